Background: an optimization exercise with open tools, aiming at small area, a short achievable clock period and few clock cycles per item. Do not read the settings as production practice.
Where RTL was checked, it was by simulation tests only, not by an equivalence proof against the original.
Runs are listed by start time; runs that overlapped did not see each other's results, and the first one shown may already differ from the original design.
Some runs may be left out. An edit can pass the tests and still lose a function that they never use.
No functional check of the RTL was part of runs 22 and 23.

`design/flow/constraint.sdc`:
```
create_clock -name core_clock -period 10.0 [get_ports {clk}]
set_input_delay 2.0000 -clock core_clock [delete_from_list [all_inputs] [get_ports {clk}]]
set_output_delay 2.0000 -clock core_clock [all_outputs]
set_load 0.01 [all_outputs]
```
`design/flow/config.mk`:
```
export PLATFORM = sky130hd
export DESIGN_NAME = ntt256
export DESIGN_NICKNAME = ntt256
export VERILOG_FILES = /design/flow/design.v
export SDC_FILE = /design/flow/constraint.sdc
export NUM_CORES = 4
export LEC_CHECK = 0
export CAP_MARGIN = 20
export CORE_MARGIN = 2
export CORE_UTILIZATION = 40
export SLEW_MARGIN = 20
```
`design/flow/design.v`:
```
`timescale 1ns / 1ps
module mod_add #(
    parameter WIDTH = 24
)(
    input  wire [WIDTH-1:0] a,
    input  wire [WIDTH-1:0] b,
    input  wire [WIDTH-1:0] q,  
    output wire [WIDTH-1:0] res
);
    wire [WIDTH:0] sum;
    assign sum = a + b;
    assign res = (sum >= q) ? (sum - q) : sum[WIDTH-1:0];
endmodule
`timescale 1ns / 1ps
module mod_sub #(
    parameter WIDTH = 24
)(
    input  wire [WIDTH-1:0] a,
    input  wire [WIDTH-1:0] b,
    input  wire [WIDTH-1:0] q,  
    output wire [WIDTH-1:0] res
);
    wire [WIDTH:0] sub_res;
    assign sub_res = (a >= b) ? (a - b) : (a + q - b);
    assign res = sub_res[WIDTH-1:0];
endmodule
`timescale 1ns / 1ps
module Barrett_reduce #(
    parameter WIDTH = 24
)(
    input  wire               clk,
    input  wire [2*WIDTH-1:0] prod,  
    input  wire [WIDTH-1:0]   q,     
    input  wire [WIDTH+1:0]   mu,    
    output reg  [WIDTH-1:0]   res
);
    (* use_dsp = "yes" *) reg [3*WIDTH+1:0] r1_big_prod;
    reg [2*WIDTH-1:0] r1_prod; 
    reg [WIDTH-1:0]   r1_q;
    always @(posedge clk) begin
        r1_big_prod <= prod * mu;
        r1_prod     <= prod;
        r1_q        <= q;
    end
    (* use_dsp = "yes" *) reg [WIDTH+2:0] r2_q_times_qhat;
    reg [WIDTH+2:0]   r2_prod_low; 
    reg [WIDTH-1:0]   r2_q;
    wire [WIDTH+2:0] q_hat;
    assign q_hat = r1_big_prod >> 48; 
    always @(posedge clk) begin
        r2_q_times_qhat <= q_hat * r1_q;
        r2_prod_low     <= r1_prod[WIDTH+2:0]; 
        r2_q            <= r1_q;
    end
    wire [WIDTH+2:0] r_raw;
    wire [WIDTH+2:0] r_corr;
    wire [WIDTH-1:0] r_final;
    assign r_raw = r2_prod_low - r2_q_times_qhat;
    assign r_corr  = (r_raw >= r2_q) ? (r_raw - r2_q) : r_raw;
    assign r_final = (r_corr >= r2_q) ? (r_corr - r2_q) : r_corr[WIDTH-1:0];
    always @(posedge clk) begin
        res <= r_final;
    end
endmodule
`timescale 1ns / 1ps
(* use_dsp48="no" *)  
module g1_rom(
    g1,
    mid,
    clk
);
    output reg [23:0] g1;
    input      [8:0]  mid;
    input             clk;
    reg [23:0] lut_val;
    always @(*) begin
        case(mid)
            9'd1:   lut_val = 24'd8380416; 
            9'd2:   lut_val = 24'd4808194;   
            9'd4:   lut_val = 24'd3765607; 
            9'd8:   lut_val = 24'd5178923;  
            9'd16:  lut_val = 24'd7778734; 
            9'd32:  lut_val = 24'd5010068; 
            9'd64:  lut_val = 24'd3602218; 
            9'd128: lut_val = 24'd3073009; 
            default: lut_val = 24'd1;
        endcase
    end
    always @(posedge clk) begin
        g1 <= lut_val;
    end
endmodule
`timescale 1ns / 1ps
module ntt_core #(
    parameter WIDTH = 24
)(
    input  wire          clk,
    input  wire          rst_n,
    input  wire          start,
    output reg           done,
    output reg  [7:0]    ram_addr_a,
    output reg           ram_we_a,        
    output reg  [WIDTH-1:0] ram_wdata_a,
    input  wire [WIDTH-1:0] ram_rdata_a,
    output reg  [7:0]    ram_addr_b,
    output reg           ram_we_b,        
    output reg  [WIDTH-1:0] ram_wdata_b,
    input  wire [WIDTH-1:0] ram_rdata_b,
    output wire [WIDTH-1:0] dbg_gk,
    output wire [WIDTH-1:0] dbg_g1,
    output wire [WIDTH-1:0] dbg_val_u,
    output wire [WIDTH-1:0] dbg_val_v,
    output wire [WIDTH-1:0] dbg_prod_y,
    output wire             dbg_butterfly_done
);
    localparam [WIDTH-1:0] Q = 24'd8380417;
    localparam [WIDTH-1:0] G = 24'd1753;
    localparam [25:0]      MU = 26'd33587228;
    localparam [2:0]       MUL_LATENCY = 3'd5;
    localparam S_IDLE           = 6'd0;
    localparam S_PRE_READ       = 6'd1;
    localparam S_PRE_READ_WAIT  = 6'd2;  
    localparam S_PRE_MUL_DAT    = 6'd3;
    localparam S_PRE_WAIT_DAT   = 6'd4;
    localparam S_PRE_MUL_G      = 6'd5;
    localparam S_PRE_WAIT_G     = 6'd6;
    localparam S_BR_CHECK       = 6'd7;
    localparam S_BR_READ_AB     = 6'd8;  
    localparam S_BR_WAIT_AB     = 6'd9; 
    localparam S_BR_WRITE_AB    = 6'd10; 
    localparam S_STAGE_INIT     = 6'd11;
    localparam S_STAGE_INIT_WAIT= 6'd12;
    localparam S_LOOP_I         = 6'd13;
    localparam S_LOOP_J         = 6'd14;
    localparam S_READ_UV        = 6'd15;  
    localparam S_READ_UV_WAIT   = 6'd16; 
    localparam S_CALC_MUL_REQ   = 6'd17; 
    localparam S_CALC_MUL_WAIT  = 6'd18; 
    localparam S_CALC_ADD       = 6'd19; 
    localparam S_WRITE_UV       = 6'd20;  
    localparam S_UPD_GK_REQ     = 6'd21;
    localparam S_UPD_GK_WAIT    = 6'd22;
    localparam S_DONE           = 6'd23;
    reg [5:0] state;
    reg [2:0] wait_cnt;
    reg [8:0] cnt;
    reg [WIDTH-1:0] g_pow;
    reg [7:0] idx_u, idx_rev;
    reg [8:0] mid;
    reg [8:0] i, j;
    reg [WIDTH-1:0] g1, gk;
    reg [WIDTH-1:0] val_u, val_v, prod_y, res_u, res_v;
    reg [WIDTH-1:0] pre_cal_data;
    wire [WIDTH-1:0] mod_add_out, mod_sub_out;
    mod_add #( .WIDTH(WIDTH) ) u_mod_add ( .a(val_u), .b(prod_y), .q(Q), .res(mod_add_out) );
    mod_sub #( .WIDTH(WIDTH) ) u_mod_sub ( .a(val_u), .b(prod_y), .q(Q), .res(mod_sub_out) );
    wire [WIDTH-1:0] g1_rom_out;
    g1_rom u_g1_rom ( .clk(clk), .mid(mid), .g1(g1_rom_out) );
    reg  [WIDTH-1:0] mul_op1, mul_op2;
    wire [WIDTH-1:0] mul_res;
    (* use_dsp = "yes" *) reg [47:0] prod_reg;
    always @(posedge clk) prod_reg <= mul_op1 * mul_op2;
    Barrett_reduce #( .WIDTH(WIDTH) ) u_barrett (
        .clk(clk), .prod(prod_reg), .q(Q), .mu(MU), .res(mul_res)
    );
    function [7:0] bit_reverse(input [7:0] in);
        integer k;
        begin
            for (k = 0; k < 8; k = k + 1) bit_reverse[k] = in[7-k];
        end
    endfunction
    assign dbg_gk = gk;
    assign dbg_g1 = g1;
    assign dbg_val_u = val_u;
    assign dbg_val_v = val_v;
    assign dbg_prod_y = prod_y;
    assign dbg_butterfly_done = (state == S_WRITE_UV);
    always @(posedge clk or negedge rst_n) begin
        if (!rst_n) begin
            state <= S_IDLE;
            done <= 0;
            ram_we_a <= 0; ram_addr_a <= 0; ram_wdata_a <= 0;
            ram_we_b <= 0; ram_addr_b <= 0; ram_wdata_b <= 0;
            cnt <= 0; g_pow <= 1;
            mid <= 1; mul_op1 <= 0; mul_op2 <= 0;
            val_u <= 0; val_v <= 0;
        end else begin
            case (state)
                S_IDLE: begin
                    done <= 0;
                    ram_we_a <= 0; ram_we_b <= 0;
                    if (start) begin
                        cnt <= 0;
                        g_pow <= 24'd1; 
                        state <= S_PRE_READ;
                    end
                end
                S_PRE_READ: begin
                    ram_we_a <= 0;
                    ram_addr_a <= cnt[7:0];
                    state <= S_PRE_READ_WAIT;
                end
                S_PRE_READ_WAIT: begin
                    state <= S_PRE_MUL_DAT;
                end
                S_PRE_MUL_DAT: begin
                    mul_op1 <= ram_rdata_a;
                    mul_op2 <= g_pow; 
                    wait_cnt <= MUL_LATENCY;
                    state <= S_PRE_WAIT_DAT;
                end
                S_PRE_WAIT_DAT: begin
                    if (wait_cnt == 0) begin
                        pre_cal_data <= mul_res; 
                        mul_op1 <= g_pow; mul_op2 <= G;
                        wait_cnt <= MUL_LATENCY;
                        state <= S_PRE_MUL_G;
                    end else wait_cnt <= wait_cnt - 1;
                end
                S_PRE_MUL_G: begin
                    ram_we_a <= 1;
                    ram_addr_a <= cnt[7:0];
                    ram_wdata_a <= pre_cal_data;
                    state <= S_PRE_WAIT_G;
                end
                S_PRE_WAIT_G: begin
                    ram_we_a <= 0; 
                    if (wait_cnt == 0) begin
                        g_pow <= mul_res;  
                        cnt <= cnt + 1;
                        if (cnt == 255) begin
                            cnt <= 0;
                            state <= S_BR_CHECK; 
                        end else state <= S_PRE_READ;
                    end else wait_cnt <= wait_cnt - 1;
                end
                S_BR_CHECK: begin
                    ram_we_a <= 0; ram_we_b <= 0;
                    if (cnt > 255) begin
                        mid <= 1;
                        state <= S_STAGE_INIT;
                    end else begin
                        idx_u = cnt[7:0];
                        idx_rev = bit_reverse(idx_u);
                        if (idx_u < idx_rev) begin
                            state <= S_BR_READ_AB;
                        end else begin
                            cnt <= cnt + 1;
                            state <= S_BR_CHECK;
                        end
                    end
                end
                S_BR_READ_AB: begin
                    ram_addr_a <= idx_u;
                    ram_addr_b <= idx_rev;
                    state <= S_BR_WAIT_AB;
                end
                S_BR_WAIT_AB: begin
                    state <= S_BR_WRITE_AB;
                end
                S_BR_WRITE_AB: begin
                    ram_we_a <= 1;
                    ram_addr_a <= idx_u;
                    ram_wdata_a <= ram_rdata_b;  
                    ram_we_b <= 1;
                    ram_addr_b <= idx_rev;
                    ram_wdata_b <= ram_rdata_a;  
                    cnt <= cnt + 1;
                    state <= S_BR_CHECK;
                end
                S_STAGE_INIT: begin
                    ram_we_a <= 0; ram_we_b <= 0;
                    if (mid < 256) state <= S_STAGE_INIT_WAIT;
                    else state <= S_DONE;
                end
                S_STAGE_INIT_WAIT: begin
                    g1 <= g1_rom_out;  
                    i <= 0;
                    state <= S_LOOP_I;
                end
                S_LOOP_I: begin
                    if (i < 256) begin
                        gk <= 24'd1;
                        j <= 0; state <= S_LOOP_J;
                    end else begin
                        mid <= mid << 1;  
                        state <= S_STAGE_INIT;
                    end
                end
                S_LOOP_J: begin
                    if (j < mid) state <= S_READ_UV;
                    else begin 
                        i <= i + (mid << 1); 
                        state <= S_LOOP_I;
                    end
                end
                S_READ_UV: begin
                    ram_addr_a <= i + j;
                    ram_addr_b <= i + j + mid;
                    state <= S_READ_UV_WAIT;
                end
                S_READ_UV_WAIT: begin
                    state <= S_CALC_MUL_REQ;
                end
                S_CALC_MUL_REQ: begin
                    val_u <= ram_rdata_a;  
                    val_v <= ram_rdata_b;  
                    mul_op1 <= ram_rdata_b; 
                    mul_op2 <= gk; 
                    wait_cnt <= MUL_LATENCY;
                    state <= S_CALC_MUL_WAIT;
                end
                S_CALC_MUL_WAIT: begin
                    if (wait_cnt == 0) begin
                        prod_y <= mul_res; 
                        state <= S_CALC_ADD;
                    end else wait_cnt <= wait_cnt - 1;
                end
                S_CALC_ADD: begin
                    res_u <= mod_add_out;
                    res_v <= mod_sub_out;
                    state <= S_WRITE_UV;
                end
                S_WRITE_UV: begin
                    ram_we_a <= 1;
                    ram_addr_a <= i + j;
                    ram_wdata_a <= res_u;
                    ram_we_b <= 1;
                    ram_addr_b <= i + j + mid;
                    ram_wdata_b <= res_v;
                    state <= S_UPD_GK_REQ;
                end
                S_UPD_GK_REQ: begin
                    ram_we_a <= 0; ram_we_b <= 0;
                    mul_op1 <= gk; mul_op2 <= g1; 
                    wait_cnt <= MUL_LATENCY;
                    state <= S_UPD_GK_WAIT;
                end
                S_UPD_GK_WAIT: begin
                    if (wait_cnt == 0) begin
                        gk <= mul_res;
                        j <= j + 1;
                        state <= S_LOOP_J;
                    end else wait_cnt <= wait_cnt - 1;
                end
                S_DONE: begin
                    done <= 1;
                    if (start == 0) state <= S_IDLE;
                end
                default: state <= S_IDLE;
            endcase
        end
    end
endmodule
`timescale 1ns / 1ps
module ntt256 (
    input  wire        clk,
    input  wire        rst_n,
    input  wire        start,
    output wire        done,
    output wire [7:0]  ram_addr_a,
    output wire        ram_we_a,
    output wire [23:0] ram_wdata_a,
    input  wire [23:0] ram_rdata_a,
    output wire [7:0]  ram_addr_b,
    output wire        ram_we_b,
    output wire [23:0] ram_wdata_b,
    input  wire [23:0] ram_rdata_b
);
    ntt_core #( .WIDTH(24) ) u_ntt (
        .clk(clk), .rst_n(rst_n), .start(start), .done(done),
        .ram_addr_a(ram_addr_a), .ram_we_a(ram_we_a), .ram_wdata_a(ram_wdata_a), .ram_rdata_a(ram_rdata_a),
        .ram_addr_b(ram_addr_b), .ram_we_b(ram_we_b), .ram_wdata_b(ram_wdata_b), .ram_rdata_b(ram_rdata_b),
        .dbg_gk(), .dbg_g1(), .dbg_val_u(), .dbg_val_v(), .dbg_prod_y(), .dbg_butterfly_done()
    );
endmodule
```
`design/flow/run.sh`:
```
#!/bin/bash
# synth_recipe.tcl (not shown) runs the flow's synth.tcl, then flattens the netlist and writes it again
# the make line also repeats each setting of config.mk as NAME=value (left out here)
make -C /OpenROAD-flow-scripts/flow DESIGN_CONFIG=/design/flow/config.mk WORK_HOME=/design/flow/orfs CLKGATE_MAP_FILE= SYNTH_SCRIPT=/design/flow/synth_recipe.tcl finish
```
==> impl_metrics.csv, run 1 <==
group,metric,value,unit
run_status,status,"complete, no violations",
detailed_routing,ant_nets,0,
yosys,ys_ff_latch,559,
grt,grt_pass1_wl,240000,um
cells_and_area,layout-drive-gt1-share,0.0503,
worst_setup_path,crit_required,10.56,ns
cells_and_area,synthToLayoutAreaGrowth,10.1,%
sta,finalSetupTns,0,ns
detailed_routing,route.detailed.drc,0,
floorplanning,core,0.137,mm^2
worst_setup_path,start_kind,"register",
worst_setup_path,crit_path_max_incr_delay,0.89,ns
yosys,synth_ff_type,"dfxtp_1",
job,max-cap-violations,0,
worst_setup_path,endpoint_kind,"register",
worst_setup_path,rr_endpoint,"u_ntt.prod_reg[46]",
worst_setup_path,cpMaxStageDelayCell,"dfrtp_1",
cts,cts_tree,"done",
cts,clk_pin_slew,0.07,ns
sta,skew,0.0444,ns
sta,drv_slew,0,
worst_setup_path,startpoint,"u_ntt.mul_op2[4]",
detailed_routing,met2RoutedLength,70500,um
yosys,synth_area_per_cell,9.70,um^2
detailed_routing,wl_per_cell,20.2,um
place,gp_congestion,0.909,
grt,grt_pass1_vias,40751,
floorplanning,ios,118,
grt,grt.total_usage,0.220,
grt,gr-total-overflow,0,
detailed_routing,vias_per_cell,5.29,
cts,root_buffer,"clkbuf_16",
cts,insertion_delay,0.68,ns
worst_setup_path,timing.rr.start,"u_ntt.mul_op2[4]",
cells_and_area,nets,7026,
yosys,synth_top_cell_area_share,0.240,
cells_and_area,largest_reg_flops,48,
detailed_routing,drtPass1Iterations,7,
worst_setup_path,crit_arrival,9.08,ns
floorplanning,die_y,375,um
detailed_routing,topRoutingLayerUsed,"met5",
cts,cts_hold_buf,0,
place,portBuffers,117,
cts,cts_buffer_depth,3,
worst_setup_path,r2r_slack,1.48,ns
worst_setup_path,criticalPathCategory,"register to register",
detailed_routing,met3WireLength,9580,um
floorplanning,dieArea,0.141,mm^2
grt,grt_max_degree,66,
sta,relSlewSlack,0.260,
sta,finalCritPeriodShare,0.852,
floorplanning,initial_core_util,0.402,
cts,cts_setup_buffers,0,
yosys,synth_cell_types,116,
yosys,netlist_area,0.0552,mm^2
detailed_routing,drt-met1-wl,68000,um
sta,worst_pin_slew,1.11,ns
worst_hold_path,hold_depth,0,
sta,maxClockFrequency,0.117,GHz
worst_setup_path,worstSetupEndpoint,"u_ntt.prod_reg[46]",
cts,clkSinkCount,559,
worst_hold_path,min_path_type,"register to register",
worst_setup_path,cp_max_fo,25,
yosys,yosysSeqAreaShare,0.251,
detailed_routing,first_iter_violations,3404,
floorplanning,dieWidth,375,um
cts,ctsResizeCount,0,
floorplanning,core.rowCount,136,
cells_and_area,layout_common_cells,"inv_1, fa_1, ha_1",
worst_setup_path,ff2ff_path_depth,30,
grt,antenna_found_initial,13,
detailed_routing,wl,153000,um
sta,fin_crit,8.52,ns
sta,setup_viol,0,
place,hpwl,119000,um
yosys,synth-edff-count,171,
yosys,yosysTopAreaCell,"fa_1",
sta,hold_viol_final,0,
detailed_routing,vias,40052,
yosys,syn_inst,5691,
cts,h-tree-depth,3,
yosys,yosys_warnings,3,
cts,cts-buffers-inserted,69,
yosys,async_flop_share,0.333,
cells_and_area,final_common_cell,"inv_1",
sta,rsz0062_at_grt,"false",
yosys,synth_area_leaders,"fa_1, ha_1, edfxtp_1",
kinds of logic after synthesis:
kind of cell               after synthesis  synth area share
and+or+nand+nor                       1479             0.132
buffers and inverters                 1205            0.0830
DFF                                    559             0.251
xor gates and xnor gates               272            0.0439
adders and majority gates             1250             0.373
muxes                                   22           0.00433
AOI/OAI and AO/OA                      904             0.113
cell usage after synthesis, types with 23 or more instances:
cell type and number:
a211oi_1 26, a21o_1 66, a21oi_1 242, a222oi_1 40, a22o_1 36, a22oi_1 62, a31oi_1 53, and2_1 347
and3_1 30, clkbuf_1 197, dfrtp_1 184, dfxtp_1 202, edfxtp_1 171, fa_1 661, ha_1 589, inv_1 973
nand2_1 544, nand2b_1 35, nand3_1 56, nand4_1 23, nor2_1 254, nor2b_1 34, nor3_1 61, o21ai_0 152
o21bai_1 41, xnor2_1 207, xor2_1 60
per-stage QoR:
| step | cells | util | area (um^2) | setup slack, ns | hold WS [ns] |
|---|---|---|---|---|---|
| global placement | 7447 | 0.425 | 58300 | 1.53 | 0.312 |
| CTS | 7573 | 0.443 | 60700 | 1.46 | 0.297 |
| global route | 7574 | 0.443 | 60700 | 0.836 | 0.310 |
| detailed placement | 7447 | 0.425 | 58300 | 1.52 | 0.312 |
| finish | 7577 | 0.443 | 60800 | 1.48 | 0.300 |
| floorplan | 5691 | - | 55200 | 2.46 | 0.310 |
how the worst min path moves through the flow:
stage | startpoint | end
2_1_floorplan | u_ntt.u_barrett.r1_prod[0] | u_ntt.u_barrett.r2_prod_low[0]
3_3_place_gp | u_ntt.u_barrett.r1_prod[23] | u_ntt.u_barrett.r2_prod_low[23]
3_5_place_dp | u_ntt.u_barrett.r1_prod[14] | u_ntt.u_barrett.r2_prod_low[14]
4_1_cts | u_ntt.u_barrett.r1_prod[12] | u_ntt.u_barrett.r2_prod_low[12]
5_1_grt | u_ntt.u_barrett.r1_prod[12] | u_ntt.u_barrett.r2_prod_low[12]
6_report | u_ntt.u_barrett.r1_prod[12] | u_ntt.u_barrett.r2_prod_low[12]
worst max-delay path, delay by kind of cell, from the launching register on:
kind | cells | cell delay, ns
AOI/OAI and AO/OA | 11 | 2.72
xor gates and xnor gates | 1 | 0.14
DFF | 1 | 0.89
and+or+nand+nor | 3 | 0.38
buffers and inverters | 7 | 0.37
adders and majority gates | 8 | 3.88
layer usage:
| layer | track usage | up-vias |
|---|---|---|
| met3 | 0.0328 | 213 |
| met5 | 0 | - |
| met1 | 0.310 | 20118 |
| met2 | 0.350 | 1159 |
| li1 | - | 18558 |
| met4 | 0.0624 | 4 |
area by class of cell:
| class | count | area (um^2) |
|---|---|---|
| Sequential cell | 559 | 13800 |
| Tap cell | 1794 | 2240 |
| Antenna cell | 3 | 7.51 |
| Clock buffer | 94 | 1950 |
| Fill cell | 13100 | 76400 |
| Clock inverter | 32 | 423 |
| Inverter | 977 | 3670 |
| Multi-Input combinational cell | 3927 | 36900 |
| Timing Repair Buffer | 191 | 1740 |
Testbench counts, summed over its fixed seeds: cycles 444,708, ntts 18.
Power of run 1 is left out: the tool's default activity adds up to more than one toggle a clock period on the data nets, which glitch-free logic cannot reach.
==> run 2: changes to the inputs <==
==> design/flow/design.v (replaced) <==
`timescale 1ns / 1ps
module mod_add #(
    parameter WIDTH = 23
)(
    input  wire [WIDTH-1:0] a,
    input  wire [WIDTH-1:0] b,
    input  wire [WIDTH-1:0] q,
    output wire [WIDTH-1:0] res
);
    wire [WIDTH:0]   sum  = a + b;
    wire [WIDTH+1:0] diff = {1'b0, sum} - {2'b00, q};
    assign res = diff[WIDTH+1] ? sum[WIDTH-1:0] : diff[WIDTH-1:0];
endmodule
`timescale 1ns / 1ps
module mod_sub #(
    parameter WIDTH = 23
)(
    input  wire [WIDTH-1:0] a,
    input  wire [WIDTH-1:0] b,
    input  wire [WIDTH-1:0] q,
    output wire [WIDTH-1:0] res
);
    wire [WIDTH:0] diff = {1'b0, a} - {1'b0, b};
    wire [WIDTH:0] corr = diff + {1'b0, q};
    assign res = diff[WIDTH] ? corr[WIDTH-1:0] : diff[WIDTH-1:0];
endmodule
`timescale 1ns / 1ps
module modq_fold1 (
    input  wire [45:0] p,
    output wire [26:0] r
);
    wire [22:0] p0  = p[22:0];
    wire [22:0] p1  = p[45:23];
    wire [9:0]  p1a = p1[9:0];
    wire [12:0] p1b = p1[22:10];
    assign r = {4'd0, p0} + {4'd0, p1a, 13'd0} + {1'b0, p1b, 13'd0}
             + {14'd0, ~p1b} + {4'd0, ~p1} + 27'd8364036;
endmodule
module modq_fold2 (
    input  wire [26:0] r,
    output wire [22:0] t
);
    wire [22:0] r0 = r[22:0];
    wire [3:0]  r1 = r[26:23];
    wire [25:0] s  = {3'd0, r0} + {9'd0, r1, 13'd0} - {22'd0, r1};
    wire [25:0] sm = s - 26'd8380417;
    wire [25:0] sp = s + 26'd8380417;
    assign t = s[25] ? sp[22:0] : (sm[25] ? s[22:0] : sm[22:0]);
endmodule
`timescale 1ns / 1ps
module g1_rom(
    input  wire [7:0]  e,
    output reg  [22:0] w
);
    always @(*) begin
        case (e)
            8'd0: w = 23'd1;
            8'd1: w = 23'd1753;
            8'd2: w = 23'd3073009;
            8'd3: w = 23'd6757063;
            8'd4: w = 23'd3602218;
            8'd5: w = 23'd4234153;
            8'd6: w = 23'd5801164;
            8'd7: w = 23'd3994671;
            8'd8: w = 23'd5010068;
            8'd9: w = 23'd8352605;
            8'd10: w = 23'd1528066;
            8'd11: w = 23'd5346675;
            8'd12: w = 23'd3415069;
            8'd13: w = 23'd2998219;
            8'd14: w = 23'd1356448;
            8'd15: w = 23'd6195333;
            8'd16: w = 23'd7778734;
            8'd17: w = 23'd1182243;
            8'd18: w = 23'd2508980;
            8'd19: w = 23'd6903432;
            8'd20: w = 23'd394148;
            8'd21: w = 23'd3747250;
            8'd22: w = 23'd7062739;
            8'd23: w = 23'd3105558;
            8'd24: w = 23'd5152541;
            8'd25: w = 23'd6695264;
            8'd26: w = 23'd4213992;
            8'd27: w = 23'd3980599;
            8'd28: w = 23'd5483103;
            8'd29: w = 23'd7921677;
            8'd30: w = 23'd348812;
            8'd31: w = 23'd8077412;
            8'd32: w = 23'd5178923;
            8'd33: w = 23'd2660408;
            8'd34: w = 23'd4183372;
            8'd35: w = 23'd586241;
            8'd36: w = 23'd5269599;
            8'd37: w = 23'd2387513;
            8'd38: w = 23'd3482206;
            8'd39: w = 23'd3363542;
            8'd40: w = 23'd4855975;
            8'd41: w = 23'd6400920;
            8'd42: w = 23'd7814814;
            8'd43: w = 23'd5767564;
            8'd44: w = 23'd3756790;
            8'd45: w = 23'd7025525;
            8'd46: w = 23'd4912752;
            8'd47: w = 23'd5365997;
            8'd48: w = 23'd3764867;
            8'd49: w = 23'd4423672;
            8'd50: w = 23'd2811291;
            8'd51: w = 23'd507927;
            8'd52: w = 23'd2071829;
            8'd53: w = 23'd3195676;
            8'd54: w = 23'd3901472;
            8'd55: w = 23'd860144;
            8'd56: w = 23'd7737789;
            8'd57: w = 23'd4829411;
            8'd58: w = 23'd1736313;
            8'd59: w = 23'd1665318;
            8'd60: w = 23'd2917338;
            8'd61: w = 23'd2039144;
            8'd62: w = 23'd4561790;
            8'd63: w = 23'd1900052;
            8'd64: w = 23'd3765607;
            8'd65: w = 23'd5720892;
            8'd66: w = 23'd5744944;
            8'd67: w = 23'd6006015;
            8'd68: w = 23'd2740543;
            8'd69: w = 23'd2192938;
            8'd70: w = 23'd5989328;
            8'd71: w = 23'd7009900;
            8'd72: w = 23'd2663378;
            8'd73: w = 23'd1009365;
            8'd74: w = 23'd1148858;
            8'd75: w = 23'd2647994;
            8'd76: w = 23'd7562881;
            8'd77: w = 23'd8291116;
            8'd78: w = 23'd2683270;
            8'd79: w = 23'd2358373;
            8'd80: w = 23'd2682288;
            8'd81: w = 23'd636927;
            8'd82: w = 23'd1937570;
            8'd83: w = 23'd2491325;
            8'd84: w = 23'd1095468;
            8'd85: w = 23'd1239911;
            8'd86: w = 23'd3035980;
            8'd87: w = 23'd508145;
            8'd88: w = 23'd2453983;
            8'd89: w = 23'd2678278;
            8'd90: w = 23'd1987814;
            8'd91: w = 23'd6764887;
            8'd92: w = 23'd556856;
            8'd93: w = 23'd4040196;
            8'd94: w = 23'd1011223;
            8'd95: w = 23'd4405932;
            8'd96: w = 23'd5234739;
            8'd97: w = 23'd8321269;
            8'd98: w = 23'd5258977;
            8'd99: w = 23'd527981;
            8'd100: w = 23'd3704823;
            8'd101: w = 23'd8111961;
            8'd102: w = 23'd7080401;
            8'd103: w = 23'd545376;
            8'd104: w = 23'd676590;
            8'd105: w = 23'd4423473;
            8'd106: w = 23'd2462444;
            8'd107: w = 23'd749577;
            8'd108: w = 23'd6663429;
            8'd109: w = 23'd7070156;
            8'd110: w = 23'd7727142;
            8'd111: w = 23'd2926054;
            8'd112: w = 23'd557458;
            8'd113: w = 23'd5095502;
            8'd114: w = 23'd7270901;
            8'd115: w = 23'd7655613;
            8'd116: w = 23'd3241972;
            8'd117: w = 23'd1254190;
            8'd118: w = 23'd2925816;
            8'd119: w = 23'd140244;
            8'd120: w = 23'd2815639;
            8'd121: w = 23'd8129971;
            8'd122: w = 23'd5130263;
            8'd123: w = 23'd1163598;
            8'd124: w = 23'd3345963;
            8'd125: w = 23'd7561656;
            8'd126: w = 23'd6143691;
            8'd127: w = 23'd1054478;
            8'd128: w = 23'd4808194;
            8'd129: w = 23'd6444997;
            8'd130: w = 23'd1277625;
            8'd131: w = 23'd2105286;
            8'd132: w = 23'd3182878;
            8'd133: w = 23'd6607829;
            8'd134: w = 23'd1787943;
            8'd135: w = 23'd8368538;
            8'd136: w = 23'd4317364;
            8'd137: w = 23'd822541;
            8'd138: w = 23'd482649;
            8'd139: w = 23'd8041997;
            8'd140: w = 23'd1759347;
            8'd141: w = 23'd141835;
            8'd142: w = 23'd5604662;
            8'd143: w = 23'd3123762;
            8'd144: w = 23'd3542485;
            8'd145: w = 23'd87208;
            8'd146: w = 23'd2028118;
            8'd147: w = 23'd1994046;
            8'd148: w = 23'd928749;
            8'd149: w = 23'd2296099;
            8'd150: w = 23'd2461387;
            8'd151: w = 23'd7277073;
            8'd152: w = 23'd1714295;
            8'd153: w = 23'd4969849;
            8'd154: w = 23'd4892034;
            8'd155: w = 23'd2569011;
            8'd156: w = 23'd3192354;
            8'd157: w = 23'd6458423;
            8'd158: w = 23'd8052569;
            8'd159: w = 23'd3531229;
            8'd160: w = 23'd5496691;
            8'd161: w = 23'd6600190;
            8'd162: w = 23'd5157610;
            8'd163: w = 23'd7200804;
            8'd164: w = 23'd2101410;
            8'd165: w = 23'd4768667;
            8'd166: w = 23'd4197502;
            8'd167: w = 23'd214880;
            8'd168: w = 23'd7946292;
            8'd169: w = 23'd1596822;
            8'd170: w = 23'd169688;
            8'd171: w = 23'd4148469;
            8'd172: w = 23'd6444618;
            8'd173: w = 23'd613238;
            8'd174: w = 23'd2312838;
            8'd175: w = 23'd6663603;
            8'd176: w = 23'd7375178;
            8'd177: w = 23'd6084020;
            8'd178: w = 23'd5396636;
            8'd179: w = 23'd7192532;
            8'd180: w = 23'd4361428;
            8'd181: w = 23'd2642980;
            8'd182: w = 23'd7153756;
            8'd183: w = 23'd3430436;
            8'd184: w = 23'd4795319;
            8'd185: w = 23'd635956;
            8'd186: w = 23'd235407;
            8'd187: w = 23'd2028038;
            8'd188: w = 23'd1853806;
            8'd189: w = 23'd6500539;
            8'd190: w = 23'd6458164;
            8'd191: w = 23'd7598542;
            8'd192: w = 23'd3761513;
            8'd193: w = 23'd6924527;
            8'd194: w = 23'd3852015;
            8'd195: w = 23'd6346610;
            8'd196: w = 23'd4793971;
            8'd197: w = 23'd6653329;
            8'd198: w = 23'd6125690;
            8'd199: w = 23'd3020393;
            8'd200: w = 23'd6705802;
            8'd201: w = 23'd5926272;
            8'd202: w = 23'd5418153;
            8'd203: w = 23'd3009748;
            8'd204: w = 23'd4805951;
            8'd205: w = 23'd2513018;
            8'd206: w = 23'd5601629;
            8'd207: w = 23'd6187330;
            8'd208: w = 23'd2129892;
            8'd209: w = 23'd4415111;
            8'd210: w = 23'd4564692;
            8'd211: w = 23'd6987258;
            8'd212: w = 23'd4874037;
            8'd213: w = 23'd4541938;
            8'd214: w = 23'd621164;
            8'd215: w = 23'd7826699;
            8'd216: w = 23'd1460718;
            8'd217: w = 23'd4611469;
            8'd218: w = 23'd5183169;
            8'd219: w = 23'd1723229;
            8'd220: w = 23'd3870317;
            8'd221: w = 23'd4908348;
            8'd222: w = 23'd6026202;
            8'd223: w = 23'd4606686;
            8'd224: w = 23'd5178987;
            8'd225: w = 23'd2772600;
            8'd226: w = 23'd8106357;
            8'd227: w = 23'd5637006;
            8'd228: w = 23'd1159875;
            8'd229: w = 23'd5199961;
            8'd230: w = 23'd6018354;
            8'd231: w = 23'd7609976;
            8'd232: w = 23'd7044481;
            8'd233: w = 23'd4620952;
            8'd234: w = 23'd5046034;
            8'd235: w = 23'd4357667;
            8'd236: w = 23'd4430364;
            8'd237: w = 23'd6161950;
            8'd238: w = 23'd7921254;
            8'd239: w = 23'd7987710;
            8'd240: w = 23'd7159240;
            8'd241: w = 23'd4663471;
            8'd242: w = 23'd4158088;
            8'd243: w = 23'd6545891;
            8'd244: w = 23'd2156050;
            8'd245: w = 23'd8368000;
            8'd246: w = 23'd3374250;
            8'd247: w = 23'd6866265;
            8'd248: w = 23'd2283733;
            8'd249: w = 23'd5925040;
            8'd250: w = 23'd3258457;
            8'd251: w = 23'd5011144;
            8'd252: w = 23'd1858416;
            8'd253: w = 23'd6201452;
            8'd254: w = 23'd1744507;
            8'd255: w = 23'd7648983;
        endcase
    end
endmodule
`timescale 1ns / 1ps
module ntt_core #(
    parameter WIDTH = 24
)(
    input  wire          clk,
    input  wire          rst_n,
    input  wire          start,
    output reg           done,
    output reg  [7:0]    ram_addr_a,
    output reg           ram_we_a,
    output wire [WIDTH-1:0] ram_wdata_a,
    input  wire [WIDTH-1:0] ram_rdata_a,
    output reg  [7:0]    ram_addr_b,
    output reg           ram_we_b,
    output wire [WIDTH-1:0] ram_wdata_b,
    input  wire [WIDTH-1:0] ram_rdata_b
);
    localparam [22:0] Q = 23'd8380417;
    localparam [10:0] T_END = 11'd1040;    
    function [7:0] rd_addr(input [1:0] P, input [5:0] g, input [1:0] k);
        begin
            case (P)
                2'd0: rd_addr = {k[0], k[1], g[2], g[3], g[4], g[5], g[1], g[0]};
                2'd1: rd_addr = {g[5], g[4], k[0], k[1], g[1], g[0], g[3], g[2]};
                2'd2: rd_addr = {g[5], g[4], k[1], k[0], g[1], g[0], g[3], g[2]};
                2'd3: rd_addr = {k[1], k[0], g[1], g[0], g[5], g[4], g[3], g[2]};
            endcase
        end
    endfunction
    function [7:0] wr_addr(input [1:0] P, input [5:0] g, input [1:0] k);
        begin
            case (P)
                2'd0: wr_addr = {g[0], g[1], g[2], g[3], g[4], g[5], k[1], k[0]};
                2'd1: wr_addr = {g[5], g[4], g[0], g[1], k[1], k[0], g[3], g[2]};
                2'd2: wr_addr = {g[5], g[4], k[1], k[0], g[1], g[0], g[3], g[2]};
                2'd3: wr_addr = {k[1], k[0], g[1], g[0], g[5], g[4], g[3], g[2]};
            endcase
        end
    endfunction
    function [7:0] tw_exp(input [1:0] P, input [5:0] g, input [1:0] sel);
        reg [7:0] m;
        begin
            m = 8'd0;
            case (P)
                2'd0: m = {1'b0, 1'b0, 1'b0, 1'b0, 1'b0, 1'b0, 1'b0, 1'b0};
                2'd1: m = {1'b0, 1'b0, 1'b0, 1'b0, 1'b0, 1'b0, g[3], g[2]};
                2'd2: m = {1'b0, 1'b0, 1'b0, 1'b0, g[1], g[0], g[3], g[2]};
                2'd3: m = {1'b0, 1'b0, g[1], g[0], g[5], g[4], g[3], g[2]};
            endcase
            case (P)
                2'd0: tw_exp = (sel == 2'd0) ? (((m << 1) | 8'd1) << 7) :
                             (sel == 2'd1) ? (((m << 1) | 8'd1) << 6) :
                                             (((m << 1) | 8'd3) << 6);
                2'd1: tw_exp = (sel == 2'd0) ? (((m << 1) | 8'd1) << 5) :
                             (sel == 2'd1) ? (((m << 1) | 8'd1) << 4) :
                                             (((m << 1) | 8'd9) << 4);
                2'd2: tw_exp = (sel == 2'd0) ? (((m << 1) | 8'd1) << 3) :
                             (sel == 2'd1) ? (((m << 1) | 8'd1) << 2) :
                                             (((m << 1) | 8'd33) << 2);
                2'd3: tw_exp = (sel == 2'd0) ? (((m << 1) | 8'd1) << 1) :
                             (sel == 2'd1) ? (((m << 1) | 8'd1) << 0) :
                                             (((m << 1) | 8'd129) << 0);
            endcase
        end
    endfunction
    reg         running;
    reg  [10:0] t;
    wire [10:0] n   = t + 11'd1;          
    wire [1:0]  ph  = n[1:0];
    wire [8:0]  qn  = n[10:2];
    wire [8:0]  gw  = qn - 9'd4;          
    wire        rd_ok = (qn < 9'd256);
    wire        wr_ok = (qn >= 9'd4) && (qn < 9'd260);
    reg  [7:0] nxt_a, nxt_b;
    reg        nxt_we;
    always @(*) begin
        nxt_a  = 8'd0;
        nxt_b  = 8'd128;
        nxt_we = 1'b0;
        case (ph)
            2'd0: if (rd_ok) begin
                nxt_a = rd_addr(qn[7:6], qn[5:0], 2'd0);
                nxt_b = rd_addr(qn[7:6], qn[5:0], 2'd1);
            end
            2'd2: if (rd_ok) begin
                nxt_a = rd_addr(qn[7:6], qn[5:0], 2'd2);
                nxt_b = rd_addr(qn[7:6], qn[5:0], 2'd3);
            end
            2'd1: if (wr_ok) begin
                nxt_a  = wr_addr(gw[7:6], gw[5:0], 2'd0);
                nxt_b  = wr_addr(gw[7:6], gw[5:0], 2'd2);
                nxt_we = 1'b1;
            end
            default: if (wr_ok) begin
                nxt_a  = wr_addr(gw[7:6], gw[5:0], 2'd1);
                nxt_b  = wr_addr(gw[7:6], gw[5:0], 2'd3);
                nxt_we = 1'b1;
            end
        endcase
    end
    always @(posedge clk or negedge rst_n) begin
        if (!rst_n) begin
            running    <= 1'b0;
            done       <= 1'b0;
            t          <= 11'd0;
            ram_addr_a <= 8'd0;
            ram_addr_b <= 8'd128;
            ram_we_a   <= 1'b0;
            ram_we_b   <= 1'b0;
        end else begin
            ram_addr_a <= nxt_a;
            ram_addr_b <= nxt_b;
            ram_we_a   <= nxt_we & running;
            ram_we_b   <= nxt_we & running;
            if (running) begin
                if (n == T_END) begin
                    running <= 1'b0;
                    done    <= 1'b1;
                    t       <= 11'd0;
                end else begin
                    t <= n;
                end
            end else if (start) begin
                running <= 1'b1;
                done    <= 1'b0;
                t       <= 11'd1;
            end
        end
    end
    wire [10:0] te  = t + 11'd2;
    wire [1:0]  phe = te[1:0];
    reg  [8:0]  ge;
    reg  [1:0]  sel;
    always @(*) begin
        case (phe)
            2'd3:    begin ge = te[10:2];          sel = 2'd0; end
            2'd1:    begin ge = te[10:2] - 9'd1;   sel = 2'd0; end
            2'd0:    begin ge = te[10:2] - 9'd3;   sel = 2'd1; end
            default: begin ge = te[10:2] - 9'd3;   sel = 2'd2; end
        endcase
    end
    reg  [7:0]  e;
    reg  [22:0] w;
    wire [22:0] rom_w;
    g1_rom u_rom ( .e(e), .w(rom_w) );
    reg  [22:0] rd_a, rd_b;           
    reg  [22:0] u, v;                 
    reg  [22:0] h0, h1, h2, h3;       
    reg  [22:0] u1, u2, u3, u4;
    reg  [34:0] pl;
    reg  [33:0] ph_;
    reg  [45:0] prod;
    reg  [26:0] r1;
    reg  [22:0] tm;
    reg  [22:0] x, y;
    wire [26:0] fold1_out;
    wire [22:0] fold2_out;
    wire [22:0] add_out, sub_out;
    modq_fold1 u_fold1 ( .p(prod), .r(fold1_out) );
    modq_fold2 u_fold2 ( .r(r1), .t(fold2_out) );
    mod_add #( .WIDTH(23) ) u_add ( .a(u4), .b(tm), .q(Q), .res(add_out) );
    mod_sub #( .WIDTH(23) ) u_sub ( .a(u4), .b(tm), .q(Q), .res(sub_out) );
    always @(posedge clk) begin
        e    <= tw_exp(ge[7:6], ge[5:0], sel);
        w    <= rom_w;
        rd_a <= ram_rdata_a[22:0];
        rd_b <= ram_rdata_b[22:0];
        case (ph)
            2'd0:    begin u <= h0;   v <= h2;   end
            2'd2:    begin u <= h2;   v <= h3;   end
            default: begin u <= rd_a; v <= rd_b; end
        endcase
        case (t[1:0])
            2'd0: begin h0 <= x; h1 <= y; end
            2'd2: begin h2 <= x; h3 <= y; end
            2'd3: begin h2 <= h1; end
            default: ;
        endcase
        pl   <= v * w[11:0];
        ph_  <= v * w[22:12];
        u1   <= u;
        prod <= {11'd0, pl} + {ph_, 12'd0};
        u2   <= u1;
        r1   <= fold1_out;
        u3   <= u2;
        tm   <= fold2_out;
        u4   <= u3;
        x    <= add_out;
        y    <= sub_out;
    end
    assign ram_wdata_a = {1'b0, x};
    assign ram_wdata_b = {1'b0, y};
endmodule
`timescale 1ns / 1ps
module ntt256 (
    input  wire        clk,
    input  wire        rst_n,
    input  wire        start,
    output wire        done,
    output wire [7:0]  ram_addr_a,
    output wire        ram_we_a,
    output wire [23:0] ram_wdata_a,
    input  wire [23:0] ram_rdata_a,
    output wire [7:0]  ram_addr_b,
    output wire        ram_we_b,
    output wire [23:0] ram_wdata_b,
    input  wire [23:0] ram_rdata_b
);
    ntt_core #( .WIDTH(24) ) u_ntt (
        .clk(clk), .rst_n(rst_n), .start(start), .done(done),
        .ram_addr_a(ram_addr_a), .ram_we_a(ram_we_a), .ram_wdata_a(ram_wdata_a), .ram_rdata_a(ram_rdata_a),
        .ram_addr_b(ram_addr_b), .ram_we_b(ram_we_b), .ram_wdata_b(ram_wdata_b), .ram_rdata_b(ram_rdata_b)
    );
endmodule
==> run 2 against run 1 <==
  * The run now fails in 1_2_yosys
==> impl_metrics.csv, run 2 <==
group,metric,value,unit
yosys,yosys_warnings,2,
run_status,error,"ERROR: TCL interpreter returned an error: Source files actually used in the design:",
run_status,status,"did not finish",
run_status,lastStage,"1_2_yosys",
Testbench counts for the RTL of run 2, summed over its fixed seeds: cycles 18,720, ntts 18.
==> run 3: changes to the inputs <==
--- a/design/flow/config.mk
+++ b/design/flow/config.mk
@@ -10,2 +10,3 @@
 export CORE_UTILIZATION = 40
 export SLEW_MARGIN = 20
+export SYNTH_MEMORY_MAX_BITS = 8192
==> run 3 against run 2 <==
  * Now clean on timing, DRC and antenna
==> impl_metrics.csv, run 3 <==
group,metric,value,unit
cells_and_area,largest_reg_flops,46,
job,max-cap-violations,0,
cells_and_area,layout_common_cells,"nand2_1, inv_1, fa_1",
place,gp_congestion,1.02,
sta,drv_slew,0,
floorplanning,core.rowCount,127,
cts,cts_tree,"done",
yosys,synth_area_leaders,"fa_1, dfxtp_1, ha_1",
cts,clkSinkCount,548,
floorplanning,initial_core_util,0.404,
yosys,yosysSeqAreaShare,0.248,
grt,gr-total-overflow,0,
worst_setup_path,crit_buf_inv,3,
cells_and_area,reg_top3,"u_ntt.prod (46), u_ntt.pl (35), u_ntt.ph_ (34)",
worst_setup_path,cpMaxStageDelayCell,"dfxtp_1",
floorplanning,dieArea,0.124,mm^2
worst_hold_path,min_path_type,"register to register",
worst_setup_path,worstPathCellList,"nand2_1 > fa_1 > fa_1 > inv_1 > fa_1 > fa_1 > inv_1 > fa_1 > inv_1 > ha_1 > nand3_1 > nor4_1 > o21bai_1 > a211oi_1 > a31oi_1 > o2111ai_1 > a31o_2 > a21oi_1 > xnor2_1",
yosys,synth_cell_types,105,
sta,fin_crit,6.93,ns
sta,rsz0062_at_grt,"false",
floorplanning,dieWidth,353,um
yosys,synth_top_cell_area_share,0.176,
run_status,status,"complete, no violations",
sta,skew,0.0900,ns
cts,cts-buffers-inserted,60,
sta,relSlewSlack,0.237,
worst_setup_path,cp_max_fo,23,
grt,grt.total_usage,0.266,
detailed_routing,route.detailed.drc,0,
cts,h-tree-depth,2,
worst_setup_path,cp_common_cell,"fa_1",
yosys,synth.most_common_cell,"nand2_1",
cts,insertion_delay,0.72,ns
cts,root_buffer,"clkbuf_16",
cells_and_area,synthToLayoutAreaGrowth,9.90,%
cells_and_area,nets,6449,
sta,finalCritPeriodShare,0.693,
grt,grt_pass1_wl,255000,um
sta,hold_viol_final,0,
sta,worst_pin_slew,1.14,ns
cts,cts_buffer_depth,3,
yosys,synth_ff_type,"dfxtp_1",
detailed_routing,drtPass1Iterations,6,
yosys,ys_ff_latch,548,
cts,clk_pin_slew,0.07,ns
detailed_routing,wl_per_cell,23.2,um
grt,grt_pass1_vias,40748,
sta,maxClockFrequency,0.144,GHz
yosys,async_flop_share,0.0547,
worst_setup_path,start_kind,"register",
floorplanning,ios,118,
yosys,syn_inst,5686,
sta,setup_viol,0,
worst_setup_path,endpoint_kind,"register",
detailed_routing,vias,41920,
cts,ctsResizeCount,0,
sta,finalSetupTns,0,ns
worst_setup_path,crit_required,10.52,ns
yosys,synth-edff-count,92,
grt,antenna_found_initial,8,
grt,grt_max_degree,137,
detailed_routing,first_iter_violations,3985,
cts,cts_setup_buffers,0,
detailed_routing,vias_per_cell,5.75,
cells_and_area,layout-drive-gt1-share,0.0578,
yosys,yosys_warnings,2,
place,portBuffers,113,
worst_setup_path,criticalPathCategory,"register to register",
worst_setup_path,crit_arrival,7.46,ns
yosys,synth_area_per_cell,8.55,um^2
yosys,netlist_area,0.0486,mm^2
yosys,synth_common_cells,"nand2_1, inv_1, fa_1",
floorplanning,die_y,353,um
worst_setup_path,crit_family,"adder cells",
detailed_routing,wl,169000,um
worst_setup_path,crit_path_max_incr_delay,0.95,ns
yosys,yosysTopAreaCell,"fa_1",
place,hpwl,124000,um
detailed_routing,ant_nets,0,
floorplanning,core,0.120,mm^2
cts,cts_hold_buf,0,
cells_and_area,n_antenna_cell,0,
cells_and_area,final_common_cell,"nand2_1",
run 3: cell families (layout without fill, tap and decap cells):
kind of cell | count (synthesis) | in the layout | share of synthesized area
other | 1 | 2 | 0.0000771
flip-flops | 548 | 548 | 0.248
AND/OR/NAND/NOR | 1787 | 1787 | 0.171
multiplexers | 67 | 67 | 0.0194
XOR/XNOR | 238 | 238 | 0.0433
AO/OA/AOI/OAI | 1307 | 1307 | 0.178
buffers and inverters | 965 | 955 | 0.0759
adder cells (fa/ha/maj) | 773 | 773 | 0.265
run 3: worst register-to-register path: stages, from the launching register on:
cell and delay, ns:
dfxtp_1 0.95, nand2_1 0.21, fa_1 0.54, fa_1 0.54, inv_1 0.05, fa_1 0.50, fa_1 0.55, inv_1 0.06
fa_1 0.53, inv_1 0.04, ha_1 0.34, nand3_1 0.15, nor4_1 0.50, o21bai_1 0.22, a211oi_1 0.57, a31oi_1 0.27
o2111ai_1 0.33, a31o_2 0.19, a21oi_1 0.07, xnor2_1 0.12
run 3: cell type report:
type | instances | area [um^2]
fill | 11879 | 66900
timing repair buffer | 217 | 1940
clock buffer | 74 | 1640
tap | 1612 | 2020
sequential | 548 | 12100
clock inverter | 40 | 495
inverter | 624 | 2340
multi-input combinational | 4174 | 32900
run 3: final timing paths:
kind	startpoint	to	slack, ns	cells after the start
setup / recovery	u_ntt.w[11]	u_ntt.pl[31]	3.07	19
min in group asynchronous	rst_n	u_ntt.t[9]	1.67	2
setup reg to reg	u_ntt.w[11]	u_ntt.pl[31]	3.07	19
hold / removal	u_ntt.u1[12]	u_ntt.u2[12]	0.32	0
hold reg to reg	u_ntt.u1[12]	u_ntt.u2[12]	0.32	0
max in group asynchronous	rst_n	u_ntt.ram_addr_b[7]	8.01	2
run 3: metal layers:
metal,share of wire,vias up,track usage
met5,0.00024,-,0
met4,0.052,6,0.121
met3,0.078,428,0.0446
met2,0.44,1798,0.417
met1,0.43,20524,0.359
li1,-,19164,-
run 3: through the flow:
step	hold slack [ns]	setup slack, ns	instances	instance area [um^2]	util
after floorplan	0.310	4.36	5687	48600	-
after global placement	0.310	3.25	7175	51300	0.426
after detailed placement	0.312	3.18	7175	51300	0.426
after CTS	0.324	3.09	7289	53400	0.444
after global routing	0.326	2.71	7289	53400	0.444
final	0.323	3.07	7289	53400	0.444
Power of run 3 is left out for the same reason.
==> run 4: changes to the inputs <==
--- a/design/flow/config.mk
+++ b/design/flow/config.mk
@@ -6,7 +6,9 @@
 export NUM_CORES = 4
 export LEC_CHECK = 0
+export ABC_CLOCK_PERIOD_IN_PS = 3000
 export CAP_MARGIN = 20
 export CORE_MARGIN = 2
 export CORE_UTILIZATION = 40
+export SETUP_SLACK_MARGIN = 5
 export SLEW_MARGIN = 20
 export SYNTH_MEMORY_MAX_BITS = 8192
==> run 4 against run 3 <==
  * Final cell count up 1.3%
  * Worst hold slack worse by 0.00074 ns
  * Via count up 2.4%
  * Clock skew down 0.052 ns
  * Worst setup slack better by 1.3 ns
  * Sequential share of layout area down 0.83 points
  * Utilization up 2.1 points
  * Wire length up 7.0%
  * Synthesized cell count unchanged
  * Global-route usage up 1.5 points
  * Critical path type unchanged
==> impl_metrics.csv, run 4 <==
group,metric,value,unit
run_status,status,"complete, no violations",
cts,root_buffer,"clkbuf_16",
worst_setup_path,cp_common_cell,"fa_1",
grt,grt_pass1_wl,265000,um
floorplanning,dieArea,0.124,mm^2
worst_setup_path,crit_path_max_incr_delay,0.55,ns
cells_and_area,fin_area,0.0560,mm^2
grt,grt_max_degree,204,
floorplanning,die_y,353,um
grt,grt.total_usage,0.281,
worst_setup_path,criticalPathCategory,"register to register",
yosys,synth_adder_area_share,0.265,
sta,rsz0062_at_grt,"true",
detailed_routing,wl_per_cell,24.5,um
yosys,synth_ff_type,"dfxtp_1",
yosys,yosysTopAreaCell,"fa_1",
sta,drv_slew,0,
cells_and_area,final_common_cell,"nand2_1",
sta,finalSetupTns,0,ns
cells_and_area,layout-drive-gt1-share,0.110,
cells_and_area,synthToLayoutAreaGrowth,15.2,%
sta,setup_viol,0,
detailed_routing,first_iter_violations,4273,
cts,cts_tree,"done",
detailed_routing,drtPass1Iterations,6,
worst_setup_path,start_kind,"register",
floorplanning,core.rowCount,127,
place,portBuffers,113,
yosys,synth_mux_area_frac,0.0194,
job,max-cap-violations,0,
yosys,synth_top_cell_area_share,0.176,
yosys,synth_area_per_cell,8.55,um^2
worst_setup_path,endpoint_kind,"register",
yosys,synth_common_cells,"nand2_1, inv_1, fa_1",
cts,cts-buffers-inserted,59,
cts,cts_buffer_depth,3,
worst_hold_path,min_path_type,"register to register",
grt,gr-total-overflow,0,
yosys,netlist_area,0.0486,mm^2
worst_setup_path,cpMaxStageDelayCell,"fa_1",
sta,maxClockFrequency,0.178,GHz
floorplanning,ios,118,
worst_setup_path,worstPathCellList,"buf_12 > buf_6 > buf_6 > and2_4 > fa_1 > fa_1 > fa_1 > fa_1 > inv_1 > fa_1 > inv_2 > ha_4 > and3_4 > nand2_4 > nor3_4 > a221o_1 > o31ai_4 > a311oi_4 > o31a_1 > mux2i_1 > nand2_1",
floorplanning,dieWidth,353,um
floorplanning,initial_core_util,0.404,
cts,clkSinkCount,548,
cts,cts_hold_buf,0,
yosys,yosysSeqAreaShare,0.248,
yosys,syn_inst,5686,
detailed_routing,wl,181000,um
yosys,synth-xor-area-share,0.0433,
sta,fin_crit,5.61,ns
yosys,synth.most_common_cell,"nand2_1",
place,gp_congestion,1.01,
yosys,synth_area_leaders,"fa_1, dfxtp_1, ha_1",
yosys,yosys_warnings,2,
cells_and_area,largest_reg_flops,46,
yosys,synth_top_family_by_area,"adder cells",
worst_setup_path,crit_arrival,6.15,ns
cts,h-tree-depth,2,
place,hpwl,125000,um
cts,clk_pin_slew,0.06,ns
detailed_routing,route.detailed.drc,0,
sta,relSlewSlack,0.135,
sta,hold_viol_final,0,
detailed_routing,vias,42906,
worst_setup_path,cp_max_fo,5,
detailed_routing,ant_nets,0,
yosys,ys_ff_latch,548,
place,dpl_cell_area,0.0516,mm^2
cts,insertion_delay,0.69,ns
cells_and_area,layout_common_cells,"nand2_1, inv_1, fa_1",
detailed_routing,vias_per_cell,5.81,
cells_and_area,nets,6543,
sta,skew,0.0384,ns
worst_setup_path,crit_required,10.54,ns
cells_and_area,reg_top3,"u_ntt.prod (46), u_ntt.pl (35), u_ntt.ph_ (34)",
floorplanning,core,0.120,mm^2
grt,antenna_found_initial,12,
yosys,synth-edff-count,92,
sta,finalCritPeriodShare,0.561,
yosys,synth_simple_gate_area_frac,0.171,
grt,grt_pass1_vias,41497,
yosys,synth_cell_types,105,
yosys,synth-compound-area-share,0.178,
sta,worst_pin_slew,1.29,ns
yosys,async_flop_share,0.0547,
run 4: cell counts after synthesis:
Identical to the previous run, type by type.
run 4: metrics by stage:
stage | setup slack (ns) | cells | hold WS (ns) | util
after floorplan | 4.82 | 5687 | 0.310 | -
after global placement | 3.63 | 7155 | 0.310 | 0.429
after CTS | 4.40 | 7351 | 0.323 | 0.459
after global routing | 4.23 | 7382 | 0.329 | 0.466
final | 4.39 | 7384 | 0.322 | 0.466
after detailed placement | 3.61 | 7155 | 0.312 | 0.429
run 4: final cells by class:
class / count / area, um^2
fill: 11572 / 64300
multi-input combinational: 4174 / 34000
sequential: 548 / 12200
timing repair buffer: 312 / 3370
inverter: 624 / 2340
tap: 1612 / 2020
clock buffer: 78 / 1650
clock inverter: 34 / 452
antenna: 2 / 5.00
run 4: per-layer routing:
metal  global-route usage  part of all wire  vias to the layer above
met2                0.429              0.44                     2032
met3               0.0568             0.086                      486
met1                0.378              0.42                    21024
li1                     -                 -                    19352
met4                0.137             0.056                       12
met5                    0           0.00051                        -
run 4: worst max-delay path: cells and delay by family, from the launching register on:
family	cells	cell delay [ns]
buffers and inverters	5	0.47
AO/OA/AOI/OAI	4	1.25
flip-flops	1	0.37
multiplexers	1	0.17
AND/OR/NAND/NOR	5	0.52
adder cells (fa/ha/maj)	6	2.66
run 4: logic make-up after synthesis:
family                   Yosys count
AO/OA/AOI/OAI                   1307
multiplexers                      67
XOR/XNOR                         238
AND/OR/NAND/NOR                 1787
flip-flops                       548
adder cells (fa/ha/maj)          773
other                              1
buffers and inverters            965
run 4: worst paths after layout:
| check | startpoint | end | slack [ns] | cells after the start |
|---|---|---|---|---|
| setup / recovery | u_ntt.v[5] | u_ntt.pl[30] | 4.39 | 21 |
| hold / removal | u_ntt.u1[20] | u_ntt.u2[20] | 0.32 | 0 |
| setup reg to reg | u_ntt.v[5] | u_ntt.pl[30] | 4.39 | 21 |
| hold reg to reg | u_ntt.u1[20] | u_ntt.u2[20] | 0.32 | 0 |
| max in group asynchronous | rst_n | u_ntt.ram_addr_b[7] | 7.98 | 2 |
| min in group asynchronous | rst_n | u_ntt.done | 1.70 | 2 |
run 4: repair_timing:
item,in CTS,in global routing
endpoints found under the setup margin,44,60
pin swaps,75,62
setup buffers,82,26
cloned,2,5
gates resized for setup,132,116
Power of run 4 is left out for the same reason.
==> run 5: changes to the inputs <==
--- a/design/flow/design.v
+++ b/design/flow/design.v
@@ -26,14 +26,991 @@
 endmodule
 `timescale 1ns / 1ps
+module mul_cs (
+    input  wire [22:0] a,
+    input  wire [22:0] b,
+    output wire [45:0] s,
+    output wire [45:0] c
+);
+    wire n1 = b[1] & ~(b[0] & 1'b0);
+    wire n2 = b[0] ^ 1'b0;
+    wire n3 = (b[1] & ~b[0] & ~1'b0) | (~b[1] & b[0] & 1'b0);
+    wire n4 = ((n2 & a[0]) | (n3 & 1'b0)) ^ n1;
+    wire n5 = ((n2 & a[1]) | (n3 & a[0])) ^ n1;
+    wire n6 = ((n2 & a[2]) | (n3 & a[1])) ^ n1;
+    wire n7 = ((n2 & a[3]) | (n3 & a[2])) ^ n1;
+    wire n8 = ((n2 & a[4]) | (n3 & a[3])) ^ n1;
+    wire n9 = ((n2 & a[5]) | (n3 & a[4])) ^ n1;
+    wire n10 = ((n2 & a[6]) | (n3 & a[5])) ^ n1;
+    wire n11 = ((n2 & a[7]) | (n3 & a[6])) ^ n1;
+    wire n12 = ((n2 & a[8]) | (n3 & a[7])) ^ n1;
+    wire n13 = ((n2 & a[9]) | (n3 & a[8])) ^ n1;
+    wire n14 = ((n2 & a[10]) | (n3 & a[9])) ^ n1;
+    wire n15 = ((n2 & a[11]) | (n3 & a[10])) ^ n1;
+    wire n16 = ((n2 & a[12]) | (n3 & a[11])) ^ n1;
+    wire n17 = ((n2 & a[13]) | (n3 & a[12])) ^ n1;
+    wire n18 = ((n2 & a[14]) | (n3 & a[13])) ^ n1;
+    wire n19 = ((n2 & a[15]) | (n3 & a[14])) ^ n1;
+    wire n20 = ((n2 & a[16]) | (n3 & a[15])) ^ n1;
+    wire n21 = ((n2 & a[17]) | (n3 & a[16])) ^ n1;
+    wire n22 = ((n2 & a[18]) | (n3 & a[17])) ^ n1;
+    wire n23 = ((n2 & a[19]) | (n3 & a[18])) ^ n1;
+    wire n24 = ((n2 & a[20]) | (n3 & a[19])) ^ n1;
+    wire n25 = ((n2 & a[21]) | (n3 & a[20])) ^ n1;
+    wire n26 = ((n2 & a[22]) | (n3 & a[21])) ^ n1;
+    wire n27 = ((n2 & 1'b0) | (n3 & a[22])) ^ n1;
+    wire n28 = ~n1;
+    wire n29 = b[3] & ~(b[2] & b[1]);
+    wire n30 = b[2] ^ b[1];
+    wire n31 = (b[3] & ~b[2] & ~b[1]) | (~b[3] & b[2] & b[1]);
+    wire n32 = ((n30 & a[0]) | (n31 & 1'b0)) ^ n29;
+    wire n33 = ((n30 & a[1]) | (n31 & a[0])) ^ n29;
+    wire n34 = ((n30 & a[2]) | (n31 & a[1])) ^ n29;
+    wire n35 = ((n30 & a[3]) | (n31 & a[2])) ^ n29;
+    wire n36 = ((n30 & a[4]) | (n31 & a[3])) ^ n29;
+    wire n37 = ((n30 & a[5]) | (n31 & a[4])) ^ n29;
+    wire n38 = ((n30 & a[6]) | (n31 & a[5])) ^ n29;
+    wire n39 = ((n30 & a[7]) | (n31 & a[6])) ^ n29;
+    wire n40 = ((n30 & a[8]) | (n31 & a[7])) ^ n29;
+    wire n41 = ((n30 & a[9]) | (n31 & a[8])) ^ n29;
+    wire n42 = ((n30 & a[10]) | (n31 & a[9])) ^ n29;
+    wire n43 = ((n30 & a[11]) | (n31 & a[10])) ^ n29;
+    wire n44 = ((n30 & a[12]) | (n31 & a[11])) ^ n29;
+    wire n45 = ((n30 & a[13]) | (n31 & a[12])) ^ n29;
+    wire n46 = ((n30 & a[14]) | (n31 & a[13])) ^ n29;
+    wire n47 = ((n30 & a[15]) | (n31 & a[14])) ^ n29;
+    wire n48 = ((n30 & a[16]) | (n31 & a[15])) ^ n29;
+    wire n49 = ((n30 & a[17]) | (n31 & a[16])) ^ n29;
+    wire n50 = ((n30 & a[18]) | (n31 & a[17])) ^ n29;
+    wire n51 = ((n30 & a[19]) | (n31 & a[18])) ^ n29;
+    wire n52 = ((n30 & a[20]) | (n31 & a[19])) ^ n29;
+    wire n53 = ((n30 & a[21]) | (n31 & a[20])) ^ n29;
+    wire n54 = ((n30 & a[22]) | (n31 & a[21])) ^ n29;
+    wire n55 = ((n30 & 1'b0) | (n31 & a[22])) ^ n29;
+    wire n56 = ~n29;
+    wire n57 = b[5] & ~(b[4] & b[3]);
+    wire n58 = b[4] ^ b[3];
+    wire n59 = (b[5] & ~b[4] & ~b[3]) | (~b[5] & b[4] & b[3]);
+    wire n60 = ((n58 & a[0]) | (n59 & 1'b0)) ^ n57;
+    wire n61 = ((n58 & a[1]) | (n59 & a[0])) ^ n57;
+    wire n62 = ((n58 & a[2]) | (n59 & a[1])) ^ n57;
+    wire n63 = ((n58 & a[3]) | (n59 & a[2])) ^ n57;
+    wire n64 = ((n58 & a[4]) | (n59 & a[3])) ^ n57;
+    wire n65 = ((n58 & a[5]) | (n59 & a[4])) ^ n57;
+    wire n66 = ((n58 & a[6]) | (n59 & a[5])) ^ n57;
+    wire n67 = ((n58 & a[7]) | (n59 & a[6])) ^ n57;
+    wire n68 = ((n58 & a[8]) | (n59 & a[7])) ^ n57;
+    wire n69 = ((n58 & a[9]) | (n59 & a[8])) ^ n57;
+    wire n70 = ((n58 & a[10]) | (n59 & a[9])) ^ n57;
+    wire n71 = ((n58 & a[11]) | (n59 & a[10])) ^ n57;
+    wire n72 = ((n58 & a[12]) | (n59 & a[11])) ^ n57;
+    wire n73 = ((n58 & a[13]) | (n59 & a[12])) ^ n57;
+    wire n74 = ((n58 & a[14]) | (n59 & a[13])) ^ n57;
+    wire n75 = ((n58 & a[15]) | (n59 & a[14])) ^ n57;
+    wire n76 = ((n58 & a[16]) | (n59 & a[15])) ^ n57;
+    wire n77 = ((n58 & a[17]) | (n59 & a[16])) ^ n57;
+    wire n78 = ((n58 & a[18]) | (n59 & a[17])) ^ n57;
+    wire n79 = ((n58 & a[19]) | (n59 & a[18])) ^ n57;
+    wire n80 = ((n58 & a[20]) | (n59 & a[19])) ^ n57;
+    wire n81 = ((n58 & a[21]) | (n59 & a[20])) ^ n57;
+    wire n82 = ((n58 & a[22]) | (n59 & a[21])) ^ n57;
+    wire n83 = ((n58 & 1'b0) | (n59 & a[22])) ^ n57;
+    wire n84 = ~n57;
+    wire n85 = b[7] & ~(b[6] & b[5]);
+    wire n86 = b[6] ^ b[5];
+    wire n87 = (b[7] & ~b[6] & ~b[5]) | (~b[7] & b[6] & b[5]);
+    wire n88 = ((n86 & a[0]) | (n87 & 1'b0)) ^ n85;
+    wire n89 = ((n86 & a[1]) | (n87 & a[0])) ^ n85;
+    wire n90 = ((n86 & a[2]) | (n87 & a[1])) ^ n85;
+    wire n91 = ((n86 & a[3]) | (n87 & a[2])) ^ n85;
+    wire n92 = ((n86 & a[4]) | (n87 & a[3])) ^ n85;
+    wire n93 = ((n86 & a[5]) | (n87 & a[4])) ^ n85;
+    wire n94 = ((n86 & a[6]) | (n87 & a[5])) ^ n85;
+    wire n95 = ((n86 & a[7]) | (n87 & a[6])) ^ n85;
+    wire n96 = ((n86 & a[8]) | (n87 & a[7])) ^ n85;
+    wire n97 = ((n86 & a[9]) | (n87 & a[8])) ^ n85;
+    wire n98 = ((n86 & a[10]) | (n87 & a[9])) ^ n85;
+    wire n99 = ((n86 & a[11]) | (n87 & a[10])) ^ n85;
+    wire n100 = ((n86 & a[12]) | (n87 & a[11])) ^ n85;
+    wire n101 = ((n86 & a[13]) | (n87 & a[12])) ^ n85;
+    wire n102 = ((n86 & a[14]) | (n87 & a[13])) ^ n85;
+    wire n103 = ((n86 & a[15]) | (n87 & a[14])) ^ n85;
+    wire n104 = ((n86 & a[16]) | (n87 & a[15])) ^ n85;
+    wire n105 = ((n86 & a[17]) | (n87 & a[16])) ^ n85;
+    wire n106 = ((n86 & a[18]) | (n87 & a[17])) ^ n85;
+    wire n107 = ((n86 & a[19]) | (n87 & a[18])) ^ n85;
+    wire n108 = ((n86 & a[20]) | (n87 & a[19])) ^ n85;
+    wire n109 = ((n86 & a[21]) | (n87 & a[20])) ^ n85;
+    wire n110 = ((n86 & a[22]) | (n87 & a[21])) ^ n85;
+    wire n111 = ((n86 & 1'b0) | (n87 & a[22])) ^ n85;
+    wire n112 = ~n85;
+    wire n113 = b[9] & ~(b[8] & b[7]);
+    wire n114 = b[8] ^ b[7];
+    wire n115 = (b[9] & ~b[8] & ~b[7]) | (~b[9] & b[8] & b[7]);
+    wire n116 = ((n114 & a[0]) | (n115 & 1'b0)) ^ n113;
+    wire n117 = ((n114 & a[1]) | (n115 & a[0])) ^ n113;
+    wire n118 = ((n114 & a[2]) | (n115 & a[1])) ^ n113;
+    wire n119 = ((n114 & a[3]) | (n115 & a[2])) ^ n113;
+    wire n120 = ((n114 & a[4]) | (n115 & a[3])) ^ n113;
+    wire n121 = ((n114 & a[5]) | (n115 & a[4])) ^ n113;
+    wire n122 = ((n114 & a[6]) | (n115 & a[5])) ^ n113;
+    wire n123 = ((n114 & a[7]) | (n115 & a[6])) ^ n113;
+    wire n124 = ((n114 & a[8]) | (n115 & a[7])) ^ n113;
+    wire n125 = ((n114 & a[9]) | (n115 & a[8])) ^ n113;
+    wire n126 = ((n114 & a[10]) | (n115 & a[9])) ^ n113;
+    wire n127 = ((n114 & a[11]) | (n115 & a[10])) ^ n113;
+    wire n128 = ((n114 & a[12]) | (n115 & a[11])) ^ n113;
+    wire n129 = ((n114 & a[13]) | (n115 & a[12])) ^ n113;
+    wire n130 = ((n114 & a[14]) | (n115 & a[13])) ^ n113;
+    wire n131 = ((n114 & a[15]) | (n115 & a[14])) ^ n113;
+    wire n132 = ((n114 & a[16]) | (n115 & a[15])) ^ n113;
+    wire n133 = ((n114 & a[17]) | (n115 & a[16])) ^ n113;
+    wire n134 = ((n114 & a[18]) | (n115 & a[17])) ^ n113;
+    wire n135 = ((n114 & a[19]) | (n115 & a[18])) ^ n113;
+    wire n136 = ((n114 & a[20]) | (n115 & a[19])) ^ n113;
+    wire n137 = ((n114 & a[21]) | (n115 & a[20])) ^ n113;
+    wire n138 = ((n114 & a[22]) | (n115 & a[21])) ^ n113;
+    wire n139 = ((n114 & 1'b0) | (n115 & a[22])) ^ n113;
+    wire n140 = ~n113;
+    wire n141 = b[11] & ~(b[10] & b[9]);
+    wire n142 = b[10] ^ b[9];
+    wire n143 = (b[11] & ~b[10] & ~b[9]) | (~b[11] & b[10] & b[9]);
+    wire n144 = ((n142 & a[0]) | (n143 & 1'b0)) ^ n141;
+    wire n145 = ((n142 & a[1]) | (n143 & a[0])) ^ n141;
+    wire n146 = ((n142 & a[2]) | (n143 & a[1])) ^ n141;
+    wire n147 = ((n142 & a[3]) | (n143 & a[2])) ^ n141;
+    wire n148 = ((n142 & a[4]) | (n143 & a[3])) ^ n141;
+    wire n149 = ((n142 & a[5]) | (n143 & a[4])) ^ n141;
+    wire n150 = ((n142 & a[6]) | (n143 & a[5])) ^ n141;
+    wire n151 = ((n142 & a[7]) | (n143 & a[6])) ^ n141;
+    wire n152 = ((n142 & a[8]) | (n143 & a[7])) ^ n141;
+    wire n153 = ((n142 & a[9]) | (n143 & a[8])) ^ n141;
+    wire n154 = ((n142 & a[10]) | (n143 & a[9])) ^ n141;
+    wire n155 = ((n142 & a[11]) | (n143 & a[10])) ^ n141;
+    wire n156 = ((n142 & a[12]) | (n143 & a[11])) ^ n141;
+    wire n157 = ((n142 & a[13]) | (n143 & a[12])) ^ n141;
+    wire n158 = ((n142 & a[14]) | (n143 & a[13])) ^ n141;
+    wire n159 = ((n142 & a[15]) | (n143 & a[14])) ^ n141;
+    wire n160 = ((n142 & a[16]) | (n143 & a[15])) ^ n141;
+    wire n161 = ((n142 & a[17]) | (n143 & a[16])) ^ n141;
+    wire n162 = ((n142 & a[18]) | (n143 & a[17])) ^ n141;
+    wire n163 = ((n142 & a[19]) | (n143 & a[18])) ^ n141;
+    wire n164 = ((n142 & a[20]) | (n143 & a[19])) ^ n141;
+    wire n165 = ((n142 & a[21]) | (n143 & a[20])) ^ n141;
+    wire n166 = ((n142 & a[22]) | (n143 & a[21])) ^ n141;
+    wire n167 = ((n142 & 1'b0) | (n143 & a[22])) ^ n141;
+    wire n168 = ~n141;
+    wire n169 = b[13] & ~(b[12] & b[11]);
+    wire n170 = b[12] ^ b[11];
+    wire n171 = (b[13] & ~b[12] & ~b[11]) | (~b[13] & b[12] & b[11]);
+    wire n172 = ((n170 & a[0]) | (n171 & 1'b0)) ^ n169;
+    wire n173 = ((n170 & a[1]) | (n171 & a[0])) ^ n169;
+    wire n174 = ((n170 & a[2]) | (n171 & a[1])) ^ n169;
+    wire n175 = ((n170 & a[3]) | (n171 & a[2])) ^ n169;
+    wire n176 = ((n170 & a[4]) | (n171 & a[3])) ^ n169;
+    wire n177 = ((n170 & a[5]) | (n171 & a[4])) ^ n169;
+    wire n178 = ((n170 & a[6]) | (n171 & a[5])) ^ n169;
+    wire n179 = ((n170 & a[7]) | (n171 & a[6])) ^ n169;
+    wire n180 = ((n170 & a[8]) | (n171 & a[7])) ^ n169;
+    wire n181 = ((n170 & a[9]) | (n171 & a[8])) ^ n169;
+    wire n182 = ((n170 & a[10]) | (n171 & a[9])) ^ n169;
+    wire n183 = ((n170 & a[11]) | (n171 & a[10])) ^ n169;
+    wire n184 = ((n170 & a[12]) | (n171 & a[11])) ^ n169;
+    wire n185 = ((n170 & a[13]) | (n171 & a[12])) ^ n169;
+    wire n186 = ((n170 & a[14]) | (n171 & a[13])) ^ n169;
+    wire n187 = ((n170 & a[15]) | (n171 & a[14])) ^ n169;
+    wire n188 = ((n170 & a[16]) | (n171 & a[15])) ^ n169;
+    wire n189 = ((n170 & a[17]) | (n171 & a[16])) ^ n169;
+    wire n190 = ((n170 & a[18]) | (n171 & a[17])) ^ n169;
+    wire n191 = ((n170 & a[19]) | (n171 & a[18])) ^ n169;
+    wire n192 = ((n170 & a[20]) | (n171 & a[19])) ^ n169;
+    wire n193 = ((n170 & a[21]) | (n171 & a[20])) ^ n169;
+    wire n194 = ((n170 & a[22]) | (n171 & a[21])) ^ n169;
+    wire n195 = ((n170 & 1'b0) | (n171 & a[22])) ^ n169;
+    wire n196 = ~n169;
+    wire n197 = b[15] & ~(b[14] & b[13]);
+    wire n198 = b[14] ^ b[13];
+    wire n199 = (b[15] & ~b[14] & ~b[13]) | (~b[15] & b[14] & b[13]);
+    wire n200 = ((n198 & a[0]) | (n199 & 1'b0)) ^ n197;
+    wire n201 = ((n198 & a[1]) | (n199 & a[0])) ^ n197;
+    wire n202 = ((n198 & a[2]) | (n199 & a[1])) ^ n197;
+    wire n203 = ((n198 & a[3]) | (n199 & a[2])) ^ n197;
+    wire n204 = ((n198 & a[4]) | (n199 & a[3])) ^ n197;
+    wire n205 = ((n198 & a[5]) | (n199 & a[4])) ^ n197;
+    wire n206 = ((n198 & a[6]) | (n199 & a[5])) ^ n197;
+    wire n207 = ((n198 & a[7]) | (n199 & a[6])) ^ n197;
+    wire n208 = ((n198 & a[8]) | (n199 & a[7])) ^ n197;
+    wire n209 = ((n198 & a[9]) | (n199 & a[8])) ^ n197;
+    wire n210 = ((n198 & a[10]) | (n199 & a[9])) ^ n197;
+    wire n211 = ((n198 & a[11]) | (n199 & a[10])) ^ n197;
+    wire n212 = ((n198 & a[12]) | (n199 & a[11])) ^ n197;
+    wire n213 = ((n198 & a[13]) | (n199 & a[12])) ^ n197;
+    wire n214 = ((n198 & a[14]) | (n199 & a[13])) ^ n197;
+    wire n215 = ((n198 & a[15]) | (n199 & a[14])) ^ n197;
+    wire n216 = ((n198 & a[16]) | (n199 & a[15])) ^ n197;
+    wire n217 = ((n198 & a[17]) | (n199 & a[16])) ^ n197;
+    wire n218 = ((n198 & a[18]) | (n199 & a[17])) ^ n197;
+    wire n219 = ((n198 & a[19]) | (n199 & a[18])) ^ n197;
+    wire n220 = ((n198 & a[20]) | (n199 & a[19])) ^ n197;
+    wire n221 = ((n198 & a[21]) | (n199 & a[20])) ^ n197;
+    wire n222 = ((n198 & a[22]) | (n199 & a[21])) ^ n197;
+    wire n223 = ((n198 & 1'b0) | (n199 & a[22])) ^ n197;
+    wire n224 = ~n197;
+    wire n225 = b[17] & ~(b[16] & b[15]);
+    wire n226 = b[16] ^ b[15];
+    wire n227 = (b[17] & ~b[16] & ~b[15]) | (~b[17] & b[16] & b[15]);
+    wire n228 = ((n226 & a[0]) | (n227 & 1'b0)) ^ n225;
+    wire n229 = ((n226 & a[1]) | (n227 & a[0])) ^ n225;
+    wire n230 = ((n226 & a[2]) | (n227 & a[1])) ^ n225;
+    wire n231 = ((n226 & a[3]) | (n227 & a[2])) ^ n225;
+    wire n232 = ((n226 & a[4]) | (n227 & a[3])) ^ n225;
+    wire n233 = ((n226 & a[5]) | (n227 & a[4])) ^ n225;
+    wire n234 = ((n226 & a[6]) | (n227 & a[5])) ^ n225;
+    wire n235 = ((n226 & a[7]) | (n227 & a[6])) ^ n225;
+    wire n236 = ((n226 & a[8]) | (n227 & a[7])) ^ n225;
+    wire n237 = ((n226 & a[9]) | (n227 & a[8])) ^ n225;
+    wire n238 = ((n226 & a[10]) | (n227 & a[9])) ^ n225;
+    wire n239 = ((n226 & a[11]) | (n227 & a[10])) ^ n225;
+    wire n240 = ((n226 & a[12]) | (n227 & a[11])) ^ n225;
+    wire n241 = ((n226 & a[13]) | (n227 & a[12])) ^ n225;
+    wire n242 = ((n226 & a[14]) | (n227 & a[13])) ^ n225;
+    wire n243 = ((n226 & a[15]) | (n227 & a[14])) ^ n225;
+    wire n244 = ((n226 & a[16]) | (n227 & a[15])) ^ n225;
+    wire n245 = ((n226 & a[17]) | (n227 & a[16])) ^ n225;
+    wire n246 = ((n226 & a[18]) | (n227 & a[17])) ^ n225;
+    wire n247 = ((n226 & a[19]) | (n227 & a[18])) ^ n225;
+    wire n248 = ((n226 & a[20]) | (n227 & a[19])) ^ n225;
+    wire n249 = ((n226 & a[21]) | (n227 & a[20])) ^ n225;
+    wire n250 = ((n226 & a[22]) | (n227 & a[21])) ^ n225;
+    wire n251 = ((n226 & 1'b0) | (n227 & a[22])) ^ n225;
+    wire n252 = ~n225;
+    wire n253 = b[19] & ~(b[18] & b[17]);
+    wire n254 = b[18] ^ b[17];
+    wire n255 = (b[19] & ~b[18] & ~b[17]) | (~b[19] & b[18] & b[17]);
+    wire n256 = ((n254 & a[0]) | (n255 & 1'b0)) ^ n253;
+    wire n257 = ((n254 & a[1]) | (n255 & a[0])) ^ n253;
+    wire n258 = ((n254 & a[2]) | (n255 & a[1])) ^ n253;
+    wire n259 = ((n254 & a[3]) | (n255 & a[2])) ^ n253;
+    wire n260 = ((n254 & a[4]) | (n255 & a[3])) ^ n253;
+    wire n261 = ((n254 & a[5]) | (n255 & a[4])) ^ n253;
+    wire n262 = ((n254 & a[6]) | (n255 & a[5])) ^ n253;
+    wire n263 = ((n254 & a[7]) | (n255 & a[6])) ^ n253;
+    wire n264 = ((n254 & a[8]) | (n255 & a[7])) ^ n253;
+    wire n265 = ((n254 & a[9]) | (n255 & a[8])) ^ n253;
+    wire n266 = ((n254 & a[10]) | (n255 & a[9])) ^ n253;
+    wire n267 = ((n254 & a[11]) | (n255 & a[10])) ^ n253;
+    wire n268 = ((n254 & a[12]) | (n255 & a[11])) ^ n253;
+    wire n269 = ((n254 & a[13]) | (n255 & a[12])) ^ n253;
+    wire n270 = ((n254 & a[14]) | (n255 & a[13])) ^ n253;
+    wire n271 = ((n254 & a[15]) | (n255 & a[14])) ^ n253;
+    wire n272 = ((n254 & a[16]) | (n255 & a[15])) ^ n253;
+    wire n273 = ((n254 & a[17]) | (n255 & a[16])) ^ n253;
+    wire n274 = ((n254 & a[18]) | (n255 & a[17])) ^ n253;
+    wire n275 = ((n254 & a[19]) | (n255 & a[18])) ^ n253;
+    wire n276 = ((n254 & a[20]) | (n255 & a[19])) ^ n253;
+    wire n277 = ((n254 & a[21]) | (n255 & a[20])) ^ n253;
+    wire n278 = ((n254 & a[22]) | (n255 & a[21])) ^ n253;
+    wire n279 = ((n254 & 1'b0) | (n255 & a[22])) ^ n253;
+    wire n280 = ~n253;
+    wire n281 = b[21] & ~(b[20] & b[19]);
+    wire n282 = b[20] ^ b[19];
+    wire n283 = (b[21] & ~b[20] & ~b[19]) | (~b[21] & b[20] & b[19]);
+    wire n284 = ((n282 & a[0]) | (n283 & 1'b0)) ^ n281;
+    wire n285 = ((n282 & a[1]) | (n283 & a[0])) ^ n281;
+    wire n286 = ((n282 & a[2]) | (n283 & a[1])) ^ n281;
+    wire n287 = ((n282 & a[3]) | (n283 & a[2])) ^ n281;
+    wire n288 = ((n282 & a[4]) | (n283 & a[3])) ^ n281;
+    wire n289 = ((n282 & a[5]) | (n283 & a[4])) ^ n281;
+    wire n290 = ((n282 & a[6]) | (n283 & a[5])) ^ n281;
+    wire n291 = ((n282 & a[7]) | (n283 & a[6])) ^ n281;
+    wire n292 = ((n282 & a[8]) | (n283 & a[7])) ^ n281;
+    wire n293 = ((n282 & a[9]) | (n283 & a[8])) ^ n281;
+    wire n294 = ((n282 & a[10]) | (n283 & a[9])) ^ n281;
+    wire n295 = ((n282 & a[11]) | (n283 & a[10])) ^ n281;
+    wire n296 = ((n282 & a[12]) | (n283 & a[11])) ^ n281;
+    wire n297 = ((n282 & a[13]) | (n283 & a[12])) ^ n281;
+    wire n298 = ((n282 & a[14]) | (n283 & a[13])) ^ n281;
+    wire n299 = ((n282 & a[15]) | (n283 & a[14])) ^ n281;
+    wire n300 = ((n282 & a[16]) | (n283 & a[15])) ^ n281;
+    wire n301 = ((n282 & a[17]) | (n283 & a[16])) ^ n281;
+    wire n302 = ((n282 & a[18]) | (n283 & a[17])) ^ n281;
+    wire n303 = ((n282 & a[19]) | (n283 & a[18])) ^ n281;
+    wire n304 = ((n282 & a[20]) | (n283 & a[19])) ^ n281;
+    wire n305 = ((n282 & a[21]) | (n283 & a[20])) ^ n281;
+    wire n306 = ((n282 & a[22]) | (n283 & a[21])) ^ n281;
+    wire n307 = ((n282 & 1'b0) | (n283 & a[22])) ^ n281;
+    wire n308 = ~n281;
+    wire n309 = 1'b0 & ~(b[22] & b[21]);
+    wire n310 = b[22] ^ b[21];
+    wire n311 = (1'b0 & ~b[22] & ~b[21]) | (~1'b0 & b[22] & b[21]);
+    wire n312 = ((n310 & a[0]) | (n311 & 1'b0)) ^ n309;
+    wire n313 = ((n310 & a[1]) | (n311 & a[0])) ^ n309;
+    wire n314 = ((n310 & a[2]) | (n311 & a[1])) ^ n309;
+    wire n315 = ((n310 & a[3]) | (n311 & a[2])) ^ n309;
+    wire n316 = ((n310 & a[4]) | (n311 & a[3])) ^ n309;
+    wire n317 = ((n310 & a[5]) | (n311 & a[4])) ^ n309;
+    wire n318 = ((n310 & a[6]) | (n311 & a[5])) ^ n309;
+    wire n319 = ((n310 & a[7]) | (n311 & a[6])) ^ n309;
+    wire n320 = ((n310 & a[8]) | (n311 & a[7])) ^ n309;
+    wire n321 = ((n310 & a[9]) | (n311 & a[8])) ^ n309;
+    wire n322 = ((n310 & a[10]) | (n311 & a[9])) ^ n309;
+    wire n323 = ((n310 & a[11]) | (n311 & a[10])) ^ n309;
+    wire n324 = ((n310 & a[12]) | (n311 & a[11])) ^ n309;
+    wire n325 = ((n310 & a[13]) | (n311 & a[12])) ^ n309;
+    wire n326 = ((n310 & a[14]) | (n311 & a[13])) ^ n309;
+    wire n327 = ((n310 & a[15]) | (n311 & a[14])) ^ n309;
+    wire n328 = ((n310 & a[16]) | (n311 & a[15])) ^ n309;
+    wire n329 = ((n310 & a[17]) | (n311 & a[16])) ^ n309;
+    wire n330 = ((n310 & a[18]) | (n311 & a[17])) ^ n309;
+    wire n331 = ((n310 & a[19]) | (n311 & a[18])) ^ n309;
+    wire n332 = ((n310 & a[20]) | (n311 & a[19])) ^ n309;
+    wire n333 = ((n310 & a[21]) | (n311 & a[20])) ^ n309;
+    wire n334 = ((n310 & a[22]) | (n311 & a[21])) ^ n309;
+    wire n335 = ((n310 & 1'b0) | (n311 & a[22])) ^ n309;
+    wire n336 = n20 ^ n46;
+    wire n337 = n20 & n46;
+    wire n338 = n21 ^ n47;
+    wire n339 = n21 & n47;
+    wire n340 = n22 ^ n48 ^ n74;
+    wire n341 = (n22 & n48) | (n22 & n74) | (n48 & n74);
+    wire n342 = n100 ^ n126;
+    wire n343 = n100 & n126;
+    wire n344 = n23 ^ n49 ^ n75;
+    wire n345 = (n23 & n49) | (n23 & n75) | (n49 & n75);
+    wire n346 = n101 ^ n127;
+    wire n347 = n101 & n127;
+    wire n348 = n24 ^ n50 ^ n76;
+    wire n349 = (n24 & n50) | (n24 & n76) | (n50 & n76);
+    wire n350 = n102 ^ n128 ^ n154;
+    wire n351 = (n102 & n128) | (n102 & n154) | (n128 & n154);
+    wire n352 = n180 ^ n206;
+    wire n353 = n180 & n206;
+    wire n354 = n25 ^ n51 ^ n77;
+    wire n355 = (n25 & n51) | (n25 & n77) | (n51 & n77);
+    wire n356 = n103 ^ n129 ^ n155;
+    wire n357 = (n103 & n129) | (n103 & n155) | (n129 & n155);
+    wire n358 = n181 ^ n207;
+    wire n359 = n181 & n207;
+    wire n360 = n26 ^ n52 ^ n78;
+    wire n361 = (n26 & n52) | (n26 & n78) | (n52 & n78);
+    wire n362 = n104 ^ n130 ^ n156;
+    wire n363 = (n104 & n130) | (n104 & n156) | (n130 & n156);
+    wire n364 = n182 ^ n208 ^ n234;
+    wire n365 = (n182 & n208) | (n182 & n234) | (n208 & n234);
+    wire n366 = n260 ^ n286;
+    wire n367 = n260 & n286;
+    wire n368 = n27 ^ n53 ^ n79;
+    wire n369 = (n27 & n53) | (n27 & n79) | (n53 & n79);
+    wire n370 = n105 ^ n131 ^ n157;
+    wire n371 = (n105 & n131) | (n105 & n157) | (n131 & n157);
+    wire n372 = n183 ^ n209 ^ n235;
+    wire n373 = (n183 & n209) | (n183 & n235) | (n209 & n235);
+    wire n374 = n261 ^ n287;
+    wire n375 = n261 & n287;
+    wire n376 = n28 ^ n54 ^ n80;
+    wire n377 = (n28 & n54) | (n28 & n80) | (n54 & n80);
+    wire n378 = n106 ^ n132 ^ n158;
+    wire n379 = (n106 & n132) | (n106 & n158) | (n132 & n158);
+    wire n380 = n184 ^ n210 ^ n236;
+    wire n381 = (n184 & n210) | (n184 & n236) | (n210 & n236);
+    wire n382 = n262 ^ n288 ^ n314;
+    wire n383 = (n262 & n288) | (n262 & n314) | (n288 & n314);
+    wire n384 = n55 ^ n81 ^ n107;
+    wire n385 = (n55 & n81) | (n55 & n107) | (n81 & n107);
+    wire n386 = n133 ^ n159 ^ n185;
+    wire n387 = (n133 & n159) | (n133 & n185) | (n159 & n185);
+    wire n388 = n211 ^ n237 ^ n263;
+    wire n389 = (n211 & n237) | (n211 & n263) | (n237 & n263);
+    wire n390 = n289 ^ n315;
+    wire n391 = n289 & n315;
+    wire n392 = n56 ^ n82 ^ n108;
+    wire n393 = (n56 & n82) | (n56 & n108) | (n82 & n108);
+    wire n394 = n134 ^ n160 ^ n186;
+    wire n395 = (n134 & n160) | (n134 & n186) | (n160 & n186);
+    wire n396 = n212 ^ n238 ^ n264;
+    wire n397 = (n212 & n238) | (n212 & n264) | (n238 & n264);
+    wire n398 = n83 ^ n109 ^ n135;
+    wire n399 = (n83 & n109) | (n83 & n135) | (n109 & n135);
+    wire n400 = n161 ^ n187 ^ n213;
+    wire n401 = (n161 & n187) | (n161 & n213) | (n187 & n213);
+    wire n402 = n239 ^ n265;
+    wire n403 = n239 & n265;
+    wire n404 = n84 ^ n110 ^ n136;
+    wire n405 = (n84 & n110) | (n84 & n136) | (n110 & n136);
+    wire n406 = n162 ^ n188 ^ n214;
+    wire n407 = (n162 & n188) | (n162 & n214) | (n188 & n214);
+    wire n408 = n111 ^ n137 ^ n163;
+    wire n409 = (n111 & n137) | (n111 & n163) | (n137 & n163);
+    wire n410 = n189 ^ n215;
+    wire n411 = n189 & n215;
+    wire n412 = n112 ^ n138 ^ n164;
+    wire n413 = (n112 & n138) | (n112 & n164) | (n138 & n164);
+    wire n414 = n139 ^ n165;
+    wire n415 = n139 & n165;
+    wire n416 = n14 ^ n40;
+    wire n417 = n14 & n40;
+    wire n418 = n15 ^ n41;
+    wire n419 = n15 & n41;
+    wire n420 = n16 ^ n42 ^ n68;
+    wire n421 = (n16 & n42) | (n16 & n68) | (n42 & n68);
+    wire n422 = n94 ^ n120;
+    wire n423 = n94 & n120;
+    wire n424 = n17 ^ n43 ^ n69;
+    wire n425 = (n17 & n43) | (n17 & n69) | (n43 & n69);
+    wire n426 = n95 ^ n121;
+    wire n427 = n95 & n121;
+    wire n428 = n18 ^ n44 ^ n70;
+    wire n429 = (n18 & n44) | (n18 & n70) | (n44 & n70);
+    wire n430 = n96 ^ n122 ^ n148;
+    wire n431 = (n96 & n122) | (n96 & n148) | (n122 & n148);
+    wire n432 = n174 ^ n200;
+    wire n433 = n174 & n200;
+    wire n434 = n19 ^ n45 ^ n71;
+    wire n435 = (n19 & n45) | (n19 & n71) | (n45 & n71);
+    wire n436 = n97 ^ n123 ^ n149;
+    wire n437 = (n97 & n123) | (n97 & n149) | (n123 & n149);
+    wire n438 = n175 ^ n201;
+    wire n439 = n175 & n201;
+    wire n440 = n336 ^ n72 ^ n98;
+    wire n441 = (n336 & n72) | (n336 & n98) | (n72 & n98);
+    wire n442 = n124 ^ n150 ^ n176;
+    wire n443 = (n124 & n150) | (n124 & n176) | (n150 & n176);
+    wire n444 = n202 ^ n228 ^ n225;
+    wire n445 = (n202 & n228) | (n202 & n225) | (n228 & n225);
+    wire n446 = n337 ^ n338 ^ n73;
+    wire n447 = (n337 & n338) | (n337 & n73) | (n338 & n73);
+    wire n448 = n99 ^ n125 ^ n151;
+    wire n449 = (n99 & n125) | (n99 & n151) | (n125 & n151);
+    wire n450 = n177 ^ n203 ^ n229;
+    wire n451 = (n177 & n203) | (n177 & n229) | (n203 & n229);
+    wire n452 = n339 ^ n340 ^ n342;
+    wire n453 = (n339 & n340) | (n339 & n342) | (n340 & n342);
+    wire n454 = n152 ^ n178 ^ n204;
+    wire n455 = (n152 & n178) | (n152 & n204) | (n178 & n204);
+    wire n456 = n230 ^ n256 ^ n253;
+    wire n457 = (n230 & n256) | (n230 & n253) | (n256 & n253);
+    wire n458 = n341 ^ n343 ^ n344;
+    wire n459 = (n341 & n343) | (n341 & n344) | (n343 & n344);
+    wire n460 = n346 ^ n153 ^ n179;
+    wire n461 = (n346 & n153) | (n346 & n179) | (n153 & n179);
+    wire n462 = n205 ^ n231 ^ n257;
+    wire n463 = (n205 & n231) | (n205 & n257) | (n231 & n257);
+    wire n464 = n345 ^ n347 ^ n348;
+    wire n465 = (n345 & n347) | (n345 & n348) | (n347 & n348);
+    wire n466 = n350 ^ n352 ^ n232;
+    wire n467 = (n350 & n352) | (n350 & n232) | (n352 & n232);
+    wire n468 = n258 ^ n284 ^ n281;
+    wire n469 = (n258 & n284) | (n258 & n281) | (n284 & n281);
+    wire n470 = n349 ^ n351 ^ n353;
+    wire n471 = (n349 & n351) | (n349 & n353) | (n351 & n353);
+    wire n472 = n354 ^ n356 ^ n358;
+    wire n473 = (n354 & n356) | (n354 & n358) | (n356 & n358);
+    wire n474 = n233 ^ n259 ^ n285;
+    wire n475 = (n233 & n259) | (n233 & n285) | (n259 & n285);
+    wire n476 = n355 ^ n357 ^ n359;
+    wire n477 = (n355 & n357) | (n355 & n359) | (n357 & n359);
+    wire n478 = n360 ^ n362 ^ n364;
+    wire n479 = (n360 & n362) | (n360 & n364) | (n362 & n364);
+    wire n480 = n366 ^ n312 ^ n309;
+    wire n481 = (n366 & n312) | (n366 & n309) | (n312 & n309);
+    wire n482 = n361 ^ n363 ^ n365;
+    wire n483 = (n361 & n363) | (n361 & n365) | (n363 & n365);
+    wire n484 = n367 ^ n368 ^ n370;
+    wire n485 = (n367 & n368) | (n367 & n370) | (n368 & n370);
+    wire n486 = n372 ^ n374 ^ n313;
+    wire n487 = (n372 & n374) | (n372 & n313) | (n374 & n313);
+    wire n488 = n369 ^ n371 ^ n373;
+    wire n489 = (n369 & n371) | (n369 & n373) | (n371 & n373);
+    wire n490 = n375 ^ n376 ^ n378;
+    wire n491 = (n375 & n376) | (n375 & n378) | (n376 & n378);
+    wire n492 = n380 ^ n382 ^ 1'b1;
+    wire n493 = (n380 & n382) | (n380 & 1'b1) | (n382 & 1'b1);
+    wire n494 = n377 ^ n379 ^ n381;
+    wire n495 = (n377 & n379) | (n377 & n381) | (n379 & n381);
+    wire n496 = n383 ^ n384 ^ n386;
+    wire n497 = (n383 & n384) | (n383 & n386) | (n384 & n386);
+    wire n498 = n388 ^ n390 ^ 1'b1;
+    wire n499 = (n388 & n390) | (n388 & 1'b1) | (n390 & 1'b1);
+    wire n500 = n385 ^ n387 ^ n389;
+    wire n501 = (n385 & n387) | (n385 & n389) | (n387 & n389);
+    wire n502 = n391 ^ n392 ^ n394;
+    wire n503 = (n391 & n392) | (n391 & n394) | (n392 & n394);
+    wire n504 = n396 ^ n290 ^ n316;
+    wire n505 = (n396 & n290) | (n396 & n316) | (n290 & n316);
+    wire n506 = n393 ^ n395 ^ n397;
+    wire n507 = (n393 & n395) | (n393 & n397) | (n395 & n397);
+    wire n508 = n398 ^ n400 ^ n402;
+    wire n509 = (n398 & n400) | (n398 & n402) | (n400 & n402);
+    wire n510 = n291 ^ n317 ^ 1'b1;
+    wire n511 = (n291 & n317) | (n291 & 1'b1) | (n317 & 1'b1);
+    wire n512 = n399 ^ n401 ^ n403;
+    wire n513 = (n399 & n401) | (n399 & n403) | (n401 & n403);
+    wire n514 = n404 ^ n406 ^ n240;
+    wire n515 = (n404 & n406) | (n404 & n240) | (n406 & n240);
+    wire n516 = n266 ^ n292 ^ n318;
+    wire n517 = (n266 & n292) | (n266 & n318) | (n292 & n318);
+    wire n518 = n405 ^ n407 ^ n408;
+    wire n519 = (n405 & n407) | (n405 & n408) | (n407 & n408);
+    wire n520 = n410 ^ n241 ^ n267;
+    wire n521 = (n410 & n241) | (n410 & n267) | (n241 & n267);
+    wire n522 = n293 ^ n319 ^ 1'b1;
+    wire n523 = (n293 & n319) | (n293 & 1'b1) | (n319 & 1'b1);
+    wire n524 = n409 ^ n411 ^ n412;
+    wire n525 = (n409 & n411) | (n409 & n412) | (n411 & n412);
+    wire n526 = n190 ^ n216 ^ n242;
+    wire n527 = (n190 & n216) | (n190 & n242) | (n216 & n242);
+    wire n528 = n268 ^ n294 ^ n320;
+    wire n529 = (n268 & n294) | (n268 & n320) | (n294 & n320);
+    wire n530 = n413 ^ n414 ^ n191;
+    wire n531 = (n413 & n414) | (n413 & n191) | (n414 & n191);
+    wire n532 = n217 ^ n243 ^ n269;
+    wire n533 = (n217 & n243) | (n217 & n269) | (n243 & n269);
+    wire n534 = n295 ^ n321 ^ 1'b1;
+    wire n535 = (n295 & n321) | (n295 & 1'b1) | (n321 & 1'b1);
+    wire n536 = n415 ^ n140 ^ n166;
+    wire n537 = (n415 & n140) | (n415 & n166) | (n140 & n166);
+    wire n538 = n192 ^ n218 ^ n244;
+    wire n539 = (n192 & n218) | (n192 & n244) | (n218 & n244);
+    wire n540 = n270 ^ n296 ^ n322;
+    wire n541 = (n270 & n296) | (n270 & n322) | (n296 & n322);
+    wire n542 = n167 ^ n193 ^ n219;
+    wire n543 = (n167 & n193) | (n167 & n219) | (n193 & n219);
+    wire n544 = n245 ^ n271 ^ n297;
+    wire n545 = (n245 & n271) | (n245 & n297) | (n271 & n297);
+    wire n546 = n323 ^ 1'b1;
+    wire n547 = n323 & 1'b1;
+    wire n548 = n168 ^ n194 ^ n220;
+    wire n549 = (n168 & n194) | (n168 & n220) | (n194 & n220);
+    wire n550 = n246 ^ n272 ^ n298;
+    wire n551 = (n246 & n272) | (n246 & n298) | (n272 & n298);
+    wire n552 = n195 ^ n221 ^ n247;
+    wire n553 = (n195 & n221) | (n195 & n247) | (n221 & n247);
+    wire n554 = n273 ^ n299;
+    wire n555 = n273 & n299;
+    wire n556 = n196 ^ n222 ^ n248;
+    wire n557 = (n196 & n222) | (n196 & n248) | (n222 & n248);
+    wire n558 = n223 ^ n249;
+    wire n559 = n223 & n249;
+    wire n560 = n10 ^ n36;
+    wire n561 = n10 & n36;
+    wire n562 = n11 ^ n37;
+    wire n563 = n11 & n37;
+    wire n564 = n12 ^ n38 ^ n64;
+    wire n565 = (n12 & n38) | (n12 & n64) | (n38 & n64);
+    wire n566 = n90 ^ n116;
+    wire n567 = n90 & n116;
+    wire n568 = n13 ^ n39 ^ n65;
+    wire n569 = (n13 & n39) | (n13 & n65) | (n39 & n65);
+    wire n570 = n91 ^ n117;
+    wire n571 = n91 & n117;
+    wire n572 = n416 ^ n66 ^ n92;
+    wire n573 = (n416 & n66) | (n416 & n92) | (n66 & n92);
+    wire n574 = n118 ^ n144 ^ n141;
+    wire n575 = (n118 & n144) | (n118 & n141) | (n144 & n141);
+    wire n576 = n417 ^ n418 ^ n67;
+    wire n577 = (n417 & n418) | (n417 & n67) | (n418 & n67);
+    wire n578 = n93 ^ n119 ^ n145;
+    wire n579 = (n93 & n119) | (n93 & n145) | (n119 & n145);
+    wire n580 = n419 ^ n420 ^ n422;
+    wire n581 = (n419 & n420) | (n419 & n422) | (n420 & n422);
+    wire n582 = n146 ^ n172 ^ n169;
+    wire n583 = (n146 & n172) | (n146 & n169) | (n172 & n169);
+    wire n584 = n421 ^ n423 ^ n424;
+    wire n585 = (n421 & n423) | (n421 & n424) | (n423 & n424);
+    wire n586 = n426 ^ n147 ^ n173;
+    wire n587 = (n426 & n147) | (n426 & n173) | (n147 & n173);
+    wire n588 = n425 ^ n427 ^ n428;
+    wire n589 = (n425 & n427) | (n425 & n428) | (n427 & n428);
+    wire n590 = n430 ^ n432 ^ n197;
+    wire n591 = (n430 & n432) | (n430 & n197) | (n432 & n197);
+    wire n592 = n429 ^ n431 ^ n433;
+    wire n593 = (n429 & n431) | (n429 & n433) | (n431 & n433);
+    wire n594 = n434 ^ n436 ^ n438;
+    wire n595 = (n434 & n436) | (n434 & n438) | (n436 & n438);
+    wire n596 = n435 ^ n437 ^ n439;
+    wire n597 = (n435 & n437) | (n435 & n439) | (n437 & n439);
+    wire n598 = n440 ^ n442 ^ n444;
+    wire n599 = (n440 & n442) | (n440 & n444) | (n442 & n444);
+    wire n600 = n441 ^ n443 ^ n445;
+    wire n601 = (n441 & n443) | (n441 & n445) | (n443 & n445);
+    wire n602 = n446 ^ n448 ^ n450;
+    wire n603 = (n446 & n448) | (n446 & n450) | (n448 & n450);
+    wire n604 = n447 ^ n449 ^ n451;
+    wire n605 = (n447 & n449) | (n447 & n451) | (n449 & n451);
+    wire n606 = n452 ^ n454 ^ n456;
+    wire n607 = (n452 & n454) | (n452 & n456) | (n454 & n456);
+    wire n608 = n453 ^ n455 ^ n457;
+    wire n609 = (n453 & n455) | (n453 & n457) | (n455 & n457);
+    wire n610 = n458 ^ n460 ^ n462;
+    wire n611 = (n458 & n460) | (n458 & n462) | (n460 & n462);
+    wire n612 = n459 ^ n461 ^ n463;
+    wire n613 = (n459 & n461) | (n459 & n463) | (n461 & n463);
+    wire n614 = n464 ^ n466 ^ n468;
+    wire n615 = (n464 & n466) | (n464 & n468) | (n466 & n468);
+    wire n616 = n465 ^ n467 ^ n469;
+    wire n617 = (n465 & n467) | (n465 & n469) | (n467 & n469);
+    wire n618 = n470 ^ n472 ^ n474;
+    wire n619 = (n470 & n472) | (n470 & n474) | (n472 & n474);
+    wire n620 = n471 ^ n473 ^ n475;
+    wire n621 = (n471 & n473) | (n471 & n475) | (n473 & n475);
+    wire n622 = n476 ^ n478 ^ n480;
+    wire n623 = (n476 & n478) | (n476 & n480) | (n478 & n480);
+    wire n624 = n477 ^ n479 ^ n481;
+    wire n625 = (n477 & n479) | (n477 & n481) | (n479 & n481);
+    wire n626 = n482 ^ n484 ^ n486;
+    wire n627 = (n482 & n484) | (n482 & n486) | (n484 & n486);
+    wire n628 = n483 ^ n485 ^ n487;
+    wire n629 = (n483 & n485) | (n483 & n487) | (n485 & n487);
+    wire n630 = n488 ^ n490 ^ n492;
+    wire n631 = (n488 & n490) | (n488 & n492) | (n490 & n492);
+    wire n632 = n489 ^ n491 ^ n493;
+    wire n633 = (n489 & n491) | (n489 & n493) | (n491 & n493);
+    wire n634 = n494 ^ n496 ^ n498;
+    wire n635 = (n494 & n496) | (n494 & n498) | (n496 & n498);
+    wire n636 = n495 ^ n497 ^ n499;
+    wire n637 = (n495 & n497) | (n495 & n499) | (n497 & n499);
+    wire n638 = n500 ^ n502 ^ n504;
+    wire n639 = (n500 & n502) | (n500 & n504) | (n502 & n504);
+    wire n640 = n501 ^ n503 ^ n505;
+    wire n641 = (n501 & n503) | (n501 & n505) | (n503 & n505);
+    wire n642 = n506 ^ n508 ^ n510;
+    wire n643 = (n506 & n508) | (n506 & n510) | (n508 & n510);
+    wire n644 = n507 ^ n509 ^ n511;
+    wire n645 = (n507 & n509) | (n507 & n511) | (n509 & n511);
+    wire n646 = n512 ^ n514 ^ n516;
+    wire n647 = (n512 & n514) | (n512 & n516) | (n514 & n516);
+    wire n648 = n513 ^ n515 ^ n517;
+    wire n649 = (n513 & n515) | (n513 & n517) | (n515 & n517);
+    wire n650 = n518 ^ n520 ^ n522;
+    wire n651 = (n518 & n520) | (n518 & n522) | (n520 & n522);
+    wire n652 = n519 ^ n521 ^ n523;
+    wire n653 = (n519 & n521) | (n519 & n523) | (n521 & n523);
+    wire n654 = n524 ^ n526 ^ n528;
+    wire n655 = (n524 & n526) | (n524 & n528) | (n526 & n528);
+    wire n656 = n525 ^ n527 ^ n529;
+    wire n657 = (n525 & n527) | (n525 & n529) | (n527 & n529);
+    wire n658 = n530 ^ n532 ^ n534;
+    wire n659 = (n530 & n532) | (n530 & n534) | (n532 & n534);
+    wire n660 = n531 ^ n533 ^ n535;
+    wire n661 = (n531 & n533) | (n531 & n535) | (n533 & n535);
+    wire n662 = n536 ^ n538 ^ n540;
+    wire n663 = (n536 & n538) | (n536 & n540) | (n538 & n540);
+    wire n664 = n537 ^ n539 ^ n541;
+    wire n665 = (n537 & n539) | (n537 & n541) | (n539 & n541);
+    wire n666 = n542 ^ n544 ^ n546;
+    wire n667 = (n542 & n544) | (n542 & n546) | (n544 & n546);
+    wire n668 = n543 ^ n545 ^ n547;
+    wire n669 = (n543 & n545) | (n543 & n547) | (n545 & n547);
+    wire n670 = n548 ^ n550 ^ n324;
+    wire n671 = (n548 & n550) | (n548 & n324) | (n550 & n324);
+    wire n672 = n549 ^ n551 ^ n552;
+    wire n673 = (n549 & n551) | (n549 & n552) | (n551 & n552);
+    wire n674 = n554 ^ n325 ^ 1'b1;
+    wire n675 = (n554 & n325) | (n554 & 1'b1) | (n325 & 1'b1);
+    wire n676 = n553 ^ n555 ^ n556;
+    wire n677 = (n553 & n555) | (n553 & n556) | (n555 & n556);
+    wire n678 = n274 ^ n300 ^ n326;
+    wire n679 = (n274 & n300) | (n274 & n326) | (n300 & n326);
+    wire n680 = n557 ^ n558 ^ n275;
+    wire n681 = (n557 & n558) | (n557 & n275) | (n558 & n275);
+    wire n682 = n301 ^ n327 ^ 1'b1;
+    wire n683 = (n301 & n327) | (n301 & 1'b1) | (n327 & 1'b1);
+    wire n684 = n559 ^ n224 ^ n250;
+    wire n685 = (n559 & n224) | (n559 & n250) | (n224 & n250);
+    wire n686 = n276 ^ n302 ^ n328;
+    wire n687 = (n276 & n302) | (n276 & n328) | (n302 & n328);
+    wire n688 = n251 ^ n277 ^ n303;
+    wire n689 = (n251 & n277) | (n251 & n303) | (n277 & n303);
+    wire n690 = n329 ^ 1'b1;
+    wire n691 = n329 & 1'b1;
+    wire n692 = n252 ^ n278 ^ n304;
+    wire n693 = (n252 & n278) | (n252 & n304) | (n278 & n304);
+    wire n694 = n279 ^ n305;
+    wire n695 = n279 & n305;
+    wire n696 = n8 ^ n34;
+    wire n697 = n8 & n34;
+    wire n698 = n9 ^ n35;
+    wire n699 = n9 & n35;
+    wire n700 = n560 ^ n62 ^ n88;
+    wire n701 = (n560 & n62) | (n560 & n88) | (n62 & n88);
+    wire n702 = n561 ^ n562 ^ n63;
+    wire n703 = (n561 & n562) | (n561 & n63) | (n562 & n63);
+    wire n704 = n563 ^ n564 ^ n566;
+    wire n705 = (n563 & n564) | (n563 & n566) | (n564 & n566);
+    wire n706 = n565 ^ n567 ^ n568;
+    wire n707 = (n565 & n567) | (n565 & n568) | (n567 & n568);
+    wire n708 = n569 ^ n571 ^ n572;
+    wire n709 = (n569 & n571) | (n569 & n572) | (n571 & n572);
+    wire n710 = n573 ^ n575 ^ n576;
+    wire n711 = (n573 & n575) | (n573 & n576) | (n575 & n576);
+    wire n712 = n577 ^ n579 ^ n580;
+    wire n713 = (n577 & n579) | (n577 & n580) | (n579 & n580);
+    wire n714 = n581 ^ n583 ^ n584;
+    wire n715 = (n581 & n583) | (n581 & n584) | (n583 & n584);
+    wire n716 = n585 ^ n587 ^ n588;
+    wire n717 = (n585 & n587) | (n585 & n588) | (n587 & n588);
+    wire n718 = n589 ^ n591 ^ n592;
+    wire n719 = (n589 & n591) | (n589 & n592) | (n591 & n592);
+    wire n720 = n593 ^ n595 ^ n596;
+    wire n721 = (n593 & n595) | (n593 & n596) | (n595 & n596);
+    wire n722 = n597 ^ n599 ^ n600;
+    wire n723 = (n597 & n599) | (n597 & n600) | (n599 & n600);
+    wire n724 = n601 ^ n603 ^ n604;
+    wire n725 = (n601 & n603) | (n601 & n604) | (n603 & n604);
+    wire n726 = n605 ^ n607 ^ n608;
+    wire n727 = (n605 & n607) | (n605 & n608) | (n607 & n608);
+    wire n728 = n609 ^ n611 ^ n612;
+    wire n729 = (n609 & n611) | (n609 & n612) | (n611 & n612);
+    wire n730 = n613 ^ n615 ^ n616;
+    wire n731 = (n613 & n615) | (n613 & n616) | (n615 & n616);
+    wire n732 = n617 ^ n619 ^ n620;
+    wire n733 = (n617 & n619) | (n617 & n620) | (n619 & n620);
+    wire n734 = n621 ^ n623 ^ n624;
+    wire n735 = (n621 & n623) | (n621 & n624) | (n623 & n624);
+    wire n736 = n625 ^ n627 ^ n628;
+    wire n737 = (n625 & n627) | (n625 & n628) | (n627 & n628);
+    wire n738 = n629 ^ n631 ^ n632;
+    wire n739 = (n629 & n631) | (n629 & n632) | (n631 & n632);
+    wire n740 = n633 ^ n635 ^ n636;
+    wire n741 = (n633 & n635) | (n633 & n636) | (n635 & n636);
+    wire n742 = n637 ^ n639 ^ n640;
+    wire n743 = (n637 & n639) | (n637 & n640) | (n639 & n640);
+    wire n744 = n641 ^ n643 ^ n644;
+    wire n745 = (n641 & n643) | (n641 & n644) | (n643 & n644);
+    wire n746 = n645 ^ n647 ^ n648;
+    wire n747 = (n645 & n647) | (n645 & n648) | (n647 & n648);
+    wire n748 = n649 ^ n651 ^ n652;
+    wire n749 = (n649 & n651) | (n649 & n652) | (n651 & n652);
+    wire n750 = n653 ^ n655 ^ n656;
+    wire n751 = (n653 & n655) | (n653 & n656) | (n655 & n656);
+    wire n752 = n657 ^ n659 ^ n660;
+    wire n753 = (n657 & n659) | (n657 & n660) | (n659 & n660);
+    wire n754 = n661 ^ n663 ^ n664;
+    wire n755 = (n661 & n663) | (n661 & n664) | (n663 & n664);
+    wire n756 = n665 ^ n667 ^ n668;
+    wire n757 = (n665 & n667) | (n665 & n668) | (n667 & n668);
+    wire n758 = n669 ^ n671 ^ n672;
+    wire n759 = (n669 & n671) | (n669 & n672) | (n671 & n672);
+    wire n760 = n673 ^ n675 ^ n676;
+    wire n761 = (n673 & n675) | (n673 & n676) | (n675 & n676);
+    wire n762 = n677 ^ n679 ^ n680;
+    wire n763 = (n677 & n679) | (n677 & n680) | (n679 & n680);
+    wire n764 = n681 ^ n683 ^ n684;
+    wire n765 = (n681 & n683) | (n681 & n684) | (n683 & n684);
+    wire n766 = n685 ^ n687 ^ n688;
+    wire n767 = (n685 & n687) | (n685 & n688) | (n687 & n688);
+    wire n768 = n689 ^ n691 ^ n692;
+    wire n769 = (n689 & n691) | (n689 & n692) | (n691 & n692);
+    wire n770 = n693 ^ n694 ^ n331;
+    wire n771 = (n693 & n694) | (n693 & n331) | (n694 & n331);
+    wire n772 = n695 ^ n280 ^ n306;
+    wire n773 = (n695 & n280) | (n695 & n306) | (n280 & n306);
+    wire n774 = n307 ^ n333;
+    wire n775 = n307 & n333;
+    wire n776 = n6 ^ n32;
+    wire n777 = n6 & n32;
+    wire n778 = n7 ^ n33;
+    wire n779 = n7 & n33;
+    wire n780 = n696 ^ n60 ^ n57;
+    wire n781 = (n696 & n60) | (n696 & n57) | (n60 & n57);
+    wire n782 = n697 ^ n698 ^ n61;
+    wire n783 = (n697 & n698) | (n697 & n61) | (n698 & n61);
+    wire n784 = n699 ^ n700 ^ n85;
+    wire n785 = (n699 & n700) | (n699 & n85) | (n700 & n85);
+    wire n786 = n701 ^ n702 ^ n89;
+    wire n787 = (n701 & n702) | (n701 & n89) | (n702 & n89);
+    wire n788 = n703 ^ n704 ^ n113;
+    wire n789 = (n703 & n704) | (n703 & n113) | (n704 & n113);
+    wire n790 = n705 ^ n706 ^ n570;
+    wire n791 = (n705 & n706) | (n705 & n570) | (n706 & n570);
+    wire n792 = n707 ^ n708 ^ n574;
+    wire n793 = (n707 & n708) | (n707 & n574) | (n708 & n574);
+    wire n794 = n709 ^ n710 ^ n578;
+    wire n795 = (n709 & n710) | (n709 & n578) | (n710 & n578);
+    wire n796 = n711 ^ n712 ^ n582;
+    wire n797 = (n711 & n712) | (n711 & n582) | (n712 & n582);
+    wire n798 = n713 ^ n714 ^ n586;
+    wire n799 = (n713 & n714) | (n713 & n586) | (n714 & n586);
+    wire n800 = n715 ^ n716 ^ n590;
+    wire n801 = (n715 & n716) | (n715 & n590) | (n716 & n590);
+    wire n802 = n717 ^ n718 ^ n594;
+    wire n803 = (n717 & n718) | (n717 & n594) | (n718 & n594);
+    wire n804 = n719 ^ n720 ^ n598;
+    wire n805 = (n719 & n720) | (n719 & n598) | (n720 & n598);
+    wire n806 = n721 ^ n722 ^ n602;
+    wire n807 = (n721 & n722) | (n721 & n602) | (n722 & n602);
+    wire n808 = n723 ^ n724 ^ n606;
+    wire n809 = (n723 & n724) | (n723 & n606) | (n724 & n606);
+    wire n810 = n725 ^ n726 ^ n610;
+    wire n811 = (n725 & n726) | (n725 & n610) | (n726 & n610);
+    wire n812 = n727 ^ n728 ^ n614;
+    wire n813 = (n727 & n728) | (n727 & n614) | (n728 & n614);
+    wire n814 = n729 ^ n730 ^ n618;
+    wire n815 = (n729 & n730) | (n729 & n618) | (n730 & n618);
+    wire n816 = n731 ^ n732 ^ n622;
+    wire n817 = (n731 & n732) | (n731 & n622) | (n732 & n622);
+    wire n818 = n733 ^ n734 ^ n626;
+    wire n819 = (n733 & n734) | (n733 & n626) | (n734 & n626);
+    wire n820 = n735 ^ n736 ^ n630;
+    wire n821 = (n735 & n736) | (n735 & n630) | (n736 & n630);
+    wire n822 = n737 ^ n738 ^ n634;
+    wire n823 = (n737 & n738) | (n737 & n634) | (n738 & n634);
+    wire n824 = n739 ^ n740 ^ n638;
+    wire n825 = (n739 & n740) | (n739 & n638) | (n740 & n638);
+    wire n826 = n741 ^ n742 ^ n642;
+    wire n827 = (n741 & n742) | (n741 & n642) | (n742 & n642);
+    wire n828 = n743 ^ n744 ^ n646;
+    wire n829 = (n743 & n744) | (n743 & n646) | (n744 & n646);
+    wire n830 = n745 ^ n746 ^ n650;
+    wire n831 = (n745 & n746) | (n745 & n650) | (n746 & n650);
+    wire n832 = n747 ^ n748 ^ n654;
+    wire n833 = (n747 & n748) | (n747 & n654) | (n748 & n654);
+    wire n834 = n749 ^ n750 ^ n658;
+    wire n835 = (n749 & n750) | (n749 & n658) | (n750 & n658);
+    wire n836 = n751 ^ n752 ^ n662;
+    wire n837 = (n751 & n752) | (n751 & n662) | (n752 & n662);
+    wire n838 = n753 ^ n754 ^ n666;
+    wire n839 = (n753 & n754) | (n753 & n666) | (n754 & n666);
+    wire n840 = n755 ^ n756 ^ n670;
+    wire n841 = (n755 & n756) | (n755 & n670) | (n756 & n670);
+    wire n842 = n757 ^ n758 ^ n674;
+    wire n843 = (n757 & n758) | (n757 & n674) | (n758 & n674);
+    wire n844 = n759 ^ n760 ^ n678;
+    wire n845 = (n759 & n760) | (n759 & n678) | (n760 & n678);
+    wire n846 = n761 ^ n762 ^ n682;
+    wire n847 = (n761 & n762) | (n761 & n682) | (n762 & n682);
+    wire n848 = n763 ^ n764 ^ n686;
+    wire n849 = (n763 & n764) | (n763 & n686) | (n764 & n686);
+    wire n850 = n765 ^ n766 ^ n690;
+    wire n851 = (n765 & n766) | (n765 & n690) | (n766 & n690);
+    wire n852 = n767 ^ n768 ^ n330;
+    wire n853 = (n767 & n768) | (n767 & n330) | (n768 & n330);
+    wire n854 = n769 ^ n770 ^ 1'b1;
+    wire n855 = (n769 & n770) | (n769 & 1'b1) | (n770 & 1'b1);
+    wire n856 = n771 ^ n772 ^ n332;
+    wire n857 = (n771 & n772) | (n771 & n332) | (n772 & n332);
+    wire n858 = n773 ^ n774 ^ 1'b1;
+    wire n859 = (n773 & n774) | (n773 & 1'b1) | (n774 & 1'b1);
+    wire n860 = n775 ^ n308 ^ n334;
+    wire n861 = (n775 & n308) | (n775 & n334) | (n308 & n334);
+    wire n862 = n335 ^ 1'b1;
+    wire n863 = n335 & 1'b1;
+    assign s = {n861, n859, n857, n855, n853, n851, n849, n847, n845, n843, n841, n839, n837, n835, n833, n831, n829, n827, n825, n823, n821, n819, n817, n815, n813, n811, n809, n807, n805, n803, n801, n799, n797, n795, n793, n791, n789, n787, n785, n783, n781, n779, n777, n776, n5, n4};
+    assign c = {n862, n860, n858, n856, n854, n852, n850, n848, n846, n844, n842, n840, n838, n836, n834, n832, n830, n828, n826, n824, n822, n820, n818, n816, n814, n812, n810, n808, n806, n804, n802, n800, n798, n796, n794, n792, n790, n788, n786, n784, n782, n780, n778, n29, 1'b0, n1};
+endmodule
 module modq_fold1 (
     input  wire [45:0] p,
     output wire [26:0] r
 );
-    wire [22:0] p0  = p[22:0];
-    wire [22:0] p1  = p[45:23];
-    wire [9:0]  p1a = p1[9:0];
-    wire [12:0] p1b = p1[22:10];
-    assign r = {4'd0, p0} + {4'd0, p1a, 13'd0} + {1'b0, p1b, 13'd0}
-             + {14'd0, ~p1b} + {4'd0, ~p1} + 27'd8364036;
+    wire n1 = p[13] ^ p[23];
+    wire n2 = p[13] & p[23];
+    wire n3 = p[14] ^ p[24];
+    wire n4 = p[14] & p[24];
+    wire n5 = p[15] ^ p[25] ^ p[35];
+    wire n6 = (p[15] & p[25]) | (p[15] & p[35]) | (p[25] & p[35]);
+    wire n7 = p[16] ^ p[26] ^ p[36];
+    wire n8 = (p[16] & p[26]) | (p[16] & p[36]) | (p[26] & p[36]);
+    wire n9 = p[17] ^ p[27] ^ p[37];
+    wire n10 = (p[17] & p[27]) | (p[17] & p[37]) | (p[27] & p[37]);
+    wire n11 = p[18] ^ p[28] ^ p[38];
+    wire n12 = (p[18] & p[28]) | (p[18] & p[38]) | (p[28] & p[38]);
+    wire n13 = p[19] ^ p[29] ^ p[39];
+    wire n14 = (p[19] & p[29]) | (p[19] & p[39]) | (p[29] & p[39]);
+    wire n15 = p[20] ^ p[30] ^ p[40];
+    wire n16 = (p[20] & p[30]) | (p[20] & p[40]) | (p[30] & p[40]);
+    wire n17 = p[21] ^ p[31] ^ p[41];
+    wire n18 = (p[21] & p[31]) | (p[21] & p[41]) | (p[31] & p[41]);
+    wire n19 = p[22] ^ p[32] ^ p[42];
+    wire n20 = (p[22] & p[32]) | (p[22] & p[42]) | (p[32] & p[42]);
+    wire n21 = p[2] ^ ~p[35];
+    wire n22 = p[2] & ~p[35];
+    wire n23 = p[3] ^ ~p[36];
+    wire n24 = p[3] & ~p[36];
+    wire n25 = p[4] ^ ~p[37];
+    wire n26 = p[4] & ~p[37];
+    wire n27 = p[5] ^ ~p[38];
+    wire n28 = p[5] & ~p[38];
+    wire n29 = p[6] ^ ~p[39];
+    wire n30 = p[6] & ~p[39];
+    wire n31 = p[7] ^ ~p[40];
+    wire n32 = p[7] & ~p[40];
+    wire n33 = p[8] ^ ~p[41];
+    wire n34 = p[8] & ~p[41];
+    wire n35 = p[9] ^ ~p[42];
+    wire n36 = p[9] & ~p[42];
+    wire n37 = p[10] ^ ~p[43];
+    wire n38 = p[10] & ~p[43];
+    wire n39 = p[11] ^ ~p[44];
+    wire n40 = p[11] & ~p[44];
+    wire n41 = p[12] ^ ~p[45];
+    wire n42 = p[12] & ~p[45];
+    wire n43 = n1 ^ p[33] ^ ~p[36];
+    wire n44 = (n1 & p[33]) | (n1 & ~p[36]) | (p[33] & ~p[36]);
+    wire n45 = n2 ^ n3 ^ p[34];
+    wire n46 = (n2 & n3) | (n2 & p[34]) | (n3 & p[34]);
+    wire n47 = n4 ^ n5 ^ ~p[38];
+    wire n48 = (n4 & n5) | (n4 & ~p[38]) | (n5 & ~p[38]);
+    wire n49 = n6 ^ n7 ^ ~p[39];
+    wire n50 = (n6 & n7) | (n6 & ~p[39]) | (n7 & ~p[39]);
+    wire n51 = n8 ^ n9 ^ ~p[40];
+    wire n52 = (n8 & n9) | (n8 & ~p[40]) | (n9 & ~p[40]);
+    wire n53 = n10 ^ n11 ^ ~p[41];
+    wire n54 = (n10 & n11) | (n10 & ~p[41]) | (n11 & ~p[41]);
+    wire n55 = n12 ^ n13 ^ ~p[42];
+    wire n56 = (n12 & n13) | (n12 & ~p[42]) | (n13 & ~p[42]);
+    wire n57 = n14 ^ n15 ^ ~p[43];
+    wire n58 = (n14 & n15) | (n14 & ~p[43]) | (n15 & ~p[43]);
+    wire n59 = n16 ^ n17 ^ ~p[44];
+    wire n60 = (n16 & n17) | (n16 & ~p[44]) | (n17 & ~p[44]);
+    wire n61 = n18 ^ n19 ^ ~p[45];
+    wire n62 = (n18 & n19) | (n18 & ~p[45]) | (n19 & ~p[45]);
+    wire n63 = p[0] ^ ~p[33];
+    wire n64 = p[0] & ~p[33];
+    wire n65 = p[1] ^ ~p[34] ^ ~p[24];
+    wire n66 = (p[1] & ~p[34]) | (p[1] & ~p[24]) | (~p[34] & ~p[24]);
+    wire n67 = n21 ^ ~p[25] ^ 1'b1;
+    wire n68 = (n21 & ~p[25]) | (n21 & 1'b1) | (~p[25] & 1'b1);
+    wire n69 = n22 ^ n23 ^ ~p[26];
+    wire n70 = (n22 & n23) | (n22 & ~p[26]) | (n23 & ~p[26]);
+    wire n71 = n24 ^ n25 ^ ~p[27];
+    wire n72 = (n24 & n25) | (n24 & ~p[27]) | (n25 & ~p[27]);
+    wire n73 = n26 ^ n27 ^ ~p[28];
+    wire n74 = (n26 & n27) | (n26 & ~p[28]) | (n27 & ~p[28]);
+    wire n75 = n28 ^ n29 ^ ~p[29];
+    wire n76 = (n28 & n29) | (n28 & ~p[29]) | (n29 & ~p[29]);
+    wire n77 = n30 ^ n31 ^ ~p[30];
+    wire n78 = (n30 & n31) | (n30 & ~p[30]) | (n31 & ~p[30]);
+    wire n79 = n32 ^ n33 ^ ~p[31];
+    wire n80 = (n32 & n33) | (n32 & ~p[31]) | (n33 & ~p[31]);
+    wire n81 = n34 ^ n35 ^ ~p[32];
+    wire n82 = (n34 & n35) | (n34 & ~p[32]) | (n35 & ~p[32]);
+    wire n83 = n36 ^ n37 ^ ~p[33];
+    wire n84 = (n36 & n37) | (n36 & ~p[33]) | (n37 & ~p[33]);
+    wire n85 = n38 ^ n39 ^ ~p[34];
+    wire n86 = (n38 & n39) | (n38 & ~p[34]) | (n39 & ~p[34]);
+    wire n87 = n40 ^ n41 ^ ~p[35];
+    wire n88 = (n40 & n41) | (n40 & ~p[35]) | (n41 & ~p[35]);
+    wire n89 = n42 ^ n43 ^ 1'b1;
+    wire n90 = (n42 & n43) | (n42 & 1'b1) | (n43 & 1'b1);
+    wire n91 = n44 ^ n45 ^ ~p[37];
+    wire n92 = (n44 & n45) | (n44 & ~p[37]) | (n45 & ~p[37]);
+    wire n93 = n46 ^ n47 ^ 1'b1;
+    wire n94 = (n46 & n47) | (n46 & 1'b1) | (n47 & 1'b1);
+    wire n95 = n48 ^ n49 ^ 1'b1;
+    wire n96 = (n48 & n49) | (n48 & 1'b1) | (n49 & 1'b1);
+    wire n97 = n50 ^ n51 ^ 1'b1;
+    wire n98 = (n50 & n51) | (n50 & 1'b1) | (n51 & 1'b1);
+    wire n99 = n52 ^ n53 ^ 1'b1;
+    wire n100 = (n52 & n53) | (n52 & 1'b1) | (n53 & 1'b1);
+    wire n101 = n54 ^ n55 ^ 1'b1;
+    wire n102 = (n54 & n55) | (n54 & 1'b1) | (n55 & 1'b1);
+    wire n103 = n56 ^ n57 ^ 1'b1;
+    wire n104 = (n56 & n57) | (n56 & 1'b1) | (n57 & 1'b1);
+    wire n105 = n58 ^ n59 ^ 1'b1;
+    wire n106 = (n58 & n59) | (n58 & 1'b1) | (n59 & 1'b1);
+    wire n107 = n60 ^ n61 ^ 1'b1;
+    wire n108 = (n60 & n61) | (n60 & 1'b1) | (n61 & 1'b1);
+    wire n109 = n62 ^ n20 ^ p[43];
+    wire n110 = (n62 & n20) | (n62 & p[43]) | (n20 & p[43]);
+    assign r = {1'b0, p[45], n110, n108, n106, n104, n102, n100, n98, n96, n94, n92, n90, n88, n86, n84, n82, n80, n78, n76, n74, n72, n70, n68, n66, n64, n63} + {1'b0, 1'b0, p[44], n109, n107, n105, n103, n101, n99, n97, n95, n93, n91, n89, n87, n85, n83, n81, n79, n77, n75, n73, n71, n69, n67, n65, ~p[23]};
 endmodule
 module modq_fold2 (
@@ -41,11 +1018,248 @@
     output wire [22:0] t
 );
-    wire [22:0] r0 = r[22:0];
-    wire [3:0]  r1 = r[26:23];
-    wire [25:0] s  = {3'd0, r0} + {9'd0, r1, 13'd0} - {22'd0, r1};
-    wire [25:0] sm = s - 26'd8380417;
-    wire [25:0] sp = s + 26'd8380417;
+    wire n1 = r[0] ^ ~r[23];
+    wire n2 = r[0] & ~r[23];
+    wire n3 = r[1] ^ ~r[24];
+    wire n4 = r[1] & ~r[24];
+    wire n5 = r[2] ^ ~r[25];
+    wire n6 = r[2] & ~r[25];
+    wire n7 = r[3] ^ ~r[26];
+    wire n8 = r[3] & ~r[26];
+    wire n9 = r[4] ^ 1'b1;
+    wire n10 = r[4] & 1'b1;
+    wire n11 = r[5] ^ 1'b1;
+    wire n12 = r[5] & 1'b1;
+    wire n13 = r[6] ^ 1'b1;
+    wire n14 = r[6] & 1'b1;
+    wire n15 = r[7] ^ 1'b1;
+    wire n16 = r[7] & 1'b1;
+    wire n17 = r[8] ^ 1'b1;
+    wire n18 = r[8] & 1'b1;
+    wire n19 = r[9] ^ 1'b1;
+    wire n20 = r[9] & 1'b1;
+    wire n21 = r[10] ^ 1'b1;
+    wire n22 = r[10] & 1'b1;
+    wire n23 = r[11] ^ 1'b1;
+    wire n24 = r[11] & 1'b1;
+    wire n25 = r[12] ^ 1'b1;
+    wire n26 = r[12] & 1'b1;
+    wire n27 = r[13] ^ r[23] ^ 1'b1;
+    wire n28 = (r[13] & r[23]) | (r[13] & 1'b1) | (r[23] & 1'b1);
+    wire n29 = r[14] ^ r[24] ^ 1'b1;
+    wire n30 = (r[14] & r[24]) | (r[14] & 1'b1) | (r[24] & 1'b1);
+    wire n31 = r[15] ^ r[25] ^ 1'b1;
+    wire n32 = (r[15] & r[25]) | (r[15] & 1'b1) | (r[25] & 1'b1);
+    wire n33 = r[16] ^ r[26] ^ 1'b1;
+    wire n34 = (r[16] & r[26]) | (r[16] & 1'b1) | (r[26] & 1'b1);
+    wire n35 = r[17] ^ 1'b1;
+    wire n36 = r[17] & 1'b1;
+    wire n37 = r[18] ^ 1'b1;
+    wire n38 = r[18] & 1'b1;
+    wire n39 = r[19] ^ 1'b1;
+    wire n40 = r[19] & 1'b1;
+    wire n41 = r[20] ^ 1'b1;
+    wire n42 = r[20] & 1'b1;
+    wire n43 = r[21] ^ 1'b1;
+    wire n44 = r[21] & 1'b1;
+    wire n45 = r[22] ^ 1'b1;
+    wire n46 = r[22] & 1'b1;
+    wire [25:0] s = {1'b1, 1'b1, n46, n44, n42, n40, n38, n36, n34, n32, n30, n28, n26, n24, n22, n20, n18, n16, n14, n12, n10, n8, n6, n4, n2, n1} + {1'b0, 1'b0, 1'b1, n45, n43, n41, n39, n37, n35, n33, n31, n29, n27, n25, n23, n21, n19, n17, n15, n13, n11, n9, n7, n5, n3, 1'b1};
+    wire [25:0] sm = {1'b1, 1'b1, 1'b1, r[22], r[21], r[20], r[19], r[18], r[17], r[16], r[15], r[14], r[13], r[12], r[11], r[10], r[9], r[8], r[7], r[6], r[5], r[4], r[3], r[2], r[1], r[0]} + {1'b0, 1'b0, 1'b0, 1'b0, 1'b0, 1'b0, 1'b0, 1'b0, 1'b0, r[26], r[25], r[24], r[23], 1'b1, 1'b1, 1'b1, 1'b1, 1'b1, 1'b1, 1'b1, 1'b1, 1'b1, ~r[26], ~r[25], ~r[24], ~r[23]};
+    wire n47 = r[1] ^ ~r[24];
+    wire n48 = r[1] & ~r[24];
+    wire n49 = r[2] ^ ~r[25];
+    wire n50 = r[2] & ~r[25];
+    wire n51 = r[3] ^ ~r[26];
+    wire n52 = r[3] & ~r[26];
+    wire n53 = r[4] ^ 1'b1;
+    wire n54 = r[4] & 1'b1;
+    wire n55 = r[5] ^ 1'b1;
+    wire n56 = r[5] & 1'b1;
+    wire n57 = r[6] ^ 1'b1;
+    wire n58 = r[6] & 1'b1;
+    wire n59 = r[7] ^ 1'b1;
+    wire n60 = r[7] & 1'b1;
+    wire n61 = r[8] ^ 1'b1;
+    wire n62 = r[8] & 1'b1;
+    wire n63 = r[9] ^ 1'b1;
+    wire n64 = r[9] & 1'b1;
+    wire n65 = r[10] ^ 1'b1;
+    wire n66 = r[10] & 1'b1;
+    wire n67 = r[11] ^ 1'b1;
+    wire n68 = r[11] & 1'b1;
+    wire n69 = r[12] ^ 1'b1;
+    wire n70 = r[12] & 1'b1;
+    wire n71 = r[13] ^ r[23];
+    wire n72 = r[13] & r[23];
+    wire n73 = r[14] ^ r[24] ^ 1'b1;
+    wire n74 = (r[14] & r[24]) | (r[14] & 1'b1) | (r[24] & 1'b1);
+    wire n75 = r[15] ^ r[25] ^ 1'b1;
+    wire n76 = (r[15] & r[25]) | (r[15] & 1'b1) | (r[25] & 1'b1);
+    wire n77 = r[16] ^ r[26] ^ 1'b1;
+    wire n78 = (r[16] & r[26]) | (r[16] & 1'b1) | (r[26] & 1'b1);
+    wire n79 = r[17] ^ 1'b1;
+    wire n80 = r[17] & 1'b1;
+    wire n81 = r[18] ^ 1'b1;
+    wire n82 = r[18] & 1'b1;
+    wire n83 = r[19] ^ 1'b1;
+    wire n84 = r[19] & 1'b1;
+    wire n85 = r[20] ^ 1'b1;
+    wire n86 = r[20] & 1'b1;
+    wire n87 = r[21] ^ 1'b1;
+    wire n88 = r[21] & 1'b1;
+    wire n89 = r[22] ^ 1'b1;
+    wire n90 = r[22] & 1'b1;
+    wire [25:0] sp = {1'b0, 1'b0, n90, n88, n86, n84, n82, n80, n78, n76, n74, n72, n70, n68, n66, n64, n62, n60, n58, n56, n54, n52, n50, n48, n47, r[0]} + {1'b0, 1'b0, 1'b0, n89, n87, n85, n83, n81, n79, n77, n75, n73, n71, n69, n67, n65, n63, n61, n59, n57, n55, n53, n51, n49, 1'b1, ~r[23]};
     assign t = s[25] ? sp[22:0] : (sm[25] ? s[22:0] : sm[22:0]);
 endmodule
+module modq_addsub (
+    input  wire [22:0] u,
+    input  wire [22:0] t,
+    output wire [22:0] x,
+    output wire [22:0] y
+);
+    wire [24:0] s = {1'b0, 1'b0, u[22], u[21], u[20], u[19], u[18], u[17], u[16], u[15], u[14], u[13], u[12], u[11], u[10], u[9], u[8], u[7], u[6], u[5], u[4], u[3], u[2], u[1], u[0]} + {1'b0, 1'b0, t[22], t[21], t[20], t[19], t[18], t[17], t[16], t[15], t[14], t[13], t[12], t[11], t[10], t[9], t[8], t[7], t[6], t[5], t[4], t[3], t[2], t[1], t[0]};
+    wire n1 = u[0] ^ t[0];
+    wire n2 = u[0] & t[0];
+    wire n3 = u[1] ^ t[1] ^ 1'b1;
+    wire n4 = (u[1] & t[1]) | (u[1] & 1'b1) | (t[1] & 1'b1);
+    wire n5 = u[2] ^ t[2] ^ 1'b1;
+    wire n6 = (u[2] & t[2]) | (u[2] & 1'b1) | (t[2] & 1'b1);
+    wire n7 = u[3] ^ t[3] ^ 1'b1;
+    wire n8 = (u[3] & t[3]) | (u[3] & 1'b1) | (t[3] & 1'b1);
+    wire n9 = u[4] ^ t[4] ^ 1'b1;
+    wire n10 = (u[4] & t[4]) | (u[4] & 1'b1) | (t[4] & 1'b1);
+    wire n11 = u[5] ^ t[5] ^ 1'b1;
+    wire n12 = (u[5] & t[5]) | (u[5] & 1'b1) | (t[5] & 1'b1);
+    wire n13 = u[6] ^ t[6] ^ 1'b1;
+    wire n14 = (u[6] & t[6]) | (u[6] & 1'b1) | (t[6] & 1'b1);
+    wire n15 = u[7] ^ t[7] ^ 1'b1;
+    wire n16 = (u[7] & t[7]) | (u[7] & 1'b1) | (t[7] & 1'b1);
+    wire n17 = u[8] ^ t[8] ^ 1'b1;
+    wire n18 = (u[8] & t[8]) | (u[8] & 1'b1) | (t[8] & 1'b1);
+    wire n19 = u[9] ^ t[9] ^ 1'b1;
+    wire n20 = (u[9] & t[9]) | (u[9] & 1'b1) | (t[9] & 1'b1);
+    wire n21 = u[10] ^ t[10] ^ 1'b1;
+    wire n22 = (u[10] & t[10]) | (u[10] & 1'b1) | (t[10] & 1'b1);
+    wire n23 = u[11] ^ t[11] ^ 1'b1;
+    wire n24 = (u[11] & t[11]) | (u[11] & 1'b1) | (t[11] & 1'b1);
+    wire n25 = u[12] ^ t[12] ^ 1'b1;
+    wire n26 = (u[12] & t[12]) | (u[12] & 1'b1) | (t[12] & 1'b1);
+    wire n27 = u[13] ^ t[13];
+    wire n28 = u[13] & t[13];
+    wire n29 = u[14] ^ t[14];
+    wire n30 = u[14] & t[14];
+    wire n31 = u[15] ^ t[15];
+    wire n32 = u[15] & t[15];
+    wire n33 = u[16] ^ t[16];
+    wire n34 = u[16] & t[16];
+    wire n35 = u[17] ^ t[17];
+    wire n36 = u[17] & t[17];
+    wire n37 = u[18] ^ t[18];
+    wire n38 = u[18] & t[18];
+    wire n39 = u[19] ^ t[19];
+    wire n40 = u[19] & t[19];
+    wire n41 = u[20] ^ t[20];
+    wire n42 = u[20] & t[20];
+    wire n43 = u[21] ^ t[21];
+    wire n44 = u[21] & t[21];
+    wire n45 = u[22] ^ t[22];
+    wire n46 = u[22] & t[22];
+    wire [24:0] sm = {1'b1, n46, n44, n42, n40, n38, n36, n34, n32, n30, n28, n26, n24, n22, n20, n18, n16, n14, n12, n10, n8, n6, n4, n2, n1} + {1'b0, 1'b1, n45, n43, n41, n39, n37, n35, n33, n31, n29, n27, n25, n23, n21, n19, n17, n15, n13, n11, n9, n7, n5, n3, 1'b1};
+    wire n47 = u[0] ^ ~t[0];
+    wire n48 = u[0] & ~t[0];
+    wire n49 = u[1] ^ ~t[1];
+    wire n50 = u[1] & ~t[1];
+    wire n51 = u[2] ^ ~t[2];
+    wire n52 = u[2] & ~t[2];
+    wire n53 = u[3] ^ ~t[3];
+    wire n54 = u[3] & ~t[3];
+    wire n55 = u[4] ^ ~t[4];
+    wire n56 = u[4] & ~t[4];
+    wire n57 = u[5] ^ ~t[5];
+    wire n58 = u[5] & ~t[5];
+    wire n59 = u[6] ^ ~t[6];
+    wire n60 = u[6] & ~t[6];
+    wire n61 = u[7] ^ ~t[7];
+    wire n62 = u[7] & ~t[7];
+    wire n63 = u[8] ^ ~t[8];
+    wire n64 = u[8] & ~t[8];
+    wire n65 = u[9] ^ ~t[9];
+    wire n66 = u[9] & ~t[9];
+    wire n67 = u[10] ^ ~t[10];
+    wire n68 = u[10] & ~t[10];
+    wire n69 = u[11] ^ ~t[11];
+    wire n70 = u[11] & ~t[11];
+    wire n71 = u[12] ^ ~t[12];
+    wire n72 = u[12] & ~t[12];
+    wire n73 = u[13] ^ ~t[13];
+    wire n74 = u[13] & ~t[13];
+    wire n75 = u[14] ^ ~t[14];
+    wire n76 = u[14] & ~t[14];
+    wire n77 = u[15] ^ ~t[15];
+    wire n78 = u[15] & ~t[15];
+    wire n79 = u[16] ^ ~t[16];
+    wire n80 = u[16] & ~t[16];
+    wire n81 = u[17] ^ ~t[17];
+    wire n82 = u[17] & ~t[17];
+    wire n83 = u[18] ^ ~t[18];
+    wire n84 = u[18] & ~t[18];
+    wire n85 = u[19] ^ ~t[19];
+    wire n86 = u[19] & ~t[19];
+    wire n87 = u[20] ^ ~t[20];
+    wire n88 = u[20] & ~t[20];
+    wire n89 = u[21] ^ ~t[21];
+    wire n90 = u[21] & ~t[21];
+    wire n91 = u[22] ^ ~t[22];
+    wire n92 = u[22] & ~t[22];
+    wire [24:0] d = {1'b1, n92, n90, n88, n86, n84, n82, n80, n78, n76, n74, n72, n70, n68, n66, n64, n62, n60, n58, n56, n54, n52, n50, n48, n47} + {1'b0, 1'b1, n91, n89, n87, n85, n83, n81, n79, n77, n75, n73, n71, n69, n67, n65, n63, n61, n59, n57, n55, n53, n51, n49, 1'b1};
+    wire n93 = u[1] ^ ~t[1];
+    wire n94 = u[1] & ~t[1];
+    wire n95 = u[2] ^ ~t[2];
+    wire n96 = u[2] & ~t[2];
+    wire n97 = u[3] ^ ~t[3];
+    wire n98 = u[3] & ~t[3];
+    wire n99 = u[4] ^ ~t[4];
+    wire n100 = u[4] & ~t[4];
+    wire n101 = u[5] ^ ~t[5];
+    wire n102 = u[5] & ~t[5];
+    wire n103 = u[6] ^ ~t[6];
+    wire n104 = u[6] & ~t[6];
+    wire n105 = u[7] ^ ~t[7];
+    wire n106 = u[7] & ~t[7];
+    wire n107 = u[8] ^ ~t[8];
+    wire n108 = u[8] & ~t[8];
+    wire n109 = u[9] ^ ~t[9];
+    wire n110 = u[9] & ~t[9];
+    wire n111 = u[10] ^ ~t[10];
+    wire n112 = u[10] & ~t[10];
+    wire n113 = u[11] ^ ~t[11];
+    wire n114 = u[11] & ~t[11];
+    wire n115 = u[12] ^ ~t[12];
+    wire n116 = u[12] & ~t[12];
+    wire n117 = u[13] ^ ~t[13] ^ 1'b1;
+    wire n118 = (u[13] & ~t[13]) | (u[13] & 1'b1) | (~t[13] & 1'b1);
+    wire n119 = u[14] ^ ~t[14] ^ 1'b1;
+    wire n120 = (u[14] & ~t[14]) | (u[14] & 1'b1) | (~t[14] & 1'b1);
+    wire n121 = u[15] ^ ~t[15] ^ 1'b1;
+    wire n122 = (u[15] & ~t[15]) | (u[15] & 1'b1) | (~t[15] & 1'b1);
+    wire n123 = u[16] ^ ~t[16] ^ 1'b1;
+    wire n124 = (u[16] & ~t[16]) | (u[16] & 1'b1) | (~t[16] & 1'b1);
+    wire n125 = u[17] ^ ~t[17] ^ 1'b1;
+    wire n126 = (u[17] & ~t[17]) | (u[17] & 1'b1) | (~t[17] & 1'b1);
+    wire n127 = u[18] ^ ~t[18] ^ 1'b1;
+    wire n128 = (u[18] & ~t[18]) | (u[18] & 1'b1) | (~t[18] & 1'b1);
+    wire n129 = u[19] ^ ~t[19] ^ 1'b1;
+    wire n130 = (u[19] & ~t[19]) | (u[19] & 1'b1) | (~t[19] & 1'b1);
+    wire n131 = u[20] ^ ~t[20] ^ 1'b1;
+    wire n132 = (u[20] & ~t[20]) | (u[20] & 1'b1) | (~t[20] & 1'b1);
+    wire n133 = u[21] ^ ~t[21] ^ 1'b1;
+    wire n134 = (u[21] & ~t[21]) | (u[21] & 1'b1) | (~t[21] & 1'b1);
+    wire n135 = u[22] ^ ~t[22] ^ 1'b1;
+    wire n136 = (u[22] & ~t[22]) | (u[22] & 1'b1) | (~t[22] & 1'b1);
+    wire [24:0] dp = {1'b1, n136, n134, n132, n130, n128, n126, n124, n122, n120, n118, n116, n114, n112, n110, n108, n106, n104, n102, n100, n98, n96, n94, n93, u[0]} + {1'b0, 1'b1, n135, n133, n131, n129, n127, n125, n123, n121, n119, n117, n115, n113, n111, n109, n107, n105, n103, n101, n99, n97, n95, 1'b1, ~t[0]};
+    assign x = sm[24] ? s[22:0] : sm[22:0];
+    assign y = d[24] ? dp[22:0] : d[22:0];
+endmodule
 `timescale 1ns / 1ps
 module g1_rom(
@@ -463,6 +1677,5 @@
     reg  [22:0] h0, h1, h2, h3;       
     reg  [22:0] u1, u2, u3, u4;
-    reg  [34:0] pl;
-    reg  [33:0] ph_;
+    reg  [45:0] ms, mc;               
     reg  [45:0] prod;
     reg  [26:0] r1;
@@ -472,8 +1685,9 @@
     wire [22:0] fold2_out;
     wire [22:0] add_out, sub_out;
+    wire [45:0] mul_s, mul_c;
+    mul_cs     u_mul   ( .a(v), .b(w), .s(mul_s), .c(mul_c) );
     modq_fold1 u_fold1 ( .p(prod), .r(fold1_out) );
     modq_fold2 u_fold2 ( .r(r1), .t(fold2_out) );
-    mod_add #( .WIDTH(23) ) u_add ( .a(u4), .b(tm), .q(Q), .res(add_out) );
-    mod_sub #( .WIDTH(23) ) u_sub ( .a(u4), .b(tm), .q(Q), .res(sub_out) );
+    modq_addsub u_as   ( .u(u4), .t(tm), .x(add_out), .y(sub_out) );
     always @(posedge clk) begin
         e    <= tw_exp(ge[7:6], ge[5:0], sel);
@@ -492,8 +1706,8 @@
             default: ;
         endcase
-        pl   <= v * w[11:0];
-        ph_  <= v * w[22:12];
+        ms   <= mul_s;
+        mc   <= mul_c;
         u1   <= u;
-        prod <= {11'd0, pl} + {ph_, 12'd0};
+        prod <= ms + mc;
         u2   <= u1;
         r1   <= fold1_out;
--- a/design/flow/config.mk
+++ b/design/flow/config.mk
@@ -6,5 +6,4 @@
 export NUM_CORES = 4
 export LEC_CHECK = 0
-export ABC_CLOCK_PERIOD_IN_PS = 3000
 export CAP_MARGIN = 20
 export CORE_MARGIN = 2
==> run 5 against run 4 <==
  * Still clean on timing, DRC and antenna
  * Clock skew shrank 0.0091 ns
  * Clock-buffer cell count grew 10
  * Via count shrank 5.6%
  * Sequential share of layout area grew 2.9 points
  * Worst hold slack lost 0.0095 ns
  * Worst setup slack gained 0.64 ns
  * Die area shrank 5.6%
  * Final cell count shrank 8.2%
  * Final area shrank 9.4%
  * Critical path type unchanged
  * Highest routed layer unchanged
==> impl_metrics.csv, run 5 <==
group,metric,value,unit
worst_setup_path,endpoint_kind,"register",
yosys,synth.most_common_cell,"inv_1",
sta,finalCritPeriodShare,0.497,
yosys,netlist_area,0.0459,mm^2
floorplanning,dieArea,0.117,mm^2
worst_setup_path,crit_buf_inv,4,
place,gp_congestion,1.04,
cells_and_area,reg_top3,"u_ntt.ms (46), u_ntt.prod (46), u_ntt.mc (45)",
floorplanning,ios,118,
cells_and_area,multi_input_area,0.0302,mm^2
cts,cts_setup_buffers,0,
detailed_routing,vias,40485,
detailed_routing,wl,169000,um
sta,skew,0.0292,ns
yosys,synth_area_per_cell,8.69,um^2
run_status,status,"complete, no violations",
worst_setup_path,criticalPathCategory,"register to register",
grt,gr-total-overflow,0,
sta,rsz0062_at_grt,"false",
yosys,yosys_warnings,2,
sta,setup_viol,0,
job,max-cap-violations,0,
floorplanning,dieWidth,343,um
worst_hold_path,min_from,"u_ntt.u2[16]",
yosys,synth_area_leaders,"dfxtp_1, fa_1, ha_1",
detailed_routing,vias_per_cell,5.97,
cts,cts-buffers-inserted,67,
sta,relSlewSlack,0.177,
cells_and_area,seq_area,0.0125,mm^2
sta,fin_crit,4.97,ns
yosys,synth_cell_types,93,
floorplanning,core,0.114,mm^2
worst_setup_path,ff2ff_path_depth,12,
worst_setup_path,timing.rr.start,"u_ntt.e[1]",
yosys,synth_common_cells,"inv_1, nand2_1, dfxtp_1",
place,portBuffers,113,
worst_setup_path,rr_endpoint,"u_ntt.w[10]",
cts,root_buffer,"clkbuf_16",
yosys,yosysSeqAreaShare,0.272,
yosys,async_flop_share,0.0526,
sta,drv_slew,0,
cts,cts_hold_buf,0,
worst_hold_path,hold_path_end,"u_ntt.u3[16]",
detailed_routing,first_iter_violations,4728,
cells_and_area,layout-drive-gt1-share,0.0663,
worst_setup_path,cp_common_cell,"a21oi_1",
cts,clk_pin_slew,0.06,ns
sta,worst_pin_slew,1.23,ns
cts,clkSinkCount,570,
worst_hold_path,hold_depth,0,
worst_setup_path,start_kind,"register",
sta,hold_viol_final,0,
worst_hold_path,min_path_type,"register to register",
cts,insertion_delay,0.64,ns
cells_and_area,layout_common_cells,"inv_1, nand2_1, dfxtp_1",
worst_setup_path,crit_required,10.48,ns
yosys,synth_top_cell_area_share,0.195,
floorplanning,die_y,343,um
cells_and_area,final_common_cell,"inv_1",
yosys,yosysTopAreaCell,"dfxtp_1",
grt,antenna_found_initial,8,
worst_setup_path,crit_arrival,5.45,ns
cells_and_area,nets,5878,
cts,cts_buffer_depth,3,
place,hpwl,119000,um
grt,grt_pass1_wl,251000,um
worst_setup_path,r2r_slack,5.03,ns
detailed_routing,route.detailed.drc,0,
detailed_routing,drtPass1Iterations,6,
grt,grt.total_usage,0.281,
detailed_routing,wl_per_cell,24.9,um
worst_setup_path,worstPathCellList,"buf_4 > clkinvlp_4 > ha_1 > buf_4 > clkinv_1 > nand2_1 > a21oi_1 > o31ai_1 > a211oi_1 > a21oi_1 > nor2_1 > a21oi_1",
grt,grt_max_degree,184,
detailed_routing,ant_nets,0,
yosys,synth-edff-count,92,
floorplanning,initial_core_util,0.402,
sta,maxClockFrequency,0.201,GHz
yosys,synth_ff_type,"dfxtp_1",
yosys,ys_ff_latch,570,
grt,grt_pass1_vias,39107,
cts,h-tree-depth,3,
worst_setup_path,cpMaxStageDelayCell,"clkinvlp_4",
cells_and_area,n_fill_cell,11073,
yosys,syn_inst,5282,
cells_and_area,synthToLayoutAreaGrowth,10.7,%
worst_setup_path,crit_family,"buffers and inverters",
cts,cts_tree,"done",
floorplanning,core.rowCount,124,
worst_setup_path,cp_max_fo,28,
sta,finalSetupTns,0,ns
worst_setup_path,crit_path_max_incr_delay,0.62,ns
run 5: changes by cell type after synthesis, sizes merged, moves of 116 or more:
cell	delta
nand2	-309
a22oi	+248
and2	-196
fa	-165
xnor2	+165
inv	-116
run 5: layer usage:
metal	GRT usage	routed length [um]
met2	0.435	74200
met3	0.0576	16000
met4	0.128	9000
met5	0	53
met1	0.376	69500
run 5: kinds of logic (layout without fill, tap and decap cells):
logic type	count (synthesis)	count (layout)	synth area share
XOR/XNOR	419	419	0.0805
adder cells (fa/ha/maj)	618	618	0.211
AO/OA/AOI/OAI	1556	1556	0.225
other	1	5	0.0000817
flip-flops	570	570	0.272
multiplexers	81	81	0.0268
buffers and inverters	870	853	0.0719
AND/OR/NAND/NOR	1167	1167	0.112
run 5: per-stage QoR:
stage,utilization,std cells,setup WS (ns),hold WS (ns),area [um^2]
after floorplan,-,5283,5.70,0.310,45900
after global placement,0.425,6655,4.65,0.310,48400
after detailed placement,0.425,6655,4.73,0.312,48400
after CTS,0.445,6778,5.08,0.310,50700
after global routing,0.445,6780,5.01,0.323,50800
final,0.445,6781,5.03,0.313,50800
run 5: final cells by class:
cell class	count	area share
multi-input combinational	3843	0.594
tap	1512	0.0373
sequential	570	0.246
clock buffer	88	0.0366
clock inverter	35	0.00895
inverter	510	0.0379
antenna	3	0.000148
timing repair buffer	220	0.0388
run 5: how the worst max path moves through the flow:
stage               slack, ns        from  cells after the start           end
floorplan                5.70  u_ntt.w[9]                     14  u_ntt.mc[22]
global placement         4.65  u_ntt.e[0]                     11   u_ntt.w[15]
detailed placement       4.73  u_ntt.e[0]                     11   u_ntt.w[15]
CTS                      5.08  u_ntt.e[0]                     11   u_ntt.w[15]
global route             5.01  u_ntt.e[1]                     15    u_ntt.w[6]
finish                   5.03  u_ntt.e[1]                     12   u_ntt.w[10]
run 5: timing repair:
action	in CTS	in global routing
endpoints found under the setup margin	4	16
cloned	0	0
gates resized for setup	1	6
Testbench counts for the RTL of run 5, summed over its fixed seeds: cycles 18,720, ntts 18.
Power of run 5 is left out for the same reason.
==> run 6: changes to the inputs <==
--- a/design/flow/config.mk
+++ b/design/flow/config.mk
@@ -9,5 +9,5 @@
 export CORE_MARGIN = 2
 export CORE_UTILIZATION = 40
-export SETUP_SLACK_MARGIN = 5
+export SETUP_SLACK_MARGIN = 3
 export SLEW_MARGIN = 20
 export SYNTH_MEMORY_MAX_BITS = 8192
==> run 6 against run 5 <==
  * Utilization barely moved
  * Still clean on timing, DRC and antenna
  * Final cell count barely moved
  * Critical path type unchanged
  * Highest routed layer unchanged
  * Area after synthesis did not move
  * Worst setup slack worse by 0.71 ns
  * Critical endpoint is now u_ntt.w[15]
  * Sequential share of layout area barely moved
  * Die area did not move
  * Critical path depth is 1 lower
  * Flip-flop and latch count stayed put
  * Wire length barely moved
==> impl_metrics.csv, run 6 <==
group,metric,value,unit
run_status,status,"complete, no violations",
job,max-cap-violations,0,
cts,cts_hold_buf,0,
place,hpwl,119000,um
cts,ctsResizeCount,0,
cts,h-tree-depth,3,
cts,clk_pin_slew,0.06,ns
place,placedCellCount,6655,
sta,finalSetupTns,0,ns
sta,worst_pin_slew,1.21,ns
place,gp_congestion,1.04,
cells_and_area,layout_common_cells,"inv_1, nand2_1, dfxtp_1",
cts,cts_buffer_depth,3,
yosys,synth_top_cell_area_share,0.195,
sta,hold_viol_final,0,
detailed_routing,vias_per_cell,5.98,
floorplanning,initial_core_util,0.402,
sta,final.setup.worst_slack,4.32,ns
yosys,netlist_area,0.0459,mm^2
sta,relSlewSlack,0.193,
detailed_routing,route.detailed.drc,0,
cells_and_area,synthToLayoutAreaGrowth,10.6,%
place,portBuffers,113,
yosys,synth_area_leaders,"dfxtp_1, fa_1, ha_1",
detailed_routing,ant_nets,0,
sta,setup_viol,0,
yosys,synth_ff_type,"dfxtp_1",
cts,clkSinkCount,570,
cells_and_area,nets,5878,
worst_hold_path,min_path_type,"register to register",
worst_setup_path,endpoint_kind,"register",
worst_setup_path,crit_arrival,6.09,ns
detailed_routing,wl_per_cell,24.9,um
yosys,yosysSeqAreaShare,0.272,
yosys,synth_cell_types,93,
floorplanning,die_y,343,um
cells_and_area,fin_util,0.445,
yosys,ys_ff_latch,570,
cts,root_buffer,"clkbuf_16",
place,pre_cts_slack,4.73,ns
grt,gr-total-overflow,0,
detailed_routing,drtPass1Iterations,8,
grt,grt_max_degree,184,
worst_setup_path,criticalPathCategory,"register to register",
cells_and_area,final_common_cell,"inv_1",
grt,grt_pass1_wl,251000,um
cts,cts_setup_buffers,0,
cells_and_area,layout-drive-gt1-share,0.0655,
grt,antenna_found_initial,8,
yosys,synth.most_common_cell,"inv_1",
sta,finalCritPeriodShare,0.568,
yosys,synth-edff-count,92,
detailed_routing,first_iter_violations,4589,
detailed_routing,wl,169000,um
worst_setup_path,cp_max_fo,28,
yosys,syn_inst,5282,
sta,fin_crit,5.68,ns
yosys,synth_common_cells,"inv_1, nand2_1, dfxtp_1",
yosys,synth_area_per_cell,8.69,um^2
cells_and_area,final_cells,6780,
detailed_routing,vias,40550,
cells_and_area,n_fill_cell,11074,
floorplanning,dieArea,0.117,mm^2
sta,drv_slew,0,
sta,maxClockFrequency,0.176,GHz
yosys,yosysTopAreaCell,"dfxtp_1",
floorplanning,core,0.114,mm^2
sta,skew,0.0287,ns
yosys,yosys_warnings,2,
yosys,async_flop_share,0.0526,
sta,rsz0062_at_grt,"false",
worst_setup_path,start_kind,"register",
cts,cts_tree,"done",
floorplanning,dieWidth,343,um
grt,grt_pass1_vias,39107,
floorplanning,ios,118,
cells_and_area,reg_top3,"u_ntt.ms (46), u_ntt.prod (46), u_ntt.mc (45)",
cts,insertion_delay,0.64,ns
grt,grt.total_usage,0.281,
floorplanning,core.rowCount,124,
cts,cts-buffers-inserted,67,
worst_setup_path,crit_required,10.41,ns
[run 6: logic make-up after synthesis]
kind of cell,after synthesis,share of synthesized area
multiplexers,81,0.0268
other,1,0.0000817
AND/OR/NAND/NOR,1167,0.112
XOR/XNOR,419,0.0805
adder cells (fa/ha/maj),618,0.211
flip-flops,570,0.272
buffers and inverters,870,0.0719
AO/OA/AOI/OAI,1556,0.225
[run 6: worst paths after layout]
kind | start | to | slack (ns) | cells past startpoint
worst min register to register | u_ntt.u2[16] | u_ntt.u3[16] | 0.31 | 0
min in group asynchronous | rst_n | u_ntt.t[9] | 1.75 | 2
worst min-delay path | u_ntt.u2[16] | u_ntt.u3[16] | 0.31 | 0
max in group asynchronous | rst_n | u_ntt.ram_addr_b[7] | 7.92 | 2
worst max register to register | u_ntt.e[1] | u_ntt.w[15] | 4.32 | 11
worst max-delay path | u_ntt.e[1] | u_ntt.w[15] | 4.32 | 11
[run 6: metrics by stage]
stage               hold slack, ns  area (um^2)
global route                 0.323        50700
detailed placement           0.312        48400
global placement             0.310        48400
finish                       0.313        50700
CTS                          0.310        50700
floorplan                    0.310        45900
[run 6: worst max-delay path: stages (launching register included)]
cell and delay [ns]:
dfxtp_1 0.30, buf_4 0.42, clkinv_1 0.82, ha_1 0.59, buf_4 0.29, clkinv_1 0.33
nor2_2 0.97, nor2_1 0.29, nor3_1 0.67, o311ai_0 0.36, o21ai_0 0.17, o21ai_0 0.22
[run 6: routing by layer]
| metal | vias to the layer above | GRT usage | part of all wire | routed length, um |
|---|---|---|---|---|
| met2 | 2203 | 0.435 | 0.44 | 74400 |
| met1 | 19497 | 0.376 | 0.41 | 69400 |
| met4 | 8 | 0.128 | 0.053 | 8900 |
| met3 | 517 | 0.0576 | 0.094 | 15900 |
| met5 | - | 0 | 0.00031 | 53 |
| li1 | 18325 | - | - | - |
[run 6: layout make-up]
cell class,count,area [um^2],share of cell area
Clock buffer,88,1860,0.0366
Tap cell,1512,1890,0.0373
Clock inverter,35,454,0.00895
Sequential cell,570,12500,0.246
Antenna cell,2,5.00,0.0000986
Timing Repair Buffer,220,1970,0.0389
Inverter,510,1910,0.0377
Multi-Input combinational cell,3843,30200,0.594
Power of run 6 is left out for the same reason.
==> run 7: changes to the inputs <==
==> design/flow/flow/run.sh (new file) <==
#!/bin/bash
# Standard layout (standard.sh), with timing repair aiming for 7 ns of setup slack.
set -euo pipefail
bash standard.sh SETUP_SLACK_MARGIN=7 finish > standard_flow.log 2>&1
==> design/flow/standard.sh (new file) <==
#!/bin/bash
# synth_recipe.tcl (not shown) runs the flow's synth.tcl, then flattens the netlist and writes it again
# the make line also repeats each setting of config.mk as NAME=value (left out here)
make -C /OpenROAD-flow-scripts/flow DESIGN_CONFIG=/design/flow/config.mk WORK_HOME=/design/flow/orfs CLKGATE_MAP_FILE= SYNTH_SCRIPT=/design/flow/synth_recipe.tcl "${@:-finish}"
--- a/design/flow/config.mk
+++ b/design/flow/config.mk
@@ -9,5 +9,5 @@
 export CORE_MARGIN = 2
 export CORE_UTILIZATION = 40
-export SETUP_SLACK_MARGIN = 3
+export SETUP_SLACK_MARGIN = 5
 export SLEW_MARGIN = 20
 export SYNTH_MEMORY_MAX_BITS = 8192
removed: design/flow/run.sh
==> run 7 against run 6 <==
  * Area after synthesis stayed put
  * Sequential share of layout area shrank 3.9 points
  * Final area grew 21%
  * Flip-flop and latch count stayed put
  * Via count grew 8.9%
==> impl_metrics.csv, run 7 <==
group,metric,value,unit
cells_and_area,multi_input_area,0.0356,mm^2
floorplanning,core,0.114,mm^2
sta,rsz0062_at_grt,"true",
cells_and_area,nets,6323,
sta,finalSetupTns,0,ns
yosys,synth-edff-count,92,
cells_and_area,reg_top3,"u_ntt.ms (46), u_ntt.prod (46), u_ntt.mc (45)",
detailed_routing,route.detailed.drc,0,
yosys,synth_common_cells,"inv_1, nand2_1, dfxtp_1",
detailed_routing,wl,190000,um
sta,finalCritPeriodShare,0.387,
place,hpwl,119000,um
grt,grt_pass1_vias,42329,
detailed_routing,ant_nets,0,
yosys,synth_cell_types,93,
sta,drv_slew,0,
yosys,yosysSeqAreaShare,0.272,
grt,use_met2,0.463,
floorplanning,ios,118,
yosys,synth_area_per_cell,8.69,um^2
grt,grt_pass1_wl,274000,um
detailed_routing,first_iter_violations,5439,
grt,antenna_found_initial,9,
yosys,synth.most_common_cell,"inv_1",
grt,grt_max_degree,88,
grt,grt_busiest_layer,"met2",
sta,skew,0.0392,ns
detailed_routing,vias_per_cell,6.11,
grt,gr-total-overflow,0,
cts,clk_pin_slew,0.06,ns
cts,insertion_delay,0.63,ns
worst_setup_path,start_kind,"register",
yosys,synth_top_cell_area_share,0.195,
cts,cts_tree,"done",
cts,h-tree-depth,3,
worst_setup_path,cp_max_fo,9,
worst_setup_path,crit_required,10.48,ns
cts,cts_hold_buf,0,
yosys,yosys_warnings,2,
grt,grt.total_usage,0.308,
grt,met1_usage,0.403,
yosys,synth_ff_type,"dfxtp_1",
sta,setup_viol,0,
yosys,netlist_area,0.0459,mm^2
cts,cts-buffers-inserted,68,
run_status,status,"complete, no violations",
yosys,async_flop_share,0.0526,
yosys,syn_inst,5282,
worst_setup_path,criticalPathCategory,"register to register",
sta,hold_viol_final,0,
sta,maxClockFrequency,0.258,GHz
floorplanning,dieArea,0.117,mm^2
floorplanning,dieWidth,343,um
cells_and_area,seq_area,0.0128,mm^2
place,gp_congestion,1.08,
yosys,yosysTopAreaCell,"dfxtp_1",
yosys,ys_ff_latch,570,
cts,clkSinkCount,570,
floorplanning,die_y,343,um
detailed_routing,vias,44151,
cells_and_area,final_common_cell,"nand2_1",
job,max-cap-violations,0,
sta,relSlewSlack,0.367,
cells_and_area,n_fill_cell,9925,
place,portBuffers,113,
cts,root_buffer,"clkbuf_16",
worst_hold_path,min_path_type,"register to register",
sta,fin_crit,3.87,ns
cells_and_area,layout-drive-gt1-share,0.324,
sta,worst_pin_slew,0.949,ns
detailed_routing,wl_per_cell,26.3,um
cells_and_area,synthToLayoutAreaGrowth,34.2,%
grt,grtUsageMet3,0.0780,
floorplanning,initial_core_util,0.402,
yosys,synth_area_leaders,"dfxtp_1, fa_1, ha_1",
worst_setup_path,endpoint_kind,"register",
cts,cts_buffer_depth,3,
floorplanning,core.rowCount,124,
worst_setup_path,crit_arrival,4.35,ns
detailed_routing,drtPass1Iterations,8,
cells_and_area,layout_common_cells,"nand2_1, inv_1, buf_4",
run 7: logic make-up (layout without fill, tap and decap cells):
| group | Yosys count | after routing | share of synthesized area |
|---|---|---|---|
| AND/OR/NAND/NOR | 1167 | 1174 | 0.112 |
| AO/OA/AOI/OAI | 1556 | 1567 | 0.225 |
| adder cells (fa/ha/maj) | 618 | 618 | 0.211 |
| other | 1 | 4 | 0.0000817 |
| buffers and inverters | 870 | 1281 | 0.0719 |
| XOR/XNOR | 419 | 419 | 0.0805 |
| flip-flops | 570 | 570 | 0.272 |
| multiplexers | 81 | 81 | 0.0268 |
run 7: layout make-up:
class	instances	share of cell area
diodes	2	0.0000813
clock buffers	93	0.0305
clock inverters	32	0.00864
inverters	510	0.0335
multi-input cells	3861	0.579
flip-flops and latches	570	0.208
well taps	1512	0.0307
repair buffers	646	0.110
run 7: worst max-delay path, cell delays in order (launching register included):
cell	delay (ns)
dfxtp_2	0.34
nand2b_1	0.18
o21ai_4	0.19
buf_12	0.18
buf_4	0.17
nand2_1	0.09
xor2_2	0.18
fa_2	0.37
fa_2	0.56
inv_1	0.06
fa_2	0.40
fa_1	0.51
inv_1	0.06
fa_1	0.45
run 7: what timing repair did:
item                                    in CTS  in global routing
cloned                                      25                  8
gates resized for setup                   1204                499
buffers inserted                           275                150
pin swaps                                  254                292
endpoints found under the setup margin     284                278
run 7: routing by layer:
metal,routed length [um],share of wire
met5,89,0.00047
met4,13200,0.069
met3,21200,0.11
met2,82200,0.43
met1,73700,0.39
run 7: through the flow:
stage | std cells | hold WS (ns) | cell area [um^2] | setup slack (ns) | util
after detailed placement | 6641 | 0.312 | 49300 | 4.69 | 0.432
final | 7226 | 0.318 | 61600 | 6.13 | 0.540
after floorplan | 5283 | 0.310 | 47500 | 6.36 | -
after CTS | 7066 | 0.317 | 58100 | 6.13 | 0.509
after global routing | 7225 | 0.311 | 61600 | 6.03 | 0.540
after global placement | 6641 | 0.310 | 49300 | 4.69 | 0.432
run 7: worst paths after layout:
path	from	to	slack [ns]	cells past startpoint
hold / removal	u_ntt.u3[17]	u_ntt.u4[17]	0.32	0
hold reg to reg	u_ntt.u3[17]	u_ntt.u4[17]	0.32	0
setup / recovery	u_ntt.w[4]	u_ntt.mc[29]	6.13	13
setup reg to reg	u_ntt.w[4]	u_ntt.mc[29]	6.13	13
min in group asynchronous	rst_n	u_ntt.t[7]	1.74	2
max in group asynchronous	rst_n	u_ntt.ram_addr_b[7]	7.93	2
Power of run 7 is left out for the same reason.
==> run 8: changes to the inputs <==
==> design/flow/flow/run.sh (replaced) <==
#!/bin/bash
# Standard layout (standard.sh), with timing repair aiming for 6 ns of setup slack.
set -euo pipefail
bash standard.sh SETUP_SLACK_MARGIN=6 finish > standard_flow.log 2>&1
==> run 8 against run 7 <==
  * Sequential share of layout area is 3.2 points higher
  * First-iteration DRC count is 10% lower
  * Register-to-register slack worse by 0.22 ns
  * Non-clock buffer count is 360 lower
  * Wire length is 7.9% lower
  * Fmax is 5.3% lower
  * Die area stayed put
  * Synthesized cell count stayed put
  * Via count is 6.6% lower
  * Global-route usage is 1.8 points lower
  * Critical path depth is 1 higher
  * Critical endpoint is now u_ntt.w[17]
  * Highest routed layer unchanged
==> impl_metrics.csv, run 8 <==
group,metric,value,unit
cts,insertion_delay,0.68,ns
run_status,status,"complete, no violations",
sta,relSlewSlack,0.181,
worst_setup_path,endpoint_kind,"register",
yosys,ys_ff_latch,570,
place,pre_cts_slack,4.71,ns
worst_setup_path,cpMaxStageDelayCell,"o21ai_0",
worst_setup_path,worstPathCellList,"buf_6 > clkinv_1 > buf_4 > ha_1 > buf_4 > nand2b_1 > nand2_1 > o21ai_0 > a21oi_1 > nand2_1 > o211ai_1 > o21ai_0 > nor2_1 > a21oi_1",
worst_hold_path,hold_path_end,"u_ntt.u1[16]",
worst_setup_path,cp_max_fo,28,
grt,grt_pass1_vias,39453,
worst_hold_path,min_path_type,"register to register",
detailed_routing,ant_nets,0,
yosys,netlist_area,0.0459,mm^2
yosys,synth_area_per_cell,8.69,um^2
detailed_routing,vias_per_cell,6.03,
cells_and_area,final_common_cell,"inv_1",
yosys,synth_top_cell_area_share,0.195,
worst_setup_path,start_kind,"register",
worst_hold_path,hold_depth,0,
yosys,synth_ff_type,"dfxtp_1",
grt,gr-total-overflow,0,
cells_and_area,layout_common_cells,"inv_1, nand2_1, dfxtp_1",
cells_and_area,fin_area,0.0522,mm^2
sta,finalSetupTns,0,ns
cts,cts-buffers-inserted,61,
cts,cts_buffer_depth,3,
cts,clk_pin_slew,0.07,ns
cts,cts_tree,"done",
cts,h-tree-depth,2,
cells_and_area,fin_util,0.458,
worst_setup_path,crit_arrival,4.64,ns
place,hpwl,122000,um
yosys,synth.most_common_cell,"inv_1",
yosys,yosysTopAreaCell,"dfxtp_1",
floorplanning,core.rowCount,124,
yosys,yosysSeqAreaShare,0.272,
detailed_routing,wl_per_cell,25.6,um
place,gp_congestion,1.02,
sta,finalCritPeriodShare,0.409,
floorplanning,ios,118,
sta,final.setup.worst_slack,5.91,ns
job,max-cap-violations,0,
worst_setup_path,rr_endpoint,"u_ntt.w[17]",
cells_and_area,n_fill_cell,11036,
detailed_routing,wl,175000,um
grt,grt_pass1_wl,258000,um
cells_and_area,layout-drive-gt1-share,0.103,
cts,root_buffer,"clkbuf_16",
floorplanning,dieArea,0.117,mm^2
sta,skew,0.0624,ns
worst_setup_path,r2r_slack,5.91,ns
sta,drv_slew,0,
floorplanning,initial_core_util,0.402,
cts,cts_hold_buf,0,
detailed_routing,drtPass1Iterations,6,
sta,fin_crit,4.09,ns
grt,grt_max_degree,173,
place,portBuffers,113,
cells_and_area,nets,5941,
cells_and_area,synthToLayoutAreaGrowth,13.8,%
worst_hold_path,min_from,"u_ntt.u[16]",
floorplanning,core,0.114,mm^2
sta,maxClockFrequency,0.245,GHz
yosys,yosys_warnings,2,
worst_setup_path,criticalPathCategory,"register to register",
detailed_routing,route.detailed.drc,0,
detailed_routing,vias,41221,
worst_setup_path,crit_path_max_incr_delay,0.72,ns
cts,clkSinkCount,570,
yosys,synth_common_cells,"inv_1, nand2_1, dfxtp_1",
floorplanning,die_y,343,um
yosys,async_flop_share,0.0526,
yosys,synth_area_leaders,"dfxtp_1, fa_1, ha_1",
worst_setup_path,crit_required,10.55,ns
grt,antenna_found_initial,8,
worst_setup_path,timing.rr.start,"u_ntt.e[1]",
detailed_routing,first_iter_violations,4895,
worst_setup_path,ff2ff_path_depth,14,
sta,worst_pin_slew,1.22,ns
cells_and_area,reg_top3,"u_ntt.ms (46), u_ntt.prod (46), u_ntt.mc (45)",
floorplanning,dieWidth,343,um
sta,hold_viol_final,0,
place,dpl_cell_area,0.0485,mm^2
sta,rsz0062_at_grt,"true",
yosys,synth-edff-count,92,
sta,setup_viol,0,
grt,grt.total_usage,0.290,
yosys,syn_inst,5282,
yosys,synth_cell_types,93,
-- run 8: per-stage QoR --
step,instances,hold WS (ns)
floorplan,5283,0.310
global placement,6660,0.310
detailed placement,6660,0.312
CTS,6799,0.287
global route,6838,0.289
finish,6839,0.292
-- run 8: area by class of cell --
type	count	area, um^2	area share
Antenna cell	2	5.00	0.0000958
Clock buffer	74	1670	0.0319
Clock inverter	39	589	0.0113
Inverter	510	1960	0.0375
Multi-Input combinational cell	3845	30800	0.590
Sequential cell	570	12500	0.240
Tap cell	1512	1890	0.0362
Timing Repair Buffer	286	2750	0.0526
Timing Repair inverter	1	5.00	0.0000958
-- run 8: logic make-up (layout without fill, tap and decap cells) --
logic type               count (synthesis)  in the layout  synth area share
AND/OR/NAND/NOR                       1167           1169             0.112
AO/OA/AOI/OAI                         1556           1556             0.225
adder cells (fa/ha/maj)                618            618             0.211
other                                    1              4         0.0000817
multiplexers                            81             81            0.0268
XOR/XNOR                               419            419            0.0805
flip-flops                             570            570             0.272
buffers and inverters                  870            910            0.0719
-- run 8: worst max-delay path by stage --
stage,to,slack (ns),startpoint,cells after the start
after floorplan,u_ntt.mc[22],5.99,u_ntt.w[5],13
after global placement,u_ntt.w[6],4.56,u_ntt.e[0],14
after detailed placement,u_ntt.w[6],4.71,u_ntt.e[0],14
after CTS,u_ntt.w[6],5.90,u_ntt.e[0],14
after global routing,u_ntt.mc[25],5.98,u_ntt.w[3],13
final,u_ntt.w[17],5.91,u_ntt.e[1],14
-- run 8: repair_timing --
item	CTS	global route
pin swaps	9	37
endpoints found under the setup margin	125	104
cloned	7	8
resized for setup	106	142
setup buffers	19	29
-- run 8: critical path, delay by kind of cell, from the launching register on --
family                     cells  cell delay (ns)
DFF                            1             0.30
and+or+nand+nor                4             0.98
AOI/OAI and AO/OA              5             1.38
buffers and inverters          4             1.07
adders and majority gates      1             0.21
-- run 8: per-layer routing --
metal	share of wire	GRT usage	wire, um
met4	0.055	0.139	9570
met1	0.41	0.387	72100
met3	0.097	0.0619	17000
met2	0.44	0.445	76600
met5	0.00027	0	48
Power of run 8 is left out for the same reason.
## Run 9: large edit since run 8, in outline
design/flow/design.v: 1743 -> 1752 lines; modules unchanged: 7
  booth_enc: new, 41 lines
  mul_cs: edited, 872 -> 836 lines, shown in part
  ntt_core: edited, 192 -> 196 lines
==> module booth_enc as of run 9 <==
module booth_enc (
    input  wire [22:0] b,
    output wire [35:0] bd
);
    assign bd[0] = b[1] & ~(b[0] & 1'b0);
    assign bd[1] = b[0] ^ 1'b0;
    assign bd[2] = (b[1] & ~b[0] & ~1'b0) | (~b[1] & b[0] & 1'b0);
    assign bd[3] = b[3] & ~(b[2] & b[1]);
    assign bd[4] = b[2] ^ b[1];
    assign bd[5] = (b[3] & ~b[2] & ~b[1]) | (~b[3] & b[2] & b[1]);
    assign bd[6] = b[5] & ~(b[4] & b[3]);
    assign bd[7] = b[4] ^ b[3];
    assign bd[8] = (b[5] & ~b[4] & ~b[3]) | (~b[5] & b[4] & b[3]);
    assign bd[9] = b[7] & ~(b[6] & b[5]);
    assign bd[10] = b[6] ^ b[5];
    assign bd[11] = (b[7] & ~b[6] & ~b[5]) | (~b[7] & b[6] & b[5]);
    assign bd[12] = b[9] & ~(b[8] & b[7]);
    assign bd[13] = b[8] ^ b[7];
    assign bd[14] = (b[9] & ~b[8] & ~b[7]) | (~b[9] & b[8] & b[7]);
    assign bd[15] = b[11] & ~(b[10] & b[9]);
    assign bd[16] = b[10] ^ b[9];
    assign bd[17] = (b[11] & ~b[10] & ~b[9]) | (~b[11] & b[10] & b[9]);
    assign bd[18] = b[13] & ~(b[12] & b[11]);
    assign bd[19] = b[12] ^ b[11];
    assign bd[20] = (b[13] & ~b[12] & ~b[11]) | (~b[13] & b[12] & b[11]);
    assign bd[21] = b[15] & ~(b[14] & b[13]);
    assign bd[22] = b[14] ^ b[13];
    assign bd[23] = (b[15] & ~b[14] & ~b[13]) | (~b[15] & b[14] & b[13]);
    assign bd[24] = b[17] & ~(b[16] & b[15]);
    assign bd[25] = b[16] ^ b[15];
    assign bd[26] = (b[17] & ~b[16] & ~b[15]) | (~b[17] & b[16] & b[15]);
    assign bd[27] = b[19] & ~(b[18] & b[17]);
    assign bd[28] = b[18] ^ b[17];
    assign bd[29] = (b[19] & ~b[18] & ~b[17]) | (~b[19] & b[18] & b[17]);
    assign bd[30] = b[21] & ~(b[20] & b[19]);
    assign bd[31] = b[20] ^ b[19];
    assign bd[32] = (b[21] & ~b[20] & ~b[19]) | (~b[21] & b[20] & b[19]);
    assign bd[33] = 1'b0 & ~(b[22] & b[21]);
    assign bd[34] = b[22] ^ b[21];
    assign bd[35] = (1'b0 & ~b[22] & ~b[21]) | (~1'b0 & b[22] & b[21]);
endmodule
==> module mul_cs as of run 9, first 35 of 836 lines <==
module mul_cs (
    input  wire [22:0] a,
    input  wire [35:0] bd,
    output wire [45:0] s,
    output wire [45:0] c
);
    wire n1 = ((bd[1] & a[0]) | (bd[2] & 1'b0)) ^ bd[0];
    wire n2 = ((bd[1] & a[1]) | (bd[2] & a[0])) ^ bd[0];
    wire n3 = ((bd[1] & a[2]) | (bd[2] & a[1])) ^ bd[0];
    wire n4 = ((bd[1] & a[3]) | (bd[2] & a[2])) ^ bd[0];
    wire n5 = ((bd[1] & a[4]) | (bd[2] & a[3])) ^ bd[0];
    wire n6 = ((bd[1] & a[5]) | (bd[2] & a[4])) ^ bd[0];
    wire n7 = ((bd[1] & a[6]) | (bd[2] & a[5])) ^ bd[0];
    wire n8 = ((bd[1] & a[7]) | (bd[2] & a[6])) ^ bd[0];
    wire n9 = ((bd[1] & a[8]) | (bd[2] & a[7])) ^ bd[0];
    wire n10 = ((bd[1] & a[9]) | (bd[2] & a[8])) ^ bd[0];
    wire n11 = ((bd[1] & a[10]) | (bd[2] & a[9])) ^ bd[0];
    wire n12 = ((bd[1] & a[11]) | (bd[2] & a[10])) ^ bd[0];
    wire n13 = ((bd[1] & a[12]) | (bd[2] & a[11])) ^ bd[0];
    wire n14 = ((bd[1] & a[13]) | (bd[2] & a[12])) ^ bd[0];
    wire n15 = ((bd[1] & a[14]) | (bd[2] & a[13])) ^ bd[0];
    wire n16 = ((bd[1] & a[15]) | (bd[2] & a[14])) ^ bd[0];
    wire n17 = ((bd[1] & a[16]) | (bd[2] & a[15])) ^ bd[0];
    wire n18 = ((bd[1] & a[17]) | (bd[2] & a[16])) ^ bd[0];
    wire n19 = ((bd[1] & a[18]) | (bd[2] & a[17])) ^ bd[0];
    wire n20 = ((bd[1] & a[19]) | (bd[2] & a[18])) ^ bd[0];
    wire n21 = ((bd[1] & a[20]) | (bd[2] & a[19])) ^ bd[0];
    wire n22 = ((bd[1] & a[21]) | (bd[2] & a[20])) ^ bd[0];
    wire n23 = ((bd[1] & a[22]) | (bd[2] & a[21])) ^ bd[0];
    wire n24 = ((bd[1] & 1'b0) | (bd[2] & a[22])) ^ bd[0];
    wire n25 = ~bd[0];
    wire n26 = ((bd[4] & a[0]) | (bd[5] & 1'b0)) ^ bd[3];
    wire n27 = ((bd[4] & a[1]) | (bd[5] & a[0])) ^ bd[3];
    wire n28 = ((bd[4] & a[2]) | (bd[5] & a[1])) ^ bd[3];
    wire n29 = ((bd[4] & a[3]) | (bd[5] & a[2])) ^ bd[3];
==> module ntt_core, changes in run 9 <==
@@ -127,5 +127,5 @@
         end
     end
-    wire [10:0] te  = t + 11'd2;
+    wire [10:0] te  = t + 11'd3;
     wire [1:0]  phe = te[1:0];
     reg  [8:0]  ge;
@@ -140,7 +140,10 @@
     end
     reg  [7:0]  e;
-    reg  [22:0] w;
+    reg  [22:0] wr;
+    reg  [35:0] w;                    
     wire [22:0] rom_w;
-    g1_rom u_rom ( .e(e), .w(rom_w) );
+    wire [35:0] w_enc;
+    g1_rom   u_rom  ( .e(e), .w(rom_w) );
+    booth_enc u_enc ( .b(wr), .bd(w_enc) );
     reg  [22:0] rd_a, rd_b;           
     reg  [22:0] u, v;                 
@@ -156,5 +159,5 @@
     wire [22:0] add_out, sub_out;
     wire [45:0] mul_s, mul_c;
-    mul_cs     u_mul   ( .a(v), .b(w), .s(mul_s), .c(mul_c) );
+    mul_cs     u_mul   ( .a(v), .bd(w), .s(mul_s), .c(mul_c) );
     modq_fold1 u_fold1 ( .p(prod), .r(fold1_out) );
     modq_fold2 u_fold2 ( .r(r1), .t(fold2_out) );
@@ -162,5 +165,6 @@
     always @(posedge clk) begin
         e    <= tw_exp(ge[7:6], ge[5:0], sel);
-        w    <= rom_w;
+        wr   <= rom_w;
+        w    <= w_enc;
         rd_a <= ram_rdata_a[22:0];
         rd_b <= ram_rdata_b[22:0];
--- a/design/flow/config.mk
+++ b/design/flow/config.mk
@@ -9,5 +9,4 @@
 export CORE_MARGIN = 2
 export CORE_UTILIZATION = 40
-export SETUP_SLACK_MARGIN = 5
 export SLEW_MARGIN = 20
 export SYNTH_MEMORY_MAX_BITS = 8192
==> run 9 against run 8 <==
  * Utilization shrank 0.73 points
  * Register-to-register slack lost 0.08 ns
  * Critical path depth shrank 2
  * Worst hold slack gained 0.023 ns
  * Final cell count grew 0.23%
  * Via count shrank 0.21%
  * Flip-flop and latch count grew 35
  * Global-route usage shrank 0.83 points
  * Non-clock buffer count shrank 51
  * Largest cell class unchanged
  * Final area grew 0.14%
  * Clock-buffer cell count grew 19
  * Die area grew 1.8%
==> impl_metrics.csv, run 9 <==
group,metric,value,unit
cells_and_area,nets,5940,
detailed_routing,wl,173000,um
cts,insertion_delay,0.64,ns
yosys,synth.most_common_cell,"inv_1",
place,gp_congestion,1.04,
cells_and_area,layout_common_cells,"inv_1, dfxtp_1, nand2_1",
sta,setup_viol,0,
cts,cts_buffer_depth,3,
worst_hold_path,min_from,"u_ntt.u[3]",
worst_setup_path,r2r_slack,5.83,ns
sta,hold_viol_final,0,
detailed_routing,vias_per_cell,6.00,
job,max-cap-violations,0,
cells_and_area,synthToLayoutAreaGrowth,11.9,%
cts,cts-buffers-inserted,69,
detailed_routing,drtPass1Iterations,6,
yosys,yosysTopAreaCell,"dfxtp_1",
grt,antenna_found_initial,7,
worst_setup_path,crit_required,10.46,ns
sta,skew,0.0336,ns
yosys,synth_common_cells,"inv_1, dfxtp_1, nand2_1",
cells_and_area,layout-drive-gt1-share,0.0839,
detailed_routing,wl_per_cell,25.3,um
worst_setup_path,rr_endpoint,"u_ntt.wr[13]",
cts,h-tree-depth,3,
sta,fin_crit,4.17,ns
floorplanning,core.rowCount,125,
sta,drv_slew,0,
detailed_routing,route.detailed.drc,0,
place,portBuffers,113,
grt,grt_pass1_wl,257000,um
cts,clk_pin_slew,0.07,ns
cts,clkSinkCount,605,
sta,maxClockFrequency,0.240,GHz
yosys,synth_cell_types,90,
cells_and_area,final_common_cell,"inv_1",
worst_setup_path,timing.rr.start,"u_ntt.e[1]",
cts,cts_tree,"done",
sta,finalSetupTns,0,ns
grt,grt.total_usage,0.282,
worst_setup_path,cp_max_fo,27,
detailed_routing,first_iter_violations,4606,
yosys,syn_inst,5338,
detailed_routing,ant_nets,0,
sta,worst_pin_slew,1.15,ns
detailed_routing,vias,41136,
cells_and_area,reg_top3,"u_ntt.ms (46), u_ntt.prod (46), u_ntt.mc (45)",
floorplanning,initial_core_util,0.403,
worst_setup_path,ff2ff_path_depth,12,
grt,grt_pass1_vias,39995,
worst_setup_path,endpoint_kind,"register",
grt,gr-total-overflow,0,
yosys,synth_top_cell_area_share,0.207,
yosys,synth_ff_type,"dfxtp_1",
worst_hold_path,hold_path_end,"u_ntt.u1[3]",
worst_setup_path,crit_arrival,4.63,ns
yosys,synth-edff-count,92,
place,hpwl,122000,um
run_status,status,"complete, no violations",
grt,grt_max_degree,160,
floorplanning,core,0.116,mm^2
floorplanning,die_y,346,um
sta,finalCritPeriodShare,0.417,
sta,rsz0062_at_grt,"true",
yosys,netlist_area,0.0467,mm^2
yosys,synth_area_leaders,"dfxtp_1, fa_1, ha_1",
yosys,async_flop_share,0.0496,
worst_hold_path,min_path_type,"register to register",
yosys,yosys_warnings,2,
floorplanning,dieWidth,346,um
floorplanning,ios,118,
worst_hold_path,hold_depth,0,
yosys,ys_ff_latch,605,
worst_setup_path,criticalPathCategory,"register to register",
yosys,yosysSeqAreaShare,0.282,
yosys,synth_area_per_cell,8.75,um^2
floorplanning,dieArea,0.120,mm^2
sta,relSlewSlack,0.232,
worst_setup_path,start_kind,"register",
cts,root_buffer,"clkbuf_16",
run 9: changes by cell type after synthesis, sizes merged, moves of 15 or more:
| cell | before | now |
|---|---|---|
| o21ai | 296 | 334 |
| nand3 | 123 | 82 |
| mux4 | 31 | 15 |
| a22oi | 309 | 336 |
| nand2 | 470 | 406 |
| dfxtp | 448 | 483 |
| clkbuf | 292 | 319 |
| o211ai | 41 | 62 |
| a21oi | 378 | 337 |
| buf | 68 | 53 |
| xnor2 | 330 | 362 |
run 9: layout make-up:
type	instances	area, um^2
clock inverter	33	428
fill	11316	63800
inverter	516	1950
clock buffer	93	2010
antenna	1	2.50
sequential	605	13200
multi-input combinational	3848	30700
timing repair buffer	235	2090
tap	1524	1910
run 9: critical path, stage by stage, from the launching register on:
cell and delay (ns):
dfxtp_2 0.31, buf_6 0.21, clkinv_1 0.13, buf_4 0.24
ha_1 0.52, inv_1 0.37, nor2_1 0.44, nor2_1 0.27
nand2_1 0.24, o31ai_1 0.09, mux4_2 0.47, o21ai_0 0.48
o21ai_0 0.18
run 9: worst max path at each step:
stage                  from      endpoint  cells past startpoint
3_5_place_dp   u_ntt.r1[23]  u_ntt.tm[22]                     15
6_report         u_ntt.e[1]  u_ntt.wr[13]                     12
5_1_grt        u_ntt.r1[24]  u_ntt.tm[20]                     15
4_1_cts        u_ntt.r1[23]   u_ntt.tm[2]                     16
3_3_place_gp   u_ntt.r1[23]  u_ntt.tm[22]                     15
2_1_floorplan   u_ntt.v[21]  u_ntt.mc[29]                     12
run 9: timing repair:
action | CTS | global route
hold buffers | 0 | 0
cloned | 2 | 0
resized for setup | 67 | 61
setup buffers | 5 | 2
pin swaps | 8 | 9
endpoints found under the setup margin | 92 | 88
endpoints found under the hold margin | 0 | 0
run 9: layer usage:
layer | global-route usage | routed length, um | vias to the layer above
met5 | 0 | 13 | -
met4 | 0.139 | 9330 | 2
met3 | 0.0576 | 15500 | 480
met2 | 0.429 | 75400 | 2122
met1 | 0.379 | 73200 | 19958
li1 | - | - | 18574
run 9: kinds of logic after synthesis:
group | count (synthesis) | synth area share
compound gates | 1623 | 0.231
simple gates | 1094 | 0.105
buf+inv | 888 | 0.0719
fa+ha+maj | 617 | 0.207
flops | 605 | 0.282
xor+xnor | 444 | 0.0832
mux | 66 | 0.0191
other cells | 1 | 0.0000803
run 9: through the flow:
step / area (um^2) / utilization / std cells / hold slack, ns / worst slack (ns)
floorplan: 46700 / - / 5339 / 0.310 / 6.04
global placement: 49300 / 0.425 / 6719 / 0.310 / 5.12
detailed placement: 49300 / 0.425 / 6719 / 0.312 / 5.14
CTS: 52000 / 0.448 / 6852 / 0.314 / 6.01
global route: 52300 / 0.451 / 6854 / 0.323 / 5.82
finish: 52300 / 0.451 / 6855 / 0.315 / 5.83
Testbench counts for the RTL of run 9, summed over its fixed seeds: cycles 18,720, ntts 18.
Power of run 9 is left out for the same reason.
==> run 10: changes to the inputs <==
==> design/flow/flow/run.sh (replaced) <==
#!/bin/bash
# Standard layout (standard.sh), with timing repair aiming for 6.5 ns of setup slack.
set -euo pipefail
bash standard.sh SETUP_SLACK_MARGIN=6.5 finish > standard_flow.log 2>&1
==> run 10 against run 9 <==
  * Via count increased by 4.2%
  * Worst hold slack got worse by 0.0034 ns
  * Utilization increased by 4.2 points
  * Die area unchanged
  * Non-clock buffer count increased by 173
  * Register-to-register slack improved by 0.51 ns
  * First-iteration DRC count increased by 16%
  * Area after synthesis unchanged
  * Critical path depth increased by 3
  * Flip-flop and latch count unchanged
  * Critical endpoint is now u_ntt.tm[22]
==> impl_metrics.csv, run 10 <==
group,metric,value,unit
run_status,status,"complete, no violations",
floorplanning,initial_core_util,0.403,
worst_setup_path,crit_required,10.48,ns
worst_hold_path,hold_path_end,"u_ntt.u1[20]",
yosys,async_flop_share,0.0496,
yosys,synth_top_family_by_area,"compound AO/OA/AOI/OAI gates",
cells_and_area,final_cells,7030,
sta,hold_viol_final,0,
worst_setup_path,cp_max_fo,7,
cells_and_area,synthToLayoutAreaGrowth,22.4,%
sta,rsz0062_at_grt,"true",
detailed_routing,vias,42859,
worst_setup_path,cpMaxStageDelayCell,"fa_1",
detailed_routing,vias_per_cell,6.10,
floorplanning,ios,118,
cts,insertion_delay,0.63,ns
place,dpl_cell_area,0.0493,mm^2
detailed_routing,ant_nets,0,
detailed_routing,drtPass1Iterations,8,
grt,grt.total_usage,0.292,
worst_setup_path,endpoint_kind,"register",
grt,antenna_found_initial,8,
sta,maxClockFrequency,0.274,GHz
cts,clkSinkCount,605,
sta,fin_crit,3.65,ns
yosys,netlist_area,0.0467,mm^2
yosys,synth_ff_type,"dfxtp_1",
yosys,synth_common_cells,"inv_1, dfxtp_1, nand2_1",
worst_hold_path,min_path_type,"register to register",
floorplanning,dieArea,0.120,mm^2
yosys,synth_area_per_cell,8.75,um^2
yosys,yosysSeqAreaShare,0.282,
job,max-cap-violations,0,
cts,root_buffer,"clkbuf_16",
cts,cts-buffers-inserted,70,
sta,finalSetupTns,0,ns
yosys,syn_inst,5338,
sta,relSlewSlack,0.256,
yosys,yosysTopAreaCell,"dfxtp_1",
yosys,synth-edff-count,92,
sta,finalCritPeriodShare,0.365,
yosys,ys_ff_latch,605,
detailed_routing,wl,187000,um
sta,setup_viol,0,
sta,skew,0.0301,ns
floorplanning,core,0.116,mm^2
cts,cts_hold_buf,0,
worst_setup_path,ff2ff_path_depth,15,
yosys,synth-compound-area-share,0.231,
worst_setup_path,crit_path_max_incr_delay,0.46,ns
cts,clk_pin_slew,0.06,ns
yosys,synth_adder_area_share,0.207,
cells_and_area,reg_top3,"u_ntt.ms (46), u_ntt.prod (46), u_ntt.mc (45)",
grt,grt_max_degree,174,
grt,grt_pass1_vias,40912,
yosys,synth.most_common_cell,"inv_1",
grt,gr-total-overflow,0,
place,placedCellCount,6716,
worst_setup_path,crit_arrival,4.14,ns
detailed_routing,first_iter_violations,5321,
cells_and_area,n_fill_cell,10812,
worst_hold_path,min_from,"u_ntt.u[20]",
yosys,synth-xor-area-share,0.0832,
worst_setup_path,cp_common_cell,"o21ai_2",
place,gp_congestion,1.02,
worst_setup_path,rr_endpoint,"u_ntt.tm[22]",
worst_setup_path,worstPathCellList,"inv_4 > ha_4 > inv_4 > fa_1 > nor2b_1 > o21ai_2 > a211oi_2 > o21ai_2 > a21oi_2 > o21ai_2 > a21oi_2 > a21oi_4 > or2_4 > a221o_1 > a211oi_4",
cts,cts_tree,"done",
sta,drv_slew,0,
cts,h-tree-depth,3,
cells_and_area,fin_area,0.0572,mm^2
yosys,synth_simple_gate_area_frac,0.105,
worst_setup_path,criticalPathCategory,"register to register",
sta,worst_pin_slew,1.11,ns
yosys,synth_cell_types,90,
worst_setup_path,start_kind,"register",
cts,cts_buffer_depth,3,
detailed_routing,route.detailed.drc,0,
yosys,synth_top_cell_area_share,0.207,
floorplanning,die_y,346,um
grt,grt_pass1_wl,266000,um
place,hpwl,121000,um
cells_and_area,layout-drive-gt1-share,0.193,
floorplanning,core.rowCount,125,
yosys,synth_area_leaders,"dfxtp_1, fa_1, ha_1",
worst_setup_path,r2r_slack,6.35,ns
cells_and_area,layout_common_cells,"inv_1, dfxtp_1, nand2_1",
yosys,yosys_warnings,2,
worst_hold_path,hold_depth,0,
place,portBuffers,113,
worst_setup_path,timing.rr.start,"u_ntt.r1[23]",
cells_and_area,final_common_cell,"inv_1",
floorplanning,dieWidth,346,um
detailed_routing,wl_per_cell,26.6,um
yosys,synth_mux_area_frac,0.0191,
cells_and_area,nets,6118,
-- run 10: worst max-delay path by stage --
stage	startpoint	to	slack, ns
detailed placement	u_ntt.e[1]	u_ntt.wr[13]	4.90
global route	u_ntt.r1[23]	u_ntt.tm[22]	6.24
CTS	u_ntt.r1[23]	u_ntt.tm[20]	6.39
global placement	u_ntt.e[1]	u_ntt.wr[18]	4.86
finish	u_ntt.r1[23]	u_ntt.tm[22]	6.35
floorplan	u_ntt.v[21]	u_ntt.mc[29]	6.49
-- run 10: stage by stage --
stage                util  hold slack (ns)  setup WS (ns)
floorplan               -            0.310           6.49
finish              0.493            0.311           6.35
CTS                 0.469            0.316           6.39
detailed placement  0.425            0.312           4.90
global route        0.493            0.323           6.24
global placement    0.425            0.310           4.86
-- run 10: per-layer routing --
metal | up-vias | track usage | routed length [um]
li1 | 18953 | - | -
met3 | 554 | 0.0587 | 18700
met1 | 20874 | 0.394 | 75600
met4 | 2 | 0.132 | 10500
met5 | - | 0 | 12
met2 | 2476 | 0.451 | 82300
-- run 10: final cells by class --
| cell class | count | area (um^2) | area share |
|---|---|---|---|
| antenna | 2 | 5.00 | 0.0000875 |
| clock buffer | 94 | 1950 | 0.0342 |
| clock inverter | 29 | 347 | 0.00606 |
| inverter | 516 | 1990 | 0.0347 |
| multi-input combinational | 3852 | 32900 | 0.576 |
| sequential | 605 | 13400 | 0.234 |
| tap | 1524 | 1910 | 0.0333 |
| timing repair buffer | 408 | 4640 | 0.0812 |
-- run 10: critical path, delay by kind of cell (launching register included) --
kind            cells  cell delay (ns)
flops               1             0.36
compound gates      9             1.96
simple gates        2             0.47
fa+ha+maj           2             0.61
buf+inv             2             0.10
-- run 10: repair_timing --
| action | 4_1_cts | 5_1_grt |
|---|---|---|
| buffers inserted | 72 | 81 |
| endpoints found under the setup margin | 239 | 141 |
| pin swaps | 80 | 194 |
| resized for setup | 534 | 383 |
| cloned | 18 | 17 |
-- run 10: logic make-up (layout without fill, tap and decap cells) --
group,count (synthesis),count (layout)
compound gates,1623,1624
xor+xnor,444,445
fa+ha+maj,617,617
buf+inv,888,1047
flops,605,605
mux,66,66
other cells,1,4
simple gates,1094,1098
Power of run 10 is left out for the same reason.
==> run 11: changes to the inputs <==
--- a/design/flow/config.mk
+++ b/design/flow/config.mk
@@ -8,5 +8,5 @@
 export CAP_MARGIN = 20
 export CORE_MARGIN = 2
-export CORE_UTILIZATION = 40
+export CORE_UTILIZATION = 60
 export SLEW_MARGIN = 20
 export SYNTH_MEMORY_MAX_BITS = 8192
==> run 11 against run 10 <==
  * Clock-buffer cell count is 8 lower
  * Fmax fell by 4.9%
  * Clock skew rose by 0.0098 ns
  * First-iteration DRC count up 21%
  * Critical path depth unchanged
  * Sequential share of layout area grew 0.33 points
  * Flip-flop and latch count did not move
  * Die area is 33% lower
  * Still clean
  * Synthesized cell count did not move
  * Area after synthesis did not move
==> impl_metrics.csv, run 11 <==
group,metric,value,unit
yosys,synth-edff-count,92,
worst_setup_path,endpoint_kind,"register",
yosys,synth_area_per_cell,8.75,um^2
detailed_routing,wl,190000,um
grt,grt_pass1_wl,268000,um
grt,grt.total_usage,0.438,
grt,antenna_found_initial,14,
worst_hold_path,hold_depth,0,
floorplanning,dieWidth,283,um
cells_and_area,final_cells,6560,
sta,setup_viol,0,
floorplanning,initial_core_util,0.604,
yosys,synth-compound-area-share,0.231,
cells_and_area,layout_common_cells,"inv_1, nand2_1, dfxtp_1",
sta,maxClockFrequency,0.260,GHz
grt,grt_max_degree,198,
sta,skew,0.0399,ns
place,gp_congestion,1.05,
detailed_routing,wl_per_cell,29.0,um
sta,fin_crit,3.84,ns
yosys,synth-xor-area-share,0.0832,
worst_setup_path,crit_required,10.51,ns
cts,root_buffer,"clkbuf_16",
grt,gr-total-overflow,0,
worst_setup_path,cp_max_fo,3,
detailed_routing,drtPass1Iterations,10,
yosys,synth_simple_gate_area_frac,0.105,
yosys,synth_area_leaders,"dfxtp_1, fa_1, ha_1",
floorplanning,core.rowCount,102,
yosys,syn_inst,5338,
sta,drv_slew,0,
yosys,synth.most_common_cell,"inv_1",
sta,finalCritPeriodShare,0.384,
cts,cts_buffer_depth,3,
yosys,yosysTopAreaCell,"dfxtp_1",
cells_and_area,nets,6127,
cts,h-tree-depth,3,
sta,finalSetupTns,0,ns
detailed_routing,ant_nets,0,
detailed_routing,first_iter_violations,6445,
place,hpwl,116000,um
worst_hold_path,hold_path_end,"u_ntt.u2[0]",
floorplanning,ios,118,
cells_and_area,final_common_cell,"inv_1",
yosys,yosysSeqAreaShare,0.282,
grt,grt_pass1_vias,42783,
sta,hold_viol_final,0,
cts,cts-buffers-inserted,67,
cells_and_area,reg_top3,"u_ntt.ms (46), u_ntt.prod (46), u_ntt.mc (45)",
yosys,netlist_area,0.0467,mm^2
cts,insertion_delay,0.64,ns
cts,clk_pin_slew,0.06,ns
worst_setup_path,crit_arrival,4.36,ns
yosys,synth_mux_area_frac,0.0191,
worst_hold_path,min_from,"u_ntt.u1[0]",
detailed_routing,route.detailed.drc,0,
worst_hold_path,min_path_type,"register to register",
detailed_routing,vias_per_cell,6.89,
worst_setup_path,start_kind,"register",
worst_setup_path,ff2ff_path_depth,15,
run_status,status,"complete, no violations",
yosys,synth_top_cell_area_share,0.207,
job,max-cap-violations,0,
cts,cts_hold_buf,0,
worst_setup_path,rr_endpoint,"u_ntt.r1[25]",
yosys,synth_top_family_by_area,"compound AO/OA/AOI/OAI gates",
cells_and_area,synthToLayoutAreaGrowth,21.1,%
floorplanning,core,0.0773,mm^2
cts,clkSinkCount,605,
yosys,ys_ff_latch,605,
sta,relSlewSlack,0.204,
worst_setup_path,timing.rr.start,"u_ntt.prod[43]",
sta,rsz0062_at_grt,"true",
worst_setup_path,criticalPathCategory,"register to register",
cells_and_area,n_fill_cell,5274,
floorplanning,dieArea,0.0801,mm^2
detailed_routing,vias,45208,
place,portBuffers,113,
yosys,synth_adder_area_share,0.207,
sta,worst_pin_slew,1.19,ns
yosys,async_flop_share,0.0496,
yosys,yosys_warnings,2,
yosys,synth_common_cells,"inv_1, dfxtp_1, nand2_1",
yosys,synth_cell_types,90,
place,placedCellCount,6224,
yosys,synth_ff_type,"dfxtp_1",
worst_setup_path,r2r_slack,6.16,ns
cts,cts_tree,"done",
cells_and_area,layout-drive-gt1-share,0.204,
floorplanning,die_y,283,um
## run 11: cell families after synthesis
group | count (synthesis)
adders and majority gates | 617
DFF | 605
buffers and inverters | 888
muxes | 66
and+or+nand+nor | 1094
xor gates and xnor gates | 444
other | 1
AOI/OAI and AO/OA | 1623
## run 11: layout make-up
type | count | area, um^2 | area share
repair buffers | 418 | 4630 | 0.0819
flip-flops and latches | 605 | 13400 | 0.237
diodes | 5 | 12.5 | 0.000221
clock inverters | 36 | 424 | 0.00750
well taps | 1040 | 1300 | 0.0230
inverters | 516 | 1990 | 0.0352
clock buffers | 86 | 1850 | 0.0327
multi-input cells | 3854 | 32900 | 0.582
## run 11: worst max-delay path by stage
stage | startpoint | end | cells after the start
global route | u_ntt.r1[25] | u_ntt.tm[19] | 14
CTS | u_ntt.tm[7] | u_ntt.x[10] | 17
finish | u_ntt.prod[43] | u_ntt.r1[25] | 15
floorplan | u_ntt.v[21] | u_ntt.mc[29] | 12
global placement | u_ntt.r1[23] | u_ntt.tm[22] | 15
detailed placement | u_ntt.r1[23] | u_ntt.tm[22] | 15
## run 11: per-stage QoR
stage               utilization  setup slack, ns  hold slack [ns]  instance area (um^2)
global placement          0.629             5.28            0.310                 48600
finish                    0.731             6.16            0.307                 56600
detailed placement        0.629             5.30            0.312                 48600
global route              0.731             6.12            0.312                 56600
floorplan                     -             6.49            0.310                 46900
CTS                       0.703             6.36            0.313                 54400
## run 11: what timing repair did
| item | CTS | global route |
|---|---|---|
| gates cloned | 31 | 4 |
| buffers inserted | 102 | 72 |
| endpoints found under the hold margin | 0 | 0 |
| pin swaps | 135 | 183 |
| endpoints found under the setup margin | 229 | 160 |
| gates resized for setup | 579 | 374 |
## run 11: layer usage
layer,global-route usage,up-vias,share of wire
met3,0.130,1126,0.14
met5,0.00417,-,0.0011
met2,0.657,3711,0.42
met4,0.265,14,0.084
met1,0.557,21363,0.36
li1,-,18994,-
## run 11: worst max-delay path, cell delays in order, from the launching register on
cell,delay (ns)
dfxtp_4,0.36
inv_1,0.21
ha_4,0.25
fa_1,0.52
ha_4,0.31
nand4_1,0.18
nor2_2,0.21
nand2_1,0.09
o31a_1,0.31
nand2b_1,0.17
nand3_2,0.11
o41ai_4,0.08
nand2b_4,0.20
a21oi_4,0.22
mux2i_2,0.30
xnor2_2,0.20
Power of run 11 is left out for the same reason.
==> run 12: changes to the inputs <==
--- a/design/flow/config.mk
+++ b/design/flow/config.mk
@@ -9,4 +9,5 @@
 export CORE_MARGIN = 2
 export CORE_UTILIZATION = 60
+export PLACE_DENSITY = 0.75
 export SLEW_MARGIN = 20
 export SYNTH_MEMORY_MAX_BITS = 8192
==> run 12 against run 11 <==
  * Global-route usage is 1.9 points lower
  * Critical endpoint is now u_ntt.wr[1]
  * Sequential share of layout area up 0.12 points
  * Still clean on timing, DRC and antenna
  * Synthesized cell count did not move
  * Critical path type unchanged
  * Area after synthesis is the same
  * Clock-buffer cell count up 1
==> impl_metrics.csv, run 12 <==
group,metric,value,unit
yosys,yosys_warnings,2,
sta,fin_crit,3.68,ns
detailed_routing,first_iter_violations,6391,
cts,root_buffer,"clkbuf_16",
floorplanning,ios,118,
detailed_routing,route.detailed.drc,0,
sta,relSlewSlack,0.215,
cts,h-tree-depth,3,
place,placedCellCount,6224,
sta,rsz0062_at_grt,"true",
yosys,synth-edff-count,92,
detailed_routing,ant_nets,0,
detailed_routing,vias,44722,
yosys,netlist_area,0.0467,mm^2
worst_setup_path,worstPathCellList,"buf_12 > clkinv_8 > ha_1 > buf_4 > nand2_2 > nand2_1 > nor2_2 > o31ai_1 > a31oi_1 > o21ai_0 > a41oi_1",
yosys,synth_common_cells,"inv_1, dfxtp_1, nand2_1",
grt,antenna_found_initial,11,
detailed_routing,wl,184000,um
place,gp_congestion,1.09,
cells_and_area,nets,6121,
floorplanning,initial_core_util,0.604,
worst_hold_path,min_path_type,"register to register",
worst_setup_path,endpoint_kind,"register",
worst_setup_path,crit_path_max_incr_delay,0.50,ns
worst_setup_path,crit_arrival,4.16,ns
cts,cts_tree,"done",
worst_setup_path,start_kind,"register",
worst_setup_path,cpMaxStageDelayCell,"a41oi_1",
yosys,ys_ff_latch,605,
yosys,synth_top_cell_area_share,0.207,
cts,clkSinkCount,605,
grt,grt_max_degree,156,
job,max-cap-violations,0,
cells_and_area,reg_top3,"u_ntt.ms (46), u_ntt.prod (46), u_ntt.mc (45)",
grt,grt_pass1_vias,41923,
cells_and_area,synthToLayoutAreaGrowth,20.6,%
run_status,status,"complete, no violations",
place,pre_cts_slack,5.02,ns
sta,finalSetupTns,0,ns
cells_and_area,final_common_cell,"inv_1",
yosys,yosysSeqAreaShare,0.282,
floorplanning,die_y,283,um
sta,setup_viol,0,
sta,worst_pin_slew,1.17,ns
worst_setup_path,criticalPathCategory,"register to register",
place,portBuffers,113,
cts,insertion_delay,0.64,ns
place,hpwl,113000,um
floorplanning,dieArea,0.0801,mm^2
cells_and_area,layout-drive-gt1-share,0.194,
detailed_routing,drtPass1Iterations,10,
worst_setup_path,cp_max_fo,24,
yosys,synth_area_per_cell,8.75,um^2
sta,drv_slew,0,
cts,clk_pin_slew,0.06,ns
yosys,syn_inst,5338,
detailed_routing,vias_per_cell,6.82,
detailed_routing,wl_per_cell,28.0,um
floorplanning,core.rowCount,102,
floorplanning,dieWidth,283,um
worst_setup_path,crit_required,10.49,ns
floorplanning,core,0.0773,mm^2
yosys,async_flop_share,0.0496,
sta,skew,0.0450,ns
sta,hold_viol_final,0,
cts,cts-buffers-inserted,67,
cts,cts_buffer_depth,3,
grt,grt_pass1_wl,258000,um
yosys,synth_ff_type,"dfxtp_1",
cells_and_area,final_cells,6556,
yosys,synth_area_leaders,"dfxtp_1, fa_1, ha_1",
grt,gr-total-overflow,0,
yosys,yosysTopAreaCell,"dfxtp_1",
yosys,synth.most_common_cell,"inv_1",
sta,maxClockFrequency,0.272,GHz
sta,final.setup.worst_slack,6.32,ns
worst_setup_path,r2r_slack,6.32,ns
cells_and_area,layout_common_cells,"inv_1, nand2_1, dfxtp_1",
yosys,synth_cell_types,90,
sta,finalCritPeriodShare,0.368,
grt,grt.total_usage,0.419,
-- run 12: timing repair --
item	in CTS	in global routing
endpoints found under the setup margin	236	137
setup buffers	88	88
gates resized for setup	526	376
pin swaps	96	200
cloned	17	10
hold buffers	0	0
-- run 12: path summary, 6_finish.rpt --
kind	from	endpoint	cells past startpoint
max in group asynchronous	rst_n	u_ntt.t[5]	2
worst max register to register	u_ntt.e[0]	u_ntt.wr[1]	11
worst min register to register	u_ntt.u[0]	u_ntt.u1[0]	0
min in group asynchronous	rst_n	u_ntt.ram_addr_b[2]	2
worst max-delay path	u_ntt.e[0]	u_ntt.wr[1]	11
worst min-delay path	u_ntt.u[0]	u_ntt.u1[0]	0
-- run 12: cells by family after synthesis --
| kind of cell | count (synthesis) | share of synthesized area |
|---|---|---|
| compound gates | 1623 | 0.231 |
| xor+xnor | 444 | 0.0832 |
| fa+ha+maj | 617 | 0.207 |
| buf+inv | 888 | 0.0719 |
| flops | 605 | 0.282 |
| mux | 66 | 0.0191 |
| other cells | 1 | 0.0000803 |
| simple gates | 1094 | 0.105 |
-- run 12: layout make-up --
| cell class | instances | area, um^2 |
|---|---|---|
| multi-input combinational | 3852 | 32700 |
| clock inverter | 36 | 449 |
| fill | 5431 | 21000 |
| tap | 1040 | 1300 |
| clock buffer | 87 | 1880 |
| inverter | 516 | 2000 |
| timing repair buffer | 414 | 4520 |
| sequential | 605 | 13500 |
| antenna | 6 | 15.0 |
-- run 12: routing by layer --
metal  global-route usage  vias to the layer above  wire (um)
li1                     -                    18958          -
met1                0.536                    21146      66400
met2                0.623                     3548      76800
met3                0.125                     1056      24700
met4                0.258                       14      15800
met5                    0                        -        161
-- run 12: stage by stage --
stage	hold slack (ns)	instance area, um^2	utilization
2_1_floorplan	0.310	46900	-
3_3_place_gp	0.310	48600	0.629
3_5_place_dp	0.312	48600	0.629
4_1_cts	0.309	53800	0.696
5_1_grt	0.322	56300	0.728
6_report	0.308	56300	0.729
-- run 12: worst max-delay path: cells and delay by family, from the launching register on --
family | cells | cell delay [ns]
flops | 1 | 0.35
compound gates | 4 | 1.07
fa+ha+maj | 1 | 0.24
simple gates | 3 | 1.22
buf+inv | 3 | 0.63
Power of run 12 is left out for the same reason.
==> run 13: changes to the inputs <==
--- a/design/flow/config.mk
+++ b/design/flow/config.mk
@@ -6,8 +6,8 @@
 export NUM_CORES = 4
 export LEC_CHECK = 0
+export ABC_AREA = 1
 export CAP_MARGIN = 20
 export CORE_MARGIN = 2
-export CORE_UTILIZATION = 60
-export PLACE_DENSITY = 0.75
+export CORE_UTILIZATION = 40
 export SLEW_MARGIN = 20
 export SYNTH_MEMORY_MAX_BITS = 8192
==> run 13 against run 12 <==
  * Clock skew down 0.012 ns
  * Fmax down 0.25%
  * Still clean
  * First-iteration DRC count down 13%
  * Non-clock buffer count down 70
  * Worst setup slack worse by 0.0091 ns
  * Global-route usage down 7.8 points
==> impl_metrics.csv, run 13 <==
group,metric,value,unit
cells_and_area,synthToLayoutAreaGrowth,17.4,%
floorplanning,ios,118,
sta,finalSetupTns,0,ns
floorplanning,dieArea,0.122,mm^2
yosys,ys_ff_latch,605,
yosys,synth_common_cells,"nand2_1, inv_1, dfxtp_1",
cts,cts_tree,"done",
sta,setup_viol,0,
grt,gr-total-overflow,0,
worst_setup_path,crit_required,10.60,ns
yosys,synth_ff_type,"dfxtp_1",
cts,root_buffer,"clkbuf_16",
run_status,status,"complete, no violations",
place,portBuffers,113,
job,max-cap-violations,0,
sta,fin_crit,3.69,ns
cts,insertion_delay,0.65,ns
cts,clkSinkCount,605,
sta,hold_viol_final,0,
grt,grt.total_usage,0.341,
cells_and_area,nets,7013,
yosys,synth_cell_types,64,
sta,maxClockFrequency,0.271,GHz
detailed_routing,vias_per_cell,5.86,
detailed_routing,first_iter_violations,5549,
cells_and_area,layout-drive-gt1-share,0.122,
cts,h-tree-depth,3,
sta,finalCritPeriodShare,0.369,
yosys,netlist_area,0.0477,mm^2
yosys,yosysSeqAreaShare,0.277,
detailed_routing,wl,215000,um
floorplanning,dieWidth,349,um
worst_setup_path,start_kind,"register",
place,hpwl,154000,um
yosys,yosysTopAreaCell,"dfxtp_1",
yosys,synth-edff-count,92,
cells_and_area,layout_common_cells,"nand2_1, inv_1, dfxtp_1",
detailed_routing,wl_per_cell,27.0,um
cells_and_area,n_fill_cell,11618,
worst_setup_path,endpoint_kind,"register",
detailed_routing,vias,46538,
floorplanning,core,0.118,mm^2
yosys,syn_inst,6180,
floorplanning,die_y,349,um
worst_hold_path,min_path_type,"register to register",
worst_setup_path,criticalPathCategory,"register to register",
cts,cts-buffers-inserted,68,
place,gp_congestion,1.07,
sta,relSlewSlack,0.332,
cts,cts_buffer_depth,3,
grt,grt_pass1_wl,306000,um
detailed_routing,drtPass1Iterations,9,
detailed_routing,route.detailed.drc,0,
sta,worst_pin_slew,1.00,ns
cts,cts_hold_buf,0,
worst_setup_path,crit_arrival,4.28,ns
yosys,synth_area_per_cell,7.71,um^2
sta,skew,0.0331,ns
floorplanning,initial_core_util,0.404,
sta,rsz0062_at_grt,"true",
yosys,synth_area_leaders,"dfxtp_1, fa_1, ha_1",
floorplanning,core.rowCount,126,
worst_setup_path,ff2ff_path_depth,12,
cts,clk_pin_slew,0.06,ns
yosys,yosys_warnings,2,
cells_and_area,reg_top3,"u_ntt.ms (46), u_ntt.prod (46), u_ntt.mc (45)",
grt,antenna_found_initial,12,
worst_setup_path,cp_max_fo,7,
yosys,synth_top_cell_area_share,0.203,
grt,grt_max_degree,107,
detailed_routing,ant_nets,0,
grt,grt_pass1_vias,44818,
yosys,synth.most_common_cell,"nand2_1",
cells_and_area,final_common_cell,"nand2_1",
sta,drv_slew,0,
yosys,async_flop_share,0.0496,
worst_hold_path,hold_depth,0,
==> run 13: cell count changes after synthesis, sizes merged, moves of 235 or more <==
cell	before	now
nand2	406	1075
xnor2	362	39
o22ai	44	291
inv	513	947
a22oi	336	29
xor2	82	404
nand3	82	317
==> run 13: critical path, stage by stage, from the launching register on <==
cell,delay [ns]
dfxtp_4,0.36
clkinvlp_4,0.23
buf_6,0.21
o22ai_2,0.14
xor2_1,0.11
fa_1,0.54
inv_1,0.05
fa_2,0.33
fa_1,0.53
inv_2,0.05
fa_1,0.54
inv_2,0.05
fa_2,0.51
==> run 13: path summary, 6_finish.rpt <==
check	startpoint	endpoint	slack, ns
worst max-delay path	u_ntt.w[1]	u_ntt.mc[19]	6.31
worst min-delay path	u_ntt.u3[3]	u_ntt.u4[3]	0.33
worst max register to register	u_ntt.w[1]	u_ntt.mc[19]	6.31
worst min register to register	u_ntt.u3[3]	u_ntt.u4[3]	0.33
max in group asynchronous	rst_n	u_ntt.ram_addr_b[7]	7.92
min in group asynchronous	rst_n	u_ntt.t[7]	1.74
==> run 13: area by class of cell <==
class / instances / area (um^2) / share of cell area
tap: 1536 / 1920 / 0.0343
inverter: 954 / 3790 / 0.0677
multi-input combinational: 4357 / 31000 / 0.553
timing repair inverter: 18 / 125 / 0.00224
clock buffer: 92 / 1980 / 0.0353
timing repair buffer: 344 / 3560 / 0.0636
sequential: 605 / 13300 / 0.238
clock inverter: 31 / 304 / 0.00543
antenna: 3 / 7.51 / 0.000134
==> run 13: layer usage <==
| layer | global-route usage | vias to the layer above | wire length, um |
|---|---|---|---|
| li1 | - | 20792 | - |
| met5 | 0 | - | 57 |
| met1 | 0.444 | 22308 | 86400 |
| met3 | 0.0796 | 714 | 21600 |
| met2 | 0.521 | 2716 | 92100 |
| met4 | 0.184 | 8 | 14400 |
==> run 13: kinds of logic after synthesis <==
kind of cell,share of synthesized area
adder cells (fa/ha/maj),0.203
multiplexers,0.000893
AO/OA/AOI/OAI,0.172
buffers and inverters,0.0969
other,0.0000787
AND/OR/NAND/NOR,0.168
flip-flops,0.277
XOR/XNOR,0.0818
==> run 13: metrics by stage <==
step	hold WS, ns	cell area (um^2)	utilization	std cells	worst slack, ns
after floorplan	0.310	47800	-	6181	6.47
after global placement	0.310	50400	0.427	7647	5.36
after detailed placement	0.312	50400	0.427	7647	5.34
after CTS	0.323	54600	0.463	7874	6.25
after global routing	0.328	56000	0.474	7937	6.26
final	0.325	56000	0.474	7940	6.31
==> run 13: repair_timing <==
item | in CTS | in global routing
endpoints found under the setup margin | 202 | 146
pin swaps | 45 | 67
hold endpoints to repair | 0 | 0
cloned | 26 | 4
buffers inserted | 78 | 59
resized for setup | 392 | 228
Power of run 13 is left out for the same reason.
==> run 14: changes to the inputs <==
==> design/flow/flow/run.sh (replaced) <==
#!/bin/bash
# Standard layout (standard.sh), with timing repair aiming for 6.8 ns of setup slack.
set -euo pipefail
bash standard.sh SETUP_SLACK_MARGIN=6.8 finish > standard_flow.log 2>&1
--- a/design/flow/config.mk
+++ b/design/flow/config.mk
@@ -6,5 +6,4 @@
 export NUM_CORES = 4
 export LEC_CHECK = 0
-export ABC_AREA = 1
 export CAP_MARGIN = 20
 export CORE_MARGIN = 2
==> run 14 against run 13 <==
  * Register-to-register slack better by 0.02 ns
  * Clock skew fell by 0.0055 ns
  * Sequential share of layout area is 1.3 points lower
  * Flip-flop and latch count unchanged
  * Clock-buffer cell count rose by 1
  * Die area decreased by 1.9%
  * Fmax grew 0.64%
  * Wire length is 8.4% lower
  * Final cell count fell by 9.5%
  * Still clean
  * Worst setup slack improved by 0.024 ns
  * Synthesized cell count down 14%
==> impl_metrics.csv, run 14 <==
group,metric,value,unit
grt,grt_pass1_vias,42104,
floorplanning,dieArea,0.120,mm^2
sta,fin_crit,3.66,ns
sta,worst_pin_slew,0.951,ns
sta,skew,0.0277,ns
detailed_routing,first_iter_violations,5400,
yosys,syn_inst,5338,
cells_and_area,nets,6267,
cells_and_area,synthToLayoutAreaGrowth,28.4,%
place,gp_congestion,1.02,
yosys,synth-edff-count,92,
worst_setup_path,criticalPathCategory,"register to register",
sta,finalSetupTns,0,ns
yosys,synth_ff_type,"dfxtp_1",
worst_setup_path,worstPathCellList,"inv_4 > ha_2 > inv_1 > fa_2 > o21ba_2 > o21bai_1 > a21oi_1 > o21a_1 > o21ai_1 > a31oi_2 > a211o_1 > o21ai_1 > o21a_1 > a221o_1 > a22oi_2",
yosys,synth_top_cell_area_share,0.207,
floorplanning,core.rowCount,125,
worst_setup_path,crit_buf_inv,2,
worst_hold_path,min_path_type,"register to register",
sta,final.setup.worst_slack,6.34,ns
worst_setup_path,start_kind,"register",
cells_and_area,layout_common_cells,"inv_1, nand2_1, dfxtp_1",
cts,cts_tree,"done",
yosys,yosysSeqAreaShare,0.282,
floorplanning,core,0.116,mm^2
worst_setup_path,cpMaxStageDelayCell,"fa_2",
cts,cts_hold_buf,0,
floorplanning,initial_core_util,0.403,
grt,use_met2,0.470,
worst_setup_path,r2r_slack,6.34,ns
sta,relSlewSlack,0.358,
yosys,synth.most_common_cell,"inv_1",
place,portBuffers,113,
yosys,synth_area_per_cell,8.75,um^2
yosys,netlist_area,0.0467,mm^2
sta,hold_viol_final,0,
cells_and_area,n_fill_cell,10368,
yosys,ys_ff_latch,605,
cts,clk_pin_slew,0.07,ns
cells_and_area,layout-drive-gt1-share,0.283,
run_status,status,"complete, no violations",
worst_setup_path,crit_required,10.50,ns
yosys,async_flop_share,0.0496,
grt,met1_usage,0.407,
worst_setup_path,endpoint_kind,"register",
yosys,synth_cell_types,90,
worst_setup_path,crit_arrival,4.16,ns
grt,gr-total-overflow,0,
worst_setup_path,crit_family,"compound AO/OA/AOI/OAI gates",
sta,maxClockFrequency,0.273,GHz
sta,drv_slew,0,
floorplanning,dieWidth,346,um
yosys,synth_area_leaders,"dfxtp_1, fa_1, ha_1",
cells_and_area,reg_top3,"u_ntt.ms (46), u_ntt.prod (46), u_ntt.mc (45)",
sta,finalCritPeriodShare,0.366,
sta,setup_viol,0,
detailed_routing,wl,197000,um
worst_setup_path,crit_path_max_incr_delay,0.51,ns
grt,grt_pass1_wl,280000,um
cts,cts-buffers-inserted,68,
cts,insertion_delay,0.63,ns
detailed_routing,vias,44251,
yosys,synth_common_cells,"inv_1, dfxtp_1, nand2_1",
sta,rsz0062_at_grt,"true",
floorplanning,die_y,346,um
cts,clkSinkCount,605,
grt,grt_busiest_layer,"met2",
worst_setup_path,cp_max_fo,4,
grt,grt_max_degree,85,
grt,grtUsageMet3,0.0659,
job,max-cap-violations,0,
place,hpwl,122000,um
detailed_routing,vias_per_cell,6.16,
cts,cts_buffer_depth,3,
grt,antenna_found_initial,4,
cells_and_area,final_common_cell,"inv_1",
place,pre_cts_slack,5.31,ns
detailed_routing,drtPass1Iterations,10,
detailed_routing,wl_per_cell,27.4,um
grt,grt.total_usage,0.310,
detailed_routing,ant_nets,0,
detailed_routing,route.detailed.drc,0,
floorplanning,ios,118,
yosys,yosys_warnings,2,
yosys,yosysTopAreaCell,"dfxtp_1",
cts,root_buffer,"clkbuf_16",
cts,h-tree-depth,3,
==> run 14: repair_timing <==
item                       4_1_cts  5_1_grt
setup endpoints to repair      272      177
gates resized for setup       1169      385
setup buffers                  197      106
pin swaps                      275      236
cloned                          36        8
==> run 14: worst paths after layout <==
check,start,end,cells past startpoint
min,u_ntt.u[8],u_ntt.u1[8],0
max reg2reg,u_ntt.r1[24],u_ntt.tm[19],15
max in group asynchronous,rst_n,u_ntt.ram_addr_b[7],2
max,u_ntt.r1[24],u_ntt.tm[19],15
min in group asynchronous,rst_n,u_ntt.t[7],2
min reg2reg,u_ntt.u[8],u_ntt.u1[8],0
==> run 14: layout make-up <==
cell class              count  area (um^2)  share of cell area
multi-input cells        3856        34300               0.572
flip-flops and latches    605        13500               0.225
repair buffers            555         5990              0.0998
inverters                 516         2020              0.0337
clock buffers              93         1940              0.0323
well taps                1524         1910              0.0318
clock inverters            32          269             0.00448
diodes                      3         7.51            0.000125
==> run 14: cell families after synthesis <==
kind of cell,count (synthesis),share of synthesized area
compound gates,1623,0.231
xor+xnor,444,0.0832
fa+ha+maj,617,0.207
buf+inv,888,0.0719
flops,605,0.282
mux,66,0.0191
other cells,1,0.0000803
simple gates,1094,0.105
==> run 14: routing by layer <==
metal / vias up / wire length [um] / part of all wire
met4: 2 / 13400 / 0.068
met1: 21449 / 78000 / 0.40
met3: 765 / 20200 / 0.10
met5: - / 7 / 0.000036
li1: 19272 / - / -
met2: 2763 / 85000 / 0.43
==> run 14: per-stage QoR <==
| step | util | hold slack (ns) | area [um^2] | std cells |
|---|---|---|---|---|
| 6_report | 0.517 | 0.314 | 60000 | 7184 |
| 4_1_cts | 0.495 | 0.322 | 57400 | 7066 |
| 2_1_floorplan | - | 0.310 | 47500 | 5339 |
| 5_1_grt | 0.517 | 0.323 | 60000 | 7181 |
| 3_5_place_dp | 0.427 | 0.312 | 49500 | 6708 |
| 3_3_place_gp | 0.427 | 0.310 | 49500 | 6707 |
Power of run 14 is left out for the same reason.
==> run 15: changes to the inputs <==
--- a/design/flow/design.v
+++ b/design/flow/design.v
@@ -1071,50 +1071,5 @@
     wire [25:0] s = {1'b1, 1'b1, n46, n44, n42, n40, n38, n36, n34, n32, n30, n28, n26, n24, n22, n20, n18, n16, n14, n12, n10, n8, n6, n4, n2, n1} + {1'b0, 1'b0, 1'b1, n45, n43, n41, n39, n37, n35, n33, n31, n29, n27, n25, n23, n21, n19, n17, n15, n13, n11, n9, n7, n5, n3, 1'b1};
     wire [25:0] sm = {1'b1, 1'b1, 1'b1, r[22], r[21], r[20], r[19], r[18], r[17], r[16], r[15], r[14], r[13], r[12], r[11], r[10], r[9], r[8], r[7], r[6], r[5], r[4], r[3], r[2], r[1], r[0]} + {1'b0, 1'b0, 1'b0, 1'b0, 1'b0, 1'b0, 1'b0, 1'b0, 1'b0, r[26], r[25], r[24], r[23], 1'b1, 1'b1, 1'b1, 1'b1, 1'b1, 1'b1, 1'b1, 1'b1, 1'b1, ~r[26], ~r[25], ~r[24], ~r[23]};
-    wire n47 = r[1] ^ ~r[24];
-    wire n48 = r[1] & ~r[24];
-    wire n49 = r[2] ^ ~r[25];
-    wire n50 = r[2] & ~r[25];
-    wire n51 = r[3] ^ ~r[26];
-    wire n52 = r[3] & ~r[26];
-    wire n53 = r[4] ^ 1'b1;
-    wire n54 = r[4] & 1'b1;
-    wire n55 = r[5] ^ 1'b1;
-    wire n56 = r[5] & 1'b1;
-    wire n57 = r[6] ^ 1'b1;
-    wire n58 = r[6] & 1'b1;
-    wire n59 = r[7] ^ 1'b1;
-    wire n60 = r[7] & 1'b1;
-    wire n61 = r[8] ^ 1'b1;
-    wire n62 = r[8] & 1'b1;
-    wire n63 = r[9] ^ 1'b1;
-    wire n64 = r[9] & 1'b1;
-    wire n65 = r[10] ^ 1'b1;
-    wire n66 = r[10] & 1'b1;
-    wire n67 = r[11] ^ 1'b1;
-    wire n68 = r[11] & 1'b1;
-    wire n69 = r[12] ^ 1'b1;
-    wire n70 = r[12] & 1'b1;
-    wire n71 = r[13] ^ r[23];
-    wire n72 = r[13] & r[23];
-    wire n73 = r[14] ^ r[24] ^ 1'b1;
-    wire n74 = (r[14] & r[24]) | (r[14] & 1'b1) | (r[24] & 1'b1);
-    wire n75 = r[15] ^ r[25] ^ 1'b1;
-    wire n76 = (r[15] & r[25]) | (r[15] & 1'b1) | (r[25] & 1'b1);
-    wire n77 = r[16] ^ r[26] ^ 1'b1;
-    wire n78 = (r[16] & r[26]) | (r[16] & 1'b1) | (r[26] & 1'b1);
-    wire n79 = r[17] ^ 1'b1;
-    wire n80 = r[17] & 1'b1;
-    wire n81 = r[18] ^ 1'b1;
-    wire n82 = r[18] & 1'b1;
-    wire n83 = r[19] ^ 1'b1;
-    wire n84 = r[19] & 1'b1;
-    wire n85 = r[20] ^ 1'b1;
-    wire n86 = r[20] & 1'b1;
-    wire n87 = r[21] ^ 1'b1;
-    wire n88 = r[21] & 1'b1;
-    wire n89 = r[22] ^ 1'b1;
-    wire n90 = r[22] & 1'b1;
-    wire [25:0] sp = {1'b0, 1'b0, n90, n88, n86, n84, n82, n80, n78, n76, n74, n72, n70, n68, n66, n64, n62, n60, n58, n56, n54, n52, n50, n48, n47, r[0]} + {1'b0, 1'b0, 1'b0, n89, n87, n85, n83, n81, n79, n77, n75, n73, n71, n69, n67, n65, n63, n61, n59, n57, n55, n53, n51, n49, 1'b1, ~r[23]};
-    assign t = s[25] ? sp[22:0] : (sm[25] ? s[22:0] : sm[22:0]);
+    assign t = sm[25] ? s[22:0] : sm[22:0];
 endmodule
 module modq_addsub (
==> design/flow/flow/run.sh (replaced) <==
#!/bin/bash
# Standard layout (standard.sh), with timing repair aiming for 6.5 ns of setup slack.
set -euo pipefail
bash standard.sh SETUP_SLACK_MARGIN=6.5 finish > standard_flow.log 2>&1
--- a/design/flow/config.mk
+++ b/design/flow/config.mk
@@ -6,4 +6,5 @@
 export NUM_CORES = 4
 export LEC_CHECK = 0
+export ABC_AREA = 1
 export CAP_MARGIN = 20
 export CORE_MARGIN = 2
==> run 15 against run 14 <==
  * Still clean
  * Fmax shrank 4.9%
  * Utilization down 4.3 points
  * Synthesized cell count up 11%
==> impl_metrics.csv, run 15 <==
group,metric,value,unit
run_status,status,"complete, no violations",
sta,fin_crit,3.85,ns
worst_setup_path,cp_max_fo,5,
grt,antenna_found_initial,8,
sta,finalSetupTns,0,ns
yosys,yosysSeqAreaShare,0.284,
sta,worst_pin_slew,1.09,ns
worst_setup_path,crit_buf_inv,4,
floorplanning,initial_core_util,0.401,
floorplanning,core,0.116,mm^2
worst_setup_path,start_kind,"register",
detailed_routing,wl_per_cell,27.2,um
grt,grt.total_usage,0.343,
worst_setup_path,crit_arrival,4.40,ns
sta,rsz0062_at_grt,"true",
yosys,synth_area_per_cell,7.84,um^2
worst_setup_path,worstPathCellList,"buf_8 > clkinvlp_4 > buf_6 > o22ai_4 > xor2_2 > fa_1 > fa_2 > fa_2 > fa_2 > inv_2 > fa_2",
job,max-cap-violations,0,
grt,gr-total-overflow,0,
cells_and_area,final_common_cell,"nand2_1",
grt,grt_max_degree,73,
cts,cts-buffers-inserted,71,
floorplanning,dieArea,0.119,mm^2
grt,grt_pass1_vias,42919,
detailed_routing,wl,209000,um
sta,finalCritPeriodShare,0.385,
detailed_routing,vias,44459,
cells_and_area,layout-drive-gt1-share,0.125,
worst_setup_path,criticalPathCategory,"register to register",
yosys,async_flop_share,0.0496,
floorplanning,dieWidth,345,um
sta,skew,0.0353,ns
place,gp_congestion,1.03,
cells_and_area,n_fill_cell,11482,
yosys,synth_area_leaders,"dfxtp_1, fa_1, ha_1",
detailed_routing,route.detailed.drc,0,
yosys,yosysTopAreaCell,"dfxtp_1",
sta,hold_viol_final,0,
cells_and_area,synthToLayoutAreaGrowth,18.0,%
cts,root_buffer,"clkbuf_16",
yosys,ys_ff_latch,605,
grt,grt_pass1_wl,298000,um
worst_setup_path,crit_required,10.55,ns
cts,clkSinkCount,605,
worst_setup_path,cpMaxStageDelayCell,"fa_1",
cts,cts_hold_buf,0,
yosys,synth.most_common_cell,"nand2_1",
cts,cts_buffer_depth,3,
cts,cts_tree,"done",
detailed_routing,ant_nets,0,
worst_setup_path,crit_family,"adder cells",
floorplanning,die_y,345,um
yosys,yosys_warnings,2,
cells_and_area,nets,6754,
worst_hold_path,min_path_type,"register to register",
worst_setup_path,crit_path_max_incr_delay,0.60,ns
yosys,synth_ff_type,"dfxtp_1",
sta,drv_slew,0,
sta,setup_viol,0,
detailed_routing,first_iter_violations,5127,
yosys,synth_top_cell_area_share,0.208,
cts,clk_pin_slew,0.06,ns
cts,insertion_delay,0.65,ns
sta,relSlewSlack,0.268,
sta,maxClockFrequency,0.260,GHz
place,hpwl,149000,um
yosys,syn_inst,5925,
place,portBuffers,113,
floorplanning,ios,118,
worst_setup_path,endpoint_kind,"register",
yosys,netlist_area,0.0465,mm^2
cts,h-tree-depth,3,
cells_and_area,layout_common_cells,"nand2_1, inv_1, dfxtp_1",
cells_and_area,reg_top3,"u_ntt.ms (46), u_ntt.prod (46), u_ntt.mc (45)",
yosys,synth_cell_types,73,
floorplanning,core.rowCount,125,
detailed_routing,drtPass1Iterations,8,
worst_setup_path,cp_common_cell,"fa_2",
yosys,synth-edff-count,92,
yosys,synth_common_cells,"nand2_1, inv_1, dfxtp_1",
detailed_routing,vias_per_cell,5.79,
[run 15: changes by cell type after synthesis, moves of 42 or more]
cell and delta:
a22oi_1 -310, nand2b_1 -47, xnor2_1 -318, nand2_1 +573, clkbuf_1 -149, xor2_1 +313, nand3_1 +228, o22ai_1 +246
inv_1 +385, a21oi_1 -58, nor2_1 +72, a21o_1 -42
[run 15: worst reg2reg max path, cell delays in order, from the launching register on]
cell,delay (ns)
dfxtp_2,0.33
buf_8,0.15
clkinvlp_4,0.25
buf_6,0.21
o22ai_4,0.17
xor2_2,0.11
fa_1,0.60
fa_2,0.47
fa_2,0.38
fa_2,0.54
inv_2,0.04
fa_2,0.54
[run 15: cells by family (layout without fill, tap and decap cells)]
kind of cell	count (synthesis)	after routing	share of synthesized area
muxes	3	3	0.000700
AOI/OAI and AO/OA	1273	1274	0.166
adders and majority gates	613	613	0.207
xor gates and xnor gates	440	440	0.0831
and+or+nand+nor	1814	1814	0.163
DFF	605	605	0.284
other	1	4	0.0000807
buffers and inverters	1176	1400	0.0961
[run 15: cell type report]
type | instances | area [um^2] | share of cell area
repair inverters | 19 | 135 | 0.00246
clock inverters | 37 | 399 | 0.00728
flip-flops and latches | 605 | 13300 | 0.242
diodes | 2 | 5.00 | 0.0000913
inverters | 912 | 3630 | 0.0661
clock buffers | 93 | 2000 | 0.0365
repair buffers | 339 | 3630 | 0.0662
multi-input cells | 4146 | 29800 | 0.544
well taps | 1524 | 1910 | 0.0348
[run 15: stage by stage]
stage | instance area, um^2 | setup WS, ns | hold slack (ns) | std cells | util
after global placement | 49200 | 5.01 | 0.309 | 7384 | 0.425
after detailed placement | 49200 | 5.11 | 0.312 | 7384 | 0.425
after global routing | 54800 | 6.13 | 0.324 | 7675 | 0.474
after CTS | 53800 | 6.23 | 0.321 | 7636 | 0.465
final | 54800 | 6.15 | 0.321 | 7677 | 0.474
after floorplan | 46700 | 6.47 | 0.310 | 5926 | -
[run 15: timing repair]
item / in CTS / in global routing
setup buffers: 90 / 37
pin swaps: 68 / 69
endpoints found under the setup margin: 189 / 127
gates resized for setup: 404 / 190
endpoints found under the hold margin: 0 / 0
gates cloned: 32 / 2
[run 15: worst paths after layout]
path                             start                  end  depth (start not counted)  slack (ns)
max in group asynchronous        rst_n  u_ntt.ram_addr_b[7]                          2        7.93
hold / removal             u_ntt.u[20]         u_ntt.u1[20]                          0        0.32
setup reg to reg           u_ntt.v[22]         u_ntt.mc[23]                         11        6.15
min in group asynchronous        rst_n  u_ntt.ram_addr_a[7]                          2        1.74
setup / recovery           u_ntt.v[22]         u_ntt.mc[23]                         11        6.15
hold reg to reg            u_ntt.u[20]         u_ntt.u1[20]                          0        0.32
[run 15: routing by layer]
| layer | global-route usage | routed length [um] | vias up |
|---|---|---|---|
| met4 | 0.189 | 14200 | 4 |
| met2 | 0.539 | 91600 | 2493 |
| li1 | - | - | 19908 |
| met1 | 0.450 | 84700 | 21450 |
| met3 | 0.0583 | 18200 | 604 |
| met5 | 0 | 26 | - |
Testbench counts for the RTL of run 15, summed over its fixed seeds: cycles 18,720, ntts 18.
Power of run 15 is left out for the same reason.
==> run 16: changes to the inputs <==
==> design/flow/flow/run.sh (replaced) <==
#!/bin/bash
# Standard layout (standard.sh), with timing repair aiming for 6.3 ns of setup slack.
set -euo pipefail
bash standard.sh SETUP_SLACK_MARGIN=6.3 finish > standard_flow.log 2>&1
==> run 16 against run 15 <==
  * Critical path depth is 1 higher
  * Final cell count is 0.36% lower
  * Wire length is 4.4% lower
  * Die area stayed put
  * Area after synthesis stayed put
  * Fmax is 0.19% higher
  * Clock-buffer cell count is 7 lower
  * First-iteration DRC count is 1.2% lower
==> impl_metrics.csv, run 16 <==
group,metric,value,unit
run_status,status,"complete, no violations",
cts,insertion_delay,0.66,ns
sta,final.setup.worst_slack,6.16,ns
cells_and_area,multi_input_area,0.0295,mm^2
detailed_routing,wl,200000,um
worst_setup_path,endpoint_kind,"register",
cells_and_area,layout-drive-gt1-share,0.107,
cts,cts-buffers-inserted,68,
floorplanning,dieArea,0.119,mm^2
sta,relSlewSlack,0.224,
floorplanning,ios,118,
worst_hold_path,min_from,"u_ntt.u3[12]",
cts,root_buffer,"clkbuf_16",
grt,grt_max_degree,76,
cts,cts_hold_buf,0,
cts,clk_pin_slew,0.06,ns
worst_setup_path,rr_endpoint,"u_ntt.wr[22]",
place,gp_congestion,1.03,
floorplanning,core.rowCount,125,
sta,rsz0062_at_grt,"true",
floorplanning,dieWidth,345,um
job,max-cap-violations,0,
yosys,yosysTopAreaCell,"dfxtp_1",
yosys,yosys_warnings,2,
grt,antenna_found_initial,5,
cells_and_area,layout_common_cells,"nand2_1, inv_1, dfxtp_1",
floorplanning,core,0.116,mm^2
sta,skew,0.0325,ns
sta,finalSetupTns,0,ns
yosys,synth_top_cell_area_share,0.208,
grt,grt.total_usage,0.326,
detailed_routing,drtPass1Iterations,8,
detailed_routing,route.detailed.drc,0,
worst_setup_path,start_kind,"register",
sta,hold_viol_final,0,
worst_setup_path,criticalPathCategory,"register to register",
cts,clkSinkCount,605,
yosys,synth_common_cells,"nand2_1, inv_1, dfxtp_1",
detailed_routing,wl_per_cell,26.1,um
sta,worst_pin_slew,1.16,ns
cells_and_area,synthToLayoutAreaGrowth,15.9,%
sta,drv_slew,0,
detailed_routing,vias_per_cell,5.73,
yosys,yosysSeqAreaShare,0.284,
cells_and_area,final_cells,7649,
cts,cts_tree,"done",
cts,cts_buffer_depth,3,
yosys,ys_ff_latch,605,
sta,finalCritPeriodShare,0.384,
floorplanning,die_y,345,um
worst_setup_path,crit_arrival,4.33,ns
worst_setup_path,crit_required,10.48,ns
cells_and_area,n_fill_cell,11495,
yosys,syn_inst,5925,
place,portBuffers,113,
grt,gr-total-overflow,0,
place,hpwl,145000,um
yosys,synth_cell_types,73,
worst_setup_path,r2r_slack,6.16,ns
worst_setup_path,ff2ff_path_depth,12,
cells_and_area,final_common_cell,"nand2_1",
yosys,synth_area_per_cell,7.84,um^2
worst_hold_path,hold_path_end,"u_ntt.u4[12]",
yosys,synth_ff_type,"dfxtp_1",
yosys,synth.most_common_cell,"nand2_1",
cells_and_area,nets,6728,
yosys,synth_area_leaders,"dfxtp_1, fa_1, ha_1",
cells_and_area,seq_area,0.0133,mm^2
detailed_routing,vias,43797,
yosys,async_flop_share,0.0496,
worst_setup_path,timing.rr.start,"u_ntt.e[1]",
detailed_routing,ant_nets,0,
yosys,synth-edff-count,92,
cells_and_area,reg_top3,"u_ntt.ms (46), u_ntt.prod (46), u_ntt.mc (45)",
cts,h-tree-depth,3,
worst_setup_path,cp_max_fo,16,
place,pre_cts_slack,5.23,ns
sta,fin_crit,3.84,ns
grt,grt_pass1_vias,42120,
worst_hold_path,hold_depth,0,
grt,grt_pass1_wl,285000,um
sta,maxClockFrequency,0.260,GHz
detailed_routing,first_iter_violations,5068,
sta,setup_viol,0,
worst_hold_path,min_path_type,"register to register",
place,placedCellCount,7386,
yosys,netlist_area,0.0465,mm^2
floorplanning,initial_core_util,0.401,
run 16: cell families (layout without fill, tap and decap cells):
kind of cell / Yosys count / count (layout) / share of synthesized area
mux: 3 / 3 / 0.000700
other cells: 1 / 4 / 0.0000807
simple gates: 1814 / 1814 / 0.163
buf+inv: 1176 / 1372 / 0.0961
fa+ha+maj: 613 / 613 / 0.207
xor+xnor: 440 / 440 / 0.0831
flops: 605 / 605 / 0.284
compound gates: 1273 / 1274 / 0.166
run 16: metrics by stage:
step           area (um^2)  hold WS, ns  utilization
3_5_place_dp         49200        0.312        0.425
4_1_cts              52200        0.307        0.451
5_1_grt              53800        0.309        0.465
6_report             53800        0.307        0.465
3_3_place_gp         49100        0.310        0.425
2_1_floorplan        46500        0.310            -
run 16: repair_timing:
action | CTS | global route
pin swaps | 4 | 59
cloned | 17 | 11
gates resized for setup | 117 | 287
endpoints found under the setup margin | 145 | 145
buffers inserted | 45 | 63
run 16: layer usage:
metal,GRT usage,vias up,part of all wire
met5,0,-,0
met4,0.185,0,0.072
met3,0.0544,664,0.084
met2,0.511,2387,0.44
met1,0.426,20902,0.41
li1,-,19844,-
run 16: worst max-delay path by stage:
| stage | start | slack (ns) | cells past startpoint | to |
|---|---|---|---|---|
| global route | u_ntt.v[22] | 6.10 | 13 | u_ntt.mc[27] |
| finish | u_ntt.e[1] | 6.16 | 12 | u_ntt.wr[22] |
| global placement | u_ntt.w[15] | 5.26 | 10 | u_ntt.mc[24] |
| floorplan | u_ntt.w[26] | 6.31 | 12 | u_ntt.mc[27] |
| CTS | u_ntt.v[17] | 6.12 | 10 | u_ntt.mc[23] |
| detailed placement | u_ntt.w[15] | 5.23 | 10 | u_ntt.mc[24] |
run 16: cell type report:
| type | instances | area share |
|---|---|---|
| repair buffers | 314 | 0.0592 |
| repair inverters | 21 | 0.00251 |
| diodes | 2 | 0.0000929 |
| clock inverters | 39 | 0.00755 |
| multi-input cells | 4146 | 0.547 |
| well taps | 1524 | 0.0354 |
| flip-flops and latches | 605 | 0.247 |
| clock buffers | 86 | 0.0348 |
| inverters | 912 | 0.0665 |
run 16: worst max-delay path, stage by stage (launching register included):
cell and delay, ns:
dfxtp_1 0.30, buf_4 0.33, inv_1 0.31, ha_1 0.47, nor2_1 0.39, inv_1 0.25, nand2_2 0.32, inv_1 0.19
o21ai_1 0.41, o211ai_1 0.15, nand2_1 0.09, nand3_1 0.07, a32o_1 0.37
Power of run 16 is left out for the same reason.
==> run 17: changes to the inputs <==
--- a/design/flow/design.v
+++ b/design/flow/design.v
@@ -1506,10 +1506,10 @@
 );
     localparam [22:0] Q = 23'd8380417;
-    localparam [10:0] T_END = 11'd1040;    
+    localparam [10:0] T_END = 11'd1039;    
     function [7:0] rd_addr(input [1:0] P, input [5:0] g, input [1:0] k);
         begin
             case (P)
-                2'd0: rd_addr = {k[0], k[1], g[2], g[3], g[4], g[5], g[1], g[0]};
-                2'd1: rd_addr = {g[5], g[4], k[0], k[1], g[1], g[0], g[3], g[2]};
+                2'd0: rd_addr = {k[0], k[1], g[2], g[3], g[4], g[5], g[1], ~(g[0] ^ g[1])};
+                2'd1: rd_addr = {g[5], g[4], k[0], k[1], g[1], ~(g[0] ^ g[1]), g[3], g[2]};
                 2'd2: rd_addr = {g[5], g[4], k[1], k[0], g[1], g[0], g[3], g[2]};
                 2'd3: rd_addr = {k[1], k[0], g[1], g[0], g[5], g[4], g[3], g[2]};
@@ -1520,6 +1520,6 @@
         begin
             case (P)
-                2'd0: wr_addr = {g[0], g[1], g[2], g[3], g[4], g[5], k[1], k[0]};
-                2'd1: wr_addr = {g[5], g[4], g[0], g[1], k[1], k[0], g[3], g[2]};
+                2'd0: wr_addr = {~(g[0] ^ g[1]), g[1], g[2], g[3], g[4], g[5], k[1], k[0]};
+                2'd1: wr_addr = {g[5], g[4], ~(g[0] ^ g[1]), g[1], k[1], k[0], g[3], g[2]};
                 2'd2: wr_addr = {g[5], g[4], k[1], k[0], g[1], g[0], g[3], g[2]};
                 2'd3: wr_addr = {k[1], k[0], g[1], g[0], g[5], g[4], g[3], g[2]};
@@ -1553,4 +1553,5 @@
         end
     endfunction
+    localparam [7:0] IDLE_B = 8'd193;     
     reg         running;
     reg  [10:0] t;
@@ -1558,30 +1559,31 @@
     wire [1:0]  ph  = n[1:0];
     wire [8:0]  qn  = n[10:2];
-    wire [8:0]  gw  = qn - 9'd4;          
-    wire        rd_ok = (qn < 9'd256);
-    wire        wr_ok = (qn >= 9'd4) && (qn < 9'd260);
+    wire [8:0]  g1  = qn - 9'd1;
+    wire [8:0]  g2  = qn - 9'd2;
+    wire [8:0]  g3  = qn - 9'd3;
+    wire [8:0]  g4  = qn - 9'd4;
     reg  [7:0] nxt_a, nxt_b;
     reg        nxt_we;
     always @(*) begin
         nxt_a  = 8'd0;
-        nxt_b  = 8'd128;
+        nxt_b  = IDLE_B;
         nxt_we = 1'b0;
         case (ph)
-            2'd0: if (rd_ok) begin
-                nxt_a = rd_addr(qn[7:6], qn[5:0], 2'd0);
-                nxt_b = rd_addr(qn[7:6], qn[5:0], 2'd1);
+            2'd0: begin
+                if (!qn[8]) nxt_b = rd_addr(qn[7:6], qn[5:0], 2'd3);
+                if (!g1[8]) nxt_a = rd_addr(g1[7:6], g1[5:0], 2'd2);
             end
-            2'd2: if (rd_ok) begin
-                nxt_a = rd_addr(qn[7:6], qn[5:0], 2'd2);
-                nxt_b = rd_addr(qn[7:6], qn[5:0], 2'd3);
+            2'd1: begin
+                if (!g1[8]) nxt_b = rd_addr(g1[7:6], g1[5:0], 2'd1);
+                if (!g2[8]) nxt_a = rd_addr(g2[7:6], g2[5:0], 2'd0);
             end
-            2'd1: if (wr_ok) begin
-                nxt_a  = wr_addr(gw[7:6], gw[5:0], 2'd0);
-                nxt_b  = wr_addr(gw[7:6], gw[5:0], 2'd2);
+            2'd3: if (!g3[8]) begin
+                nxt_a  = wr_addr(g3[7:6], g3[5:0], 2'd0);
+                nxt_b  = wr_addr(g3[7:6], g3[5:0], 2'd2);
                 nxt_we = 1'b1;
             end
-            default: if (wr_ok) begin
-                nxt_a  = wr_addr(gw[7:6], gw[5:0], 2'd1);
-                nxt_b  = wr_addr(gw[7:6], gw[5:0], 2'd3);
+            default: if (!g4[8]) begin
+                nxt_a  = wr_addr(g4[7:6], g4[5:0], 2'd1);
+                nxt_b  = wr_addr(g4[7:6], g4[5:0], 2'd3);
                 nxt_we = 1'b1;
             end
@@ -1594,5 +1596,5 @@
             t          <= 11'd0;
             ram_addr_a <= 8'd0;
-            ram_addr_b <= 8'd128;
+            ram_addr_b <= IDLE_B;
             ram_we_a   <= 1'b0;
             ram_we_b   <= 1'b0;
@@ -1624,6 +1626,6 @@
         case (phe)
             2'd3:    begin ge = te[10:2];          sel = 2'd0; end
-            2'd1:    begin ge = te[10:2] - 9'd1;   sel = 2'd0; end
-            2'd0:    begin ge = te[10:2] - 9'd3;   sel = 2'd1; end
+            2'd0:    begin ge = te[10:2] - 9'd2;   sel = 2'd0; end
+            2'd2:    begin ge = te[10:2] - 9'd2;   sel = 2'd1; end
             default: begin ge = te[10:2] - 9'd3;   sel = 2'd2; end
         endcase
@@ -1637,7 +1639,7 @@
     booth_enc u_enc ( .b(wr), .bd(w_enc) );
     reg  [22:0] rd_a, rd_b;           
-    reg  [22:0] u, v;                 
-    reg  [22:0] h0, h1, h2, h3;       
-    reg  [22:0] u1, u2, u3, u4;
+    reg  [22:0] v;                    
+    reg  [22:0] ua;                   
+    reg  [22:0] h1, h2, h3;           
     reg  [45:0] ms, mc;               
     reg  [45:0] prod;
@@ -1652,5 +1654,5 @@
     modq_fold1 u_fold1 ( .p(prod), .r(fold1_out) );
     modq_fold2 u_fold2 ( .r(r1), .t(fold2_out) );
-    modq_addsub u_as   ( .u(u4), .t(tm), .x(add_out), .y(sub_out) );
+    modq_addsub u_as   ( .u(ua), .t(tm), .x(add_out), .y(sub_out) );
     always @(posedge clk) begin
         e    <= tw_exp(ge[7:6], ge[5:0], sel);
@@ -1660,23 +1662,18 @@
         rd_b <= ram_rdata_b[22:0];
         case (ph)
-            2'd0:    begin u <= h0;   v <= h2;   end
-            2'd2:    begin u <= h2;   v <= h3;   end
-            default: begin u <= rd_a; v <= rd_b; end
+            2'd2:    begin v <= h2;   ua <= x;    end
+            2'd1:    begin v <= h3;   ua <= h1;   end
+            default: begin v <= rd_b; ua <= rd_a; end
         endcase
         case (t[1:0])
-            2'd0: begin h0 <= x; h1 <= y; end
-            2'd2: begin h2 <= x; h3 <= y; end
-            2'd3: begin h2 <= h1; end
+            2'd0: begin h2 <= x; h3 <= y; end
+            2'd1: begin h1 <= y; end
             default: ;
         endcase
         ms   <= mul_s;
         mc   <= mul_c;
-        u1   <= u;
         prod <= ms + mc;
-        u2   <= u1;
         r1   <= fold1_out;
-        u3   <= u2;
         tm   <= fold2_out;
-        u4   <= u3;
         x    <= add_out;
         y    <= sub_out;
==> design/flow/flow/run.sh (replaced) <==
#!/bin/bash
# Standard layout (standard.sh), with timing repair aiming for 6.5 ns of setup slack.
set -euo pipefail
bash standard.sh SETUP_SLACK_MARGIN=6.5 finish > standard_flow.log 2>&1
==> run 17 against run 16 <==
  * Still clean on timing, DRC and antenna
  * Area after synthesis shrank 4.6%
  * Wire length grew 1.4%
  * Final area shrank 1.6%
  * Die area shrank 4.6%
  * Sequential share of layout area shrank 4.2 points
  * Clock skew grew 0.039 ns
  * Worst hold slack gained 0.058 ns
  * Critical path type unchanged
  * Critical endpoint is now u_ntt.mc[22]
  * Largest cell class unchanged
==> impl_metrics.csv, run 17 <==
group,metric,value,unit
cts,h-tree-depth,2,
cells_and_area,reg_top3,"u_ntt.ms (46), u_ntt.prod (46), u_ntt.mc (45)",
yosys,synth-edff-count,69,
floorplanning,core.rowCount,122,
sta,relSlewSlack,0.222,
yosys,synth_ff_type,"dfxtp_1",
yosys,async_flop_share,0.0612,
grt,grt_pass1_vias,42816,
sta,fin_crit,3.72,ns
yosys,syn_inst,5822,
worst_setup_path,cp_common_cell,"fa_2",
sta,finalSetupTns,0,ns
detailed_routing,first_iter_violations,5249,
cts,cts-buffers-inserted,57,
cells_and_area,fin_util,0.481,
grt,grt_pass1_wl,289000,um
worst_setup_path,worstPathCellList,"buf_6 > buf_12 > clkinvlp_4 > o22ai_4 > xor2_2 > fa_2 > inv_2 > fa_2 > fa_2 > fa_1 > inv_2 > fa_2",
detailed_routing,wl_per_cell,26.8,um
floorplanning,dieArea,0.113,mm^2
worst_setup_path,criticalPathCategory,"register to register",
worst_setup_path,crit_buf_inv,5,
cells_and_area,n_fill_cell,10862,
sta,rsz0062_at_grt,"true",
yosys,synth_top_cell_area_share,0.177,
floorplanning,core,0.110,mm^2
yosys,yosysTopAreaCell,"dfxtp_1",
cells_and_area,synthToLayoutAreaGrowth,19.5,%
sta,drv_slew,0,
sta,hold_viol_final,0,
floorplanning,dieWidth,337,um
worst_setup_path,crit_required,10.59,ns
detailed_routing,vias_per_cell,5.85,
cells_and_area,final_common_cell,"nand2_1",
yosys,synth_area_leaders,"dfxtp_1, fa_1, ha_1",
detailed_routing,wl,202000,um
grt,grt_max_degree,60,
sta,maxClockFrequency,0.268,GHz
sta,finalCritPeriodShare,0.372,
yosys,synth_area_per_cell,7.61,um^2
run_status,status,"complete, no violations",
cts,cts_tree,"done",
cells_and_area,multi_input_area,0.0305,mm^2
yosys,synth_cell_types,71,
worst_setup_path,start_kind,"register",
worst_setup_path,endpoint_kind,"register",
cts,insertion_delay,0.69,ns
worst_setup_path,r2r_slack,6.28,ns
yosys,ys_ff_latch,490,
cts,clk_pin_slew,0.06,ns
detailed_routing,ant_nets,0,
place,hpwl,144000,um
worst_setup_path,crit_family,"adder cells",
grt,grt.total_usage,0.346,
cts,clkSinkCount,490,
floorplanning,die_y,337,um
cells_and_area,layout-drive-gt1-share,0.147,
grt,gr-total-overflow,0,
sta,worst_pin_slew,1.17,ns
place,gp_congestion,1.04,
cts,cts_hold_buf,0,
worst_setup_path,crit_path_max_incr_delay,0.56,ns
detailed_routing,drtPass1Iterations,8,
yosys,synth_common_cells,"inv_1, nand2_1, xor2_1",
sta,skew,0.0719,ns
cells_and_area,seq_area,0.0108,mm^2
cts,cts_buffer_depth,3,
worst_setup_path,cpMaxStageDelayCell,"fa_2",
cells_and_area,layout_common_cells,"nand2_1, inv_1, xor2_1",
worst_hold_path,min_path_type,"register to register",
detailed_routing,route.detailed.drc,0,
worst_setup_path,cp_max_fo,5,
cts,root_buffer,"clkbuf_16",
worst_setup_path,crit_arrival,4.31,ns
yosys,yosysSeqAreaShare,0.240,
place,portBuffers,113,
detailed_routing,vias,44244,
yosys,synth.most_common_cell,"inv_1",
job,max-cap-violations,0,
floorplanning,ios,118,
cells_and_area,nets,6679,
yosys,yosys_warnings,2,
floorplanning,initial_core_util,0.402,
grt,antenna_found_initial,12,
sta,setup_viol,0,
yosys,netlist_area,0.0443,mm^2
-- run 17: cell count changes after synthesis, moves of 18 or more --
| cell | delta |
|---|---|
| a22oi_1 | +23 |
| o211ai_1 | -18 |
| o21ai_0 | +23 |
| inv_1 | +23 |
| edfxtp_1 | -23 |
| nand2_1 | -85 |
| nand3_1 | +18 |
| dfxtp_1 | -92 |
-- run 17: layout make-up --
type | instances | area share
sequential | 490 | 0.204
clock buffer | 73 | 0.0306
tap | 1488 | 0.0352
clock inverter | 35 | 0.00827
antenna | 4 | 0.000189
multi-input combinational | 4136 | 0.577
inverter | 940 | 0.0700
timing repair buffer | 366 | 0.0713
timing repair inverter | 25 | 0.00333
-- run 17: cell families (layout without fill, tap and decap cells) --
group                    count (synthesis)  count (layout)  share of synthesized area
AND/OR/NAND/NOR                       1736            1736                      0.166
AO/OA/AOI/OAI                         1323            1323                      0.179
buffers and inverters                 1197            1439                      0.102
adder cells (fa/ha/maj)                615             615                      0.218
flip-flops                             490             490                      0.240
XOR/XNOR                               452             452                     0.0924
multiplexers                             8               8                    0.00186
other                                    1               6                  0.0000846
-- run 17: layer usage --
layer | global-route usage | part of all wire
met5 | 0.00255 | 0.00022
met4 | 0.210 | 0.074
met3 | 0.0757 | 0.099
met2 | 0.534 | 0.43
met1 | 0.441 | 0.39
-- run 17: worst reg2reg max path: cells and delay by family, from the launching register on --
family,cells,cell delay [ns]
fa+ha+maj,5,2.47
compound gates,1,0.21
flops,1,0.38
xor+xnor,1,0.10
buf+inv,5,0.50
-- run 17: stage by stage --
step	hold slack, ns	cell area [um^2]	setup slack [ns]	instances
finish	0.365	53000	6.28	7557
global route	0.382	53000	6.22	7553
CTS	0.363	51600	6.35	7498
detailed placement	0.359	47000	5.71	7251
global placement	0.338	47000	5.62	7251
floorplan	0.330	44500	6.48	5823
-- run 17: timing repair --
item / in CTS / in global routing
gates resized for setup: 499 / 208
setup buffers: 112 / 50
endpoints found under the setup margin: 195 / 140
pin swaps: 102 / 70
cloned: 27 / 5
-- run 17: path summary, 6_finish.rpt --
check,startpoint,endpoint,cells after the start
setup / recovery,u_ntt.w[8],u_ntt.mc[22],12
hold / removal,u_ntt.wr[0],u_ntt.w[1],0
setup reg to reg,u_ntt.w[8],u_ntt.mc[22],12
hold reg to reg,u_ntt.wr[0],u_ntt.w[1],0
max in group asynchronous,rst_n,u_ntt.ram_addr_b[6],2
min in group asynchronous,rst_n,u_ntt.ram_addr_b[5],2
Testbench counts for the RTL of run 17, summed over its fixed seeds: cycles 18,702, ntts 18.
Power of run 17 is left out for the same reason.
==> run 18: changes to the inputs <==
==> design/flow/flow/run.sh (replaced) <==
#!/bin/bash
# Standard layout (standard.sh), with timing repair aiming for 6.0 ns of setup slack.
set -euo pipefail
bash standard.sh SETUP_SLACK_MARGIN=6.0 finish > standard_flow.log 2>&1
==> run 18 against run 17 <==
  * Sequential share of layout area is 1.0 points higher
  * Final area is 6.0% lower
  * Worst setup slack worse by 0.38 ns
  * Utilization is 2.9 points lower
==> impl_metrics.csv, run 18 <==
group,metric,value,unit
run_status,status,"complete, no violations",
yosys,synth_cell_types,71,
detailed_routing,wl,195000,um
yosys,netlist_area,0.0443,mm^2
sta,finalCritPeriodShare,0.410,
floorplanning,dieArea,0.113,mm^2
grt,grt_pass1_vias,41324,
yosys,synth_common_cells,"inv_1, nand2_1, xor2_1",
cells_and_area,final_common_cell,"nand2_1",
sta,worst_pin_slew,1.26,ns
yosys,synth_area_per_cell,7.61,um^2
sta,skew,0.0647,ns
place,hpwl,145000,um
worst_setup_path,criticalPathCategory,"register to register",
floorplanning,die_y,337,um
yosys,synth_ff_type,"dfxtp_1",
cells_and_area,seq_area,0.0107,mm^2
worst_setup_path,r2r_slack,5.90,ns
cts,insertion_delay,0.68,ns
detailed_routing,drtPass1Iterations,6,
cells_and_area,n_fill_cell,11334,
cts,root_buffer,"clkbuf_16",
detailed_routing,wl_per_cell,26.2,um
detailed_routing,ant_nets,0,
worst_setup_path,ff2ff_path_depth,13,
worst_setup_path,start_kind,"register",
detailed_routing,route.detailed.drc,0,
worst_setup_path,startpoint,"u_ntt.e[0]",
sta,rsz0062_at_grt,"true",
yosys,yosysTopAreaCell,"dfxtp_1",
cts,clk_pin_slew,0.06,ns
worst_setup_path,cp_max_fo,13,
cells_and_area,layout_common_cells,"nand2_1, inv_1, xor2_1",
sta,relSlewSlack,0.150,
grt,grt_max_degree,72,
cts,h-tree-depth,2,
grt,gr-total-overflow,0,
yosys,synth.most_common_cell,"inv_1",
cells_and_area,nets,6551,
worst_setup_path,timing.rr.start,"u_ntt.e[0]",
job,max-cap-violations,0,
sta,finalSetupTns,0,ns
cells_and_area,final_cells,7430,
place,placedCellCount,7251,
grt,grt_pass1_wl,280000,um
sta,drv_slew,0,
yosys,synth_area_leaders,"dfxtp_1, fa_1, ha_1",
grt,grt.total_usage,0.335,
yosys,async_flop_share,0.0612,
place,gp_congestion,1.04,
yosys,syn_inst,5822,
worst_setup_path,crit_arrival,4.50,ns
grt,antenna_found_initial,11,
sta,maxClockFrequency,0.244,GHz
cells_and_area,fin_util,0.452,
detailed_routing,first_iter_violations,4887,
worst_setup_path,rr_endpoint,"u_ntt.wr[3]",
floorplanning,initial_core_util,0.402,
worst_setup_path,endpoint_kind,"register",
cts,cts_buffer_depth,3,
cells_and_area,synthToLayoutAreaGrowth,12.4,%
floorplanning,core.rowCount,122,
yosys,synth_top_cell_area_share,0.177,
cells_and_area,reg_top3,"u_ntt.ms (46), u_ntt.prod (46), u_ntt.mc (45)",
cts,cts-buffers-inserted,57,
sta,setup_viol,0,
floorplanning,core,0.110,mm^2
floorplanning,dieWidth,337,um
sta,hold_viol_final,0,
cts,cts_tree,"done",
sta,fin_crit,4.10,ns
yosys,synth-edff-count,69,
cts,clkSinkCount,490,
detailed_routing,vias,42997,
cells_and_area,multi_input_area,0.0293,mm^2
detailed_routing,vias_per_cell,5.79,
yosys,yosys_warnings,2,
cells_and_area,layout-drive-gt1-share,0.0684,
place,portBuffers,113,
worst_setup_path,crit_required,10.40,ns
worst_hold_path,min_path_type,"register to register",
cts,cts_hold_buf,0,
floorplanning,ios,118,
yosys,ys_ff_latch,490,
yosys,yosysSeqAreaShare,0.240,
worst_setup_path,worstSetupEndpoint,"u_ntt.wr[3]",
## run 18: logic make-up (layout without fill, tap and decap cells)
group                    count (synthesis)  in the layout  share of synthesized area
AND/OR/NAND/NOR                       1736           1736                      0.166
other                                    1              8                  0.0000846
adder cells (fa/ha/maj)                615            615                      0.218
flip-flops                             490            490                      0.240
multiplexers                             8              8                    0.00186
XOR/XNOR                               452            452                     0.0924
AO/OA/AOI/OAI                         1323           1323                      0.179
buffers and inverters                 1197           1310                      0.102
## run 18: cell type report
| cell class | instances | share of cell area |
|---|---|---|
| multi-input cells | 4136 | 0.588 |
| flip-flops and latches | 490 | 0.215 |
| inverters | 940 | 0.0731 |
| repair buffers | 242 | 0.0439 |
| well taps | 1488 | 0.0374 |
| clock buffers | 74 | 0.0313 |
| clock inverters | 33 | 0.00867 |
| repair inverters | 21 | 0.00236 |
| diodes | 6 | 0.000302 |
## run 18: worst min path at each step
| stage | from | end | slack [ns] | depth (start not counted) |
|---|---|---|---|---|
| 6_report | u_ntt.wr[0] | u_ntt.w[1] | 0.37 | 0 |
| 5_1_grt | u_ntt.wr[0] | u_ntt.w[1] | 0.37 | 0 |
| 4_1_cts | u_ntt.wr[0] | u_ntt.w[1] | 0.36 | 0 |
| 3_5_place_dp | u_ntt.wr[0] | u_ntt.w[1] | 0.36 | 0 |
| 3_3_place_gp | u_ntt.wr[0] | u_ntt.w[1] | 0.36 | 0 |
| 2_1_floorplan | u_ntt.w[0] | u_ntt.mc[0] | 0.33 | 0 |
## run 18: worst max-delay path, cell delays in order (launching register included)
cell     delay [ns]
dfxtp_1        0.30
buf_4          0.22
inv_1          0.14
buf_4          0.27
ha_2           0.44
inv_1          0.14
nor2_1         0.46
inv_1          0.29
nand2_1        0.41
a31oi_1        0.13
o21ai_0        0.14
a21oi_1        0.11
nor3_1         0.52
a31oi_1        0.24
## run 18: per-stage QoR
stage               hold slack, ns  area, um^2  worst slack (ns)
global placement             0.357       47000              5.38
global route                 0.371       49800              5.91
finish                       0.367       49800              5.90
CTS                          0.364       49200              5.77
detailed placement           0.355       47000              5.48
floorplan                    0.329       44300              6.03
## run 18: repair_timing
item                       in CTS  in global routing
pin swaps                       1                  1
cloned                          9                 12
setup endpoints to repair      70                 87
setup buffers                  14                 31
resized for setup              33                 53
## run 18: routing by layer
metal	GRT usage	vias to the layer above	wire [um]
li1	-	19437	-
met1	0.435	20641	78700
met3	0.0605	592	17100
met5	0	-	28
met4	0.192	4	13000
met2	0.523	2323	85800
Power of run 18 is left out for the same reason.
==> run 19: changes to the inputs <==
--- a/design/flow/design.v
+++ b/design/flow/design.v
@@ -71,5 +71,6 @@
     input  wire [35:0] bd,
     output wire [45:0] s,
-    output wire [45:0] c
+    output wire [45:0] c,
+    output wire [45:0] d
 );
     wire n1 = ((bd[1] & a[0]) | (bd[2] & 1'b0)) ^ bd[0];
@@ -812,94 +813,107 @@
     wire n738 = n274 ^ n297;
     wire n739 = n274 & n297;
-    wire n740 = n3 ^ n26;
-    wire n741 = n3 & n26;
-    wire n742 = n4 ^ n27;
-    wire n743 = n4 & n27;
-    wire n744 = n660 ^ n51 ^ bd[6];
-    wire n745 = (n660 & n51) | (n660 & bd[6]) | (n51 & bd[6]);
-    wire n746 = n661 ^ n662 ^ n52;
-    wire n747 = (n661 & n662) | (n661 & n52) | (n662 & n52);
-    wire n748 = n663 ^ n664 ^ bd[9];
-    wire n749 = (n663 & n664) | (n663 & bd[9]) | (n664 & bd[9]);
-    wire n750 = n665 ^ n666 ^ n77;
-    wire n751 = (n665 & n666) | (n665 & n77) | (n666 & n77);
-    wire n752 = n667 ^ n668 ^ bd[12];
-    wire n753 = (n667 & n668) | (n667 & bd[12]) | (n668 & bd[12]);
-    wire n754 = n669 ^ n670 ^ n534;
-    wire n755 = (n669 & n670) | (n669 & n534) | (n670 & n534);
-    wire n756 = n671 ^ n672 ^ n538;
-    wire n757 = (n671 & n672) | (n671 & n538) | (n672 & n538);
-    wire n758 = n673 ^ n674 ^ n542;
-    wire n759 = (n673 & n674) | (n673 & n542) | (n674 & n542);
-    wire n760 = n675 ^ n676 ^ n546;
-    wire n761 = (n675 & n676) | (n675 & n546) | (n676 & n546);
-    wire n762 = n677 ^ n678 ^ n550;
-    wire n763 = (n677 & n678) | (n677 & n550) | (n678 & n550);
-    wire n764 = n679 ^ n680 ^ n554;
-    wire n765 = (n679 & n680) | (n679 & n554) | (n680 & n554);
-    wire n766 = n681 ^ n682 ^ n558;
-    wire n767 = (n681 & n682) | (n681 & n558) | (n682 & n558);
-    wire n768 = n683 ^ n684 ^ n562;
-    wire n769 = (n683 & n684) | (n683 & n562) | (n684 & n562);
-    wire n770 = n685 ^ n686 ^ n566;
-    wire n771 = (n685 & n686) | (n685 & n566) | (n686 & n566);
-    wire n772 = n687 ^ n688 ^ n570;
-    wire n773 = (n687 & n688) | (n687 & n570) | (n688 & n570);
-    wire n774 = n689 ^ n690 ^ n574;
-    wire n775 = (n689 & n690) | (n689 & n574) | (n690 & n574);
-    wire n776 = n691 ^ n692 ^ n578;
-    wire n777 = (n691 & n692) | (n691 & n578) | (n692 & n578);
-    wire n778 = n693 ^ n694 ^ n582;
-    wire n779 = (n693 & n694) | (n693 & n582) | (n694 & n582);
-    wire n780 = n695 ^ n696 ^ n586;
-    wire n781 = (n695 & n696) | (n695 & n586) | (n696 & n586);
-    wire n782 = n697 ^ n698 ^ n590;
-    wire n783 = (n697 & n698) | (n697 & n590) | (n698 & n590);
-    wire n784 = n699 ^ n700 ^ n594;
-    wire n785 = (n699 & n700) | (n699 & n594) | (n700 & n594);
-    wire n786 = n701 ^ n702 ^ n598;
-    wire n787 = (n701 & n702) | (n701 & n598) | (n702 & n598);
-    wire n788 = n703 ^ n704 ^ n602;
-    wire n789 = (n703 & n704) | (n703 & n602) | (n704 & n602);
-    wire n790 = n705 ^ n706 ^ n606;
-    wire n791 = (n705 & n706) | (n705 & n606) | (n706 & n606);
-    wire n792 = n707 ^ n708 ^ n610;
-    wire n793 = (n707 & n708) | (n707 & n610) | (n708 & n610);
-    wire n794 = n709 ^ n710 ^ n614;
-    wire n795 = (n709 & n710) | (n709 & n614) | (n710 & n614);
-    wire n796 = n711 ^ n712 ^ n618;
-    wire n797 = (n711 & n712) | (n711 & n618) | (n712 & n618);
-    wire n798 = n713 ^ n714 ^ n622;
-    wire n799 = (n713 & n714) | (n713 & n622) | (n714 & n622);
-    wire n800 = n715 ^ n716 ^ n626;
-    wire n801 = (n715 & n716) | (n715 & n626) | (n716 & n626);
-    wire n802 = n717 ^ n718 ^ n630;
-    wire n803 = (n717 & n718) | (n717 & n630) | (n718 & n630);
-    wire n804 = n719 ^ n720 ^ n634;
-    wire n805 = (n719 & n720) | (n719 & n634) | (n720 & n634);
-    wire n806 = n721 ^ n722 ^ n638;
-    wire n807 = (n721 & n722) | (n721 & n638) | (n722 & n638);
-    wire n808 = n723 ^ n724 ^ n642;
-    wire n809 = (n723 & n724) | (n723 & n642) | (n724 & n642);
-    wire n810 = n725 ^ n726 ^ n646;
-    wire n811 = (n725 & n726) | (n725 & n646) | (n726 & n646);
-    wire n812 = n727 ^ n728 ^ n650;
-    wire n813 = (n727 & n728) | (n727 & n650) | (n728 & n650);
-    wire n814 = n729 ^ n730 ^ n654;
-    wire n815 = (n729 & n730) | (n729 & n654) | (n730 & n654);
-    wire n816 = n731 ^ n732 ^ n294;
-    wire n817 = (n731 & n732) | (n731 & n294) | (n732 & n294);
-    wire n818 = n733 ^ n734 ^ 1'b1;
-    wire n819 = (n733 & n734) | (n733 & 1'b1) | (n734 & 1'b1);
-    wire n820 = n735 ^ n736 ^ n296;
-    wire n821 = (n735 & n736) | (n735 & n296) | (n736 & n296);
-    wire n822 = n737 ^ n738 ^ 1'b1;
-    wire n823 = (n737 & n738) | (n737 & 1'b1) | (n738 & 1'b1);
-    wire n824 = n739 ^ n275 ^ n298;
-    wire n825 = (n739 & n275) | (n739 & n298) | (n275 & n298);
-    wire n826 = n299 ^ 1'b1;
-    wire n827 = n299 & 1'b1;
-    assign s = {n825, n823, n821, n819, n817, n815, n813, n811, n809, n807, n805, n803, n801, n799, n797, n795, n793, n791, n789, n787, n785, n783, n781, n779, n777, n775, n773, n771, n769, n767, n765, n763, n761, n759, n757, n755, n753, n751, n749, n747, n745, n743, n741, n740, n2, n1};
-    assign c = {n826, n824, n822, n820, n818, n816, n814, n812, n810, n808, n806, n804, n802, n800, n798, n796, n794, n792, n790, n788, n786, n784, n782, n780, n778, n776, n774, n772, n770, n768, n766, n764, n762, n760, n758, n756, n754, n752, n750, n748, n746, n744, n742, bd[3], 1'b0, bd[0]};
+    assign s = {n299, n739, n737, n735, n733, n731, n729, n727, n725, n723, n721, n719, n717, n715, n713, n711, n709, n707, n705, n703, n701, n699, n697, n695, n693, n691, n689, n687, n685, n683, n681, n679, n677, n675, n673, n671, n669, n667, n665, n663, n661, n660, n4, n3, n2, n1};
+    assign c = {1'b1, n275, n738, n736, n734, n732, n730, n728, n726, n724, n722, n720, n718, n716, n714, n712, n710, n708, n706, n704, n702, n700, n698, n696, n694, n692, n690, n688, n686, n684, n682, n680, n678, n676, n674, n672, n670, n668, n666, n664, n662, n51, n27, n26, 1'b0, bd[0]};
+    assign d = {1'b0, n298, 1'b1, n296, 1'b1, n294, n654, n650, n646, n642, n638, n634, n630, n626, n622, n618, n614, n610, n606, n602, n598, n594, n590, n586, n582, n578, n574, n570, n566, n562, n558, n554, n550, n546, n542, n538, n534, bd[12], n77, bd[9], n52, bd[6], 1'b0, bd[3], 1'b0, 1'b0};
+endmodule
+module add3_46 (
+    input  wire [45:0] a,
+    input  wire [45:0] b,
+    input  wire [45:0] c,
+    output wire [45:0] s
+);
+    wire n1 = a[0] ^ b[0];
+    wire n2 = a[0] & b[0];
+    wire n3 = a[1] ^ b[1] ^ c[1];
+    wire n4 = (a[1] & b[1]) | (a[1] & c[1]) | (b[1] & c[1]);
+    wire n5 = a[2] ^ b[2] ^ c[2];
+    wire n6 = (a[2] & b[2]) | (a[2] & c[2]) | (b[2] & c[2]);
+    wire n7 = a[3] ^ b[3] ^ c[3];
+    wire n8 = (a[3] & b[3]) | (a[3] & c[3]) | (b[3] & c[3]);
+    wire n9 = a[4] ^ b[4] ^ c[4];
+    wire n10 = (a[4] & b[4]) | (a[4] & c[4]) | (b[4] & c[4]);
+    wire n11 = a[5] ^ b[5] ^ c[5];
+    wire n12 = (a[5] & b[5]) | (a[5] & c[5]) | (b[5] & c[5]);
+    wire n13 = a[6] ^ b[6] ^ c[6];
+    wire n14 = (a[6] & b[6]) | (a[6] & c[6]) | (b[6] & c[6]);
+    wire n15 = a[7] ^ b[7] ^ c[7];
+    wire n16 = (a[7] & b[7]) | (a[7] & c[7]) | (b[7] & c[7]);
+    wire n17 = a[8] ^ b[8] ^ c[8];
+    wire n18 = (a[8] & b[8]) | (a[8] & c[8]) | (b[8] & c[8]);
+    wire n19 = a[9] ^ b[9] ^ c[9];
+    wire n20 = (a[9] & b[9]) | (a[9] & c[9]) | (b[9] & c[9]);
+    wire n21 = a[10] ^ b[10] ^ c[10];
+    wire n22 = (a[10] & b[10]) | (a[10] & c[10]) | (b[10] & c[10]);
+    wire n23 = a[11] ^ b[11] ^ c[11];
+    wire n24 = (a[11] & b[11]) | (a[11] & c[11]) | (b[11] & c[11]);
+    wire n25 = a[12] ^ b[12] ^ c[12];
+    wire n26 = (a[12] & b[12]) | (a[12] & c[12]) | (b[12] & c[12]);
+    wire n27 = a[13] ^ b[13] ^ c[13];
+    wire n28 = (a[13] & b[13]) | (a[13] & c[13]) | (b[13] & c[13]);
+    wire n29 = a[14] ^ b[14] ^ c[14];
+    wire n30 = (a[14] & b[14]) | (a[14] & c[14]) | (b[14] & c[14]);
+    wire n31 = a[15] ^ b[15] ^ c[15];
+    wire n32 = (a[15] & b[15]) | (a[15] & c[15]) | (b[15] & c[15]);
+    wire n33 = a[16] ^ b[16] ^ c[16];
+    wire n34 = (a[16] & b[16]) | (a[16] & c[16]) | (b[16] & c[16]);
+    wire n35 = a[17] ^ b[17] ^ c[17];
+    wire n36 = (a[17] & b[17]) | (a[17] & c[17]) | (b[17] & c[17]);
+    wire n37 = a[18] ^ b[18] ^ c[18];
+    wire n38 = (a[18] & b[18]) | (a[18] & c[18]) | (b[18] & c[18]);
+    wire n39 = a[19] ^ b[19] ^ c[19];
+    wire n40 = (a[19] & b[19]) | (a[19] & c[19]) | (b[19] & c[19]);
+    wire n41 = a[20] ^ b[20] ^ c[20];
+    wire n42 = (a[20] & b[20]) | (a[20] & c[20]) | (b[20] & c[20]);
+    wire n43 = a[21] ^ b[21] ^ c[21];
+    wire n44 = (a[21] & b[21]) | (a[21] & c[21]) | (b[21] & c[21]);
+    wire n45 = a[22] ^ b[22] ^ c[22];
+    wire n46 = (a[22] & b[22]) | (a[22] & c[22]) | (b[22] & c[22]);
+    wire n47 = a[23] ^ b[23] ^ c[23];
+    wire n48 = (a[23] & b[23]) | (a[23] & c[23]) | (b[23] & c[23]);
+    wire n49 = a[24] ^ b[24] ^ c[24];
+    wire n50 = (a[24] & b[24]) | (a[24] & c[24]) | (b[24] & c[24]);
+    wire n51 = a[25] ^ b[25] ^ c[25];
+    wire n52 = (a[25] & b[25]) | (a[25] & c[25]) | (b[25] & c[25]);
+    wire n53 = a[26] ^ b[26] ^ c[26];
+    wire n54 = (a[26] & b[26]) | (a[26] & c[26]) | (b[26] & c[26]);
+    wire n55 = a[27] ^ b[27] ^ c[27];
+    wire n56 = (a[27] & b[27]) | (a[27] & c[27]) | (b[27] & c[27]);
+    wire n57 = a[28] ^ b[28] ^ c[28];
+    wire n58 = (a[28] & b[28]) | (a[28] & c[28]) | (b[28] & c[28]);
+    wire n59 = a[29] ^ b[29] ^ c[29];
+    wire n60 = (a[29] & b[29]) | (a[29] & c[29]) | (b[29] & c[29]);
+    wire n61 = a[30] ^ b[30] ^ c[30];
+    wire n62 = (a[30] & b[30]) | (a[30] & c[30]) | (b[30] & c[30]);
+    wire n63 = a[31] ^ b[31] ^ c[31];
+    wire n64 = (a[31] & b[31]) | (a[31] & c[31]) | (b[31] & c[31]);
+    wire n65 = a[32] ^ b[32] ^ c[32];
+    wire n66 = (a[32] & b[32]) | (a[32] & c[32]) | (b[32] & c[32]);
+    wire n67 = a[33] ^ b[33] ^ c[33];
+    wire n68 = (a[33] & b[33]) | (a[33] & c[33]) | (b[33] & c[33]);
+    wire n69 = a[34] ^ b[34] ^ c[34];
+    wire n70 = (a[34] & b[34]) | (a[34] & c[34]) | (b[34] & c[34]);
+    wire n71 = a[35] ^ b[35] ^ c[35];
+    wire n72 = (a[35] & b[35]) | (a[35] & c[35]) | (b[35] & c[35]);
+    wire n73 = a[36] ^ b[36] ^ c[36];
+    wire n74 = (a[36] & b[36]) | (a[36] & c[36]) | (b[36] & c[36]);
+    wire n75 = a[37] ^ b[37] ^ c[37];
+    wire n76 = (a[37] & b[37]) | (a[37] & c[37]) | (b[37] & c[37]);
+    wire n77 = a[38] ^ b[38] ^ c[38];
+    wire n78 = (a[38] & b[38]) | (a[38] & c[38]) | (b[38] & c[38]);
+    wire n79 = a[39] ^ b[39] ^ c[39];
+    wire n80 = (a[39] & b[39]) | (a[39] & c[39]) | (b[39] & c[39]);
+    wire n81 = a[40] ^ b[40] ^ c[40];
+    wire n82 = (a[40] & b[40]) | (a[40] & c[40]) | (b[40] & c[40]);
+    wire n83 = a[41] ^ b[41] ^ c[41];
+    wire n84 = (a[41] & b[41]) | (a[41] & c[41]) | (b[41] & c[41]);
+    wire n85 = a[42] ^ b[42] ^ c[42];
+    wire n86 = (a[42] & b[42]) | (a[42] & c[42]) | (b[42] & c[42]);
+    wire n87 = a[43] ^ b[43] ^ c[43];
+    wire n88 = (a[43] & b[43]) | (a[43] & c[43]) | (b[43] & c[43]);
+    wire n89 = a[44] ^ b[44] ^ c[44];
+    wire n90 = (a[44] & b[44]) | (a[44] & c[44]) | (b[44] & c[44]);
+    wire n91 = a[45] ^ b[45] ^ c[45];
+    wire n92 = (a[45] & b[45]) | (a[45] & c[45]) | (b[45] & c[45]);
+    assign s = {n90, n88, n86, n84, n82, n80, n78, n76, n74, n72, n70, n68, n66, n64, n62, n60, n58, n56, n54, n52, n50, n48, n46, n44, n42, n40, n38, n36, n34, n32, n30, n28, n26, n24, n22, n20, n18, n16, n14, n12, n10, n8, n6, n4, n2, n1} + {n91, n89, n87, n85, n83, n81, n79, n77, n75, n73, n71, n69, n67, n65, n63, n61, n59, n57, n55, n53, n51, n49, n47, n45, n43, n41, n39, n37, n35, n33, n31, n29, n27, n25, n23, n21, n19, n17, n15, n13, n11, n9, n7, n5, n3, c[0]};
 endmodule
 module modq_fold1 (
@@ -1642,5 +1656,5 @@
     reg  [22:0] ua;                   
     reg  [22:0] h1, h2, h3;           
-    reg  [45:0] ms, mc;               
+    reg  [45:0] ms, mc, md;           
     reg  [45:0] prod;
     reg  [26:0] r1;
@@ -1650,6 +1664,7 @@
     wire [22:0] fold2_out;
     wire [22:0] add_out, sub_out;
-    wire [45:0] mul_s, mul_c;
-    mul_cs     u_mul   ( .a(v), .bd(w), .s(mul_s), .c(mul_c) );
+    wire [45:0] mul_s, mul_c, mul_d, prod_sum;
+    mul_cs     u_mul   ( .a(v), .bd(w), .s(mul_s), .c(mul_c), .d(mul_d) );
+    add3_46    u_add3  ( .a(ms), .b(mc), .c(md), .s(prod_sum) );
     modq_fold1 u_fold1 ( .p(prod), .r(fold1_out) );
     modq_fold2 u_fold2 ( .r(r1), .t(fold2_out) );
@@ -1673,5 +1688,6 @@
         ms   <= mul_s;
         mc   <= mul_c;
-        prod <= ms + mc;
+        md   <= mul_d;
+        prod <= prod_sum;
         r1   <= fold1_out;
         tm   <= fold2_out;
==> design/flow/flow/run.sh (replaced) <==
#!/bin/bash
# Standard layout (standard.sh), with timing repair aiming for 6.5 ns of setup slack.
set -euo pipefail
bash standard.sh SETUP_SLACK_MARGIN=6.5 finish > standard_flow.log 2>&1
==> run 19 against run 18 <==
  * Synthesized cell count down 0.79%
  * Final area up 2.5%
  * Clock-buffer cell count down 4
  * Worst setup slack better by 0.43 ns
  * Register-to-register slack better by 0.43 ns
  * Worst hold slack better by 0.016 ns
  * Utilization up 0.86 points
  * Global-route usage up 0.10 points
  * Largest cell class unchanged
==> impl_metrics.csv, run 19 <==
group,metric,value,unit
run_status,status,"complete, no violations",
worst_setup_path,cp_max_fo,14,
floorplanning,initial_core_util,0.404,
cts,clk_pin_slew,0.06,ns
detailed_routing,route.detailed.drc,0,
detailed_routing,ant_nets,0,
floorplanning,core,0.111,mm^2
sta,skew,0.0554,ns
sta,rsz0062_at_grt,"true",
yosys,synth_ff_type,"dfxtp_1",
worst_setup_path,criticalPathCategory,"register to register",
place,portBuffers,113,
place,gp_congestion,1.04,
cts,cts-buffers-inserted,59,
yosys,synth_top_cell_area_share,0.192,
detailed_routing,first_iter_violations,4841,
yosys,synth_cell_types,78,
floorplanning,die_y,339,um
yosys,netlist_area,0.0448,mm^2
detailed_routing,wl_per_cell,27.0,um
cts,insertion_delay,0.70,ns
worst_setup_path,crit_arrival,4.19,ns
worst_hold_path,min_path_type,"register to register",
sta,setup_viol,0,
sta,finalSetupTns,0,ns
cells_and_area,reg_top3,"u_ntt.ms (46), u_ntt.prod (46), u_ntt.mc (44)",
cells_and_area,nets,6539,
yosys,synth-edff-count,69,
cells_and_area,synthToLayoutAreaGrowth,13.9,%
sta,fin_crit,3.67,ns
worst_setup_path,crit_required,10.52,ns
sta,relSlewSlack,0.200,
grt,antenna_found_initial,11,
job,max-cap-violations,0,
cts,root_buffer,"clkbuf_16",
cells_and_area,final_common_cell,"nand2_1",
cts,cts_tree,"done",
worst_hold_path,min_from,"u_ntt.wr[0]",
yosys,synth_common_cells,"nand2_1, inv_1, dfxtp_1",
sta,drv_slew,0,
cells_and_area,layout-drive-gt1-share,0.101,
cts,h-tree-depth,2,
floorplanning,ios,118,
cells_and_area,layout_common_cells,"nand2_1, inv_1, xor2_1",
worst_setup_path,start_kind,"register",
grt,grt_pass1_vias,41448,
yosys,yosysSeqAreaShare,0.255,
sta,maxClockFrequency,0.273,GHz
sta,whs,0.384,ns
sta,hold_viol_final,0,
cts,clkSinkCount,529,
worst_hold_path,hold_path_end,"u_ntt.w[1]",
grt,grt_pass1_wl,287000,um
detailed_routing,wl,201000,um
place,hpwl,147000,um
detailed_routing,vias_per_cell,5.87,
cells_and_area,n_fill_cell,11280,
yosys,syn_inst,5776,
worst_setup_path,ff2ff_path_depth,13,
yosys,ys_ff_latch,529,
yosys,synth_area_per_cell,7.75,um^2
sta,finalCritPeriodShare,0.367,
sta,worst_pin_slew,1.19,ns
detailed_routing,vias,43518,
cells_and_area,fin_area,0.0510,mm^2
floorplanning,core.rowCount,122,
floorplanning,dieWidth,339,um
yosys,async_flop_share,0.0567,
yosys,yosys_warnings,2,
yosys,synth_area_leaders,"dfxtp_1, fa_1, ha_1",
grt,gr-total-overflow,0,
yosys,yosysTopAreaCell,"dfxtp_1",
worst_setup_path,endpoint_kind,"register",
worst_hold_path,hold_depth,0,
grt,grt_max_degree,110,
worst_setup_path,r2r_slack,6.33,ns
cts,cts_buffer_depth,3,
grt,grt.total_usage,0.336,
worst_setup_path,timing.rr.start,"u_ntt.e[1]",
worst_setup_path,rr_endpoint,"u_ntt.wr[19]",
place,dpl_cell_area,0.0474,mm^2
floorplanning,dieArea,0.115,mm^2
detailed_routing,drtPass1Iterations,6,
yosys,synth.most_common_cell,"nand2_1",
-- run 19: cell types whose count changed in the layout (fill, tap and decap cells not counted), sizes merged, moves of 25 or more --
cell / before / now
dlygate4sd2: 0 / 58
buf: 129 / 166
clkdlybuf4s50: 113 / 48
dfxtp: 391 / 430
inv: 916 / 809
nand2: 913 / 938
-- run 19: final cells by class --
class | count | area, um^2 | area share
diodes | 4 | 10.0 | 0.000196
multi-input cells | 4150 | 29700 | 0.582
repair buffers | 280 | 2520 | 0.0494
clock inverters | 42 | 464 | 0.00910
flip-flops and latches | 529 | 11500 | 0.226
repair inverters | 20 | 120 | 0.00236
inverters | 834 | 3270 | 0.0640
clock buffers | 70 | 1550 | 0.0303
well taps | 1488 | 1860 | 0.0365
-- run 19: timing repair --
item	CTS	global route
endpoints found under the setup margin	175	131
resized for setup	249	124
pin swaps	2	15
buffers inserted	26	55
hold buffers	0	0
gates cloned	15	5
-- run 19: layer usage --
layer,vias up,track usage,share of wire
met5,-,0.000833,0.00043
met4,14,0.186,0.070
met3,649,0.0606,0.087
met2,2424,0.526,0.44
met1,20986,0.438,0.41
li1,19445,-,-
-- run 19: per-stage QoR --
stage                     setup WS (ns)  utilization  cells
after floorplan                    6.53            -   5777
after global placement             4.86        0.428   7198
after detailed placement           5.00        0.428   7200
after CTS                          6.41        0.452   7353
after global routing               6.40        0.460   7414
final                              6.33        0.460   7417
-- run 19: worst max path at each step --
stage,startpoint,cells after the start,slack (ns),to
after global placement,u_ntt.e[1],13,4.86,u_ntt.wr[19]
after CTS,u_ntt.e[1],13,6.41,u_ntt.wr[19]
after floorplan,u_ntt.w[18],9,6.53,u_ntt.mc[24]
after detailed placement,u_ntt.e[1],13,5.00,u_ntt.wr[19]
final,u_ntt.e[1],13,6.33,u_ntt.wr[19]
after global routing,u_ntt.e[0],14,6.40,u_ntt.wr[5]
-- run 19: cells by family (layout without fill, tap and decap cells) --
logic type,count (synthesis),in the layout,synth area share
XOR/XNOR,442,442,0.0876
flip-flops,529,529,0.255
AO/OA/AOI/OAI,1320,1320,0.178
buffers and inverters,1098,1246,0.0935
other,1,6,0.0000838
AND/OR/NAND/NOR,1766,1766,0.168
adder cells (fa/ha/maj),616,616,0.216
multiplexers,4,4,0.000978
-- run 19: worst max-delay path, cell delays in order, from the launching register on --
cell and delay (ns):
dfxtp_1 0.32, buf_6 0.28, clkinv_4 0.23, ha_2 0.51
nand2_1 0.15, nand2_1 0.16, inv_1 0.23, nor2_4 0.30
inv_1 0.13, nor2_4 0.25, o21ai_1 0.27, o2111ai_1 0.16
o21ai_0 0.13, o21ai_2 0.35
Testbench counts for the RTL of run 19, summed over its fixed seeds: cycles 18,702, ntts 18.
Power of run 19 is left out for the same reason.
==> run 20: changes to the inputs <==
==> design/flow/flow/run.sh (replaced) <==
#!/bin/bash
# Standard layout (standard.sh), with timing repair aiming for 6.8 ns of setup slack.
set -euo pipefail
bash standard.sh SETUP_SLACK_MARGIN=6.8 finish > standard_flow.log 2>&1
==> run 20 against run 19 <==
  * Via count increased by 1.7%
  * Die area unchanged
  * Clock skew decreased by 0.029 ns
  * Global-route usage decreased by 0.45 points
  * Wire length decreased by 1.3%
  * Synthesized cell count unchanged
  * First-iteration DRC count increased by 3.2%
  * Utilization increased by 2.6 points
  * Non-clock buffer count increased by 107
  * Fmax increased by 12%
  * Final area increased by 5.6%
  * Largest cell class unchanged
==> impl_metrics.csv, run 20 <==
group,metric,value,unit
sta,maxClockFrequency,0.305,GHz
yosys,synth_area_per_cell,7.75,um^2
detailed_routing,ant_nets,0,
detailed_routing,wl_per_cell,26.3,um
job,max-cap-violations,0,
cts,clk_pin_slew,0.06,ns
yosys,synth_ff_type,"dfxtp_1",
cells_and_area,layout-drive-gt1-share,0.171,
worst_setup_path,worstPathCellList,"buf_12 > clkinvlp_4 > buf_4 > buf_4 > ha_1 > buf_4 > nand2_1 > nand2_2 > clkinvlp_4 > o221ai_1 > a32o_1 > o21ai_0 > o32ai_2",
floorplanning,dieWidth,339,um
cts,cts_hold_buf,0,
grt,gr-total-overflow,0,
yosys,synth_area_leaders,"dfxtp_1, fa_1, ha_1",
worst_setup_path,cpMaxStageDelayCell,"o32ai_2",
cells_and_area,multi_input_area,0.0311,mm^2
cts,root_buffer,"clkbuf_16",
cts,cts_buffer_depth,3,
worst_setup_path,path_depth,13,
place,portBuffers,113,
sta,relSlewSlack,0.368,
yosys,synth_common_cells,"nand2_1, inv_1, dfxtp_1",
floorplanning,ios,118,
cts,cts-buffers-inserted,67,
grt,grt_pass1_vias,42406,
worst_hold_path,hold_depth,0,
detailed_routing,drtPass1Iterations,6,
cells_and_area,nets,6651,
worst_setup_path,crit_arrival,3.75,ns
grt,grt_max_degree,84,
sta,finalCritPeriodShare,0.328,
sta,skew,0.0260,ns
yosys,yosysTopAreaCell,"dfxtp_1",
detailed_routing,route.detailed.drc,0,
worst_setup_path,crit_required,10.47,ns
worst_setup_path,crit_path_max_incr_delay,0.35,ns
grt,grt.total_usage,0.331,
run_status,status,"complete, no violations",
detailed_routing,wl,198000,um
worst_setup_path,criticalPathCategory,"register to register",
yosys,synth_top_cell_area_share,0.192,
yosys,synth.most_common_cell,"nand2_1",
floorplanning,core.rowCount,122,
worst_setup_path,crit_buf_inv,6,
worst_setup_path,start_kind,"register",
cells_and_area,n_fill_cell,10939,
cts,clkSinkCount,529,
place,gp_congestion,1.10,
cells_and_area,final_common_cell,"nand2_1",
grt,grt_pass1_wl,284000,um
floorplanning,die_y,339,um
yosys,ys_ff_latch,529,
place,hpwl,142000,um
detailed_routing,drt-met1-wl,80100,um
worst_hold_path,min_path_type,"register to register",
floorplanning,core,0.111,mm^2
worst_setup_path,endpoint_kind,"register",
detailed_routing,vias,44278,
sta,fin_crit,3.28,ns
yosys,syn_inst,5776,
sta,setup_viol,0,
cts,cts_tree,"done",
cells_and_area,seq_area,0.0117,mm^2
sta,drv_slew,0,
worst_setup_path,cp_common_cell,"buf_4",
detailed_routing,met3WireLength,20500,um
sta,finalSetupTns,0,ns
yosys,synth_cell_types,78,
detailed_routing,topRoutingLayerUsed,"met5",
yosys,netlist_area,0.0448,mm^2
cts,insertion_delay,0.65,ns
worst_setup_path,cp_max_fo,10,
worst_setup_path,crit_family,"buffers and inverters",
grt,antenna_found_initial,9,
cells_and_area,layout_common_cells,"nand2_1, inv_1, xor2_1",
yosys,async_flop_share,0.0567,
detailed_routing,met2RoutedLength,83700,um
detailed_routing,vias_per_cell,5.88,
cells_and_area,reg_top3,"u_ntt.ms (46), u_ntt.prod (46), u_ntt.mc (44)",
floorplanning,initial_core_util,0.404,
sta,hold_viol_final,0,
yosys,yosys_warnings,2,
sta,rsz0062_at_grt,"true",
cells_and_area,synthToLayoutAreaGrowth,20.4,%
worst_setup_path,ff2ff_path_depth,13,
detailed_routing,first_iter_violations,4995,
sta,worst_pin_slew,0.948,ns
yosys,yosysSeqAreaShare,0.255,
yosys,synth-edff-count,69,
floorplanning,dieArea,0.115,mm^2
cts,h-tree-depth,3,
==> run 20: cell counts after synthesis <==
No cell type changed its count.
==> run 20: logic make-up after synthesis <==
| group | count (synthesis) | synth area share |
|---|---|---|
| buffers and inverters | 1098 | 0.0935 |
| AO/OA/AOI/OAI | 1320 | 0.178 |
| multiplexers | 4 | 0.000978 |
| AND/OR/NAND/NOR | 1766 | 0.168 |
| XOR/XNOR | 442 | 0.0876 |
| flip-flops | 529 | 0.255 |
| adder cells (fa/ha/maj) | 616 | 0.216 |
| other | 1 | 0.0000838 |
==> run 20: per-layer routing <==
metal,vias up,track usage
met4,2,0.183
li1,19677,-
met5,-,0
met2,2678,0.496
met3,698,0.0799
met1,21223,0.438
==> run 20: final timing paths <==
| check | start | end | slack (ns) |
|---|---|---|---|
| max in group asynchronous | rst_n | u_ntt.ram_addr_b[0] | 7.88 |
| max | u_ntt.e[0] | u_ntt.wr[10] | 6.72 |
| max reg2reg | u_ntt.e[0] | u_ntt.wr[10] | 6.72 |
| min | u_ntt.wr[1] | u_ntt.w[0] | 0.43 |
| min in group asynchronous | rst_n | u_ntt.ram_addr_a[4] | 1.77 |
| min reg2reg | u_ntt.wr[1] | u_ntt.w[0] | 0.43 |
==> run 20: repair_timing <==
item                                    CTS  global route
pin swaps                                15            67
gates resized for setup                 668           375
endpoints found under the setup margin  242           181
gates cloned                             18             2
setup buffers                            90            82
==> run 20: metrics by stage <==
stage | hold WS, ns | cells | worst slack [ns] | util | instance area, um^2
floorplan | 0.329 | 5777 | 6.80 | - | 44800
global placement | 0.419 | 7213 | 5.48 | 0.429 | 47500
detailed placement | 0.423 | 7213 | 5.60 | 0.429 | 47500
CTS | 0.424 | 7444 | 6.69 | 0.466 | 51700
global route | 0.426 | 7529 | 6.65 | 0.486 | 53900
finish | 0.428 | 7533 | 6.72 | 0.486 | 53900
==> run 20: worst reg2reg max path, cell delays in order (launching register included) <==
cell and delay, ns:
dfxtp_1 0.32, buf_12 0.15, clkinvlp_4 0.11, buf_4 0.17
buf_4 0.25, ha_1 0.21, buf_4 0.25, nand2_1 0.17
nand2_2 0.23, clkinvlp_4 0.23, o221ai_1 0.34, a32o_1 0.19
o21ai_0 0.14, o32ai_2 0.35
==> run 20: cell type report <==
class / instances / area share
timing repair buffer: 387 / 0.0643
sequential: 529 / 0.217
timing repair inverter: 17 / 0.00223
multi-input combinational: 4150 / 0.577
antenna: 5 / 0.000232
tap: 1488 / 0.0346
clock inverter: 33 / 0.00887
inverter: 834 / 0.0616
clock buffer: 90 / 0.0344
Power of run 20 is left out for the same reason.
==> run 21: changes to the inputs <==
==> design/flow/flow/run.sh (replaced) <==
#!/bin/bash
# Standard layout (standard.sh), with timing repair aiming for 7.1 ns of setup slack.
set -euo pipefail
bash standard.sh SETUP_SLACK_MARGIN=7.1 finish > standard_flow.log 2>&1
==> run 21 against run 20 <==
  * Register-to-register slack improved by 0.02 ns
  * Still clean
  * Final area rose by 9.8%
  * Largest cell class unchanged
  * Critical path depth fell by 12
==> impl_metrics.csv, run 21 <==
group,metric,value,unit
yosys,synth_area_leaders,"dfxtp_1, fa_1, ha_1",
detailed_routing,first_iter_violations,5143,
detailed_routing,vias_per_cell,5.91,
cts,cts-buffers-inserted,61,
detailed_routing,wl_per_cell,27.8,um
sta,worst_pin_slew,0.924,ns
cells_and_area,final_common_cell,"nand2_1",
yosys,ys_ff_latch,529,
yosys,synth_common_cells,"nand2_1, inv_1, dfxtp_1",
grt,grt_pass1_vias,43711,
sta,skew,0.0626,ns
yosys,synth_ff_type,"dfxtp_1",
detailed_routing,route.detailed.drc,0,
cts,clkSinkCount,529,
floorplanning,ios,118,
yosys,netlist_area,0.0448,mm^2
worst_setup_path,endpoint_kind,"output pin",
yosys,async_flop_share,0.0567,
cts,root_buffer,"clkbuf_16",
cts,cts_hold_buf,0,
yosys,synth-edff-count,69,
worst_setup_path,worstPathCellList,"buf_6",
worst_setup_path,criticalPathCategory,"register to output pin",
cells_and_area,layout-drive-gt1-share,0.290,
sta,maxClockFrequency,0.301,GHz
worst_setup_path,timing.rr.start,"u_ntt.prod[24]",
floorplanning,die_y,339,um
worst_setup_path,crit_required,8.00,ns
grt,grt_max_degree,73,
yosys,yosysTopAreaCell,"dfxtp_1",
yosys,synth_top_cell_area_share,0.192,
worst_setup_path,path_depth,1,
detailed_routing,vias,45810,
cells_and_area,nets,6870,
yosys,yosysSeqAreaShare,0.255,
floorplanning,core,0.111,mm^2
worst_setup_path,crit_buf_inv,1,
sta,setup_viol,0,
yosys,synth_area_per_cell,7.75,um^2
worst_setup_path,r2r_slack,6.74,ns
cts,cts_tree,"done",
run_status,status,"complete, no violations",
detailed_routing,drtPass1Iterations,8,
worst_setup_path,cp_max_fo,1,
sta,whs,0.365,ns
cells_and_area,seq_area,0.0118,mm^2
worst_setup_path,start_kind,"register",
sta,drv_slew,0,
yosys,syn_inst,5776,
yosys,synth_cell_types,78,
sta,fin_crit,3.33,ns
cells_and_area,layout_common_cells,"nand2_1, inv_1, buf_4",
worst_setup_path,crit_arrival,1.33,ns
worst_setup_path,cpMaxStageDelayCell,"dfstp_2",
worst_hold_path,min_path_type,"register to register",
worst_setup_path,crit_path_max_incr_delay,0.53,ns
place,hpwl,146000,um
sta,rsz0062_at_grt,"true",
grt,grt.total_usage,0.355,
yosys,synth.most_common_cell,"nand2_1",
worst_hold_path,min_from,"u_ntt.wr[0]",
cells_and_area,reg_top3,"u_ntt.ms (46), u_ntt.prod (46), u_ntt.mc (44)",
detailed_routing,ant_nets,0,
grt,grt_pass1_wl,302000,um
cts,clk_pin_slew,0.06,ns
job,max-cap-violations,0,
worst_setup_path,startpoint,"u_ntt.ram_addr_b[0]",
sta,finalCritPeriodShare,0.333,
worst_setup_path,ff2ff_path_depth,15,
place,portBuffers,113,
grt,gr-total-overflow,0,
cts,cts_buffer_depth,3,
worst_setup_path,crit_family,"flip-flops",
floorplanning,dieArea,0.115,mm^2
worst_hold_path,hold_depth,0,
cells_and_area,synthToLayoutAreaGrowth,32.2,%
sta,finalSetupTns,0,ns
detailed_routing,wl,216000,um
grt,antenna_found_initial,17,
sta,hold_viol_final,0,
sta,relSlewSlack,0.382,
cells_and_area,multi_input_area,0.0337,mm^2
floorplanning,core.rowCount,122,
cells_and_area,n_fill_cell,10332,
cells_and_area,fin_util,0.534,
cts,h-tree-depth,2,
yosys,yosys_warnings,2,
cts,insertion_delay,0.71,ns
place,gp_congestion,1.05,
floorplanning,dieWidth,339,um
floorplanning,initial_core_util,0.404,
-- run 21: routing by layer --
metal,wire length [um],track usage,up-vias,share of wire
li1,-,-,20117,-
met1,85100,0.460,22269,0.39
met2,93400,0.545,2647,0.43
met3,19900,0.0675,767,0.092
met4,17200,0.220,10,0.080
met5,56,0,-,0.00026
-- run 21: layout make-up --
class,count,share of cell area
multi-input cells,4153,0.570
flip-flops and latches,529,0.200
repair buffers,599,0.101
inverters,834,0.0581
well taps,1488,0.0315
clock buffers,75,0.0288
clock inverters,38,0.00748
repair inverters,27,0.00326
diodes,6,0.000254
-- run 21: path summary, 6_finish.rpt --
path                                       end
setup / recovery                 ram_addr_b[0]
hold / removal                      u_ntt.w[1]
setup reg to reg                  u_ntt.r1[20]
hold reg to reg                     u_ntt.w[1]
max in group asynchronous  u_ntt.ram_addr_b[7]
min in group asynchronous  u_ntt.ram_addr_b[4]
-- run 21: metrics by stage --
stage / worst slack (ns) / std cells / instance area [um^2]
3_3_place_gp: 5.01 / 7193 / 47600
4_1_cts: 6.64 / 7587 / 55500
2_1_floorplan: 7.07 / 5777 / 45300
3_5_place_dp: 5.23 / 7193 / 47600
6_report: 6.67 / 7749 / 59200
5_1_grt: 6.64 / 7748 / 59200
-- run 21: logic make-up after synthesis --
| group | after synthesis | share of synthesized area |
|---|---|---|
| and+or+nand+nor | 1766 | 0.168 |
| AOI/OAI and AO/OA | 1320 | 0.178 |
| buffers and inverters | 1098 | 0.0935 |
| adders and majority gates | 616 | 0.216 |
| DFF | 529 | 0.255 |
| xor gates and xnor gates | 442 | 0.0876 |
| muxes | 4 | 0.000978 |
| other | 1 | 0.0000838 |
-- run 21: repair_timing --
item / in CTS / in global routing
gates resized for setup: 1283 / 626
setup endpoints to repair: 287 / 269
pin swaps: 160 / 260
gates cloned: 36 / 5
buffers inserted: 245 / 151
Power of run 21 is left out for the same reason.
==> run 22: changes to the inputs <==
--- a/design/flow/design.v
+++ b/design/flow/design.v
@@ -1681,7 +1681,8 @@
             default: begin v <= rd_b; ua <= rd_a; end
         endcase
+        h2 <= x;                      
         case (t[1:0])
-            2'd0: begin h2 <= x; h3 <= y; end
-            2'd1: begin h1 <= y; end
+            2'd0: h3 <= y;
+            2'd1: h1 <= y;
             default: ;
         endcase
==> design/flow/flow/run.sh (replaced) <==
#!/bin/bash
# Standard layout (standard.sh), with timing repair aiming for 6.8 ns of setup slack.
set -euo pipefail
bash standard.sh SETUP_SLACK_MARGIN=6.8 finish > standard_flow.log 2>&1
--- a/design/flow/config.mk
+++ b/design/flow/config.mk
@@ -7,7 +7,7 @@
 export LEC_CHECK = 0
 export ABC_AREA = 1
-export CAP_MARGIN = 20
+export CAP_MARGIN = 5
 export CORE_MARGIN = 2
 export CORE_UTILIZATION = 40
-export SLEW_MARGIN = 20
+export SLEW_MARGIN = 5
 export SYNTH_MEMORY_MAX_BITS = 8192
==> run 22 against run 21 <==
  * Critical path depth increased by 12
  * Final area decreased by 8.8%
  * Wire length decreased by 3.8%
  * Synthesized cell count decreased by 0.21%
  * Worst hold slack improved by 0.011 ns
  * Register-to-register slack got worse by 0.09 ns
  * Die area decreased by 0.71%
==> impl_metrics.csv, run 22 <==
group,metric,value,unit
place,portBuffers,113,
yosys,yosysSeqAreaShare,0.252,
detailed_routing,wl,208000,um
place,hpwl,148000,um
floorplanning,core,0.110,mm^2
floorplanning,ios,118,
yosys,synth_top_family_by_area,"adder cells",
worst_hold_path,hold_depth,0,
yosys,synth-compound-area-share,0.172,
yosys,async_flop_share,0.0567,
yosys,synth_adder_area_share,0.218,
yosys,synth_simple_gate_area_frac,0.176,
yosys,synth_cell_types,71,
sta,finalCritPeriodShare,0.335,
cells_and_area,reg_top3,"u_ntt.ms (46), u_ntt.prod (46), u_ntt.mc (44)",
cells_and_area,final_common_cell,"nand2_1",
place,gp_congestion,1.06,
sta,drv_slew,0,
cells_and_area,nets,6691,
worst_setup_path,endpoint_kind,"register",
worst_setup_path,criticalPathCategory,"register to register",
grt,grt_pass1_vias,42441,
worst_hold_path,hold_path_end,"u_ntt.h2[19]",
cts,root_buffer,"clkbuf_16",
cts,clkSinkCount,529,
detailed_routing,vias,44239,
yosys,ys_ff_latch,529,
worst_hold_path,min_path_type,"register to register",
sta,worst_pin_slew,1.16,ns
grt,grt_max_degree,66,
worst_hold_path,min_from,"u_ntt.x[19]",
cts,cts-buffers-inserted,59,
cells_and_area,synthToLayoutAreaGrowth,21.5,%
yosys,synth_mux_area_frac,0.00121,
detailed_routing,route.detailed.drc,0,
cells_and_area,fin_util,0.489,
yosys,syn_inst,5764,
cts,cts_buffer_depth,3,
yosys,synth_ff_type,"dfxtp_1",
grt,antenna_found_initial,15,
cells_and_area,seq_area,0.0115,mm^2
floorplanning,initial_core_util,0.403,
floorplanning,die_y,337,um
sta,rsz0062_at_grt,"true",
floorplanning,dieWidth,337,um
cts,clk_pin_slew,0.06,ns
yosys,yosys_warnings,2,
worst_setup_path,timing.rr.start,"u_ntt.e[2]",
sta,finalSetupTns,0,ns
worst_setup_path,start_kind,"register",
yosys,synth_top_cell_area_share,0.204,
worst_setup_path,crit_required,10.47,ns
cells_and_area,multi_input_area,0.0311,mm^2
detailed_routing,ant_nets,0,
detailed_routing,vias_per_cell,5.85,
cells_and_area,layout-drive-gt1-share,0.182,
grt,grt_pass1_wl,294000,um
worst_setup_path,ff2ff_path_depth,13,
cts,cts_hold_buf,0,
yosys,synth-edff-count,46,
sta,setup_viol,0,
grt,gr-total-overflow,0,
cells_and_area,n_fill_cell,10849,
sta,maxClockFrequency,0.299,GHz
sta,fin_crit,3.35,ns
floorplanning,dieArea,0.114,mm^2
yosys,netlist_area,0.0444,mm^2
yosys,synth_common_cells,"nand2_1, inv_1, dfxtp_1",
cts,h-tree-depth,2,
worst_setup_path,r2r_slack,6.65,ns
worst_setup_path,crit_arrival,3.81,ns
cts,insertion_delay,0.73,ns
sta,relSlewSlack,0.221,
detailed_routing,first_iter_violations,5060,
yosys,synth_area_per_cell,7.71,um^2
cells_and_area,layout_common_cells,"nand2_1, inv_1, xor2_1",
sta,skew,0.0903,ns
detailed_routing,wl_per_cell,27.4,um
detailed_routing,drtPass1Iterations,8,
worst_setup_path,cp_max_fo,23,
floorplanning,core.rowCount,122,
worst_setup_path,rr_endpoint,"u_ntt.wr[4]",
job,max-cap-violations,0,
grt,grt.total_usage,0.354,
yosys,synth_area_leaders,"dfxtp_1, fa_1, ha_1",
cts,cts_tree,"done",
yosys,synth.most_common_cell,"nand2_1",
yosys,synth-xor-area-share,0.0903,
sta,hold_viol_final,0,
run_status,status,"complete, no violations",
yosys,yosysTopAreaCell,"dfxtp_1",
==> run 22: cell types whose count changed after synthesis, moves of 10 or more <==
cell / change
a21oi_1: +20
a31oi_1: -12
dfxtp_1: +23
edfxtp_1: -23
inv_1: -28
nand2_1: +61
nand2_2: -10
nand3_1: +50
nor2_1: -28
o211ai_1: +12
o21ai_0: -21
==> run 22: cell families (layout without fill, tap and decap cells) <==
| group | Yosys count | count (layout) |
|---|---|---|
| buffers and inverters | 1062 | 1372 |
| AOI/OAI and AO/OA | 1271 | 1271 |
| xor gates and xnor gates | 443 | 443 |
| other | 1 | 5 |
| muxes | 5 | 5 |
| adders and majority gates | 615 | 615 |
| DFF | 529 | 529 |
| and+or+nand+nor | 1838 | 1840 |
==> run 22: area by class of cell <==
| cell class | instances | share of cell area |
|---|---|---|
| flip-flops and latches | 529 | 0.213 |
| clock inverters | 35 | 0.00811 |
| clock buffers | 76 | 0.0308 |
| diodes | 3 | 0.000139 |
| repair buffers | 424 | 0.0733 |
| well taps | 1488 | 0.0345 |
| inverters | 804 | 0.0602 |
| repair inverters | 33 | 0.00399 |
| multi-input cells | 4176 | 0.576 |
==> run 22: worst max-delay path, cell delays in order (launching register included) <==
cell and delay [ns]:
dfxtp_2 0.36, buf_12 0.20, clkinv_2 0.14, buf_4 0.39, nor2_1 0.07, buf_4 0.21, nand2_1 0.16, nand2_1 0.14
nor2_1 0.52, a21oi_1 0.13, a21oi_1 0.38, a21oi_1 0.17, nand2_1 0.10, o21ai_0 0.15
==> run 22: through the flow <==
stage	instance area (um^2)	instances	worst slack (ns)	hold WS [ns]
floorplan	44500	5765	6.80	0.329
global placement	47000	7177	5.15	0.368
detailed placement	47000	7177	5.28	0.361
CTS	52000	7468	6.66	0.375
global route	54000	7567	6.55	0.379
finish	54000	7568	6.65	0.376
==> run 22: what timing repair did <==
| action | 4_1_cts | 5_1_grt |
|---|---|---|
| endpoints found under the setup margin | 258 | 216 |
| hold endpoints to repair | 0 | 0 |
| pin swaps | 27 | 86 |
| buffers inserted | 143 | 94 |
| cloned | 37 | 3 |
| gates resized for setup | 791 | 301 |
==> run 22: how the worst max path moves through the flow <==
stage                               end  cells past startpoint  slack [ns]                start
after detailed placement   u_ntt.wr[16]                     11        5.28           u_ntt.e[0]
after floorplan            u_ntt.mc[22]                      9        6.80           u_ntt.w[0]
after global routing       u_ntt.r1[26]                     15        6.55       u_ntt.prod[43]
after global placement     u_ntt.wr[15]                     10        5.15           u_ntt.e[0]
after CTS                 ram_addr_b[6]                      1        6.66  u_ntt.ram_addr_b[6]
final                       u_ntt.wr[4]                     13        6.65           u_ntt.e[2]
==> run 22: layer usage <==
metal	GRT usage	wire, um	vias to the layer above
li1	-	-	19707
met1	0.463	83700	21263
met2	0.537	89000	2597
met3	0.0734	20200	668
met4	0.216	14700	4
met5	0	25	-
Power of run 22 is left out for the same reason.
==> run 23: changes to the inputs <==
--- a/design/flow/config.mk
+++ b/design/flow/config.mk
@@ -7,7 +7,7 @@
 export LEC_CHECK = 0
 export ABC_AREA = 1
-export CAP_MARGIN = 5
+export CAP_MARGIN = 20
 export CORE_MARGIN = 2
 export CORE_UTILIZATION = 40
-export SLEW_MARGIN = 5
+export SLEW_MARGIN = 20
 export SYNTH_MEMORY_MAX_BITS = 8192
==> run 23 against run 22 <==
  * Still clean
  * Non-clock buffer count stayed put
  * Clock-buffer cell count fell by 2
  * Flip-flop and latch count stayed put
  * Register-to-register slack about the same
  * Fmax increased by 0.19%
==> impl_metrics.csv, run 23 <==
group,metric,value,unit
worst_setup_path,crit_required,8.00,ns
cts,insertion_delay,0.72,ns
sta,worst_pin_slew,1.01,ns
floorplanning,die_y,337,um
worst_setup_path,startpoint,"u_ntt.ram_addr_b[6]",
worst_setup_path,criticalPathCategory,"register to output pin",
worst_setup_path,path_depth,1,
sta,finalCritPeriodShare,0.334,
sta,setup_viol,0,
yosys,async_flop_share,0.0567,
worst_setup_path,worstPathCellList,"buf_6",
worst_setup_path,crit_path_max_incr_delay,0.54,ns
cells_and_area,nets,6689,
yosys,syn_inst,5764,
grt,grt.total_usage,0.356,
grt,gr-total-overflow,0,
cts,cts_buffer_depth,3,
sta,fin_crit,3.34,ns
detailed_routing,ant_nets,0,
worst_setup_path,ff2ff_path_depth,15,
detailed_routing,first_iter_violations,5376,
cells_and_area,final_common_cell,"nand2_1",
floorplanning,dieWidth,337,um
worst_setup_path,timing.rr.start,"u_ntt.prod[24]",
cells_and_area,layout-drive-gt1-share,0.192,
worst_setup_path,crit_family,"flip-flops",
detailed_routing,vias_per_cell,5.89,
cells_and_area,reg_top3,"u_ntt.ms (46), u_ntt.prod (46), u_ntt.mc (44)",
yosys,synth_cell_types,71,
worst_setup_path,start_kind,"register",
cts,h-tree-depth,2,
yosys,synth_area_leaders,"dfxtp_1, fa_1, ha_1",
yosys,synth_ff_type,"dfxtp_1",
cts,cts_hold_buf,0,
worst_setup_path,cpMaxStageDelayCell,"dfstp_2",
cts,root_buffer,"clkbuf_16",
worst_setup_path,crit_buf_inv,1,
sta,finalSetupTns,0,ns
yosys,synth_area_per_cell,7.71,um^2
grt,grt_pass1_vias,42493,
yosys,synth-edff-count,46,
yosys,synth_common_cells,"nand2_1, inv_1, dfxtp_1",
yosys,yosysSeqAreaShare,0.252,
cells_and_area,n_fill_cell,10624,
sta,hold_viol_final,0,
yosys,ys_ff_latch,529,
yosys,yosys_warnings,2,
grt,antenna_found_initial,14,
detailed_routing,wl,210000,um
cts,clk_pin_slew,0.06,ns
grt,grt_pass1_wl,294000,um
sta,drv_slew,0,
cts,cts_tree,"done",
floorplanning,core,0.110,mm^2
yosys,yosysTopAreaCell,"dfxtp_1",
yosys,synth.most_common_cell,"nand2_1",
worst_setup_path,endpoint_kind,"output pin",
cells_and_area,synthToLayoutAreaGrowth,23.0,%
worst_setup_path,r2r_slack,6.66,ns
sta,skew,0.0648,ns
job,max-cap-violations,0,
cts,clkSinkCount,529,
run_status,status,"complete, no violations",
detailed_routing,drtPass1Iterations,6,
worst_setup_path,crit_arrival,1.34,ns
place,gp_congestion,1.06,
detailed_routing,wl_per_cell,27.8,um
worst_setup_path,worstSetupEndpoint,"ram_addr_b[6]",
yosys,netlist_area,0.0444,mm^2
detailed_routing,vias,44576,
sta,relSlewSlack,0.330,
sta,maxClockFrequency,0.299,GHz
cells_and_area,layout_common_cells,"nand2_1, inv_1, xor2_1",
place,hpwl,148000,um
detailed_routing,route.detailed.drc,0,
worst_setup_path,cp_max_fo,1,
place,portBuffers,113,
floorplanning,dieArea,0.114,mm^2
floorplanning,ios,118,
grt,grt_max_degree,66,
floorplanning,initial_core_util,0.403,
cts,cts-buffers-inserted,60,
worst_hold_path,min_path_type,"register to register",
yosys,synth_top_cell_area_share,0.204,
worst_setup_path,rr_endpoint,"u_ntt.r1[23]",
floorplanning,core.rowCount,122,
sta,rsz0062_at_grt,"true",
run 23: cells by family (layout without fill, tap and decap cells):
family | Yosys count | after routing | share of synthesized area
buffers and inverters | 1062 | 1369 | 0.0907
multiplexers | 5 | 5 | 0.00121
flip-flops | 529 | 529 | 0.252
AND/OR/NAND/NOR | 1838 | 1839 | 0.176
XOR/XNOR | 443 | 443 | 0.0903
AO/OA/AOI/OAI | 1271 | 1271 | 0.172
other | 1 | 4 | 0.0000844
adder cells (fa/ha/maj) | 615 | 615 | 0.218
run 23: cell type report:
| type | count | area [um^2] | area share |
|---|---|---|---|
| multi-input cells | 4175 | 31500 | 0.576 |
| flip-flops and latches | 529 | 11500 | 0.211 |
| well taps | 1488 | 1860 | 0.0341 |
| inverters | 804 | 3260 | 0.0597 |
| clock inverters | 36 | 492 | 0.00900 |
| repair buffers | 424 | 4170 | 0.0763 |
| clock buffers | 74 | 1620 | 0.0296 |
| repair inverters | 31 | 208 | 0.00380 |
| diodes | 2 | 5.00 | 0.0000916 |
run 23: layer usage:
| metal | vias to the layer above | track usage | wire, um |
|---|---|---|---|
| met1 | 21438 | 0.458 | 84400 |
| li1 | 19697 | - | - |
| met2 | 2688 | 0.539 | 88700 |
| met3 | 753 | 0.0807 | 20500 |
| met5 | - | 0 | 0 |
| met4 | 0 | 0.223 | 16600 |
run 23: worst min-delay path by stage:
stage | startpoint | endpoint | slack, ns | cells past startpoint
2_1_floorplan | u_ntt.w[0] | u_ntt.mc[0] | 0.33 | 0
3_3_place_gp | u_ntt.x[19] | u_ntt.h2[19] | 0.37 | 0
3_5_place_dp | u_ntt.x[19] | u_ntt.h2[19] | 0.36 | 0
4_1_cts | u_ntt.wr[0] | u_ntt.w[1] | 0.32 | 0
5_1_grt | u_ntt.wr[0] | u_ntt.w[1] | 0.34 | 0
6_report | u_ntt.wr[0] | u_ntt.w[1] | 0.33 | 0
run 23: timing repair:
item	CTS	global route
pin swaps	47	110
gates cloned	36	3
gates resized for setup	842	367
buffers inserted	151	83
endpoints found under the setup margin	264	213
run 23: through the flow:
step	utilization	instances	hold slack, ns	instance area [um^2]	setup slack, ns
CTS	0.474	7475	0.322	52300	6.60
finish	0.495	7563	0.325	54600	6.66
global placement	0.426	7177	0.368	47000	5.15
detailed placement	0.426	7178	0.361	47000	5.18
floorplan	-	5765	0.329	44500	6.80
global route	0.495	7563	0.340	54600	6.58
Power of run 23 is left out for the same reason.
==> run 24: changes to the inputs <==
--- a/design/flow/design.v
+++ b/design/flow/design.v
@@ -1681,8 +1681,7 @@
             default: begin v <= rd_b; ua <= rd_a; end
         endcase
-        h2 <= x;                      
         case (t[1:0])
-            2'd0: h3 <= y;
-            2'd1: h1 <= y;
+            2'd0: begin h2 <= x; h3 <= y; end
+            2'd1: begin h1 <= y; end
             default: ;
         endcase
==> design/flow/run.sh (new file) <==
#!/bin/bash
# synth_recipe.tcl (not shown) runs the flow's synth.tcl, then flattens the netlist and writes it again
# the make line also repeats each setting of config.mk as NAME=value (left out here)
make -C /OpenROAD-flow-scripts/flow DESIGN_CONFIG=/design/flow/config.mk WORK_HOME=/design/flow/orfs CLKGATE_MAP_FILE= SYNTH_SCRIPT=/design/flow/synth_recipe.tcl finish
--- a/design/flow/config.mk
+++ b/design/flow/config.mk
@@ -10,4 +10,5 @@
 export CORE_MARGIN = 2
 export CORE_UTILIZATION = 40
+export SETUP_SLACK_MARGIN = 5
 export SLEW_MARGIN = 20
 export SYNTH_MEMORY_MAX_BITS = 8192
removed: design/flow/flow/run.sh
removed: design/flow/standard.sh
==> run 24 against run 23 <==
  * Still clean on timing, DRC and antenna
  * Non-clock buffer count shrank 219
  * Via count shrank 4.3%
  * Global-route usage decreased by 2.8 points
  * Critical path type is now register to register
  * Critical endpoint is now u_ntt.wr[18]
  * First-iteration DRC count is 8.4% lower
==> impl_metrics.csv, run 24 <==
group,metric,value,unit
run_status,status,"complete, no violations",
yosys,synth_common_cells,"nand2_1, inv_1, dfxtp_1",
sta,relSlewSlack,0.177,
cells_and_area,layout-drive-gt1-share,0.0559,
cells_and_area,n_fill_cell,11400,
floorplanning,core.rowCount,122,
detailed_routing,wl_per_cell,26.5,um
worst_setup_path,crit_arrival,5.36,ns
cts,root_buffer,"clkbuf_16",
worst_setup_path,crit_required,10.43,ns
sta,hold_viol_final,0,
cts,ctsResizeCount,0,
grt,grt.total_usage,0.328,
cts,cts-buffers-inserted,60,
cells_and_area,reg_top3,"u_ntt.ms (46), u_ntt.prod (46), u_ntt.mc (44)",
cells_and_area,multi_input_area,0.0292,mm^2
detailed_routing,vias,42640,
cts,h-tree-depth,2,
floorplanning,die_y,339,um
detailed_routing,first_iter_violations,4922,
place,portBuffers,113,
yosys,ys_ff_latch,529,
floorplanning,core,0.111,mm^2
worst_setup_path,r2r_slack,5.07,ns
floorplanning,initial_core_util,0.404,
sta,finalCritPeriodShare,0.493,
place,hpwl,147000,um
cells_and_area,fin_area,0.0496,mm^2
worst_hold_path,min_from,"u_ntt.wr[0]",
yosys,synth_area_leaders,"dfxtp_1, fa_1, ha_1",
sta,fin_crit,4.93,ns
yosys,yosysSeqAreaShare,0.255,
detailed_routing,ant_nets,0,
yosys,yosys_warnings,2,
yosys,yosysTopAreaCell,"dfxtp_1",
cts,cts_buffer_depth,3,
sta,drv_slew,0,
floorplanning,ios,118,
yosys,async_flop_share,0.0567,
yosys,synth_ff_type,"dfxtp_1",
yosys,synth_top_cell_area_share,0.192,
sta,finalSetupTns,0,ns
grt,antenna_found_initial,5,
cts,cts_tree,"done",
worst_setup_path,timing.rr.start,"u_ntt.e[1]",
floorplanning,dieArea,0.115,mm^2
cells_and_area,layout_common_cells,"nand2_1, inv_1, dfxtp_1",
detailed_routing,drtPass1Iterations,6,
cells_and_area,synthToLayoutAreaGrowth,10.7,%
job,max-cap-violations,0,
detailed_routing,vias_per_cell,5.82,
grt,grt_pass1_wl,281000,um
cells_and_area,final_common_cell,"nand2_1",
yosys,synth-edff-count,69,
place,gp_congestion,0.997,
sta,rsz0062_at_grt,"false",
cts,clkSinkCount,529,
sta,skew,0.0796,ns
worst_hold_path,min_path_type,"register to register",
worst_setup_path,startpoint,"u_ntt.e[1]",
detailed_routing,route.detailed.drc,0,
cts,clk_pin_slew,0.06,ns
cells_and_area,nets,6445,
place,dpl_cell_area,0.0474,mm^2
worst_setup_path,cp_max_fo,14,
sta,setup_viol,0,
grt,grt_max_degree,60,
cts,cts_setup_buffers,0,
detailed_routing,wl,194000,um
yosys,netlist_area,0.0448,mm^2
cts,insertion_delay,0.70,ns
sta,maxClockFrequency,0.203,GHz
worst_setup_path,criticalPathCategory,"register to register",
grt,grt_pass1_vias,40862,
worst_setup_path,endpoint_kind,"register",
floorplanning,dieWidth,339,um
cells_and_area,seq_area,0.0114,mm^2
worst_setup_path,start_kind,"register",
yosys,synth.most_common_cell,"nand2_1",
cts,cts_hold_buf,0,
yosys,synth_cell_types,78,
yosys,syn_inst,5776,
sta,worst_pin_slew,1.22,ns
yosys,synth_area_per_cell,7.75,um^2
grt,gr-total-overflow,0,
## run 24: final timing paths
path	end	depth (start not counted)
worst max-delay path	u_ntt.wr[18]	11
worst min-delay path	u_ntt.w[1]	0
worst max register to register	u_ntt.wr[18]	11
worst min register to register	u_ntt.w[1]	0
max in group asynchronous	u_ntt.ram_addr_b[6]	2
min in group asynchronous	u_ntt.t[7]	2
## run 24: kinds of logic after synthesis
kind of cell    after synthesis  share of synthesized area
buf+inv                    1098                     0.0935
fa+ha+maj                   616                      0.216
mux                           4                   0.000978
compound gates             1320                      0.178
flops                       529                      0.255
simple gates               1766                      0.168
xor+xnor                    442                     0.0876
other cells                   1                  0.0000838
## run 24: area by class of cell
cell class / count / area share
antenna: 1 / 0.0000505
inverter: 834 / 0.0635
timing repair buffer: 205 / 0.0368
clock buffer: 67 / 0.0316
sequential: 529 / 0.231
tap: 1488 / 0.0376
clock inverter: 47 / 0.0108
multi-input combinational: 4150 / 0.589
## run 24: routing by layer
layer | up-vias | GRT usage | routed length [um]
li1 | 19255 | - | -
met1 | 20671 | 0.445 | 82300
met2 | 2227 | 0.505 | 84600
met3 | 485 | 0.0484 | 15600
met4 | 2 | 0.171 | 11800
met5 | - | 0 | 11
## run 24: critical path, cell delays in order, from the launching register on
cell and delay (ns):
dfxtp_1 0.31, buf_4 0.35, clkinv_1 0.65, ha_1 0.62
nand2_1 0.24, nand2_1 0.14, inv_1 0.44, o22ai_1 0.19
a221oi_1 0.65, o21ai_0 0.18, o21ai_0 0.55, o21ai_0 0.34
## run 24: through the flow
| step | utilization | setup slack (ns) | hold WS [ns] | cells |
|---|---|---|---|---|
| after detailed placement | 0.428 | 5.46 | 0.371 | 7206 |
| after global placement | 0.428 | 5.36 | 0.372 | 7206 |
| after floorplan | - | 6.31 | 0.329 | 5777 |
| after CTS | 0.447 | 5.39 | 0.374 | 7320 |
| final | 0.447 | 5.07 | 0.375 | 7321 |
| after global routing | 0.447 | 5.18 | 0.389 | 7320 |
Testbench counts for the RTL of run 24, summed over its fixed seeds: cycles 18,702, ntts 18.
Power of run 24 is left out for the same reason.
==> run 25: changes to the inputs <==
--- a/design/flow/design.v
+++ b/design/flow/design.v
@@ -1239,266 +1239,52 @@
 module g1_rom(
     input  wire [7:0]  e,
-    output reg  [22:0] w
+    output wire [22:0] w
 );
-    always @(*) begin
-        case (e)
-            8'd0: w = 23'd1;
-            8'd1: w = 23'd1753;
-            8'd2: w = 23'd3073009;
-            8'd3: w = 23'd6757063;
-            8'd4: w = 23'd3602218;
-            8'd5: w = 23'd4234153;
-            8'd6: w = 23'd5801164;
-            8'd7: w = 23'd3994671;
-            8'd8: w = 23'd5010068;
-            8'd9: w = 23'd8352605;
-            8'd10: w = 23'd1528066;
-            8'd11: w = 23'd5346675;
-            8'd12: w = 23'd3415069;
-            8'd13: w = 23'd2998219;
-            8'd14: w = 23'd1356448;
-            8'd15: w = 23'd6195333;
-            8'd16: w = 23'd7778734;
-            8'd17: w = 23'd1182243;
-            8'd18: w = 23'd2508980;
-            8'd19: w = 23'd6903432;
-            8'd20: w = 23'd394148;
-            8'd21: w = 23'd3747250;
-            8'd22: w = 23'd7062739;
-            8'd23: w = 23'd3105558;
-            8'd24: w = 23'd5152541;
-            8'd25: w = 23'd6695264;
-            8'd26: w = 23'd4213992;
-            8'd27: w = 23'd3980599;
-            8'd28: w = 23'd5483103;
-            8'd29: w = 23'd7921677;
-            8'd30: w = 23'd348812;
-            8'd31: w = 23'd8077412;
-            8'd32: w = 23'd5178923;
-            8'd33: w = 23'd2660408;
-            8'd34: w = 23'd4183372;
-            8'd35: w = 23'd586241;
-            8'd36: w = 23'd5269599;
-            8'd37: w = 23'd2387513;
-            8'd38: w = 23'd3482206;
-            8'd39: w = 23'd3363542;
-            8'd40: w = 23'd4855975;
-            8'd41: w = 23'd6400920;
-            8'd42: w = 23'd7814814;
-            8'd43: w = 23'd5767564;
-            8'd44: w = 23'd3756790;
-            8'd45: w = 23'd7025525;
-            8'd46: w = 23'd4912752;
-            8'd47: w = 23'd5365997;
-            8'd48: w = 23'd3764867;
-            8'd49: w = 23'd4423672;
-            8'd50: w = 23'd2811291;
-            8'd51: w = 23'd507927;
-            8'd52: w = 23'd2071829;
-            8'd53: w = 23'd3195676;
-            8'd54: w = 23'd3901472;
-            8'd55: w = 23'd860144;
-            8'd56: w = 23'd7737789;
-            8'd57: w = 23'd4829411;
-            8'd58: w = 23'd1736313;
-            8'd59: w = 23'd1665318;
-            8'd60: w = 23'd2917338;
-            8'd61: w = 23'd2039144;
-            8'd62: w = 23'd4561790;
-            8'd63: w = 23'd1900052;
-            8'd64: w = 23'd3765607;
-            8'd65: w = 23'd5720892;
-            8'd66: w = 23'd5744944;
-            8'd67: w = 23'd6006015;
-            8'd68: w = 23'd2740543;
-            8'd69: w = 23'd2192938;
-            8'd70: w = 23'd5989328;
-            8'd71: w = 23'd7009900;
-            8'd72: w = 23'd2663378;
-            8'd73: w = 23'd1009365;
-            8'd74: w = 23'd1148858;
-            8'd75: w = 23'd2647994;
-            8'd76: w = 23'd7562881;
-            8'd77: w = 23'd8291116;
-            8'd78: w = 23'd2683270;
-            8'd79: w = 23'd2358373;
-            8'd80: w = 23'd2682288;
-            8'd81: w = 23'd636927;
-            8'd82: w = 23'd1937570;
-            8'd83: w = 23'd2491325;
-            8'd84: w = 23'd1095468;
-            8'd85: w = 23'd1239911;
-            8'd86: w = 23'd3035980;
-            8'd87: w = 23'd508145;
-            8'd88: w = 23'd2453983;
-            8'd89: w = 23'd2678278;
-            8'd90: w = 23'd1987814;
-            8'd91: w = 23'd6764887;
-            8'd92: w = 23'd556856;
-            8'd93: w = 23'd4040196;
-            8'd94: w = 23'd1011223;
-            8'd95: w = 23'd4405932;
-            8'd96: w = 23'd5234739;
-            8'd97: w = 23'd8321269;
-            8'd98: w = 23'd5258977;
-            8'd99: w = 23'd527981;
-            8'd100: w = 23'd3704823;
-            8'd101: w = 23'd8111961;
-            8'd102: w = 23'd7080401;
-            8'd103: w = 23'd545376;
-            8'd104: w = 23'd676590;
-            8'd105: w = 23'd4423473;
-            8'd106: w = 23'd2462444;
-            8'd107: w = 23'd749577;
-            8'd108: w = 23'd6663429;
-            8'd109: w = 23'd7070156;
-            8'd110: w = 23'd7727142;
-            8'd111: w = 23'd2926054;
-            8'd112: w = 23'd557458;
-            8'd113: w = 23'd5095502;
-            8'd114: w = 23'd7270901;
-            8'd115: w = 23'd7655613;
-            8'd116: w = 23'd3241972;
-            8'd117: w = 23'd1254190;
-            8'd118: w = 23'd2925816;
-            8'd119: w = 23'd140244;
-            8'd120: w = 23'd2815639;
-            8'd121: w = 23'd8129971;
-            8'd122: w = 23'd5130263;
-            8'd123: w = 23'd1163598;
-            8'd124: w = 23'd3345963;
-            8'd125: w = 23'd7561656;
-            8'd126: w = 23'd6143691;
-            8'd127: w = 23'd1054478;
-            8'd128: w = 23'd4808194;
-            8'd129: w = 23'd6444997;
-            8'd130: w = 23'd1277625;
-            8'd131: w = 23'd2105286;
-            8'd132: w = 23'd3182878;
-            8'd133: w = 23'd6607829;
-            8'd134: w = 23'd1787943;
-            8'd135: w = 23'd8368538;
-            8'd136: w = 23'd4317364;
-            8'd137: w = 23'd822541;
-            8'd138: w = 23'd482649;
-            8'd139: w = 23'd8041997;
-            8'd140: w = 23'd1759347;
-            8'd141: w = 23'd141835;
-            8'd142: w = 23'd5604662;
-            8'd143: w = 23'd3123762;
-            8'd144: w = 23'd3542485;
-            8'd145: w = 23'd87208;
-            8'd146: w = 23'd2028118;
-            8'd147: w = 23'd1994046;
-            8'd148: w = 23'd928749;
-            8'd149: w = 23'd2296099;
-            8'd150: w = 23'd2461387;
-            8'd151: w = 23'd7277073;
-            8'd152: w = 23'd1714295;
-            8'd153: w = 23'd4969849;
-            8'd154: w = 23'd4892034;
-            8'd155: w = 23'd2569011;
-            8'd156: w = 23'd3192354;
-            8'd157: w = 23'd6458423;
-            8'd158: w = 23'd8052569;
-            8'd159: w = 23'd3531229;
-            8'd160: w = 23'd5496691;
-            8'd161: w = 23'd6600190;
-            8'd162: w = 23'd5157610;
-            8'd163: w = 23'd7200804;
-            8'd164: w = 23'd2101410;
-            8'd165: w = 23'd4768667;
-            8'd166: w = 23'd4197502;
-            8'd167: w = 23'd214880;
-            8'd168: w = 23'd7946292;
-            8'd169: w = 23'd1596822;
-            8'd170: w = 23'd169688;
-            8'd171: w = 23'd4148469;
-            8'd172: w = 23'd6444618;
-            8'd173: w = 23'd613238;
-            8'd174: w = 23'd2312838;
-            8'd175: w = 23'd6663603;
-            8'd176: w = 23'd7375178;
-            8'd177: w = 23'd6084020;
-            8'd178: w = 23'd5396636;
-            8'd179: w = 23'd7192532;
-            8'd180: w = 23'd4361428;
-            8'd181: w = 23'd2642980;
-            8'd182: w = 23'd7153756;
-            8'd183: w = 23'd3430436;
-            8'd184: w = 23'd4795319;
-            8'd185: w = 23'd635956;
-            8'd186: w = 23'd235407;
-            8'd187: w = 23'd2028038;
-            8'd188: w = 23'd1853806;
-            8'd189: w = 23'd6500539;
-            8'd190: w = 23'd6458164;
-            8'd191: w = 23'd7598542;
-            8'd192: w = 23'd3761513;
-            8'd193: w = 23'd6924527;
-            8'd194: w = 23'd3852015;
-            8'd195: w = 23'd6346610;
-            8'd196: w = 23'd4793971;
-            8'd197: w = 23'd6653329;
-            8'd198: w = 23'd6125690;
-            8'd199: w = 23'd3020393;
-            8'd200: w = 23'd6705802;
-            8'd201: w = 23'd5926272;
-            8'd202: w = 23'd5418153;
-            8'd203: w = 23'd3009748;
-            8'd204: w = 23'd4805951;
-            8'd205: w = 23'd2513018;
-            8'd206: w = 23'd5601629;
-            8'd207: w = 23'd6187330;
-            8'd208: w = 23'd2129892;
-            8'd209: w = 23'd4415111;
-            8'd210: w = 23'd4564692;
-            8'd211: w = 23'd6987258;
-            8'd212: w = 23'd4874037;
-            8'd213: w = 23'd4541938;
-            8'd214: w = 23'd621164;
-            8'd215: w = 23'd7826699;
-            8'd216: w = 23'd1460718;
-            8'd217: w = 23'd4611469;
-            8'd218: w = 23'd5183169;
-            8'd219: w = 23'd1723229;
-            8'd220: w = 23'd3870317;
-            8'd221: w = 23'd4908348;
-            8'd222: w = 23'd6026202;
-            8'd223: w = 23'd4606686;
-            8'd224: w = 23'd5178987;
-            8'd225: w = 23'd2772600;
-            8'd226: w = 23'd8106357;
-            8'd227: w = 23'd5637006;
-            8'd228: w = 23'd1159875;
-            8'd229: w = 23'd5199961;
-            8'd230: w = 23'd6018354;
-            8'd231: w = 23'd7609976;
-            8'd232: w = 23'd7044481;
-            8'd233: w = 23'd4620952;
-            8'd234: w = 23'd5046034;
-            8'd235: w = 23'd4357667;
-            8'd236: w = 23'd4430364;
-            8'd237: w = 23'd6161950;
-            8'd238: w = 23'd7921254;
-            8'd239: w = 23'd7987710;
-            8'd240: w = 23'd7159240;
-            8'd241: w = 23'd4663471;
-            8'd242: w = 23'd4158088;
-            8'd243: w = 23'd6545891;
-            8'd244: w = 23'd2156050;
-            8'd245: w = 23'd8368000;
-            8'd246: w = 23'd3374250;
-            8'd247: w = 23'd6866265;
-            8'd248: w = 23'd2283733;
-            8'd249: w = 23'd5925040;
-            8'd250: w = 23'd3258457;
-            8'd251: w = 23'd5011144;
-            8'd252: w = 23'd1858416;
-            8'd253: w = 23'd6201452;
-            8'd254: w = 23'd1744507;
-            8'd255: w = 23'd7648983;
-        endcase
-    end
+    localparam [255:0] T0 = 256'hc58a09351e9254b725008821ebf13e66570c1a7f49aa9219071da1393942baaf;
+    localparam [255:0] T1 = 256'hc05aec59c1aab15ebd01f2773d6cf0d9df23c1114f264d395a0d15d118e32c98;
+    localparam [255:0] T2 = 256'ha102f00cbb575806dffe6b4aa11d4b7a8dbef51aef7ae29bc938bdd4f99593c8;
+    localparam [255:0] T3 = 256'h6cc7b2abfbc875c7b4451466c25a2e94f86a2d28915a2cba75268e77750932f2;
+    localparam [255:0] T4 = 256'hd790b6e6e83c7878635eaf63eb8dd5b427dd0273598b0f5ed5be76f219e41b06;
+    localparam [255:0] T5 = 256'h724ac8c7317934df73a2a9df3b3ad144327cc79f94bfacbf6fc2f1238e3748b4;
+    localparam [255:0] T6 = 256'hfd89c0b7dd6de8df90593cc7c355142a48d6a5fe0de283c97682f0d496402a4e;
+    localparam [255:0] T7 = 256'h8b6f8318c72f0f26a51ece36845301ae63dda556858f5f4813879f80447de16e;
+    localparam [255:0] T8 = 256'h10a9854c6bb9d229d50ba2a3ce3946baaab5b270197b6d5779b62a040bb12e34;
+    localparam [255:0] T9 = 256'hd8347e9bdc57019c4d0874a558d4a82fd1b007bcf27a3fe2d4a376e9519a633e;
+    localparam [255:0] T10 = 256'hc8f16dc336bf1ebd063a9ec3764b4e0fd350923c76139ea9a49644250d6838d2;
+    localparam [255:0] T11 = 256'h57635da29bfbee4251ddea4161f9b64d5600524eda218006ecd207321f26b028;
+    localparam [255:0] T12 = 256'hdd455df4465b71c8aeae36175a061cbfc11c0f869f56c0b1e793758e49097fb8;
+    localparam [255:0] T13 = 256'hae7f8d1460c5ce53ab48800e9d1ca98461f4fa07f933dbed8e07e6783aa16394;
+    localparam [255:0] T14 = 256'h1bdccd62ebf3fb4d98a67ba9c20e15672d1e6ba357e1daf38c2fd0bce4cc0794;
+    localparam [255:0] T15 = 256'he5b8d654600c0c2ece1b842ff644dbb0494ff43322b7e59cd27cc20e3941e8f4;
+    localparam [255:0] T16 = 256'h046f917554e65873a748e9898ae2c5c578327e21e986967f6adbb6c5d0e82e08;
+    localparam [255:0] T17 = 256'h636e3b6fff9aa784ec145c856fbdbcc635a42b23cce8b2ce255e658593d7861c;
+    localparam [255:0] T18 = 256'hb82726a987a4e9e018ca880e88ddc6a0464ed4436dcc2206f19804654b95f79c;
+    localparam [255:0] T19 = 256'h7aa5e5677c589ad71b6a2b2c479c9ac14747a9fb76476bd9bed5790fa9e8a3c4;
+    localparam [255:0] T20 = 256'hf664e0dc5980c64598870b01d10d58d4fa3840362434344fad719cd4b823ded0;
+    localparam [255:0] T21 = 256'h85fdc186108929afe0e9d91af8e188ba335cf4722b49f9b1116536e6aaed329c;
+    localparam [255:0] T22 = 256'haaabffede6bed77ae15f916f668049a3660e7267880030ce4302ef11b7498b68;
+    assign w[0] = T0[e];
+    assign w[1] = T1[e];
+    assign w[2] = T2[e];
+    assign w[3] = T3[e];
+    assign w[4] = T4[e];
+    assign w[5] = T5[e];
+    assign w[6] = T6[e];
+    assign w[7] = T7[e];
+    assign w[8] = T8[e];
+    assign w[9] = T9[e];
+    assign w[10] = T10[e];
+    assign w[11] = T11[e];
+    assign w[12] = T12[e];
+    assign w[13] = T13[e];
+    assign w[14] = T14[e];
+    assign w[15] = T15[e];
+    assign w[16] = T16[e];
+    assign w[17] = T17[e];
+    assign w[18] = T18[e];
+    assign w[19] = T19[e];
+    assign w[20] = T20[e];
+    assign w[21] = T21[e];
+    assign w[22] = T22[e];
 endmodule
 `timescale 1ns / 1ps
==> design/flow/flow/run.sh (new file) <==
#!/bin/bash
# Standard layout (standard.sh), with timing repair aiming for 6.8 ns of setup slack.
set -euo pipefail
bash standard.sh SETUP_SLACK_MARGIN=6.8 finish > standard_flow.log 2>&1
==> design/flow/standard.sh (new file) <==
#!/bin/bash
# synth_recipe.tcl (not shown) runs the flow's synth.tcl, then flattens the netlist and writes it again
# the make line also repeats each setting of config.mk as NAME=value (left out here)
make -C /OpenROAD-flow-scripts/flow DESIGN_CONFIG=/design/flow/config.mk WORK_HOME=/design/flow/orfs CLKGATE_MAP_FILE= SYNTH_SCRIPT=/design/flow/synth_recipe.tcl "${@:-finish}"
--- a/design/flow/config.mk
+++ b/design/flow/config.mk
@@ -10,5 +10,3 @@
 export CORE_MARGIN = 2
 export CORE_UTILIZATION = 40
-export SETUP_SLACK_MARGIN = 5
 export SLEW_MARGIN = 20
-export SYNTH_MEMORY_MAX_BITS = 8192
removed: design/flow/run.sh
==> run 25 against run 24 <==
  * Final cell count increased by 2.1%
  * Fmax increased by 43%
  * Still clean
  * Critical endpoint is now u_ntt.wr[12]
  * Synthesized cell count decreased by 1.3%
  * Final area increased by 7.1%
  * Wire length increased by 2.9%
==> impl_metrics.csv, run 25 <==
group,metric,value,unit
run_status,status,"complete, no violations",
yosys,synth_simple_gate_area_frac,0.167,
cts,root_buffer,"clkbuf_16",
floorplanning,ios,118,
cells_and_area,final_common_cell,"nand2_1",
worst_setup_path,crit_buf_inv,3,
detailed_routing,route.detailed.drc,0,
yosys,synth-edff-count,69,
cells_and_area,seq_area,0.0117,mm^2
worst_setup_path,cpMaxStageDelayCell,"nor2_2",
cts,h-tree-depth,2,
detailed_routing,ant_nets,0,
yosys,synth_area_per_cell,7.80,um^2
worst_setup_path,endpoint_kind,"register",
sta,fin_crit,3.44,ns
grt,grt_pass1_vias,41966,
floorplanning,die_y,337,um
yosys,netlist_area,0.0445,mm^2
place,gp_congestion,1.02,
cts,cts_hold_buf,0,
floorplanning,dieWidth,337,um
sta,hold_viol_final,0,
yosys,synth.most_common_cell,"nand2_1",
yosys,synth_cell_types,77,
floorplanning,core,0.111,mm^2
place,hpwl,141000,um
worst_setup_path,criticalPathCategory,"register to register",
worst_setup_path,crit_arrival,3.92,ns
grt,gr-total-overflow,0,
cts,cts_tree,"done",
sta,finalCritPeriodShare,0.344,
yosys,synth_adder_area_share,0.216,
yosys,synth_top_cell_area_share,0.194,
cells_and_area,nets,6590,
yosys,synth_common_cells,"nand2_1, inv_1, dfxtp_1",
yosys,synth_top_family_by_area,"adder cells",
detailed_routing,vias_per_cell,5.82,
sta,finalSetupTns,0,ns
detailed_routing,wl,200000,um
yosys,yosys_warnings,1,
floorplanning,core.rowCount,122,
sta,drv_slew,0,
cts,clkSinkCount,529,
sta,relSlewSlack,0.182,
cells_and_area,layout-drive-gt1-share,0.176,
yosys,synth-xor-area-share,0.0893,
sta,skew,0.0542,ns
yosys,synth-compound-area-share,0.179,
grt,grt.total_usage,0.342,
detailed_routing,vias,43491,
sta,worst_pin_slew,1.23,ns
worst_setup_path,cp_max_fo,9,
yosys,synth_ff_type,"dfxtp_1",
detailed_routing,first_iter_violations,5113,
cts,cts_buffer_depth,3,
detailed_routing,wl_per_cell,26.8,um
worst_hold_path,min_path_type,"register to register",
yosys,ys_ff_latch,529,
cells_and_area,layout_common_cells,"nand2_1, inv_1, xor2_1",
cells_and_area,synthToLayoutAreaGrowth,19.3,%
worst_setup_path,worstPathCellList,"buf_12 > clkinvlp_4 > ha_2 > nor2_2 > inv_1 > nand2_1 > nand4_1 > a31oi_1 > o21ai_1",
cells_and_area,reg_top3,"u_ntt.ms (46), u_ntt.prod (46), u_ntt.mc (44)",
detailed_routing,drtPass1Iterations,6,
place,portBuffers,113,
cells_and_area,n_fill_cell,11080,
yosys,yosysSeqAreaShare,0.257,
grt,grt_pass1_wl,286000,um
cts,insertion_delay,0.68,ns
cts,cts-buffers-inserted,61,
yosys,syn_inst,5701,
floorplanning,initial_core_util,0.402,
sta,setup_viol,0,
yosys,yosysTopAreaCell,"dfxtp_1",
worst_setup_path,crit_required,10.48,ns
cells_and_area,multi_input_area,0.0306,mm^2
yosys,synth_area_leaders,"dfxtp_1, fa_1, ha_1",
worst_setup_path,crit_path_max_incr_delay,0.56,ns
cts,clk_pin_slew,0.06,ns
yosys,synth_mux_area_frac,0.000985,
grt,grt_max_degree,66,
yosys,async_flop_share,0.0567,
grt,antenna_found_initial,8,
sta,rsz0062_at_grt,"true",
job,max-cap-violations,0,
worst_setup_path,crit_family,"simple AND/OR/NAND/NOR gates",
sta,maxClockFrequency,0.290,GHz
floorplanning,dieArea,0.114,mm^2
worst_setup_path,start_kind,"register",
-- run 25: repair_timing --
action	in CTS	in global routing
pin swaps	31	70
setup buffers	122	74
cloned	28	1
gates resized for setup	687	298
endpoints found under the setup margin	251	186
-- run 25: routing by layer --
metal  part of all wire  up-vias  wire length, um  GRT usage
li1                   -    19489                -          -
met4              0.071       10            14200      0.200
met1               0.40    21026            80500      0.441
met5            0.00052        -              103          0
met2               0.44     2360            87700      0.534
met3              0.088      606            17600     0.0664
-- run 25: per-stage QoR --
step / instances / utilization / hold slack [ns] / setup slack [ns] / area [um^2]
after global routing: 7473 / 0.480 / 0.364 / 6.64 / 53000
after detailed placement: 7132 / 0.426 / 0.367 / 5.59 / 47100
final: 7473 / 0.480 / 0.344 / 6.56 / 53000
after global placement: 7132 / 0.426 / 0.353 / 5.52 / 47100
after CTS: 7397 / 0.465 / 0.362 / 6.68 / 51400
after floorplan: 5702 / - / 0.329 / 6.80 / 44500
-- run 25: worst reg2reg max path: cells and delay by family (launching register included) --
kind,cells,cell delay [ns]
buffers and inverters,3,0.68
and+or+nand+nor,3,1.17
AOI/OAI and AO/OA,2,0.75
adders and majority gates,1,0.33
DFF,1,0.35
-- run 25: cell type report --
class                           count  area share
Sequential cell                   529       0.220
Inverter                          819      0.0619
Timing Repair inverter             25     0.00297
Clock inverter                     41     0.00849
Antenna cell                        1   0.0000472
Timing Repair Buffer              391      0.0646
Multi-Input combinational cell   4105       0.576
Clock buffer                       74      0.0312
Tap cell                         1488      0.0351
-- run 25: kinds of logic after synthesis --
kind of cell / after synthesis
XOR/XNOR: 443
AND/OR/NAND/NOR: 1730
adder cells (fa/ha/maj): 609
buffers and inverters: 1069
multiplexers: 4
other: 1
AO/OA/AOI/OAI: 1316
flip-flops: 529
-- run 25: path summary, 6_finish.rpt --
check | start | end | slack, ns | cells past startpoint
worst max-delay path | u_ntt.e[1] | u_ntt.wr[12] | 6.56 | 9
worst min-delay path | u_ntt.wr[0] | u_ntt.w[1] | 0.34 | 0
worst max register to register | u_ntt.e[1] | u_ntt.wr[12] | 6.56 | 9
worst min register to register | u_ntt.wr[0] | u_ntt.w[1] | 0.34 | 0
max in group asynchronous | rst_n | u_ntt.ram_addr_b[6] | 7.92 | 2
min in group asynchronous | rst_n | u_ntt.ram_addr_a[5] | 1.75 | 2
Testbench counts for the RTL of run 25, summed over its fixed seeds: cycles 18,702, ntts 18.
Power of run 25 is left out for the same reason.
==> run 26: changes to the inputs <==
--- a/design/flow/config.mk
+++ b/design/flow/config.mk
@@ -9,4 +9,4 @@
 export CAP_MARGIN = 20
 export CORE_MARGIN = 2
-export CORE_UTILIZATION = 40
+export CORE_UTILIZATION = 50
 export SLEW_MARGIN = 20
==> run 26 against run 25 <==
  * Still clean
  * Final area rose by 0.19%
  * Register-to-register slack got worse by 0.20 ns
  * First-iteration DRC count rose by 14%
  * Global-route usage rose by 7.6 points
  * Clock-buffer cell count fell by 2
  * Die area fell by 20%
==> impl_metrics.csv, run 26 <==
group,metric,value,unit
yosys,netlist_area,0.0445,mm^2
yosys,synth_area_per_cell,7.80,um^2
worst_setup_path,crit_arrival,4.23,ns
grt,grt.total_usage,0.418,
cells_and_area,fin_util,0.602,
floorplanning,ios,118,
detailed_routing,first_iter_violations,5838,
yosys,ys_ff_latch,529,
sta,fin_crit,3.65,ns
cts,clk_pin_slew,0.06,ns
grt,grt_pass1_wl,282000,um
worst_setup_path,crit_required,10.58,ns
place,gp_congestion,1.06,
sta,finalCritPeriodShare,0.365,
yosys,syn_inst,5701,
cts,root_buffer,"clkbuf_16",
cts,cts_tree,"done",
place,portBuffers,113,
worst_setup_path,start_kind,"register",
yosys,synth_ff_type,"dfxtp_1",
run_status,status,"complete, no violations",
detailed_routing,vias,44696,
detailed_routing,wl,198000,um
cts,h-tree-depth,2,
grt,gr-total-overflow,0,
yosys,synth_top_cell_area_share,0.194,
cells_and_area,reg_top3,"u_ntt.ms (46), u_ntt.prod (46), u_ntt.mc (44)",
place,hpwl,137000,um
sta,hold_viol_final,0,
sta,finalSetupTns,0,ns
worst_setup_path,endpoint_kind,"register",
cells_and_area,layout_common_cells,"nand2_1, inv_1, xor2_1",
yosys,async_flop_share,0.0567,
yosys,synth-edff-count,69,
worst_setup_path,criticalPathCategory,"register to register",
detailed_routing,ant_nets,0,
floorplanning,dieWidth,302,um
detailed_routing,vias_per_cell,6.23,
detailed_routing,wl_per_cell,27.6,um
yosys,synth_common_cells,"nand2_1, inv_1, dfxtp_1",
sta,maxClockFrequency,0.274,GHz
floorplanning,dieArea,0.0913,mm^2
worst_hold_path,min_path_type,"register to register",
yosys,yosysSeqAreaShare,0.257,
grt,antenna_found_initial,12,
cts,clkSinkCount,529,
job,max-cap-violations,0,
cts,cts-buffers-inserted,58,
floorplanning,die_y,302,um
worst_setup_path,cp_max_fo,12,
grt,grt_pass1_vias,43023,
cells_and_area,synthToLayoutAreaGrowth,19.5,%
cells_and_area,nets,6610,
floorplanning,initial_core_util,0.504,
sta,relSlewSlack,0.399,
sta,setup_viol,0,
grt,grt_max_degree,109,
cts,cts_buffer_depth,3,
sta,drv_slew,0,
yosys,synth.most_common_cell,"nand2_1",
floorplanning,core.rowCount,109,
sta,worst_pin_slew,0.899,ns
cts,insertion_delay,0.70,ns
sta,whs,0.358,ns
cells_and_area,final_common_cell,"nand2_1",
place,dpl_cell_area,0.0467,mm^2
cells_and_area,fin_area,0.0532,mm^2
sta,rsz0062_at_grt,"true",
yosys,yosysTopAreaCell,"dfxtp_1",
yosys,yosys_warnings,1,
detailed_routing,drtPass1Iterations,15,
yosys,synth_cell_types,77,
detailed_routing,route.detailed.drc,0,
floorplanning,core,0.0882,mm^2
yosys,synth_area_leaders,"dfxtp_1, fa_1, ha_1",
cells_and_area,layout-drive-gt1-share,0.182,
sta,skew,0.0446,ns
run 26: cell counts after synthesis:
No cell type changed its count.
run 26: layout make-up:
type | instances | area, um^2
Tap cell | 1165 | 1460
Clock buffer | 72 | 1650
Inverter | 819 | 3290
Fill cell | 7655 | 35100
Timing Repair Buffer | 407 | 3570
Antenna cell | 7 | 17.5
Sequential cell | 529 | 11700
Timing Repair inverter | 32 | 200
Clock inverter | 38 | 443
Multi-Input combinational cell | 4105 | 30800
run 26: repair_timing:
item / 4_1_cts / 5_1_grt
cloned: 34 / 3
gates resized for setup: 695 / 337
hold buffers: 0 / 0
hold endpoints to repair: 0 / 0
setup endpoints to repair: 259 / 185
setup buffers: 137 / 75
pin swaps: 30 / 68
run 26: final timing paths:
path | startpoint | endpoint | slack [ns] | cells past startpoint
min in group asynchronous | rst_n | u_ntt.t[9] | 1.74 | 2
max in group asynchronous | rst_n | u_ntt.ram_addr_b[6] | 7.93 | 2
worst max register to register | u_ntt.v[16] | u_ntt.mc[29] | 6.35 | 9
worst max-delay path | u_ntt.v[16] | u_ntt.mc[29] | 6.35 | 9
worst min-delay path | u_ntt.wr[0] | u_ntt.w[1] | 0.36 | 0
worst min register to register | u_ntt.wr[0] | u_ntt.w[1] | 0.36 | 0
run 26: per-stage QoR:
step,setup WS (ns),cells
4_1_cts,6.68,7089
3_3_place_gp,5.29,6807
3_5_place_dp,5.50,6808
6_report,6.35,7174
2_1_floorplan,6.80,5702
5_1_grt,6.41,7167
run 26: logic make-up after synthesis:
family / after synthesis / synth area share
AND/OR/NAND/NOR: 1730 / 0.167
AO/OA/AOI/OAI: 1316 / 0.179
buffers and inverters: 1069 / 0.0914
adder cells (fa/ha/maj): 609 / 0.216
flip-flops: 529 / 0.257
XOR/XNOR: 443 / 0.0893
multiplexers: 4 / 0.000985
other: 1 / 0.0000843
run 26: worst max-delay path, stage by stage, from the launching register on:
cell and delay [ns]:
dfxtp_4 0.38, clkinvlp_4 0.08, buf_6 0.18, o22ai_1 0.31, xor2_1 0.48, fa_1 0.63
fa_1 0.46, inv_1 0.14, fa_1 0.45, fa_1 0.43
run 26: routing by layer:
layer,wire (um),vias up,track usage
met5,148,-,0
met4,15300,16,0.250
met3,22400,926,0.125
met2,84500,2993,0.635
met1,75700,21246,0.524
li1,-,19515,-
Power of run 26 is left out for the same reason.

==> port drivers added, routing unchanged <==
No port has a modelled driver above. Below, the same layouts with a new extraction and two added sets of constraints.
Step 1 sets driving cells, clkbuf_16 on the clock port and buf_2 on the other inputs (assumed; they add their load-dependent delay and slew).
Step 2 moves the port delays by t, midway between the first and last clock arrival at a register: inputs arrive t later, outputs are due t later. That takes back most of the time a late clock gives input paths.
Three values: no drivers, after step 1, after step 2; two values: the first two.
| run | t (ns) | setup slack, ns | worst setup path after step 2 | worst data-port slew with drivers (ns) | cell pins on the clock port's net |
|---|---|---|---|---|---|
| run 1 | 0.732 | 1.483 / 1.483 / 1.483 | register to register | 0.14 | 1 |
| run 3 | 0.751 | 3.069 / 3.069 / 3.069 | register to register | 0.07 | 1 |
| run 4 | 0.748 | 4.387 / 4.387 / 4.387 | register to register | 0.08 | 1 |
| run 5 | 0.694 | 5.030 / 5.030 / 5.030 | register to register | 0.13 | 1 |
| run 6 | 0.691 | 4.320 / 4.320 / 4.320 | register to register | 0.13 | 1 |
| run 7 | 0.691 | 6.131 / 6.131 / 6.131 | register to register | 0.09 | 1 |
| run 8 | 0.721 | 5.913 / 5.913 / 5.913 | register to register | 0.13 | 1 |
| run 9 | 0.688 | 5.831 / 5.831 / 5.831 | register to register | 0.06 | 1 |
| run 10 | 0.694 | 6.345 / 6.345 / 6.345 | register to register | 0.06 | 1 |
| run 11 | 0.690 | 6.156 / 6.156 / 6.156 | register to register | 0.13 | 1 |
| run 12 | 0.686 | 6.322 / 6.322 / 6.322 | register to register | 0.12 | 1 |
| run 13 | 0.714 | 6.313 / 6.313 / 6.313 | register to register | 0.19 | 1 |
| run 14 | 0.690 | 6.336 / 6.336 / 6.336 | register to register | 0.07 | 1 |
| run 15 | 0.705 | 6.149 / 6.149 / 6.149 | register to register | 0.12 | 1 |
| run 16 | 0.708 | 6.156 / 6.156 / 6.156 | register to register | 0.12 | 1 |
| run 17 | 0.730 | 6.275 / 6.275 / 6.275 | register to register | 0.12 | 1 |
| run 18 | 0.722 | 5.899 / 5.899 / 5.899 | register to register | 0.13 | 1 |
| run 19 | 0.750 | 6.332 / 6.332 / 6.332 | register to register | 0.10 | 1 |
| run 20 | 0.714 | 6.718 / 6.654 / 6.718 | register to register | 0.06 | 1 |
| run 21 | 0.754 | 6.674 / 6.598 / 6.657 | input to register | 0.12 | 1 |
| run 22 | 0.760 | 6.651 / 6.616 / 6.519 | input to register | 0.12 | 1 |
| run 23 | 0.765 | 6.657 / 6.578 / 6.551 | input to register | 0.14 | 1 |
| run 24 | 0.738 | 5.066 / 5.066 / 5.066 | register to register | 0.08 | 1 |
| run 25 | 0.734 | 6.556 / 6.556 / 6.556 | register to register | 0.11 | 1 |
| run 26 | 0.750 | 6.351 / 6.351 / 6.308 | input to register | 0.14 | 1 |
After both steps every run listed still meets setup and hold. The setup slack of run 22, which loses most, moves by -0.035 ns with the drivers and by -0.132 ns with both steps.
